Source: an optimization exercise on an open RTL-to-GDS flow (aim: small area, a short achievable clock period and few clock cycles). Production flows keep margins and buffers that such runs may drop. Where RTL was checked, it was by simulation tests only, not by an equivalence proof against the original. Order is by start time. A run may have started before the one above it ended, and the first run may already hold edits. Some runs may be left out. An edit can pass the tests and still lose a function that they never use. The RTL of runs 3 to 10, 13 to 15, 19 to 23 and 26 was laid out without a check of its function. Power figures rest on the tool's default switching activity, not on a simulated workload.

### flow/design.v
module Decoder ( input [3:0] reg_addr,
                 output [13:0] out
);
  reg [13:0] register;
  always @(*) begin
    case (reg_addr) 
            4'b0001: register = 14'b10000000000000;  
			4'b0010: register = 14'b01000000000000;  
			4'b0011: register = 14'b00100000000000;  
			4'b0100: register = 14'b00010000000000;  
			4'b0101: register = 14'b00001000000000;  
			4'b0110: register = 14'b00000100000000;  
			4'b0111: register = 14'b00000010000000;  
			4'b1000: register = 14'b00000001000000;  
			4'b1001: register = 14'b00000000100000;  
			4'b1010: register = 14'b00000000010000;  
			4'b1011: register = 14'b00000000001000;  
			4'b1100: register = 14'b00000000000100;  
            4'b1101: register = 14'b00000000000010;  
            4'b1110: register = 14'b00000000000001;  
			default: register = 14'b00000000000000;  
    endcase   
  end
    assign out = register;
endmodule  
module Controller ( input clk, rst, neg_flag,
                    input [23:0] IR,
                    output reg IR_write, IR_read, IRAM_read, DRAM_read, DRAM_write, MDR_write, MDR_read, AC_write, AC_read, ALU_MUX, AC_reset, 
                        L_write, L_read, X_read, X_write, CenterP_write, CenterP_read, J_read, J_write, MAR_write, MAR_read, T_write, T_read, H_read, H_write,
                        W_read, W_write, PC_write, K_read, K_write, Count_write, Count_read, PC_inc, PC_read, 
                    output reg [2:0] ALU_op,
                    output reg [2:0] MUX,
                    output halted
);
    reg [4:0] state;
    reg [3:0] read_reg;
    reg [3:0] write_reg;
    wire [13:0] out_w;
    wire [13:0] out_r;
    Decoder write(write_reg, out_w);
    Decoder read(read_reg, out_r);
    assign halted = (state == 5'd0);
    always @(posedge clk) begin
        if (rst) begin
            state <= 5'd1;
            PC_inc <= 1'b0;
            AC_reset <= 1'b0;
            DRAM_write <= 1'b0;
            DRAM_read <= 1'b0;
            IRAM_read <= 1'b0;
            ALU_MUX <= 1'b0;
            MUX <= 3'b111;
            ALU_op <= 3'b000;
            write_reg <= 4'b0;
            read_reg <= 4'b0;
            {H_read, W_read, K_read, Count_read, X_read, J_read, L_read, CenterP_read, T_read, AC_read, PC_read, MDR_read, MAR_read, IR_read} <= 14'b0;
            {H_write, W_write, K_write, Count_write, X_write, J_write, L_write, CenterP_write, T_write, AC_write, PC_write, MDR_write, MAR_write, IR_write} <= 14'b0;
        end
        else case (state)
            5'd0 : begin  
                PC_inc <= 1'b0;
            end
            5'd1 : begin  
                PC_inc <= 1'b0; 
                AC_reset <= 0; 
                DRAM_write <= 1'b0;
                DRAM_read <= 1'b0;
                ALU_MUX <= 0;
                MUX <= 3'b111;
                write_reg <= 4'b0;
                read_reg <= 4'b0;
                {H_read, W_read, K_read, Count_read, X_read, J_read, L_read, CenterP_read, T_read, AC_read, PC_read, MDR_read, MAR_read, IR_read} <= 14'b0;
                {H_write, W_write, K_write, Count_write, X_write, J_write, L_write, CenterP_write, T_write, AC_write, PC_write, MDR_write, MAR_write, IR_write} <= 14'b0;
                IR_write <= 1'b1;
                IRAM_read <= 1'b1;
                state <= 5'd2;
            end
            5'd2 : begin  
                IR_write <= 1'b0;
                IRAM_read <= 1'b0;
                PC_inc <= 1'b1;
                read_reg <= IR[12:9];
                write_reg <= IR[8:5];
                state <= IR[4:0];
            end
            5'd3 : begin  
                PC_inc <= 1'b0;
                DRAM_read <= 1'b1;
                MDR_write <= 1'b1;
                state <= 5'd4;
            end
            5'd4 : begin  
                DRAM_read <= 1'b0;
                MDR_write <= 1'b0;
                MDR_read <= 1'b1;
                AC_write <= 1'b1;
                ALU_MUX <= 1'b0;
                state <= 5'd1;
            end
            5'd5 : begin  
                PC_inc <= 1'b0;
                AC_read <= 1'b1;
                ALU_MUX <= 1'b0;
                MDR_write <= 1'b1;
                state <= 5'd6;
            end
            5'd6 : begin  
                AC_read <= 1'b0;
                MDR_write <= 1'b0;
                DRAM_write <= 1'b1;
                state <= 5'd1;
            end
            5'd7 : begin  
                PC_inc <= 1'b0;
                AC_reset <= 1'b1;
                state <= 5'd1;
            end
            5'd8 : begin  
                PC_inc <= 1'b0;
                ALU_MUX <= 1'b0;
                {H_write, W_write, K_write, Count_write, X_write, J_write, L_write, CenterP_write, T_write, AC_write, PC_write, MDR_write, MAR_write, IR_write} <= {out_w};
                {H_read, W_read, K_read, Count_read, X_read, J_read, L_read, CenterP_read, T_read, AC_read, PC_read, MDR_read, MAR_read, IR_read} <= {out_r};
                state <= 5'd1;
            end 
            5'd9 : begin  
                PC_inc <= 1'b0;
                ALU_op <= 3'b110;
                ALU_MUX <= 1'b1;
                AC_write <= 1'b1;
                state <= 5'd1;
            end
            5'd10 : begin  
                PC_inc <= 1'b0;
                ALU_op <= 3'b111;
                ALU_MUX <= 1'b1;
                AC_write <= 1'b1;
                state <= 5'd1;
            end
            5'd11 : begin  
                PC_inc <= 1'b0;
                MUX <= write_reg[3:0];
                ALU_op <= 3'b000;
                ALU_MUX <= 1'b1;
                AC_write <= 1'b1;
                state <= 5'd1;
            end
            5'd12 : begin  
                PC_inc <= 1'b0;
                MUX <= write_reg[3:0];
                ALU_op <= 3'b001;
                ALU_MUX <= 1'b1;
                AC_write <= 1'b1;
                state <= 5'd1;
            end
            5'd13 : begin  
                PC_inc <= 1'b0;
                ALU_op <= 3'b101;
                ALU_MUX <= 1'b1;
                AC_write <= 1'b1;
                state <= 5'd1;
            end
            5'd14 : begin  
                PC_inc <= 1'b0;
                ALU_op <= 3'b010;
                ALU_MUX <= 1'b1;
                AC_write <= 1'b1;
                state <= 5'd1;
            end            
            5'd15 : begin  
                PC_inc <= 1'b0;
                ALU_op <= 3'b011;
                ALU_MUX <= 1'b1;
                AC_write <= 1'b1;
                state <= 5'd1;
            end
            5'd16 : begin  
                PC_inc <= 1'b0;
                MUX <= write_reg[3:0];
                ALU_op <= 3'b100;
                ALU_MUX <= 1'b1;
                AC_write <= 1'b1;
                state <= 5'd1;
            end
            5'd17 : begin  
                PC_inc <= 1'b0;
                MUX <= write_reg[3:0];
                ALU_op <= 3'b001;
                state <= 5'd18;
            end 
            5'd18 : begin  
                if (neg_flag) begin
                    PC_inc <= 1'b1;
                    state <= 5'd1;
                end
                else begin
                    IR_write <= 1'b1;
                    IRAM_read <= 1'b1;
                    state <= 5'd19;                    
                end
            end
            5'd19 : begin   
                IR_write <= 1'b0;
                IRAM_read <= 1'b0;
                IR_read <= 1'b1;
                PC_write <= 1'b1;
                state <= 5'd1;
            end 
            5'd20 : begin  
                PC_inc <= 1'b1;
                IR_write <= 1'b1;
                IRAM_read <= 1'b1;
                state <= 5'd21;
            end
            5'd21 : begin  
                PC_inc <= 1'b0;
                IR_write <= 1'b0;
                IRAM_read <= 1'b0;
                IR_read <= 1'b1; 
                ALU_MUX <= 1'b0;
                {H_write, W_write, K_write, Count_write, X_write, J_write, L_write, CenterP_write, T_write, AC_write, PC_write, MDR_write, MAR_write, IR_write} <= {out_w};
                state <= 5'd1;
            end
        endcase
    end
endmodule  
module ALU ( input [2:0] operation,
             input [23:0] alu_in1,  
             input [23:0] alu_in2,  
             output [23:0] alu_out,
             output neg_flag
);
    reg [23:0] result;
    always @(*) begin
        case (operation)
            3'b000: result = alu_in1 + alu_in2;
            3'b001: result = alu_in1 - alu_in2;
            3'b010: result = alu_in1 * 2;
            3'b011: result = alu_in1 * 4;
            3'b100: result = alu_in1 * alu_in2;
            3'b101: result = alu_in1 / 16;
            3'b110: result = alu_in1 + 1;
            3'b111: result = alu_in1 - 1;
            default : result = 24'd0;
        endcase
    end
    assign neg_flag = (result[23] == 1'b1) ? 1'b1: 1'b0;
    assign alu_out = result;
endmodule  
module ALU_MUX (input clk, mux,
                input [23:0] ALU_out,
                input [23:0] Bus_out,
                output [23:0] MUX_out
);
    assign MUX_out = mux ? ALU_out : Bus_out ;
endmodule  
module MUX ( input clk, 
             input [2:0] mux,
             input [23:0] L,
             input [23:0] W,
             input [23:0] K,
             input [23:0] T,
             input [23:0] X,
             input [23:0] J,
             output [23:0] MUX_out   
);
    assign MUX_out = (mux == 3'b111) ? L  : (mux == 3'b010) ? W : (mux == 3'b011) ? K : (mux == 3'b001) ? T : (mux == 3'b101) ? X : (mux == 3'b110) ? J : L;
endmodule  
module AC ( input clk, read_bus, write, reset,
            input [23:0] data_in,
            output [23:0] BUS_OUT, 
            output [23:0] ALU_IN 
);
    reg [23:0] register ;
    always @(posedge clk ) begin
        if (write) begin
            register <= data_in;
        end 
        if (reset) begin
            register <= 24'b0;
        end
    end
    assign ALU_IN = register;
    assign BUS_OUT = read_bus ? register : 24'd0;
endmodule  
module GPR1 ( input clk, read_bus, write,
              input [23:0] data_in,
              output [23:0] MUX,
              output [23:0] BUS_OUT
);
    reg [23:0] register;
    always @(posedge clk ) begin
        if (write) begin
            register <= data_in;
        end
    end
    assign MUX = register;
    assign BUS_OUT = read_bus ? register : 24'd0;
endmodule  
module GPR2 (input clk, write, read,
             input [23:0] data_in,
             output [23:0] data_out
);
    reg [23:0] register ;
    always @(posedge clk ) begin
        if (write) begin
            register <= data_in;
        end
    end
    assign data_out = read ? register : 24'd0;
endmodule  
module IR ( input clk, write, read,
            input [23:0] ins_in,      
            output [23:0] ins_out     
);
    reg [23:0] register;
    always @(posedge clk ) begin
        if (write) begin
            register <= ins_in;
        end
    end
  assign ins_out = read ? register : 24'd0; 
endmodule  
module MAR (input clk, rst, write,
            input [23:0] addr_in,
            output [23:0] DMEM    
);
    reg [23:0] register ;
    assign DMEM = register ;
    always @(posedge clk ) begin
        if (rst) begin
            register <= 24'b0 ;
        end
        else if (write) begin
            register <= addr_in ;
        end
    end
endmodule  
module MDR (input clk, write, read_bus,
            input [23:0] data_in,
            output [23:0] Bus_out,
            output [23:0] DMEM 
);
    reg [23:0] register ;
    assign DMEM = register;
    always @(posedge clk ) begin
        if (write) begin
            register <= data_in;
        end    
    end
    assign Bus_out = read_bus ? register : 24'd0;
endmodule  
module PC (input clk, rst, write, PC_INC,
           input [23:0] ins_in,       
           output [23:0] ins_out      
);
    reg [23:0] register ;
    assign ins_out = register;
    always @(posedge clk ) begin
        if (write) begin
            register <= ins_in;
        end
        if (PC_INC) begin
            register <= register + 24'b00000001;
        end
        if (rst) begin
            register <= 24'b0;
        end
    end
endmodule  
module Bus ( input clk, rst, H_read, W_read, K_read, Count_read, X_read, J_read, L_read, CenterP_read, T_read, AC_read, PC_read, MDR_read, MAR_read, IR_read,
                H_write, W_write, K_write, Count_write, X_write, J_write, L_write, CenterP_write, T_write, AC_write, PC_write, MDR_write, MAR_write, IR_write, 
                DRAM_read, AC_reset, PC_inc,
             input [2:0] mux_ctrl,
             input [23:0] FROM_IRAM,  
             input [23:0] FROM_DMEM,   
             input [23:0] C_Bus, 
             output [23:0] B_Bus, ALU_IN, TO_DMEM, IRAM_addr, MUX_out, DMEM_addr, IR_out
     );
    wire [23:0] MUX_J, MUX_L, MUX_K, MUX_T, MUX_X, MUX_W, MDR_out, H_out, CenterP_out, J_out, Count_out, X_out, L_out, W_out, K_out, T_out, AC_out, ALU_IN_;
    MUX mux(.clk(clk), .mux(mux_ctrl), .L(MUX_L), .W(MUX_W), .K(MUX_K), .T(MUX_T), .X(MUX_X), .J(MUX_J), .MUX_out(MUX_out));
    MAR MAR(.clk(clk), .rst(rst), .write(MAR_write), .addr_in(C_Bus), .DMEM(DMEM_addr));  
    MDR MDR(.clk(clk), .write(MDR_write), .read_bus(MDR_read), .data_in(C_Bus), .Bus_out(MDR_out), .DMEM(TO_DMEM));  
    PC PC(.clk(clk), .rst(rst), .write(PC_write), .PC_INC(PC_inc), .ins_in(C_Bus), .ins_out(IRAM_addr));  
    IR IR(.clk(clk), .write(IR_write), .read(IR_read), .ins_in(FROM_IRAM), .ins_out(IR_out));  
    GPR2 H(.clk(clk), .write(H_write), .read(H_read), .data_in(C_Bus), .data_out(H_out));  
    GPR2 CenterP(.clk(clk), .write(CenterP_write), .read(CenterP_read), .data_in(C_Bus), .data_out(CenterP_out));  
    GPR1 J(.clk(clk), .write(J_write), .read_bus(J_read), .data_in(C_Bus), .MUX(MUX_J), .BUS_OUT(J_out));  
    GPR2 Count(.clk(clk), .write(Count_write), .read(Count_read), .data_in(C_Bus), .data_out(Count_out));  
    GPR1 X(.clk(clk), .write(X_write), .read_bus(X_read), .data_in(C_Bus), .MUX(MUX_X), .BUS_OUT(X_out));  
    GPR1 L(.clk(clk), .write(L_write), .read_bus(L_read), .data_in(C_Bus), .MUX(MUX_L), .BUS_OUT(L_out));  
    GPR1 W(.clk(clk), .write(W_write), .read_bus(W_read), .data_in(C_Bus), .MUX(MUX_W), .BUS_OUT(W_out));  
    GPR1 K(.clk(clk), .write(K_write), .read_bus(K_read), .data_in(C_Bus), .MUX(MUX_K), .BUS_OUT(K_out));  
    GPR1 T(.clk(clk), .write(T_write), .read_bus(T_read), .data_in(C_Bus), .MUX(MUX_T), .BUS_OUT(T_out));  
    AC AC(.clk(clk), .read_bus(AC_read), .write(AC_write), .reset(AC_reset), .data_in(C_Bus), .BUS_OUT(AC_out), .ALU_IN(ALU_IN));  
    assign B_Bus = DRAM_read ? FROM_DMEM : Count_read ? Count_out : W_read ? W_out : IR_read ? IR_out : K_read ? K_out : AC_read ? AC_out : H_read ? H_out : T_read ? T_out : CenterP_read ? CenterP_out : J_read ? J_out : X_read ? X_out : L_read ? L_out : MDR_read ? MDR_out : T_read ? T_out : AC_read ? AC_out : 24'b0;
endmodule  
module Datapath (input clk, rst,
                 input [23:0] imem_data,    
                 input [23:0] dmem_rdata,   
                 output [23:0] imem_addr,   
                 output [23:0] dmem_addr,   
                 output [23:0] dmem_wdata,  
                 output dmem_we,            
                 output halted              
);
    wire IR_write, IR_read, IRAM_read, DRAM_read, DRAM_write, MDR_write, MDR_read, AC_write, AC_read, alu_mux, AC_reset, 
                        L_write, L_read, X_read, X_write, CenterP_write, CenterP_read, J_read, J_write, MAR_write, MAR_read, T_write, T_read, H_read, H_write,
                        W_read, W_write, PC_write, K_read, K_write, Count_write, Count_read, PC_inc, PC_read, neg_flag;
    wire [23:0] TO_DMEM, FROM_DMEM, FROM_IRAM, C_Bus, B_Bus, ALU_out, ALU_IN, MUX_out, IR, IRAM_addr, IR_out, DMEM_addr;
    wire [2:0] ALU_op, mux_ctrl;
    assign FROM_DMEM = dmem_rdata;
    assign FROM_IRAM = imem_data;
    assign imem_addr = IRAM_addr;
    assign dmem_addr = DMEM_addr;
    assign dmem_wdata = TO_DMEM;
    assign dmem_we = DRAM_write;
    Bus BUS(.clk(clk), .rst(rst), .AC_read(AC_read), .AC_reset(AC_reset), .L_read(L_read), .L_write(L_write), .X_read(X_read), .X_write(X_write), .CenterP_write(CenterP_write), 
    .CenterP_read(CenterP_read), .J_read(J_read), .J_write(J_write), .MAR_write(MAR_write), .MAR_read(MAR_read),.PC_read(PC_read), .PC_inc(PC_inc), .IR_read(IR_read),
    .T_write(T_write), .T_read(T_read), .H_read(H_read), .H_write(H_write), .W_read(W_read), .AC_write(AC_write), .W_write(W_write), .DRAM_read(DRAM_read), .IR_write(IR_write),
    .PC_write(PC_write), .K_read(K_read), .K_write(K_write), .Count_write(Count_write), .Count_read(Count_read), .MDR_write(MDR_write), .MDR_read(MDR_read), 
    .mux_ctrl(mux_ctrl), .FROM_DMEM(FROM_DMEM), .FROM_IRAM(FROM_IRAM), .C_Bus(C_Bus), .IR_out(IR_out),
    .B_Bus(B_Bus), .ALU_IN(ALU_IN), .TO_DMEM(TO_DMEM), .IRAM_addr(IRAM_addr), .MUX_out(MUX_out), .DMEM_addr(DMEM_addr));
    ALU ALU(.operation(ALU_op), .alu_in1(ALU_IN), .alu_in2(MUX_out), .alu_out(ALU_out), .neg_flag(neg_flag));
    ALU_MUX ALU_MUX(.clk(clk), .mux(alu_mux), .ALU_out(ALU_out), .Bus_out(B_Bus), .MUX_out(C_Bus));
    Controller Controller(.clk(clk), .rst(rst), .halted(halted), .PC_read(PC_read), .neg_flag(neg_flag), .IR(FROM_IRAM), .IR_write(IR_write), .L_read(L_read),
    .IRAM_read(IRAM_read), .PC_inc(PC_inc), .DRAM_read(DRAM_read), .DRAM_write(DRAM_write), .MDR_read(MDR_read),
    .MDR_write(MDR_write), .AC_write(AC_write), .ALU_MUX(alu_mux), .AC_read(AC_read), .IR_read(IR_read),
    .AC_reset(AC_reset), .L_write(L_write), .X_read(X_read), .X_write(X_write), .CenterP_write(CenterP_write), 
    .CenterP_read(CenterP_read), .J_read(J_read), .J_write(J_write), .MAR_write(MAR_write), .MAR_read(MAR_read), 
    .T_write(T_write), .T_read(T_read), .H_read(H_read), .H_write(H_write), .W_read(W_read), .W_write(W_write), 
    .PC_write(PC_write), .K_read(K_read), .K_write(K_write), .Count_write(Count_write), .Count_read(Count_read), 
    .ALU_op(ALU_op), .MUX(mux_ctrl));
endmodule  
### flow/run.sh
#!/bin/bash
# synth_recipe.tcl (not shown) runs the flow's synth.tcl, then flattens the netlist and writes it again
# the make line also repeats each setting of config.mk as NAME=value (left out here)
make -C /OpenROAD-flow-scripts/flow DESIGN_CONFIG=/design/flow/config.mk WORK_HOME=/design/flow/orfs CLKGATE_MAP_FILE= SYNTH_SCRIPT=/design/flow/synth_recipe.tcl finish
### flow/config.mk
export PLATFORM = sky130hd
export DESIGN_NAME = Datapath
export DESIGN_NICKNAME = Datapath
export VERILOG_FILES = /design/flow/design.v
export SDC_FILE = /design/flow/constraint.sdc
export NUM_CORES = 4
export LEC_CHECK = 0
export CAP_MARGIN = 20
export CORE_MARGIN = 2
export CORE_UTILIZATION = 40
export SLEW_MARGIN = 20
### flow/constraint.sdc
create_clock -name core_clock -period 10.0 [get_ports {clk}]
set_input_delay 2.0000 -clock core_clock [delete_from_list [all_inputs] [get_ports {clk}]]
set_output_delay 2.0000 -clock core_clock [all_outputs]
set_load 0.01 [all_outputs]
==> summary.md, run 1 <==
| Metric | Value |
|---|---|
| Yosys cell types | ~90 |
| TritonCTS Buffers | 41 |
| All-layer global routing usage | 0.287 |
| Slew HR | 0.293 |
| Count of flip-flops with a built-in enable after synthesis | 264 |
| Mapped Nets | roughly 3700 |
| Final hold vios | 0 |
| Post-CTS Resized | 0 |
| Clock Pin Slew Worst Setup and Hold Paths | ~0.06 ns |
| Port bufs | approximately 120 |
| Final setup TNS | 0 ns |
| First DRT Iteration DRCs | roughly 2800 |
| Min-Delay Endpoint | Controller.MDR_write |
| Synth top cells by count | nand2_1, inv_1, edfxtp_1, nor2_1, fa_1 |
| Clk_skew | roughly 0.028 ns |
| First-pass GRT wire length | ~170 mm |
| CP bufs+invs | 5 |
| Top-count cell post-synth | nand2_1 |
| Avg Inst Size Synth | slightly above 9 um^2 |
| CTS tree | done |
| Crit end category | register |
| Vias per inst | approximately 6 |
| Worst Hold Class | register to register |
| Flop2flop setup slack | 0.50 ns |
| DRC viols | 0 |
| HPWL Detailed | about 86 mm |
| Crit path arrival time | ~9.8 ns |
| Die height | around 280 um |
| Hold path start | Controller.out_w[2] |
| Initial antenna violation count | 2 |
| Path depth of the worst reg2reg path | 28 |
| Syn. warnings | 10 |
| Async SR Flop Fraction | 0 |
| RR Startpoint | Controller.MUX[1] |
| Fillers | ~7500 |
| Final net count | between 3000 and 4000 |
| Largest net degree at the start of global routing | 70 |
| Cell Area, Synth | 31100 um^2 |
| Top_reg_cell synth | edfxtp_1 |
| CP max stage delay | between 0.6 and 0.7 ns |
| DR WL/cell | 25.8 um |
| Status | timing/DRC/antenna clean |
| DRT Pass-1 Iters | 8 |
| Total global routing overflow | 0 |
| CP required | slightly above 10 ns |
| Setup Viol. Count Final | 0 |
| Mapped Cells | 3335 |
| Ports | 124 |
| Max_cap viols | 0 |
| Later-pin clock latency in the skew report | 0.60 ns |
| Core area | 77200 um^2 |
| Post-synth top area share | 0.255 |
| Max stage delay cell, worst path | a32oi_2 |
| Chip width | ~280 um |
| Antenna viol nets, final | 0 |
| DR vias | approximately 26000 |
| Crit-path max FO | 23 |
| Post-CTS Setup Bufs | 0 |
| R2r endpoint | BUS.X.register[23] |
| Hold Path Depth | 2 |
| # hold bufs at CTS | 0 |
| Worst path top cell family by delay | adder cells |
| Synth area leaders | edfxtp_1, fa_1, dfxtp_1, nand2_1, ha_1 |
| Die area | 79900 um^2 |
| Row cnt | approximately 100 |
| Vias in the first global route | 25600 |
| Initial Util | 0.402 |
| Setup crit start kind | register |
| CTS max path bufs | 3 |
| Area Overhead vs Synth | 11.8% |
| Gpl congestion | between 0.9 and 1 |
| Max-slew violations | 0 |
| Crit Path Category | register to register |
| Layout cell share with drive strength beyond 1 | 0.0691 |
| Number of H-tree levels | 2 |
| Final wirelength | 114 mm |
| Final worst-path cycle share | 0.950 |
| Cell taking the most area after synthesis | edfxtp_1 |
| Seq/Total Area, Yosys | 0.350 |
| #FFs+latches synth | 412 |
| CTS sink cnt | ~400 |
| Fmax achieved | about 0.11 GHz |
| Least-Margin Pin Slew | between 1 and 1.5 ns |
| RSZ-0062 raised after global routing | false |
| Post-route minimum period | 9.50 ns |
| Root buf cell | clkbuf_16 |
[metrics by stage]
step           cell area (um^2)  utilization  setup WS (ns)  hold slack [ns]  std cells
2_1_floorplan             31100            -           1.92            0.422       3335
3_3_place_gp              33400        0.433          0.807            0.429       4364
3_5_place_dp              33400        0.433          0.745            0.436       4364
4_1_cts                   34700        0.450          0.710            0.446       4440
5_1_grt                   34700        0.450          0.187            0.474       4440
6_report                  34700        0.450          0.499            0.445       4441
[how the worst max path moves through the flow]
stage / slack, ns / from / depth (start not counted) / end
CTS: 0.71 / Controller.MUX[1] / 30 / BUS.Count.register[23]
global route: 0.19 / Controller.MUX[0] / 29 / BUS.Count.register[23]
floorplan: 1.92 / Controller.MUX[1] / 34 / Controller.PC_inc
global placement: 0.81 / Controller.MUX[1] / 28 / BUS.MDR.register[23]
finish: 0.50 / Controller.MUX[1] / 28 / BUS.X.register[23]
detailed placement: 0.75 / Controller.MUX[1] / 30 / BUS.CenterP.register[23]
[kinds of logic after synthesis]
| family | after synthesis | synth area share |
|---|---|---|
| flops | 412 | 0.350 |
| compound gates | 807 | 0.180 |
| simple gates | 1050 | 0.159 |
| buf+inv | 585 | 0.0753 |
| fa+ha+maj | 322 | 0.181 |
| xor+xnor | 71 | 0.0227 |
| mux | 88 | 0.0305 |
[layer usage]
layer,wire (um),part of all wire,up-vias,global-route usage
met2,54000,0.47,1380,0.476
met1,45700,0.40,12900,0.374
met3,8680,0.076,272,0.0376
met4,6160,0.054,0,0.133
li1,-,-,11700,-
met5,0,0,-,0
[worst reg2reg max path, delay by kind of cell (launching register included)]
family	cells	cell delay (ns)
adder cells (fa/ha/maj)	7	3.26
AO/OA/AOI/OAI	4	1.82
XOR/XNOR	9	1.69
AND/OR/NAND/NOR	3	1.02
buffers and inverters	5	0.84
flip-flops	1	0.53
[placed cells by master (no fill, tap or decap), types with 26 or more instances in the layout]
master	instances
a211oi_1	47
a21oi_1	144
fa_1	214
clkdlybuf4s50_1	122
and3_1	29
nor2_1	247
o21ai_0	159
o31ai_1	39
nor3_1	57
nor2b_1	65
buf_4	97
o211ai_1	37
a22oi_1	45
xnor2_1	49
nand2b_1	38
a221oi_1	62
nand2_1	374
nand3_1	42
edfxtp_1	264
and2_1	136
dfxtp_1	134
mux2i_1	62
clkbuf_16	42
inv_1	344
ha_1	108
o311ai_0	26
[cell type report]
type                       count  area, um^2  share of cell area
tap                         1040        1300              0.0375
multi-input combinational   2338       17900               0.515
inverter                     352        1320              0.0380
antenna                        1        2.50           0.0000720
clock inverter                21         158             0.00454
timing repair buffer         222        2010              0.0578
clock buffer                  55        1160              0.0334
sequential                   412       10900               0.314
Testbench counts, summed over its fixed seeds: cycles 309,012.
Power of run 1 is left out: the tool's default activity adds up to more than one toggle a clock period on the data nets, which glitch-free logic cannot reach.
==> inputs of run 2 (changes only) <==
==> flow/design.v (replaced) <==
module Datapath (input clk, rst,
                 input [23:0] imem_data,
                 input [23:0] dmem_rdata,
                 output [23:0] imem_addr,
                 output [23:0] dmem_addr,
                 output [23:0] dmem_wdata,
                 output dmem_we,
                 output halted
);
    reg [23:0] H, W, K, C, X, J, L, P, T, AC, MDR, MAR, PC, IR;
    reg [4:0]  mcnt;
    wire [4:0] op  = IR[4:0];
    wire [3:0] dst = IR[8:5];
    wire [3:0] src = IR[12:9];
    wire is_halt  = ~op[4] & ~op[3] & ~op[0];
    wire is_ld    = op == 5'd3;
    wire is_st    = op == 5'd5;
    wire is_clac  = op == 5'd7;
    wire is_mv    = op == 5'd8;
    wire is_inc   = op == 5'd9;
    wire is_dec   = op == 5'd10;
    wire is_add   = op == 5'd11;
    wire is_sub   = op == 5'd12;
    wire is_div   = op == 5'd13;
    wire is_mul2  = op == 5'd14;
    wire is_mul4  = op == 5'd15;
    wire is_mul   = op[4] & ~op[2] & ~op[0];
    wire is_jmp   = op[4] & op[0];
    wire is_const = op[4] & op[2];
    reg [23:0] opnd;
    always @(*) begin
        case (dst[2:0])
            3'd2: opnd = W;
            3'd3: opnd = K;
            3'd1: opnd = T;
            3'd5: opnd = X;
            3'd6: opnd = J;
            default: opnd = L;
        endcase
    end
    reg [23:0] srcv;
    always @(*) begin
        case (src)
            4'd1:  srcv = H;
            4'd2:  srcv = W;
            4'd3:  srcv = K;
            4'd4:  srcv = C;
            4'd5:  srcv = X;
            4'd6:  srcv = J;
            4'd7:  srcv = L;
            4'd8:  srcv = P;
            4'd9:  srcv = T;
            4'd10: srcv = AC;
            4'd12: srcv = MDR;
            default: srcv = IR;
        endcase
    end
    wire        wr   = is_mv | is_const;
    wire [23:0] wval = is_const ? imem_data : srcv;
    wire        sub   = is_sub | is_jmp | is_dec;
    wire [23:0] a_in  = is_mul ? {AC[22:0], 1'b0} : AC;
    wire [23:0] b_in  = (is_inc | is_dec) ? 24'd0 : opnd;
    wire [23:0] sum   = a_in + (b_in ^ {24{sub}}) + {23'd0, is_inc | is_sub | is_jmp};
    wire [23:0] mmask = ~(24'hFFFFFE << mcnt);
    wire        mlast = mcnt == 5'd23;
    wire [23:0] mstep = (mmask & {24{AC[23]}} & sum) | (~(mmask & {24{AC[23]}}) & {AC[22:0], 1'b0});
    wire taken = is_jmp & ~sum[23];
    wire stall = (is_mul & ~mlast) | is_halt;
    assign imem_addr  = PC;
    assign dmem_addr  = MAR;
    assign dmem_wdata = AC;
    assign dmem_we    = is_st;
    assign halted     = is_halt;
    always @(posedge clk) begin
        if (rst) begin
            PC   <= 24'd0;
            IR   <= 24'd1;
            mcnt <= 5'd0;
        end else begin
            if (!stall) PC <= taken ? imem_data : PC + 24'd1;
            if (!stall) IR <= (is_jmp | is_const) ? 24'd1 : imem_data;
            mcnt <= (is_mul & ~mlast) ? mcnt + 5'd1 : 5'd0;
        end
    end
    always @(posedge clk) begin
        if (wr && dst == 4'd1)  H <= wval;
        if (wr && dst == 4'd2)  W <= wval;
        if (wr && dst == 4'd3)  K <= wval;
        if (wr && dst == 4'd4)  C <= wval;
        if (wr && dst == 4'd5)  X <= wval;
        if (wr && dst == 4'd6)  J <= wval;
        if (wr && dst == 4'd7)  L <= wval;
        if (wr && dst == 4'd8)  P <= wval;
        if (wr && dst == 4'd9)  T <= wval;
        if (wr && dst == 4'd13) MAR <= wval;
        if (wr && dst == 4'd12) MDR <= wval;
        else if (is_ld)         MDR <= dmem_rdata;
        else if (is_st)         MDR <= AC;
        if (wr && dst == 4'd10)                          AC <= wval;
        else if (is_ld)                                  AC <= dmem_rdata;
        else if (is_clac)                                AC <= 24'd0;
        else if (is_inc | is_dec | is_add | is_sub)      AC <= sum;
        else if (is_div)                                 AC <= {4'd0, AC[23:4]};
        else if (is_mul2)                                AC <= {AC[22:0], 1'b0};
        else if (is_mul4)                                AC <= {AC[21:0], 2'b0};
        else if (is_mul)                                 AC <= mstep;
    end
endmodule
==> run 2 against run 1 <==
Compared with the run above: area after synthesis shrank 41%; final area decreased by 38%; critical path depth shrank 13; clock skew grew 0.0072 ns; sequential cell count down 71; routed wire length decreased by 34%; non-clock buffer count shrank 41; final cell count is 45% lower; first-iteration DRC count fell by 14%; synthesized cell count fell by 48%; register-to-register slack improved by 3.3 ns; global-route usage up 2.6 points.
==> summary.md, run 2 <==
| Metric | Value |
|---|---|
| Most frequent cells in the layout | edfxtp_1, nand2_1, clkdlybuf4s50_1 (was nand2_1, inv_1, edfxtp_1) |
| Count of flip-flops with a built-in enable after synthesis | 288 (was 264) |
| Top_reg_cell synth | edfxtp_1 (unchanged) |
| First DRT Iteration DRCs | 2362 (was 2755) |
| Yosys cell types | 70 (was 91) |
| Die height | 218 um (was 283 um) |
| Ports | 124 (unchanged) |
| CTS sink cnt | 341 (was 412) |
| Max_cap viols | 0 (unchanged) |
| Cell taking the most area after synthesis | edfxtp_1 (unchanged) |
| Port bufs | 123 (unchanged) |
| Crit-path cells | buf_4 > inv_1 > nand2_1 > o221ai_1 > a21oi_1 > xnor2_1 > ha_1 > nand4_1 > nor3_1 > nand2_1 > o211a_1 > o21ai_0 > nand3_1 > and3_1 > nor4_1 |
| CP max stage delay | 0.79 ns (was 0.68 ns) |
| Syn. warnings | 1 (was 10) |
| Leakage | around 7.4 nW |
| Largest net degree at the start of global routing | 63 (was 70) |
| First-pass GRT wire length | 109 mm (was 169 mm) |
| Most common cell after layout, fill and taps aside | edfxtp_1 (was nand2_1) |
| Ant. Diodes | 0 (was 1) |
| Path depth of the worst reg2reg path | 15 (was 28) |
| Vias in the first global route | 15800 (was 25600) |
| DR vias | 16500 (was 26200) |
| TritonCTS Buffers | 40 (was 41) |
| Row cnt | 78 (was 102) |
| CTS max path bufs | 3 (unchanged) |
| PD cells | between 200 and 250 nW/um^2 |
| # hold bufs at CTS | 0 (unchanged) |
| Async SR Flop Fraction | 0 (unchanged) |
| Final setup TNS | 0 ns (unchanged) |
| Antenna viol nets, final | 0 (unchanged) |
| Crit Path Category | register to register (unchanged) |
| CP required | 10.47 ns (was 10.25 ns) |
| Max stage delay cell, worst path | nand3_1 (was a32oi_2) |
| Initial Util | 0.405 (was 0.402) |
| Status | timing/DRC/antenna clean (unchanged) |
| HPWL Detailed | 50.6 mm (was 85.7 mm) |
| Cell Area, Synth | 18400 um^2 (was 31100 um^2) |
| Area Overhead vs Synth | 18.1% (was 11.8%) |
| Final net count | 1911 (was 3739) |
| Post-route minimum period | 6.15 ns (was 9.50 ns) |
| RSZ-0062 raised after global routing | false (unchanged) |
| Hold Path Depth | 2 (unchanged) |
| Die area | 47700 um^2 (was 79900 um^2) |
| All-layer global routing usage | 0.313 (was 0.287) |
| CTS tree | done (unchanged) |
| Final worst-path cycle share | 0.615 (was 0.950) |
| Chip width | 218 um (was 283 um) |
| Total global routing overflow | 0 (unchanged) |
| #FFs+latches synth | 341 (was 412) |
| Final Total Pwr | 5.11 mW |
| Layout cell share with drive strength beyond 1 | 0.106 (was 0.0691) |
| DRT Pass-1 Iters | 6 (was 8) |
| Crit end category | register (unchanged) |
| Max-slew violations | 0 (unchanged) |
| Post-CTS Setup Bufs | 0 (unchanged) |
| Fillers | 4158 (was 7502) |
| Worst path top cell family by delay | simple AND/OR/NAND/NOR gates (was adder cells) |
| Crit-path max FO | 38 (was 23) |
| Mapped Nets | 1824 (was 3707) |
| Register area | 9710 um^2 (was 10900 um^2) |
| Slew HR | 0.199 (was 0.293) |
| CP bufs+invs | 2 (was 5) |
| Top-count cell post-synth | edfxtp_1 (was nand2_1) |
| Final wirelength | 75.5 mm (was 114 mm) |
| Post-CTS Resized | 0 (unchanged) |
| Worst path depth | 15 (was 28) |
| Worst path most repeated cell | nand2_1 |
| DR WL/cell | 30.6 um (was 25.8 um) |
| Gpl congestion | 0.978 (was 0.994) |
| Synth area leaders | edfxtp_1, dfxtp_1, a221oi_1, nand2_1, a21oi_1 (was edfxtp_1, fa_1, dfxtp_1, nand2_1, ha_1) |
| Avg Inst Size Synth | 10.5 um^2 (was 9.32 um^2) |
| Mapped Cells | 1745 (was 3335) |
| Worst Hold Class | register to register (unchanged) |
| Post-synth top area share | 0.471 (was 0.255) |
| Later-pin clock latency in the skew report | 0.59 ns (was 0.60 ns) |
| Vias per inst | 6.69 (was 5.91) |
| Seq/Total Area, Yosys | 0.528 (was 0.350) |
| Core area | 45400 um^2 (was 77200 um^2) |
| Crit path arrival time | 6.63 ns (was 9.76 ns) |
| Final hold vios | 0 (unchanged) |
| Synth top cells by count | edfxtp_1, nand2_1, a21oi_1, clkbuf_1, o21ai_0 (was nand2_1, inv_1, edfxtp_1, nor2_1, fa_1) |
| Least-Margin Pin Slew | 1.20 ns (was 1.05 ns) |
| Number of H-tree levels | 2 (unchanged) |
| Clk_skew | 0.0347 ns (was 0.0276 ns) |
| Setup Viol. Count Final | 0 (unchanged) |
| Fmax achieved | 0.163 GHz (was 0.105 GHz) |
| Root buf cell | clkbuf_16 (unchanged) |
| Clock Pin Slew Worst Setup and Hold Paths | 0.06 ns (about the same) |
| Setup crit start kind | register (unchanged) |
| Multi-input logic area | 8160 um^2 (was 17900 um^2) |
| DRC viols | 0 (unchanged) |
| Initial antenna violation count | 7 (was 2) |
| Max IR drop VDD | between 0.0001 and 0.00015 V |
-- run 2: cell types whose count changed in the layout (fill, tap and decap cells not counted), moves of 84 or more --
cell	previous run	this run
inv_1	344	40
nand2_1	374	165
dfxtp_1	134	50
fa_1	214	2
and2_1	136	11
nor2_1	247	85
-- run 2: worst paths after layout --
| kind | slack [ns] | from | to |
|---|---|---|---|
| setup / recovery | 3.85 | IR[5] | PC[23] |
| hold reg to reg | 0.46 | IR[21] | IR[21] |
| hold / removal | 0.46 | IR[21] | IR[21] |
| setup reg to reg | 3.85 | IR[5] | PC[23] |
-- run 2: tightest hold or removal path, cell delays in order (launching register included) --
cell and delay, ns:
dfxtp_1 0.31, nand2_1 0.05, a21oi_1 0.05
-- run 2: routing by layer --
metal	share of wire	vias up	GRT usage
li1	-	7002	-
met1	0.39	8060	0.416
met2	0.44	1171	0.473
met5	0.00034	-	0
met3	0.10	239	0.0624
met4	0.066	4	0.184
-- run 2: stage by stage --
stage | area, um^2 | hold WS (ns) | setup WS, ns | util | std cells
2_1_floorplan | 18400 | 0.429 | 5.57 | - | 1745
3_3_place_gp | 20400 | 0.439 | 4.08 | 0.450 | 2388
3_5_place_dp | 20400 | 0.447 | 3.98 | 0.450 | 2389
4_1_cts | 21700 | 0.458 | 3.96 | 0.478 | 2463
5_1_grt | 21700 | 0.471 | 3.48 | 0.478 | 2464
6_report | 21700 | 0.456 | 3.85 | 0.478 | 2464
-- run 2: cells by family (layout without fill, tap and decap cells) --
kind of cell,after synthesis,count (layout),share of synthesized area
buffers and inverters,176,295,0.0369
DFF,341,341,0.528
AOI/OAI and AO/OA,608,608,0.227
and+or+nand+nor,475,475,0.124
muxes,69,69,0.0403
xor gates and xnor gates,46,46,0.0219
adders and majority gates,30,30,0.0211
-- run 2: report_power, final --
group / switching, mW / internal, mW
Sequential: 0.171 / 1.74
Combinational: 1.11 / 0.629
Clock: 0.644 / 0.810
Total: 1.92 / 3.18
-- run 2: area by class of cell --
type / instances / share of cell area
Sequential cell: 341 / 0.447
Clock buffer: 50 / 0.0503
Timing Repair Buffer: 181 / 0.0769
Inverter: 40 / 0.00692
Tap cell: 600 / 0.0346
Clock inverter: 24 / 0.00836
Multi-Input combinational cell: 1228 / 0.376
Testbench counts for the RTL of run 2, summed over its fixed seeds: cycles 104,856.
==> inputs of run 3 (changes only) <==
==> flow/design.v (replaced) <==
module Datapath (input clk, rst,
                 input [23:0] imem_data,
                 input [23:0] dmem_rdata,
                 output [23:0] imem_addr,
                 output [23:0] dmem_addr,
                 output [23:0] dmem_wdata,
                 output dmem_we,
                 output halted
);
    reg [23:0] H, W, K, C, X, J, L, P, T, AC, MDR, MAR, PC;
    reg [4:0]  op;       
    reg [3:0]  dst;      
    reg [10:0] ihi;      
    reg [11:0] rsel;     
    reg [4:0]  mcnt;
    wire [4:0] f_op  = imem_data[4:0];
    wire [3:0] f_dst = imem_data[8:5];
    wire [3:0] f_src = imem_data[12:9];
    wire f_mv   = f_op == 5'd8;
    wire f_st   = f_op == 5'd5;
    wire f_opnd = (f_op == 5'd11) | (f_op == 5'd12) | (f_op == 5'd16) | (f_op == 5'd17);
    reg [11:0] f_rsel;
    always @(*) begin
        f_rsel = 12'd0;
        if (f_mv) begin
            case (f_src)
                4'd1:  f_rsel[0]  = 1'b1;
                4'd2:  f_rsel[1]  = 1'b1;
                4'd3:  f_rsel[2]  = 1'b1;
                4'd4:  f_rsel[3]  = 1'b1;
                4'd5:  f_rsel[4]  = 1'b1;
                4'd6:  f_rsel[5]  = 1'b1;
                4'd7:  f_rsel[6]  = 1'b1;
                4'd8:  f_rsel[7]  = 1'b1;
                4'd9:  f_rsel[8]  = 1'b1;
                4'd10: f_rsel[9]  = 1'b1;
                4'd12: f_rsel[10] = 1'b1;
                4'd14: f_rsel[11] = 1'b1;
                default: ;
            endcase
        end else if (f_opnd) begin
            case (f_dst[2:0])
                3'd2: f_rsel[1] = 1'b1;
                3'd3: f_rsel[2] = 1'b1;
                3'd1: f_rsel[8] = 1'b1;
                3'd5: f_rsel[4] = 1'b1;
                3'd6: f_rsel[5] = 1'b1;
                default: f_rsel[6] = 1'b1;
            endcase
        end else if (f_st) begin
            f_rsel[9] = 1'b1;
        end
    end
    wire is_halt  = ~op[4] & ~op[3] & ~op[0];
    wire is_ld    = op == 5'd3;
    wire is_st    = op == 5'd5;
    wire is_clac  = op == 5'd7;
    wire is_mv    = op == 5'd8;
    wire is_inc   = op == 5'd9;
    wire is_dec   = op == 5'd10;
    wire is_add   = op == 5'd11;
    wire is_sub   = op == 5'd12;
    wire is_div   = op == 5'd13;
    wire is_mul2  = op == 5'd14;
    wire is_mul4  = op == 5'd15;
    wire is_mul   = op[4] & ~op[2] & ~op[0];
    wire is_jmp   = op[4] & op[0];
    wire is_const = op[4] & op[2];
    wire [23:0] irword = {ihi, 4'd14, dst, 5'd8};    
    wire [23:0] rd = ({24{rsel[0]}}  & H)  | ({24{rsel[1]}}  & W)  | ({24{rsel[2]}}  & K) |
                     ({24{rsel[3]}}  & C)  | ({24{rsel[4]}}  & X)  | ({24{rsel[5]}}  & J) |
                     ({24{rsel[6]}}  & L)  | ({24{rsel[7]}}  & P)  | ({24{rsel[8]}}  & T) |
                     ({24{rsel[9]}}  & AC) | ({24{rsel[10]}} & MDR) | ({24{rsel[11]}} & irword);
    wire [23:0] wval = rd | ({24{is_const}} & imem_data) | ({24{is_ld}} & dmem_rdata);
    wire        wr   = is_mv | is_const;
    wire        sub   = is_sub | is_jmp | is_dec;
    wire [23:0] a_in  = is_mul ? {AC[22:0], 1'b0} : AC;
    wire [23:0] sum   = a_in + (rd ^ {24{sub}}) + {23'd0, is_inc | is_sub | is_jmp};
    wire [23:0] mmask = ~(24'hFFFFFE << mcnt) & {24{AC[23]}};
    wire        mlast = mcnt == 5'd23;
    wire taken = is_jmp & ~sum[23];
    wire stall = (is_mul & ~mlast) | is_halt;
    assign imem_addr  = PC;
    assign dmem_addr  = MAR;
    assign dmem_wdata = AC;
    assign dmem_we    = is_st;
    assign halted     = is_halt;
    always @(posedge clk) begin
        if (rst) begin
            PC   <= 24'd0;
            op   <= 5'd1;
            mcnt <= 5'd0;
        end else begin
            if (!stall) begin
                PC <= taken ? imem_data : PC + 24'd1;
                op <= (is_jmp | is_const) ? 5'd1 : f_op;
            end
            mcnt <= (is_mul & ~mlast) ? mcnt + 5'd1 : 5'd0;
        end
    end
    always @(posedge clk) begin
        ihi <= imem_data[23:13];
        if (!stall) begin
            dst  <= f_dst;
            rsel <= f_rsel;
        end
    end
    always @(posedge clk) begin
        if (wr && dst == 4'd1)  H <= wval;
        if (wr && dst == 4'd2)  W <= wval;
        if (wr && dst == 4'd3)  K <= wval;
        if (wr && dst == 4'd4)  C <= wval;
        if (wr && dst == 4'd5)  X <= wval;
        if (wr && dst == 4'd6)  J <= wval;
        if (wr && dst == 4'd7)  L <= wval;
        if (wr && dst == 4'd8)  P <= wval;
        if (wr && dst == 4'd9)  T <= wval;
        if (wr && dst == 4'd13) MAR <= wval;
        if ((wr && dst == 4'd12) || is_ld || is_st) MDR <= wval;
        if ((wr && dst == 4'd10) || is_ld)               AC <= wval;
        else if (is_clac)                                AC <= 24'd0;
        else if (is_inc | is_dec | is_add | is_sub)      AC <= sum;
        else if (is_div)                                 AC <= {4'd0, AC[23:4]};
        else if (is_mul2)                                AC <= {AC[22:0], 1'b0};
        else if (is_mul4)                                AC <= {AC[21:0], 2'b0};
        else if (is_mul)                                 AC <= (mmask & sum) | (~mmask & {AC[22:0], 1'b0});
    end
endmodule
--- a/flow/config.mk
+++ b/flow/config.mk
@@ -6,6 +6,8 @@
 export NUM_CORES = 4
 export LEC_CHECK = 0
+export ABC_AREA = 1
 export CAP_MARGIN = 20
 export CORE_MARGIN = 2
-export CORE_UTILIZATION = 40
+export CORE_UTILIZATION = 60
+export SETUP_SLACK_MARGIN = 5
 export SLEW_MARGIN = 20
==> run 3 against run 2 <==
Compared with the run above: largest cell class unchanged; synthesized cell count rose by 8.2%; core utilization rose by 23 points; combinational power rose by 14%; clock skew fell by 0.011 ns; still clean; global-route usage rose by 9.2 points.
==> summary.md, run 3 <==
| Metric | Value |
|---|---|
| Chip width | 175 um (was 218 um) |
| Crit Path Category | register to register (unchanged) |
| Vias per inst | 6.41 (was 6.69) |
| PD cells | 259 nW/um^2 (was 235 nW/um^2) |
| Final net count | 2092 (was 1911) |
| Cell taking the most area after synthesis | edfxtp_1 (unchanged) |
| Layout cell share with drive strength beyond 1 | 0.0632 (was 0.106) |
| DR WL/cell | 25.6 um (was 30.6 um) |
| CTS max path bufs | 3 (unchanged) |
| Avg Inst Size Synth | 9.30 um^2 (was 10.5 um^2) |
| Area Overhead vs Synth | 16.4% (was 18.1%) |
| Vias in the first global route | 14700 (was 15800) |
| Max IR drop VDD | 0.000263 V (was 0.000121 V) |
| Initial antenna violation count | 1 (was 7) |
| Mapped Nets | 1967 (was 1824) |
| Final setup TNS | 0 ns (unchanged) |
| Least-Margin Pin Slew | 0.977 ns (was 1.20 ns) |
| Top_reg_cell synth | edfxtp_1 (unchanged) |
| Row cnt | 62 (was 78) |
| Initial Util | 0.610 (was 0.405) |
| Total global routing overflow | 0 (unchanged) |
| Port bufs | 123 (unchanged) |
| Post-synth top area share | 0.520 (was 0.471) |
| Final worst-path cycle share | 0.472 (was 0.615) |
| Yosys cell types | 52 (was 70) |
| Slew HR | 0.347 (was 0.199) |
| Most frequent cells in the layout | nand2_1, edfxtp_1, inv_1 (was edfxtp_1, nand2_1, clkdlybuf4s50_1) |
| DRC viols | 0 (unchanged) |
| Root buf cell | clkbuf_16 (unchanged) |
| Crit-path max FO | 15 (was 38) |
| # hold bufs at CTS | 0 (unchanged) |
| Max-slew violations | 0 (unchanged) |
| Syn. warnings | 1 (unchanged) |
| DR vias | 15600 (was 16500) |
| Final hold vios | 0 (unchanged) |
| Gpl congestion | 1.04 (was 0.978) |
| DRT Pass-1 Iters | 9 (was 6) |
| CTS sink cnt | 349 (was 341) |
| TritonCTS Buffers | 36 (was 40) |
| Die area | 30600 um^2 (was 47700 um^2) |
| Synth area leaders | edfxtp_1, nand2_1, dfxtp_1, inv_1, a21oi_1 (was edfxtp_1, dfxtp_1, a221oi_1, nand2_1, a21oi_1) |
| Top-count cell post-synth | nand2_1 (was edfxtp_1) |
| Cell Area, Synth | 17600 um^2 (was 18400 um^2) |
| Ports | 124 (unchanged) |
| Post-route minimum period | 4.72 ns (was 6.15 ns) |
| Setup crit start kind | register (unchanged) |
| Setup Viol. Count Final | 0 (unchanged) |
| Post-CTS Setup Bufs | 0 (unchanged) |
| Count of flip-flops with a built-in enable after synthesis | 304 (was 288) |
| Async SR Flop Fraction | 0 (unchanged) |
| All-layer global routing usage | 0.405 (was 0.313) |
| Later-pin clock latency in the skew report | 0.56 ns (was 0.59 ns) |
| Die height | 175 um (was 218 um) |
| Fillers | 2087 (was 4158) |
| First-pass GRT wire length | 90.6 mm (was 109 mm) |
| Status | timing/DRC/antenna clean (unchanged) |
| Most common cell after layout, fill and taps aside | nand2_1 (was edfxtp_1) |
| Max_cap viols | 0 (unchanged) |
| Core area | 28800 um^2 (was 45400 um^2) |
| Clk_skew | 0.0238 ns (was 0.0347 ns) |
| Final wirelength | 62.1 mm (was 75.5 mm) |
| #FFs+latches synth | 349 (was 341) |
| Seq/Total Area, Yosys | 0.571 (was 0.528) |
| CTS tree | done (unchanged) |
| Clock Pin Slew Worst Setup and Hold Paths | 0.06 ns (about the same) |
| Leakage | 8.00 nW (was 7.43 nW) |
| Crit path arrival time | 5.02 ns (was 6.63 ns) |
| Mapped Cells | 1888 (was 1745) |
| Crit end category | register (unchanged) |
| Synth top cells by count | nand2_1, edfxtp_1, inv_1, nor2_1, a21oi_1 (was edfxtp_1, nand2_1, a21oi_1, clkbuf_1, o21ai_0) |
| Fmax achieved | 0.212 GHz (was 0.163 GHz) |
| First DRT Iteration DRCs | 2545 (was 2362) |
| HPWL Detailed | 42.6 mm (was 50.6 mm) |
| CP required | 10.31 ns (was 10.47 ns) |
| Post-CTS Resized | 0 (unchanged) |
| RSZ-0062 raised after global routing | false (unchanged) |
| Antenna viol nets, final | 0 (unchanged) |
| Largest net degree at the start of global routing | 41 (was 63) |
| Finished Core Util | 0.710 (was 0.478) |
| Worst Hold Class | register to register (unchanged) |
| Number of H-tree levels | 2 (unchanged) |
[run 3: changes by cell type after synthesis, moves of 28 or more]
| cell | change |
|---|---|
| o21ai_0 | -28 |
| clkbuf_1 | -63 |
| nand3_1 | +38 |
| a22oi_1 | -45 |
| o221ai_1 | -31 |
| nand2_1 | +410 |
| a221oi_1 | -38 |
| mux2i_1 | -29 |
| nand4_1 | +30 |
| inv_1 | +134 |
| mux2_2 | -40 |
[run 3: report_power, final]
| part | internal (mW) | total (mW) | switching [mW] |
|---|---|---|---|
| logic | 0.600 | 1.98 | 1.38 |
| registers | 1.81 | 1.95 | 0.137 |
| clock network | 0.766 | 1.36 | 0.595 |
| total | 3.17 | 5.29 | 2.12 |
[run 3: logic make-up (layout without fill, tap and decap cells)]
logic type / Yosys count / count (layout) / share of synthesized area
AND/OR/NAND/NOR: 883 / 883 / 0.211
AO/OA/AOI/OAI: 318 / 318 / 0.113
adder cells (fa/ha/maj): 29 / 29 / 0.0215
buffers and inverters: 257 / 409 / 0.0579
flip-flops: 349 / 349 / 0.571
other: 0 / 1 / 0
XOR/XNOR: 52 / 52 / 0.0259
[run 3: path summary, 6_finish.rpt]
path	start	end	slack, ns	cells after the start
worst max-delay path	rsel[9]	AC[16]	5.28	20
worst min-delay path	mcnt[0]	mcnt[0]	0.48	1
worst max register to register	rsel[9]	AC[16]	5.28	20
worst min register to register	mcnt[0]	mcnt[0]	0.48	1
[run 3: final cells by class]
cell class	count	area, um^2	share of cell area
Sequential cell	349	10000	0.491
Multi-Input combinational cell	1282	6560	0.321
Timing Repair Buffer	154	1480	0.0722
Clock buffer	43	948	0.0464
Inverter	190	719	0.0352
Tap cell	384	480	0.0235
Clock inverter	22	218	0.0107
Antenna cell	1	2.50	0.000122
[run 3: per-layer routing]
metal	up-vias	global-route usage	wire [um]
met5	-	0	0
met4	0	0.188	3490
met3	234	0.111	8850
met2	1315	0.625	27600
met1	7233	0.536	22100
li1	6773	-	-
[run 3: metrics by stage]
step	area (um^2)	power (mW)	cells	setup WS, ns	hold WS, ns
finish	20400	5.29	2425	5.28	0.479
global placement	19200	3.84	2358	5.50	0.428
floorplan	17600	3.12	1888	6.59	0.417
CTS	20400	5.20	2424	5.31	0.478
global route	20400	5.50	2424	5.09	0.503
detailed placement	19300	3.86	2359	5.34	0.471
[run 3: worst max-delay path, cell delays in order (launching register included)]
cell,delay [ns]
edfxtp_1,0.68
clkinvlp_4,0.46
o211ai_1,0.34
nor3_1,0.15
xor2_1,0.19
fa_1,0.61
fa_1,0.56
nand3_1,0.12
nand3_1,0.18
nand2_1,0.11
nand3_1,0.20
nand3_1,0.25
nand2_1,0.08
nand2_1,0.07
nand2_1,0.10
nand2_1,0.08
nand3_1,0.06
nand2_1,0.08
nand2_1,0.05
nand2_1,0.06
nand2_1,0.05
==> inputs of run 4 (changes only) <==
--- a/flow/config.mk
+++ b/flow/config.mk
@@ -6,8 +6,6 @@
 export NUM_CORES = 4
 export LEC_CHECK = 0
-export ABC_AREA = 1
 export CAP_MARGIN = 20
 export CORE_MARGIN = 2
-export CORE_UTILIZATION = 60
-export SETUP_SLACK_MARGIN = 5
+export CORE_UTILIZATION = 40
 export SLEW_MARGIN = 20
==> run 4 against run 3 <==
Compared with the run above: die area up 39%; via count down 18%; synthesized cell count down 27%; largest power group is now registers; final area down 3.9%.
==> summary.md, run 4 <==
| Metric | Value |
|---|---|
| Synth area leaders | edfxtp_1, dfxtp_1, nand2_1, a221oi_1, a22o_1 (was edfxtp_1, nand2_1, dfxtp_1, inv_1, a21oi_1) |
| Status | timing/DRC/antenna clean (unchanged) |
| Sw frac | 0.357 (was 0.400) |
| PnR worst setup slack | 5.03 ns (was 5.28 ns) |
| Initial Util | 0.404 (was 0.610) |
| Core area | 40700 um^2 (was 28800 um^2) |
| Crit end category | register (unchanged) |
| Crit-path cells | buf_4 > xor2_1 > a31oi_4 > buf_4 > xnor2_1 > fa_1 > fa_1 > a21o_1 > a21oi_1 > o21ai_0 > a21oi_1 > a21oi_1 > a211o_1 > a21oi_1 > xnor2_1 > a221o_1 (was clkinvlp_4 > o211ai_1 > nor3_1 > xor2_1 > fa_1 > fa_1 > nand3_1 > nand3_1 > nand2_1 > nand3_1 > nand3_1 > nand2_1 > nand2_1 > nand2_1 > nand2_1 > nand3_1 > nand2_1 > nand2_1 > nand2_1 > nand2_1) |
| Max_cap viols | 0 (unchanged) |
| DR vias | 12700 (was 15600) |
| Die height | 207 um (was 175 um) |
| Clock power share | 0.283 (was 0.257) |
| Post-Place Cells | 1990 (was 2359) |
| Area Overhead vs Synth | 19.4% (was 16.4%) |
| Reg power frac | 0.385 (was 0.368) |
| CP required | 10.32 ns (was 10.31 ns) |
| CTS max path bufs | 3 (unchanged) |
| CTS sink cnt | 349 (unchanged) |
| Flop2flop setup slack | 5.03 ns (was 5.28 ns) |
| Internal power | 3.30 mW (was 3.17 mW) |
| Die area | 42700 um^2 (was 30600 um^2) |
| Mapped Nets | 1460 (was 1967) |
| Number of H-tree levels | 2 (unchanged) |
| Final wirelength | 55.8 mm (was 62.1 mm) |
| Layout cell share with drive strength beyond 1 | 0.0830 (was 0.0632) |
| Multi-input logic area | 6050 um^2 (was 6560 um^2) |
| Leakage | 6.57 nW (was 8.00 nW) |
| All-layer global routing usage | 0.261 (was 0.405) |
| Top_reg_cell synth | edfxtp_1 (unchanged) |
| Finished Core Util | 0.482 (was 0.710) |
| Final Instance Area | 19600 um^2 (was 20400 um^2) |
| Final Total Pwr | 5.13 mW (was 5.29 mW) |
| Port bufs | 123 (unchanged) |
| Vias in the first global route | 11900 (was 14700) |
| First DRT Iteration DRCs | 1628 (was 2545) |
| Largest net degree at the start of global routing | 48 (was 41) |
| Initial antenna violation count | 2 (was 1) |
| Cell Area, Synth | 16400 um^2 (was 17600 um^2) |
| Max IR drop VDD | 0.000132 V (was 0.000263 V) |
| Total global routing overflow | 0 (unchanged) |
| Net Sw Power | 1.83 mW (was 2.12 mW) |
| #FFs+latches synth | 349 (unchanged) |
| CTS tree | done (unchanged) |
| Chip width | 207 um (was 175 um) |
| Post-synth top area share | 0.555 (was 0.520) |
| Yosys cell types | 65 (was 52) |
| Max stage delay cell, worst path | fa_1 (was edfxtp_1) |
| Combinational share of power | 0.332 (was 0.375) |
| # hold bufs at CTS | 0 (unchanged) |
| Top-count cell post-synth | edfxtp_1 (was nand2_1) |
| Seq/Total Area, Yosys | 0.610 (was 0.571) |
| Worst path top cell family by delay | compound AO/OA/AOI/OAI gates (was simple AND/OR/NAND/NOR gates) |
| Least-Margin Pin Slew | 1.01 ns (was 0.977 ns) |
| Avg Inst Size Synth | 11.9 um^2 (was 9.30 um^2) |
| Crit path arrival time | 5.29 ns (was 5.02 ns) |
| Setup crit start kind | register (unchanged) |
| Worst Hold Class | register to register (unchanged) |
| Clk_skew | 0.0213 ns (was 0.0238 ns) |
| Later-pin clock latency in the skew report | 0.57 ns (was 0.56 ns) |
| Most common cell after layout, fill and taps aside | edfxtp_1 (was nand2_1) |
| Syn. warnings | 1 (unchanged) |
| First-pass GRT wire length | 80.7 mm (was 90.6 mm) |
| DR WL/cell | 27.0 um (was 25.6 um) |
| Most frequent cells in the layout | edfxtp_1, nand2_1, clkdlybuf4s50_1 (was nand2_1, edfxtp_1, inv_1) |
| Max-slew violations | 0 (unchanged) |
| Cell taking the most area after synthesis | edfxtp_1 (unchanged) |
| PD cells | 261 nW/um^2 (was 259 nW/um^2) |
| Setup Viol. Count Final | 0 (unchanged) |
| Crit Path Category | register to register (unchanged) |
| Final setup TNS | 0 ns (unchanged) |
| Pre-CTS setup slack | 5.13 ns (was 5.34 ns) |
| Async SR Flop Fraction | 0 (unchanged) |
| Mapped Cells | 1381 (was 1888) |
| Vias per inst | 6.16 (was 6.41) |
| Finished Layout Cells | 2063 (was 2425) |
| Root buf cell | clkbuf_16 (unchanged) |
| Post-CTS Setup Bufs | 0 (unchanged) |
| Hold path start | mcnt[0] (unchanged) |
| Synth top cells by count | edfxtp_1, nand2_1, a21oi_1, clkbuf_1, a221oi_1 (was nand2_1, edfxtp_1, inv_1, nor2_1, a21oi_1) |
| RSZ-0062 raised after global routing | false (unchanged) |
| DRC viols | 0 (unchanged) |
| Post-route minimum period | 4.97 ns (was 4.72 ns) |
| Placement Cell Area | 18300 um^2 (was 19300 um^2) |
| Fmax achieved | 0.201 GHz (was 0.212 GHz) |
| WHS | 0.467 ns (was 0.479 ns) |
| Fillers | 3660 (was 2087) |
| Ports | 124 (unchanged) |
| RR Startpoint | op[1] (was rsel[9]) |
| Register area | 10000 um^2 (about the same) |
| Final net count | 1578 (was 2092) |
| Antenna viol nets, final | 0 (unchanged) |
| DRT Pass-1 Iters | 5 (was 9) |
| Final worst-path cycle share | 0.497 (was 0.472) |
| CP bufs+invs | 2 (was 1) |
| TritonCTS Buffers | 39 (was 36) |
| Gpl congestion | 0.930 (was 1.04) |
| Worst path most repeated cell | a21oi_1 (was nand2_1) |
| Crit path launch | op[1] (was rsel[9]) |
| Crit-path max FO | 47 (was 15) |
| CP max stage delay | 0.46 ns (was 0.68 ns) |
| Post-CTS Resized | 0 (unchanged) |
| Count of flip-flops with a built-in enable after synthesis | 304 (unchanged) |
| Clock Pin Slew Worst Setup and Hold Paths | 0.06 ns (about the same) |
| Row cnt | 74 (was 62) |
| Slew HR | 0.326 (was 0.347) |
| Final hold vios | 0 (unchanged) |
| HPWL Detailed | 37.5 mm (was 42.6 mm) |
==> run 4: cell type report <==
type / instances / share of cell area
clock inverter: 27 / 0.0144
sequential: 349 / 0.511
clock buffer: 45 / 0.0514
antenna: 1 / 0.000127
timing repair buffer: 159 / 0.0765
inverter: 26 / 0.00497
tap: 532 / 0.0339
multi-input combinational: 924 / 0.308
==> run 4: per-layer routing <==
metal	up-vias	track usage	wire length, um
li1	5641	-	-
met1	6295	0.371	23600
met2	663	0.395	25100
met3	97	0.0512	5230
met4	2	0.0970	1890
met5	-	0	19
==> run 4: final timing paths <==
check	to	cells after the start
setup reg to reg	AC[22]	16
setup / recovery	AC[22]	16
hold reg to reg	mcnt[0]	1
hold / removal	mcnt[0]	1
==> run 4: kinds of logic (layout without fill, tap and decap cells) <==
family                     Yosys count  after routing  synth area share
adders and majority gates           29             29            0.0230
other                                0              1                 0
muxes                               19             19            0.0120
DFF                                349            349             0.610
xor gates and xnor gates            64             64            0.0341
and+or+nand+nor                    386            386             0.107
AOI/OAI and AO/OA                  426            426             0.188
buffers and inverters              108            257            0.0254
==> run 4: power by group through the flow <==
| stage | combinational, mW | clock [mW] | sequential (mW) |
|---|---|---|---|
| finish | 1.70 | 1.45 | 1.98 |
| detailed placement | 1.66 | 0 | 2.00 |
| global route | 1.85 | 1.53 | 1.99 |
| CTS | 1.67 | 1.47 | 1.97 |
| floorplan | 1.08 | 0 | 1.94 |
| global placement | 1.66 | 0 | 2.00 |
==> inputs of run 5 (changes only) <==
--- a/flow/design.v
+++ b/flow/design.v
@@ -13,5 +13,7 @@
     reg [10:0] ihi;      
     reg [11:0] rsel;     
-    reg [4:0]  mcnt;
+    reg        x_sub, x_cin, x_mul, x_jmp, x_alu, x_st, x_halt;
+    reg [4:0]  mcnt;     
+    reg        mskip;    
     wire [4:0] f_op  = imem_data[4:0];
     wire [3:0] f_dst = imem_data[8:5];
@@ -52,19 +54,12 @@
         end
     end
-    wire is_halt  = ~op[4] & ~op[3] & ~op[0];
     wire is_ld    = op == 5'd3;
-    wire is_st    = op == 5'd5;
     wire is_clac  = op == 5'd7;
     wire is_mv    = op == 5'd8;
-    wire is_inc   = op == 5'd9;
-    wire is_dec   = op == 5'd10;
-    wire is_add   = op == 5'd11;
-    wire is_sub   = op == 5'd12;
     wire is_div   = op == 5'd13;
     wire is_mul2  = op == 5'd14;
     wire is_mul4  = op == 5'd15;
-    wire is_mul   = op[4] & ~op[2] & ~op[0];
-    wire is_jmp   = op[4] & op[0];
     wire is_const = op[4] & op[2];
+    wire bubble   = x_jmp | is_const;     
     wire [23:0] irword = {ihi, 4'd14, dst, 5'd8};    
     wire [23:0] rd = ({24{rsel[0]}}  & H)  | ({24{rsel[1]}}  & W)  | ({24{rsel[2]}}  & K) |
@@ -74,27 +69,44 @@
     wire [23:0] wval = rd | ({24{is_const}} & imem_data) | ({24{is_ld}} & dmem_rdata);
     wire        wr   = is_mv | is_const;
-    wire        sub   = is_sub | is_jmp | is_dec;
-    wire [23:0] a_in  = is_mul ? {AC[22:0], 1'b0} : AC;
-    wire [23:0] sum   = a_in + (rd ^ {24{sub}}) + {23'd0, is_inc | is_sub | is_jmp};
+    wire [23:0] a_in = x_mul ? {AC[22:0], 1'b0} : AC;
+    wire [23:0] b_in = rd ^ {24{x_sub}};
+    wire [23:0] sum;
+    wire        c23;
+    prefix_add24 adder (.a(a_in), .b(b_in), .cin(x_cin), .s(sum), .c23(c23));
     wire [23:0] mmask = ~(24'hFFFFFE << mcnt) & {24{AC[23]}};
-    wire        mlast = mcnt == 5'd23;
-    wire taken = is_jmp & ~sum[23];
-    wire stall = (is_mul & ~mlast) | is_halt;
+    wire        skip4 = mskip & (AC[23:20] == 4'd0);
+    wire [4:0]  mnext = mcnt + (skip4 ? 5'd4 : 5'd1);
+    wire        mdone = skip4 ? (mcnt == 5'd20) : (mcnt == 5'd23);
+    wire taken = x_jmp & ~sum[23];
+    wire stall = (x_mul & ~mdone) | x_halt;
+    wire [23:0] pc_inc;
+    inc24 pcinc (.a(PC), .y(pc_inc));
     assign imem_addr  = PC;
     assign dmem_addr  = MAR;
     assign dmem_wdata = AC;
-    assign dmem_we    = is_st;
-    assign halted     = is_halt;
+    assign dmem_we    = x_st;
+    assign halted     = x_halt;
+    wire f_halt = ~f_op[4] & ~f_op[3] & ~f_op[0];
     always @(posedge clk) begin
         if (rst) begin
-            PC   <= 24'd0;
-            op   <= 5'd1;
-            mcnt <= 5'd0;
+            PC     <= 24'd0;
+            op     <= 5'd1;
+            x_jmp  <= 1'b0;
+            x_mul  <= 1'b0;
+            x_st   <= 1'b0;
+            x_halt <= 1'b0;
+            mcnt   <= 5'd0;
+            mskip  <= 1'b1;
         end else begin
             if (!stall) begin
-                PC <= taken ? imem_data : PC + 24'd1;
-                op <= (is_jmp | is_const) ? 5'd1 : f_op;
+                PC     <= taken ? imem_data : pc_inc;
+                op     <= bubble ? 5'd1 : f_op;
+                x_jmp  <= ~bubble & (f_op == 5'd17);
+                x_mul  <= ~bubble & (f_op == 5'd16);
+                x_st   <= ~bubble & f_st;
+                x_halt <= ~bubble & f_halt;
             end
-            mcnt <= (is_mul & ~mlast) ? mcnt + 5'd1 : 5'd0;
+            mcnt  <= (x_mul & ~mdone) ? mnext : 5'd0;
+            mskip <= ~(x_mul & ~mdone) | skip4;
         end
     end
@@ -102,6 +114,9 @@
         ihi <= imem_data[23:13];
         if (!stall) begin
-            dst  <= f_dst;
-            rsel <= f_rsel;
+            dst   <= f_dst;
+            rsel  <= f_rsel;
+            x_sub <= (f_op == 5'd12) | (f_op == 5'd17) | (f_op == 5'd10);
+            x_cin <= (f_op == 5'd12) | (f_op == 5'd17) | (f_op == 5'd9);
+            x_alu <= ~bubble & ((f_op == 5'd9) | (f_op == 5'd10) | (f_op == 5'd11) | (f_op == 5'd12));
         end
     end
@@ -117,12 +132,56 @@
         if (wr && dst == 4'd9)  T <= wval;
         if (wr && dst == 4'd13) MAR <= wval;
-        if ((wr && dst == 4'd12) || is_ld || is_st) MDR <= wval;
+        if ((wr && dst == 4'd12) || is_ld || x_st) MDR <= wval;
         if ((wr && dst == 4'd10) || is_ld)               AC <= wval;
         else if (is_clac)                                AC <= 24'd0;
-        else if (is_inc | is_dec | is_add | is_sub)      AC <= sum;
+        else if (x_alu)                                  AC <= sum;
         else if (is_div)                                 AC <= {4'd0, AC[23:4]};
         else if (is_mul2)                                AC <= {AC[22:0], 1'b0};
         else if (is_mul4)                                AC <= {AC[21:0], 2'b0};
-        else if (is_mul)                                 AC <= (mmask & sum) | (~mmask & {AC[22:0], 1'b0});
+        else if (x_mul & skip4)                          AC <= {AC[19:0], 4'd0};
+        else if (x_mul)                                  AC <= (mmask & sum) | (~mmask & {AC[22:0], 1'b0});
     end
 endmodule
+module prefix_add24 (input [23:0] a, b, input cin, output [23:0] s, output c23);
+    wire [23:0] p0 = a ^ b;
+    wire [23:0] g0 = a & b;
+    wire [23:0] g [0:5];
+    wire [23:0] p [0:5];
+    assign g[0] = {g0[23:1], g0[0] | (p0[0] & cin)};
+    assign p[0] = p0;
+    genvar l, i;
+    generate
+        for (l = 0; l < 5; l = l + 1) begin : lev
+            for (i = 0; i < 24; i = i + 1) begin : bi
+                if (i >= (1 << l)) begin : n
+                    assign g[l+1][i] = g[l][i] | (p[l][i] & g[l][i - (1 << l)]);
+                    assign p[l+1][i] = p[l][i] & p[l][i - (1 << l)];
+                end else begin : pass
+                    assign g[l+1][i] = g[l][i];
+                    assign p[l+1][i] = p[l][i];
+                end
+            end
+        end
+    endgenerate
+    wire [23:0] c = {g[5][22:0], cin};    
+    assign s   = p0 ^ c;
+    assign c23 = c[23];
+endmodule
+module inc24 (input [23:0] a, output [23:0] y);
+    wire [23:0] t [0:5];
+    assign t[0] = a;
+    genvar l, i;
+    generate
+        for (l = 0; l < 5; l = l + 1) begin : lev
+            for (i = 0; i < 24; i = i + 1) begin : bi
+                if (i >= (1 << l)) begin : n
+                    assign t[l+1][i] = t[l][i] & t[l][i - (1 << l)];
+                end else begin : pass
+                    assign t[l+1][i] = t[l][i];
+                end
+            end
+        end
+    endgenerate
+    wire [23:0] c = {t[5][22:0], 1'b1};   
+    assign y = a ^ c;
+endmodule
==> run 5 against run 4 <==
Compared with the run above: still clean on timing, DRC and antenna; sequential power decreased by 7%; die area increased by 6.9%; register-to-register slack improved by 0.24 ns; hold slack improved by 0.022 ns; non-clock buffer count increased by 2; critical endpoint is now PC[1]; largest cell class unchanged; largest power group unchanged.
==> summary.md, run 5 <==
| Metric | Value |
|---|---|
| Status | timing/DRC/antenna clean (unchanged) |
| Worst path top cell family by delay | compound AO/OA/AOI/OAI gates (unchanged) |
| Final wirelength | 58.0 mm (was 55.8 mm) |
| Clock Pin Slew Worst Setup and Hold Paths | 0.06 ns (about the same) |
| Avg Inst Size Synth | 12.1 um^2 (was 11.9 um^2) |
| Vias per inst | 6.25 (was 6.16) |
| Async SR Flop Fraction | 0 (unchanged) |
| Syn. warnings | 3 (was 1) |
| Ports | 124 (unchanged) |
| CP required | 10.47 ns (was 10.32 ns) |
| Fillers | 3814 (was 3660) |
| Post-CTS Setup Bufs | 0 (unchanged) |
| Top-count cell post-synth | edfxtp_1 (unchanged) |
| Worst path depth | 15 (was 16) |
| PD cells | 209 nW/um^2 (was 261 nW/um^2) |
| Mapped Cells | 1448 (was 1381) |
| Max-slew violations | 0 (unchanged) |
| CTS max path bufs | 3 (unchanged) |
| Crit-path cells | buf_4 > a22o_1 > a221oi_1 > nand3_1 > xor2_1 > ha_1 > o211ai_1 > a21oi_2 > o211a_1 > o2111ai_2 > a2111oi_2 > or3_1 > and2_4 > a21oi_1 > o31ai_1 (was buf_4 > xor2_1 > a31oi_4 > buf_4 > xnor2_1 > fa_1 > fa_1 > a21o_1 > a21oi_1 > o21ai_0 > a21oi_1 > a21oi_1 > a211o_1 > a21oi_1 > xnor2_1 > a221o_1) |
| First-pass GRT wire length | 85.3 mm (was 80.7 mm) |
| Crit-path max FO | 44 (was 47) |
| Synth top cells by count | edfxtp_1, nand2_1, nor2_1, clkbuf_1, a22o_1 (was edfxtp_1, nand2_1, a21oi_1, clkbuf_1, a221oi_1) |
| Vias in the first global route | 12800 (was 11900) |
| Final hold vios | 0 (unchanged) |
| Final worst-path cycle share | 0.473 (was 0.497) |
| Max IR drop VDD | 0.000130 V (was 0.000132 V) |
| Post-route minimum period | 4.73 ns (was 4.97 ns) |
| Final net count | 1629 (was 1578) |
| Max stage delay cell, worst path | a2111oi_2 (was fa_1) |
| Synth area leaders | edfxtp_1, dfxtp_1, a22o_1, a221oi_1, nand2_1 (was edfxtp_1, dfxtp_1, nand2_1, a221oi_1, a22o_1) |
| RSZ-0062 raised after global routing | false (unchanged) |
| # hold bufs at CTS | 0 (unchanged) |
| DR vias | 13500 (was 12700) |
| Crit end category | register (unchanged) |
| Die height | 214 um (was 207 um) |
| Core area | 43300 um^2 (was 40700 um^2) |
| Area Overhead vs Synth | 18.0% (was 19.4%) |
| Finished Core Util | 0.480 (was 0.482) |
| Most frequent cells in the layout | edfxtp_1, clkdlybuf4s50_1, nand2_1 (was edfxtp_1, nand2_1, clkdlybuf4s50_1) |
| #FFs+latches synth | 357 (was 349) |
| Initial Util | 0.407 (was 0.404) |
| Yosys cell types | 78 (was 65) |
| Mapped Nets | 1526 (was 1460) |
| Final setup TNS | 0 ns (unchanged) |
| Ant. Diodes | 0 (was 1) |
| Least-Margin Pin Slew | 0.842 ns (was 1.01 ns) |
| Hold Path Depth | 2 (was 1) |
| Setup Viol. Count Final | 0 (unchanged) |
| Total global routing overflow | 0 (unchanged) |
| Cell taking the most area after synthesis | edfxtp_1 (unchanged) |
| Die area | 45700 um^2 (was 42700 um^2) |
| Leakage | 7.03 nW (was 6.57 nW) |
| Gpl congestion | 0.885 (was 0.930) |
| Path depth of the worst reg2reg path | 15 (was 16) |
| Setup crit start kind | register (unchanged) |
| Chip width | 214 um (was 207 um) |
| DR WL/cell | 26.8 um (was 27.0 um) |
| Seq/Total Area, Yosys | 0.581 (was 0.610) |
| Root buf cell | clkbuf_16 (unchanged) |
| Most common cell after layout, fill and taps aside | edfxtp_1 (unchanged) |
| All-layer global routing usage | 0.255 (was 0.261) |
| Count of flip-flops with a built-in enable after synthesis | 307 (was 304) |
| CP bufs+invs | 1 (was 2) |
| Max_cap viols | 0 (unchanged) |
| CP max stage delay | 0.62 ns (was 0.46 ns) |
| Top_reg_cell synth | edfxtp_1 (unchanged) |
| Largest net degree at the start of global routing | 83 (was 48) |
| Crit path arrival time | 5.20 ns (was 5.29 ns) |
| Crit Path Category | register to register (unchanged) |
| CTS sink cnt | 357 (was 349) |
| TritonCTS Buffers | 39 (unchanged) |
| Fmax achieved | 0.211 GHz (was 0.201 GHz) |
| First DRT Iteration DRCs | 1735 (was 1628) |
| DRT Pass-1 Iters | 5 (unchanged) |
| Row cnt | 76 (was 74) |
| Port bufs | 123 (unchanged) |
| Initial antenna violation count | 0 (was 2) |
| Post-synth top area share | 0.524 (was 0.555) |
| Post-CTS Resized | 0 (unchanged) |
| Number of H-tree levels | 2 (unchanged) |
| CTS tree | done (unchanged) |
| HPWL Detailed | 37.6 mm (was 37.5 mm) |
| Cell Area, Synth | 17600 um^2 (was 16400 um^2) |
| Clk_skew | 0.0215 ns (was 0.0213 ns) |
| DRC viols | 0 (unchanged) |
| Later-pin clock latency in the skew report | 0.57 ns (about the same) |
| Worst Hold Class | register to register (unchanged) |
| Slew HR | 0.438 (was 0.326) |
| Antenna viol nets, final | 0 (unchanged) |
| Layout cell share with drive strength beyond 1 | 0.120 (was 0.0830) |
## run 5: area by class of cell
type                            count  area (um^2)  area share
Tap cell                          585          732      0.0353
Multi-Input combinational cell    974         6940       0.334
Clock buffer                       47         1010      0.0485
Inverter                           18         67.6     0.00325
Clock inverter                     23          285      0.0137
Timing Repair Buffer              161         1510      0.0728
Sequential cell                   357        10200       0.492
## run 5: worst register-to-register path: stages (launching register included)
cell       delay, ns
edfxtp_1        0.36
buf_4           0.27
a22o_1          0.26
a221oi_1        0.40
nand3_1         0.24
xor2_1          0.20
ha_1            0.37
o211ai_1        0.12
a21oi_2         0.20
o211a_1         0.25
o2111ai_2       0.17
a2111oi_2       0.62
or3_1           0.23
and2_4          0.60
a21oi_1         0.16
o31ai_1         0.19
## run 5: per-layer routing
metal | vias to the layer above | GRT usage | wire, um
met5 | - | 0 | 0
met4 | 0 | 0.0886 | 1860
met3 | 100 | 0.0347 | 4730
met2 | 657 | 0.400 | 26700
met1 | 6794 | 0.364 | 24800
li1 | 5991 | - | -
## run 5: kinds of logic after synthesis
group                    Yosys count  share of synthesized area
AO/OA/AOI/OAI                    446                      0.200
XOR/XNOR                          50                     0.0249
adder cells (fa/ha/maj)           28                     0.0208
buffers and inverters            117                     0.0275
flip-flops                       357                      0.581
multiplexers                      41                     0.0249
AND/OR/NAND/NOR                  409                      0.121
## run 5: final timing paths
| check | startpoint | end | slack, ns |
|---|---|---|---|
| worst max-delay path | rsel[7] | PC[1] | 5.27 |
| worst min register to register | x_halt | x_halt | 0.49 |
| worst max register to register | rsel[7] | PC[1] | 5.27 |
| worst min-delay path | x_halt | x_halt | 0.49 |
## run 5: report_power, final
| part | switching (mW) | internal, mW | total [mW] |
|---|---|---|---|
| Sequential | 0.100 | 1.74 | 1.84 |
| Clock | 0.615 | 0.856 | 1.47 |
| Combinational | 0.640 | 0.384 | 1.02 |
## run 5: per-stage QoR
stage	instances	power (mW)	setup slack (ns)	hold slack, ns	cell area [um^2]
after floorplan	1448	2.48	5.92	0.457	17600
after global placement	2095	2.87	5.46	0.468	19500
after detailed placement	2095	2.87	5.41	0.481	19500
after CTS	2165	4.34	5.34	0.495	20800
after global routing	2165	4.50	5.08	0.533	20800
final	2165	4.34	5.27	0.489	20800
==> inputs of run 6 (changes only) <==
--- a/flow/config.mk
+++ b/flow/config.mk
@@ -6,4 +6,5 @@
 export NUM_CORES = 4
 export LEC_CHECK = 0
+export ABC_AREA = 1
 export CAP_MARGIN = 20
 export CORE_MARGIN = 2
==> run 6 against run 5 <==
Compared with the run above: fmax fell by 4.7%; setup slack worse by 0.23 ns; register-to-register slack got worse by 0.23 ns; still clean; critical path depth grew 3; sequential share of layout area decreased by 1.2 points; critical path type unchanged; die area rose by 3.0%; non-clock buffer count shrank 7; final area is 2.5% higher; sequential power hardly changed.
==> summary.md, run 6 <==
| Metric | Value |
|---|---|
| Max IR drop VDD | 0.000122 V (was 0.000130 V) |
| Final worst-path cycle share | 0.496 (was 0.473) |
| Vias per inst | 5.77 (was 6.25) |
| Vias in the first global route | 14700 (was 12800) |
| Crit path arrival time | 5.46 ns (was 5.20 ns) |
| Crit-path max FO | 26 (was 44) |
| Clock Pin Slew Worst Setup and Hold Paths | 0.06 ns (about the same) |
| Total global routing overflow | 0 (unchanged) |
| Max-slew violations | 0 (unchanged) |
| Top_reg_cell synth | edfxtp_1 (unchanged) |
| Status | timing/DRC/antenna clean (unchanged) |
| DR vias | 15500 (was 13500) |
| DR WL/cell | 25.6 um (was 26.8 um) |
| Clk_skew | 0.0410 ns (was 0.0215 ns) |
| Slew HR | 0.351 (was 0.438) |
| Final Total Pwr | 4.58 mW (was 4.34 mW) |
| Gpl congestion | 0.976 (was 0.885) |
| Worst Hold Class | register to register (unchanged) |
| Mapped Cells | 1931 (was 1448) |
| PD cells | 215 nW/um^2 (was 209 nW/um^2) |
| Fmax achieved | 0.201 GHz (was 0.211 GHz) |
| Root buf cell | clkbuf_16 (unchanged) |
| CTS tree | done (unchanged) |
| Die height | 217 um (was 214 um) |
| Layout cell share with drive strength beyond 1 | 0.0672 (was 0.120) |
| Path depth of the worst reg2reg path | 18 (was 15) |
| Fillers | 4332 (was 3814) |
| Mapped Nets | 2009 (was 1526) |
| Crit end category | register (unchanged) |
| Count of flip-flops with a built-in enable after synthesis | 307 (unchanged) |
| Hold Path Depth | 2 (unchanged) |
| Ant. Diodes | 0 (unchanged) |
| # hold bufs at CTS | 0 (unchanged) |
| Post-CTS Resized | 0 (unchanged) |
| Core area | 45100 um^2 (was 43300 um^2) |
| Leakage | 8.32 nW (was 7.03 nW) |
| Top-count cell post-synth | nand2_1 (was edfxtp_1) |
| Post-synth top area share | 0.509 (was 0.524) |
| Yosys cell types | 58 (was 78) |
| Largest net degree at the start of global routing | 56 (was 83) |
| All-layer global routing usage | 0.291 (was 0.255) |
| Cell taking the most area after synthesis | edfxtp_1 (unchanged) |
| Max stage delay cell, worst path | inv_1 (was a2111oi_2) |
| Crit Path Category | register to register (unchanged) |
| Post-route minimum period | 4.96 ns (was 4.73 ns) |
| CTS max path bufs | 3 (unchanged) |
| Final hold vios | 0 (unchanged) |
| RSZ-0062 raised after global routing | false (unchanged) |
| Ports | 124 (unchanged) |
| Setup Viol. Count Final | 0 (unchanged) |
| Chip width | 217 um (was 214 um) |
| Max_cap viols | 0 (unchanged) |
| Final net count | 2130 (was 1629) |
| DRT Pass-1 Iters | 6 (was 5) |
| CTS sink cnt | 357 (unchanged) |
| TritonCTS Buffers | 39 (unchanged) |
| Antenna viol nets, final | 0 (unchanged) |
| CP max stage delay | 0.59 ns (was 0.62 ns) |
| Most common cell after layout, fill and taps aside | nand2_1 (was edfxtp_1) |
| Port bufs | 123 (unchanged) |
| Seq/Total Area, Yosys | 0.564 (was 0.581) |
| Most frequent cells in the layout | nand2_1, edfxtp_1, inv_1 (was edfxtp_1, clkdlybuf4s50_1, nand2_1) |
| Crit-path cells | inv_1 > o21ai_0 > a221oi_1 > nand4_1 > nor3_1 > xor2_1 > ha_1 > a21oi_1 > o21ai_1 > a21oi_1 > inv_1 > a21oi_1 > nand3_2 > nand3_4 > nand3_1 > nand3_1 > nand2_1 > inv_1 (was buf_4 > a22o_1 > a221oi_1 > nand3_1 > xor2_1 > ha_1 > o211ai_1 > a21oi_2 > o211a_1 > o2111ai_2 > a2111oi_2 > or3_1 > and2_4 > a21oi_1 > o31ai_1) |
| Final wirelength | 68.8 mm (was 58.0 mm) |
| CP required | 10.50 ns (was 10.47 ns) |
| HPWL Detailed | 48.1 mm (was 37.6 mm) |
| Synth top cells by count | nand2_1, edfxtp_1, inv_1, nor2_1, a21oi_1 (was edfxtp_1, nand2_1, nor2_1, clkbuf_1, a22o_1) |
| Avg Inst Size Synth | 9.39 um^2 (was 12.1 um^2) |
| Setup crit start kind | register (unchanged) |
| Multi-input logic area | 6840 um^2 (was 6940 um^2) |
| Initial Util | 0.402 (was 0.407) |
| Least-Margin Pin Slew | 0.966 ns (was 0.842 ns) |
| Cell Area, Synth | 18100 um^2 (was 17600 um^2) |
| Final setup TNS | 0 ns (unchanged) |
| Register area | 10200 um^2 (unchanged) |
| Initial antenna violation count | 2 (was 0) |
| First DRT Iteration DRCs | 2102 (was 1735) |
| Async SR Flop Fraction | 0 (unchanged) |
| Area Overhead vs Synth | 17.4% (was 18.0%) |
| Die area | 47000 um^2 (was 45700 um^2) |
| Number of H-tree levels | 2 (unchanged) |
| Row cnt | 78 (was 76) |
| Synth area leaders | edfxtp_1, nand2_1, dfxtp_1, inv_1, a21oi_1 (was edfxtp_1, dfxtp_1, a22o_1, a221oi_1, nand2_1) |
| Post-CTS Setup Bufs | 0 (unchanged) |
| Syn. warnings | 3 (unchanged) |
| DRC viols | 0 (unchanged) |
| Later-pin clock latency in the skew report | 0.58 ns (was 0.57 ns) |
| First-pass GRT wire length | 100 mm (was 85.3 mm) |
| #FFs+latches synth | 357 (unchanged) |
==> run 6: cell count changes after synthesis, sizes merged, moves of 26 or more <==
cell,delta
nand2b,-35
nand2,+448
nor2,+34
clkbuf,-29
nand3,+55
nand4,+52
o21ai,+26
a22o,-48
inv,+187
a21oi,+43
==> run 6: worst paths after layout <==
| kind | startpoint | endpoint | slack, ns |
|---|---|---|---|
| setup / recovery | rsel[9] | PC[4] | 5.04 |
| hold / removal | op[1] | op[1] | 0.53 |
| setup reg to reg | rsel[9] | PC[4] | 5.04 |
| hold reg to reg | op[1] | op[1] | 0.53 |
==> run 6: cells by family after synthesis <==
family | Yosys count | synth area share
mux | 1 | 0.000621
compound gates | 352 | 0.125
fa+ha+maj | 28 | 0.0202
xor+xnor | 54 | 0.0261
flops | 357 | 0.564
buf+inv | 281 | 0.0612
simple gates | 858 | 0.203
==> run 6: through the flow <==
step	hold WS, ns	setup slack, ns	instances	util	instance area (um^2)
3_3_place_gp	0.516	5.22	2611	0.445	20100
2_1_floorplan	0.483	6.83	1931	-	18100
6_report	0.531	5.04	2682	0.472	21300
5_1_grt	0.561	4.59	2682	0.472	21300
3_5_place_dp	0.529	5.12	2611	0.445	20100
4_1_cts	0.537	5.06	2682	0.472	21300
==> run 6: per-layer routing <==
metal | vias up | wire length [um] | track usage
met5 | - | 0 | 0
met1 | 7488 | 29900 | 0.422
li1 | 6987 | - | -
met4 | 0 | 2860 | 0.124
met2 | 873 | 30100 | 0.434
met3 | 136 | 5930 | 0.0422
==> run 6: cell type report <==
type | instances | share of cell area
Sequential cell | 357 | 0.480
Multi-Input combinational cell | 1293 | 0.321
Timing Repair Buffer | 154 | 0.0688
Clock buffer | 51 | 0.0494
Inverter | 207 | 0.0367
Tap cell | 600 | 0.0353
Clock inverter | 20 | 0.00870
==> run 6: worst max-delay path: cells and delay by family, from the launching register on <==
family / cells / cell delay (ns)
buffers and inverters: 3 / 0.72
AND/OR/NAND/NOR: 7 / 1.87
XOR/XNOR: 1 / 0.14
AO/OA/AOI/OAI: 6 / 1.33
flip-flops: 1 / 0.38
adder cells (fa/ha/maj): 1 / 0.43
==> run 6: power by group <==
part | switching (mW) | internal [mW] | total (mW)
Clock | 0.614 | 0.803 | 1.42
Combinational | 0.922 | 0.390 | 1.31
Sequential | 0.0928 | 1.75 | 1.85
Total | 1.63 | 2.95 | 4.58
==> inputs of run 7 (changes only) <==
--- a/flow/design.v
+++ b/flow/design.v
@@ -11,6 +11,5 @@
     reg [4:0]  op;       
     reg [3:0]  dst;      
-    reg [10:0] ihi;      
-    reg [11:0] rsel;     
+    reg [10:0] rsel;     
     reg        x_sub, x_cin, x_mul, x_jmp, x_alu, x_st, x_halt;
     reg [4:0]  mcnt;     
@@ -22,7 +21,8 @@
     wire f_st   = f_op == 5'd5;
     wire f_opnd = (f_op == 5'd11) | (f_op == 5'd12) | (f_op == 5'd16) | (f_op == 5'd17);
-    reg [11:0] f_rsel;
+    wire f_mvir = f_mv & (f_src == 4'd14);
+    reg [10:0] f_rsel;
     always @(*) begin
-        f_rsel = 12'd0;
+        f_rsel = 11'd0;
         if (f_mv) begin
             case (f_src)
@@ -38,5 +38,4 @@
                 4'd10: f_rsel[9]  = 1'b1;
                 4'd12: f_rsel[10] = 1'b1;
-                4'd14: f_rsel[11] = 1'b1;
                 default: ;
             endcase
@@ -62,9 +61,8 @@
     wire is_const = op[4] & op[2];
     wire bubble   = x_jmp | is_const;     
-    wire [23:0] irword = {ihi, 4'd14, dst, 5'd8};    
     wire [23:0] rd = ({24{rsel[0]}}  & H)  | ({24{rsel[1]}}  & W)  | ({24{rsel[2]}}  & K) |
                      ({24{rsel[3]}}  & C)  | ({24{rsel[4]}}  & X)  | ({24{rsel[5]}}  & J) |
                      ({24{rsel[6]}}  & L)  | ({24{rsel[7]}}  & P)  | ({24{rsel[8]}}  & T) |
-                     ({24{rsel[9]}}  & AC) | ({24{rsel[10]}} & MDR) | ({24{rsel[11]}} & irword);
+                     ({24{rsel[9]}}  & AC) | ({24{rsel[10]}} & MDR);
     wire [23:0] wval = rd | ({24{is_const}} & imem_data) | ({24{is_ld}} & dmem_rdata);
     wire        wr   = is_mv | is_const;
@@ -100,6 +98,6 @@
         end else begin
             if (!stall) begin
-                PC     <= taken ? imem_data : pc_inc;
-                op     <= bubble ? 5'd1 : f_op;
+                if (bubble | ~f_mvir) PC <= taken ? imem_data : pc_inc;
+                op     <= bubble ? 5'd1 : f_mvir ? 5'd20 : f_op;
                 x_jmp  <= ~bubble & (f_op == 5'd17);
                 x_mul  <= ~bubble & (f_op == 5'd16);
@@ -112,5 +110,4 @@
     end
     always @(posedge clk) begin
-        ihi <= imem_data[23:13];
         if (!stall) begin
             dst   <= f_dst;
--- a/flow/config.mk
+++ b/flow/config.mk
@@ -6,5 +6,4 @@
 export NUM_CORES = 4
 export LEC_CHECK = 0
-export ABC_AREA = 1
 export CAP_MARGIN = 20
 export CORE_MARGIN = 2
==> run 7 against run 6 <==
Compared with the run above: largest cell class unchanged; critical path type unchanged; critical endpoint is now AC[20]; sequential cell count decreased by 12; synthesized cell count fell by 28%; routed wire length is 20% lower; setup slack worse by 0.18 ns; hold slack worse by 0.028 ns; sequential share of layout area grew 2.0 points; clock skew down 0.0026 ns; critical path depth fell by 3; clock power is 6% lower; total power down 4.4%; fmax down 3.6%.
==> summary.md, run 7 <==
| Metric | Value |
|---|---|
| Top-count cell post-synth | edfxtp_1 (was nand2_1) |
| # hold bufs at CTS | 0 (unchanged) |
| Number of H-tree levels | 2 (unchanged) |
| Fmax achieved | 0.194 GHz (was 0.201 GHz) |
| Most frequent cells in the layout | edfxtp_1, clkdlybuf4s50_1, nand2_1 (was nand2_1, edfxtp_1, inv_1) |
| CP required | 10.37 ns (was 10.50 ns) |
| Count of flip-flops with a built-in enable after synthesis | 306 (was 307) |
| Final Total Pwr | 4.37 mW (was 4.58 mW) |
| Gpl congestion | 0.898 (was 0.976) |
| Final hold vios | 0 (unchanged) |
| Avg Inst Size Synth | 12.1 um^2 (was 9.39 um^2) |
| Max stage delay cell, worst path | a2111oi_0 (was inv_1) |
| Largest net degree at the start of global routing | 46 (was 56) |
| CP bufs+invs | 1 (was 3) |
| Post-synth top area share | 0.545 (was 0.509) |
| Die area | 43800 um^2 (was 47000 um^2) |
| TritonCTS Buffers | 38 (was 39) |
| CTS max path bufs | 3 (unchanged) |
| Vias per inst | 6.32 (was 5.77) |
| Die height | 209 um (was 217 um) |
| Setup crit start kind | register (unchanged) |
| First DRT Iteration DRCs | 1580 (was 2102) |
| Final worst-path cycle share | 0.515 (was 0.496) |
| Crit-path cells | buf_4 > a22o_1 > a221oi_1 > nand3_1 > xnor2_1 > fa_1 > fa_1 > nor2b_1 > o2111ai_1 > a2111oi_0 > o2111ai_1 > a21boi_0 > o21ai_0 > nor3b_1 > o31ai_1 (was inv_1 > o21ai_0 > a221oi_1 > nand4_1 > nor3_1 > xor2_1 > ha_1 > a21oi_1 > o21ai_1 > a21oi_1 > inv_1 > a21oi_1 > nand3_2 > nand3_4 > nand3_1 > nand3_1 > nand2_1 > inv_1) |
| Initial antenna violation count | 3 (was 2) |
| Total global routing overflow | 0 (unchanged) |
| Worst path top cell family by delay | compound AO/OA/AOI/OAI gates (was simple AND/OR/NAND/NOR gates) |
| Area Overhead vs Synth | 18.2% (was 17.4%) |
| Crit Path Category | register to register (unchanged) |
| Syn. warnings | 3 (unchanged) |
| Final net count | 1590 (was 2130) |
| Max IR drop VDD | 0.000128 V (was 0.000122 V) |
| Ports | 124 (unchanged) |
| DRC viols | 0 (unchanged) |
| RSZ-0062 raised after global routing | false (unchanged) |
| Setup Viol. Count Final | 0 (unchanged) |
| Status | timing/DRC/antenna clean (unchanged) |
| Port bufs | 123 (unchanged) |
| Max-slew violations | 0 (unchanged) |
| Crit-path max FO | 24 (was 26) |
| Max_cap viols | 0 (unchanged) |
| Mapped Nets | 1476 (was 2009) |
| Top_reg_cell synth | edfxtp_1 (unchanged) |
| DR vias | 13100 (was 15500) |
| CTS tree | done (unchanged) |
| Cell Area, Synth | 16900 um^2 (was 18100 um^2) |
| Vias in the first global route | 12400 (was 14700) |
| DR WL/cell | 26.6 um (was 25.6 um) |
| Leakage | 6.72 nW (was 8.32 nW) |
| Initial Util | 0.404 (was 0.402) |
| Crit path arrival time | 5.51 ns (was 5.46 ns) |
| Core area | 41800 um^2 (was 45100 um^2) |
| Clock Pin Slew Worst Setup and Hold Paths | 0.06 ns (about the same) |
| Mapped Cells | 1398 (was 1931) |
| Post-route minimum period | 5.15 ns (was 4.96 ns) |
| Post-CTS Setup Bufs | 0 (unchanged) |
| CTS sink cnt | 345 (was 357) |
| Chip width | 209 um (was 217 um) |
| Ant. Diodes | 0 (unchanged) |
| HPWL Detailed | 37.3 mm (was 48.1 mm) |
| Synth area leaders | edfxtp_1, dfxtp_1, a221oi_1, a22o_1, o21ai_0 (was edfxtp_1, nand2_1, dfxtp_1, inv_1, a21oi_1) |
| Seq/Total Area, Yosys | 0.591 (was 0.564) |
| Cell taking the most area after synthesis | edfxtp_1 (unchanged) |
| Row cnt | 75 (was 78) |
| #FFs+latches synth | 345 (was 357) |
| First-pass GRT wire length | 81.7 mm (was 100 mm) |
| Post-CTS Resized | 0 (unchanged) |
| Async SR Flop Fraction | 0 (unchanged) |
| Layout cell share with drive strength beyond 1 | 0.0994 (was 0.0672) |
| Synth top cells by count | edfxtp_1, nand2_1, nor2_1, clkbuf_1, o21ai_0 (was nand2_1, edfxtp_1, inv_1, nor2_1, a21oi_1) |
| Least-Margin Pin Slew | 0.980 ns (was 0.966 ns) |
| Antenna viol nets, final | 0 (unchanged) |
| Final wirelength | 55.3 mm (was 68.8 mm) |
| Final setup TNS | 0 ns (unchanged) |
| Worst Hold Class | register to register (unchanged) |
| Slew HR | 0.330 (was 0.351) |
| Later-pin clock latency in the skew report | 0.56 ns (was 0.58 ns) |
| Yosys cell types | 78 (was 58) |
| DRT Pass-1 Iters | 7 (was 6) |
| PD cells | 219 nW/um^2 (was 215 nW/um^2) |
| Root buf cell | clkbuf_16 (unchanged) |
| Crit end category | register (unchanged) |
| Most common cell after layout, fill and taps aside | edfxtp_1 (was nand2_1) |
| Clk_skew | 0.0385 ns (was 0.0410 ns) |
| CP max stage delay | 0.89 ns (was 0.59 ns) |
| All-layer global routing usage | 0.248 (was 0.291) |
## run 7: kinds of logic after synthesis
group,synth area share
flip-flops,0.591
AO/OA/AOI/OAI,0.190
buffers and inverters,0.0270
XOR/XNOR,0.0254
adder cells (fa/ha/maj),0.0217
AND/OR/NAND/NOR,0.115
multiplexers,0.0291
## run 7: stage by stage
step           std cells  utilization  hold slack, ns  setup WS, ns  area, um^2
5_1_grt             2078        0.477           0.544          4.50       19900
6_report            2078        0.477           0.503          4.85       19900
2_1_floorplan       1398            -           0.457          5.79       16900
4_1_cts             2078        0.477           0.498          4.89       19900
3_3_place_gp        2011        0.449           0.478          4.70       18800
3_5_place_dp        2011        0.449           0.492          4.66       18800
## run 7: worst paths after layout
path	start	end	slack, ns	depth (start not counted)
min reg2reg	op[3]	op[3]	0.50	2
min	op[3]	op[3]	0.50	2
max	rsel[5]	AC[20]	4.85	15
max reg2reg	rsel[5]	AC[20]	4.85	15
## run 7: routing by layer
| layer | part of all wire | track usage |
|---|---|---|
| met1 | 0.43 | 0.357 |
| met2 | 0.44 | 0.375 |
| met3 | 0.091 | 0.0413 |
| met4 | 0.036 | 0.0998 |
| met5 | 0 | 0 |
## run 7: report_power, final
part	internal, mW	switching (mW)	total (mW)	leakage (nW)
clock	0.747	0.588	1.34	0.568
sequential	1.71	0.116	1.83	3.12
combinational	0.461	0.749	1.21	3.03
## run 7: cell type report
class                   instances  area (um^2)
clock buffers                  49         1010
clock inverters                18          158
fillers                      3693        21800
inverters                      23         86.3
multi-input cells             940         6490
flip-flops and latches        345         9970
well taps                     539          674
repair buffers                164         1540
## run 7: worst reg2reg max path: cells and delay by family, from the launching register on
family | cells | cell delay, ns
adder cells (fa/ha/maj) | 2 | 0.95
AND/OR/NAND/NOR | 3 | 0.57
flip-flops | 1 | 0.36
AO/OA/AOI/OAI | 8 | 2.66
XOR/XNOR | 1 | 0.20
buffers and inverters | 1 | 0.23
==> inputs of run 8 (changes only) <==
==> flow/flow/run.sh (new file) <==
#!/bin/bash
# Standard layout, with timing repair aiming at a 6.5 ns setup margin.
bash standard.sh SETUP_SLACK_MARGIN=6.5 finish > standard.log 2>&1
==> flow/standard.sh (new file) <==
#!/bin/bash
# synth_recipe.tcl (not shown) runs the flow's synth.tcl, then flattens the netlist and writes it again
# the make line also repeats each setting of config.mk as NAME=value (left out here)
make -C /OpenROAD-flow-scripts/flow DESIGN_CONFIG=/design/flow/config.mk WORK_HOME=/design/flow/orfs CLKGATE_MAP_FILE= SYNTH_SCRIPT=/design/flow/synth_recipe.tcl "${@:-finish}"
removed: flow/run.sh
==> run 8 against run 7 <==
Compared with the run above: sequential share of layout area down 4.4 points; synthesized cell count stayed put; sequential power down 3%; core utilization rose by 4.7 points; register-to-register slack improved by 0.93 ns; critical endpoint is now AC[22]; critical path depth grew 1; routed wire length increased by 9.4%; setup slack improved by 0.93 ns; global-route usage is 1.9 points higher; die area is the same; still clean on timing, DRC and antenna; count of clock-buffer cells in the layout fell by 3; largest power group unchanged; first-iteration DRC count increased by 7.1%.
==> summary.md, run 8 <==
| Metric | Value |
|---|---|
| Status | timing/DRC/antenna clean (unchanged) |
| Met1 Wirelength | 25.5 mm (was 23.8 mm) |
| CTS max path bufs | 3 (unchanged) |
| R2r endpoint | AC[22] (was AC[20]) |
| Sw frac | 0.338 (was 0.332) |
| Largest net degree at the start of global routing | 41 (was 46) |
| Initial antenna violation count | 2 (was 3) |
| Top-count cell post-synth | edfxtp_1 (unchanged) |
| Seq/Total Area, Yosys | 0.591 (unchanged) |
| Count of flip-flops with a built-in enable after synthesis | 306 (unchanged) |
| WL met2 | 26.7 mm (was 24.5 mm) |
| Post-Place Cells | 2006 (was 2011) |
| PnR worst setup slack | 5.78 ns (was 4.85 ns) |
| Initial Util | 0.404 (unchanged) |
| Max IR drop VDD | 0.000121 V (was 0.000128 V) |
| Crit-path cells | buf_12 > a22o_1 > a221oi_2 > nand3_2 > xnor2_2 > fa_2 > fa_2 > nor2b_4 > o2111ai_4 > a2111oi_4 > o21a_1 > buf_4 > a211oi_1 > a211oi_2 > a2bb2oi_1 > o21ai_0 (was buf_4 > a22o_1 > a221oi_1 > nand3_1 > xnor2_1 > fa_1 > fa_1 > nor2b_1 > o2111ai_1 > a2111oi_0 > o2111ai_1 > a21boi_0 > o21ai_0 > nor3b_1 > o31ai_1) |
| Post-synth top area share | 0.545 (unchanged) |
| Gpl congestion | 0.971 (was 0.898) |
| Port bufs | 123 (unchanged) |
| #FFs+latches synth | 345 (unchanged) |
| DRT Pass-1 Iters | 6 (was 7) |
| Yosys cell types | 78 (unchanged) |
| Main combinational cell family by area after synthesis | compound AO/OA/AOI/OAI gates (unchanged) |
| DR WL/cell | 27.6 um (was 26.6 um) |
| Internal power | 3.24 mW (was 2.92 mW) |
| CP required | 10.31 ns (was 10.37 ns) |
| Vias in the first global route | 13100 (was 12400) |
| Final wirelength | 60.5 mm (was 55.3 mm) |
| Finished Layout Cells | 2197 (was 2078) |
| Xor and xnor area share after synthesis | 0.0254 (unchanged) |
| Die area | 43800 um^2 (unchanged) |
| Met3 wire len | 5.70 mm (was 5.05 mm) |
| Least-Margin Pin Slew | 0.860 ns (was 0.980 ns) |
| Crit end category | register (unchanged) |
| Synth area leaders | edfxtp_1, dfxtp_1, a221oi_1, a22o_1, o21ai_0 (unchanged) |
| DR vias | 13900 (was 13100) |
| Cell taking the most area after synthesis | edfxtp_1 (unchanged) |
| CTS sink cnt | 345 (unchanged) |
| Avg Inst Size Synth | 12.1 um^2 (unchanged) |
| Mapped Cells | 1398 (unchanged) |
| Later-pin clock latency in the skew report | 0.57 ns (was 0.56 ns) |
| CP max stage delay | 0.44 ns (was 0.89 ns) |
| Hold path start | op[3] (unchanged) |
| Post-route minimum period | 4.22 ns (was 5.15 ns) |
| Vias per inst | 6.32 (about the same) |
| Total global routing overflow | 0 (unchanged) |
| Die height | 209 um (unchanged) |
| Top_reg_cell synth | edfxtp_1 (unchanged) |
| Reg power frac | 0.361 (was 0.418) |
| Chip width | 209 um (unchanged) |
| PD cells | 224 nW/um^2 (was 219 nW/um^2) |
| Worst Hold Class | register to register (unchanged) |
| Leakage | 7.89 nW (was 6.72 nW) |
| Most frequent cells in the layout | edfxtp_1, buf_4, nand2_1 (was edfxtp_1, clkdlybuf4s50_1, nand2_1) |
| First-pass GRT wire length | 86.7 mm (was 81.7 mm) |
| Crit Path Category | register to register (unchanged) |
| Mapped Nets | 1476 (unchanged) |
| Max-slew violations | 0 (unchanged) |
| Fmax achieved | 0.237 GHz (was 0.194 GHz) |
| Flop2flop setup slack | 5.78 ns (was 4.85 ns) |
| Most common cell after layout, fill and taps aside | edfxtp_1 (unchanged) |
| Max_cap viols | 0 (unchanged) |
| Slew HR | 0.425 (was 0.330) |
| Final net count | 1706 (was 1590) |
| Max stage delay cell, worst path | edfxtp_1 (was a2111oi_0) |
| Clock Pin Slew Worst Setup and Hold Paths | 0.06 ns (about the same) |
| RSZ-0062 raised after global routing | true (was false) |
| Post-synthesis adder-cell area fraction | 0.0217 (unchanged) |
| DRC viols | 0 (unchanged) |
| Min-Delay Endpoint | op[3] (unchanged) |
| Crit-path max FO | 5 (was 24) |
| Path depth of the worst reg2reg path | 16 (was 15) |
| Async SR Flop Fraction | 0 (unchanged) |
| All-layer global routing usage | 0.267 (was 0.248) |
| Worst path most repeated cell | fa_2 |
| HPWL Detailed | 37.5 mm (was 37.3 mm) |
| Number of H-tree levels | 2 (unchanged) |
| Final setup TNS | 0 ns (unchanged) |
| Worst path top cell family by delay | compound AO/OA/AOI/OAI gates (unchanged) |
| Finished Core Util | 0.524 (was 0.477) |
| TritonCTS Buffers | 39 (was 38) |
| Area Overhead vs Synth | 29.8% (was 18.2%) |
| Final worst-path cycle share | 0.422 (was 0.515) |
| Post-synthesis compound-gate area fraction | 0.190 (unchanged) |
| Core area | 41800 um^2 (unchanged) |
| Root buf cell | clkbuf_16 (unchanged) |
| # hold bufs at CTS | 0 (unchanged) |
| Cell Area, Synth | 16900 um^2 (unchanged) |
| Top Metal Used | met5 (was met4) |
| Clock power share | 0.293 (was 0.305) |
| Post-synthesis mux area share | 0.0291 (unchanged) |
| Row cnt | 75 (unchanged) |
| Crit path arrival time | 4.52 ns (was 5.51 ns) |
| Synth top cells by count | edfxtp_1, nand2_1, nor2_1, clkbuf_1, o21ai_0 (unchanged) |
| CP bufs+invs | 2 (was 1) |
| Antenna viol nets, final | 0 (unchanged) |
| Final Total Pwr | 4.90 mW (was 4.37 mW) |
| Final hold vios | 0 (unchanged) |
| Clk_skew | 0.0350 ns (was 0.0385 ns) |
| First DRT Iteration DRCs | 1692 (was 1580) |
| Syn. warnings | 3 (unchanged) |
| Pre-CTS setup slack | 4.99 ns (was 4.66 ns) |
| Setup crit start kind | register (unchanged) |
| RR Startpoint | rsel[5] (unchanged) |
| Hold Path Depth | 2 (unchanged) |
| Net Sw Power | 1.66 mW (was 1.45 mW) |
| CTS tree | done (unchanged) |
| Simple-gate share of the synthesized area | 0.115 (unchanged) |
| Combinational share of power | 0.346 (was 0.277) |
| Layout cell share with drive strength beyond 1 | 0.240 (was 0.0994) |
| Ports | 124 (unchanged) |
| Setup Viol. Count Final | 0 (unchanged) |
==> run 8: cell counts after synthesis <==
Identical to the previous run, type by type.
==> run 8: cells by family after synthesis <==
family | Yosys count
xor+xnor | 49
simple gates | 383
buf+inv | 113
flops | 345
fa+ha+maj | 28
mux | 45
compound gates | 435
==> run 8: metrics by stage <==
step / hold WS [ns] / cell area [um^2]
after floorplan: 0.457 / 17100
after global placement: 0.480 / 18800
after detailed placement: 0.494 / 18800
after CTS: 0.500 / 21200
after global routing: 0.527 / 21900
final: 0.498 / 21900
==> run 8: cell type report <==
type | instances | area [um^2]
Antenna cell | 1 | 2.50
Clock buffer | 46 | 1000
Clock inverter | 24 | 259
Fill cell | 3556 | 19900
Inverter | 23 | 90.1
Multi-Input combinational cell | 943 | 7250
Sequential cell | 345 | 9990
Tap cell | 539 | 674
Timing Repair Buffer | 275 | 2610
Timing Repair inverter | 1 | 5.00
==> run 8: timing repair <==
action                                  4_1_cts  5_1_grt
resized for setup                           197       74
endpoints found under the setup margin      125       61
buffers inserted                             79       31
gates cloned                                  5        5
pin swaps                                    27       42
==> run 8: per-layer routing <==
layer  GRT usage  vias up
met1       0.383     6927
met4       0.119        2
met2       0.393      749
li1            -     6086
met5           0        -
met3      0.0515      129
==> run 8: tightest hold or removal path, stage by stage (launching register included) <==
cell     delay (ns)
dfxtp_1        0.33
nand2_1        0.06
a21oi_1        0.05
==> run 8: power groups by stage <==
stage / combinational (mW) / sequential [mW] / clock (mW)
detailed placement: 1.20 / 1.85 / 0
global placement: 1.19 / 1.85 / 0
global route: 1.79 / 1.77 / 1.51
floorplan: 0.812 / 1.80 / 0
CTS: 1.52 / 1.76 / 1.45
finish: 1.70 / 1.77 / 1.43
==> run 8: worst max-delay path by stage <==
stage                  from      to  cells past startpoint
2_1_floorplan  imem_data[0]  PC[15]                     11
3_3_place_gp   imem_data[3]  PC[21]                     10
3_5_place_dp   imem_data[3]  PC[21]                     10
4_1_cts             rsel[5]  AC[14]                     15
5_1_grt             rsel[5]  AC[14]                     15
6_report            rsel[5]  AC[22]                     16
==> inputs of run 9 (changes only) <==
==> flow/design.v (replaced) <==
module Datapath (input clk, rst,
                 input [23:0] imem_data,
                 input [23:0] dmem_rdata,
                 output [23:0] imem_addr,
                 output [23:0] dmem_addr,
                 output [23:0] dmem_wdata,
                 output dmem_we,
                 output halted
);
    reg [23:0] H, W, K, C, X, J, L, P, T, AC, MDR, MAR, PC;
    reg [23:0] OPR;      
    reg [4:0]  op;       
    reg [3:0]  dst;      
    reg [3:0]  src;      
    reg        x_sub, x_cin, x_mul, x_jmp, x_alu, x_st, x_halt;
    reg [4:0]  mcnt;     
    reg        mskip;    
    wire is_ld    = op == 5'd3;
    wire is_mv    = op == 5'd8;
    wire is_div   = op == 5'd13;
    wire is_mul2  = op == 5'd14;
    wire is_mul4  = op == 5'd15;
    wire is_const = op[4] & op[2];
    wire bubble   = x_jmp | is_const;     
    wire [23:0] rd = ({24{is_mv & (src == 4'd1)}}  & H) | ({24{is_mv & (src == 4'd2)}}  & W) |
                     ({24{is_mv & (src == 4'd3)}}  & K) | ({24{is_mv & (src == 4'd4)}}  & C) |
                     ({24{is_mv & (src == 4'd5)}}  & X) | ({24{is_mv & (src == 4'd6)}}  & J) |
                     ({24{is_mv & (src == 4'd7)}}  & L) | ({24{is_mv & (src == 4'd8)}}  & P) |
                     ({24{is_mv & (src == 4'd9)}}  & T) | ({24{(is_mv & (src == 4'd10)) | x_st}} & AC) |
                     ({24{is_mv & (src == 4'd12)}} & MDR);
    wire [23:0] wval = rd | ({24{is_const}} & imem_data) | ({24{is_ld}} & dmem_rdata);
    wire        wr   = is_mv | is_const;
    wire we_H = wr & (dst == 4'd1), we_W = wr & (dst == 4'd2), we_K = wr & (dst == 4'd3);
    wire we_C = wr & (dst == 4'd4), we_X = wr & (dst == 4'd5), we_J = wr & (dst == 4'd6);
    wire we_L = wr & (dst == 4'd7), we_P = wr & (dst == 4'd8), we_T = wr & (dst == 4'd9);
    wire we_A = wr & (dst == 4'd10), we_D = wr & (dst == 4'd12), we_M = wr & (dst == 4'd13);
    wire [23:0] a_in = x_mul ? {AC[22:0], 1'b0} : AC;
    wire [23:0] b_in = OPR ^ {24{x_sub}};
    wire [23:0] sum;
    prefix_add24 adder (.a(a_in), .b(b_in), .cin(x_cin), .s(sum));
    wire [23:0] mmask = ~(24'hFFFFFE << mcnt) & {24{AC[23]}};
    wire        skip4 = mskip & (AC[23:20] == 4'd0);
    wire [4:0]  mnext = mcnt + (skip4 ? 5'd4 : 5'd1);
    wire        mdone = skip4 ? (mcnt == 5'd20) : (mcnt == 5'd23);
    wire taken = x_jmp & ~sum[23];
    wire stall = (x_mul & ~mdone) | x_halt;
    wire        ac_ld   = we_A | is_ld;
    wire        ac_hold = ~(ac_ld | x_alu | x_mul | is_div | is_mul2 | is_mul4 | (op == 5'd7));
    wire        mstep   = x_mul & ~skip4;
    wire [23:0] use_sum = {24{x_alu}} | ({24{mstep}} & mmask);
    wire [23:0] ac_oth  = ({24{ac_ld}} & wval) | ({24{ac_hold}} & AC) |
                          ({24{is_div}} & {4'd0, AC[23:4]}) |
                          (({24{is_mul2}} | ({24{mstep}} & ~mmask)) & {AC[22:0], 1'b0}) |
                          ({24{is_mul4}} & {AC[21:0], 2'b0}) |
                          ({24{x_mul & skip4}} & {AC[19:0], 4'd0});
    wire [23:0] ac_next = (use_sum & sum) | (~use_sum & ac_oth);
    wire [23:0] pc_inc;
    inc24 pcinc (.a(PC), .y(pc_inc));
    assign imem_addr  = PC;
    assign dmem_addr  = MAR;
    assign dmem_wdata = AC;
    assign dmem_we    = x_st;
    assign halted     = x_halt;
    wire [4:0] f_op  = imem_data[4:0];
    wire [3:0] f_dst = imem_data[8:5];
    wire [3:0] f_src = imem_data[12:9];
    wire f_mvir   = f_op == 5'd8 && f_src[3:1] == 3'b111;
    wire f_halt   = ~f_op[4] & ~f_op[3] & ~f_op[0];
    wire f_incdec = f_op == 5'd9 || f_op == 5'd10;
    wire o_W = ~f_incdec & (f_dst[2:0] == 3'd2);
    wire o_K = ~f_incdec & (f_dst[2:0] == 3'd3);
    wire o_T = ~f_incdec & (f_dst[2:0] == 3'd1);
    wire o_X = ~f_incdec & (f_dst[2:0] == 3'd5);
    wire o_J = ~f_incdec & (f_dst[2:0] == 3'd6);
    wire o_L = ~f_incdec & (f_dst[2:0] == 3'd0 || f_dst[2:0] == 3'd4 || f_dst[2:0] == 3'd7);
    wire fwd = (o_W & we_W) | (o_K & we_K) | (o_T & we_T) | (o_X & we_X) | (o_J & we_J) | (o_L & we_L);
    wire [23:0] opr_rd = ({24{o_W}} & W) | ({24{o_K}} & K) | ({24{o_T}} & T) |
                         ({24{o_X}} & X) | ({24{o_J}} & J) | ({24{o_L}} & L);
    wire [23:0] opr_next = fwd ? wval : opr_rd;
    always @(posedge clk) begin
        if (rst) begin
            PC     <= 24'd0;
            op     <= 5'd1;
            x_jmp  <= 1'b0;
            x_mul  <= 1'b0;
            x_alu  <= 1'b0;
            x_st   <= 1'b0;
            x_halt <= 1'b0;
            mcnt   <= 5'd0;
            mskip  <= 1'b1;
        end else begin
            if (!stall) begin
                if (bubble | ~f_mvir) PC <= taken ? imem_data : pc_inc;
                op     <= bubble ? 5'd1 : f_mvir ? 5'd20 : f_op;
                x_jmp  <= ~bubble & (f_op == 5'd17);
                x_mul  <= ~bubble & (f_op == 5'd16);
                x_alu  <= ~bubble & (f_op == 5'd9 || f_op == 5'd10 || f_op == 5'd11 || f_op == 5'd12);
                x_st   <= ~bubble & (f_op == 5'd5);
                x_halt <= ~bubble & f_halt;
            end
            mcnt  <= (x_mul & ~mdone) ? mnext : 5'd0;
            mskip <= ~(x_mul & ~mdone) | skip4;
        end
    end
    always @(posedge clk) begin
        if (!stall) begin
            dst   <= f_dst;
            src   <= f_src;
            OPR   <= opr_next;
            x_sub <= f_op == 5'd12 || f_op == 5'd17 || f_op == 5'd10;
            x_cin <= f_op == 5'd12 || f_op == 5'd17 || f_op == 5'd9;
        end
    end
    always @(posedge clk) begin
        if (we_H) H <= wval;
        if (we_W) W <= wval;
        if (we_K) K <= wval;
        if (we_C) C <= wval;
        if (we_X) X <= wval;
        if (we_J) J <= wval;
        if (we_L) L <= wval;
        if (we_P) P <= wval;
        if (we_T) T <= wval;
        if (we_M) MAR <= wval;
        if (we_D | is_ld | x_st) MDR <= wval;
        AC <= ac_next;
    end
endmodule
module prefix_add24 (input [23:0] a, b, input cin, output [23:0] s);
    wire [23:0] p0 = a ^ b;
    wire [23:0] g0 = a & b;
    wire [23:0] g [0:5];
    wire [23:0] p [0:5];
    assign g[0] = {g0[23:1], g0[0] | (p0[0] & cin)};
    assign p[0] = p0;
    genvar l, i;
    generate
        for (l = 0; l < 5; l = l + 1) begin : lev
            for (i = 0; i < 24; i = i + 1) begin : bi
                if (i >= (1 << l)) begin : n
                    assign g[l+1][i] = g[l][i] | (p[l][i] & g[l][i - (1 << l)]);
                    assign p[l+1][i] = p[l][i] & p[l][i - (1 << l)];
                end else begin : pass
                    assign g[l+1][i] = g[l][i];
                    assign p[l+1][i] = p[l][i];
                end
            end
        end
    endgenerate
    wire [23:0] c = {g[5][22:0], cin};    
    assign s = p0 ^ c;
endmodule
module inc24 (input [23:0] a, output [23:0] y);
    wire [23:0] t [0:5];
    assign t[0] = a;
    genvar l, i;
    generate
        for (l = 0; l < 5; l = l + 1) begin : lev
            for (i = 0; i < 24; i = i + 1) begin : bi
                if (i >= (1 << l)) begin : n
                    assign t[l+1][i] = t[l][i] & t[l][i - (1 << l)];
                end else begin : pass
                    assign t[l+1][i] = t[l][i];
                end
            end
        end
    endgenerate
    wire [23:0] c = {t[5][22:0], 1'b1};   
    assign y = a ^ c;
endmodule
==> run 9 against run 8 <==
Compared with the run above: first-iteration DRC count grew 27%; count of clock-buffer cells in the layout grew 1; sequential cell count up 17; routed wire length up 16%; clock power up 18%; clock skew down 0.023 ns; die area up 8.1%; via count rose by 12%; sequential share of layout area decreased by 2.1 points; critical path depth shrank 4; largest power group unchanged.
==> summary.md, run 9 <==
| Metric | Value |
|---|---|
| Status | timing/DRC/antenna clean (unchanged) |
| Crit Path Category | input pin to register (was register to register) |
| Hold path start | x_halt (was op[3]) |
| Setup Viol. Count Final | 0 (unchanged) |
| Chip width | 218 um (was 209 um) |
| Synth area leaders | edfxtp_1, dfxtp_1, mux2i_1, a22oi_1, a221oi_1 (was edfxtp_1, dfxtp_1, a221oi_1, a22o_1, o21ai_0) |
| R2r endpoint | PC[17] (was AC[22]) |
| Vias in the first global route | 14800 (was 13100) |
| CP required | 10.40 ns (was 10.31 ns) |
| Min-Delay Endpoint | x_mul (was op[3]) |
| Fmax achieved | 0.263 GHz (was 0.237 GHz) |
| RSZ-0062 raised after global routing | true (unchanged) |
| Die height | 218 um (was 209 um) |
| Mapped Cells | 1600 (was 1398) |
| Top-count cell post-synth | edfxtp_1 (unchanged) |
| Max IR drop VDD | 0.000213 V (was 0.000121 V) |
| Later-pin clock latency in the skew report | 0.57 ns (about the same) |
| First DRT Iteration DRCs | 2147 (was 1692) |
| Clk_skew | 0.0121 ns (was 0.0350 ns) |
| PnR worst setup slack | 6.20 ns (was 5.78 ns) |
| # hold bufs at CTS | 0 (unchanged) |
| Crit-path cells | buf_12 > xnor2_4 > nor3_4 > buf_12 > or3b_4 > or4_4 > a21oi_4 > a211oi_4 > buf_6 > buf_6 > buf_16 > a31oi_1 (was buf_12 > a22o_1 > a221oi_2 > nand3_2 > xnor2_2 > fa_2 > fa_2 > nor2b_4 > o2111ai_4 > a2111oi_4 > o21a_1 > buf_4 > a211oi_1 > a211oi_2 > a2bb2oi_1 > o21ai_0) |
| Met3 Use GR | 0.0699 (was 0.0515) |
| Antenna viol nets, final | 0 (unchanged) |
| Initial antenna violation count | 1 (was 2) |
| Gpl congestion | 0.936 (was 0.971) |
| Cell taking the most area after synthesis | edfxtp_1 (unchanged) |
| Fillers | 3897 (was 3556) |
| Sw frac | 0.322 (was 0.338) |
| TritonCTS Buffers | 41 (was 39) |
| PD cells | 216 nW/um^2 (was 224 nW/um^2) |
| Final worst-path cycle share | 0.380 (was 0.422) |
| GRT busiest layer | met2 (unchanged) |
| Synth top cells by count | edfxtp_1, nor2_1, nand2_1, a22oi_1, clkbuf_1 (was edfxtp_1, nand2_1, nor2_1, clkbuf_1, o21ai_0) |
| Crit end category | register (unchanged) |
| Least-Margin Pin Slew | 1.08 ns (was 0.860 ns) |
| DRC viols | 0 (unchanged) |
| Max-slew violations | 0 (unchanged) |
| Flop2flop setup slack | 6.53 ns (was 5.78 ns) |
| CP max stage delay | 0.50 ns (was 0.44 ns) |
| CTS tree | done (unchanged) |
| Final hold vios | 0 (unchanged) |
| Setup crit start kind | input pin (was register) |
| Avg Inst Size Synth | 11.4 um^2 (was 12.1 um^2) |
| Internal power | 3.48 mW (was 3.24 mW) |
| Most frequent cells in the layout | edfxtp_1, buf_4, nand2_1 (unchanged) |
| Count of flip-flops with a built-in enable after synthesis | 298 (was 306) |
| Top_reg_cell synth | edfxtp_1 (unchanged) |
| Final wirelength | 70.0 mm (was 60.5 mm) |
| HPWL Detailed | 44.9 mm (was 37.5 mm) |
| DR WL/cell | 28.7 um (was 27.6 um) |
| Die area | 47300 um^2 (was 43800 um^2) |
| Largest net degree at the start of global routing | 48 (was 41) |
| Placement Cell Area | 20300 um^2 (was 18800 um^2) |
| Port bufs | 123 (unchanged) |
| Mapped Nets | 1678 (was 1476) |
| Path depth of the worst reg2reg path | 13 (was 16) |
| CTS max path bufs | 3 (unchanged) |
| Vias per inst | 6.39 (was 6.32) |
| GR met2 Demand/Resource | 0.450 (was 0.393) |
| Slew HR | 0.279 (was 0.425) |
| First-pass GRT wire length | 101 mm (was 86.7 mm) |
| Most common cell after layout, fill and taps aside | edfxtp_1 (unchanged) |
| DR vias | 15600 (was 13900) |
| Crit path arrival time | 4.20 ns (was 4.52 ns) |
| Total global routing overflow | 0 (unchanged) |
| Cell Area, Synth | 18300 um^2 (was 16900 um^2) |
| Post-synth top area share | 0.490 (was 0.545) |
| Seq/Total Area, Yosys | 0.561 (was 0.591) |
| Reg power frac | 0.375 (was 0.361) |
| Crit-path max FO | 6 (was 5) |
| Initial Util | 0.404 (about the same) |
| Pre-CTS setup slack | 4.41 ns (was 4.99 ns) |
| Hold Path Depth | 1 (was 2) |
| Final Instance Area | 23700 um^2 (was 21900 um^2) |
| Combinational share of power | 0.295 (was 0.346) |
| #FFs+latches synth | 362 (was 345) |
| Core area | 45200 um^2 (was 41800 um^2) |
| GR Layer Usage met1 | 0.396 (was 0.383) |
| Area Overhead vs Synth | 29.9% (was 29.8%) |
| Number of H-tree levels | 2 (unchanged) |
| WHS | 0.473 ns (was 0.498 ns) |
| Final setup TNS | 0 ns (unchanged) |
| Worst Hold Class | register to register (unchanged) |
| Net Sw Power | 1.65 mW (was 1.66 mW) |
| Async SR Flop Fraction | 0 (unchanged) |
| CTS sink cnt | 362 (was 345) |
| Clock power share | 0.329 (was 0.293) |
| Max_cap viols | 0 (unchanged) |
| Post-route minimum period | 3.80 ns (was 4.22 ns) |
| All-layer global routing usage | 0.290 (was 0.267) |
| RR Startpoint | x_mul (was rsel[5]) |
| Leakage | 8.78 nW (was 7.89 nW) |
| Yosys cell types | 79 (was 78) |
| Syn. warnings | 3 (unchanged) |
| Clock Pin Slew Worst Setup and Hold Paths | 0.06 ns (about the same) |
| Max stage delay cell, worst path | or4_4 (was edfxtp_1) |
| Final net count | 1882 (was 1706) |
| Layout cell share with drive strength beyond 1 | 0.231 (was 0.240) |
| Root buf cell | clkbuf_16 (unchanged) |
| Ports | 124 (unchanged) |
| Row cnt | 78 (was 75) |
| DRT Pass-1 Iters | 7 (was 6) |
run 9: changes by cell type after synthesis, sizes merged, moves of 10 or more:
cell,previous run,this run
a221oi,48,67
nand4,7,33
inv,23,34
dfxtp,39,64
a22o,47,6
nor2,78,135
a22oi,13,83
nand2,84,110
nand3,69,42
nor3,31,18
a221o,27,17
mux2i,16,68
nand2b,11,23
run 9: logic make-up after synthesis:
| family | synth area share |
|---|---|
| AND/OR/NAND/NOR | 0.126 |
| AO/OA/AOI/OAI | 0.182 |
| flip-flops | 0.561 |
| buffers and inverters | 0.0305 |
| multiplexers | 0.0577 |
| XOR/XNOR | 0.0230 |
| adder cells (fa/ha/maj) | 0.0206 |
run 9: how the worst max path moves through the flow:
stage,startpoint,to,slack (ns),depth (start not counted)
after detailed placement,imem_data[0],OPR[10],4.41,9
after global placement,imem_data[0],OPR[11],4.47,9
after floorplan,imem_data[0],OPR[14],5.79,11
after CTS,imem_data[1],OPR[17],6.18,12
after global routing,imem_data[1],OPR[17],6.18,12
final,imem_data[1],OPR[17],6.20,12
run 9: critical path, delay by kind of cell:
kind / cells / cell delay (ns)
xor gates and xnor gates: 1 / 0.17
buffers and inverters: 5 / 0.66
and+or+nand+nor: 3 / 0.97
AOI/OAI and AO/OA: 3 / 0.39
run 9: power by group through the flow:
stage,Clock (mW),Combinational [mW],Sequential (mW)
detailed placement,0,1.13,1.98
global placement,0,1.11,1.98
finish,1.69,1.52,1.93
floorplan,0,0.749,1.87
global route,1.76,1.62,1.93
CTS,1.71,1.41,1.91
run 9: per-stage QoR:
stage,utilization,total power [mW],instances
2_1_floorplan,-,2.62,1600
3_3_place_gp,0.450,3.09,2262
3_5_place_dp,0.450,3.10,2262
4_1_cts,0.514,5.03,2418
5_1_grt,0.525,5.31,2437
6_report,0.525,5.13,2440
run 9: layout make-up:
class / instances / area (um^2) / area share
inverter: 34 / 135 / 0.00570
clock inverter: 29 / 418 / 0.0176
timing repair buffer: 260 / 2550 / 0.107
tap: 600 / 751 / 0.0317
antenna: 3 / 7.51 / 0.000317
clock buffer: 47 / 1090 / 0.0460
multi-input combinational: 1103 / 8410 / 0.355
timing repair inverter: 2 / 12.5 / 0.000528
sequential: 362 / 10300 / 0.436
run 9: metal layers:
metal / share of wire / wire length, um
met5: 0 / 0
met4: 0.036 / 2550
met3: 0.10 / 7220
met2: 0.45 / 31400
met1: 0.41 / 28800
run 9: what timing repair did:
action / CTS / global route
resized for setup: 247 / 60
cloned: 10 / 3
setup buffers: 70 / 16
endpoints found under the hold margin: 0 / 0
pin swaps: 34 / 27
endpoints found under the setup margin: 388 / 294
==> inputs of run 10 (changes only) <==
==> flow/flow/run.sh (replaced) <==
#!/bin/bash
# Standard layout, with timing repair aiming at a 7.0 ns setup margin.
bash standard.sh SETUP_SLACK_MARGIN=7.0 finish > standard.log 2>&1
==> run 10 against run 9 <==
Compared with the run above: sequential power is 4% lower; hold slack better by 0.060 ns; die area stayed put; non-clock buffer count is 121 higher; register-to-register slack hardly changed; synthesized cell count stayed put; critical path type unchanged; largest power group is now combinational logic; setup slack better by 0.20 ns; first-iteration DRC count is 11% higher; clock power is 15% lower; clock skew is 0.0021 ns higher; routed wire length is 8.2% higher; combinational power is 35% higher.
==> summary.md, run 10 <==
| Metric | Value |
|---|---|
| Crit end category | register (unchanged) |
| First DRT Iteration DRCs | 2387 (was 2147) |
| Post-route minimum period | 3.61 ns (was 3.80 ns) |
| DR WL/cell | 29.4 um (was 28.7 um) |
| Total global routing overflow | 0 (unchanged) |
| Syn. warnings | 3 (unchanged) |
| Final Instance Area | 25700 um^2 (was 23700 um^2) |
| Worst Hold Class | register to register (unchanged) |
| Seq/Total Area, Yosys | 0.561 (unchanged) |
| CTS tree | done (unchanged) |
| Antenna viol nets, final | 0 (unchanged) |
| CTS sink cnt | 362 (unchanged) |
| Top_reg_cell synth | edfxtp_1 (unchanged) |
| First-pass GRT wire length | 105 mm (was 101 mm) |
| Final setup TNS | 0 ns (unchanged) |
| Placement Cell Area | 20500 um^2 (was 20300 um^2) |
| Slew HR | 0.366 (was 0.279) |
| Crit path to | OPR[6] (was OPR[17]) |
| Final worst-path cycle share | 0.361 (was 0.380) |
| Avg Inst Size Synth | 11.4 um^2 (unchanged) |
| Setup crit start kind | input pin (unchanged) |
| DRT Pass-1 Iters | 6 (was 7) |
| Row cnt | 78 (unchanged) |
| Status | timing/DRC/antenna clean (unchanged) |
| DR vias | 16600 (was 15600) |
| WHS | 0.533 ns (was 0.473 ns) |
| Crit-path max FO | 21 (was 6) |
| Mapped Cells | 1600 (unchanged) |
| CTS max path bufs | 3 (unchanged) |
| Setup Viol. Count Final | 0 (unchanged) |
| Layout cell share with drive strength beyond 1 | 0.390 (was 0.231) |
| Clock Pin Slew Worst Setup and Hold Paths | 0.06 ns (about the same) |
| DRC viols | 0 (unchanged) |
| # hold bufs at CTS | 0 (unchanged) |
| Path depth of the worst reg2reg path | 14 (was 13) |
| Die area | 47300 um^2 (unchanged) |
| Area Overhead vs Synth | 40.7% (was 29.9%) |
| Crit path launch | imem_data[1] (unchanged) |
| Die height | 218 um (unchanged) |
| Crit path arrival time | 3.91 ns (was 4.20 ns) |
| Later-pin clock latency in the skew report | 0.57 ns (about the same) |
| Vias in the first global route | 15600 (was 14800) |
| Cell taking the most area after synthesis | edfxtp_1 (unchanged) |
| Max IR drop VDD | 0.000133 V (was 0.000213 V) |
| Fmax achieved | 0.277 GHz (was 0.263 GHz) |
| All-layer global routing usage | 0.306 (was 0.290) |
| Post-synth top area share | 0.490 (unchanged) |
| Least-Margin Pin Slew | 0.950 ns (was 1.08 ns) |
| Initial Util | 0.404 (unchanged) |
| RSZ-0062 raised after global routing | true (unchanged) |
| Cell Area, Synth | 18300 um^2 (unchanged) |
| Port bufs | 123 (unchanged) |
| Ports | 124 (unchanged) |
| PD cells | 209 nW/um^2 (was 216 nW/um^2) |
| Chip width | 218 um (unchanged) |
| Most common cell after layout, fill and taps aside | edfxtp_1 (unchanged) |
| CP required | 10.31 ns (was 10.40 ns) |
| Max-slew violations | 0 (unchanged) |
| Final wirelength | 75.7 mm (was 70.0 mm) |
| Initial antenna violation count | 2 (was 1) |
| RR Startpoint | x_sub (was x_mul) |
| Top-count cell post-synth | edfxtp_1 (unchanged) |
| Most frequent cells in the layout | edfxtp_1, buf_4, nand2_1 (unchanged) |
| Synth top cells by count | edfxtp_1, nor2_1, nand2_1, a22oi_1, clkbuf_1 (unchanged) |
| TritonCTS Buffers | 41 (unchanged) |
| Async SR Flop Fraction | 0 (unchanged) |
| Leakage | 9.46 nW (was 8.78 nW) |
| Vias per inst | 6.46 (was 6.39) |
| Flop2flop setup slack | 6.53 ns (about the same) |
| Largest net degree at the start of global routing | 48 (unchanged) |
| Core area | 45200 um^2 (unchanged) |
| Final hold vios | 0 (unchanged) |
| Max_cap viols | 0 (unchanged) |
| Count of flip-flops with a built-in enable after synthesis | 298 (unchanged) |
| #FFs+latches synth | 362 (unchanged) |
| Fillers | 3680 (was 3897) |
| Gpl congestion | 0.928 (was 0.936) |
| Mapped Nets | 1678 (unchanged) |
| Crit Path Category | input pin to register (unchanged) |
| Root buf cell | clkbuf_16 (unchanged) |
| R2r endpoint | PC[20] (was PC[17]) |
| Synth area leaders | edfxtp_1, dfxtp_1, mux2i_1, a22oi_1, a221oi_1 (unchanged) |
| Yosys cell types | 79 (unchanged) |
| Finished Core Util | 0.568 (was 0.525) |
| HPWL Detailed | 45.0 mm (was 44.9 mm) |
| Clk_skew | 0.0143 ns (was 0.0121 ns) |
| Number of H-tree levels | 2 (unchanged) |
| Final net count | 2017 (was 1882) |
[run 10: through the flow]
stage | total power, mW | setup WS, ns | std cells
floorplan | 2.66 | 5.83 | 1600
global placement | 3.13 | 4.28 | 2260
detailed placement | 3.14 | 4.19 | 2260
CTS | 5.05 | 6.41 | 2505
global route | 5.53 | 6.36 | 2572
finish | 5.36 | 6.39 | 2572
[run 10: worst max-delay path, cell delays in order]
cell	delay, ns
buf_12	0.11
xnor2_4	0.18
nor3_4	0.10
or3b_4	0.39
or4_4	0.44
a21oi_4	0.16
a211oi_4	0.07
buf_6	0.14
buf_12	0.15
mux2i_2	0.15
[run 10: cell type report]
| class | instances | area (um^2) | share of cell area |
|---|---|---|---|
| repair buffers | 381 | 3780 | 0.147 |
| multi-input cells | 1105 | 9200 | 0.359 |
| flip-flops and latches | 362 | 10400 | 0.405 |
| clock buffers | 50 | 1060 | 0.0413 |
| well taps | 600 | 751 | 0.0292 |
| diodes | 1 | 2.50 | 0.0000975 |
| inverters | 34 | 194 | 0.00756 |
| clock inverters | 25 | 185 | 0.00721 |
| repair inverters | 14 | 104 | 0.00405 |
[run 10: how the worst min path moves through the flow]
stage	from	end	cells past startpoint
floorplan	PC[23]	PC[23]	2
global placement	x_halt	x_mul	1
detailed placement	x_halt	x_mul	1
CTS	x_halt	x_mul	2
global route	x_halt	x_mul	2
finish	x_halt	x_mul	2
[run 10: routing by layer]
layer  GRT usage  wire, um  up-vias  share of wire
met3      0.0901      9250      218           0.12
met5           0        13        -        0.00017
met2       0.464     34000     1133           0.45
li1            -         -     7018              -
met4       0.129      3370        2          0.045
met1       0.408     29000     8252           0.38
[run 10: kinds of logic after synthesis]
| logic type | count (synthesis) | share of synthesized area |
|---|---|---|
| simple gates | 461 | 0.126 |
| mux | 101 | 0.0577 |
| compound gates | 459 | 0.182 |
| xor+xnor | 48 | 0.0230 |
| flops | 362 | 0.561 |
| fa+ha+maj | 29 | 0.0206 |
| buf+inv | 140 | 0.0305 |
[run 10: timing repair]
action	CTS	global route
buffers inserted	150	56
pin swaps	94	119
resized for setup	769	201
setup endpoints to repair	498	379
gates cloned	20	10
[run 10: power breakdown]
group	total, mW	internal, mW	leakage, nW	switching (mW)
clock network	1.44	0.809	0.601	0.635
registers	1.86	1.76	3.36	0.109
logic	2.05	0.957	5.49	1.10
==> inputs of run 11 (changes only) <==
--- a/flow/design.v
+++ b/flow/design.v
@@ -68,14 +68,14 @@
     wire f_halt   = ~f_op[4] & ~f_op[3] & ~f_op[0];
     wire f_incdec = f_op == 5'd9 || f_op == 5'd10;
-    wire o_W = ~f_incdec & (f_dst[2:0] == 3'd2);
-    wire o_K = ~f_incdec & (f_dst[2:0] == 3'd3);
-    wire o_T = ~f_incdec & (f_dst[2:0] == 3'd1);
-    wire o_X = ~f_incdec & (f_dst[2:0] == 3'd5);
-    wire o_J = ~f_incdec & (f_dst[2:0] == 3'd6);
-    wire o_L = ~f_incdec & (f_dst[2:0] == 3'd0 || f_dst[2:0] == 3'd4 || f_dst[2:0] == 3'd7);
+    wire o_W = (f_dst[2:0] == 3'd2);
+    wire o_K = (f_dst[2:0] == 3'd3);
+    wire o_T = (f_dst[2:0] == 3'd1);
+    wire o_X = (f_dst[2:0] == 3'd5);
+    wire o_J = (f_dst[2:0] == 3'd6);
+    wire o_L = (f_dst[2:0] == 3'd0 || f_dst[2:0] == 3'd4 || f_dst[2:0] == 3'd7);
     wire fwd = (o_W & we_W) | (o_K & we_K) | (o_T & we_T) | (o_X & we_X) | (o_J & we_J) | (o_L & we_L);
     wire [23:0] opr_rd = ({24{o_W}} & W) | ({24{o_K}} & K) | ({24{o_T}} & T) |
                          ({24{o_X}} & X) | ({24{o_J}} & J) | ({24{o_L}} & L);
-    wire [23:0] opr_next = fwd ? wval : opr_rd;
+    wire [23:0] opr_next = (fwd ? wval : opr_rd) & {24{~f_incdec}};    
     always @(posedge clk) begin
         if (rst) begin
==> flow/flow/run.sh (replaced) <==
#!/bin/bash
# Standard layout, with plain buffers on the ports and timing repair aiming
# at a 6.5 ns setup margin.
bash standard.sh SETUP_SLACK_MARGIN=6.5 'BUFFER_PORTS_ARGS=-buffer_cell sky130_fd_sc_hd__buf_2' finish > standard.log 2>&1
--- a/flow/config.mk
+++ b/flow/config.mk
@@ -8,4 +8,5 @@
 export CAP_MARGIN = 20
 export CORE_MARGIN = 2
-export CORE_UTILIZATION = 40
+export CORE_UTILIZATION = 60
+export CTS_BUF_LIST = sky130_fd_sc_hd__clkbuf_8
 export SLEW_MARGIN = 20
==> run 11 against run 10 <==
Compared with the run above: clock power decreased by 16%; core utilization up 15 points; count of clock-buffer cells in the layout up 9; clock skew increased by 0.0023 ns; highest routed layer is now met4.
==> summary.md, run 11 <==
| Metric | Value |
|---|---|
| Internal power | 2.88 mW (was 3.52 mW) |
| GR Layer Usage met1 | 0.531 (was 0.408) |
| CTS max path bufs | 3 (unchanged) |
| #FFs+latches synth | 362 (unchanged) |
| Area Overhead vs Synth | 17.3% (was 40.7%) |
| Chip width | 181 um (was 218 um) |
| Crit Path Category | register to primary output (was input pin to register) |
| Syn. warnings | 3 (unchanged) |
| Worst path top cell family by delay | flip-flops (was simple AND/OR/NAND/NOR gates) |
| DR WL/cell | 28.9 um (was 29.4 um) |
| Clk_skew | 0.0166 ns (was 0.0143 ns) |
| RSZ-0062 raised after global routing | true (unchanged) |
| Crit-path max FO | 10 (was 21) |
| Synth area leaders | edfxtp_1, dfxtp_1, a221oi_1, mux2_2, nand2_1 (was edfxtp_1, dfxtp_1, mux2i_1, a22oi_1, a221oi_1) |
| Initial Util | 0.610 (was 0.404) |
| Setup crit start kind | register (was input pin) |
| Mapped Nets | 1743 (was 1678) |
| Cell Area, Synth | 18700 um^2 (was 18300 um^2) |
| GRT busiest layer | met2 (unchanged) |
| Die height | 181 um (was 218 um) |
| Yosys cell types | 89 (was 79) |
| Vias per inst | 7.07 (was 6.46) |
| Seq/Total Area, Yosys | 0.547 (was 0.561) |
| Most common cell after layout, fill and taps aside | edfxtp_1 (unchanged) |
| CP required | 8.00 ns (was 10.31 ns) |
| Ports | 124 (unchanged) |
| Layout cell share with drive strength beyond 1 | 0.251 (was 0.390) |
| Synth top cells by count | edfxtp_1, nand2_1, nor2_1, a21oi_1, clkbuf_1 (was edfxtp_1, nor2_1, nand2_1, a22oi_1, clkbuf_1) |
| Status | timing/DRC/antenna clean (unchanged) |
| Later-pin clock latency in the skew report | 0.62 ns (was 0.57 ns) |
| WHS | 0.532 ns (was 0.533 ns) |
| Avg Inst Size Synth | 11.2 um^2 (was 11.4 um^2) |
| Finished Core Util | 0.715 (was 0.568) |
| Gpl congestion | 0.933 (was 0.928) |
| Port bufs | 123 (unchanged) |
| Final Instance Area | 21900 um^2 (was 25700 um^2) |
| DRC viols | 0 (unchanged) |
| Die area | 32600 um^2 (was 47300 um^2) |
| Top_reg_cell synth | edfxtp_1 (unchanged) |
| Setup Viol. Count Final | 0 (unchanged) |
| Fmax achieved | 0.281 GHz (was 0.277 GHz) |
| Post-route minimum period | 3.56 ns (was 3.61 ns) |
| Leakage | 8.26 nW (was 9.46 nW) |
| First DRT Iteration DRCs | 2348 (was 2387) |
| CP bufs+invs | 1 (was 3) |
| Count of flip-flops with a built-in enable after synthesis | 298 (unchanged) |
| Crit end category | primary output (was register) |
| Met3 Use GR | 0.0988 (was 0.0901) |
| CTS sink cnt | 362 (unchanged) |
| Initial antenna violation count | 0 (was 2) |
| Async SR Flop Fraction | 0 (unchanged) |
| GR met2 Demand/Resource | 0.601 (was 0.464) |
| TritonCTS Buffers | 58 (was 41) |
| Most frequent cells in the layout | edfxtp_1, nand2_1, nor2_1, buf_2, a21oi_1 (was edfxtp_1, buf_4, nand2_1) |
| Total global routing overflow | 0 (unchanged) |
| Number of H-tree levels | 2 (unchanged) |
| Row cnt | 64 (was 78) |
| Hold Path Depth | 2 (unchanged) |
| Mapped Cells | 1665 (was 1600) |
| Vias in the first global route | 15100 (was 15600) |
| Final hold vios | 0 (unchanged) |
| Worst path depth | 1 (was 10) |
| Max-slew violations | 0 (unchanged) |
| Core area | 30700 um^2 (was 45200 um^2) |
| Final net count | 1877 (was 2017) |
| CP max stage delay | 0.71 ns (was 0.44 ns) |
| Top-count cell post-synth | edfxtp_1 (unchanged) |
| First-pass GRT wire length | 95.0 mm (was 105 mm) |
| Clock power share | 0.270 (was 0.269) |
| PD cells | 204 nW/um^2 (was 209 nW/um^2) |
| Max IR drop VDD | 0.000174 V (was 0.000133 V) |
| DR vias | 15900 (was 16600) |
| Net Sw Power | 1.60 mW (was 1.84 mW) |
| HPWL Detailed | 41.8 mm (was 45.0 mm) |
| Least-Margin Pin Slew | 1.14 ns (was 0.950 ns) |
| Post-synth top area share | 0.478 (was 0.490) |
| Final setup TNS | 0 ns (unchanged) |
| All-layer global routing usage | 0.387 (was 0.306) |
| CTS tree | done (unchanged) |
| Max stage delay cell, worst path | dfxtp_1 (was or4_4) |
| DRT Pass-1 Iters | 9 (was 6) |
| Worst Hold Class | register to register (unchanged) |
| Cell taking the most area after synthesis | edfxtp_1 (unchanged) |
| Crit path arrival time | 1.56 ns (was 3.91 ns) |
| Clock Pin Slew Worst Setup and Hold Paths | 0.07 ns (was 0.06 ns) |
| Fillers | 2235 (was 3680) |
| Largest net degree at the start of global routing | 43 (was 48) |
| Path depth of the worst reg2reg path | 13 (was 14) |
| Combinational share of power | 0.289 (was 0.383) |
| Antenna viol nets, final | 0 (unchanged) |
| Max_cap viols | 0 (unchanged) |
| Sw frac | 0.357 (was 0.343) |
| Root buf cell | clkbuf_8 (was clkbuf_16) |
| Reg power frac | 0.442 (was 0.348) |
| Crit-path cells | buf_2 (was buf_12 > xnor2_4 > nor3_4 > or3b_4 > or4_4 > a21oi_4 > a211oi_4 > buf_6 > buf_12 > mux2i_2) |
| Final worst-path cycle share | 0.356 (was 0.361) |
| Placement Cell Area | 19900 um^2 (was 20500 um^2) |
| Final wirelength | 64.9 mm (was 75.7 mm) |
| Slew HR | 0.234 (was 0.366) |
run 11: changes by cell type in the layout (fill, tap and decap cells not counted), moves of 37 or more:
cell / before / now
clkbuf_8: 0 / 59
clkbuf_16: 45 / 5
dfxtp_4: 38 / 1
a22oi_1: 75 / 33
inv_1: 17 / 55
a221oi_1: 40 / 77
buf_6: 99 / 4
buf_2: 33 / 121
buf_4: 169 / 54
nand2_1: 104 / 145
run 11: area by class of cell:
| cell class | count | area, um^2 | share of cell area |
|---|---|---|---|
| flip-flops and latches | 362 | 10300 | 0.467 |
| well taps | 396 | 495 | 0.0226 |
| repair buffers | 191 | 1330 | 0.0608 |
| diodes | 2 | 5.00 | 0.000228 |
| clock inverters | 49 | 275 | 0.0125 |
| clock buffers | 59 | 812 | 0.0370 |
| multi-input cells | 1154 | 8640 | 0.394 |
| inverters | 32 | 128 | 0.00582 |
run 11: metal layers:
metal / up-vias / share of wire / routed length, um
met2: 1145 / 0.46 / 29600
li1: 6830 / - / -
met5: - / 0 / 0
met4: 0 / 0.038 / 2440
met1: 7718 / 0.37 / 23900
met3: 186 / 0.14 / 8920
run 11: through the flow:
stage,power [mW],std cells,setup slack [ns]
after global placement,3.04,2106,5.05
after global routing,4.65,2243,6.38
after floorplan,2.64,1665,5.99
after CTS,4.33,2222,6.44
after detailed placement,3.06,2106,4.95
final,4.48,2245,6.44
run 11: tightest hold or removal path, delay by kind of cell (launching register included):
kind / cells / cell delay [ns]
simple gates: 1 / 0.07
compound gates: 1 / 0.08
flops: 1 / 0.33
run 11: cells by family (layout without fill, tap and decap cells):
group,after synthesis,count (layout),synth area share
compound gates,473,475,0.184
xor+xnor,48,48,0.0225
other cells,0,2,0
simple gates,494,495,0.130
flops,362,362,0.547
buf+inv,152,331,0.0330
fa+ha+maj,29,29,0.0201
mux,107,107,0.0644
run 11: final timing paths:
check,startpoint,slack (ns),endpoint
max,AC[22],6.44,dmem_wdata[22]
min,PC[23],0.53,PC[23]
max reg2reg,x_sub,6.46,PC[5]
min reg2reg,PC[23],0.53,PC[23]
run 11: timing repair:
item                       4_1_cts  5_1_grt
hold buffers                     0        0
pin swaps                        5       12
gates cloned                     1        9
resized for setup               68       58
setup buffers                    7       12
setup endpoints to repair      161      100
run 11: power groups by stage:
stage	Clock [mW]	Combinational (mW)	Sequential [mW]
final	1.21	1.29	1.98
after global routing	1.29	1.39	1.98
after CTS	1.21	1.16	1.95
after detailed placement	0	1.08	1.98
after global placement	0	1.07	1.98
after floorplan	0	0.772	1.86
Testbench counts for the RTL of run 11, summed over its fixed seeds: cycles 102,099.
==> inputs of run 12 (changes only) <==
==> flow/flow/run.sh (replaced) <==
#!/bin/bash
# Standard layout, with timing repair aiming at a 6.5 ns setup margin.
bash standard.sh SETUP_SLACK_MARGIN=6.5 finish > standard.log 2>&1
--- a/flow/config.mk
+++ b/flow/config.mk
@@ -8,5 +8,4 @@
 export CAP_MARGIN = 20
 export CORE_MARGIN = 2
-export CORE_UTILIZATION = 60
-export CTS_BUF_LIST = sky130_fd_sc_hd__clkbuf_8
+export CORE_UTILIZATION = 40
 export SLEW_MARGIN = 20
==> run 12 against run 11 <==
Compared with the run above: largest power group unchanged; register-to-register slack improved by 0.06 ns; still clean; sequential cell count unchanged; critical endpoint is now AC[6]; first-iteration DRC count decreased by 1.5%; non-clock buffer count increased by 81; combinational power increased by 19%.
==> summary.md, run 12 <==
| Metric | Value |
|---|---|
| Largest net degree at the start of global routing | 50 (was 43) |
| Setup crit start kind | input pin (was register) |
| Port bufs | 123 (unchanged) |
| DR WL/cell | 28.7 um (was 28.9 um) |
| Antenna viol nets, final | 0 (unchanged) |
| Combinational share of power | 0.303 (was 0.289) |
| Clock Pin Slew Worst Setup and Hold Paths | 0.07 ns (about the same) |
| Fillers | 4002 (was 2235) |
| Clk_skew | 0.0189 ns (was 0.0166 ns) |
| DRT Pass-1 Iters | 8 (was 9) |
| Cell taking the most area after synthesis | edfxtp_1 (unchanged) |
| Cell Area, Synth | 18700 um^2 (unchanged) |
| Status | timing/DRC/antenna clean (unchanged) |
| Vias per inst | 6.42 (was 7.07) |
| Synth area leaders | edfxtp_1, dfxtp_1, a221oi_1, mux2_2, nand2_1 (unchanged) |
| Least-Margin Pin Slew | 1.02 ns (was 1.14 ns) |
| Crit-path max FO | 10 (unchanged) |
| Core area | 46400 um^2 (was 30700 um^2) |
| Gpl congestion | 0.919 (was 0.933) |
| Ports | 124 (unchanged) |
| DR vias | 16100 (was 15900) |
| Net Sw Power | 1.68 mW (was 1.60 mW) |
| Reg power frac | 0.381 (was 0.442) |
| Final wirelength | 71.8 mm (was 64.9 mm) |
| Crit Path Category | input pin to register (was register to primary output) |
| RSZ-0062 raised after global routing | true (unchanged) |
| Sw frac | 0.334 (was 0.357) |
| Chip width | 220 um (was 181 um) |
| Mapped Cells | 1665 (unchanged) |
| Final net count | 1944 (was 1877) |
| Slew HR | 0.319 (was 0.234) |
| Initial Util | 0.403 (was 0.610) |
| Post-route minimum period | 3.52 ns (was 3.56 ns) |
| Count of flip-flops with a built-in enable after synthesis | 298 (unchanged) |
| Most common cell after layout, fill and taps aside | edfxtp_1 (unchanged) |
| Max-slew violations | 0 (unchanged) |
| Die height | 220 um (was 181 um) |
| Die area | 48500 um^2 (was 32600 um^2) |
| Yosys cell types | 89 (unchanged) |
| Top-count cell post-synth | edfxtp_1 (unchanged) |
| Mapped Nets | 1743 (unchanged) |
| Final worst-path cycle share | 0.352 (was 0.356) |
| Final setup TNS | 0 ns (unchanged) |
| CTS sink cnt | 362 (unchanged) |
| Internal power | 3.36 mW (was 2.88 mW) |
| Fmax achieved | 0.284 GHz (was 0.281 GHz) |
| #FFs+latches synth | 362 (unchanged) |
| CTS tree | done (unchanged) |
| First DRT Iteration DRCs | 2313 (was 2348) |
| Post-synth top area share | 0.478 (unchanged) |
| Max_cap viols | 0 (unchanged) |
| Async SR Flop Fraction | 0 (unchanged) |
| Total global routing overflow | 0 (unchanged) |
| Clock power share | 0.316 (was 0.270) |
| # hold bufs at CTS | 0 (unchanged) |
| Crit end category | register (was primary output) |
| Vias in the first global route | 15000 (was 15100) |
| PD cells | 208 nW/um^2 (was 204 nW/um^2) |
| All-layer global routing usage | 0.284 (was 0.387) |
| CP required | 10.46 ns (was 8.00 ns) |
| Initial antenna violation count | 3 (was 0) |
| CTS max path bufs | 3 (unchanged) |
| Most frequent cells in the layout | edfxtp_1, nand2_1, buf_4 (was edfxtp_1, nand2_1, nor2_1, buf_2, a21oi_1) |
| Synth top cells by count | edfxtp_1, nand2_1, nor2_1, a21oi_1, clkbuf_1 (unchanged) |
| Crit path arrival time | 3.97 ns (was 1.56 ns) |
| DRC viols | 0 (unchanged) |
| Final hold vios | 0 (unchanged) |
| Top_reg_cell synth | edfxtp_1 (unchanged) |
| Root buf cell | clkbuf_16 (was clkbuf_8) |
| Seq/Total Area, Yosys | 0.547 (unchanged) |
| Row cnt | 79 (was 64) |
| Later-pin clock latency in the skew report | 0.57 ns (was 0.62 ns) |
| Layout cell share with drive strength beyond 1 | 0.258 (was 0.251) |
| Max IR drop VDD | 0.000163 V (was 0.000174 V) |
| Leakage | 9.11 nW (was 8.26 nW) |
| Area Overhead vs Synth | 29.4% (was 17.3%) |
| Setup Viol. Count Final | 0 (unchanged) |
| Number of H-tree levels | 2 (unchanged) |
| HPWL Detailed | 44.7 mm (was 41.8 mm) |
| Avg Inst Size Synth | 11.2 um^2 (unchanged) |
| First-pass GRT wire length | 101 mm (was 95.0 mm) |
| TritonCTS Buffers | 40 (was 58) |
| Syn. warnings | 3 (unchanged) |
| Worst Hold Class | register to register (unchanged) |
| WHS | 0.517 ns (was 0.532 ns) |
## run 12: cell counts after synthesis
Identical to the previous run, type by type.
## run 12: cells by family (layout without fill, tap and decap cells)
kind of cell	Yosys count	in the layout	synth area share
simple gates	494	496	0.130
compound gates	473	475	0.184
flops	362	362	0.547
buf+inv	152	381	0.0330
mux	107	107	0.0644
xor+xnor	48	48	0.0225
fa+ha+maj	29	29	0.0201
other cells	0	1	0
## run 12: layout make-up
type,instances,area [um^2],area share
Timing Repair Buffer,272,2600,0.107
Clock buffer,48,1100,0.0456
Clock inverter,26,294,0.0122
Antenna cell,1,2.50,0.000103
Inverter,32,138,0.00569
Tap cell,607,759,0.0314
Timing Repair inverter,3,20.0,0.000827
Multi-Input combinational cell,1155,8940,0.370
Sequential cell,362,10300,0.427
## run 12: final timing paths
check | from | endpoint | slack (ns) | cells past startpoint
setup reg to reg | x_mul | PC[5] | 6.52 | 12
hold reg to reg | PC[21] | PC[21] | 0.52 | 2
hold / removal | PC[21] | PC[21] | 0.52 | 2
setup / recovery | imem_data[6] | AC[6] | 6.48 | 9
## run 12: power by group through the flow
stage               registers (mW)  logic, mW  clock network, mW
finish                        1.92       1.53               1.59
global route                  1.93       1.62               1.67
CTS                           1.91       1.33               1.60
detailed placement            1.98       1.14                  0
global placement              1.98       1.13                  0
floorplan                     1.86      0.772                  0
## run 12: layer usage
metal	global-route usage	wire length (um)	vias to the layer above
met5	0	19	-
met4	0.0969	2570	4
met3	0.0504	7560	150
met2	0.444	32800	959
met1	0.397	28900	7997
li1	-	-	6971
## run 12: through the flow
step                cells  utilization  instance area (um^2)  setup slack, ns  power (mW)
floorplan            1665            -                 18900             5.99        2.64
global placement     2320        0.447                 20700             5.01        3.11
detailed placement   2320        0.448                 20800             5.13        3.12
CTS                  2446        0.498                 23100             6.45        4.84
global route         2506        0.522                 24200             6.43        5.22
finish               2506        0.522                 24200             6.48        5.04
## run 12: worst max-delay path: stages
cell,delay [ns]
buf_4,0.15
buf_12,0.15
buf_4,0.21
a22o_1,0.22
a221o_1,0.33
a221oi_2,0.24
nand3_2,0.28
a221oi_1,0.32
nor2_1,0.06
## run 12: timing repair
item | CTS | global route
buffers inserted | 48 | 44
endpoints found under the setup margin | 398 | 189
resized for setup | 202 | 119
pin swaps | 21 | 40
cloned | 4 | 13
==> inputs of run 13 (changes only) <==
--- a/flow/design.v
+++ b/flow/design.v
@@ -22,4 +22,5 @@
     wire is_mul4  = op == 5'd15;
     wire is_const = op[4] & op[2];
+    wire is_cw    = op == 5'd2;           
     wire bubble   = x_jmp | is_const;     
     wire [23:0] rd = ({24{is_mv & (src == 4'd1)}}  & H) | ({24{is_mv & (src == 4'd2)}}  & W) |
@@ -29,6 +30,6 @@
                      ({24{is_mv & (src == 4'd9)}}  & T) | ({24{(is_mv & (src == 4'd10)) | x_st}} & AC) |
                      ({24{is_mv & (src == 4'd12)}} & MDR);
-    wire [23:0] wval = rd | ({24{is_const}} & imem_data) | ({24{is_ld}} & dmem_rdata);
-    wire        wr   = is_mv | is_const;
+    wire [23:0] wval = rd | ({24{is_cw}} & OPR) | ({24{is_ld}} & dmem_rdata);
+    wire        wr   = is_mv | is_cw;
     wire we_H = wr & (dst == 4'd1), we_W = wr & (dst == 4'd2), we_K = wr & (dst == 4'd3);
     wire we_C = wr & (dst == 4'd4), we_X = wr & (dst == 4'd5), we_J = wr & (dst == 4'd6);
@@ -92,5 +93,5 @@
             if (!stall) begin
                 if (bubble | ~f_mvir) PC <= taken ? imem_data : pc_inc;
-                op     <= bubble ? 5'd1 : f_mvir ? 5'd20 : f_op;
+                op     <= is_const ? 5'd2 : bubble ? 5'd1 : f_mvir ? 5'd20 : f_op;
                 x_jmp  <= ~bubble & (f_op == 5'd17);
                 x_mul  <= ~bubble & (f_op == 5'd16);
@@ -105,7 +106,7 @@
     always @(posedge clk) begin
         if (!stall) begin
-            dst   <= f_dst;
+            if (!is_const) dst <= f_dst;
             src   <= f_src;
-            OPR   <= opr_next;
+            OPR   <= is_const ? imem_data : opr_next;
             x_sub <= f_op == 5'd12 || f_op == 5'd17 || f_op == 5'd10;
             x_cin <= f_op == 5'd12 || f_op == 5'd17 || f_op == 5'd9;
==> flow/flow/run.sh (replaced) <==
#!/bin/bash
# Standard layout, with plain buffers on the ports and timing repair aiming
# at a 6.5 ns setup margin.
bash standard.sh SETUP_SLACK_MARGIN=6.5 'BUFFER_PORTS_ARGS=-buffer_cell sky130_fd_sc_hd__buf_2' finish > standard.log 2>&1
--- a/flow/config.mk
+++ b/flow/config.mk
@@ -8,4 +8,5 @@
 export CAP_MARGIN = 20
 export CORE_MARGIN = 2
-export CORE_UTILIZATION = 40
+export CORE_UTILIZATION = 60
+export CTS_BUF_LIST = sky130_fd_sc_hd__clkbuf_8
 export SLEW_MARGIN = 20
==> run 13 against run 12 <==
Compared with the run above: area after synthesis hardly changed; die area is 33% lower; final area is 9.1% lower; global-route usage is 13 points higher; routed wire length is 3.0% lower; largest power group unchanged; highest routed layer is now met4.
==> summary.md, run 13 <==
| Metric | Value |
|---|---|
| Status | timing/DRC/antenna clean (unchanged) |
| Crit-path max FO | 3 (was 10) |
| DR WL/cell | 30.1 um (was 28.7 um) |
| Crit Path Category | register to register (was input pin to register) |
| PD cells | 204 nW/um^2 (was 208 nW/um^2) |
| Chip width | 181 um (was 220 um) |
| Worst Hold Class | register to register (unchanged) |
| Initial Util | 0.610 (was 0.403) |
| Die area | 32600 um^2 (was 48500 um^2) |
| Post-synth top area share | 0.478 (about the same) |
| Top_reg_cell synth | edfxtp_1 (unchanged) |
| DRC viols | 0 (unchanged) |
| Cell Area, Synth | 18700 um^2 (about the same) |
| Later-pin clock latency in the skew report | 0.65 ns (was 0.57 ns) |
| PnR worst setup slack | 6.33 ns (was 6.48 ns) |
| Mapped Cells | 1708 (was 1665) |
| Core area | 30700 um^2 (was 46400 um^2) |
| Fmax achieved | 0.273 GHz (was 0.284 GHz) |
| Crit path arrival time | 4.15 ns (was 3.97 ns) |
| Setup crit start kind | register (was input pin) |
| Synth top cells by count | edfxtp_1, nand2_1, o21ai_0, a21oi_1, nor2_1 (was edfxtp_1, nand2_1, nor2_1, a21oi_1, clkbuf_1) |
| Initial antenna violation count | 0 (was 3) |
| Row cnt | 64 (was 79) |
| Max IR drop VDD | 0.000170 V (was 0.000163 V) |
| Layout cell share with drive strength beyond 1 | 0.243 (was 0.258) |
| Final net count | 1954 (was 1944) |
| HPWL Detailed | 44.0 mm (was 44.7 mm) |
| #FFs+latches synth | 362 (unchanged) |
| Pre-CTS setup slack | 5.05 ns (was 5.13 ns) |
| Die height | 181 um (was 220 um) |
| DRT Pass-1 Iters | 7 (was 8) |
| CTS tree | done (unchanged) |
| Cell taking the most area after synthesis | edfxtp_1 (unchanged) |
| All-layer global routing usage | 0.411 (was 0.284) |
| Setup Viol. Count Final | 0 (unchanged) |
| Final worst-path cycle share | 0.367 (was 0.352) |
| Final hold vios | 0 (unchanged) |
| Most frequent cells in the layout | edfxtp_1, nand2_1, buf_2 (was edfxtp_1, nand2_1, buf_4) |
| Slew HR | 0.243 (was 0.319) |
| Gpl congestion | 1.01 (was 0.919) |
| Final wirelength | 69.6 mm (was 71.8 mm) |
| Final setup TNS | 0 ns (unchanged) |
| CTS max path bufs | 3 (unchanged) |
| First DRT Iteration DRCs | 2712 (was 2313) |
| Async SR Flop Fraction | 0 (unchanged) |
| Avg Inst Size Synth | 11.0 um^2 (was 11.2 um^2) |
| Finished Core Util | 0.717 (was 0.522) |
| Seq/Total Area, Yosys | 0.547 (about the same) |
| TritonCTS Buffers | 56 (was 40) |
| RSZ-0062 raised after global routing | true (unchanged) |
| Port bufs | 123 (unchanged) |
| Vias per inst | 7.18 (was 6.42) |
| Yosys cell types | 74 (was 89) |
| Leakage | 8.23 nW (was 9.11 nW) |
| DR vias | 16600 (was 16100) |
| Ports | 124 (unchanged) |
| Root buf cell | clkbuf_8 (was clkbuf_16) |
| Most common cell after layout, fill and taps aside | edfxtp_1 (unchanged) |
| Least-Margin Pin Slew | 1.13 ns (was 1.02 ns) |
| Top-count cell post-synth | edfxtp_1 (unchanged) |
| Largest net degree at the start of global routing | 60 (was 50) |
| Max_cap viols | 0 (unchanged) |
| Number of H-tree levels | 2 (unchanged) |
| Antenna viol nets, final | 0 (unchanged) |
| Vias in the first global route | 15200 (was 15000) |
| Synth area leaders | edfxtp_1, dfxtp_1, mux2_2, nand2_1, a221oi_1 (was edfxtp_1, dfxtp_1, a221oi_1, mux2_2, nand2_1) |
| Clk_skew | 0.0529 ns (was 0.0189 ns) |
| Crit end category | register (unchanged) |
| CP required | 10.48 ns (was 10.46 ns) |
| Post-route minimum period | 3.67 ns (was 3.52 ns) |
| # hold bufs at CTS | 0 (unchanged) |
| Count of flip-flops with a built-in enable after synthesis | 298 (unchanged) |
| First-pass GRT wire length | 99.6 mm (was 101 mm) |
| Syn. warnings | 3 (unchanged) |
| Max-slew violations | 0 (unchanged) |
| Clock Pin Slew Worst Setup and Hold Paths | 0.07 ns (about the same) |
| CTS sink cnt | 362 (unchanged) |
| Total global routing overflow | 0 (unchanged) |
| Mapped Nets | 1786 (was 1743) |
| Area Overhead vs Synth | 17.6% (was 29.4%) |
[run 13: critical path, cell delays in order, from the launching register on]
cell	delay, ns
edfxtp_1	0.46
buf_12	0.17
xor2_2	0.14
fa_2	0.37
inv_2	0.07
fa_2	0.24
nor2b_4	0.05
o31a_1	0.27
o31a_1	0.27
a221o_1	0.41
o221a_4	0.27
o41ai_4	0.44
buf_4	0.19
o21a_1	0.12
nor4b_2	0.05
[run 13: cells by family (layout without fill, tap and decap cells)]
family          count (synthesis)  in the layout  share of synthesized area
compound gates                534            537                      0.198
xor+xnor                       51             51                     0.0239
fa+ha+maj                      29             29                     0.0201
buf+inv                       153            361                     0.0326
flops                         362            362                      0.547
mux                            79             79                     0.0473
other cells                     0              2                          0
simple gates                  500            500                      0.131
[run 13: power breakdown]
part | total (mW) | switching [mW] | internal, mW
clock | 1.14 | 0.597 | 0.543
sequential | 1.96 | 0.224 | 1.74
combinational | 1.39 | 0.784 | 0.606
[run 13: layout make-up]
type | count | area, um^2
Fill cell | 2257 | 8670
Timing Repair Buffer | 229 | 1660
Antenna cell | 2 | 5.00
Clock inverter | 43 | 209
Multi-Input combinational cell | 1196 | 8480
Inverter | 31 | 120
Tap cell | 396 | 495
Sequential cell | 362 | 10200
Clock buffer | 58 | 798
[run 13: timing repair]
item | in CTS | in global routing
pin swaps | 13 | 28
endpoints found under the setup margin | 114 | 85
gates cloned | 3 | 8
gates resized for setup | 49 | 73
buffers inserted | 17 | 35
[run 13: path summary, 6_finish.rpt]
check	from	end	slack, ns	cells after the start
min	PC[13]	PC[13]	0.50	2
max	x_sub	AC[22]	6.33	14
max reg2reg	x_sub	AC[22]	6.33	14
min reg2reg	PC[13]	PC[13]	0.50	2
[run 13: per-layer routing]
metal,vias up,wire (um),track usage
met4,0,3900,0.187
met2,1382,30100,0.613
met5,-,0,0
met1,7983,25300,0.562
li1,7021,-,-
met3,244,10300,0.114
[run 13: through the flow]
step | power, mW | area, um^2 | hold WS (ns) | std cells
after CTS | 4.33 | 21200 | 0.492 | 2272
final | 4.50 | 22000 | 0.500 | 2317
after global placement | 3.11 | 19800 | 0.479 | 2151
after global routing | 4.66 | 22000 | 0.526 | 2315
after floorplan | 2.71 | 18800 | 0.500 | 1708
after detailed placement | 3.13 | 19800 | 0.480 | 2151
==> inputs of run 14 (changes only) <==
==> flow/design.v (replaced) <==
module Datapath (input clk, rst,
                 input [23:0] imem_data,
                 input [23:0] dmem_rdata,
                 output [23:0] imem_addr,
                 output [23:0] dmem_addr,
                 output [23:0] dmem_wdata,
                 output dmem_we,
                 output halted
);
    reg [23:0] H, W, K, C, X, J, L, P, T, AC, MDR, MAR, PC;
    reg [23:0] IR;       
    reg        vD;       
    reg [23:0] OPR;      
    reg        o0;       
    reg [3:0]  dst;
    reg        x_ld, x_st, x_clac, x_mv, x_alu, x_cin, x_div, x_mul2, x_mul4, x_mul, x_jmp, x_const, x_halt;
    reg        x_rac, x_rmdr;    
    reg [4:0]  mcnt;     
    reg        mskip;    
    wire [23:0] wval = OPR | ({24{x_rac}} & AC) | ({24{x_rmdr}} & MDR) |
                       ({24{x_const}} & IR) | ({24{x_ld}} & dmem_rdata);
    wire        wr   = x_mv | x_const;
    wire we_H = wr & (dst == 4'd1), we_W = wr & (dst == 4'd2), we_K = wr & (dst == 4'd3);
    wire we_C = wr & (dst == 4'd4), we_X = wr & (dst == 4'd5), we_J = wr & (dst == 4'd6);
    wire we_L = wr & (dst == 4'd7), we_P = wr & (dst == 4'd8), we_T = wr & (dst == 4'd9);
    wire we_A = wr & (dst == 4'd10), we_D = wr & (dst == 4'd12), we_M = wr & (dst == 4'd13);
    wire [23:0] sum;
    prefix_add24 adder (.a(AC), .b(OPR), .cin(x_cin), .s(sum));
    wire [23:0] mmask = ~(24'hFFFFFE << mcnt) & {24{AC[23]}};
    wire        skip4 = mskip & (AC[23:20] == 4'd0);
    wire [4:0]  mnext = mcnt + (skip4 ? 5'd4 : 5'd1);
    wire        mdone = skip4 ? (mcnt == 5'd20) : (mcnt == 5'd23);
    wire        mstep = x_mul & ~skip4;
    wire taken = x_jmp & ~sum[23];
    wire stall = (x_mul & ~mdone) | x_halt;
    wire        ac_wr   = we_A | x_ld;
    wire        ac_hold = ~(ac_wr | x_alu | x_mul | x_div | x_mul2 | x_mul4 | x_clac);
    wire [23:0] use_sum = {24{x_alu}};
    wire [23:0] use_ms  = {24{mstep}} & mmask;
    wire [23:0] ac_oth  = ({24{ac_wr}} & wval) | ({24{ac_hold}} & AC) |
                          ({24{x_div}} & {4'd0, AC[23:4]}) |
                          (({24{x_mul2}} | ({24{mstep}} & ~mmask)) & {AC[22:0], 1'b0}) |
                          ({24{x_mul4}} & {AC[21:0], 2'b0}) |
                          ({24{x_mul & skip4}} & {AC[19:0], 4'd0});
    wire [23:0] ac_next = (use_sum & sum) | (use_ms & {sum[22:0], o0}) | (~use_sum & ~use_ms & ac_oth);
    wire [23:0] pc_inc;
    inc24 pcinc (.a(PC), .y(pc_inc));
    assign imem_addr  = PC;
    assign dmem_addr  = MAR;
    assign dmem_wdata = AC;
    assign dmem_we    = x_st;
    assign halted     = x_halt;
    wire [4:0] d_op  = IR[4:0];
    wire [3:0] d_dst = IR[8:5];
    wire [3:0] d_src = IR[12:9];
    wire d_mv   = d_op == 5'd8;
    wire d_opnd = d_op == 5'd11 || d_op == 5'd12 || d_op == 5'd16 || d_op == 5'd17;
    wire d_inv  = d_op == 5'd12 || d_op == 5'd17 || d_op == 5'd10;
    wire d_mul  = d_op == 5'd16;
    wire d_2w   = d_op == 5'd17 || d_op == 5'd20;       
    wire [2:0] od = d_dst[2:0];
    wire s_H  = d_mv & (d_src == 4'd1);
    wire s_W  = d_mv ? (d_src == 4'd2) : d_opnd & (od == 3'd2);
    wire s_K  = d_mv ? (d_src == 4'd3) : d_opnd & (od == 3'd3);
    wire s_C  = d_mv & (d_src == 4'd4);
    wire s_X  = d_mv ? (d_src == 4'd5) : d_opnd & (od == 3'd5);
    wire s_J  = d_mv ? (d_src == 4'd6) : d_opnd & (od == 3'd6);
    wire s_L  = d_mv ? (d_src == 4'd7) : d_opnd & (od == 3'd0 || od == 3'd4 || od == 3'd7);
    wire s_P  = d_mv & (d_src == 4'd8);
    wire s_T  = d_mv ? (d_src == 4'd9) : d_opnd & (od == 3'd1);
    wire s_IR = d_mv & (d_src == 4'd14);
    wire fwd  = x_mv & ((s_H & we_H) | (s_W & we_W) | (s_K & we_K) | (s_C & we_C) | (s_X & we_X) |
                        (s_J & we_J) | (s_L & we_L) | (s_P & we_P) | (s_T & we_T));
    wire [23:0] rdv = ({24{s_H}} & H) | ({24{s_W}} & W) | ({24{s_K}} & K) | ({24{s_C}} & C) |
                      ({24{s_X}} & X) | ({24{s_J}} & J) | ({24{s_L}} & L) | ({24{s_P}} & P) |
                      ({24{s_T}} & T) | ({24{s_IR}} & IR);
    wire [23:0] opv = fwd ? wval : rdv;
    wire [23:0] opr_next = d_mul ? {1'b0, opv[23:1]} : opv ^ {24{d_inv}};
    always @(posedge clk) begin
        if (rst) begin
            PC      <= 24'd0;
            vD      <= 1'b0;
            x_ld    <= 1'b0;
            x_st    <= 1'b0;
            x_clac  <= 1'b0;
            x_mv    <= 1'b0;
            x_alu   <= 1'b0;
            x_div   <= 1'b0;
            x_mul2  <= 1'b0;
            x_mul4  <= 1'b0;
            x_mul   <= 1'b0;
            x_jmp   <= 1'b0;
            x_const <= 1'b0;
            x_halt  <= 1'b0;
            x_rac   <= 1'b0;
            x_rmdr  <= 1'b0;
            mcnt    <= 5'd0;
            mskip   <= 1'b1;
        end else begin
            if (!stall) begin
                PC      <= taken ? IR : pc_inc;
                vD      <= ~taken & ~(vD & d_2w);
                x_ld    <= vD & (d_op == 5'd3);
                x_st    <= vD & (d_op == 5'd5);
                x_clac  <= vD & (d_op == 5'd7);
                x_mv    <= vD & d_mv;
                x_alu   <= vD & (d_op == 5'd9 || d_op == 5'd10 || d_op == 5'd11 || d_op == 5'd12);
                x_div   <= vD & (d_op == 5'd13);
                x_mul2  <= vD & (d_op == 5'd14);
                x_mul4  <= vD & (d_op == 5'd15);
                x_mul   <= vD & d_mul;
                x_jmp   <= vD & (d_op == 5'd17);
                x_const <= vD & (d_op == 5'd20);
                x_halt  <= vD & ~d_op[4] & ~d_op[3] & ~d_op[0];
                x_rac   <= vD & ((d_mv & (d_src == 4'd10)) | (d_op == 5'd5));
                x_rmdr  <= vD & d_mv & (d_src == 4'd12);
            end
            mcnt  <= (x_mul & ~mdone) ? mnext : 5'd0;
            mskip <= ~(x_mul & ~mdone) | skip4;
        end
    end
    always @(posedge clk) begin
        if (!stall) begin
            IR    <= imem_data;
            dst   <= d_dst;
            OPR   <= opr_next;
            o0    <= opv[0];
            x_cin <= d_op == 5'd12 || d_op == 5'd17 || d_op == 5'd9;
        end
    end
    always @(posedge clk) begin
        if (we_H) H <= wval;
        if (we_W) W <= wval;
        if (we_K) K <= wval;
        if (we_C) C <= wval;
        if (we_X) X <= wval;
        if (we_J) J <= wval;
        if (we_L) L <= wval;
        if (we_P) P <= wval;
        if (we_T) T <= wval;
        if (we_M) MAR <= wval;
        if (we_D | x_ld | x_st) MDR <= wval;
        AC <= ac_next;
    end
endmodule
module prefix_add24 (input [23:0] a, b, input cin, output [23:0] s);
    wire [23:0] p0 = a ^ b;
    wire [23:0] g0 = a & b;
    wire [23:0] g [0:5];
    wire [23:0] p [0:5];
    assign g[0] = {g0[23:1], g0[0] | (p0[0] & cin)};
    assign p[0] = p0;
    genvar l, i;
    generate
        for (l = 0; l < 5; l = l + 1) begin : lev
            for (i = 0; i < 24; i = i + 1) begin : bi
                if (i >= (1 << l)) begin : n
                    assign g[l+1][i] = g[l][i] | (p[l][i] & g[l][i - (1 << l)]);
                    assign p[l+1][i] = p[l][i] & p[l][i - (1 << l)];
                end else begin : pass
                    assign g[l+1][i] = g[l][i];
                    assign p[l+1][i] = p[l][i];
                end
            end
        end
    endgenerate
    wire [23:0] c = {g[5][22:0], cin};    
    assign s = p0 ^ c;
endmodule
module inc24 (input [23:0] a, output [23:0] y);
    wire [23:0] t [0:5];
    assign t[0] = a;
    genvar l, i;
    generate
        for (l = 0; l < 5; l = l + 1) begin : lev
            for (i = 0; i < 24; i = i + 1) begin : bi
                if (i >= (1 << l)) begin : n
                    assign t[l+1][i] = t[l][i] & t[l][i - (1 << l)];
                end else begin : pass
                    assign t[l+1][i] = t[l][i];
                end
            end
        end
    endgenerate
    wire [23:0] c = {t[5][22:0], 1'b1};   
    assign y = a ^ c;
endmodule
==> run 14 against run 13 <==
Compared with the run above: clock power increased by 13%; global-route usage decreased by 6.6 points; critical path depth decreased by 2; non-clock buffer count decreased by 23; setup slack improved by 0.052 ns; critical path type unchanged; clock skew decreased by 0.014 ns; total power decreased by 0.83%; final area decreased by 3.1%; first-iteration DRC count decreased by 16%; still clean; largest cell class unchanged; core utilization increased by 0.39 points; sequential cell count increased by 25; largest power group unchanged.
==> summary.md, run 14 <==
| Metric | Value |
|---|---|
| Initial Util | 0.608 (was 0.610) |
| DR vias | 14700 (was 16600) |
| CP bufs+invs | 2 (was 3) |
| Most frequent cells in the layout | edfxtp_1, nand2_1, buf_2 (unchanged) |
| Ant. Diodes | 0 (was 2) |
| Finished Core Util | 0.721 (was 0.717) |
| Initial antenna violation count | 0 (unchanged) |
| Post-synthesis adder-cell area fraction | 0.0203 (was 0.0201) |
| Final Total Pwr | 4.46 mW (was 4.50 mW) |
| Final worst-path cycle share | 0.362 (was 0.367) |
| Largest net degree at the start of global routing | 69 (was 60) |
| Die height | 177 um (was 181 um) |
| Placement Cell Area | 19100 um^2 (was 19800 um^2) |
| Fmax achieved | 0.276 GHz (was 0.273 GHz) |
| Top_reg_cell synth | edfxtp_1 (unchanged) |
| Core area | 29600 um^2 (was 30700 um^2) |
| Chip width | 177 um (was 181 um) |
| Setup crit start kind | register (unchanged) |
| Worst Hold Class | register to register (unchanged) |
| Setup Viol. Count Final | 0 (unchanged) |
| Crit-path cells | or3_4 > or4_4 > nor3_4 > buf_12 > a32o_1 > a211o_1 > o41ai_4 > clkbuf_16 > mux2i_4 > mux2_4 > o22ai_2 > a211oi_2 (was buf_12 > xor2_2 > fa_2 > inv_2 > fa_2 > nor2b_4 > o31a_1 > o31a_1 > a221o_1 > o221a_4 > o41ai_4 > buf_4 > o21a_1 > nor4b_2) |
| Main combinational cell family by area after synthesis | compound AO/OA/AOI/OAI gates (unchanged) |
| PD cells | 209 nW/um^2 (was 204 nW/um^2) |
| Worst path top cell family by delay | simple AND/OR/NAND/NOR gates (was compound AO/OA/AOI/OAI gates) |
| Later-pin clock latency in the skew report | 0.61 ns (was 0.65 ns) |
| DRT Pass-1 Iters | 9 (was 7) |
| Area Overhead vs Synth | 18.7% (was 17.6%) |
| Clk_skew | 0.0391 ns (was 0.0529 ns) |
| Max_cap viols | 0 (unchanged) |
| First-pass GRT wire length | 80.7 mm (was 99.6 mm) |
| Number of H-tree levels | 3 (was 2) |
| Final net count | 1761 (was 1954) |
| Vias per inst | 6.93 (was 7.18) |
| Async SR Flop Fraction | 0 (unchanged) |
| Max IR drop VDD | 0.000174 V (was 0.000170 V) |
| Mapped Nets | 1586 (was 1786) |
| Final Instance Area | 21300 um^2 (was 22000 um^2) |
| Cell Area, Synth | 18000 um^2 (was 18700 um^2) |
| Least-Margin Pin Slew | 1.01 ns (was 1.13 ns) |
| Top-count cell post-synth | edfxtp_1 (unchanged) |
| #FFs+latches synth | 387 (was 362) |
| Mapped Cells | 1508 (was 1708) |
| CP max stage delay | 0.62 ns (was 0.46 ns) |
| Slew HR | 0.324 (was 0.243) |
| Max-slew violations | 0 (unchanged) |
| Antenna viol nets, final | 0 (unchanged) |
| Post-synthesis mux area share | 0.0237 (was 0.0473) |
| Simple-gate share of the synthesized area | 0.128 (was 0.131) |
| TritonCTS Buffers | 66 (was 56) |
| Max stage delay cell, worst path | or4_4 (was edfxtp_1) |
| HPWL Detailed | 35.4 mm (was 44.0 mm) |
| Crit-path max FO | 7 (was 3) |
| Synth top cells by count | edfxtp_1, nand2_1, a21oi_1, nor2_1, clkbuf_1 (was edfxtp_1, nand2_1, o21ai_0, a21oi_1, nor2_1) |
| Syn. warnings | 3 (unchanged) |
| Count of flip-flops with a built-in enable after synthesis | 318 (was 298) |
| CTS sink cnt | 387 (was 362) |
| Crit Path Category | register to register (unchanged) |
| Avg Inst Size Synth | 11.9 um^2 (was 11.0 um^2) |
| Yosys cell types | 74 (unchanged) |
| All-layer global routing usage | 0.344 (was 0.411) |
| Crit path arrival time | 3.94 ns (was 4.15 ns) |
| Seq/Total Area, Yosys | 0.609 (was 0.547) |
| Leakage | 7.87 nW (was 8.23 nW) |
| Layout cell share with drive strength beyond 1 | 0.222 (was 0.243) |
| Xor and xnor area share after synthesis | 0.0122 (was 0.0239) |
| RSZ-0062 raised after global routing | true (unchanged) |
| Ports | 124 (unchanged) |
| CTS tree | done (unchanged) |
| Final hold vios | 0 (unchanged) |
| Synth area leaders | edfxtp_1, dfxtp_1, a222oi_1, a21oi_1, nand2_1 (was edfxtp_1, dfxtp_1, mux2_2, nand2_1, a221oi_1) |
| Post-route minimum period | 3.62 ns (was 3.67 ns) |
| CP required | 10.32 ns (was 10.48 ns) |
| DR WL/cell | 26.7 um (was 30.1 um) |
| CTS max path bufs | 3 (unchanged) |
| Gpl congestion | 0.932 (was 1.01) |
| Root buf cell | clkbuf_8 (unchanged) |
| Status | timing/DRC/antenna clean (unchanged) |
| Total global routing overflow | 0 (unchanged) |
| Cell taking the most area after synthesis | edfxtp_1 (unchanged) |
| Post-synthesis compound-gate area fraction | 0.182 (was 0.198) |
| Final setup TNS | 0 ns (unchanged) |
| Final wirelength | 56.5 mm (was 69.6 mm) |
| First DRT Iteration DRCs | 2289 (was 2712) |
| Row cnt | 63 (was 64) |
| Vias in the first global route | 13400 (was 15200) |
| Clock Pin Slew Worst Setup and Hold Paths | 0.06 ns (was 0.07 ns) |
| Most common cell after layout, fill and taps aside | edfxtp_1 (unchanged) |
| DRC viols | 0 (unchanged) |
| Post-synth top area share | 0.532 (was 0.478) |
| Die area | 31300 um^2 (was 32600 um^2) |
| Crit end category | register (unchanged) |
| Port bufs | 123 (unchanged) |
[run 14: cell count changes after synthesis, sizes merged, moves of 20 or more]
cell | previous run | this run
a311oi | 0 | 21
o21ai | 112 | 55
a22o | 27 | 4
xor2 | 30 | 5
a31oi | 15 | 40
mux2 | 55 | 1
a222oi | 31 | 83
a221oi | 64 | 9
edfxtp | 298 | 318
a221o | 6 | 41
a22oi | 62 | 13
[run 14: cell families (layout without fill, tap and decap cells)]
family                     after synthesis  count (layout)
AOI/OAI and AO/OA                      442             442
xor gates and xnor gates                25              25
adders and majority gates               28              28
buffers and inverters                  122             339
DFF                                    387             387
muxes                                   42              42
and+or+nand+nor                        462             463
[run 14: area by class of cell]
cell class | count | area [um^2]
Sequential cell | 387 | 10900
Fill cell | 2084 | 8240
Multi-Input combinational cell | 1000 | 7130
Timing Repair Buffer | 206 | 1500
Clock buffer | 68 | 936
Tap cell | 390 | 488
Clock inverter | 43 | 230
Inverter | 22 | 85.1
[run 14: tightest hold or removal path: cells and delay by family, from the launching register on]
family / cells / cell delay (ns)
flip-flops: 1 / 0.34
AND/OR/NAND/NOR: 1 / 0.07
AO/OA/AOI/OAI: 1 / 0.07
[run 14: stage by stage]
| step | cells | hold WS (ns) | worst slack, ns |
|---|---|---|---|
| 2_1_floorplan | 1508 | 0.424 | 6.31 |
| 3_3_place_gp | 1955 | 0.469 | 5.89 |
| 3_5_place_dp | 1955 | 0.493 | 5.83 |
| 4_1_cts | 2087 | 0.507 | 6.48 |
| 5_1_grt | 2116 | 0.540 | 6.34 |
| 6_report | 2116 | 0.516 | 6.38 |
[run 14: path summary, 6_finish.rpt]
| kind | from | end | slack, ns | cells after the start |
|---|---|---|---|---|
| worst min-delay path | x_clac | x_clac | 0.52 | 2 |
| worst max register to register | IR[2] | OPR[23] | 6.38 | 12 |
| worst max-delay path | IR[2] | OPR[23] | 6.38 | 12 |
| worst min register to register | x_clac | x_clac | 0.52 | 2 |
[run 14: layer usage]
layer | global-route usage | share of wire
met5 | 0 | 0
met1 | 0.496 | 0.40
met2 | 0.518 | 0.45
met3 | 0.0730 | 0.11
met4 | 0.128 | 0.036
[run 14: report_power, final]
part | switching, mW | leakage [nW] | internal [mW]
combinational | 0.649 | 3.63 | 0.371
sequential | 0.208 | 3.57 | 1.94
clock | 0.646 | 0.673 | 0.642
total | 1.50 | 7.87 | 2.96
[run 14: timing repair]
item | in CTS | in global routing
hold buffers | 0 | 0
setup endpoints to repair | 102 | 54
resized for setup | 32 | 84
pin swaps | 2 | 16
buffers inserted | 20 | 22
gates cloned | 1 | 7
endpoints found under the hold margin | 0 | 0
==> inputs of run 15 (changes only) <==
==> flow/flow/run.sh (replaced) <==
#!/bin/bash
# Standard layout, except: adders are left to abc as plain gates (no full or
# half adder cells), plain buffers on the ports, and timing repair aiming at
# a 6.5 ns setup margin.
bash standard.sh ADDER_MAP_FILE= SETUP_SLACK_MARGIN=6.5 'BUFFER_PORTS_ARGS=-buffer_cell sky130_fd_sc_hd__buf_2' finish > standard.log 2>&1
==> run 15 against run 14 <==
Compared with the run above: core utilization fell by 1.2 points; clock skew rose by 0.0023 ns; sequential share of layout area rose by 0.60 points; still clean; combinational power fell by about 20%; synthesized cell count rose by 3.2%; register-to-register slack improved by 0.09 ns; sequential cell count did not move; non-clock buffer count fell by 8.
==> summary.md, run 15 <==
| Metric | Value |
|---|---|
| Cell Area, Synth | 18200 um^2 (was 18000 um^2) |
| Row cnt | 63 (unchanged) |
| Hold path start | x_st (was x_clac) |
| Slew HR | 0.336 (was 0.324) |
| Top_reg_cell synth | edfxtp_1 (unchanged) |
| Post-synth top area share | 0.525 (was 0.532) |
| Gpl congestion | 0.908 (was 0.932) |
| #FFs+latches synth | 387 (unchanged) |
| Later-pin clock latency in the skew report | 0.67 ns (was 0.61 ns) |
| Status | timing/DRC/antenna clean (unchanged) |
| Clk_skew | 0.0414 ns (was 0.0391 ns) |
| Final worst-path cycle share | 0.353 (was 0.362) |
| Crit path arrival time | 4.09 ns (was 3.94 ns) |
| DRC viols | 0 (unchanged) |
| TritonCTS Buffers | 60 (was 66) |
| First-pass GRT wire length | 82.2 mm (was 80.7 mm) |
| Layout cell share with drive strength beyond 1 | 0.213 (was 0.222) |
| Cell taking the most area after synthesis | edfxtp_1 (unchanged) |
| Count of flip-flops with a built-in enable after synthesis | 318 (unchanged) |
| DR vias | 14400 (was 14700) |
| Worst Hold Class | register to register (unchanged) |
| Initial antenna violation count | 1 (was 0) |
| Fmax achieved | 0.283 GHz (was 0.276 GHz) |
| Die area | 31700 um^2 (was 31300 um^2) |
| Multi-input logic area | 7120 um^2 (was 7130 um^2) |
| Total global routing overflow | 0 (unchanged) |
| DR WL/cell | 25.8 um (was 26.7 um) |
| Seq/Total Area, Yosys | 0.601 (was 0.609) |
| Post-route minimum period | 3.53 ns (was 3.62 ns) |
| Synth area leaders | edfxtp_1, dfxtp_1, a222oi_1, a21oi_1, nand2_1 (unchanged) |
| Synth top cells by count | edfxtp_1, nand2_1, a21oi_1, clkbuf_1, a222oi_1 (was edfxtp_1, nand2_1, a21oi_1, nor2_1, clkbuf_1) |
| First DRT Iteration DRCs | 2188 (was 2289) |
| Root buf cell | clkbuf_8 (unchanged) |
| Area Overhead vs Synth | 15.9% (was 18.7%) |
| DRT Pass-1 Iters | 9 (unchanged) |
| Largest net degree at the start of global routing | 72 (was 69) |
| RSZ-0062 raised after global routing | true (unchanged) |
| Crit-path max FO | 5 (was 7) |
| RR Startpoint | OPR[0] (was IR[2]) |
| Final hold vios | 0 (unchanged) |
| Register area | 11000 um^2 (was 10900 um^2) |
| HPWL Detailed | 35.1 mm (was 35.4 mm) |
| Fillers | 2136 (was 2084) |
| Setup Viol. Count Final | 0 (unchanged) |
| Final wirelength | 55.0 mm (was 56.5 mm) |
| Crit end category | register (unchanged) |
| Ant. Diodes | 0 (unchanged) |
| Number of H-tree levels | 2 (was 3) |
| Antenna viol nets, final | 0 (unchanged) |
| Clock Pin Slew Worst Setup and Hold Paths | 0.06 ns (about the same) |
| Ports | 124 (unchanged) |
| Max-slew violations | 0 (unchanged) |
| CTS sink cnt | 387 (unchanged) |
| Max IR drop VDD | 0.000147 V (was 0.000174 V) |
| Vias in the first global route | 13600 (was 13400) |
| CP required | 10.56 ns (was 10.32 ns) |
| Final setup TNS | 0 ns (unchanged) |
| Setup crit start kind | register (unchanged) |
| Die height | 178 um (was 177 um) |
| Mapped Cells | 1556 (was 1508) |
| Mapped Nets | 1606 (was 1586) |
| Initial Util | 0.612 (was 0.608) |
| PnR worst setup slack | 6.47 ns (was 6.38 ns) |
| PD cells | 198 nW/um^2 (was 209 nW/um^2) |
| Crit Path Category | register to register (unchanged) |
| Chip width | 178 um (was 177 um) |
| Avg Inst Size Synth | 11.7 um^2 (was 11.9 um^2) |
| CTS max path bufs | 3 (unchanged) |
| Most common cell after layout, fill and taps aside | edfxtp_1 (unchanged) |
| Most frequent cells in the layout | edfxtp_1, nand2_1, a21oi_1 (was edfxtp_1, nand2_1, buf_2) |
| Core area | 29700 um^2 (was 29600 um^2) |
| Top-count cell post-synth | edfxtp_1 (unchanged) |
| Least-Margin Pin Slew | 0.995 ns (was 1.01 ns) |
| Syn. warnings | 3 (unchanged) |
| Max_cap viols | 0 (unchanged) |
| CTS tree | done (unchanged) |
| Final net count | 1740 (was 1761) |
| Leakage | 7.64 nW (was 7.87 nW) |
| Crit path launch | OPR[0] (was IR[2]) |
| All-layer global routing usage | 0.346 (was 0.344) |
| Yosys cell types | 73 (was 74) |
| Vias per inst | 6.77 (was 6.93) |
| Pre-CTS setup slack | 5.45 ns (was 5.83 ns) |
| Port bufs | 123 (unchanged) |
| Async SR Flop Fraction | 0 (unchanged) |
| # hold bufs at CTS | 0 (unchanged) |
run 15: where the power goes:
group	switching, mW	internal, mW
clock network	0.637	0.586
logic	0.495	0.320
registers	0.233	1.90
total	1.37	2.80
run 15: kinds of logic after synthesis:
logic type,count (synthesis),synth area share
AND/OR/NAND/NOR,461,0.125
flip-flops,387,0.601
XOR/XNOR,53,0.0255
buffers and inverters,138,0.0296
multiplexers,57,0.0320
AO/OA/AOI/OAI,445,0.179
adder cells (fa/ha/maj),15,0.00839
run 15: final cells by class:
class	count	area share
flip-flops and latches	387	0.519
multi-input cells	1031	0.338
repair buffers	198	0.0649
clock buffers	62	0.0405
well taps	390	0.0231
clock inverters	50	0.0120
inverters	12	0.00249
run 15: worst paths after layout:
path / slack [ns] / cells after the start / to
worst max register to register: 6.47 / 11 / PC[7]
worst min register to register: 0.49 / 2 / x_st
worst min-delay path: 0.49 / 2 / x_st
worst max-delay path: 6.47 / 11 / PC[7]
run 15: critical path, stage by stage (launching register included):
cell       delay, ns
edfxtp_1        0.44
maj3_2          0.35
maj3_2          0.35
a2bb2oi_4       0.16
a211o_4         0.38
o211ai_1        0.25
a31oi_2         0.15
or3_4           0.43
and3_4          0.19
buf_12          0.13
or4_4           0.49
a31oi_4         0.14
run 15: layer usage:
metal | up-vias | global-route usage | part of all wire
met2 | 855 | 0.529 | 0.45
met5 | - | 0 | 0
met1 | 6982 | 0.492 | 0.41
li1 | 6476 | - | -
met3 | 102 | 0.0642 | 0.10
met4 | 0 | 0.144 | 0.037
run 15: per-stage QoR:
step                      total power, mW  area [um^2]   util  std cells  hold WS [ns]
final                                4.17        21100  0.710       2130         0.493
after global routing                 4.33        21100  0.710       2130         0.514
after CTS                            4.12        20700  0.695       2112         0.478
after detailed placement             2.89        19300  0.648       1975         0.470
after global placement               2.88        19300  0.648       1975         0.460
after floorplan                      2.59        18300      -       1556         0.424
run 15: timing repair:
item                       in CTS  in global routing
pin swaps                      12                 26
setup endpoints to repair     111                112
cloned                          0                  3
resized for setup              28                 48
setup buffers                  25                 15
hold endpoints to repair        0                  0
==> inputs of run 16 (changes only) <==
--- a/flow/design.v
+++ b/flow/design.v
@@ -11,4 +11,7 @@
     reg [23:0] IR;       
     reg        vD;       
+    reg [3:0]  rcode;    
+    reg        d_inv;    
+    reg        d_mul;    
     reg [23:0] OPR;      
     reg        o0;       
@@ -28,7 +31,7 @@
     prefix_add24 adder (.a(AC), .b(OPR), .cin(x_cin), .s(sum));
     wire [23:0] mmask = ~(24'hFFFFFE << mcnt) & {24{AC[23]}};
-    wire        skip4 = mskip & (AC[23:20] == 4'd0);
+    wire        skip4 = mskip & (AC[23:20] == 4'd0) & (mcnt != 5'd20);
     wire [4:0]  mnext = mcnt + (skip4 ? 5'd4 : 5'd1);
-    wire        mdone = skip4 ? (mcnt == 5'd20) : (mcnt == 5'd23);
+    wire        mdone = mcnt == 5'd23;
     wire        mstep = x_mul & ~skip4;
     wire taken = x_jmp & ~sum[23];
@@ -51,25 +54,23 @@
     assign dmem_we    = x_st;
     assign halted     = x_halt;
+    wire [4:0] f_op  = imem_data[4:0];
+    wire [2:0] f_od  = imem_data[7:5];
+    wire [3:0] f_src = imem_data[12:9];
+    wire f_mv   = f_op == 5'd8;
+    wire f_opnd = f_op == 5'd11 || f_op == 5'd12 || f_op == 5'd16 || f_op == 5'd17;
+    wire [3:0] f_ocode = (f_od == 3'd2) ? 4'd2 : (f_od == 3'd3) ? 4'd3 : (f_od == 3'd1) ? 4'd9 :
+                         (f_od == 3'd5) ? 4'd5 : (f_od == 3'd6) ? 4'd6 : 4'd7;
+    wire [3:0] f_rcode = f_mv ? ((f_src == 4'd10 || f_src == 4'd12) ? 4'd0 : f_src) :
+                         f_opnd ? f_ocode : 4'd0;
     wire [4:0] d_op  = IR[4:0];
     wire [3:0] d_dst = IR[8:5];
     wire [3:0] d_src = IR[12:9];
     wire d_mv   = d_op == 5'd8;
-    wire d_opnd = d_op == 5'd11 || d_op == 5'd12 || d_op == 5'd16 || d_op == 5'd17;
-    wire d_inv  = d_op == 5'd12 || d_op == 5'd17 || d_op == 5'd10;
-    wire d_mul  = d_op == 5'd16;
     wire d_2w   = d_op == 5'd17 || d_op == 5'd20;       
-    wire [2:0] od = d_dst[2:0];
-    wire s_H  = d_mv & (d_src == 4'd1);
-    wire s_W  = d_mv ? (d_src == 4'd2) : d_opnd & (od == 3'd2);
-    wire s_K  = d_mv ? (d_src == 4'd3) : d_opnd & (od == 3'd3);
-    wire s_C  = d_mv & (d_src == 4'd4);
-    wire s_X  = d_mv ? (d_src == 4'd5) : d_opnd & (od == 3'd5);
-    wire s_J  = d_mv ? (d_src == 4'd6) : d_opnd & (od == 3'd6);
-    wire s_L  = d_mv ? (d_src == 4'd7) : d_opnd & (od == 3'd0 || od == 3'd4 || od == 3'd7);
-    wire s_P  = d_mv & (d_src == 4'd8);
-    wire s_T  = d_mv ? (d_src == 4'd9) : d_opnd & (od == 3'd1);
-    wire s_IR = d_mv & (d_src == 4'd14);
-    wire fwd  = x_mv & ((s_H & we_H) | (s_W & we_W) | (s_K & we_K) | (s_C & we_C) | (s_X & we_X) |
-                        (s_J & we_J) | (s_L & we_L) | (s_P & we_P) | (s_T & we_T));
+    wire s_H  = rcode == 4'd1, s_W = rcode == 4'd2, s_K = rcode == 4'd3;
+    wire s_C  = rcode == 4'd4, s_X = rcode == 4'd5, s_J = rcode == 4'd6;
+    wire s_L  = rcode == 4'd7, s_P = rcode == 4'd8, s_T = rcode == 4'd9;
+    wire s_IR = rcode == 4'd14;
+    wire fwd  = x_mv & (dst == rcode) & (rcode != 4'd0);
     wire [23:0] rdv = ({24{s_H}} & H) | ({24{s_W}} & W) | ({24{s_K}} & K) | ({24{s_C}} & C) |
                       ({24{s_X}} & X) | ({24{s_J}} & J) | ({24{s_L}} & L) | ({24{s_P}} & P) |
@@ -109,5 +110,5 @@
                 x_mul2  <= vD & (d_op == 5'd14);
                 x_mul4  <= vD & (d_op == 5'd15);
-                x_mul   <= vD & d_mul;
+                x_mul   <= vD & (d_op == 5'd16);
                 x_jmp   <= vD & (d_op == 5'd17);
                 x_const <= vD & (d_op == 5'd20);
@@ -123,4 +124,7 @@
         if (!stall) begin
             IR    <= imem_data;
+            rcode <= f_rcode;
+            d_inv <= f_op == 5'd12 || f_op == 5'd17 || f_op == 5'd10;
+            d_mul <= f_op == 5'd16;
             dst   <= d_dst;
             OPR   <= opr_next;
==> run 16 against run 15 <==
Compared with the run above: sequential share of layout area increased by 3.0 points; clock power increased by 8%; global-route usage decreased by 0.87 points; critical path depth decreased by 10; synthesized cell count decreased by 1.9%; count of clock-buffer cells in the layout increased by 5; critical endpoint is now dmem_wdata[4]; still clean; sequential cell count increased by 6; setup slack improved by 0.048 ns; routed wire length decreased by 3.2%.
==> summary.md, run 16 <==
| Metric | Value |
|---|---|
| Root buf cell | clkbuf_8 (unchanged) |
| Vias in the first global route | 12800 (was 13600) |
| CP bufs+invs | 1 (unchanged) |
| Most frequent cells in the layout | edfxtp_1, buf_2, nand2_1 (was edfxtp_1, nand2_1, a21oi_1) |
| Final net count | 1670 (was 1740) |
| Later-pin clock latency in the skew report | 0.60 ns (was 0.67 ns) |
| Top-count cell post-synth | edfxtp_1 (unchanged) |
| Vias per inst | 6.85 (was 6.77) |
| Avg Inst Size Synth | 11.8 um^2 (was 11.7 um^2) |
| Async SR Flop Fraction | 0 (unchanged) |
| PD cells | 247 nW/um^2 (was 198 nW/um^2) |
| DR vias | 14100 (was 14400) |
| Max IR drop VDD | 0.000171 V (was 0.000147 V) |
| Simple-gate share of the synthesized area | 0.115 (was 0.125) |
| CP required | 8.00 ns (was 10.56 ns) |
| Internal power | 3.22 mW (was 2.80 mW) |
| Max-slew violations | 0 (unchanged) |
| Post-synthesis adder-cell area fraction | 0.0100 (was 0.00839) |
| Crit end category | primary output (was register) |
| Count of flip-flops with a built-in enable after synthesis | 324 (was 318) |
| Ant. Diodes | 0 (unchanged) |
| Worst Hold Class | register to register (unchanged) |
| Top_reg_cell synth | edfxtp_1 (unchanged) |
| Layout cell share with drive strength beyond 1 | 0.181 (was 0.213) |
| Cell Area, Synth | 18000 um^2 (was 18200 um^2) |
| Mapped Nets | 1576 (was 1606) |
| All-layer global routing usage | 0.338 (was 0.346) |
| Net Sw Power | 1.78 mW (was 1.37 mW) |
| Number of H-tree levels | 3 (was 2) |
| Most common cell after layout, fill and taps aside | edfxtp_1 (unchanged) |
| Cell taking the most area after synthesis | edfxtp_1 (unchanged) |
| Met3 wire len | 6.15 mm (was 5.63 mm) |
| Post-route minimum period | 3.48 ns (was 3.53 ns) |
| CTS sink cnt | 393 (was 387) |
| Die area | 31400 um^2 (was 31700 um^2) |
| Port bufs | 123 (unchanged) |
| TritonCTS Buffers | 66 (was 60) |
| Status | timing/DRC/antenna clean (unchanged) |
| Final wirelength | 53.3 mm (was 55.0 mm) |
| Chip width | 177 um (was 178 um) |
| Max_cap viols | 0 (unchanged) |
| First DRT Iteration DRCs | 1941 (was 2188) |
| RSZ-0062 raised after global routing | true (unchanged) |
| Post-synthesis compound-gate area fraction | 0.188 (was 0.179) |
| Final hold vios | 0 (unchanged) |
| Final setup TNS | 0 ns (unchanged) |
| Antenna viol nets, final | 0 (unchanged) |
| Least-Margin Pin Slew | 1.04 ns (was 0.995 ns) |
| Crit-path cells | buf_2 (was maj3_2 > maj3_2 > a2bb2oi_4 > a211o_4 > o211ai_1 > a31oi_2 > or3_4 > and3_4 > buf_12 > or4_4 > a31oi_4) |
| Leakage | 6.99 nW (was 7.64 nW) |
| DRC viols | 0 (unchanged) |
| Clk_skew | 0.0294 ns (was 0.0414 ns) |
| CTS max path bufs | 3 (unchanged) |
| Fmax achieved | 0.287 GHz (was 0.283 GHz) |
| Clock power share | 0.264 (was 0.294) |
| Xor and xnor area share after synthesis | 0.0402 (was 0.0255) |
| Met1 Wirelength | 21.2 mm (was 22.3 mm) |
| Ports | 124 (unchanged) |
| Die height | 177 um (was 178 um) |
| Worst path top cell family by delay | flip-flops (was simple AND/OR/NAND/NOR gates) |
| Yosys cell types | 68 (was 73) |
| Initial antenna violation count | 1 (unchanged) |
| Syn. warnings | 3 (unchanged) |
| Main combinational cell family by area after synthesis | compound AO/OA/AOI/OAI gates (unchanged) |
| Setup Viol. Count Final | 0 (unchanged) |
| #FFs+latches synth | 393 (was 387) |
| Max stage delay cell, worst path | dfxtp_1 (was or4_4) |
| Total global routing overflow | 0 (unchanged) |
| Top Metal Used | met4 (unchanged) |
| HPWL Detailed | 33.3 mm (was 35.1 mm) |
| WL met2 | 24.1 mm (was 25.0 mm) |
| Initial Util | 0.608 (was 0.612) |
| Post-synth top area share | 0.540 (was 0.525) |
| DR WL/cell | 25.9 um (was 25.8 um) |
| Slew HR | 0.306 (was 0.336) |
| Gpl congestion | 0.924 (was 0.908) |
| DRT Pass-1 Iters | 7 (was 9) |
| Synth top cells by count | edfxtp_1, nand2_1, clkbuf_1, nor2_1, a21oi_1 (was edfxtp_1, nand2_1, a21oi_1, clkbuf_1, a222oi_1) |
| Largest net degree at the start of global routing | 66 (was 72) |
| Core area | 29600 um^2 (was 29700 um^2) |
| # hold bufs at CTS | 0 (unchanged) |
| Setup crit start kind | register (unchanged) |
| Mapped Cells | 1526 (was 1556) |
| Crit Path Category | register to primary output (was register to register) |
| Crit path arrival time | 1.48 ns (was 4.09 ns) |
| Sw frac | 0.356 (was 0.328) |
| Post-synthesis mux area share | 0.000556 (was 0.0320) |
| Combinational share of power | 0.257 (was 0.196) |
| Seq/Total Area, Yosys | 0.617 (was 0.601) |
| CP max stage delay | 0.65 ns (was 0.49 ns) |
| Synth area leaders | edfxtp_1, dfxtp_1, xnor2_1, a21oi_1, a221oi_1 (was edfxtp_1, dfxtp_1, a222oi_1, a21oi_1, nand2_1) |
| Area Overhead vs Synth | 12.3% (was 15.9%) |
| CTS tree | done (unchanged) |
| Row cnt | 63 (unchanged) |
| Reg power frac | 0.478 (was 0.511) |
| Clock Pin Slew Worst Setup and Hold Paths | 0.06 ns (about the same) |
| First-pass GRT wire length | 78.6 mm (was 82.2 mm) |
| Final Total Pwr | 4.99 mW (was 4.17 mW) |
| Crit-path max FO | 12 (was 5) |
| Final worst-path cycle share | 0.348 (was 0.353) |
[run 16: cell count changes after synthesis, sizes merged, moves of 34 or more]
cell	change
mux2i	-46
nand3	-37
nand2	-34
a221oi	+45
a22o	+45
nor2	+37
[run 16: stage by stage]
| stage | area, um^2 | hold WS, ns | setup WS (ns) | util | cells |
|---|---|---|---|---|---|
| after floorplan | 18000 | 0.449 | 6.51 | - | 1526 |
| after global placement | 19000 | 0.472 | 6.11 | 0.640 | 1940 |
| after detailed placement | 19000 | 0.488 | 5.98 | 0.640 | 1940 |
| after CTS | 20200 | 0.501 | 6.52 | 0.681 | 2058 |
| after global routing | 20200 | 0.534 | 6.43 | 0.683 | 2060 |
| final | 20200 | 0.497 | 6.52 | 0.683 | 2060 |
[run 16: final timing paths]
check | from | endpoint | slack, ns | depth (start not counted)
min | x_clac | x_clac | 0.50 | 2
max reg2reg | OPR[0] | AC[13] | 6.56 | 10
min reg2reg | x_clac | x_clac | 0.50 | 2
max | AC[4] | dmem_wdata[4] | 6.52 | 1
[run 16: repair_timing]
item | CTS | global route
pin swaps | 0 | 3
resized for setup | 10 | 13
gates cloned | 0 | 1
buffers inserted | 0 | 1
endpoints found under the setup margin | 56 | 37
hold endpoints to repair | 0 | 0
[run 16: logic make-up (layout without fill, tap and decap cells)]
logic type / after synthesis / count (layout)
mux: 1 / 1
fa+ha+maj: 17 / 17
xor+xnor: 81 / 81
simple gates: 425 / 426
compound gates: 468 / 468
buf+inv: 141 / 284
flops: 393 / 393
[run 16: layer usage]
metal / vias up / GRT usage
met5: - / 0
met2: 875 / 0.519
met1: 6871 / 0.482
li1: 6236 / -
met3: 124 / 0.0704
met4: 0 / 0.114
[run 16: power by group through the flow]
stage | Clock (mW) | Sequential (mW) | Combinational, mW
2_1_floorplan | 0 | 2.23 | 0.951
3_3_place_gp | 0 | 2.40 | 1.21
3_5_place_dp | 0 | 2.41 | 1.22
4_1_cts | 1.33 | 2.37 | 1.24
5_1_grt | 1.41 | 2.40 | 1.39
6_report | 1.32 | 2.39 | 1.28
[run 16: layout make-up]
class / instances / area (um^2)
Timing Repair Buffer: 153 / 841
Tap cell: 390 / 488
Clock buffer: 67 / 922
Sequential cell: 393 / 11100
Clock inverter: 51 / 294
Fill cell: 2220 / 9400
Inverter: 13 / 53.8
Multi-Input combinational cell: 993 / 6520
Testbench counts for the RTL of run 16, summed over its fixed seeds: cycles 103,338.
==> inputs of run 17 (changes only) <==
==> flow/flow/run.sh (replaced) <==
#!/bin/bash
# Standard layout, with plain buffers on the ports and timing repair aiming
# at a 6.5 ns setup margin.
bash standard.sh SETUP_SLACK_MARGIN=6.5 'BUFFER_PORTS_ARGS=-buffer_cell sky130_fd_sc_hd__buf_2' finish > standard.log 2>&1
--- a/flow/config.mk
+++ b/flow/config.mk
@@ -10,3 +10,5 @@
 export CORE_UTILIZATION = 60
 export CTS_BUF_LIST = sky130_fd_sc_hd__clkbuf_8
+export CTS_CLUSTER_DIAMETER = 60
+export CTS_CLUSTER_SIZE = 15
 export SLEW_MARGIN = 20
==> run 17 against run 16 <==
Compared with the run above: still clean; first-iteration DRC count rose by 6.8%; total power shrank 7.3%; setup slack better by 0.092 ns; hold slack improved by 0.00066 ns; fmax grew 2.7%; non-clock buffer count up 3; count of clock-buffer cells in the layout decreased by 29; area after synthesis is 0.72% higher; final cell count is 3.8% lower; final area shrank 1.6%; combinational power rose by 7%; critical path depth unchanged; critical path type unchanged; largest power group unchanged.
==> summary.md, run 17 <==
| Metric | Value |
|---|---|
| CP max stage delay | 0.61 ns (was 0.65 ns) |
| Top_reg_cell synth | edfxtp_1 (unchanged) |
| Gpl congestion | 0.927 (was 0.924) |
| Final worst-path cycle share | 0.339 (was 0.348) |
| CP required | 8.00 ns (about the same) |
| Post-Place Cells | 1927 (was 1940) |
| Finished Layout Cells | 1982 (was 2060) |
| Die height | 178 um (was 177 um) |
| Fmax achieved | 0.295 GHz (was 0.287 GHz) |
| Max_cap viols | 0 (unchanged) |
| Crit-path cells | buf_2 (unchanged) |
| Syn. warnings | 3 (unchanged) |
| Initial antenna violation count | 1 (unchanged) |
| Path depth of the worst reg2reg path | 9 (was 10) |
| Met3 Use GR | 0.0581 (was 0.0704) |
| Flop2flop setup slack | 6.62 ns (was 6.56 ns) |
| Count of flip-flops with a built-in enable after synthesis | 324 (unchanged) |
| RR Startpoint | OPR[0] (unchanged) |
| Final net count | 1656 (was 1670) |
| Avg Inst Size Synth | 12.3 um^2 (was 11.8 um^2) |
| GR Layer Usage met1 | 0.493 (was 0.482) |
| Vias in the first global route | 12900 (was 12800) |
| Status | timing/DRC/antenna clean (unchanged) |
| Vias per inst | 7.04 (was 6.85) |
| Hold Path Depth | 2 (unchanged) |
| Yosys cell types | 76 (was 68) |
| Leakage | 6.92 nW (was 6.99 nW) |
| Core area | 29700 um^2 (was 29600 um^2) |
| Layout cell share with drive strength beyond 1 | 0.156 (was 0.181) |
| Post-synth top area share | 0.536 (was 0.540) |
| Final setup TNS | 0 ns (unchanged) |
| Row cnt | 63 (unchanged) |
| Mapped Cells | 1481 (was 1526) |
| DR WL/cell | 27.4 um (was 25.9 um) |
| Die area | 31600 um^2 (was 31400 um^2) |
| Placement Cell Area | 19200 um^2 (was 19000 um^2) |
| CTS tree | done (unchanged) |
| # hold bufs at CTS | 0 (unchanged) |
| CTS max path bufs | 3 (unchanged) |
| Top-count cell post-synth | edfxtp_1 (unchanged) |
| Least-Margin Pin Slew | 1.14 ns (was 1.04 ns) |
| Setup Viol. Count Final | 0 (unchanged) |
| GR met2 Demand/Resource | 0.522 (was 0.519) |
| Largest net degree at the start of global routing | 61 (was 66) |
| Setup crit start kind | register (unchanged) |
| RSZ-0062 raised after global routing | false (was true) |
| Max-slew violations | 0 (unchanged) |
| Worst path top cell family by delay | flip-flops (unchanged) |
| Max IR drop VDD | 0.000167 V (was 0.000171 V) |
| Post-CTS Setup Bufs | 0 (unchanged) |
| Ports | 124 (unchanged) |
| First DRT Iteration DRCs | 2073 (was 1941) |
| Async SR Flop Fraction | 0 (unchanged) |
| #FFs+latches synth | 393 (unchanged) |
| Crit-path max FO | 8 (was 12) |
| Clk_skew | 0.0372 ns (was 0.0294 ns) |
| Final wirelength | 54.2 mm (was 53.3 mm) |
| Crit end category | primary output (unchanged) |
| PnR worst setup slack | 6.61 ns (was 6.52 ns) |
| Pre-CTS setup slack | 5.39 ns (was 5.98 ns) |
| Hold path start | vD (was x_clac) |
| Slew HR | 0.238 (was 0.306) |
| Ant. Diodes | 0 (unchanged) |
| Clock Pin Slew Worst Setup and Hold Paths | 0.08 ns (was 0.06 ns) |
| Final Total Pwr | 4.63 mW (was 4.99 mW) |
| HPWL Detailed | 35.5 mm (was 33.3 mm) |
| DRC viols | 0 (unchanged) |
| Synth area leaders | edfxtp_1, dfxtp_1, a21oi_1, nand2_1, a222oi_1 (was edfxtp_1, dfxtp_1, xnor2_1, a21oi_1, a221oi_1) |
| Initial Util | 0.611 (was 0.608) |
| Finished Core Util | 0.670 (was 0.683) |
| Antenna viol nets, final | 0 (unchanged) |
| Most frequent cells in the layout | edfxtp_1, nand2_1, buf_2 (was edfxtp_1, buf_2, nand2_1) |
| Crit path arrival time | 1.39 ns (was 1.48 ns) |
| Seq/Total Area, Yosys | 0.612 (was 0.617) |
| Min-Delay Endpoint | vD (was x_clac) |
| CTS sink cnt | 393 (unchanged) |
| Port bufs | 123 (unchanged) |
| Cell taking the most area after synthesis | edfxtp_1 (unchanged) |
| Mapped Nets | 1559 (was 1576) |
| Final hold vios | 0 (unchanged) |
| GRT busiest layer | met2 (unchanged) |
| Total global routing overflow | 0 (unchanged) |
| DR vias | 13900 (was 14100) |
| Final Instance Area | 19900 um^2 (was 20200 um^2) |
| Worst Hold Class | register to register (unchanged) |
| Chip width | 178 um (was 177 um) |
| Root buf cell | clkbuf_8 (unchanged) |
| TritonCTS Buffers | 38 (was 66) |
| Number of H-tree levels | 2 (was 3) |
| Most common cell after layout, fill and taps aside | edfxtp_1 (unchanged) |
| CP bufs+invs | 1 (unchanged) |
| WHS | 0.498 ns (was 0.497 ns) |
| R2r endpoint | PC[3] (was AC[13]) |
| PD cells | 233 nW/um^2 (was 247 nW/um^2) |
| All-layer global routing usage | 0.343 (was 0.338) |
| First-pass GRT wire length | 81.0 mm (was 78.6 mm) |
| Post-route minimum period | 3.39 ns (was 3.48 ns) |
| Cell Area, Synth | 18100 um^2 (was 18000 um^2) |
| DRT Pass-1 Iters | 8 (was 7) |
| Crit Path Category | register to primary output (unchanged) |
| Max stage delay cell, worst path | dfxtp_1 (unchanged) |
| Later-pin clock latency in the skew report | 0.58 ns (was 0.60 ns) |
| Area Overhead vs Synth | 9.71% (was 12.3%) |
| Synth top cells by count | edfxtp_1, nand2_1, a21oi_1, clkbuf_1, nor2_1 (was edfxtp_1, nand2_1, clkbuf_1, nor2_1, a21oi_1) |
-- run 17: cell types whose count changed in the layout (fill, tap and decap cells not counted), sizes merged, moves of 17 or more --
cell    previous run  this run
ha                 0        26
mux2i              1        24
xor2              18        36
a31oi             37         9
nor2             105        73
clkinv            28         7
clkbuf            67        39
xnor2             63        19
maj3              17         0
-- run 17: cell families (layout without fill, tap and decap cells) --
| logic type | Yosys count | in the layout | share of synthesized area |
|---|---|---|---|
| xor+xnor | 55 | 55 | 0.0265 |
| mux | 24 | 24 | 0.0132 |
| compound gates | 458 | 458 | 0.192 |
| fa+ha+maj | 28 | 28 | 0.0201 |
| buf+inv | 115 | 226 | 0.0247 |
| flops | 393 | 393 | 0.612 |
| simple gates | 408 | 408 | 0.112 |
-- run 17: layout make-up --
class                           instances  area [um^2]
Clock buffer                           38          523
Fill cell                            2240         9810
Inverter                               16         67.6
Clock inverter                         16          145
Multi-Input combinational cell        973         6690
Tap cell                              390          488
Timing Repair Buffer                  156          877
Sequential cell                       393        11100
-- run 17: what timing repair did --
item                                   4_1_cts  5_1_grt
setup endpoints to repair                   81       70
resized for setup                            5        7
endpoints found under the hold margin        0        0
-- run 17: layer usage --
metal	wire length, um	share of wire
met1	22100	0.41
met5	0	0
met4	2190	0.040
met3	5500	0.10
met2	24400	0.45
-- run 17: worst max path at each step --
| stage | start | to | slack [ns] | depth (start not counted) |
|---|---|---|---|---|
| 3_3_place_gp | rst | PC[22] | 5.45 | 5 |
| 6_report | AC[13] | dmem_wdata[13] | 6.61 | 1 |
| 5_1_grt | OPR[0] | PC[3] | 6.52 | 9 |
| 3_5_place_dp | rst | PC[22] | 5.39 | 5 |
| 2_1_floorplan | x_const | H[0] | 6.66 | 5 |
| 4_1_cts | AC[23] | dmem_wdata[23] | 6.53 | 1 |
-- run 17: report_power, final --
part / internal, mW / switching [mW] / leakage (nW)
registers: 2.08 / 0.228 / 3.61
logic: 0.451 / 0.916 / 2.96
clock network: 0.391 / 0.564 / 0.343
total: 2.92 / 1.71 / 6.92
==> inputs of run 18 (changes only) <==
--- a/flow/config.mk
+++ b/flow/config.mk
@@ -10,5 +10,3 @@
 export CORE_UTILIZATION = 60
 export CTS_BUF_LIST = sky130_fd_sc_hd__clkbuf_8
-export CTS_CLUSTER_DIAMETER = 60
-export CTS_CLUSTER_SIZE = 15
 export SLEW_MARGIN = 20
==> run 18 against run 17 <==
Compared with the run above: sequential share of layout area shrank 1.4 points; critical path depth is the same; clock skew shrank 0.0053 ns; final area grew 2.6%; still clean on timing, DRC and antenna; first-iteration DRC count shrank 5.6%; critical endpoint unchanged; setup slack lost 0.026 ns; clock power grew 37%; global-route usage grew 0.48 points; sequential cell count is the same; core utilization grew 1.7 points; combinational power is essentially flat; sequential power is essentially flat.
==> summary.md, run 18 <==
| Metric | Value |
|---|---|
| Min-Delay Endpoint | x_clac (was vD) |
| CTS sink cnt | 393 (unchanged) |
| Net Sw Power | 1.80 mW (was 1.71 mW) |
| Hold Path Depth | 2 (unchanged) |
| Clk_skew | 0.0319 ns (was 0.0372 ns) |
| #FFs+latches synth | 393 (unchanged) |
| Sw frac | 0.362 (was 0.369) |
| Final wirelength | 54.8 mm (was 54.2 mm) |
| Post-route minimum period | 3.42 ns (was 3.39 ns) |
| Crit end category | primary output (unchanged) |
| Area Overhead vs Synth | 12.6% (was 9.71%) |
| Max IR drop VDD | 0.000161 V (was 0.000167 V) |
| Seq/Total Area, Yosys | 0.612 (unchanged) |
| Flop2flop setup slack | 6.67 ns (was 6.62 ns) |
| Top-count cell post-synth | edfxtp_1 (unchanged) |
| Port bufs | 123 (unchanged) |
| Most common cell after layout, fill and taps aside | edfxtp_1 (unchanged) |
| DRT Pass-1 Iters | 8 (unchanged) |
| Clock Pin Slew Worst Setup and Hold Paths | 0.06 ns (was 0.08 ns) |
| Ant. Diodes | 0 (unchanged) |
| Max stage delay cell, worst path | dfxtp_1 (unchanged) |
| Mapped Cells | 1481 (unchanged) |
| Synth top cells by count | edfxtp_1, nand2_1, a21oi_1, clkbuf_1, nor2_1 (unchanged) |
| Die height | 178 um (unchanged) |
| Synth area leaders | edfxtp_1, dfxtp_1, a21oi_1, nand2_1, a222oi_1 (unchanged) |
| Gpl congestion | 0.927 (unchanged) |
| Post-CTS Setup Bufs | 0 (unchanged) |
| Number of H-tree levels | 3 (was 2) |
| Vias per inst | 6.95 (was 7.04) |
| PD cells | 244 nW/um^2 (was 233 nW/um^2) |
| Final Instance Area | 20400 um^2 (was 19900 um^2) |
| Largest net degree at the start of global routing | 61 (unchanged) |
| DRC viols | 0 (unchanged) |
| Final worst-path cycle share | 0.342 (was 0.339) |
| CP bufs+invs | 1 (unchanged) |
| R2r endpoint | AC[5] (was PC[3]) |
| Slew HR | 0.244 (was 0.238) |
| Initial Util | 0.611 (unchanged) |
| Fmax achieved | 0.293 GHz (was 0.295 GHz) |
| Worst path top cell family by delay | flip-flops (unchanged) |
| Vias in the first global route | 13300 (was 12900) |
| TritonCTS Buffers | 66 (was 38) |
| HPWL Detailed | 35.5 mm (unchanged) |
| Cell taking the most area after synthesis | edfxtp_1 (unchanged) |
| CP required | 8.00 ns (about the same) |
| Crit Path Category | register to primary output (unchanged) |
| Post-synth top area share | 0.536 (unchanged) |
| Mapped Nets | 1559 (unchanged) |
| Clock power share | 0.263 (was 0.206) |
| Final net count | 1684 (was 1656) |
| Least-Margin Pin Slew | 1.13 ns (was 1.14 ns) |
| Chip width | 178 um (unchanged) |
| Leakage | 7.27 nW (was 6.92 nW) |
| Syn. warnings | 3 (unchanged) |
| DR WL/cell | 26.8 um (was 27.4 um) |
| Avg Inst Size Synth | 12.3 um^2 (unchanged) |
| Most frequent cells in the layout | edfxtp_1, nand2_1, buf_2 (unchanged) |
| Path depth of the worst reg2reg path | 7 (was 9) |
| First-pass GRT wire length | 81.8 mm (was 81.0 mm) |
| Initial antenna violation count | 1 (unchanged) |
| Hold path start | x_clac (was vD) |
| CP max stage delay | 0.61 ns (about the same) |
| Placement Cell Area | 19200 um^2 (unchanged) |
| Top_reg_cell synth | edfxtp_1 (unchanged) |
| Internal power | 3.19 mW (was 2.92 mW) |
| Yosys cell types | 76 (unchanged) |
| Layout cell share with drive strength beyond 1 | 0.169 (was 0.156) |
| Cell Area, Synth | 18100 um^2 (unchanged) |
| Async SR Flop Fraction | 0 (unchanged) |
| Status | timing/DRC/antenna clean (unchanged) |
| Row cnt | 63 (unchanged) |
| Antenna viol nets, final | 0 (unchanged) |
| First DRT Iteration DRCs | 1957 (was 2073) |
| Later-pin clock latency in the skew report | 0.62 ns (was 0.58 ns) |
| Max_cap viols | 0 (unchanged) |
| Setup Viol. Count Final | 0 (unchanged) |
| All-layer global routing usage | 0.348 (was 0.343) |
| Final setup TNS | 0 ns (unchanged) |
| DR vias | 14200 (was 13900) |
| Crit path arrival time | 1.42 ns (was 1.39 ns) |
| RR Startpoint | x_alu (was OPR[0]) |
| Crit-path cells | buf_2 (unchanged) |
| RSZ-0062 raised after global routing | false (unchanged) |
| CTS max path bufs | 3 (unchanged) |
| Ports | 124 (unchanged) |
| Combinational share of power | 0.274 (was 0.295) |
| Die area | 31600 um^2 (unchanged) |
| Count of flip-flops with a built-in enable after synthesis | 324 (unchanged) |
| Final hold vios | 0 (unchanged) |
| Core area | 29700 um^2 (unchanged) |
| CTS tree | done (unchanged) |
| Crit-path max FO | 8 (unchanged) |
| Root buf cell | clkbuf_8 (unchanged) |
| Reg power frac | 0.463 (was 0.499) |
| Worst Hold Class | register to register (unchanged) |
| Max-slew violations | 0 (unchanged) |
| Total global routing overflow | 0 (unchanged) |
| Worst path depth | 1 (unchanged) |
| Setup crit start kind | register (unchanged) |
-- run 18: cell types whose count changed in the layout (fill, tap and decap cells not counted), moves of 2 or more --
cell        delta
inv_8          -2
clkinv_2       +5
clkbuf_8      +31
clkinvlp_4     -3
inv_1         +21
clkinv_1       +8
clkinv_4       -2
inv_12         +2
-- run 18: what timing repair did --
| action | 4_1_cts | 5_1_grt |
|---|---|---|
| hold buffers | 0 | 0 |
| resized for setup | 5 | 5 |
| endpoints found under the setup margin | 82 | 73 |
-- run 18: layout make-up --
cell class | instances | area (um^2)
multi-input combinational | 973 | 6690
clock buffer | 69 | 950
inverter | 16 | 65.1
tap | 390 | 488
fill | 2184 | 9290
timing repair buffer | 156 | 875
clock inverter | 46 | 244
sequential | 393 | 11100
-- run 18: cells by family (layout without fill, tap and decap cells) --
| family | count (synthesis) | in the layout | synth area share |
|---|---|---|---|
| buffers and inverters | 115 | 287 | 0.0247 |
| AND/OR/NAND/NOR | 408 | 408 | 0.112 |
| flip-flops | 393 | 393 | 0.612 |
| multiplexers | 24 | 24 | 0.0132 |
| AO/OA/AOI/OAI | 458 | 458 | 0.192 |
| XOR/XNOR | 55 | 55 | 0.0265 |
| adder cells (fa/ha/maj) | 28 | 28 | 0.0201 |
-- run 18: metal layers --
metal | wire [um] | track usage | share of wire | vias up
li1 | - | - | - | 6235
met1 | 21800 | 0.490 | 0.40 | 6884
met2 | 24600 | 0.526 | 0.45 | 956
met3 | 6210 | 0.0696 | 0.11 | 130
met4 | 2210 | 0.150 | 0.040 | 0
met5 | 0 | 0 | 0 | -
-- run 18: through the flow --
stage	cells	power [mW]	utilization	hold slack (ns)	setup WS, ns
2_1_floorplan	1481	3.13	-	0.445	6.66
6_report	2043	4.99	0.687	0.500	6.58
3_3_place_gp	1927	3.62	0.645	0.476	5.45
5_1_grt	2043	5.19	0.687	0.536	6.53
4_1_cts	2042	4.96	0.686	0.495	6.52
3_5_place_dp	1927	3.65	0.645	0.482	5.39
-- run 18: how the worst max path moves through the flow --
| stage | slack [ns] | startpoint | end |
|---|---|---|---|
| finish | 6.58 | AC[13] | dmem_wdata[13] |
| global route | 6.53 | x_mul4 | AC[15] |
| CTS | 6.52 | rst | PC[18] |
| detailed placement | 5.39 | rst | PC[22] |
| global placement | 5.45 | rst | PC[22] |
| floorplan | 6.66 | x_const | H[0] |
-- run 18: worst register-to-register path: cells and delay by family (launching register included) --
family / cells / cell delay (ns)
and+or+nand+nor: 3 / 2.06
AOI/OAI and AO/OA: 3 / 0.64
buffers and inverters: 1 / 0.26
DFF: 1 / 0.29
-- run 18: power groups by stage --
stage,registers [mW],clock network (mW),logic [mW]
detailed placement,2.33,0,1.32
CTS,2.30,1.33,1.33
global route,2.32,1.39,1.48
floorplan,2.23,0,0.904
global placement,2.33,0,1.29
finish,2.31,1.31,1.37
==> inputs of run 19 (changes only) <==
--- a/flow/design.v
+++ b/flow/design.v
@@ -19,4 +19,5 @@
     reg        x_ld, x_st, x_clac, x_mv, x_alu, x_cin, x_div, x_mul2, x_mul4, x_mul, x_jmp, x_const, x_halt;
     reg        x_rac, x_rmdr;    
+    reg        x_acwr, x_achold;  
     reg [4:0]  mcnt;     
     reg        mskip;    
@@ -37,6 +38,6 @@
     wire taken = x_jmp & ~sum[23];
     wire stall = (x_mul & ~mdone) | x_halt;
-    wire        ac_wr   = we_A | x_ld;
-    wire        ac_hold = ~(ac_wr | x_alu | x_mul | x_div | x_mul2 | x_mul4 | x_clac);
+    wire        ac_wr   = x_acwr;        
+    wire        ac_hold = x_achold;      
     wire [23:0] use_sum = {24{x_alu}};
     wire [23:0] use_ms  = {24{mstep}} & mmask;
@@ -96,4 +97,6 @@
             x_rac   <= 1'b0;
             x_rmdr  <= 1'b0;
+            x_acwr  <= 1'b0;
+            x_achold <= 1'b1;
             mcnt    <= 5'd0;
             mskip   <= 1'b1;
@@ -116,4 +119,9 @@
                 x_rac   <= vD & ((d_mv & (d_src == 4'd10)) | (d_op == 5'd5));
                 x_rmdr  <= vD & d_mv & (d_src == 4'd12);
+                x_acwr  <= vD & (d_op == 5'd3 || ((d_mv || d_op == 5'd20) && d_dst == 4'd10));
+                x_achold <= ~vD | ~(d_op == 5'd3 || ((d_mv || d_op == 5'd20) && d_dst == 4'd10) ||
+                                    d_op == 5'd7 || d_op == 5'd9 || d_op == 5'd10 || d_op == 5'd11 ||
+                                    d_op == 5'd12 || d_op == 5'd13 || d_op == 5'd14 || d_op == 5'd15 ||
+                                    d_op == 5'd16);
             end
             mcnt  <= (x_mul & ~mdone) ? mnext : 5'd0;
==> flow/flow/run.sh (replaced) <==
#!/bin/bash
# Standard layout, with plain buffers on the ports and timing repair aiming
# at a 7.0 ns setup margin.
bash standard.sh SETUP_SLACK_MARGIN=7.0 'BUFFER_PORTS_ARGS=-buffer_cell sky130_fd_sc_hd__buf_2' finish > standard.log 2>&1
--- a/flow/config.mk
+++ b/flow/config.mk
@@ -10,3 +10,5 @@
 export CORE_UTILIZATION = 60
 export CTS_BUF_LIST = sky130_fd_sc_hd__clkbuf_8
+export CTS_CLUSTER_DIAMETER = 60
+export CTS_CLUSTER_SIZE = 15
 export SLEW_MARGIN = 20
==> run 19 against run 18 <==
Compared with the run above: still clean on timing, DRC and antenna; via count grew 2.4%; clock skew up 0.0066 ns; clock power is 29% lower; final cell count up 1.6%; final area grew 7.2%.
==> summary.md, run 19 <==
| Metric | Value |
|---|---|
| Status | timing/DRC/antenna clean (unchanged) |
| Port bufs | 123 (unchanged) |
| Most common cell after layout, fill and taps aside | edfxtp_1 (unchanged) |
| DRT Pass-1 Iters | 9 (was 8) |
| Top_reg_cell synth | edfxtp_1 (unchanged) |
| RSZ-0062 raised after global routing | true (was false) |
| Final Total Pwr | 4.47 mW (was 4.99 mW) |
| Hold path start | o0 (was x_clac) |
| Finished Layout Cells | 2075 (was 2043) |
| Async SR Flop Fraction | 0 (unchanged) |
| Layout cell share with drive strength beyond 1 | 0.291 (was 0.169) |
| All-layer global routing usage | 0.353 (was 0.348) |
| HPWL Detailed | 35.3 mm (was 35.5 mm) |
| Area Overhead vs Synth | 20.1% (was 12.6%) |
| CP max stage delay | 0.50 ns (was 0.61 ns) |
| #FFs+latches synth | 394 (was 393) |
| Crit end category | primary output (unchanged) |
| Slew HR | 0.269 (was 0.244) |
| Combinational share of power | 0.317 (was 0.274) |
| Mapped Nets | 1558 (was 1559) |
| Clock power share | 0.209 (was 0.263) |
| CTS sink cnt | 394 (was 393) |
| Most frequent cells in the layout | edfxtp_1, buf_4, nand2_1 (was edfxtp_1, nand2_1, buf_2) |
| Top-count cell post-synth | edfxtp_1 (unchanged) |
| DR vias | 14500 (was 14200) |
| Number of H-tree levels | 2 (was 3) |
| Net Sw Power | 1.53 mW (was 1.80 mW) |
| Sw frac | 0.342 (was 0.362) |
| Max-slew violations | 0 (unchanged) |
| Post-Place Cells | 1919 (was 1927) |
| Clock Pin Slew Worst Setup and Hold Paths | 0.10 ns (was 0.06 ns) |
| Final wirelength | 58.1 mm (was 54.8 mm) |
| Ant. Diodes | 0 (unchanged) |
| PD cells | 204 nW/um^2 (was 244 nW/um^2) |
| Initial antenna violation count | 0 (was 1) |
| Crit Path Category | register to primary output (unchanged) |
| Syn. warnings | 3 (unchanged) |
| Die height | 178 um (about the same) |
| Vias per inst | 7.01 (was 6.95) |
| Max_cap viols | 0 (unchanged) |
| Post-route minimum period | 3.28 ns (was 3.42 ns) |
| Synth top cells by count | edfxtp_1, nand2_1, a21oi_1, clkbuf_1, a22oi_1 (was edfxtp_1, nand2_1, a21oi_1, clkbuf_1, nor2_1) |
| Path depth of the worst reg2reg path | 9 (was 7) |
| Max stage delay cell, worst path | edfxtp_1 (was dfxtp_1) |
| Mapped Cells | 1480 (was 1481) |
| Cell taking the most area after synthesis | edfxtp_1 (unchanged) |
| Count of flip-flops with a built-in enable after synthesis | 324 (unchanged) |
| Final hold vios | 0 (unchanged) |
| Min-Delay Endpoint | AC[0] (was x_clac) |
| Multi-input logic area | 7370 um^2 (was 6690 um^2) |
| Core area | 29800 um^2 (was 29700 um^2) |
| Leakage | 7.75 nW (was 7.27 nW) |
| First DRT Iteration DRCs | 2116 (was 1957) |
| Worst Hold Class | register to register (unchanged) |
| Post-synth top area share | 0.533 (was 0.536) |
| Seq/Total Area, Yosys | 0.610 (was 0.612) |
| Reg power frac | 0.474 (was 0.463) |
| Root buf cell | clkbuf_8 (unchanged) |
| DRC viols | 0 (unchanged) |
| Chip width | 178 um (about the same) |
| Synth area leaders | edfxtp_1, dfxtp_1, a22oi_1, mux2i_1, nand2_1 (was edfxtp_1, dfxtp_1, a21oi_1, nand2_1, a222oi_1) |
| Placement Cell Area | 19500 um^2 (was 19200 um^2) |
| Setup Viol. Count Final | 0 (unchanged) |
| Die area | 31800 um^2 (was 31600 um^2) |
| Yosys cell types | 71 (was 76) |
| Avg Inst Size Synth | 12.3 um^2 (about the same) |
| Initial Util | 0.612 (was 0.611) |
| Flop2flop setup slack | 6.97 ns (was 6.67 ns) |
| Register area | 11300 um^2 (was 11100 um^2) |
| Crit-path cells | buf_2 (unchanged) |
| Crit path arrival time | 1.28 ns (was 1.42 ns) |
| Final setup TNS | 0 ns (unchanged) |
| Ports | 124 (unchanged) |
| Antenna viol nets, final | 0 (unchanged) |
| CP bufs+invs | 1 (unchanged) |
| Final Instance Area | 21900 um^2 (was 20400 um^2) |
| Crit-path max FO | 1 (was 8) |
| Cell Area, Synth | 18200 um^2 (was 18100 um^2) |
| CTS tree | done (unchanged) |
| Least-Margin Pin Slew | 1.09 ns (was 1.13 ns) |
| Fmax achieved | 0.305 GHz (was 0.293 GHz) |
| Clk_skew | 0.0385 ns (was 0.0319 ns) |
| RR Startpoint | AC[12] (was x_alu) |
| Largest net degree at the start of global routing | 67 (was 61) |
| R2r endpoint | PC[5] (was AC[5]) |
| Vias in the first global route | 13300 (about the same) |
| CTS max path bufs | 3 (unchanged) |
| Max IR drop VDD | 0.000129 V (was 0.000161 V) |
| Hold Path Depth | 1 (was 2) |
| # hold bufs at CTS | 0 (unchanged) |
| Later-pin clock latency in the skew report | 0.60 ns (was 0.62 ns) |
| Internal power | 2.94 mW (was 3.19 mW) |
| Gpl congestion | 0.929 (was 0.927) |
| Total global routing overflow | 0 (unchanged) |
| TritonCTS Buffers | 37 (was 66) |
| Worst path top cell family by delay | flip-flops (unchanged) |
| Row cnt | 63 (unchanged) |
| First-pass GRT wire length | 82.6 mm (was 81.8 mm) |
| CP required | 8.00 ns (about the same) |
| Setup crit start kind | register (unchanged) |
| Final worst-path cycle share | 0.328 (was 0.342) |
| Fillers | 1958 (was 2184) |
| Final net count | 1748 (was 1684) |
| DR WL/cell | 28.0 um (was 26.8 um) |
==> run 19: what timing repair did <==
| item | in CTS | in global routing |
|---|---|---|
| gates cloned | 0 | 6 |
| endpoints found under the setup margin | 122 | 146 |
| setup buffers | 52 | 44 |
| pin swaps | 7 | 55 |
| gates resized for setup | 167 | 81 |
==> run 19: through the flow <==
step,setup WS (ns),hold WS (ns),util
after global placement,6.22,0.469,0.653
final,6.72,0.511,0.735
after detailed placement,6.27,0.481,0.653
after floorplan,6.18,0.445,-
after global routing,6.71,0.529,0.735
after CTS,6.70,0.504,0.708
==> run 19: cell families after synthesis <==
group,count (synthesis),synth area share
AOI/OAI and AO/OA,421,0.175
DFF,394,0.610
and+or+nand+nor,392,0.107
buffers and inverters,128,0.0274
muxes,59,0.0324
xor gates and xnor gates,58,0.0279
adders and majority gates,28,0.0200
==> run 19: metal layers <==
layer | GRT usage | vias up | routed length, um
li1 | - | 6303 | -
met1 | 0.492 | 7108 | 22300
met2 | 0.549 | 952 | 26600
met3 | 0.0701 | 183 | 6570
met4 | 0.139 | 0 | 2700
met5 | 0 | - | 0
==> run 19: worst max-delay path by stage <==
stage | depth (start not counted) | slack, ns | from | end
2_1_floorplan | 4 | 6.18 | x_const | C[0]
3_3_place_gp | 7 | 6.22 | dmem_rdata[20] | AC[20]
3_5_place_dp | 6 | 6.27 | dmem_rdata[19] | OPR[19]
4_1_cts | 1 | 6.70 | MAR[19] | dmem_addr[19]
5_1_grt | 1 | 6.71 | MAR[19] | dmem_addr[19]
6_report | 1 | 6.72 | MAR[19] | dmem_addr[19]
==> run 19: cell type report <==
cell class | count | area share
flip-flops and latches | 394 | 0.515
multi-input cells | 959 | 0.336
repair buffers | 255 | 0.0931
clock buffers | 37 | 0.0232
well taps | 390 | 0.0223
clock inverters | 17 | 0.00623
inverters | 23 | 0.00400
==> run 19: power groups by stage <==
stage / Clock (mW) / Combinational [mW] / Sequential (mW)
3_5_place_dp: 0 / 0.966 / 2.21
3_3_place_gp: 0 / 0.949 / 2.21
2_1_floorplan: 0 / 0.685 / 2.11
4_1_cts: 0.938 / 1.22 / 2.11
6_report: 0.933 / 1.42 / 2.12
5_1_grt: 0.990 / 1.51 / 2.12
==> run 19: worst reg2reg max path, stage by stage (launching register included) <==
cell and delay, ns:
dfxtp_4 0.36, buf_4 0.17, ha_2 0.43, nand3_2 0.16, nor3_4 0.22, nand4_1 0.28
and2_4 0.28, a211o_4 0.40, or4_4 0.52, a31oi_4 0.13
==> inputs of run 20 (changes only) <==
--- a/flow/design.v
+++ b/flow/design.v
@@ -50,4 +50,8 @@
     wire [23:0] pc_inc;
     inc24 pcinc (.a(PC), .y(pc_inc));
+    wire        pc_take = taken & ~rst;
+    wire        pc_step = ~rst & ~stall & ~taken;
+    wire        pc_keep = ~rst & stall;
+    wire [23:0] pc_next = ({24{pc_take}} & IR) | ({24{pc_step}} & pc_inc) | ({24{pc_keep}} & PC);
     assign imem_addr  = PC;
     assign dmem_addr  = MAR;
@@ -81,5 +85,4 @@
     always @(posedge clk) begin
         if (rst) begin
-            PC      <= 24'd0;
             vD      <= 1'b0;
             x_ld    <= 1'b0;
@@ -103,5 +106,4 @@
         end else begin
             if (!stall) begin
-                PC      <= taken ? IR : pc_inc;
                 vD      <= ~taken & ~(vD & d_2w);
                 x_ld    <= vD & (d_op == 5'd3);
@@ -129,4 +131,5 @@
         end
     end
+    always @(posedge clk) PC <= pc_next;
     always @(posedge clk) begin
         if (!stall) begin
==> run 20 against run 19 <==
Compared with the run above: still clean on timing, DRC and antenna; critical path depth stayed put; total power grew 6.6%; sequential power hardly changed; routed wire length grew 1.2%; register-to-register slack worse by 0.06 ns; sequential cell count unchanged; highest routed layer is now met5.
==> summary.md, run 20 <==
| Metric | Value |
|---|---|
| Status | timing/DRC/antenna clean (unchanged) |
| Fillers | 2078 (was 1958) |
| Die area | 32200 um^2 (was 31800 um^2) |
| HPWL Detailed | 36.5 mm (was 35.3 mm) |
| Register area | 11300 um^2 (about the same) |
| Mapped Cells | 1491 (was 1480) |
| Later-pin clock latency in the skew report | 0.58 ns (was 0.60 ns) |
| Least-Margin Pin Slew | 1.07 ns (was 1.09 ns) |
| DRC viols | 0 (unchanged) |
| Chip width | 180 um (was 178 um) |
| Core area | 30400 um^2 (was 29800 um^2) |
| Syn. warnings | 3 (unchanged) |
| Mapped Nets | 1569 (was 1558) |
| CTS tree | done (unchanged) |
| Most common cell after layout, fill and taps aside | edfxtp_1 (unchanged) |
| Fmax achieved | 0.310 GHz (was 0.305 GHz) |
| Port bufs | 123 (unchanged) |
| Synth top cells by count | edfxtp_1, nand2_1, a22oi_1, clkbuf_1 (was edfxtp_1, nand2_1, a21oi_1, clkbuf_1, a22oi_1) |
| Max IR drop VDD | 0.000155 V (was 0.000129 V) |
| Crit Path Category | register to primary output (unchanged) |
| All-layer global routing usage | 0.354 (was 0.353) |
| DR vias | 14800 (was 14500) |
| Crit-path cells | buf_2 (unchanged) |
| Area Overhead vs Synth | 19.7% (was 20.1%) |
| Hold path start | o0 (unchanged) |
| Ports | 124 (unchanged) |
| Slew HR | 0.283 (was 0.269) |
| Vias per inst | 7.04 (was 7.01) |
| R2r endpoint | PC[11] (was PC[5]) |
| CTS sink cnt | 394 (unchanged) |
| Min-Delay Endpoint | AC[0] (unchanged) |
| Cell taking the most area after synthesis | edfxtp_1 (unchanged) |
| Avg Inst Size Synth | 12.4 um^2 (was 12.3 um^2) |
| Top_reg_cell synth | edfxtp_1 (unchanged) |
| DR WL/cell | 27.9 um (was 28.0 um) |
| Gpl congestion | 0.922 (was 0.929) |
| Final worst-path cycle share | 0.323 (was 0.328) |
| PD cells | 215 nW/um^2 (was 204 nW/um^2) |
| Final net count | 1764 (was 1748) |
| Final hold vios | 0 (unchanged) |
| Final wirelength | 58.8 mm (was 58.1 mm) |
| Die height | 180 um (was 178 um) |
| Hold Path Depth | 1 (unchanged) |
| Max_cap viols | 0 (unchanged) |
| Clk_skew | 0.0336 ns (was 0.0385 ns) |
| RSZ-0062 raised after global routing | true (unchanged) |
| Async SR Flop Fraction | 0 (unchanged) |
| First-pass GRT wire length | 86.9 mm (was 82.6 mm) |
| CP max stage delay | 0.47 ns (was 0.50 ns) |
| Seq/Total Area, Yosys | 0.602 (was 0.610) |
| Yosys cell types | 77 (was 71) |
| Net Sw Power | 1.69 mW (was 1.53 mW) |
| Flop2flop setup slack | 6.91 ns (was 6.97 ns) |
| Crit path arrival time | 1.23 ns (was 1.28 ns) |
| Leakage | 7.97 nW (was 7.75 nW) |
| Total global routing overflow | 0 (unchanged) |
| Post-synth top area share | 0.526 (was 0.533) |
| Crit-path max FO | 1 (unchanged) |
| Number of H-tree levels | 2 (unchanged) |
| RR Startpoint | AC[0] (was AC[12]) |
| Top-count cell post-synth | edfxtp_1 (unchanged) |
| Path depth of the worst reg2reg path | 10 (was 9) |
| First DRT Iteration DRCs | 2015 (was 2116) |
| #FFs+latches synth | 394 (unchanged) |
| Largest net degree at the start of global routing | 66 (was 67) |
| CP required | 8.00 ns (about the same) |
| Initial Util | 0.608 (was 0.612) |
| Layout cell share with drive strength beyond 1 | 0.282 (was 0.291) |
| Final setup TNS | 0 ns (unchanged) |
| Cell Area, Synth | 18500 um^2 (was 18200 um^2) |
| Clock Pin Slew Worst Setup and Hold Paths | 0.10 ns (about the same) |
| Max stage delay cell, worst path | edfxtp_1 (unchanged) |
| Most frequent cells in the layout | edfxtp_1, buf_4, nand2_1 (unchanged) |
| Root buf cell | clkbuf_8 (unchanged) |
| Max-slew violations | 0 (unchanged) |
| TritonCTS Buffers | 38 (was 37) |
| Row cnt | 64 (was 63) |
| Synth area leaders | edfxtp_1, dfxtp_1, a22oi_1, mux2i_1, nand2_1 (unchanged) |
| Reg power frac | 0.444 (was 0.474) |
| Final Total Pwr | 4.76 mW (was 4.47 mW) |
| CP bufs+invs | 1 (unchanged) |
| Setup Viol. Count Final | 0 (unchanged) |
| Internal power | 3.07 mW (was 2.94 mW) |
| Combinational share of power | 0.345 (was 0.317) |
| Count of flip-flops with a built-in enable after synthesis | 324 (unchanged) |
| Worst Hold Class | register to register (unchanged) |
| DRT Pass-1 Iters | 10 (was 9) |
| Crit end category | primary output (unchanged) |
| # hold bufs at CTS | 0 (unchanged) |
| CTS max path bufs | 3 (unchanged) |
| Setup crit start kind | register (unchanged) |
| Multi-input logic area | 7480 um^2 (was 7370 um^2) |
| Antenna viol nets, final | 0 (unchanged) |
| Post-route minimum period | 3.23 ns (was 3.28 ns) |
| Initial antenna violation count | 1 (was 0) |
| Vias in the first global route | 14000 (was 13300) |
| Crit path launch | MAR[19] (unchanged) |
| Worst path top cell family by delay | flip-flops (unchanged) |
| Clock power share | 0.211 (was 0.209) |
| Sw frac | 0.356 (was 0.342) |
## run 20: power by group through the flow
stage | combinational, mW | sequential, mW | clock, mW
finish | 1.64 | 2.11 | 1.00
detailed placement | 1.07 | 2.23 | 0
global route | 1.75 | 2.12 | 1.07
global placement | 1.05 | 2.23 | 0
floorplan | 0.773 | 2.11 | 0
CTS | 1.45 | 2.11 | 1.01
## run 20: how the worst max path moves through the flow
| stage | cells after the start | slack, ns | endpoint |
|---|---|---|---|
| floorplan | 4 | 6.19 | C[0] |
| global placement | 5 | 6.06 | x_mul2 |
| detailed placement | 5 | 5.99 | x_rac |
| CTS | 1 | 6.77 | dmem_addr[19] |
| global route | 1 | 6.75 | dmem_addr[19] |
| finish | 1 | 6.77 | dmem_addr[19] |
## run 20: metrics by stage
step	setup WS (ns)	hold WS (ns)	area, um^2	util	cells
after floorplan	6.19	0.445	18600	-	1491
after global placement	6.06	0.485	19700	0.648	1933
after detailed placement	5.99	0.476	19700	0.648	1933
after CTS	6.77	0.511	21600	0.710	2067
after global routing	6.75	0.538	22100	0.727	2103
final	6.77	0.503	22100	0.727	2104
## run 20: repair_timing
| action | CTS | global route |
|---|---|---|
| resized for setup | 177 | 57 |
| pin swaps | 20 | 57 |
| setup buffers | 72 | 35 |
| gates cloned | 1 | 1 |
| endpoints found under the setup margin | 136 | 138 |
## run 20: cell families after synthesis
group                    synth area share
XOR/XNOR                           0.0232
buffers and inverters              0.0273
AND/OR/NAND/NOR                     0.111
multiplexers                       0.0255
adder cells (fa/ha/maj)            0.0198
AO/OA/AOI/OAI                       0.192
flip-flops                          0.602
## run 20: routing by layer
metal	vias to the layer above	track usage	wire length (um)
li1	6443	-	-
met1	7265	0.485	22900
met2	945	0.546	26700
met3	159	0.0855	6760
met4	2	0.146	2430
met5	-	0	14
## run 20: area by class of cell
cell class                 instances  area share
sequential                       394       0.511
multi-input combinational        971       0.338
timing repair buffer             260      0.0920
clock buffer                      38      0.0236
tap                              396      0.0224
clock inverter                    23     0.00933
inverter                          21     0.00379
antenna                            1    0.000113
==> inputs of run 21 (changes only) <==
==> flow/flow/run.sh (replaced) <==
#!/bin/bash
# Standard layout, with plain buffers on the ports and timing repair aiming
# at a 6.6 ns setup margin.
bash standard.sh SETUP_SLACK_MARGIN=6.6 'BUFFER_PORTS_ARGS=-buffer_cell sky130_fd_sc_hd__buf_2' finish > standard.log 2>&1
==> run 21 against run 20 <==
Compared with the run above: register-to-register slack worse by 0.22 ns; sequential cell count unchanged; sequential share of layout area up 3.7 points; largest power group unchanged; final area down 8.1%; total power down 9.7%; clock power about the same; critical path depth up 7; fmax down 6.3%; sequential power up 5%; count of clock-buffer cells in the layout up 1.
==> summary.md, run 21 <==
| Metric | Value |
|---|---|
| Final net count | 1658 (was 1764) |
| Antenna viol nets, final | 0 (unchanged) |
| Post-synth top area share | 0.526 (unchanged) |
| Ant. Diodes | 0 (was 1) |
| Max-slew violations | 0 (unchanged) |
| Cell Area, Synth | 18500 um^2 (unchanged) |
| DR WL/cell | 28.3 um (was 27.9 um) |
| Worst Hold Class | register to register (unchanged) |
| Number of H-tree levels | 2 (unchanged) |
| First-pass GRT wire length | 83.7 mm (was 86.9 mm) |
| Setup Viol. Count Final | 0 (unchanged) |
| DR vias | 14200 (was 14800) |
| CTS max path bufs | 3 (unchanged) |
| All-layer global routing usage | 0.340 (was 0.354) |
| Setup crit start kind | input pin (was register) |
| Avg Inst Size Synth | 12.4 um^2 (unchanged) |
| CTS sink cnt | 394 (unchanged) |
| Async SR Flop Fraction | 0 (unchanged) |
| Mapped Nets | 1569 (unchanged) |
| Yosys cell types | 77 (unchanged) |
| Chip width | 180 um (unchanged) |
| Gpl congestion | 0.930 (was 0.922) |
| DRT Pass-1 Iters | 8 (was 10) |
| CTS tree | done (unchanged) |
| Final setup TNS | 0 ns (unchanged) |
| Crit-path max FO | 13 (was 1) |
| PnR worst setup slack | 6.55 ns (was 6.77 ns) |
| Fmax achieved | 0.290 GHz (was 0.310 GHz) |
| Post-Place Cells | 1934 (was 1933) |
| Sw frac | 0.356 (about the same) |
| Synth area leaders | edfxtp_1, dfxtp_1, a22oi_1, mux2i_1, nand2_1 (unchanged) |
| Most frequent cells in the layout | edfxtp_1, buf_2, nand2_1 (was edfxtp_1, buf_4, nand2_1) |
| Top_reg_cell synth | edfxtp_1 (unchanged) |
| Pre-CTS setup slack | 5.99 ns (about the same) |
| Slew HR | 0.267 (was 0.283) |
| Vias per inst | 7.10 (was 7.04) |
| Count of flip-flops with a built-in enable after synthesis | 324 (unchanged) |
| Largest net degree at the start of global routing | 65 (was 66) |
| Most common cell after layout, fill and taps aside | edfxtp_1 (unchanged) |
| Seq/Total Area, Yosys | 0.602 (unchanged) |
| Internal power | 2.77 mW (was 3.07 mW) |
| Syn. warnings | 3 (unchanged) |
| Area Overhead vs Synth | 9.99% (was 19.7%) |
| Least-Margin Pin Slew | 1.10 ns (was 1.07 ns) |
| #FFs+latches synth | 394 (unchanged) |
| Final Total Pwr | 4.30 mW (was 4.76 mW) |
| Cell taking the most area after synthesis | edfxtp_1 (unchanged) |
| Mapped Cells | 1491 (unchanged) |
| Leakage | 7.22 nW (was 7.97 nW) |
| CP required | 10.45 ns (was 8.00 ns) |
| Finished Core Util | 0.668 (was 0.727) |
| Ports | 124 (unchanged) |
| Clock power share | 0.229 (was 0.211) |
| Finished Layout Cells | 1993 (was 2104) |
| HPWL Detailed | 36.4 mm (was 36.5 mm) |
| Vias in the first global route | 13100 (was 14000) |
| Clk_skew | 0.0471 ns (was 0.0336 ns) |
| Net Sw Power | 1.53 mW (was 1.69 mW) |
| Crit path arrival time | 3.90 ns (was 1.23 ns) |
| Total global routing overflow | 0 (unchanged) |
| Layout cell share with drive strength beyond 1 | 0.160 (was 0.282) |
| Final wirelength | 56.5 mm (was 58.8 mm) |
| Synth top cells by count | edfxtp_1, nand2_1, a22oi_1, clkbuf_1 (unchanged) |
| TritonCTS Buffers | 38 (unchanged) |
| PD cells | 211 nW/um^2 (was 215 nW/um^2) |
| Post-route minimum period | 3.45 ns (was 3.23 ns) |
| Final hold vios | 0 (unchanged) |
| Die height | 180 um (unchanged) |
| Max_cap viols | 0 (unchanged) |
| Reg power frac | 0.514 (was 0.444) |
| Die area | 32200 um^2 (unchanged) |
| Status | timing/DRC/antenna clean (unchanged) |
| RSZ-0062 raised after global routing | true (unchanged) |
| Later-pin clock latency in the skew report | 0.59 ns (was 0.58 ns) |
| # hold bufs at CTS | 0 (unchanged) |
| Crit Path Category | input pin to register (was register to primary output) |
| Crit end category | register (was primary output) |
| Root buf cell | clkbuf_8 (unchanged) |
| Top-count cell post-synth | edfxtp_1 (unchanged) |
| DRC viols | 0 (unchanged) |
| Combinational share of power | 0.257 (was 0.345) |
| Core area | 30400 um^2 (unchanged) |
| Initial antenna violation count | 0 (was 1) |
| Initial Util | 0.608 (unchanged) |
| Max IR drop VDD | 0.000183 V (was 0.000155 V) |
| Final worst-path cycle share | 0.345 (was 0.323) |
| Clock Pin Slew Worst Setup and Hold Paths | 0.09 ns (was 0.10 ns) |
| First DRT Iteration DRCs | 2000 (was 2015) |
| Row cnt | 64 (unchanged) |
| Port bufs | 123 (unchanged) |
==> run 21: cell counts after synthesis <==
No cell type changed its count.
==> run 21: final timing paths <==
check	from	end	slack, ns	cells after the start
worst max register to register	AC[0]	PC[11]	6.69	9
worst min-delay path	o0	AC[0]	0.49	1
worst max-delay path	dmem_rdata[19]	AC[19]	6.55	8
worst min register to register	o0	AC[0]	0.49	1
==> run 21: kinds of logic (layout without fill, tap and decap cells) <==
family / after synthesis / after routing / synth area share
AO/OA/AOI/OAI: 451 / 451 / 0.192
AND/OR/NAND/NOR: 395 / 395 / 0.111
flip-flops: 394 / 394 / 0.602
buffers and inverters: 127 / 233 / 0.0273
XOR/XNOR: 49 / 49 / 0.0232
multiplexers: 47 / 47 / 0.0255
adder cells (fa/ha/maj): 28 / 28 / 0.0198
==> run 21: cell type report <==
type / count / area [um^2]
Clock buffer: 39 / 537
Sequential cell: 394 / 11100
Timing Repair Buffer: 155 / 866
Clock inverter: 18 / 175
Inverter: 21 / 78.8
Multi-Input combinational cell: 970 / 7040
Tap cell: 396 / 495
Fill cell: 2330 / 10100
==> run 21: per-stage QoR <==
step	instance area, um^2	hold WS, ns
floorplan	18500	0.445
global placement	19600	0.459
detailed placement	19600	0.468
CTS	20300	0.489
global route	20300	0.511
finish	20300	0.488
==> run 21: per-layer routing <==
layer,share of wire,up-vias,track usage
met4,0.029,0,0.103
met2,0.46,866,0.526
met1,0.40,6967,0.497
met3,0.10,105,0.0614
met5,0,-,0
li1,-,6214,-
==> run 21: timing repair <==
action	in CTS	in global routing
pin swaps	0	2
setup endpoints to repair	11	35
gates resized for setup	10	7
setup buffers	0	2
==> run 21: power groups by stage <==
| stage | sequential [mW] | combinational [mW] | clock (mW) |
|---|---|---|---|
| 3_5_place_dp | 2.22 | 1.06 | 0 |
| 2_1_floorplan | 2.11 | 0.761 | 0 |
| 6_report | 2.21 | 1.10 | 0.982 |
| 3_3_place_gp | 2.23 | 1.05 | 0 |
| 5_1_grt | 2.21 | 1.19 | 1.05 |
| 4_1_cts | 2.19 | 1.07 | 0.997 |
==> run 21: worst max-delay path: stages <==
cell      delay [ns]
buf_2           0.10
a222oi_1        0.26
nand2_1         0.40
a221o_1         0.41
a221oi_1        0.20
or3_1           0.14
o31ai_1         0.06
or3_1           0.32
==> inputs of run 22 (changes only) <==
==> flow/flow/run.sh (replaced) <==
#!/bin/bash
# Standard layout, with plain buffers on the ports and timing repair aiming
# at a 6.5 ns setup margin.
bash standard.sh SETUP_SLACK_MARGIN=6.5 'BUFFER_PORTS_ARGS=-buffer_cell sky130_fd_sc_hd__buf_2' finish > standard.log 2>&1
--- a/flow/config.mk
+++ b/flow/config.mk
@@ -9,6 +9,6 @@
 export CORE_MARGIN = 2
 export CORE_UTILIZATION = 60
-export CTS_BUF_LIST = sky130_fd_sc_hd__clkbuf_8
+export CTS_BUF_LIST = sky130_fd_sc_hd__clkbuf_16
 export CTS_CLUSTER_DIAMETER = 60
-export CTS_CLUSTER_SIZE = 15
+export CTS_CLUSTER_SIZE = 20
 export SLEW_MARGIN = 20
==> run 22 against run 21 <==
Compared with the run above: critical path depth down 7; setup slack got worse by 0.021 ns; core utilization increased by 0.89 points; hold slack about the same; final cell count decreased by 0.40%; combinational power barely moved; sequential share of layout area is 0.78 points lower; clock skew shrank 0.028 ns; critical path type is now register to primary output; fmax is 0.62% lower; final area is 1.3% higher.
==> summary.md, run 22 <==
| Metric | Value |
|---|---|
| Core area | 30400 um^2 (unchanged) |
| PD cells | 221 nW/um^2 (was 211 nW/um^2) |
| Worst path depth | 1 (was 8) |
| Port bufs | 123 (unchanged) |
| Least-Margin Pin Slew | 1.08 ns (was 1.10 ns) |
| Synth top cells by count | edfxtp_1, nand2_1, a22oi_1, clkbuf_1 (unchanged) |
| HPWL Detailed | 36.4 mm (unchanged) |
| Max_cap viols | 0 (unchanged) |
| Hold Path Depth | 1 (unchanged) |
| Largest net degree at the start of global routing | 65 (unchanged) |
| Yosys cell types | 77 (unchanged) |
| WHS | 0.488 ns (about the same) |
| All-layer global routing usage | 0.339 (was 0.340) |
| Sw frac | 0.348 (was 0.356) |
| Max-slew violations | 0 (unchanged) |
| Post-route minimum period | 3.47 ns (was 3.45 ns) |
| CP bufs+invs | 1 (unchanged) |
| Max IR drop VDD | 0.000178 V (was 0.000183 V) |
| Vias per inst | 7.13 (was 7.10) |
| Clock Pin Slew Worst Setup and Hold Paths | 0.08 ns (was 0.09 ns) |
| Synth area leaders | edfxtp_1, dfxtp_1, a22oi_1, mux2i_1, nand2_1 (unchanged) |
| RSZ-0062 raised after global routing | false (was true) |
| Initial antenna violation count | 0 (unchanged) |
| Final worst-path cycle share | 0.347 (was 0.345) |
| CP required | 8.00 ns (was 10.45 ns) |
| Seq/Total Area, Yosys | 0.602 (unchanged) |
| Async SR Flop Fraction | 0 (unchanged) |
| Fmax achieved | 0.288 GHz (was 0.290 GHz) |
| Chip width | 180 um (unchanged) |
| Cell Area, Synth | 18500 um^2 (unchanged) |
| Layout cell share with drive strength beyond 1 | 0.148 (was 0.160) |
| Slew HR | 0.277 (was 0.267) |
| Area Overhead vs Synth | 11.5% (was 9.99%) |
| Count of flip-flops with a built-in enable after synthesis | 324 (unchanged) |
| Vias in the first global route | 13100 (about the same) |
| Cell taking the most area after synthesis | edfxtp_1 (unchanged) |
| Syn. warnings | 3 (unchanged) |
| Number of H-tree levels | 1 (was 2) |
| CP max stage delay | 0.66 ns (was 0.41 ns) |
| Status | timing/DRC/antenna clean (unchanged) |
| Max stage delay cell, worst path | dfxtp_1 (was a221o_1) |
| DRT Pass-1 Iters | 10 (was 8) |
| Later-pin clock latency in the skew report | 0.58 ns (was 0.59 ns) |
| Path depth of the worst reg2reg path | 9 (unchanged) |
| Final wirelength | 56.2 mm (was 56.5 mm) |
| Row cnt | 64 (unchanged) |
| Post-synth top area share | 0.526 (unchanged) |
| CTS sink cnt | 394 (unchanged) |
| First-pass GRT wire length | 83.6 mm (was 83.7 mm) |
| Crit-path max FO | 8 (was 13) |
| Crit-path cells | buf_2 (was buf_2 > a222oi_1 > nand2_1 > a221o_1 > a221oi_1 > or3_1 > o31ai_1 > or3_1) |
| Leakage | 7.34 nW (was 7.22 nW) |
| Crit Path Category | register to primary output (was input pin to register) |
| Avg Inst Size Synth | 12.4 um^2 (unchanged) |
| DRC viols | 0 (unchanged) |
| Final net count | 1649 (was 1658) |
| Final Instance Area | 20600 um^2 (was 20300 um^2) |
| Total global routing overflow | 0 (unchanged) |
| Post-CTS Setup Bufs | 0 (unchanged) |
| First DRT Iteration DRCs | 2101 (was 2000) |
| Net Sw Power | 1.59 mW (was 1.53 mW) |
| Placement Cell Area | 19600 um^2 (unchanged) |
| Worst Hold Class | register to register (unchanged) |
| Top_reg_cell synth | edfxtp_1 (unchanged) |
| DR vias | 14200 (unchanged) |
| Root buf cell | clkbuf_16 (was clkbuf_8) |
| Combinational share of power | 0.240 (was 0.257) |
| Most common cell after layout, fill and taps aside | edfxtp_1 (unchanged) |
| Die area | 32200 um^2 (unchanged) |
| Ant. Diodes | 0 (unchanged) |
| PnR worst setup slack | 6.53 ns (was 6.55 ns) |
| Crit path arrival time | 1.47 ns (was 3.90 ns) |
| Internal power | 2.97 mW (was 2.77 mW) |
| TritonCTS Buffers | 31 (was 38) |
| CTS tree | done (unchanged) |
| Reg power frac | 0.484 (was 0.514) |
| Pre-CTS setup slack | 5.99 ns (unchanged) |
| Worst path top cell family by delay | flip-flops (was compound AO/OA/AOI/OAI gates) |
| Mapped Cells | 1491 (unchanged) |
| Setup crit start kind | register (was input pin) |
| Final setup TNS | 0 ns (unchanged) |
| Setup Viol. Count Final | 0 (unchanged) |
| Most frequent cells in the layout | edfxtp_1, buf_2, nand2_1 (unchanged) |
| Gpl congestion | 0.930 (unchanged) |
| Top-count cell post-synth | edfxtp_1 (unchanged) |
| Final hold vios | 0 (unchanged) |
| DR WL/cell | 28.3 um (about the same) |
| Ports | 124 (unchanged) |
| Clock power share | 0.276 (was 0.229) |
| Mapped Nets | 1569 (unchanged) |
| CTS max path bufs | 3 (unchanged) |
| Die height | 180 um (unchanged) |
| Antenna viol nets, final | 0 (unchanged) |
| Initial Util | 0.608 (unchanged) |
| #FFs+latches synth | 394 (unchanged) |
| Clk_skew | 0.0187 ns (was 0.0471 ns) |
| Crit end category | primary output (was register) |
[run 22: what timing repair did]
action,CTS,global route
hold buffers,0,0
endpoints found under the setup margin,1,30
gates resized for setup,1,4
pin swaps,0,1
[run 22: metrics by stage]
| stage | util | cells | power (mW) |
|---|---|---|---|
| finish | 0.677 | 1985 | 4.56 |
| floorplan | - | 1491 | 2.87 |
| detailed placement | 0.643 | 1934 | 3.29 |
| global route | 0.677 | 1985 | 4.71 |
| global placement | 0.643 | 1934 | 3.28 |
| CTS | 0.677 | 1985 | 4.52 |
[run 22: layout make-up]
type / instances / area (um^2)
sequential: 394 / 11100
fill: 2288 / 9820
multi-input combinational: 970 / 7040
timing repair buffer: 153 / 847
clock buffer: 31 / 776
tap: 396 / 495
clock inverter: 20 / 240
inverter: 21 / 78.8
[run 22: cell families after synthesis]
family                   after synthesis  share of synthesized area
AO/OA/AOI/OAI                        451                      0.192
AND/OR/NAND/NOR                      395                      0.111
flip-flops                           394                      0.602
buffers and inverters                127                     0.0273
XOR/XNOR                              49                     0.0232
multiplexers                          47                     0.0255
adder cells (fa/ha/maj)               28                     0.0198
[run 22: path summary, 6_finish.rpt]
path / startpoint / to / slack (ns)
hold reg to reg: o0 / AC[0] / 0.49
setup reg to reg: AC[18] / PC[11] / 6.61
setup / recovery: AC[20] / dmem_wdata[20] / 6.53
hold / removal: o0 / AC[0] / 0.49
[run 22: metal layers]
metal | GRT usage | vias up | part of all wire
met5 | 0 | - | 0
met4 | 0.0972 | 0 | 0.029
met3 | 0.0598 | 100 | 0.10
met2 | 0.526 | 862 | 0.46
met1 | 0.494 | 6971 | 0.40
li1 | - | 6219 | -
[run 22: power by group through the flow]
stage / logic (mW) / registers (mW) / clock network, mW
6_report: 1.09 / 2.20 / 1.26
2_1_floorplan: 0.761 / 2.11 / 0
5_1_grt: 1.18 / 2.20 / 1.32
4_1_cts: 1.07 / 2.19 / 1.27
3_3_place_gp: 1.05 / 2.23 / 0
3_5_place_dp: 1.06 / 2.22 / 0
==> inputs of run 23 (changes only) <==
--- a/flow/design.v
+++ b/flow/design.v
@@ -20,8 +20,10 @@
     reg        x_rac, x_rmdr;    
     reg        x_acwr, x_achold;  
+    reg        st_pend;  
+    reg        halt_q;   
     reg [4:0]  mcnt;     
     reg        mskip;    
-    wire [23:0] wval = OPR | ({24{x_rac}} & AC) | ({24{x_rmdr}} & MDR) |
-                       ({24{x_const}} & IR) | ({24{x_ld}} & dmem_rdata);
+    wire [23:0] wval = OPR | ({24{x_rac}} & AC) | ({24{x_rmdr | (x_ld & st_pend)}} & MDR) |
+                       ({24{x_const}} & IR) | ({24{x_ld & ~st_pend}} & dmem_rdata);
     wire        wr   = x_mv | x_const;
     wire we_H = wr & (dst == 4'd1), we_W = wr & (dst == 4'd2), we_K = wr & (dst == 4'd3);
@@ -56,7 +58,7 @@
     assign imem_addr  = PC;
     assign dmem_addr  = MAR;
-    assign dmem_wdata = AC;
-    assign dmem_we    = x_st;
-    assign halted     = x_halt;
+    assign dmem_wdata = MDR;
+    assign dmem_we    = st_pend;
+    assign halted     = halt_q;
     wire [4:0] f_op  = imem_data[4:0];
     wire [2:0] f_od  = imem_data[7:5];
@@ -104,5 +106,9 @@
             mcnt    <= 5'd0;
             mskip   <= 1'b1;
+            st_pend <= 1'b0;
+            halt_q  <= 1'b0;
         end else begin
+            st_pend <= x_st & ~stall;
+            halt_q  <= x_halt;
             if (!stall) begin
                 vD      <= ~taken & ~(vD & d_2w);
--- a/flow/config.mk
+++ b/flow/config.mk
@@ -9,6 +9,6 @@
 export CORE_MARGIN = 2
 export CORE_UTILIZATION = 60
-export CTS_BUF_LIST = sky130_fd_sc_hd__clkbuf_16
+export CTS_BUF_LIST = sky130_fd_sc_hd__clkbuf_8
 export CTS_CLUSTER_DIAMETER = 60
-export CTS_CLUSTER_SIZE = 20
+export CTS_CLUSTER_SIZE = 15
 export SLEW_MARGIN = 20
==> run 23 against run 22 <==
Compared with the run above: fmax is 1.3% higher; register-to-register slack worse by 0.03 ns; combinational power shrank 12%; clock skew shrank 0.00064 ns; sequential cell count rose by 2; clock power down 14%; total power fell by 7.7%; hold slack gained 0.013 ns; area after synthesis down 2.8%; critical path depth up 8.
==> summary.md, run 23 <==
| Metric | Value |
|---|---|
| Status | timing/DRC/antenna clean (unchanged) |
| Count of flip-flops with a built-in enable after synthesis | 324 (unchanged) |
| Row cnt | 63 (was 64) |
| Worst Hold Class | register to register (unchanged) |
| Fillers | 2218 (was 2288) |
| Crit path to | PC[22] (was dmem_wdata[20]) |
| Initial antenna violation count | 0 (unchanged) |
| Layout cell share with drive strength beyond 1 | 0.158 (was 0.148) |
| Max-slew violations | 0 (unchanged) |
| Cell Area, Synth | 18000 um^2 (was 18500 um^2) |
| Number of H-tree levels | 2 (was 1) |
| Ant. Diodes | 0 (unchanged) |
| Final hold vios | 0 (unchanged) |
| PD cells | 211 nW/um^2 (was 221 nW/um^2) |
| Leakage | 6.93 nW (was 7.34 nW) |
| All-layer global routing usage | 0.347 (was 0.339) |
| Vias in the first global route | 12800 (was 13100) |
| Combinational share of power | 0.228 (was 0.240) |
| Max IR drop VDD | 0.000132 V (was 0.000178 V) |
| Crit path arrival time | 3.90 ns (was 1.47 ns) |
| HPWL Detailed | 35.6 mm (was 36.4 mm) |
| Sw frac | 0.323 (was 0.348) |
| Gpl congestion | 0.936 (was 0.930) |
| Mapped Nets | 1492 (was 1569) |
| DRC viols | 0 (unchanged) |
| Root buf cell | clkbuf_8 (was clkbuf_16) |
| Cell taking the most area after synthesis | edfxtp_1 (unchanged) |
| Later-pin clock latency in the skew report | 0.58 ns (about the same) |
| RR Startpoint | OPR[0] (was AC[18]) |
| Final setup TNS | 0 ns (unchanged) |
| CTS max path bufs | 3 (unchanged) |
| Max_cap viols | 0 (unchanged) |
| Port bufs | 123 (unchanged) |
| Clock Pin Slew Worst Setup and Hold Paths | 0.10 ns (was 0.08 ns) |
| Async SR Flop Fraction | 0 (unchanged) |
| Top_reg_cell synth | edfxtp_1 (unchanged) |
| PnR worst setup slack | 6.58 ns (was 6.53 ns) |
| Synth top cells by count | edfxtp_1, nand2_1, a22oi_1, nor2_1 (was edfxtp_1, nand2_1, a22oi_1, clkbuf_1) |
| First-pass GRT wire length | 80.1 mm (was 83.6 mm) |
| Yosys cell types | 64 (was 77) |
| Flop2flop setup slack | 6.58 ns (was 6.61 ns) |
| Syn. warnings | 3 (unchanged) |
| TritonCTS Buffers | 37 (was 31) |
| CTS sink cnt | 396 (was 394) |
| RSZ-0062 raised after global routing | true (was false) |
| Pre-CTS setup slack | 6.32 ns (was 5.99 ns) |
| Ports | 124 (unchanged) |
| Total global routing overflow | 0 (unchanged) |
| Top-count cell post-synth | edfxtp_1 (unchanged) |
| DRT Pass-1 Iters | 13 (was 10) |
| Fmax achieved | 0.292 GHz (was 0.288 GHz) |
| Vias per inst | 7.14 (was 7.13) |
| #FFs+latches synth | 396 (was 394) |
| Initial Util | 0.608 (about the same) |
| Most frequent cells in the layout | edfxtp_1, buf_2, nand2_1 (unchanged) |
| Crit-path max FO | 16 (was 8) |
| Finished Core Util | 0.673 (was 0.677) |
| Avg Inst Size Synth | 12.7 um^2 (was 12.4 um^2) |
| Path depth of the worst reg2reg path | 9 (unchanged) |
| Crit path launch | OPR[0] (was AC[20]) |
| Clk_skew | 0.0180 ns (was 0.0187 ns) |
| Seq/Total Area, Yosys | 0.621 (was 0.602) |
| Final wirelength | 54.3 mm (was 56.2 mm) |
| Reg power frac | 0.515 (was 0.484) |
| R2r endpoint | PC[22] (was PC[11]) |
| Final worst-path cycle share | 0.342 (was 0.347) |
| Die area | 31400 um^2 (was 32200 um^2) |
| Core area | 29600 um^2 (was 30400 um^2) |
| Mapped Cells | 1414 (was 1491) |
| CTS tree | done (unchanged) |
| Chip width | 177 um (was 180 um) |
| Antenna viol nets, final | 0 (unchanged) |
| DR vias | 13700 (was 14200) |
| Most common cell after layout, fill and taps aside | edfxtp_1 (unchanged) |
| Post-CTS Setup Bufs | 0 (unchanged) |
| Crit end category | register (was primary output) |
| Post-route minimum period | 3.42 ns (was 3.47 ns) |
| Crit Path Category | register to register (was register to primary output) |
| Clock power share | 0.257 (was 0.276) |
| Synth area leaders | edfxtp_1, dfxtp_1, a221o_1, a22oi_1, nand2_1 (was edfxtp_1, dfxtp_1, a22oi_1, mux2i_1, nand2_1) |
| Setup Viol. Count Final | 0 (unchanged) |
| DR WL/cell | 28.3 um (about the same) |
| Least-Margin Pin Slew | 1.10 ns (was 1.08 ns) |
| # hold bufs at CTS | 0 (unchanged) |
| CP required | 10.48 ns (was 8.00 ns) |
| Final Instance Area | 19900 um^2 (was 20600 um^2) |
| Net Sw Power | 1.36 mW (was 1.59 mW) |
| Internal power | 2.85 mW (was 2.97 mW) |
| Post-synth top area share | 0.541 (was 0.526) |
| Final net count | 1593 (was 1649) |
| Slew HR | 0.265 (was 0.277) |
| Setup crit start kind | register (unchanged) |
| Largest net degree at the start of global routing | 61 (was 65) |
| First DRT Iteration DRCs | 2086 (was 2101) |
| Area Overhead vs Synth | 10.7% (was 11.5%) |
| Placement Cell Area | 19100 um^2 (was 19600 um^2) |
| Final Total Pwr | 4.21 mW (was 4.56 mW) |
| Die height | 177 um (was 180 um) |
## run 23: cell count changes after synthesis, sizes merged, moves of 9 or more
cell and delta:
a221o +50, a221oi -13, a222oi -21, a311oi +19, mux2i -18, nand2 -26, nor2 +14, nor2b -11
nor3 -19, o21ai +13, or4 -9, xnor2 +13
## run 23: logic make-up (layout without fill, tap and decap cells)
logic type      Yosys count  in the layout  share of synthesized area
compound gates          461            461                      0.197
xor+xnor                 59             59                     0.0287
fa+ha+maj                28             28                     0.0203
buf+inv                 115            232                     0.0249
flops                   396            396                      0.621
mux                      29             29                     0.0162
simple gates            326            326                     0.0910
## run 23: worst min path at each step
stage                start      to  slack (ns)  cells after the start
floorplan           x_rmdr  x_rmdr        0.43                      2
global placement    x_rmdr  x_rmdr        0.46                      2
detailed placement  x_rmdr  x_rmdr        0.47                      2
CTS                 x_rmdr  x_rmdr        0.50                      2
global route          x_st    x_st        0.54                      1
finish              x_rmdr  x_rmdr        0.50                      2
## run 23: critical path, stage by stage (launching register included)
cell      delay, ns
edfxtp_1       0.51
fa_1           0.48
a211oi_1       0.23
o21ai_1        0.21
o211ai_1       0.32
a21oi_2        0.21
a22o_1         0.30
or3b_4         0.53
a32o_1         0.26
a211o_1        0.27
## run 23: power groups by stage
stage	sequential, mW	clock (mW)	combinational [mW]
floorplan	2.10	0	0.668
global placement	2.20	0	0.910
detailed placement	2.19	0	0.929
CTS	2.16	1.09	0.935
global route	2.17	1.15	1.03
finish	2.17	1.08	0.959
## run 23: per-stage QoR
step | hold slack [ns] | std cells
CTS | 0.498 | 1921
finish | 0.501 | 1921
global placement | 0.457 | 1866
detailed placement | 0.470 | 1866
global route | 0.537 | 1921
floorplan | 0.427 | 1414
## run 23: timing repair
action	CTS	global route
setup endpoints to repair	4	2
resized for setup	2	2
cloned	0	0
## run 23: layout make-up
type / count / area (um^2) / share of cell area
multi-input combinational: 903 / 6530 / 0.328
timing repair buffer: 154 / 848 / 0.0426
tap: 390 / 488 / 0.0245
clock inverter: 18 / 274 / 0.0138
sequential: 396 / 11200 / 0.561
clock buffer: 37 / 509 / 0.0256
inverter: 23 / 86.3 / 0.00434
## run 23: metal layers
metal  share of wire  GRT usage  wire length [um]  up-vias
met2            0.45      0.531             24400      873
met3            0.10     0.0777              5660      152
met4           0.049      0.147              2660        0
met1            0.40      0.480             21600     6762
li1                -          -                 -     5929
met5               0          0                 0        -
==> inputs of run 24 (changes only) <==
--- a/flow/design.v
+++ b/flow/design.v
@@ -22,4 +22,5 @@
     reg        st_pend;  
     reg        halt_q;   
+    reg        stl;      
     reg [4:0]  mcnt;     
     reg        mskip;    
@@ -39,5 +40,5 @@
     wire        mstep = x_mul & ~skip4;
     wire taken = x_jmp & ~sum[23];
-    wire stall = (x_mul & ~mdone) | x_halt;
+    wire stall = stl;    
     wire        ac_wr   = x_acwr;        
     wire        ac_hold = x_achold;      
@@ -108,5 +109,8 @@
             st_pend <= 1'b0;
             halt_q  <= 1'b0;
+            stl     <= 1'b0;
         end else begin
+            stl     <= stall ? (x_halt | (x_mul & (mnext != 5'd23)))
+                             : (vD & (d_op == 5'd16 || (~d_op[4] & ~d_op[3] & ~d_op[0])));
             st_pend <= x_st & ~stall;
             halt_q  <= x_halt;
==> run 24 against run 23 <==
Compared with the run above: clock skew is essentially flat; total power shrank 4.2%; largest power group unchanged; core utilization is essentially flat; sequential power is essentially flat; first-iteration DRC count grew 4.7%; sequential cell count grew 1; via count grew 1.9%; final cell count grew 1.8%; still clean on timing, DRC and antenna; critical path depth is the same.
==> summary.md, run 24 <==
| Metric | Value |
|---|---|
| Post-synth top area share | 0.535 (was 0.541) |
| Layout cell share with drive strength beyond 1 | 0.159 (was 0.158) |
| Avg Inst Size Synth | 12.5 um^2 (was 12.7 um^2) |
| First DRT Iteration DRCs | 2184 (was 2086) |
| Crit path arrival time | 3.81 ns (was 3.90 ns) |
| Largest net degree at the start of global routing | 69 (was 61) |
| Post-synthesis compound-gate area fraction | 0.193 (was 0.197) |
| Port bufs | 123 (unchanged) |
| Slew HR | 0.286 (was 0.265) |
| Final wirelength | 56.1 mm (was 54.3 mm) |
| Final hold vios | 0 (unchanged) |
| Max IR drop VDD | 0.000155 V (was 0.000132 V) |
| Die height | 178 um (was 177 um) |
| Synth area leaders | edfxtp_1, dfxtp_1, a221o_1, a22oi_1, nand2_1 (unchanged) |
| Cell taking the most area after synthesis | edfxtp_1 (unchanged) |
| Count of flip-flops with a built-in enable after synthesis | 324 (unchanged) |
| Finished Layout Cells | 1955 (was 1921) |
| Yosys cell types | 73 (was 64) |
| Mapped Nets | 1530 (was 1492) |
| DRT Pass-1 Iters | 8 (was 13) |
| Ant. Diodes | 0 (unchanged) |
| CP required | 10.49 ns (was 10.48 ns) |
| TritonCTS Buffers | 37 (unchanged) |
| Clk_skew | 0.0180 ns (about the same) |
| Flop2flop setup slack | 6.68 ns (was 6.58 ns) |
| Total global routing overflow | 0 (unchanged) |
| CTS sink cnt | 397 (was 396) |
| Final net count | 1628 (was 1593) |
| Seq/Total Area, Yosys | 0.616 (was 0.621) |
| Max_cap viols | 0 (unchanged) |
| HPWL Detailed | 36.3 mm (was 35.6 mm) |
| All-layer global routing usage | 0.355 (was 0.347) |
| Later-pin clock latency in the skew report | 0.58 ns (about the same) |
| Setup crit start kind | register (unchanged) |
| RSZ-0062 raised after global routing | false (was true) |
| #FFs+latches synth | 397 (was 396) |
| Row cnt | 63 (unchanged) |
| Post-synthesis adder-cell area fraction | 0.0201 (was 0.0203) |
| Main combinational cell family by area after synthesis | compound AO/OA/AOI/OAI gates (unchanged) |
| Post-CTS Setup Bufs | 0 (unchanged) |
| Gpl congestion | 0.992 (was 0.936) |
| Least-Margin Pin Slew | 1.07 ns (was 1.10 ns) |
| Xor and xnor area share after synthesis | 0.0265 (was 0.0287) |
| Status | timing/DRC/antenna clean (unchanged) |
| Setup Viol. Count Final | 0 (unchanged) |
| Post-Place Cells | 1901 (was 1866) |
| Top_reg_cell synth | edfxtp_1 (unchanged) |
| Area Overhead vs Synth | 10.1% (was 10.7%) |
| # hold bufs at CTS | 0 (unchanged) |
| Post-synthesis mux area share | 0.0184 (was 0.0162) |
| Post-route minimum period | 3.32 ns (was 3.42 ns) |
| CTS max path bufs | 3 (unchanged) |
| Chip width | 178 um (was 177 um) |
| CTS tree | done (unchanged) |
| Mapped Cells | 1452 (was 1414) |
| Number of H-tree levels | 2 (unchanged) |
| Leakage | 6.91 nW (was 6.93 nW) |
| First-pass GRT wire length | 82.4 mm (was 80.1 mm) |
| PD cells | 201 nW/um^2 (was 211 nW/um^2) |
| Most common cell after layout, fill and taps aside | edfxtp_1 (unchanged) |
| Syn. warnings | 3 (unchanged) |
| Fmax achieved | 0.301 GHz (was 0.292 GHz) |
| Most frequent cells in the layout | edfxtp_1, nand2_1, buf_2 (was edfxtp_1, buf_2, nand2_1) |
| Async SR Flop Fraction | 0 (unchanged) |
| Worst Hold Class | register to register (unchanged) |
| Core area | 29700 um^2 (was 29600 um^2) |
| Crit end category | register (unchanged) |
| DRC viols | 0 (unchanged) |
| Vias in the first global route | 13000 (was 12800) |
| Cell Area, Synth | 18200 um^2 (was 18000 um^2) |
| Root buf cell | clkbuf_8 (unchanged) |
| Clock Pin Slew Worst Setup and Hold Paths | 0.09 ns (was 0.10 ns) |
| Initial antenna violation count | 1 (was 0) |
| Simple-gate share of the synthesized area | 0.100 (was 0.0910) |
| Max-slew violations | 0 (unchanged) |
| Top-count cell post-synth | edfxtp_1 (unchanged) |
| Vias per inst | 7.15 (was 7.14) |
| Final setup TNS | 0 ns (unchanged) |
| Final worst-path cycle share | 0.332 (was 0.342) |
| Die area | 31700 um^2 (was 31400 um^2) |
| Ports | 124 (unchanged) |
| DR WL/cell | 28.7 um (was 28.3 um) |
| Antenna viol nets, final | 0 (unchanged) |
| DR vias | 14000 (was 13700) |
| Crit-path max FO | 29 (was 16) |
| Crit Path Category | register to register (unchanged) |
| Synth top cells by count | edfxtp_1, nand2_1, a22oi_1, nor2_1, dfxtp_1 (was edfxtp_1, nand2_1, a22oi_1, nor2_1) |
| Initial Util | 0.612 (was 0.608) |
## run 24: changes by cell type in the layout (fill, tap and decap cells not counted), sizes merged, moves of 6 or more
cell	delta
nand3b	-7
a221o	-6
xor2	-8
nor3	+6
nand2	+30
nor2	+14
o21ai	-6
o21a	+6
## run 24: worst max-delay path, stage by stage, from the launching register on
cell     delay [ns]
dfxtp_1        0.55
ha_1           0.38
a21oi_2        0.17
nor2_1         0.08
o41ai_4        0.57
a21oi_4        0.17
o21ai_1        0.30
nand2_4        0.25
or4_1          0.57
a31oi_1        0.19
## run 24: logic make-up after synthesis
family / after synthesis
AOI/OAI and AO/OA: 452
xor gates and xnor gates: 55
adders and majority gates: 28
buffers and inverters: 117
DFF: 397
muxes: 33
and+or+nand+nor: 370
## run 24: layout make-up
class	instances	area (um^2)
Fill cell	2151	9700
Clock inverter	17	204
Clock buffer	37	509
Inverter	23	86.3
Sequential cell	397	11200
Tap cell	390	488
Timing Repair Buffer	153	841
Multi-Input combinational cell	938	6700
## run 24: path summary, 6_finish.rpt
kind / to / start / cells after the start
worst max-delay path: PC[19] / AC[8] / 9
worst min-delay path: x_jmp / x_jmp / 2
worst max register to register: PC[19] / AC[8] / 9
worst min register to register: x_jmp / x_jmp / 2
## run 24: what timing repair did
item | 4_1_cts | 5_1_grt
gates resized for setup | 2 | 4
setup endpoints to repair | 7 | 13
endpoints found under the hold margin | 0 | 0
## run 24: stage by stage
stage / total power [mW] / utilization / setup WS [ns] / hold slack, ns / instance area [um^2]
floorplan: 2.68 / - / 6.18 / 0.427 / 18200
detailed placement: 3.01 / 0.648 / 6.19 / 0.462 / 19300
global placement: 3.00 / 0.648 / 6.22 / 0.461 / 19300
CTS: 3.99 / 0.673 / 6.58 / 0.469 / 20000
finish: 4.03 / 0.674 / 6.68 / 0.475 / 20000
global route: 4.16 / 0.674 / 6.58 / 0.484 / 20000
## run 24: power breakdown
group / internal (mW) / switching (mW)
combinational: 0.334 / 0.543
sequential: 1.94 / 0.200
clock: 0.436 / 0.575
total: 2.71 / 1.32
## run 24: routing by layer
| layer | track usage | part of all wire | vias to the layer above |
|---|---|---|---|
| met1 | 0.519 | 0.40 | 6824 |
| met3 | 0.0592 | 0.11 | 143 |
| met4 | 0.147 | 0.044 | 0 |
| li1 | - | - | 6021 |
| met2 | 0.530 | 0.44 | 990 |
| met5 | 0 | 0 | - |
Testbench counts for the RTL of run 24, summed over its fixed seeds: cycles 103,362.
==> inputs of run 25 (changes only) <==
==> flow/flow/run.sh (replaced) <==
#!/bin/bash
# Standard layout, with plain buffers on the ports and timing repair aiming
# at a 6.9 ns setup margin.
bash standard.sh SETUP_SLACK_MARGIN=6.9 'BUFFER_PORTS_ARGS=-buffer_cell sky130_fd_sc_hd__buf_2' finish > standard.log 2>&1
==> run 25 against run 24 <==
Compared with the run above: total power is 0.13% higher; global-route usage is 0.077 points higher; synthesized cell count is the same; clock skew rose by 0.017 ns; still clean on timing, DRC and antenna; die area stayed put; sequential cell count is the same; largest power group unchanged.
==> summary.md, run 25 <==
| Metric | Value |
|---|---|
| Ant. Diodes | 0 (unchanged) |
| Synth area leaders | edfxtp_1, dfxtp_1, a221o_1, a22oi_1, nand2_1 (unchanged) |
| Syn. warnings | 3 (unchanged) |
| Avg Inst Size Synth | 12.5 um^2 (unchanged) |
| Worst path top cell family by delay | flip-flops (was compound AO/OA/AOI/OAI gates) |
| Top-count cell post-synth | edfxtp_1 (unchanged) |
| Slew HR | 0.264 (was 0.286) |
| Vias per inst | 7.04 (was 7.15) |
| Core area | 29700 um^2 (unchanged) |
| # hold bufs at CTS | 0 (unchanged) |
| Initial antenna violation count | 2 (was 1) |
| Final net count | 1692 (was 1628) |
| Placement Cell Area | 19300 um^2 (about the same) |
| Seq/Total Area, Yosys | 0.616 (unchanged) |
| Number of H-tree levels | 2 (unchanged) |
| RR Startpoint | AC[12] (was AC[8]) |
| Largest net degree at the start of global routing | 48 (was 69) |
| Final hold vios | 0 (unchanged) |
| Final setup TNS | 0 ns (unchanged) |
| Synth top cells by count | edfxtp_1, nand2_1, a22oi_1, nor2_1, dfxtp_1 (unchanged) |
| CP required | 8.00 ns (was 10.49 ns) |
| Mapped Cells | 1452 (unchanged) |
| DR vias | 14200 (was 14000) |
| Mapped Nets | 1530 (unchanged) |
| Crit path launch | MDR[16] (was AC[8]) |
| CP bufs+invs | 1 (was 0) |
| Met3 wire len | 6.46 mm (was 6.14 mm) |
| CTS tree | done (unchanged) |
| Register area | 11200 um^2 (about the same) |
| Max_cap viols | 0 (unchanged) |
| DRT Pass-1 Iters | 9 (was 8) |
| Cell taking the most area after synthesis | edfxtp_1 (unchanged) |
| Max stage delay cell, worst path | edfxtp_1 (was o41ai_4) |
| DRC viols | 0 (unchanged) |
| Crit path arrival time | 1.22 ns (was 3.81 ns) |
| RSZ-0062 raised after global routing | true (was false) |
| Most common cell after layout, fill and taps aside | edfxtp_1 (unchanged) |
| Status | timing/DRC/antenna clean (unchanged) |
| All-layer global routing usage | 0.356 (was 0.355) |
| PD cells | 194 nW/um^2 (was 201 nW/um^2) |
| Yosys cell types | 73 (unchanged) |
| Fillers | 2114 (was 2151) |
| Crit Path Category | register to primary output (was register to register) |
| Chip width | 178 um (unchanged) |
| Fmax achieved | 0.311 GHz (was 0.301 GHz) |
| Row cnt | 63 (unchanged) |
| Worst Hold Class | register to register (unchanged) |
| Pre-CTS setup slack | 6.30 ns (was 6.19 ns) |
| Antenna viol nets, final | 0 (unchanged) |
| Area Overhead vs Synth | 14.2% (was 10.1%) |
| Die area | 31700 um^2 (unchanged) |
| CP max stage delay | 0.47 ns (was 0.57 ns) |
| Met1 Wirelength | 22.2 mm (was 22.7 mm) |
| Final worst-path cycle share | 0.322 (was 0.332) |
| Most frequent cells in the layout | edfxtp_1, nand2_1, buf_2 (unchanged) |
| Port bufs | 123 (unchanged) |
| Total global routing overflow | 0 (unchanged) |
| DR WL/cell | 28.0 um (was 28.7 um) |
| Max IR drop VDD | 0.000144 V (was 0.000155 V) |
| Setup Viol. Count Final | 0 (unchanged) |
| Least-Margin Pin Slew | 1.10 ns (was 1.07 ns) |
| WL met2 | 25.7 mm (was 24.8 mm) |
| Async SR Flop Fraction | 0 (unchanged) |
| Top Metal Used | met5 (was met4) |
| Clock Pin Slew Worst Setup and Hold Paths | 0.09 ns (about the same) |
| Count of flip-flops with a built-in enable after synthesis | 324 (unchanged) |
| Final wirelength | 56.6 mm (was 56.1 mm) |
| Multi-input logic area | 6820 um^2 (was 6700 um^2) |
| Cell Area, Synth | 18200 um^2 (unchanged) |
| Layout cell share with drive strength beyond 1 | 0.221 (was 0.159) |
| Leakage | 7.28 nW (was 6.91 nW) |
| Vias in the first global route | 13200 (was 13000) |
| Initial Util | 0.612 (unchanged) |
| HPWL Detailed | 36.2 mm (was 36.3 mm) |
| First-pass GRT wire length | 83.2 mm (was 82.4 mm) |
| #FFs+latches synth | 397 (unchanged) |
| Die height | 178 um (unchanged) |
| PnR worst setup slack | 6.78 ns (was 6.68 ns) |
| Post-synth top area share | 0.535 (unchanged) |
| Crit-path max FO | 2 (was 29) |
| TritonCTS Buffers | 38 (was 37) |
| Max-slew violations | 0 (unchanged) |
| Later-pin clock latency in the skew report | 0.60 ns (was 0.58 ns) |
| Crit end category | primary output (was register) |
| CTS max path bufs | 3 (unchanged) |
| Hold path start | x_rmdr (was x_jmp) |
| Post-route minimum period | 3.22 ns (was 3.32 ns) |
| Final Instance Area | 20800 um^2 (was 20000 um^2) |
| Clk_skew | 0.0350 ns (was 0.0180 ns) |
| Top_reg_cell synth | edfxtp_1 (unchanged) |
| Root buf cell | clkbuf_8 (unchanged) |
| First DRT Iteration DRCs | 2073 (was 2184) |
| Gpl congestion | 0.939 (was 0.992) |
| CTS sink cnt | 397 (unchanged) |
| Crit-path cells | buf_6 (was ha_1 > a21oi_2 > nor2_1 > o41ai_4 > a21oi_4 > o21ai_1 > nand2_4 > or4_1 > a31oi_1) |
| Ports | 124 (unchanged) |
| Finished Core Util | 0.699 (was 0.674) |
| Setup crit start kind | register (unchanged) |
-- run 25: changes by cell type in the layout (fill, tap and decap cells not counted), moves of 5 or more --
cell     previous run  this run
buf_2             123       110
buf_4              30        91
buf_6               0        11
dfxtp_1            73        45
dfxtp_2             0        21
dfxtp_4             0         7
nor3_2              5         0
nor3_4              1         6
-- run 25: cell type report --
| type | count | share of cell area |
|---|---|---|
| inverter | 23 | 0.00434 |
| timing repair buffer | 214 | 0.0673 |
| clock buffer | 39 | 0.0259 |
| timing repair inverter | 1 | 0.000241 |
| sequential | 397 | 0.542 |
| tap | 390 | 0.0235 |
| clock inverter | 18 | 0.00850 |
| multi-input combinational | 939 | 0.329 |
-- run 25: tightest hold or removal path, cell delays in order, from the launching register on --
cell and delay, ns:
dfxtp_1 0.34, nand2_1 0.06, o21ai_1 0.05
-- run 25: path summary, 6_finish.rpt --
path,slack (ns),end,cells past startpoint
worst min register to register,0.48,x_rmdr,2
worst max-delay path,6.78,dmem_wdata[16],1
worst max register to register,6.99,PC[21],10
worst min-delay path,0.48,x_rmdr,2
-- run 25: power by group --
part,internal [mW],leakage (nW),total [mW],switching [mW]
Combinational,0.352,3.23,0.900,0.548
Clock,0.407,0.365,0.995,0.589
Sequential,1.94,3.68,2.14,0.199
Total,2.70,7.28,4.04,1.34
-- run 25: layer usage --
layer	track usage	vias up
met5	0	-
met4	0.128	2
met3	0.0620	141
met2	0.555	1003
met1	0.505	6919
li1	-	6161
-- run 25: cell families (layout without fill, tap and decap cells) --
logic type,Yosys count,in the layout,synth area share
flip-flops,397,397,0.616
AND/OR/NAND/NOR,370,371,0.100
adder cells (fa/ha/maj),28,28,0.0201
XOR/XNOR,55,55,0.0265
buffers and inverters,117,295,0.0257
multiplexers,33,33,0.0184
AO/OA/AOI/OAI,452,452,0.193
-- run 25: per-stage QoR --
step / total power, mW / hold slack, ns / instances
after detailed placement: 3.00 / 0.464 / 1901
after floorplan: 2.68 / 0.426 / 1452
final: 4.04 / 0.482 / 2021
after global routing: 4.18 / 0.497 / 2021
after global placement: 3.00 / 0.457 / 1901
after CTS: 3.98 / 0.478 / 1978
-- run 25: timing repair --
item	CTS	global route
setup endpoints to repair	100	121
gates resized for setup	44	35
cloned	0	2
pin swaps	3	8
buffers inserted	20	41
==> inputs of run 26 (changes only) <==
--- a/flow/design.v
+++ b/flow/design.v
@@ -89,20 +89,8 @@
         if (rst) begin
             vD      <= 1'b0;
-            x_ld    <= 1'b0;
             x_st    <= 1'b0;
-            x_clac  <= 1'b0;
-            x_mv    <= 1'b0;
-            x_alu   <= 1'b0;
-            x_div   <= 1'b0;
-            x_mul2  <= 1'b0;
-            x_mul4  <= 1'b0;
             x_mul   <= 1'b0;
             x_jmp   <= 1'b0;
-            x_const <= 1'b0;
             x_halt  <= 1'b0;
-            x_rac   <= 1'b0;
-            x_rmdr  <= 1'b0;
-            x_acwr  <= 1'b0;
-            x_achold <= 1'b1;
             mcnt    <= 5'd0;
             mskip   <= 1'b1;
@@ -117,23 +105,8 @@
             if (!stall) begin
                 vD      <= ~taken & ~(vD & d_2w);
-                x_ld    <= vD & (d_op == 5'd3);
+                x_jmp   <= vD & (d_op == 5'd17);
+                x_halt  <= vD & ~d_op[4] & ~d_op[3] & ~d_op[0];
+                x_mul   <= vD & (d_op == 5'd16);
                 x_st    <= vD & (d_op == 5'd5);
-                x_clac  <= vD & (d_op == 5'd7);
-                x_mv    <= vD & d_mv;
-                x_alu   <= vD & (d_op == 5'd9 || d_op == 5'd10 || d_op == 5'd11 || d_op == 5'd12);
-                x_div   <= vD & (d_op == 5'd13);
-                x_mul2  <= vD & (d_op == 5'd14);
-                x_mul4  <= vD & (d_op == 5'd15);
-                x_mul   <= vD & (d_op == 5'd16);
-                x_jmp   <= vD & (d_op == 5'd17);
-                x_const <= vD & (d_op == 5'd20);
-                x_halt  <= vD & ~d_op[4] & ~d_op[3] & ~d_op[0];
-                x_rac   <= vD & ((d_mv & (d_src == 4'd10)) | (d_op == 5'd5));
-                x_rmdr  <= vD & d_mv & (d_src == 4'd12);
-                x_acwr  <= vD & (d_op == 5'd3 || ((d_mv || d_op == 5'd20) && d_dst == 4'd10));
-                x_achold <= ~vD | ~(d_op == 5'd3 || ((d_mv || d_op == 5'd20) && d_dst == 4'd10) ||
-                                    d_op == 5'd7 || d_op == 5'd9 || d_op == 5'd10 || d_op == 5'd11 ||
-                                    d_op == 5'd12 || d_op == 5'd13 || d_op == 5'd14 || d_op == 5'd15 ||
-                                    d_op == 5'd16);
             end
             mcnt  <= (x_mul & ~mdone) ? mnext : 5'd0;
@@ -152,4 +125,19 @@
             o0    <= opv[0];
             x_cin <= d_op == 5'd12 || d_op == 5'd17 || d_op == 5'd9;
+            x_ld    <= vD & (d_op == 5'd3);
+            x_clac  <= vD & (d_op == 5'd7);
+            x_mv    <= vD & d_mv;
+            x_alu   <= vD & (d_op == 5'd9 || d_op == 5'd10 || d_op == 5'd11 || d_op == 5'd12);
+            x_div   <= vD & (d_op == 5'd13);
+            x_mul2  <= vD & (d_op == 5'd14);
+            x_mul4  <= vD & (d_op == 5'd15);
+            x_const <= vD & (d_op == 5'd20);
+            x_rac   <= vD & ((d_mv & (d_src == 4'd10)) | (d_op == 5'd5));
+            x_rmdr  <= vD & d_mv & (d_src == 4'd12);
+            x_acwr  <= vD & (d_op == 5'd3 || ((d_mv || d_op == 5'd20) && d_dst == 4'd10));
+            x_achold <= ~vD | ~(d_op == 5'd3 || ((d_mv || d_op == 5'd20) && d_dst == 4'd10) ||
+                            d_op == 5'd7 || d_op == 5'd9 || d_op == 5'd10 || d_op == 5'd11 ||
+                            d_op == 5'd12 || d_op == 5'd13 || d_op == 5'd14 || d_op == 5'd15 ||
+                            d_op == 5'd16);
         end
     end
==> flow/flow/run.sh (replaced) <==
#!/bin/bash
# Standard layout, with plain buffers on the ports and timing repair aiming
# at a 6.7 ns setup margin.
bash standard.sh SETUP_SLACK_MARGIN=6.7 'BUFFER_PORTS_ARGS=-buffer_cell sky130_fd_sc_hd__buf_2' finish > standard.log 2>&1
==> run 26 against run 25 <==
Compared with the run above: still clean on timing, DRC and antenna; clock skew decreased by 0.0070 ns; setup slack lost 0.029 ns; fmax decreased by 0.89%; critical path type unchanged; critical endpoint is now dmem_addr[8]; highest routed layer is now met4.
==> summary.md, run 26 <==
| Metric | Value |
|---|---|
| Area Overhead vs Synth | 10.2% (was 14.2%) |
| Slew HR | 0.317 (was 0.264) |
| DR WL/cell | 28.4 um (was 28.0 um) |
| # hold bufs at CTS | 0 (unchanged) |
| #FFs+latches synth | 397 (unchanged) |
| Ports | 124 (unchanged) |
| First-pass GRT wire length | 81.4 mm (was 83.2 mm) |
| Post-CTS Setup Bufs | 0 (was 20) |
| Avg Inst Size Synth | 12.6 um^2 (was 12.5 um^2) |
| CTS sink cnt | 397 (unchanged) |
| Layout cell share with drive strength beyond 1 | 0.168 (was 0.221) |
| Post-synth top area share | 0.545 (was 0.535) |
| Yosys cell types | 71 (was 73) |
| Setup Viol. Count Final | 0 (unchanged) |
| Antenna viol nets, final | 0 (unchanged) |
| Die height | 179 um (was 178 um) |
| Post-route minimum period | 3.24 ns (was 3.22 ns) |
| Multi-input logic area | 6840 um^2 (was 6820 um^2) |
| Worst Hold Class | register to register (unchanged) |
| Status | timing/DRC/antenna clean (unchanged) |
| Top-count cell post-synth | edfxtp_1 (unchanged) |
| Seq/Total Area, Yosys | 0.613 (was 0.616) |
| Clk_skew | 0.0281 ns (was 0.0350 ns) |
| Die area | 32200 um^2 (was 31700 um^2) |
| Total global routing overflow | 0 (unchanged) |
| HPWL Detailed | 36.6 mm (was 36.2 mm) |
| Worst path top cell family by delay | flip-flops (unchanged) |
| Final hold vios | 0 (unchanged) |
| Clock Pin Slew Worst Setup and Hold Paths | 0.10 ns (was 0.09 ns) |
| Least-Margin Pin Slew | 1.01 ns (was 1.10 ns) |
| Port bufs | 123 (unchanged) |
| Crit Path Category | register to primary output (unchanged) |
| Final setup TNS | 0 ns (unchanged) |
| RSZ-0062 raised after global routing | false (was true) |
| Vias per inst | 7.15 (was 7.04) |
| Initial antenna violation count | 0 (was 2) |
| Max-slew violations | 0 (unchanged) |
| Top_reg_cell synth | edfxtp_1 (unchanged) |
| Final wirelength | 56.2 mm (was 56.6 mm) |
| CP bufs+invs | 1 (unchanged) |
| Largest net degree at the start of global routing | 73 (was 48) |
| Max IR drop VDD | 0.000141 V (was 0.000144 V) |
| Count of flip-flops with a built-in enable after synthesis | 335 (was 324) |
| Async SR Flop Fraction | 0 (unchanged) |
| Final net count | 1642 (was 1692) |
| Max stage delay cell, worst path | edfxtp_1 (unchanged) |
| Gpl congestion | 0.950 (was 0.939) |
| Crit-path cells | buf_2 (was buf_6) |
| Row cnt | 64 (was 63) |
| Core area | 30400 um^2 (was 29700 um^2) |
| Post-Place Cells | 1919 (was 1901) |
| Synth area leaders | edfxtp_1, dfxtp_1, a22oi_1, a221o_1, mux2i_1 (was edfxtp_1, dfxtp_1, a221o_1, a22oi_1, nand2_1) |
| Vias in the first global route | 13100 (was 13200) |
| Mapped Cells | 1459 (was 1452) |
| Register area | 11300 um^2 (was 11200 um^2) |
| Fillers | 2301 (was 2114) |
| Number of H-tree levels | 2 (unchanged) |
| Mapped Nets | 1537 (was 1530) |
| DRC viols | 0 (unchanged) |
| Crit-path max FO | 1 (was 2) |
| CTS max path bufs | 3 (unchanged) |
| Leakage | 6.94 nW (was 7.28 nW) |
| Chip width | 179 um (was 178 um) |
| Crit path arrival time | 1.24 ns (was 1.22 ns) |
| DR vias | 14100 (was 14200) |
| First DRT Iteration DRCs | 1948 (was 2073) |
| Later-pin clock latency in the skew report | 0.58 ns (was 0.60 ns) |
| Max_cap viols | 0 (unchanged) |
| Setup crit start kind | register (unchanged) |
| Initial Util | 0.606 (was 0.612) |
| Root buf cell | clkbuf_8 (unchanged) |
| PD cells | 203 nW/um^2 (was 194 nW/um^2) |
| Ant. Diodes | 0 (unchanged) |
| Fmax achieved | 0.308 GHz (was 0.311 GHz) |
| Cell taking the most area after synthesis | edfxtp_1 (unchanged) |
| Synth top cells by count | edfxtp_1, a22oi_1, nand2_1, nor2_1, clkbuf_1 (was edfxtp_1, nand2_1, a22oi_1, nor2_1, dfxtp_1) |
| CP max stage delay | 0.48 ns (was 0.47 ns) |
| All-layer global routing usage | 0.345 (was 0.356) |
| Finished Layout Cells | 1977 (was 2021) |
| Syn. warnings | 3 (unchanged) |
| Crit end category | primary output (unchanged) |
| CP required | 8.00 ns (about the same) |
| Final worst-path cycle share | 0.324 (was 0.322) |
| TritonCTS Buffers | 38 (unchanged) |
| CTS tree | done (unchanged) |
| Most frequent cells in the layout | edfxtp_1, buf_2, a22oi_1 (was edfxtp_1, nand2_1, buf_2) |
| DRT Pass-1 Iters | 9 (unchanged) |
| Most common cell after layout, fill and taps aside | edfxtp_1 (unchanged) |
| Cell Area, Synth | 18500 um^2 (was 18200 um^2) |
[run 26: through the flow]
step | instance area, um^2 | hold WS (ns) | util | setup slack, ns | total power, mW
after floorplan | 18500 | 0.438 | - | 6.20 | 2.78
after global placement | 19600 | 0.453 | 0.644 | 6.12 | 3.13
after detailed placement | 19600 | 0.463 | 0.644 | 6.16 | 3.14
after CTS | 20300 | 0.474 | 0.667 | 6.72 | 4.09
after global routing | 20300 | 0.503 | 0.668 | 6.70 | 4.29
final | 20300 | 0.474 | 0.668 | 6.76 | 4.14
[run 26: logic make-up (layout without fill, tap and decap cells)]
logic type / Yosys count / in the layout / share of synthesized area
muxes: 53 / 54 / 0.0296
adders and majority gates: 28 / 28 / 0.0198
AOI/OAI and AO/OA: 442 / 442 / 0.187
buffers and inverters: 127 / 248 / 0.0269
xor gates and xnor gates: 50 / 50 / 0.0237
DFF: 397 / 397 / 0.613
and+or+nand+nor: 362 / 362 / 0.101
[run 26: area by class of cell]
type | count | share of cell area
Timing Repair Buffer | 162 | 0.0447
Sequential cell | 397 | 0.556
Clock buffer | 39 | 0.0264
Clock inverter | 18 | 0.00701
Tap cell | 396 | 0.0244
Multi-Input combinational cell | 936 | 0.336
Inverter | 29 | 0.00535
[run 26: worst paths after layout]
kind / end / depth (start not counted) / slack [ns] / startpoint
max reg2reg: PC[20] / 8 / 6.80 / OPR[16]
min: halt_q / 1 / 0.47 / x_halt
min reg2reg: halt_q / 1 / 0.47 / x_halt
max: dmem_addr[8] / 1 / 6.76 / MAR[8]
[run 26: power breakdown]
group	switching (mW)	total, mW	internal, mW
registers	0.200	2.17	1.97
clock network	0.569	0.968	0.398
logic	0.613	0.994	0.382
[run 26: repair_timing]
item	CTS	global route
pin swaps	0	0
gates cloned	0	1
gates resized for setup	2	11
hold endpoints to repair	0	0
endpoints found under the setup margin	5	17
[run 26: layer usage]
metal	GRT usage	up-vias	wire length, um
li1	-	6128	-
met1	0.503	6925	23000
met2	0.516	930	24900
met3	0.0614	147	5850
met4	0.144	0	2460
met5	0	-	0
==> inputs of run 27 (changes only) <==
==> flow/design.v: back to that of run 24 <==
==> run 27 against run 26 <==
Compared with the run above: die area decreased by 1.4%; register-to-register slack improved by 0.08 ns; routed wire length about the same; core utilization increased by 0.64 points; final cell count decreased by 0.86%; area after synthesis decreased by 1.5%; first-iteration DRC count increased by 17%; fmax increased by 0.58%; synthesized cell count decreased by 0.48%; global-route usage increased by 0.96 points; clock skew decreased by 0.0081 ns; critical path type unchanged; largest cell class unchanged.
==> summary.md, run 27 <==
| Metric | Value |
|---|---|
| Synth top cells by count | edfxtp_1, nand2_1, a22oi_1, nor2_1, dfxtp_1 (was edfxtp_1, a22oi_1, nand2_1, nor2_1, clkbuf_1) |
| Yosys cell types | 73 (was 71) |
| Cell Area, Synth | 18200 um^2 (was 18500 um^2) |
| Later-pin clock latency in the skew report | 0.58 ns (about the same) |
| Most common cell after layout, fill and taps aside | edfxtp_1 (unchanged) |
| CTS sink cnt | 397 (unchanged) |
| Async SR Flop Fraction | 0 (unchanged) |
| Clk_skew | 0.0199 ns (was 0.0281 ns) |
| Mapped Cells | 1452 (was 1459) |
| Top_reg_cell synth | edfxtp_1 (unchanged) |
| Layout cell share with drive strength beyond 1 | 0.163 (was 0.168) |
| HPWL Detailed | 36.3 mm (was 36.6 mm) |
| Largest net degree at the start of global routing | 69 (was 73) |
| DRC viols | 0 (unchanged) |
| Synth area leaders | edfxtp_1, dfxtp_1, a221o_1, a22oi_1, nand2_1 (was edfxtp_1, dfxtp_1, a22oi_1, a221o_1, mux2i_1) |
| Mapped Nets | 1530 (was 1537) |
| Cell taking the most area after synthesis | edfxtp_1 (unchanged) |
| Chip width | 178 um (was 179 um) |
| Root buf cell | clkbuf_8 (unchanged) |
| Setup crit start kind | register (unchanged) |
| Die height | 178 um (was 179 um) |
| Core area | 29700 um^2 (was 30400 um^2) |
| Row cnt | 63 (was 64) |
| Slew HR | 0.290 (was 0.317) |
| Leakage | 6.94 nW (about the same) |
| Max IR drop VDD | 0.000154 V (was 0.000141 V) |
| Post-route minimum period | 3.23 ns (was 3.24 ns) |
| TritonCTS Buffers | 37 (was 38) |
| Least-Margin Pin Slew | 1.06 ns (was 1.01 ns) |
| Max-slew violations | 0 (unchanged) |
| CTS max path bufs | 3 (unchanged) |
| DR WL/cell | 28.7 um (was 28.4 um) |
| CP required | 8.00 ns (about the same) |
| DR vias | 14100 (about the same) |
| Total global routing overflow | 0 (unchanged) |
| Clock Pin Slew Worst Setup and Hold Paths | 0.10 ns (about the same) |
| Number of H-tree levels | 2 (unchanged) |
| Setup Viol. Count Final | 0 (unchanged) |
| Syn. warnings | 3 (unchanged) |
| Die area | 31700 um^2 (was 32200 um^2) |
| Final setup TNS | 0 ns (unchanged) |
| Top-count cell post-synth | edfxtp_1 (unchanged) |
| PD cells | 201 nW/um^2 (was 203 nW/um^2) |
| Initial Util | 0.612 (was 0.606) |
| Port bufs | 123 (unchanged) |
| Final wirelength | 56.2 mm (about the same) |
| All-layer global routing usage | 0.355 (was 0.345) |
| Vias in the first global route | 13000 (was 13100) |
| Max stage delay cell, worst path | dfxtp_1 (was edfxtp_1) |
| Final hold vios | 0 (unchanged) |
| Worst Hold Class | register to register (unchanged) |
| RSZ-0062 raised after global routing | false (unchanged) |
| Initial antenna violation count | 1 (was 0) |
| #FFs+latches synth | 397 (unchanged) |
| Seq/Total Area, Yosys | 0.616 (was 0.613) |
| Fmax achieved | 0.310 GHz (was 0.308 GHz) |
| Gpl congestion | 0.992 (was 0.950) |
| First DRT Iteration DRCs | 2277 (was 1948) |
| Vias per inst | 7.19 (was 7.15) |
| CTS tree | done (unchanged) |
| Crit path arrival time | 1.23 ns (was 1.24 ns) |
| # hold bufs at CTS | 0 (unchanged) |
| Ports | 124 (unchanged) |
| Crit-path max FO | 7 (was 1) |
| Status | timing/DRC/antenna clean (unchanged) |
| Area Overhead vs Synth | 10.3% (was 10.2%) |
| Post-synth top area share | 0.535 (was 0.545) |
| CP max stage delay | 0.47 ns (was 0.48 ns) |
| Avg Inst Size Synth | 12.5 um^2 (was 12.6 um^2) |
| Final worst-path cycle share | 0.323 (was 0.324) |
| Final net count | 1632 (was 1642) |
| Crit-path cells | buf_2 (unchanged) |
| First-pass GRT wire length | 82.4 mm (was 81.4 mm) |
| Max_cap viols | 0 (unchanged) |
| Count of flip-flops with a built-in enable after synthesis | 324 (was 335) |
| Most frequent cells in the layout | edfxtp_1, nand2_1, buf_2 (was edfxtp_1, buf_2, a22oi_1) |
| CP bufs+invs | 1 (unchanged) |
| Crit Path Category | register to primary output (unchanged) |
| Antenna viol nets, final | 0 (unchanged) |
| Worst path top cell family by delay | flip-flops (unchanged) |
| Finished Core Util | 0.675 (was 0.668) |
| DRT Pass-1 Iters | 9 (unchanged) |
| Crit end category | primary output (unchanged) |
[run 27: cell count changes in the layout (fill, tap and decap cells not counted), sizes merged, moves of 8 or more]
cell and delta:
mux2i -17, nand3 -12, a221o +9, xnor2 +18
dfxtp +11, nor3 +8, edfxtp -11, a21oi +20
nand4 -13, xor2 -13, nand2 +39, or4 -8
[run 27: repair_timing]
action | CTS | global route
buffers inserted | 1 | 2
gates cloned | 0 | 1
resized for setup | 4 | 6
pin swaps | 0 | 3
setup endpoints to repair | 28 | 18
[run 27: cell type report]
cell class | instances | area, um^2
Antenna cell | 1 | 2.50
Clock buffer | 37 | 509
Clock inverter | 17 | 204
Fill cell | 2155 | 9660
Inverter | 23 | 86.3
Multi-Input combinational cell | 939 | 6710
Sequential cell | 397 | 11200
Tap cell | 390 | 488
Timing Repair Buffer | 156 | 866
[run 27: logic make-up (layout without fill, tap and decap cells)]
kind of cell / Yosys count / in the layout / share of synthesized area
flops: 397 / 397 / 0.616
mux: 33 / 33 / 0.0184
buf+inv: 117 / 233 / 0.0257
compound gates: 452 / 452 / 0.193
xor+xnor: 55 / 55 / 0.0265
other cells: 0 / 1 / 0
simple gates: 370 / 371 / 0.100
fa+ha+maj: 28 / 28 / 0.0201
[run 27: through the flow]
| step | worst slack, ns | power, mW | hold slack [ns] | cells | area, um^2 |
|---|---|---|---|---|---|
| floorplan | 6.18 | 2.68 | 0.427 | 1452 | 18200 |
| global placement | 6.22 | 3.00 | 0.461 | 1901 | 19300 |
| detailed placement | 6.19 | 3.01 | 0.462 | 1901 | 19300 |
| CTS | 6.71 | 3.99 | 0.469 | 1956 | 20000 |
| global route | 6.70 | 4.16 | 0.484 | 1959 | 20100 |
| finish | 6.77 | 4.03 | 0.473 | 1960 | 20100 |
[run 27: path summary, 6_finish.rpt]
check,start,end,slack [ns],cells past startpoint
max,PC[7],imem_addr[7],6.77,1
min,x_halt,halt_q,0.47,1
max reg2reg,OPR[0],AC[20],6.88,12
min reg2reg,x_halt,halt_q,0.47,1
[run 27: layer usage]
layer,wire (um),global-route usage,vias to the layer above
met5,0,0,-
met4,2240,0.138,0
li1,-,-,6042
met2,25000,0.533,1015
met3,6370,0.0580,137
met1,22600,0.521,6903
[run 27: power breakdown]
part           total [mW]  internal (mW)  switching, mW
sequential           2.15           1.94          0.201
clock                1.01          0.436          0.571
combinational       0.880          0.336          0.544
total                4.03           2.72           1.32
Testbench counts for the RTL of run 27, summed over its fixed seeds: cycles 103,362.
==> inputs of run 28 (changes only) <==
==> flow/flow/run.sh (replaced) <==
#!/bin/bash
# Standard layout, with plain buffers on the ports and timing repair aiming
# at a 6.8 ns setup margin.
bash standard.sh SETUP_SLACK_MARGIN=6.8 'BUFFER_PORTS_ARGS=-buffer_cell sky130_fd_sc_hd__buf_2' finish > standard.log 2>&1
==> run 28 against run 27 <==
Compared with the run above: still clean; global-route usage down 0.058 points; sequential cell count stayed put; setup slack got worse by 0.014 ns; non-clock buffer count up 5; clock power shrank 7%; sequential power about the same; critical path type unchanged.
==> summary.md, run 28 <==
| Metric | Value |
|---|---|
| First-pass GRT wire length | 82.9 mm (was 82.4 mm) |
| Final wirelength | 56.4 mm (was 56.2 mm) |
| Mapped Nets | 1530 (unchanged) |
| Seq/Total Area, Yosys | 0.616 (unchanged) |
| WHS | 0.470 ns (was 0.473 ns) |
| Crit path arrival time | 1.24 ns (was 1.23 ns) |
| Row cnt | 63 (unchanged) |
| Die height | 178 um (unchanged) |
| Initial Util | 0.612 (unchanged) |
| Fmax achieved | 0.309 GHz (was 0.310 GHz) |
| Top-count cell post-synth | edfxtp_1 (unchanged) |
| Setup crit start kind | register (unchanged) |
| First DRT Iteration DRCs | 2242 (was 2277) |
| DR vias | 14100 (about the same) |
| Chip width | 178 um (unchanged) |
| Async SR Flop Fraction | 0 (unchanged) |
| Cell Area, Synth | 18200 um^2 (unchanged) |
| CP required | 8.00 ns (about the same) |
| Crit Path Category | register to primary output (unchanged) |
| Slew HR | 0.211 (was 0.290) |
| Total global routing overflow | 0 (unchanged) |
| Vias per inst | 7.19 (about the same) |
| Die area | 31700 um^2 (unchanged) |
| All-layer global routing usage | 0.354 (was 0.355) |
| Finished Layout Cells | 1961 (was 1960) |
| Root buf cell | clkbuf_8 (unchanged) |
| Post-route minimum period | 3.24 ns (was 3.23 ns) |
| Max stage delay cell, worst path | edfxtp_1 (was dfxtp_1) |
| Synth area leaders | edfxtp_1, dfxtp_1, a221o_1, a22oi_1, nand2_1 (unchanged) |
| Crit-path cells | buf_2 (unchanged) |
| Least-Margin Pin Slew | 1.18 ns (was 1.06 ns) |
| Leakage | 6.96 nW (was 6.94 nW) |
| Crit end category | primary output (unchanged) |
| DRC viols | 0 (unchanged) |
| Vias in the first global route | 13100 (was 13000) |
| RSZ-0062 raised after global routing | true (was false) |
| Fillers | 2171 (was 2155) |
| Top_reg_cell synth | edfxtp_1 (unchanged) |
| Ant. Diodes | 0 (was 1) |
| Post-synth top area share | 0.535 (unchanged) |
| Initial antenna violation count | 1 (unchanged) |
| Layout cell share with drive strength beyond 1 | 0.170 (was 0.163) |
| PD cells | 198 nW/um^2 (was 201 nW/um^2) |
| CTS max path bufs | 3 (unchanged) |
| Area Overhead vs Synth | 10.5% (was 10.3%) |
| Clk_skew | 0.0199 ns (about the same) |
| Count of flip-flops with a built-in enable after synthesis | 324 (unchanged) |
| Worst path top cell family by delay | flip-flops (unchanged) |
| Max_cap viols | 0 (unchanged) |
| Number of H-tree levels | 2 (unchanged) |
| Synth top cells by count | edfxtp_1, nand2_1, a22oi_1, nor2_1, dfxtp_1 (unchanged) |
| Final hold vios | 0 (unchanged) |
| Finished Core Util | 0.676 (was 0.675) |
| Final worst-path cycle share | 0.324 (was 0.323) |
| #FFs+latches synth | 397 (unchanged) |
| Crit-path max FO | 2 (was 7) |
| Final net count | 1635 (was 1632) |
| Port bufs | 123 (unchanged) |
| CTS tree | done (unchanged) |
| Placement Cell Area | 19300 um^2 (about the same) |
| Status | timing/DRC/antenna clean (unchanged) |
| Max-slew violations | 0 (unchanged) |
| Max IR drop VDD | 0.000150 V (was 0.000154 V) |
| HPWL Detailed | 36.7 mm (was 36.3 mm) |
| Largest net degree at the start of global routing | 69 (unchanged) |
| Final Instance Area | 20100 um^2 (about the same) |
| DR WL/cell | 28.8 um (was 28.7 um) |
| Most frequent cells in the layout | edfxtp_1, nand2_1, buf_2 (unchanged) |
| Mapped Cells | 1452 (unchanged) |
| Core area | 29700 um^2 (unchanged) |
| Setup Viol. Count Final | 0 (unchanged) |
| # hold bufs at CTS | 0 (unchanged) |
| DRT Pass-1 Iters | 7 (was 9) |
| Worst Hold Class | register to register (unchanged) |
| Cell taking the most area after synthesis | edfxtp_1 (unchanged) |
| Most common cell after layout, fill and taps aside | edfxtp_1 (unchanged) |
| CP max stage delay | 0.48 ns (was 0.47 ns) |
| Yosys cell types | 73 (unchanged) |
| Later-pin clock latency in the skew report | 0.57 ns (was 0.58 ns) |
| Post-Place Cells | 1901 (unchanged) |
| Antenna viol nets, final | 0 (unchanged) |
| Gpl congestion | 0.966 (was 0.992) |
| Clock Pin Slew Worst Setup and Hold Paths | 0.10 ns (about the same) |
| Final setup TNS | 0 ns (unchanged) |
| Ports | 124 (unchanged) |
| TritonCTS Buffers | 35 (was 37) |
| CP bufs+invs | 1 (unchanged) |
| CTS sink cnt | 397 (unchanged) |
| Syn. warnings | 3 (unchanged) |
| Avg Inst Size Synth | 12.5 um^2 (unchanged) |
-- run 28: cell type report --
| type | instances | area [um^2] | share of cell area |
|---|---|---|---|
| Clock buffer | 35 | 482 | 0.0240 |
| Clock inverter | 16 | 159 | 0.00791 |
| Inverter | 23 | 86.3 | 0.00430 |
| Multi-Input combinational cell | 939 | 6750 | 0.336 |
| Sequential cell | 397 | 11200 | 0.558 |
| Tap cell | 390 | 488 | 0.0243 |
| Timing Repair Buffer | 161 | 920 | 0.0458 |
-- run 28: timing repair --
item                       CTS  global route
pin swaps                    2             3
setup endpoints to repair   35            32
resized for setup            9            15
setup buffers                5             3
gates cloned                 0             1
-- run 28: power breakdown --
group	switching, mW	internal, mW
Sequential	0.206	1.94
Combinational	0.539	0.338
Clock	0.552	0.388
Total	1.30	2.67
-- run 28: final timing paths --
check / startpoint / endpoint / slack, ns / depth (start not counted)
max: MDR[16] / dmem_wdata[16] / 6.76 / 1
min: x_rmdr / x_rmdr / 0.47 / 2
max reg2reg: rcode[0] / OPR[4] / 6.92 / 9
min reg2reg: x_rmdr / x_rmdr / 0.47 / 2
-- run 28: metrics by stage --
step           worst slack, ns  total power [mW]
6_report                  6.76              3.97
5_1_grt                   6.76              4.11
4_1_cts                   6.76              3.93
3_5_place_dp              6.26              3.01
3_3_place_gp              6.31              3.00
2_1_floorplan             6.18              2.68
-- run 28: cell families (layout without fill, tap and decap cells) --
group / count (synthesis) / after routing / share of synthesized area
AOI/OAI and AO/OA: 452 / 452 / 0.193
DFF: 397 / 397 / 0.616
xor gates and xnor gates: 55 / 55 / 0.0265
and+or+nand+nor: 370 / 371 / 0.100
buffers and inverters: 117 / 235 / 0.0257
muxes: 33 / 33 / 0.0184
adders and majority gates: 28 / 28 / 0.0201
-- run 28: layer usage --
| metal | track usage | routed length, um | vias to the layer above | share of wire |
|---|---|---|---|---|
| met2 | 0.537 | 25100 | 995 | 0.44 |
| met3 | 0.0744 | 6600 | 152 | 0.12 |
| met4 | 0.142 | 2480 | 2 | 0.044 |
| met1 | 0.502 | 22300 | 6897 | 0.39 |
| li1 | - | - | 6050 | - |
| met5 | 0 | 13 | - | 0.00023 |
==> inputs of run 29 (changes only) <==
==> flow/flow/run.sh (replaced) <==
#!/bin/bash
# Standard layout, with plain buffers on the ports and timing repair aiming
# at a 6.7 ns setup margin.
bash standard.sh SETUP_SLACK_MARGIN=6.7 'BUFFER_PORTS_ARGS=-buffer_cell sky130_fd_sc_hd__buf_2' finish > standard.log 2>&1
--- a/flow/config.mk
+++ b/flow/config.mk
@@ -12,3 +12,4 @@
 export CTS_CLUSTER_DIAMETER = 60
 export CTS_CLUSTER_SIZE = 15
+export GPL_TIMING_DRIVEN = 1
 export SLEW_MARGIN = 20
==> run 29 against run 28 <==
Compared with the run above: total power is 1.6% higher; still clean on timing, DRC and antenna; clock power rose by 7%; hold slack improved by 0.0035 ns; combinational power about the same; count of clock-buffer cells in the layout grew 2; largest cell class unchanged.
==> summary.md, run 29 <==
| Metric | Value |
|---|---|
| Status | timing/DRC/antenna clean (unchanged) |
| Final hold vios | 0 (unchanged) |
| Flop2flop setup slack | 6.88 ns (was 6.92 ns) |
| Multi-input logic area | 6710 um^2 (was 6750 um^2) |
| Most common cell after layout, fill and taps aside | edfxtp_1 (unchanged) |
| Port bufs | 123 (unchanged) |
| Crit-path cells | buf_2 (unchanged) |
| Area Overhead vs Synth | 10.3% (was 10.5%) |
| Max IR drop VDD | 0.000154 V (was 0.000150 V) |
| Synth top cells by count | edfxtp_1, nand2_1, a22oi_1, nor2_1, dfxtp_1 (unchanged) |
| DRT Pass-1 Iters | 9 (was 7) |
| HPWL Detailed | 36.3 mm (was 36.7 mm) |
| Register area | 11200 um^2 (about the same) |
| Max-slew violations | 0 (unchanged) |
| Final worst-path cycle share | 0.323 (was 0.324) |
| Top-count cell post-synth | edfxtp_1 (unchanged) |
| Total global routing overflow | 0 (unchanged) |
| Setup crit start kind | register (unchanged) |
| Chip width | 178 um (unchanged) |
| Most frequent cells in the layout | edfxtp_1, nand2_1, buf_2 (unchanged) |
| Cell taking the most area after synthesis | edfxtp_1 (unchanged) |
| Crit-path max FO | 7 (was 2) |
| DR vias | 14100 (about the same) |
| Worst Hold Class | register to register (unchanged) |
| Cell Area, Synth | 18200 um^2 (unchanged) |
| Count of flip-flops with a built-in enable after synthesis | 324 (unchanged) |
| Row cnt | 63 (unchanged) |
| Clock Pin Slew Worst Setup and Hold Paths | 0.10 ns (about the same) |
| Die height | 178 um (unchanged) |
| Post-route minimum period | 3.23 ns (was 3.24 ns) |
| Crit Path Category | register to primary output (unchanged) |
| Gpl congestion | 0.992 (was 0.966) |
| Initial antenna violation count | 1 (unchanged) |
| Die area | 31700 um^2 (unchanged) |
| TritonCTS Buffers | 37 (was 35) |
| CTS tree | done (unchanged) |
| Number of H-tree levels | 2 (unchanged) |
| Mapped Nets | 1530 (unchanged) |
| CP bufs+invs | 1 (unchanged) |
| Avg Inst Size Synth | 12.5 um^2 (unchanged) |
| DRC viols | 0 (unchanged) |
| Syn. warnings | 3 (unchanged) |
| Seq/Total Area, Yosys | 0.616 (unchanged) |
| Slew HR | 0.290 (was 0.211) |
| Pre-CTS setup slack | 6.19 ns (was 6.26 ns) |
| Worst path top cell family by delay | flip-flops (unchanged) |
| Vias per inst | 7.19 (about the same) |
| Yosys cell types | 73 (unchanged) |
| Largest net degree at the start of global routing | 69 (unchanged) |
| Hold Path Depth | 1 (was 2) |
| Max_cap viols | 0 (unchanged) |
| Root buf cell | clkbuf_8 (unchanged) |
| Post-synth top area share | 0.535 (unchanged) |
| Worst path depth | 1 (unchanged) |
| First DRT Iteration DRCs | 2277 (was 2242) |
| All-layer global routing usage | 0.355 (was 0.354) |
| Core area | 29700 um^2 (unchanged) |
| Leakage | 6.94 nW (was 6.96 nW) |
| Antenna viol nets, final | 0 (unchanged) |
| Async SR Flop Fraction | 0 (unchanged) |
| RSZ-0062 raised after global routing | false (was true) |
| Initial Util | 0.612 (unchanged) |
| Synth area leaders | edfxtp_1, dfxtp_1, a221o_1, a22oi_1, nand2_1 (unchanged) |
| CTS max path bufs | 3 (unchanged) |
| CTS sink cnt | 397 (unchanged) |
| Path depth of the worst reg2reg path | 12 (was 9) |
| Mapped Cells | 1452 (unchanged) |
| Fmax achieved | 0.310 GHz (was 0.309 GHz) |
| Final setup TNS | 0 ns (unchanged) |
| DR WL/cell | 28.7 um (was 28.8 um) |
| Crit path arrival time | 1.23 ns (was 1.24 ns) |
| #FFs+latches synth | 397 (unchanged) |
| Crit end category | primary output (unchanged) |
| PnR worst setup slack | 6.77 ns (was 6.76 ns) |
| CP max stage delay | 0.47 ns (was 0.48 ns) |
| # hold bufs at CTS | 0 (unchanged) |
| Max stage delay cell, worst path | dfxtp_1 (was edfxtp_1) |
| PD cells | 201 nW/um^2 (was 198 nW/um^2) |
| Final wirelength | 56.2 mm (was 56.4 mm) |
| Final net count | 1632 (was 1635) |
| Later-pin clock latency in the skew report | 0.58 ns (was 0.57 ns) |
| Vias in the first global route | 13000 (was 13100) |
| Top_reg_cell synth | edfxtp_1 (unchanged) |
| Ports | 124 (unchanged) |
| Clk_skew | 0.0199 ns (about the same) |
| CP required | 8.00 ns (about the same) |
| First-pass GRT wire length | 82.4 mm (was 82.9 mm) |
| Least-Margin Pin Slew | 1.06 ns (was 1.18 ns) |
| Fillers | 2155 (was 2171) |
| Layout cell share with drive strength beyond 1 | 0.163 (was 0.170) |
| Setup Viol. Count Final | 0 (unchanged) |
## run 29: cell counts after synthesis
No cell type changed its count.
## run 29: stage by stage
stage	std cells	util	area, um^2	total power [mW]	hold slack [ns]
after global routing	1959	0.675	20100	4.16	0.484
after floorplan	1452	-	18200	2.68	0.427
after global placement	1901	0.648	19300	3.00	0.461
after detailed placement	1901	0.648	19300	3.01	0.462
after CTS	1956	0.673	20000	3.99	0.469
final	1960	0.675	20100	4.03	0.473
## run 29: logic make-up (layout without fill, tap and decap cells)
group	after synthesis	count (layout)	synth area share
flops	397	397	0.616
mux	33	33	0.0184
simple gates	370	371	0.100
compound gates	452	452	0.193
xor+xnor	55	55	0.0265
fa+ha+maj	28	28	0.0201
buf+inv	117	233	0.0257
other cells	0	1	0
## run 29: report_power, final
group          leakage [nW]  internal (mW)  switching [mW]
logic                  2.92          0.336           0.544
clock network         0.357          0.436           0.571
registers              3.66           1.94           0.201
## run 29: timing repair
item	4_1_cts	5_1_grt
pin swaps	0	3
buffers inserted	1	2
endpoints found under the setup margin	28	18
cloned	0	1
resized for setup	4	6
## run 29: per-layer routing
layer	GRT usage	share of wire
met4	0.138	0.040
met1	0.521	0.40
met3	0.0580	0.11
met2	0.533	0.45
met5	0	0
## run 29: path summary, 6_finish.rpt
path / from / to
hold / removal: x_halt / halt_q
hold reg to reg: x_halt / halt_q
setup reg to reg: OPR[0] / AC[20]
setup / recovery: PC[7] / imem_addr[7]
## run 29: area by class of cell
| cell class | count | area share |
|---|---|---|
| Antenna cell | 1 | 0.000125 |
| Clock buffer | 37 | 0.0254 |
| Clock inverter | 17 | 0.0102 |
| Inverter | 23 | 0.00431 |
| Multi-Input combinational cell | 939 | 0.334 |
| Sequential cell | 397 | 0.558 |
| Tap cell | 390 | 0.0243 |
| Timing Repair Buffer | 156 | 0.0432 |
==> inputs of run 30 (changes only) <==
--- a/flow/config.mk
+++ b/flow/config.mk
@@ -8,8 +8,7 @@
 export CAP_MARGIN = 20
 export CORE_MARGIN = 2
-export CORE_UTILIZATION = 60
+export CORE_UTILIZATION = 65
 export CTS_BUF_LIST = sky130_fd_sc_hd__clkbuf_8
 export CTS_CLUSTER_DIAMETER = 60
 export CTS_CLUSTER_SIZE = 15
-export GPL_TIMING_DRIVEN = 1
 export SLEW_MARGIN = 20
==> run 30 against run 29 <==
Compared with the run above: global-route usage up 1.6 points; sequential power hardly changed; core utilization is 5.1 points higher; die area shrank 7.5%; count of clock-buffer cells in the layout down 1; critical path type unchanged; largest power group unchanged.
==> summary.md, run 30 <==
| Metric | Value |
|---|---|
| Async SR Flop Fraction | 0 (unchanged) |
| Crit end category | primary output (unchanged) |
| Chip width | 171 um (was 178 um) |
| PD cells | 199 nW/um^2 (was 201 nW/um^2) |
| Combinational share of power | 0.217 (was 0.218) |
| CP bufs+invs | 1 (unchanged) |
| Max stage delay cell, worst path | dfxtp_1 (unchanged) |
| Worst Hold Class | register to register (unchanged) |
| Least-Margin Pin Slew | 1.15 ns (was 1.06 ns) |
| Cell taking the most area after synthesis | edfxtp_1 (unchanged) |
| Root buf cell | clkbuf_8 (unchanged) |
| CP required | 8.00 ns (about the same) |
| Initial Util | 0.658 (was 0.612) |
| RR Startpoint | AC[0] (was OPR[0]) |
| Most common cell after layout, fill and taps aside | edfxtp_1 (unchanged) |
| Crit-path cells | buf_2 (unchanged) |
| Layout cell share with drive strength beyond 1 | 0.163 (about the same) |
| # hold bufs at CTS | 0 (unchanged) |
| Die area | 29300 um^2 (was 31700 um^2) |
| Clock power share | 0.245 (was 0.250) |
| Fmax achieved | 0.312 GHz (was 0.310 GHz) |
| DRT Pass-1 Iters | 10 (was 9) |
| Net Sw Power | 1.29 mW (was 1.32 mW) |
| Crit Path Category | register to primary output (unchanged) |
| Post-route minimum period | 3.21 ns (was 3.23 ns) |
| Final net count | 1631 (was 1632) |
| Later-pin clock latency in the skew report | 0.58 ns (about the same) |
| Port bufs | 123 (unchanged) |
| Sw frac | 0.323 (was 0.326) |
| First-pass GRT wire length | 80.0 mm (was 82.4 mm) |
| CTS tree | done (unchanged) |
| Status | timing/DRC/antenna clean (unchanged) |
| Post-synth top area share | 0.535 (unchanged) |
| Vias in the first global route | 12900 (was 13000) |
| Crit path to | imem_addr[9] (was imem_addr[7]) |
| Slew HR | 0.233 (was 0.290) |
| Count of flip-flops with a built-in enable after synthesis | 324 (unchanged) |
| Mapped Nets | 1530 (unchanged) |
| Clk_skew | 0.0317 ns (was 0.0199 ns) |
| Worst path top cell family by delay | flip-flops (unchanged) |
| DR vias | 13900 (was 14100) |
| All-layer global routing usage | 0.371 (was 0.355) |
| RSZ-0062 raised after global routing | true (was false) |
| Yosys cell types | 73 (unchanged) |
| Top_reg_cell synth | edfxtp_1 (unchanged) |
| Max_cap viols | 0 (unchanged) |
| First DRT Iteration DRCs | 2277 (unchanged) |
| Gpl congestion | 0.960 (was 0.992) |
| Leakage | 6.93 nW (was 6.94 nW) |
| #FFs+latches synth | 397 (unchanged) |
| Final worst-path cycle share | 0.321 (was 0.323) |
| Vias per inst | 7.14 (was 7.19) |
| Antenna viol nets, final | 0 (unchanged) |
| Finished Core Util | 0.725 (was 0.675) |
| Reg power frac | 0.538 (was 0.532) |
| Final hold vios | 0 (unchanged) |
| Max-slew violations | 0 (unchanged) |
| Path depth of the worst reg2reg path | 12 (unchanged) |
| Seq/Total Area, Yosys | 0.616 (unchanged) |
| Syn. warnings | 3 (unchanged) |
| Crit path launch | PC[9] (was PC[7]) |
| Internal power | 2.70 mW (was 2.72 mW) |
| Final setup TNS | 0 ns (unchanged) |
| Final wirelength | 54.3 mm (was 56.2 mm) |
| HPWL Detailed | 35.1 mm (was 36.3 mm) |
| Avg Inst Size Synth | 12.5 um^2 (unchanged) |
| Flop2flop setup slack | 6.79 ns (was 6.88 ns) |
| Number of H-tree levels | 2 (unchanged) |
| DR WL/cell | 27.9 um (was 28.7 um) |
| Max IR drop VDD | 0.000205 V (was 0.000154 V) |
| CTS max path bufs | 3 (unchanged) |
| Crit path arrival time | 1.21 ns (was 1.23 ns) |
| Top-count cell post-synth | edfxtp_1 (unchanged) |
| Die height | 171 um (was 178 um) |
| Initial antenna violation count | 0 (was 1) |
| DRC viols | 0 (unchanged) |
| Ports | 124 (unchanged) |
| Setup Viol. Count Final | 0 (unchanged) |
| Crit-path max FO | 6 (was 7) |
| Worst path depth | 1 (unchanged) |
| CP max stage delay | 0.46 ns (was 0.47 ns) |
| Total global routing overflow | 0 (unchanged) |
| Mapped Cells | 1452 (unchanged) |
| Synth top cells by count | edfxtp_1, nand2_1, a22oi_1, nor2_1, dfxtp_1 (unchanged) |
| Setup crit start kind | register (unchanged) |
| Cell Area, Synth | 18200 um^2 (unchanged) |
| Ant. Diodes | 0 (was 1) |
| CTS sink cnt | 397 (unchanged) |
| Most frequent cells in the layout | edfxtp_1, nand2_1, buf_2 (unchanged) |
| Row cnt | 61 (was 63) |
| Clock Pin Slew Worst Setup and Hold Paths | 0.09 ns (was 0.10 ns) |
| TritonCTS Buffers | 36 (was 37) |
| R2r endpoint | AC[20] (unchanged) |
| Synth area leaders | edfxtp_1, dfxtp_1, a221o_1, a22oi_1, nand2_1 (unchanged) |
| Largest net degree at the start of global routing | 68 (was 69) |
| Area Overhead vs Synth | 10.2% (was 10.3%) |
| Core area | 27600 um^2 (was 29700 um^2) |
[run 30: layout make-up]
cell class / count / area, um^2
Fill cell: 1904 / 7590
Sequential cell: 397 / 11200
Clock buffer: 36 / 495
Clock inverter: 16 / 186
Timing Repair Buffer: 156 / 882
Inverter: 23 / 86.3
Tap cell: 378 / 473
Multi-Input combinational cell: 939 / 6730
[run 30: worst reg2reg max path, stage by stage (launching register included)]
cell	delay [ns]
dfxtp_1	0.48
fa_1	0.32
inv_1	0.08
fa_1	0.42
nor2b_1	0.21
o2111ai_2	0.17
a21oi_1	0.23
a221oi_2	0.05
buf_4	0.17
a211oi_4	0.30
a221o_1	0.21
xor2_1	0.09
a221o_1	0.36
[run 30: per-stage QoR]
step                      instances  power (mW)  setup WS (ns)  hold slack (ns)  area [um^2]
after floorplan                1452        2.68           6.18            0.427        18200
after global placement         1888        2.99           6.17            0.458        19200
after detailed placement       1888        3.00           6.15            0.460        19200
after CTS                      1941        3.96           6.71            0.481        20000
after global routing           1945        4.13           6.69            0.498        20000
final                          1945        3.99           6.79            0.481        20000
[run 30: worst min path at each step]
stage           start     end  slack (ns)  depth (start not counted)
2_1_floorplan  x_rmdr  x_rmdr        0.43                          2
5_1_grt        x_halt  halt_q        0.50                          1
3_5_place_dp   x_rmdr  x_rmdr        0.46                          2
6_report       x_halt  halt_q        0.48                          1
3_3_place_gp   PC[23]  PC[23]        0.46                          2
4_1_cts        x_rmdr  x_rmdr        0.48                          2
[run 30: power groups by stage]
stage                     sequential, mW  combinational, mW  clock, mW
final                               2.15              0.869      0.977
after global routing                2.15              0.940       1.04
after CTS                           2.14              0.839      0.981
after detailed placement            2.17              0.829          0
after global placement              2.18              0.814          0
after floorplan                     2.06              0.620          0
[run 30: logic make-up after synthesis]
| group | after synthesis | share of synthesized area |
|---|---|---|
| buffers and inverters | 117 | 0.0257 |
| muxes | 33 | 0.0184 |
| AOI/OAI and AO/OA | 452 | 0.193 |
| DFF | 397 | 0.616 |
| and+or+nand+nor | 370 | 0.100 |
| xor gates and xnor gates | 55 | 0.0265 |
| adders and majority gates | 28 | 0.0201 |
[run 30: what timing repair did]
action | in CTS | in global routing
pin swaps | 0 | 3
setup endpoints to repair | 28 | 28
gates resized for setup | 5 | 9
setup buffers | 1 | 3
cloned | 0 | 1
endpoints found under the hold margin | 0 | 0
[run 30: layer usage]
layer  vias to the layer above  wire length (um)  share of wire  global-route usage
met5                         -                 0              0                   0
met4                         0              2440          0.045               0.165
met3                       151              6330           0.12              0.0817
met2                       982             24500           0.45               0.566
met1                      6707             21000           0.39               0.517
li1                       6040                 -              -                   -
==> inputs of run 31 (changes only) <==
--- a/flow/config.mk
+++ b/flow/config.mk
@@ -8,5 +8,5 @@
 export CAP_MARGIN = 20
 export CORE_MARGIN = 2
-export CORE_UTILIZATION = 65
+export CORE_UTILIZATION = 50
 export CTS_BUF_LIST = sky130_fd_sc_hd__clkbuf_8
 export CTS_CLUSTER_DIAMETER = 60
==> run 31 against run 30 <==
Compared with the run above: total power decreased by 0.26%; non-clock buffer count increased by 2; first-iteration DRC count decreased by 27%; area after synthesis unchanged; largest cell class unchanged.
==> summary.md, run 31 <==
| Metric | Value |
|---|---|
| Status | timing/DRC/antenna clean (unchanged) |
| # hold bufs at CTS | 0 (unchanged) |
| Yosys cell types | 73 (unchanged) |
| First-pass GRT wire length | 82.8 mm (was 80.0 mm) |
| Largest net degree at the start of global routing | 69 (was 68) |
| Vias in the first global route | 12700 (was 12900) |
| Later-pin clock latency in the skew report | 0.59 ns (was 0.58 ns) |
| Reg power frac | 0.538 (about the same) |
| Die area | 37900 um^2 (was 29300 um^2) |
| Crit path arrival time | 1.23 ns (was 1.21 ns) |
| CTS sink cnt | 397 (unchanged) |
| Crit end category | primary output (unchanged) |
| Async SR Flop Fraction | 0 (unchanged) |
| First DRT Iteration DRCs | 1657 (was 2277) |
| CP max stage delay | 0.46 ns (about the same) |
| HPWL Detailed | 37.1 mm (was 35.1 mm) |
| Final wirelength | 56.9 mm (was 54.3 mm) |
| CP bufs+invs | 1 (unchanged) |
| TritonCTS Buffers | 37 (was 36) |
| Number of H-tree levels | 2 (unchanged) |
| Post-route minimum period | 3.23 ns (was 3.21 ns) |
| Syn. warnings | 3 (unchanged) |
| Max-slew violations | 0 (unchanged) |
| DRC viols | 0 (unchanged) |
| Mapped Cells | 1452 (unchanged) |
| Synth area leaders | edfxtp_1, dfxtp_1, a221o_1, a22oi_1, nand2_1 (unchanged) |
| Worst path top cell family by delay | flip-flops (unchanged) |
| Most common cell after layout, fill and taps aside | edfxtp_1 (unchanged) |
| Top_reg_cell synth | edfxtp_1 (unchanged) |
| #FFs+latches synth | 397 (unchanged) |
| Crit-path max FO | 7 (was 6) |
| Setup crit start kind | register (unchanged) |
| Final Total Pwr | 3.98 mW (was 3.99 mW) |
| Avg Inst Size Synth | 12.5 um^2 (unchanged) |
| Clk_skew | 0.0300 ns (was 0.0317 ns) |
| Worst Hold Class | register to register (unchanged) |
| Antenna viol nets, final | 0 (unchanged) |
| Initial Util | 0.510 (was 0.658) |
| Setup Viol. Count Final | 0 (unchanged) |
| DR WL/cell | 28.0 um (was 27.9 um) |
| Final hold vios | 0 (unchanged) |
| Net Sw Power | 1.31 mW (was 1.29 mW) |
| Vias per inst | 6.72 (was 7.14) |
| Die height | 195 um (was 171 um) |
| CTS max path bufs | 3 (unchanged) |
| Layout cell share with drive strength beyond 1 | 0.166 (was 0.163) |
| RSZ-0062 raised after global routing | false (was true) |
| Clock power share | 0.241 (was 0.245) |
| Most frequent cells in the layout | edfxtp_1, nand2_1, buf_2 (unchanged) |
| DR vias | 13700 (was 13900) |
| Least-Margin Pin Slew | 1.11 ns (was 1.15 ns) |
| Max IR drop VDD | 0.000101 V (was 0.000205 V) |
| Core area | 35700 um^2 (was 27600 um^2) |
| Fmax achieved | 0.310 GHz (was 0.312 GHz) |
| Max stage delay cell, worst path | dfxtp_1 (unchanged) |
| Crit-path cells | buf_2 (unchanged) |
| Seq/Total Area, Yosys | 0.616 (unchanged) |
| Ports | 124 (unchanged) |
| Initial antenna violation count | 0 (unchanged) |
| Final net count | 1634 (was 1631) |
| Area Overhead vs Synth | 11.0% (was 10.2%) |
| All-layer global routing usage | 0.294 (was 0.371) |
| Row cnt | 69 (was 61) |
| CTS tree | done (unchanged) |
| Cell taking the most area after synthesis | edfxtp_1 (unchanged) |
| Final setup TNS | 0 ns (unchanged) |
| Clock Pin Slew Worst Setup and Hold Paths | 0.10 ns (was 0.09 ns) |
| Slew HR | 0.258 (was 0.233) |
| Root buf cell | clkbuf_8 (unchanged) |
| Port bufs | 123 (unchanged) |
| Gpl congestion | 0.934 (was 0.960) |
| Synth top cells by count | edfxtp_1, nand2_1, a22oi_1, nor2_1, dfxtp_1 (unchanged) |
| Pre-CTS setup slack | 6.20 ns (was 6.15 ns) |
| Post-synth top area share | 0.535 (unchanged) |
| Leakage | 6.95 nW (was 6.93 nW) |
| Ant. Diodes | 0 (unchanged) |
| PD cells | 197 nW/um^2 (was 199 nW/um^2) |
| DRT Pass-1 Iters | 6 (was 10) |
| Cell Area, Synth | 18200 um^2 (unchanged) |
| Total global routing overflow | 0 (unchanged) |
| PnR worst setup slack | 6.77 ns (was 6.79 ns) |
| Count of flip-flops with a built-in enable after synthesis | 324 (unchanged) |
| Internal power | 2.67 mW (was 2.70 mW) |
| Combinational share of power | 0.221 (was 0.217) |
| Final worst-path cycle share | 0.323 (was 0.321) |
| Top-count cell post-synth | edfxtp_1 (unchanged) |
| Max_cap viols | 0 (unchanged) |
| Chip width | 195 um (was 171 um) |
| Sw frac | 0.329 (was 0.323) |
| Mapped Nets | 1530 (unchanged) |
| Crit Path Category | register to primary output (unchanged) |
| CP required | 8.00 ns (about the same) |
| Finished Core Util | 0.566 (was 0.725) |
run 31: power groups by stage:
stage	Combinational, mW	Clock [mW]	Sequential, mW
after CTS	0.857	0.976	2.14
after global routing	0.949	1.03	2.15
after global placement	0.839	0	2.18
after floorplan	0.620	0	2.06
final	0.881	0.959	2.14
after detailed placement	0.848	0	2.17
run 31: routing by layer:
layer  wire length [um]  share of wire  GRT usage
met4               2150          0.038      0.113
met5                  0              0          0
met1              24400           0.43      0.422
met2              25400           0.45      0.450
met3               4980          0.088     0.0500
run 31: layout make-up:
class	instances	area (um^2)
fill	2990	15500
sequential	397	11200
multi-input combinational	939	6740
timing repair buffer	158	906
tap	461	577
clock buffer	38	523
clock inverter	19	149
inverter	23	86.3
run 31: what timing repair did:
item | CTS | global route
resized for setup | 7 | 11
buffers inserted | 3 | 1
hold endpoints to repair | 0 | 0
pin swaps | 1 | 3
cloned | 0 | 1
endpoints found under the setup margin | 30 | 26
run 31: logic make-up (layout without fill, tap and decap cells):
group           count (synthesis)  after routing  synth area share
flops                         397            397             0.616
simple gates                  370            371             0.100
buf+inv                       117            238            0.0257
fa+ha+maj                      28             28            0.0201
xor+xnor                       55             55            0.0265
mux                            33             33            0.0184
compound gates                452            452             0.193
run 31: path summary, 6_finish.rpt:
path / start / endpoint / slack, ns / cells after the start
min reg2reg: x_rmdr / x_rmdr / 0.48 / 2
max: PC[15] / imem_addr[15] / 6.77 / 1
min: x_rmdr / x_rmdr / 0.48 / 2
max reg2reg: rcode[3] / OPR[8] / 6.81 / 7
run 31: per-stage QoR:
step / std cells / hold slack (ns) / instance area, um^2
after floorplan: 1452 / 0.427 / 18200
after global placement: 1972 / 0.466 / 19400
after detailed placement: 1972 / 0.458 / 19400
after CTS: 2032 / 0.478 / 20100
after global routing: 2035 / 0.501 / 20200
final: 2035 / 0.482 / 20200
==> inputs of run 32 (changes only) <==
--- a/flow/config.mk
+++ b/flow/config.mk
@@ -8,6 +8,6 @@
 export CAP_MARGIN = 20
 export CORE_MARGIN = 2
-export CORE_UTILIZATION = 50
-export CTS_BUF_LIST = sky130_fd_sc_hd__clkbuf_8
+export CORE_UTILIZATION = 60
+export CTS_BUF_LIST = sky130_fd_sc_hd__clkbuf_16 sky130_fd_sc_hd__clkbuf_8
 export CTS_CLUSTER_DIAMETER = 60
 export CTS_CLUSTER_SIZE = 15
==> run 32 against run 31 <==
Compared with the run above: register-to-register slack gained 0.03 ns; core utilization up 12 points; sequential cell count unchanged; clock power rose by 43%; highest routed layer unchanged; non-clock buffer count down 3; area after synthesis is the same; die area fell by 16%.
==> summary.md, run 32 <==
| Metric | Value |
|---|---|
| Top-count cell post-synth | edfxtp_1 (unchanged) |
| Post-synth top area share | 0.535 (unchanged) |
| Finished Layout Cells | 1957 (was 2035) |
| Max-slew violations | 0 (unchanged) |
| Status | timing/DRC/antenna clean (unchanged) |
| #FFs+latches synth | 397 (unchanged) |
| Root buf cell | clkbuf_16 (was clkbuf_8) |
| Final Instance Area | 20500 um^2 (was 20200 um^2) |
| Die height | 178 um (was 195 um) |
| CTS max path bufs | 3 (unchanged) |
| Least-Margin Pin Slew | 1.08 ns (was 1.11 ns) |
| All-layer global routing usage | 0.354 (was 0.294) |
| DR WL/cell | 28.6 um (was 28.0 um) |
| Post-Place Cells | 1901 (was 1972) |
| CP bufs+invs | 1 (unchanged) |
| Vias per inst | 7.17 (was 6.72) |
| Crit-path max FO | 13 (was 7) |
| Final hold vios | 0 (unchanged) |
| Clock Pin Slew Worst Setup and Hold Paths | 0.06 ns (was 0.10 ns) |
| Layout cell share with drive strength beyond 1 | 0.161 (was 0.166) |
| Most frequent cells in the layout | edfxtp_1, nand2_1, buf_2 (unchanged) |
| Post-route minimum period | 3.19 ns (was 3.23 ns) |
| DR vias | 14000 (was 13700) |
| Initial Util | 0.612 (was 0.510) |
| Core area | 29700 um^2 (was 35700 um^2) |
| Fmax achieved | 0.313 GHz (was 0.310 GHz) |
| CP max stage delay | 0.56 ns (was 0.46 ns) |
| Worst Hold Class | register to register (unchanged) |
| Row cnt | 63 (was 69) |
| Port bufs | 123 (unchanged) |
| Final worst-path cycle share | 0.319 (was 0.323) |
| Syn. warnings | 3 (unchanged) |
| Async SR Flop Fraction | 0 (unchanged) |
| Max IR drop VDD | 0.000197 V (was 0.000101 V) |
| # hold bufs at CTS | 0 (unchanged) |
| Ant. Diodes | 0 (unchanged) |
| Yosys cell types | 73 (unchanged) |
| TritonCTS Buffers | 37 (unchanged) |
| Crit path arrival time | 3.52 ns (was 1.23 ns) |
| PD cells | 215 nW/um^2 (was 197 nW/um^2) |
| Slew HR | 0.282 (was 0.258) |
| Mapped Cells | 1452 (unchanged) |
| Initial antenna violation count | 1 (was 0) |
| Leakage | 7.12 nW (was 6.95 nW) |
| Cell Area, Synth | 18200 um^2 (unchanged) |
| DRT Pass-1 Iters | 9 (was 6) |
| Max stage delay cell, worst path | a221o_1 (was dfxtp_1) |
| Final wirelength | 56.0 mm (was 56.9 mm) |
| First DRT Iteration DRCs | 2029 (was 1657) |
| Clk_skew | 0.0120 ns (was 0.0300 ns) |
| CP required | 10.33 ns (was 8.00 ns) |
| HPWL Detailed | 36.3 mm (was 37.1 mm) |
| Total global routing overflow | 0 (unchanged) |
| CTS sink cnt | 397 (unchanged) |
| Crit Path Category | input pin to register (was register to primary output) |
| Mapped Nets | 1530 (unchanged) |
| Ports | 124 (unchanged) |
| Area Overhead vs Synth | 12.6% (was 11.0%) |
| Most common cell after layout, fill and taps aside | edfxtp_1 (unchanged) |
| Chip width | 178 um (was 195 um) |
| Finished Core Util | 0.689 (was 0.566) |
| Crit end category | register (was primary output) |
| Gpl congestion | 0.992 (was 0.934) |
| Count of flip-flops with a built-in enable after synthesis | 324 (unchanged) |
| Number of H-tree levels | 2 (unchanged) |
| Synth area leaders | edfxtp_1, dfxtp_1, a221o_1, a22oi_1, nand2_1 (unchanged) |
| Crit-path cells | buf_2 > a221o_1 > mux2_2 > xor2_1 > nor2_1 > a21oi_1 (was buf_2) |
| Max_cap viols | 0 (unchanged) |
| Flop2flop setup slack | 6.84 ns (was 6.81 ns) |
| Cell taking the most area after synthesis | edfxtp_1 (unchanged) |
| Top_reg_cell synth | edfxtp_1 (unchanged) |
| Final net count | 1630 (was 1634) |
| First-pass GRT wire length | 82.4 mm (was 82.8 mm) |
| RSZ-0062 raised after global routing | false (unchanged) |
| DRC viols | 0 (unchanged) |
| Avg Inst Size Synth | 12.5 um^2 (unchanged) |
| Setup Viol. Count Final | 0 (unchanged) |
| Seq/Total Area, Yosys | 0.616 (unchanged) |
| Synth top cells by count | edfxtp_1, nand2_1, a22oi_1, nor2_1, dfxtp_1 (unchanged) |
| CTS tree | done (unchanged) |
| Worst path top cell family by delay | compound AO/OA/AOI/OAI gates (was flip-flops) |
| Final setup TNS | 0 ns (unchanged) |
| Placement Cell Area | 19300 um^2 (was 19400 um^2) |
| Antenna viol nets, final | 0 (unchanged) |
| Largest net degree at the start of global routing | 69 (unchanged) |
| Setup crit start kind | input pin (was register) |
| Die area | 31700 um^2 (was 37900 um^2) |
| Later-pin clock latency in the skew report | 0.53 ns (was 0.59 ns) |
| Vias in the first global route | 13000 (was 12700) |
## run 32: cell types whose count changed in the layout (fill, tap and decap cells not counted), moves of 2 or more
cell | previous run | this run
clkbuf_16 | 0 | 38
buf_4 | 31 | 33
clkbuf_8 | 38 | 0
buf_6 | 2 | 0
nor3_2 | 3 | 5
clkinv_2 | 3 | 0
dfxtp_2 | 2 | 0
dfxtp_1 | 71 | 73
nor3_4 | 3 | 1
## run 32: logic make-up after synthesis
| logic type | after synthesis | synth area share |
|---|---|---|
| compound gates | 452 | 0.193 |
| flops | 397 | 0.616 |
| simple gates | 370 | 0.100 |
| buf+inv | 117 | 0.0257 |
| xor+xnor | 55 | 0.0265 |
| mux | 33 | 0.0184 |
| fa+ha+maj | 28 | 0.0201 |
## run 32: final timing paths
path	startpoint	endpoint	cells past startpoint
max reg2reg	AC[0]	AC[20]	11
max	dmem_rdata[0]	OPR[0]	6
min reg2reg	x_jmp	x_jmp	2
min	x_jmp	x_jmp	2
## run 32: layer usage
layer | wire [um] | track usage | up-vias
met2 | 24500 | 0.526 | 990
met5 | 0 | 0 | -
met3 | 6530 | 0.0601 | 156
li1 | - | - | 6046
met1 | 22600 | 0.522 | 6830
met4 | 2450 | 0.145 | 0
## run 32: worst register-to-register path, cell delays in order, from the launching register on
cell       delay, ns
dfxtp_1         0.38
fa_1            0.51
inv_1           0.10
fa_1            0.22
nor2b_1         0.08
o2111ai_2       0.21
a21oi_1         0.14
a221oi_4        0.40
a211oi_4        0.15
a221o_1         0.36
xor2_1          0.16
a221o_1         0.34
## run 32: metrics by stage
| stage | power (mW) | setup slack [ns] | hold WS [ns] |
|---|---|---|---|
| 3_3_place_gp | 3.00 | 6.22 | 0.461 |
| 3_5_place_dp | 3.01 | 6.19 | 0.462 |
| 5_1_grt | 4.53 | 6.70 | 0.488 |
| 6_report | 4.41 | 6.81 | 0.478 |
| 2_1_floorplan | 2.68 | 6.18 | 0.427 |
| 4_1_cts | 4.36 | 6.71 | 0.474 |
## run 32: repair_timing
| action | 4_1_cts | 5_1_grt |
|---|---|---|
| cloned | 0 | 0 |
| resized for setup | 6 | 4 |
| endpoints found under the setup margin | 29 | 14 |
| setup buffers | 0 | 2 |
| pin swaps | 0 | 2 |
## run 32: where the power goes
group	internal [mW]	switching [mW]
Sequential	1.95	0.201
Clock	0.748	0.625
Combinational	0.336	0.549
Total	3.03	1.38
## run 32: area by class of cell
type | instances | area (um^2)
clock buffer | 38 | 951
timing repair buffer | 155 | 858
fill | 2111 | 9250
tap | 390 | 488
clock inverter | 16 | 176
multi-input combinational | 938 | 6710
sequential | 397 | 11200
inverter | 23 | 86.3

-- port drivers added, routing unchanged --
The flow's constraints put no driver on any port. The routed layouts listed below were extracted and timed again, unchanged, in two steps. Step 1, drivers: a clkbuf_16 drives clk and a buf_2 each remaining input, both assumed. Step 2 adds t to the input delays and takes it off the output delays; t is the mean of the earliest and latest rising clock arrival at the registers after step 1. Input paths then give back, and output paths get back, about the clock's delay inside the block. Three values: ideal, step 1, step 2; two values: the first two.
run | shift t [ns] | slack for setup (ns) | latest minus earliest clock arrival (ns) | slew at the worst register clock pin (ns) | worst slew at a driven data input, ns
run 1 | 0.645 | 0.499 / 0.499 / 0.499 | 0.027 / 0.027 | 0.08 / 0.08 | 0.04
run 2 | 0.629 | 3.847 / 3.847 / 3.847 | 0.035 / 0.034 | 0.07 / 0.07 | 0.05
run 3 | 0.607 | 5.284 / 5.284 / 5.284 | 0.024 / 0.024 | 0.07 / 0.07 | 0.06
run 4 | 0.619 | 5.031 / 5.031 / 5.031 | 0.021 / 0.021 | 0.06 / 0.06 | 0.06
run 5 | 0.613 | 5.269 / 5.269 / 5.269 | 0.022 / 0.021 | 0.07 / 0.07 | 0.06
run 6 | 0.623 | 5.036 / 5.036 / 5.036 | 0.041 / 0.041 | 0.07 / 0.07 | 0.08
run 7 | 0.596 | 4.852 / 4.852 / 4.504 | 0.039 / 0.038 | 0.06 / 0.06 | 0.05
run 8 | 0.611 | 5.783 / 5.783 / 5.625 | 0.035 / 0.035 | 0.07 / 0.07 | 0.08
run 9 | 0.615 | 6.197 / 6.192 / 5.577 | 0.013 / 0.014 | 0.07 / 0.07 | 0.07
run 10 | 0.616 | 6.394 / 6.394 / 5.778 | 0.015 / 0.014 | 0.06 / 0.06 | 0.07
run 11 | 0.670 | 6.435 / 6.382 / 5.891 | 0.017 / 0.016 | 0.07 / 0.07 | 0.05
run 12 | 0.625 | 6.483 / 6.468 / 5.897 | 0.019 / 0.019 | 0.07 / 0.07 | 0.06
run 13 | 0.674 | 6.331 / 6.331 / 5.863 | 0.053 / 0.054 | 0.08 / 0.08 | 0.06
run 14 | 0.637 | 6.383 / 6.383 / 6.005 | 0.039 / 0.039 | 0.06 / 0.06 | 0.04
run 15 | 0.698 | 6.471 / 6.471 / 5.985 | 0.042 / 0.041 | 0.07 / 0.07 | 0.05
run 16 | 0.634 | 6.518 / 6.473 / 6.195 | 0.030 / 0.030 | 0.07 / 0.07 | 0.04
run 17 | 0.608 | 6.610 / 6.561 / 6.155 | 0.038 / 0.038 | 0.10 / 0.10 | 0.06
run 18 | 0.649 | 6.584 / 6.535 / 6.141 | 0.032 / 0.032 | 0.07 / 0.07 | 0.06
run 19 | 0.626 | 6.724 / 6.675 / 6.451 | 0.039 / 0.038 | 0.10 / 0.10 | 0.06
run 20 | 0.617 | 6.772 / 6.722 / 6.349 | 0.033 / 0.033 | 0.10 / 0.10 | 0.04
run 21 | 0.613 | 6.554 / 6.543 / 5.970 | 0.048 / 0.048 | 0.10 / 0.10 | 0.04
run 22 | 0.627 | 6.533 / 6.478 / 6.012 | 0.022 / 0.023 | 0.09 / 0.09 | 0.04
run 23 | 0.619 | 6.578 / 6.578 / 6.286 | 0.024 / 0.023 | 0.10 / 0.10 | 0.05
run 24 | 0.617 | 6.678 / 6.678 / 6.133 | 0.018 / 0.018 | 0.10 / 0.10 | 0.04
run 25 | 0.629 | 6.784 / 6.736 / 6.334 | 0.036 / 0.035 | 0.10 / 0.10 | 0.07
run 26 | 0.618 | 6.755 / 6.706 / 6.217 | 0.028 / 0.028 | 0.10 / 0.10 | 0.04
run 27 | 0.619 | 6.774 / 6.724 / 6.288 | 0.020 / 0.020 | 0.10 / 0.10 | 0.04
run 28 | 0.613 | 6.760 / 6.712 / 6.253 | 0.021 / 0.022 | 0.10 / 0.10 | 0.06
run 29 | 0.619 | 6.774 / 6.724 / 6.288 | 0.020 / 0.020 | 0.10 / 0.10 | 0.04
run 30 | 0.616 | 6.792 / 6.740 / 6.220 | 0.032 / 0.032 | 0.10 / 0.10 | 0.05
run 31 | 0.635 | 6.773 / 6.721 / 6.278 | 0.039 / 0.039 | 0.10 / 0.10 | 0.03
run 32 | 0.580 | 6.805 / 6.780 / 6.256 | 0.012 / 0.012 | 0.07 / 0.07 | 0.04
After both steps setup and hold are still met in every run listed. The setup slack of run 9, which loses most, moves by -0.005 ns with the drivers and by -0.620 ns with both steps.
